This design comes from an exercise in tuning for small area and a short achievable clock period on the open sky130 flow, not from production work. At most, simulation tests tie the RTL to the original design; equivalence was not proved. Order is by start time. A run may have started before the one above it ended, and the first run may already hold edits. The series may have gaps, and a smaller design here may also do less where the tests do not look. Only the layout flow was run in runs 10, 12, 17, 22, 23, 27 and 31; the RTL was not checked for function there. No activity file was given, so power comes from the tool's default toggle rates.

<file path="design/flow/config.mk">
export PLATFORM = sky130hd
export DESIGN_NAME = cpu
export DESIGN_NICKNAME = cpu
export VERILOG_FILES = /design/flow/design.v
export SDC_FILE = /design/flow/constraint.sdc
export NUM_CORES = 4
export LEC_CHECK = 0
export CAP_MARGIN = 20
export CORE_MARGIN = 2
export CORE_UTILIZATION = 40
export SLEW_MARGIN = 20
</file>
<file path="design/flow/constraint.sdc">
create_clock -name core_clock -period 11.0 [get_ports {CLK}]
set_input_delay 2.2000 -clock core_clock [delete_from_list [all_inputs] [get_ports {CLK}]]
set_output_delay 2.2000 -clock core_clock [all_outputs]
set_load 0.01 [all_outputs]
</file>
<file path="design/flow/design.v">
module twos_compliment(IN,OUT);
    input [7:0] IN;   
    output [7:0] OUT;   
    assign OUT = ~IN + 8'd1;
endmodule
module mux_2x1(IN0,IN1,SELECT,OUT);
    input [7:0] IN0,IN1;   
    input SELECT;   
    output reg [7:0] OUT;   
    always @(*) begin
        if (SELECT == 1'b0)
            OUT = IN0;
        else
            OUT = IN1;
    end
endmodule
module mux_32(IN0,IN1,SELECT,OUT);
    input [31:0] IN0,IN1;   
    input SELECT;   
    output reg [31:0] OUT;   
    always @(*) begin
        if (SELECT == 1'b0)
            OUT = IN0;
        else
            OUT = IN1;
    end
endmodule
module extend(address,byteAddress);
    input [7:0] address;
    output [31:0] byteAddress;
    assign byteAddress = { {32{address[7]}}, address,2'b00 };
endmodule
module branchControl(jump,branch,zero,branch_sel);
    input  branch,zero,jump;
    output branch_sel;
    assign branch_sel = jump ^ (branch & zero);  
endmodule
module pc_adder1(CURRENT_PC,PC_4);
    input [31:0] CURRENT_PC;   
    output [31:0] PC_4;   
    assign PC_4 = CURRENT_PC + 32'd4;
endmodule
module pc_adder2(pc_4,offset,offset_pc);
    input [31:0] offset,pc_4;   
    output [31:0] offset_pc;   
    assign offset_pc = pc_4 + offset;
endmodule
module pc_unit(CLK,RESET,NEXT_PC,PC);
    input CLK,RESET;   
    input  [31:0] NEXT_PC;
    output reg [31:0] PC;   
    always @(posedge CLK) begin
        if (RESET == 1'b1)
            PC <= 32'b0;
        else
            PC <= NEXT_PC;   
    end
endmodule
module control_unit(OPCODE,WRITE_ENABLE,ALUOP,REG2_SIGN_SEL,OP2_SEL,JUMP,BRANCH);
    input [7:0] OPCODE;
    output reg WRITE_ENABLE,REG2_SIGN_SEL,OP2_SEL;     
    output reg [2:0] ALUOP;
    output reg JUMP,BRANCH;
    always @ (*)begin
      JUMP = 0;
      BRANCH=0;
      WRITE_ENABLE = 0;      
      ALUOP = 3'b000;
      REG2_SIGN_SEL = 0;
      OP2_SEL = 0;
      case (OPCODE)
        8'b00000000: {WRITE_ENABLE,ALUOP,REG2_SIGN_SEL,OP2_SEL} = 6'b1_000_0_1;    
        8'b00000001: {WRITE_ENABLE,ALUOP,REG2_SIGN_SEL,OP2_SEL} = 6'b1_000_0_0;
        8'b00000010: {WRITE_ENABLE,ALUOP,REG2_SIGN_SEL,OP2_SEL} = 6'b1_001_0_0;
        8'b00000011: {WRITE_ENABLE,ALUOP,REG2_SIGN_SEL,OP2_SEL} = 6'b1_001_1_0;
        8'b00000100: {WRITE_ENABLE,ALUOP,REG2_SIGN_SEL,OP2_SEL} = 6'b1_010_0_0;
        8'b00000101: {WRITE_ENABLE,ALUOP,REG2_SIGN_SEL,OP2_SEL} = 6'b1_011_0_0;
        8'b00000110: {WRITE_ENABLE,ALUOP,REG2_SIGN_SEL,OP2_SEL,JUMP} = 7'b0_000_0_0_1;
	      8'b00000111: {WRITE_ENABLE,ALUOP,REG2_SIGN_SEL,OP2_SEL,BRANCH} = 7'b0_001_1_0_1;
			  8'b00001000: {WRITE_ENABLE,ALUOP,REG2_SIGN_SEL,OP2_SEL,BRANCH,JUMP} = 8'b0_001_1_0_1_1;
        8'b00001001:	{WRITE_ENABLE,ALUOP,REG2_SIGN_SEL,OP2_SEL} = 6'b1_110_0_0;
        8'b00001010:	{WRITE_ENABLE,ALUOP,REG2_SIGN_SEL,OP2_SEL} = 6'b1_100_0_1;
        8'b00001011:	{WRITE_ENABLE,ALUOP,REG2_SIGN_SEL,OP2_SEL} = 6'b1_101_0_1;
        8'b00001101:	{WRITE_ENABLE,ALUOP,REG2_SIGN_SEL,OP2_SEL} = 6'b1_101_0_1;
        8'b00001100:	{WRITE_ENABLE,ALUOP,REG2_SIGN_SEL,OP2_SEL} = 6'b1_101_0_1;
      endcase
    end
endmodule
module reg_file(IN, OUT1, OUT2, INADDRESS, OUT1ADDRESS, OUT2ADDRESS, WRITE, CLK, RESET );
    input [7:0] IN;   
    input [2:0] INADDRESS, OUT1ADDRESS, OUT2ADDRESS;   
    input WRITE, CLK, RESET;   
    output  [7:0] OUT1, OUT2;   
    reg [7:0] register [7:0];   
    integer i;   
    assign OUT1 = register[OUT1ADDRESS];   
    assign OUT2 = register[OUT2ADDRESS];   
    always @(posedge CLK) begin   
        if (RESET == 1'b1) begin   
            for (i = 0; i < 8; i = i + 1) begin   
                register[i] <= 8'b00000000;   
            end
        end
        else if (WRITE == 1'b1)   
            register[INADDRESS] <= IN;   
    end
endmodule
module FullAdder(A, B, Cin, SUM, Cout);
	input A, B, Cin;
	output SUM, Cout;
	assign SUM = (A ^ B ^ Cin);
	assign Cout = (A & B) + (Cin & (A ^ B));
endmodule
module MULT(OUT,MULTIPLICAND, MULTIPLIER);
	input signed [7:0] MULTIPLICAND, MULTIPLIER;
	output signed[7:0] OUT;
	wire C0 [5:0];
	wire C1 [4:0];
	wire C2 [3:0];
	wire C3 [2:0];
	wire C4 [1:0];
	wire C5;
	wire sum0 [5:0];
	wire sum1 [4:0];
	wire sum2 [3:0];
	wire sum3 [2:0];
	wire sum4 [1:0];
	wire sum5;
	wire [7:0] RESULT;
	assign RESULT[0] = MULTIPLIER[0] & MULTIPLICAND[0];	
	FullAdder FA00(MULTIPLIER[0] & MULTIPLICAND[1], MULTIPLIER[1] & MULTIPLICAND[0], 1'b0, RESULT[1], C0[0]);
	FullAdder FA01(MULTIPLIER[0] & MULTIPLICAND[2], MULTIPLIER[1] & MULTIPLICAND[1], C0[0], sum0[0], C0[1]);
	FullAdder FA02(MULTIPLIER[0] & MULTIPLICAND[3], MULTIPLIER[1] & MULTIPLICAND[2], C0[1], sum0[1], C0[2]);
	FullAdder FA03(MULTIPLIER[0] & MULTIPLICAND[4], MULTIPLIER[1] & MULTIPLICAND[3], C0[2], sum0[2], C0[3]);
	FullAdder FA04(MULTIPLIER[0] & MULTIPLICAND[5], MULTIPLIER[1] & MULTIPLICAND[4], C0[3], sum0[3], C0[4]);
	FullAdder FA05(MULTIPLIER[0] & MULTIPLICAND[6], MULTIPLIER[1] & MULTIPLICAND[5], C0[4], sum0[4], C0[5]);
	FullAdder FA06(MULTIPLIER[0] & MULTIPLICAND[7], MULTIPLIER[1] & MULTIPLICAND[6], C0[5], sum0[5], );
	FullAdder FA10(sum0[0], MULTIPLIER[2] & MULTIPLICAND[0], 1'b0, RESULT[2], C1[0]);
	FullAdder FA11(sum0[1], MULTIPLIER[2] & MULTIPLICAND[1], C1[0], sum1[0], C1[1]);
	FullAdder FA12(sum0[2], MULTIPLIER[2] & MULTIPLICAND[2], C1[1], sum1[1], C1[2]);
	FullAdder FA13(sum0[3], MULTIPLIER[2] & MULTIPLICAND[3], C1[2], sum1[2], C1[3]);
	FullAdder FA14(sum0[4], MULTIPLIER[2] & MULTIPLICAND[4], C1[3], sum1[3], C1[4]);
	FullAdder FA15(sum0[5], MULTIPLIER[2] & MULTIPLICAND[5], C1[4], sum1[4], );
	FullAdder FA20(sum1[0], MULTIPLIER[3] & MULTIPLICAND[0], 1'b0, RESULT[3], C2[0]);
	FullAdder FA21(sum1[1], MULTIPLIER[3] & MULTIPLICAND[1], C2[0], sum2[0], C2[1]);
	FullAdder FA22(sum1[2], MULTIPLIER[3] & MULTIPLICAND[2], C2[1], sum2[1], C2[2]);
	FullAdder FA23(sum1[3], MULTIPLIER[3] & MULTIPLICAND[3], C2[2], sum2[2], C2[3]);
	FullAdder FA24(sum1[4], MULTIPLIER[3] & MULTIPLICAND[4], C2[3], sum2[3], );
	FullAdder FA30(sum2[0], MULTIPLIER[4] & MULTIPLICAND[0], 1'b0, RESULT[4], C3[0]);
	FullAdder FA31(sum2[1], MULTIPLIER[4] & MULTIPLICAND[1], C3[0], sum3[0], C3[1]);
	FullAdder FA32(sum2[2], MULTIPLIER[4] & MULTIPLICAND[2], C3[1], sum3[1], C3[2]);
	FullAdder FA33(sum2[3], MULTIPLIER[4] & MULTIPLICAND[3], C3[2], sum3[2], );
	FullAdder FA40(sum3[0], MULTIPLIER[5] & MULTIPLICAND[0], 1'b0, RESULT[5], C4[0]);
	FullAdder FA41(sum3[1], MULTIPLIER[5] & MULTIPLICAND[1], C4[0], sum4[0], C4[1]);
	FullAdder FA42(sum3[2], MULTIPLIER[5] & MULTIPLICAND[2], C4[1], sum4[1], );
	FullAdder FA50(sum4[0], MULTIPLIER[6] & MULTIPLICAND[0], 1'b0, RESULT[6], C5);
	FullAdder FA51(sum4[1], MULTIPLIER[6] & MULTIPLICAND[1], C5, sum5, );
	FullAdder FA60(sum5, MULTIPLIER[7] & MULTIPLICAND[0], 1'b0, RESULT[7], );
	assign OUT = RESULT;
endmodule
module mux2x1(out, in0,in1,sel);
    input in0, in1,sel;
    output out ;
    wire orIn0 ,orIn1;
    and (orIn0,in0,!sel);
    and (orIn1,in1,sel);
    or (out , orIn0,orIn1);
endmodule
module mux3x1 (out , in2 , in1 , in0 , sel);
    input in0,in1,in2;
    output out ; 
    input [1:0] sel ;
    wire orIn [2:0] ;
    wire andOut[2:0];
    or (out , orIn[0], orIn[1] , orIn[2]);
    and(andOut[0] , !sel[0],!sel[1]);
    and (orIn[0] , in0 , andOut[0]);
    and(andOut[1] , sel[0],!sel[1]);
    and (orIn[1] , in1 , andOut[1]);
    and(andOut[2] , !sel[0],sel[1]);
    and (orIn[2] , in2 , andOut[2]);
endmodule
module LeftShift(out, data1, data2);
    input [7:0] data1, data2;  
    output [7:0] out;  
    wire [7:0] lOut [2:0];  
    mux2x1 layer00(lOut[0][0], data1[0], 1'b0, data2[0]);
    mux2x1 layer01(lOut[0][1], data1[1], data1[0], data2[0]);
    mux2x1 layer02(lOut[0][2], data1[2], data1[1], data2[0]);
    mux2x1 layer03(lOut[0][3], data1[3], data1[2], data2[0]);
    mux2x1 layer04(lOut[0][4], data1[4], data1[3], data2[0]);
    mux2x1 layer05(lOut[0][5], data1[5], data1[4], data2[0]);
    mux2x1 layer06(lOut[0][6], data1[6], data1[5], data2[0]);
    mux2x1 layer07(lOut[0][7], data1[7], data1[6], data2[0]);
    mux2x1 layer10(lOut[1][0], lOut[0][0], 1'b0, data2[1]);
    mux2x1 layer11(lOut[1][1], lOut[0][1], 1'b0, data2[1]);
    mux2x1 layer12(lOut[1][2], lOut[0][2], lOut[0][0], data2[1]);
    mux2x1 layer13(lOut[1][3], lOut[0][3], lOut[0][1], data2[1]);
    mux2x1 layer14(lOut[1][4], lOut[0][4], lOut[0][2], data2[1]);
    mux2x1 layer15(lOut[1][5], lOut[0][5], lOut[0][3], data2[1]);
    mux2x1 layer16(lOut[1][6], lOut[0][6], lOut[0][4], data2[1]);
    mux2x1 layer17(lOut[1][7], lOut[0][7], lOut[0][5], data2[1]);
    mux2x1 layer20(lOut[2][0], lOut[1][0], 1'b0, data2[2]);
    mux2x1 layer21(lOut[2][1], lOut[1][1], 1'b0, data2[2]);
    mux2x1 layer22(lOut[2][2], lOut[1][2], 1'b0, data2[2]);
    mux2x1 layer23(lOut[2][3], lOut[1][3], 1'b0, data2[2]);
    mux2x1 layer24(lOut[2][4], lOut[1][4], lOut[1][0], data2[2]);
    mux2x1 layer25(lOut[2][5], lOut[1][5], lOut[1][1], data2[2]);
    mux2x1 layer26(lOut[2][6], lOut[1][6], lOut[1][2], data2[2]);
    mux2x1 layer27(lOut[2][7], lOut[1][7], lOut[1][3], data2[2]);
    assign out = (data2 == 8'd8) ? 8'd0 : lOut[2];
endmodule
module RightShift(out, data1, data2);
    input [7:0] data1, data2;  
    output reg [7:0] out;  
    wire [7:0] rOut [2:0];  
    wire m07;  
    wire m17, m16;  
    wire m27, m26, m25, m24;  
    mux2x1 layer00(rOut[0][0], data1[0], data1[1], data2[0]);
    mux2x1 layer01(rOut[0][1], data1[1], data1[2], data2[0]);
    mux2x1 layer02(rOut[0][2], data1[2], data1[3], data2[0]);
    mux2x1 layer03(rOut[0][3], data1[3], data1[4], data2[0]);
    mux2x1 layer04(rOut[0][4], data1[4], data1[5], data2[0]);
    mux2x1 layer05(rOut[0][5], data1[5], data1[6], data2[0]);
    mux2x1 layer06(rOut[0][6], data1[6], data1[7], data2[0]);
    mux2x1 layer07(rOut[0][7], data1[7], m07, data2[0]);
    mux3x1 M07(m07, data1[0], data1[7], 1'b0, data2[7:6]);
    mux2x1 layer10(rOut[1][0], rOut[0][0], rOut[0][2], data2[1]);
    mux2x1 layer11(rOut[1][1], rOut[0][1], rOut[0][3], data2[1]);
    mux2x1 layer12(rOut[1][2], rOut[0][2], rOut[0][4], data2[1]);
    mux2x1 layer13(rOut[1][3], rOut[0][3], rOut[0][5], data2[1]);
    mux2x1 layer14(rOut[1][4], rOut[0][4], rOut[0][6], data2[1]);
    mux2x1 layer15(rOut[1][5], rOut[0][5], rOut[0][7], data2[1]);
    mux2x1 layer16(rOut[1][6], rOut[0][6], m16, data2[1]);
    mux3x1 M16(m16, rOut[0][0], rOut[0][7], 1'b0, data2[7:6]);
    mux2x1 layer17(rOut[1][7], rOut[0][7], m17, data2[1]);
    mux3x1 M17(m17, rOut[0][1], rOut[0][7], 1'b0, data2[7:6]);
    mux2x1 layer20(rOut[2][0], rOut[1][0], rOut[1][4], data2[2]);
    mux2x1 layer21(rOut[2][1], rOut[1][1], rOut[1][5], data2[2]);
    mux2x1 layer22(rOut[2][2], rOut[1][2], rOut[1][6], data2[2]);
    mux2x1 layer23(rOut[2][3], rOut[1][3], rOut[1][7], data2[2]);
    mux2x1 layer24(rOut[2][4], rOut[1][4], m24, data2[2]);
    mux3x1 M24(m24, rOut[1][0], rOut[1][7], 1'b0, data2[7:6]);
    mux2x1 layer25(rOut[2][5], rOut[1][5], m25, data2[2]);
    mux3x1 M25(m25, rOut[1][1], rOut[1][7], 1'b0, data2[7:6]);
    mux2x1 layer26(rOut[2][6], rOut[1][6], m26, data2[2]);
    mux3x1 M26(m26, rOut[1][2], rOut[1][7], 1'b0, data2[7:6]);
    mux2x1 layer27(rOut[2][7], rOut[1][7], m27, data2[2]);
    mux3x1 M27(m27, rOut[1][3], rOut[1][7], 1'b0, data2[7:6]);
	always @ (*)
	begin
		out = rOut[2];	 
		if (data2[7:6] == 2'b10) out = rOut[2];	 
		else if (data2[7:6] == 2'b01)    
		begin
			if (data2[3:0] == 4'd8) out = {8{data1[7]}};	 
			else out = rOut[2];		 
		end
		else if (data2[7:6] == 2'b00)    
		begin
			if (data2[3:0] == 4'd8) out = 8'b0;	 
			else out = rOut[2];		 
		end
    end
endmodule
module alu(aluResult, select, data1, data2,zero);
    input [2:0] select;   
    input [7:0] data1, data2;   
    output reg [7:0] aluResult;   
    output  zero;
    wire [7:0] forwardOut, andOut, addOut, orOut,LShiftOut,multOut,rightOut;
    ADD add1(addOut, data1, data2,zero);
    AND and1(andOut, data1, data2);
    OR or1(orOut, data1, data2);
    FORWARD f(forwardOut, data2);
    LeftShift lshiftUnit(LShiftOut,data1, data2 );
	MULT multUnit(multOut,data1, data2);
    RightShift rshiftUnit(rightOut,data1,data2);
    always @ (*) begin
        case (select)
            3'b000 : aluResult = forwardOut;   
            3'b001 : aluResult = addOut;       
            3'b010 : aluResult = andOut;       
            3'b011 : aluResult = orOut;        
            3'b100 : aluResult = LShiftOut;	   
			3'b101 : aluResult = rightOut;	   
            3'b110 : aluResult = multOut;	   
            default : aluResult = 8'b00000000;	   
        endcase
    end
endmodule
module ADD(out, data1, data2,zero);
    input [7:0] data1, data2;   
    output [7:0] out;   
    output zero;
    assign out = data1 + data2;   
    assign zero = (out == 8'b00000000); 
endmodule
module AND(out, data1, data2);
    input [7:0] data1, data2;   
    output [7:0] out;   
    assign out = data1 & data2;   
endmodule
module FORWARD(out, data2);
    input [7:0] data2;   
    output [7:0] out;   
    assign out = data2;   
endmodule
module OR(out, data1, data2);
    input [7:0] data1, data2;   
    output [7:0] out;   
    assign out = data1 | data2;   
endmodule
module cpu(PC,INSTRUCTION,CLK,RESET);
    input [31:0] INSTRUCTION;   
    input CLK,RESET;   
    output [31:0] PC;   
    wire [7:0] opcode , immediate,offset;   
    wire [2:0] readreg1 , readreg2 , writereg , aluop;   
    wire write_enable , reg2_sign_sel , op2_sel;   
    assign opcode   = INSTRUCTION[31:24];
    assign immediate = INSTRUCTION[7:0];
    assign readreg1 = INSTRUCTION[10:8];
    assign readreg2 = INSTRUCTION[2:0];
    assign writereg = INSTRUCTION [18:16]; 
    assign offset = INSTRUCTION [23:16];
    wire jump,branch,zero;
    wire [7:0] regout2,regout1;   
    wire [7:0] aluresult;   
    wire [7:0] regout2_negative;   
    wire [7:0] reg2_mux_out;   
    wire [7:0] oprend2;   
    control_unit cpu_control(opcode,write_enable,aluop,reg2_sign_sel,op2_sel,jump,branch);     
    reg_file cpu_reg(aluresult, regout1, regout2, writereg, readreg1, readreg2, write_enable, CLK, RESET );  
    twos_compliment cpu_compliment(regout2,regout2_negative);    
    mux_2x1 cpu_mux1(regout2,regout2_negative,reg2_sign_sel,reg2_mux_out);   
    mux_2x1 cpu_mux2(reg2_mux_out,immediate,op2_sel,oprend2);    
    alu cpu_alu(aluresult, aluop, regout1, oprend2,zero);    
    wire [31:0] byteAddress;             
    wire [31:0] pc_4,next_pc,b_address;     
    wire branch_sel;                     
    wire [31:0] branch_mux_out;          
    wire [31:0] jumpaddress;             
    extend cpu_extend(offset,byteAddress);   
    pc_adder1 cpu_pcadder1(PC,pc_4);     
    pc_adder2 cpu_pcadder2(pc_4,byteAddress,b_address);     
    branchControl cpu_branch(jump,branch,zero,branch_sel);    
    mux_32 cpu_branch_mux(pc_4,b_address,branch_sel,next_pc);    
    pc_unit cpu_pc(CLK,RESET,next_pc,PC);    
endmodule
</file>
<file path="design/flow/run.sh">
#!/bin/bash
# synth_recipe.tcl (not shown) runs the flow's synth.tcl, then flattens the netlist and writes it again
# the make line also repeats each setting of config.mk as NAME=value (left out here)
make -C /OpenROAD-flow-scripts/flow DESIGN_CONFIG=/design/flow/config.mk WORK_HOME=/design/flow/orfs CLKGATE_MAP_FILE= SYNTH_SCRIPT=/design/flow/synth_recipe.tcl finish
</file>
==> metrics.md, run 1 <==
| Metric | Value |
|---|---|
| Worst vdd ir | `0.0747 mV` |
| LEAKAGE | `about 4.5 nW` |
| Placed cells | `roughly 1400` |
| EDFF count, synth | `64` |
| Post-Route Skew | `0.0105 ns` |
| TritonCTS buffer count | `9` |
| CTS Root Cell | `clkbuf_16` |
| Yosys top cell by area | `edfxtp_1` |
| Power Total | `0.00116 W` |
| Final core occ | `0.489` |
| First-pass GRT wire length | `41100 um` |
| Worst-Skew Late Latency | `between 0.3 and 0.4 ns` |
| Synth warn | `10` |
| FF+latch count, synth | `94` |
| Residual DRC | `0` |
| Pin count of the biggest net entering global routing | `44` |
| Most frequent cells in the layout | `nor2_1, buf_4, edfxtp_1` |
| Num ports | `66` |
| Final GP Congestion | `approximately 0.95` |
| Global Route Usage Sum | `0.213` |
| Final antenna-violating net count | `0` |
| Maximum operating frequency | `about 94 MHz` |
| Hold-fix buffers, CTS | `0` |
| WP data required | `11.08 ns` |
| Pwr Density | `105 nW/um2` |
| Port-buffer cells | `58` |
| Flop2flop setup slack | `about 2.6 ns` |
| Worst EP arrival | `between 10 and 15 ns` |
| Vias in the first global route | `approximately 7600` |
| Post-DR wirelength/cell | `about 18 um` |
| Worst setup EP type | `flop` |
| Clock sink count | `94` |
| Top post-synthesis cells by area | `edfxtp_1, ha_1, mux2i_1, dfxtp_1, nor2_1` |
| Clock slew at the register clock pins of the worst setup and hold paths | `0.07 ns` |
| Width of the chip | `157 um` |
| Hold WC Path Type | `reg -> reg` |
| Cell variety after synth | `87` |
| Antenna Cells | `0` |
| Clock buffer depth | `2` |
| Mapped Cells | `1012` |
| Slew Limit Fails | `0` |
| Die H | `around 160 um` |
| Slew margin rel. | `0.449` |
| Setup violators final | `0` |
| Fillers | `around 2200` |
| Tcrit/Tclk final | `0.963` |
| Via count | `7979` |
| Total Die Area | `approximately 25000 um2` |
| CP peak stage delay | `roughly 0.55 ns` |
| Most frequent CP cell | `fa_1` |
| Initial Util | `0.410` |
| Crit start category | `primary input` |
| Outcome | `complete, no violations` |
| Post-synth design cell area | `9310 um2` |
| Asr flop ratio synth | `0` |
| Via density | `between 5 and 6` |
| Wirelength, routed | `around 26000 um` |
| CTS H-tree lvls | `3` |
| Fin cells | `around 1400` |
| Share of cells above drive strength 1 | `0.153` |
| Slowest cell on the critical path | `fa_1` |
| Crit path time final | `roughly 11 ns` |
| Worst slack, placed | `-0.345 ns` |
| Setup CP Type | `in -> reg` |
| Final net count | `1234` |
| Post-route setup slack | `about 0.41 ns` |
| Hold Fails Final Rpt | `0` |
| CTS tree | `done` |
| Core Region | `between 20000 and 25000 um2` |
| Main synth FF type | `edfxtp_1` |
| Post-Syn Area per Cell | `roughly 9.2 um2` |
| Slew @ Worst Pin | `just over 0.8 ns` |
| FP Rows | `55` |
| Grt ovf | `0` |
| Most common cell after layout, fill and taps aside | `nor2_1` |
| Setup total negative slack | `0 ns` |
| Post-DP HPWL | `20300 um` |
| Maximum Capacitance Violations | `0` |
| Initial antenna violation count | `0` |
| Area grow syn2layout | `19.3%` |
| Crit path max fanout | `8` |
| Synth top area share | `0.207` |
| Starting DRT DRC Count | `549` |
| Pre-antenna DRT Iters | `5` |
| Sequential fraction of the synthesis area | `0.271` |
cells in the mapped netlist (5+ instances only):
| library cell | number |
|---|---|
| nor2_1 | 150 |
| mux2i_1 | 69 |
| edfxtp_1 | 64 |
| ha_1 | 63 |
| nand2_1 | 55 |
| a21oi_1 | 51 |
| inv_1 | 50 |
| xnor2_1 | 44 |
| dfxtp_1 | 30 |
| nand3_1 | 30 |
| o21ai_0 | 23 |
| mux4_2 | 22 |
| nor3_1 | 22 |
| xor2_1 | 21 |
| clkbuf_1 | 19 |
| nand2b_1 | 19 |
| nor2b_1 | 18 |
| a21o_1 | 17 |
| fa_1 | 16 |
| and3_1 | 14 |
| and2_1 | 11 |
| buf_2 | 11 |
| a211oi_1 | 9 |
| a31oi_1 | 9 |
| nand4_1 | 9 |
| o22ai_1 | 9 |
| o21ai_1 | 8 |
| a22oi_1 | 7 |
| mux2_2 | 7 |
| nand3b_1 | 7 |
| nor3b_1 | 7 |
| a222oi_1 | 6 |
| o21a_1 | 6 |
| a2111oi_0 | 5 |
| a211o_1 | 5 |
| or3_1 | 5 |
final timing paths:
kind                          start                endpoint  depth (start not counted)
max                  INSTRUCTION[2]  cpu_reg.register[0][7]                         36
min                   cpu_pc.PC[31]           cpu_pc.PC[31]                          3
max reg2reg  cpu_reg.register[6][0]  cpu_reg.register[0][7]                         33
min reg2reg           cpu_pc.PC[31]           cpu_pc.PC[31]                          3
layer usage:
metal | vias to the layer above | track usage | routed length [um] | share of wire
met3 | 35 | 0.0210 | 1060 | 0.041
met4 | 0 | 0.0690 | 689 | 0.027
met1 | 3805 | 0.287 | 11500 | 0.45
met5 | - | 0 | 0 | 0
li1 | 3937 | - | - | -
met2 | 202 | 0.361 | 12300 | 0.48
flip-flops by register name, indices dropped and copies added (netlist names):
register	count
cpu_reg.register	64
cpu_pc.PC	30
per-stage QoR:
step | hold WS (ns) | cell area (um2)
6_report | 0.640 | 11100
5_1_grt | 0.685 | 11100
4_1_cts | 0.645 | 10900
3_5_place_dp | 0.628 | 10600
3_3_place_gp | 0.617 | 10600
2_1_floorplan | 0.605 | 9310
report_power, final:
group / leakage, nW / internal, W / switching [W] / total, W
Combinational: 3.46 / 0.000186 / 0.000241 / 0.000426
Sequential: 0.904 / 0.000386 / 0.00000808 / 0.000394
Clock: 0.153 / 0.000201 / 0.000138 / 0.000339
Total: 4.52 / 0.000773 / 0.000387 / 0.00116
kinds of logic (layout without fill, tap and decap cells):
kind of cell             after synthesis  in the layout  share of synthesized area
XOR/XNOR                              68             68                     0.0684
AND/OR/NAND/NOR                      367            367                      0.193
other                                  1              2                   0.000403
flip-flops                            94             94                      0.271
AO/OA/AOI/OAI                        208            208                      0.163
buffers and inverters                 94            207                     0.0445
adder cells (fa/ha/maj)               79             79                      0.119
multiplexers                         101            101                      0.141
worst max-delay path, delay by kind of cell:
family,cells,cell delay [ns]
adder cells (fa/ha/maj),12,4.58
buffers and inverters,8,1.21
multiplexers,1,0.20
AO/OA/AOI/OAI,4,0.72
XOR/XNOR,9,1.57
AND/OR/NAND/NOR,2,0.19
cell type report:
class / count / area [um2] / share of cell area
Multi-Input combinational cell: 825 / 6510 / 0.586
Tap cell: 285 / 357 / 0.0321
Clock buffer: 10 / 229 / 0.0206
Sequential cell: 94 / 2520 / 0.227
Timing Repair Buffer: 136 / 1180 / 0.106
Inverter: 55 / 209 / 0.0188
Clock inverter: 6 / 93.8 / 0.00846
repair_timing:
item / CTS / global route
setup endpoints to repair: 4 / 8
resized for setup: 1 / 21
hold endpoints to repair: 0 / 0
buffers inserted: 0 / 4
pin swaps: 0 / 13
==> run 2, diff against run 1 <==
==> design/flow/design.v (replaced) <==
module mul8lo(a, b, p);
    input  [7:0] a, b;
    output [7:0] p;
    assign p = a * b;
endmodule
module shifter(d, imm, is_sll, out);
    input  [7:0] d, imm;
    input        is_sll;
    output [7:0] out;
    wire [2:0] n   = imm[2:0];
    wire [1:0] k   = imm[7:6];
    wire [2:0] amt = is_sll ? (3'd0 - n) : n;
    wire [7:0] r0 = amt[0] ? {d[0],  d[7:1]}  : d;
    wire [7:0] r1 = amt[1] ? {r0[1:0], r0[7:2]} : r0;
    wire [7:0] r2 = amt[2] ? {r1[3:0], r1[7:4]} : r1;
    wire [7:0] ml, mr;
    genvar j;
    generate for (j = 0; j < 8; j = j + 1) begin : m
        assign ml[j] = (n <= j);
        assign mr[j] = (n <= 7 - j);
    end endgenerate
    wire spec_l = (imm == 8'd8);
    wire spec_r = ~k[1] & (imm[3:0] == 4'd8);
    wire [7:0] msk = is_sll ? (spec_l ? 8'd0 : ml)
                            : (k == 2'b10) ? 8'hff : (spec_r ? 8'd0 : mr);
    wire fill = ~is_sll & (k == 2'b01) & d[7];
    assign out = (r2 & msk) | ({8{fill}} & ~msk);
endmodule
module cpu(PC, INSTRUCTION, CLK, RESET);
    input  [31:0] INSTRUCTION;
    input         CLK, RESET;
    output [31:0] PC;
    wire [3:0] o   = INSTRUCTION[27:24];
    wire       vld = (INSTRUCTION[31:28] == 4'd0);
    wire [7:0] off = INSTRUCTION[23:16];
    wire [2:0] rd  = INSTRUCTION[18:16];
    wire [2:0] rt  = INSTRUCTION[10:8];
    wire [2:0] rs  = INSTRUCTION[2:0];
    wire [7:0] imm = INSTRUCTION[7:0];
    reg  [29:0] pc_q;
    reg  [7:0]  R [0:7];
    assign PC = {pc_q, 2'b00};
    wire [7:0] d1 = R[rt];
    wire [7:0] d2 = R[rs];
    wire nr     = ~RESET;
    wire s_imm  = nr & ~o[2] & ~o[1] & ~o[0];           
    wire s_mov  = nr & ~o[3] & ~o[2] & ~o[1] & o[0];    
    wire s_add  = nr & ~o[3] & o[1];                    
    wire s_and  = nr & ~o[3] & o[2] & ~o[0];            
    wire s_or   = nr & ~o[3] & o[2] & o[0];             
    wire s_mul  = nr & o[3] & ~o[2] & ~o[1];            
    wire s_sh   = nr & o[3] & (o[2] | o[1]);            
    wire we     = vld & ((~o[3] & ~(o[2] & o[1])) | (o[3] & (o[2] ? ~o[1] : (o[1] | o[0]))));
    wire       sub = o[0];
    wire [7:0] sum = d1 + (d2 ^ {8{sub}}) + {7'd0, sub};
    wire [7:0] prod;
    mul8lo mu(.a(d1), .b(d2), .p(prod));
    wire [7:0] shv;
    shifter sh(.d(d1), .imm(imm), .is_sll(o[1] & ~o[0]), .out(shv));
    wire [7:0] res = ({8{s_imm}} & imm) | ({8{s_mov}} & d2) | ({8{s_add}} & sum) |
                     ({8{s_and}} & (d1 & d2)) | ({8{s_or}} & (d1 | d2)) |
                     ({8{s_mul}} & prod) | ({8{s_sh}} & shv);
    integer i;
    always @(posedge CLK) begin
        for (i = 0; i < 8; i = i + 1)
            if (RESET | (we & (rd == i))) R[i] <= res;
    end
    wire eq   = (d1 == d2);
    wire take = vld & ((o == 4'd6) | ((o == 4'd7) & eq) | ((o == 4'd8) & ~eq));
    wire [7:0]  L = pc_q[7:0];
    wire [21:0] U = pc_q[29:8];
    wire [8:0] lb = {1'b0, L} + {1'b0, off} + 9'd1;
    wire [8:0] li = {1'b0, L} + 9'd1;
    wire [7:0] nl  = take ? lb[7:0] : li[7:0];
    wire       inc = take ? (lb[8] & ~off[7]) : li[8];
    wire       dec = take & ~lb[8] & off[7];
    wire [21:0] A, Z;
    assign A[0] = 1'b1;
    assign Z[0] = 1'b1;
    genvar g;
    generate for (g = 1; g < 22; g = g + 1) begin : chain
        assign A[g] = A[g-1] & U[g-1];
        assign Z[g] = Z[g-1] & ~U[g-1];
    end endgenerate
    wire [21:0] nu = U ^ (({22{inc}} & A) | ({22{dec}} & Z));
    always @(posedge CLK) begin
        if (RESET) pc_q <= 30'd0;
        else       pc_q <= {nu, nl};
    end
endmodule
==> run 2 against run 1 <==
Net effect:
- cell count is 20% lower
- hold slack worse by 0.15 ns
- utilization shrank 1.4 points
- global-route usage decreased by 0.65 points
- setup slack gained 1.2 ns
- routed wire length down 19%
- critical path type unchanged
- highest routed layer unchanged
==> metrics.md, run 2 <==
| Metric | Value |
|---|---|
| FP Rows | `50` |
| Met3 routed WL | `1260 um` |
| Sequential fraction of the synthesis area | `0.326` |
| Biggest register | `R` |
| Post-Syn Area per Cell | `just under 10 um2` |
| Final antenna-violating net count | `0` |
| Met2 Wirelength | `9730 um` |
| Worst Min Path Start | `pc_q[29]` |
| Total Die Area | `20500 um2` |
| Count leader, synth | `nor2_1` |
| Port-buffer cells | `58` |
| Post-route setup slack | `1.60 ns` |
| Num ports | `66` |
| First-pass GRT wire length | `roughly 33000 um` |
| EDFF count, synth | `64` |
| Share of cells above drive strength 1 | `0.104` |
| CP peak stage delay | `between 0.9 and 1 ns` |
| Cts repair resizes | `0` |
| TritonCTS buffer count | `9` |
| Worst path cell trace | `clkdlybuf4s50_1 > inv_1 > ha_1 > o21bai_4 > a211oi_4 > a22oi_1 > inv_1 > ha_1 > inv_1 > fa_1 > inv_1 > ha_1 > fa_1 > inv_1 > fa_1 > inv_1 > ha_1 > a21oi_1 > xnor2_1 > xnor2_1 > xnor3_1 > xnor2_1 > a221o_1` |
| Wirelength, routed | `20900 um` |
| Pwr Density | `~160 nW/um2` |
| Crit path max fanout | `16` |
| Grt ovf | `0` |
| Final GP Congestion | `approximately 0.91` |
| Worst-case reg-to-reg path depth | `20` |
| Clock buffer depth | `2` |
| Hold-fix buffers, CTS | `0` |
| Setup violators final | `0` |
| Setup CP Type | `in -> reg` |
| Worst setup EP type | `flop` |
| Uppermost routed layer | `met4` |
| Outcome | `complete, no violations` |
| Most common cell after layout, fill and taps aside | `nor2_1` |
| Post-DR wirelength/cell | `around 19 um` |
| Post CTS Setup Buffer Count | `0` |
| Slew margin rel. | `0.288` |
| Cell variety after synth | `a little under 80` |
| Worst slack, placed | `1.27 ns` |
| Die H | `roughly 140 um` |
| Starting DRT DRC Count | `approximately 570` |
| Synth warn | `2` |
| Tcrit/Tclk final | `0.854` |
| Main synth FF type | `edfxtp_1` |
| Most frequent cells after synthesis | `nor2_1, edfxtp_1, inv_1, ha_1, nand2_1` |
| Post-synth design cell area | `slightly below 8000 um2` |
| RSZ-0062 raised after global routing | `false` |
| CTS tree | `done` |
| CP Launch Point | `INSTRUCTION[0]` |
| Setup total negative slack | `0 ns` |
| Most frequent CP cell | `inv_1` |
| Via count | `~6500` |
| Antenna Cells | `0` |
| DRT met1 WL | `9610 um` |
| Slew Limit Fails | `0` |
| Maximum Capacitance Violations | `0` |
| Vias in the first global route | `~6100` |
| WHS Path Cells | `2` |
| Worst vdd ir | `a little over 0.08 mV` |
| Global Route Usage Sum | `0.207` |
| Residual DRC | `0` |
| Pre-antenna DRT Iters | `7` |
| Maximum operating frequency | `~110 MHz` |
| Crit path time final | `~9.4 ns` |
| Most frequent cells in the layout | `nor2_1, edfxtp_1, inv_1` |
| Crit start category | `primary input` |
| Core Region | `around 19000 um2` |
| CTS H-tree lvls | `3` |
| Width of the chip | `143 um` |
| Clock sink count | `between 90 and 100` |
| Initial antenna violation count | `0` |
| Slowest cell on the critical path | `clkdlybuf4s50_1` |
| Hold Fails Final Rpt | `0` |
| Mapped Cells | `about 800` |
| Hold WC Path Type | `reg -> reg` |
| Worst EP arrival | `roughly 9.5 ns` |
| Post-DP HPWL | `around 15000 um` |
| Area grow syn2layout | `15.5%` |
| Top post-synthesis cells by area | `edfxtp_1, ha_1, dfxtp_1, mux4_2, fa_1` |
| Slew @ Worst Pin | `between 1 and 1.5 ns` |
| Asr flop ratio synth | `0` |
| LEAKAGE | `around 3.5 nW` |
| Worst-Skew Late Latency | `roughly 0.36 ns` |
| CTS Root Cell | `clkbuf_16` |
| Reg2reg start | `R[3][3]` |
| Pin count of the biggest net entering global routing | `38` |
| Synth top area share | `0.248` |
| Biggest regs | `R: 64 flops, pc_q: 30 flops` |
| Final core occ | `0.475` |
| Post-Route Skew | `approximately 0.007 ns` |
| Yosys top cell by area | `edfxtp_1` |
| Clock slew at the register clock pins of the worst setup and hold paths | `0.07 ns` |
| WP data required | `roughly 11 ns` |
| FF+latch count, synth | `94` |
| Via density | `5.77` |
| Max reg flops | `between 60 and 70` |
| Final net count | `about 960` |
| Initial Util | `0.411` |
-- run 2: changes by cell type after synthesis, moves of 7 or more --
cell,change
ha_1,-11
inv_1,+13
mux2i_1,-48
nand2b_1,-14
nor2_1,-76
nor3_1,-7
nor4_1,+8
o22ai_1,-7
xnor2_1,-16
-- run 2: worst max-delay path: cells and delay by family --
family | cells | cell delay (ns)
buffers and inverters | 7 | 1.83
adders and majority gates | 7 | 2.71
xor gates and xnor gates | 4 | 0.88
AOI/OAI and AO/OA | 5 | 1.81
-- run 2: worst paths after layout --
| path | end | slack [ns] |
|---|---|---|
| worst max register to register | R[1][7] | 4.99 |
| worst max-delay path | R[1][7] | 1.60 |
| worst min register to register | pc_q[29] | 0.49 |
| worst min-delay path | pc_q[29] | 0.49 |
-- run 2: kinds of logic (layout without fill, tap and decap cells) --
kind of cell	Yosys count	after routing	share of synthesized area
buf+inv	104	163	0.0604
xor+xnor	45	45	0.0545
other cells	1	2	0.000484
compound gates	200	200	0.191
mux	47	47	0.0912
fa+ha+maj	66	66	0.120
flops	94	94	0.326
simple gates	245	245	0.157
-- run 2: power breakdown --
group	internal, W	total, W	switching [W]	leakage, nW
Sequential	0.000452	0.000479	0.0000261	0.896
Clock	0.000159	0.000308	0.000149	0.143
Combinational	0.000306	0.000682	0.000375	2.47
-- run 2: routing by layer --
metal,GRT usage,vias to the layer above
li1,-,3100
met1,0.285,3156
met2,0.341,203
met3,0.0359,19
met4,0.0453,0
met5,0,-
-- run 2: through the flow --
| step | cells | total power (W) | hold slack [ns] | instance area, um2 |
|---|---|---|---|---|
| after global routing | 1122 | 0.00157 | 0.508 | 8940 |
| after detailed placement | 1106 | 0.00117 | 0.481 | 8630 |
| final | 1122 | 0.00147 | 0.494 | 8940 |
| after CTS | 1122 | 0.00148 | 0.496 | 8930 |
| after floorplan | 803 | 0.000982 | 0.500 | 7740 |
| after global placement | 1106 | 0.00116 | 0.476 | 8630 |
-- run 2: area by class of cell --
class | instances | area (um2)
flip-flops and latches | 94 | 2520
multi-input cells | 605 | 4790
clock buffers | 9 | 225
clock inverters | 7 | 68.8
inverters | 64 | 240
repair buffers | 83 | 768
well taps | 260 | 325
fillers | 1780 | 9890
==> run 3, diff against run 2 <==
--- a/design/flow/design.v
+++ b/design/flow/design.v
@@ -1,6 +1,111 @@
+module pcnext(pc, off, take, n);
+    input  [29:0] pc;
+    input  [7:0]  off;
+    input         take;
+    output [29:0] n;
+    wire [7:0]  L = pc[7:0];
+    wire [21:0] U = pc[29:8];
+    wire [8:0] lb = {1'b0, L} + {1'b0, off} + 9'd1;
+    wire [8:0] li = {1'b0, L} + 9'd1;
+    wire [7:0] nl  = take ? lb[7:0] : li[7:0];
+    wire       inc = take ? (lb[8] & ~off[7]) : li[8];
+    wire       dec = take & ~lb[8] & off[7];
+    wire [21:0] A, Z;
+    assign A[0] = 1'b1;
+    assign Z[0] = 1'b1;
+    genvar g;
+    generate for (g = 1; g < 22; g = g + 1) begin : chain
+        assign A[g] = A[g-1] & U[g-1];
+        assign Z[g] = Z[g-1] & ~U[g-1];
+    end endgenerate
+    wire [21:0] nu = U ^ (({22{inc}} & A) | ({22{dec}} & Z));
+    assign n = {nu, nl};
+endmodule
+module rdmux(s, i0, i1, i2, i3, i4, i5, i6, i7, o);
+    input  [2:0] s;
+    input  [7:0] i0, i1, i2, i3, i4, i5, i6, i7;
+    output [7:0] o;
+    wire [7:0] a = s[1] ? (s[0] ? i3 : i2) : (s[0] ? i1 : i0);
+    wire [7:0] b = s[1] ? (s[0] ? i7 : i6) : (s[0] ? i5 : i4);
+    assign o = s[2] ? b : a;
+endmodule
 module mul8lo(a, b, p);
     input  [7:0] a, b;
     output [7:0] p;
-    assign p = a * b;
+    wire pp0_0 = a[0] & b[0];
+    wire pp0_1 = a[1] & b[0];
+    wire pp0_2 = a[2] & b[0];
+    wire pp0_3 = a[3] & b[0];
+    wire pp0_4 = a[4] & b[0];
+    wire pp0_5 = a[5] & b[0];
+    wire pp0_6 = a[6] & b[0];
+    wire pp0_7 = a[7] & b[0];
+    wire pp1_0 = a[0] & b[1];
+    wire pp1_1 = a[1] & b[1];
+    wire pp1_2 = a[2] & b[1];
+    wire pp1_3 = a[3] & b[1];
+    wire pp1_4 = a[4] & b[1];
+    wire pp1_5 = a[5] & b[1];
+    wire pp1_6 = a[6] & b[1];
+    wire pp2_0 = a[0] & b[2];
+    wire pp2_1 = a[1] & b[2];
+    wire pp2_2 = a[2] & b[2];
+    wire pp2_3 = a[3] & b[2];
+    wire pp2_4 = a[4] & b[2];
+    wire pp2_5 = a[5] & b[2];
+    wire pp3_0 = a[0] & b[3];
+    wire pp3_1 = a[1] & b[3];
+    wire pp3_2 = a[2] & b[3];
+    wire pp3_3 = a[3] & b[3];
+    wire pp3_4 = a[4] & b[3];
+    wire pp4_0 = a[0] & b[4];
+    wire pp4_1 = a[1] & b[4];
+    wire pp4_2 = a[2] & b[4];
+    wire pp4_3 = a[3] & b[4];
+    wire pp5_0 = a[0] & b[5];
+    wire pp5_1 = a[1] & b[5];
+    wire pp5_2 = a[2] & b[5];
+    wire pp6_0 = a[0] & b[6];
+    wire pp6_1 = a[1] & b[6];
+    wire pp7_0 = a[0] & b[7];
+    wire s1 = pp0_6 ^ pp1_5;
+    wire c2 = pp0_6 & pp1_5;
+    wire s3 = pp0_7 ^ pp1_6 ^ pp2_5;
+    wire s5 = pp3_4 ^ pp4_3;
+    wire s7 = pp0_4 ^ pp1_3;
+    wire c8 = pp0_4 & pp1_3;
+    wire s9 = pp0_5 ^ pp1_4 ^ pp2_3;
+    wire c10 = (pp0_5 & pp1_4) | (pp2_3 & (pp0_5 ^ pp1_4));
+    wire s11 = pp3_2 ^ pp4_1;
+    wire c12 = pp3_2 & pp4_1;
+    wire s13 = s1 ^ pp2_4 ^ pp3_3;
+    wire c14 = (s1 & pp2_4) | (pp3_3 & (s1 ^ pp2_4));
+    wire s15 = pp4_2 ^ pp5_1 ^ pp6_0;
+    wire c16 = (pp4_2 & pp5_1) | (pp6_0 & (pp4_2 ^ pp5_1));
+    wire s17 = c2 ^ s3 ^ s5;
+    wire s19 = pp5_2 ^ pp6_1 ^ pp7_0;
+    wire s21 = pp0_3 ^ pp1_2;
+    wire c22 = pp0_3 & pp1_2;
+    wire s23 = s7 ^ pp2_2 ^ pp3_1;
+    wire c24 = (s7 & pp2_2) | (pp3_1 & (s7 ^ pp2_2));
+    wire s25 = c8 ^ s9 ^ s11;
+    wire c26 = (c8 & s9) | (s11 & (c8 ^ s9));
+    wire s27 = c10 ^ c12 ^ s13;
+    wire c28 = (c10 & c12) | (s13 & (c10 ^ c12));
+    wire s29 = c14 ^ c16 ^ s17;
+    wire s31 = pp0_2 ^ pp1_1;
+    wire c32 = pp0_2 & pp1_1;
+    wire s33 = s21 ^ pp2_1 ^ pp3_0;
+    wire c34 = (s21 & pp2_1) | (pp3_0 & (s21 ^ pp2_1));
+    wire s35 = c22 ^ s23 ^ pp4_0;
+    wire c36 = (c22 & s23) | (pp4_0 & (c22 ^ s23));
+    wire s37 = c24 ^ s25 ^ pp5_0;
+    wire c38 = (c24 & s25) | (pp5_0 & (c24 ^ s25));
+    wire s39 = c26 ^ s27 ^ s15;
+    wire c40 = (c26 & s27) | (s15 & (c26 ^ s27));
+    wire s41 = c28 ^ s29 ^ s19;
+    wire [7:0] ra = {c40, c38, c36, c34, c32, s31, pp0_1, pp0_0};
+    wire [7:0] rb = {s41, s39, s37, s35, s33, pp2_0, pp1_0, 1'b0};
+    assign p = ra + rb;
 endmodule
 module shifter(d, imm, is_sll, out);
@@ -39,8 +144,9 @@
     wire [7:0] imm = INSTRUCTION[7:0];
     reg  [29:0] pc_q;
-    reg  [7:0]  R [0:7];
+    reg  [7:0]  r0, r1, r2, r3, r4, r5, r6, r7;
     assign PC = {pc_q, 2'b00};
-    wire [7:0] d1 = R[rt];
-    wire [7:0] d2 = R[rs];
+    wire [7:0] d1, d2;
+    rdmux rm1(.s(rt), .i0(r0), .i1(r1), .i2(r2), .i3(r3), .i4(r4), .i5(r5), .i6(r6), .i7(r7), .o(d1));
+    rdmux rm2(.s(rs), .i0(r0), .i1(r1), .i2(r2), .i3(r3), .i4(r4), .i5(r5), .i6(r6), .i7(r7), .o(d2));
     wire nr     = ~RESET;
     wire s_imm  = nr & ~o[2] & ~o[1] & ~o[0];           
@@ -61,30 +167,30 @@
                      ({8{s_and}} & (d1 & d2)) | ({8{s_or}} & (d1 | d2)) |
                      ({8{s_mul}} & prod) | ({8{s_sh}} & shv);
-    integer i;
+    wire [7:0] wen;
+    assign wen[0] = RESET | (we & ~rd[2] & ~rd[1] & ~rd[0]);
+    assign wen[1] = RESET | (we & ~rd[2] & ~rd[1] &  rd[0]);
+    assign wen[2] = RESET | (we & ~rd[2] &  rd[1] & ~rd[0]);
+    assign wen[3] = RESET | (we & ~rd[2] &  rd[1] &  rd[0]);
+    assign wen[4] = RESET | (we &  rd[2] & ~rd[1] & ~rd[0]);
+    assign wen[5] = RESET | (we &  rd[2] & ~rd[1] &  rd[0]);
+    assign wen[6] = RESET | (we &  rd[2] &  rd[1] & ~rd[0]);
+    assign wen[7] = RESET | (we &  rd[2] &  rd[1] &  rd[0]);
     always @(posedge CLK) begin
-        for (i = 0; i < 8; i = i + 1)
-            if (RESET | (we & (rd == i))) R[i] <= res;
+        if (wen[0]) r0 <= res;
+        if (wen[1]) r1 <= res;
+        if (wen[2]) r2 <= res;
+        if (wen[3]) r3 <= res;
+        if (wen[4]) r4 <= res;
+        if (wen[5]) r5 <= res;
+        if (wen[6]) r6 <= res;
+        if (wen[7]) r7 <= res;
     end
     wire eq   = (d1 == d2);
     wire take = vld & ((o == 4'd6) | ((o == 4'd7) & eq) | ((o == 4'd8) & ~eq));
-    wire [7:0]  L = pc_q[7:0];
-    wire [21:0] U = pc_q[29:8];
-    wire [8:0] lb = {1'b0, L} + {1'b0, off} + 9'd1;
-    wire [8:0] li = {1'b0, L} + 9'd1;
-    wire [7:0] nl  = take ? lb[7:0] : li[7:0];
-    wire       inc = take ? (lb[8] & ~off[7]) : li[8];
-    wire       dec = take & ~lb[8] & off[7];
-    wire [21:0] A, Z;
-    assign A[0] = 1'b1;
-    assign Z[0] = 1'b1;
-    genvar g;
-    generate for (g = 1; g < 22; g = g + 1) begin : chain
-        assign A[g] = A[g-1] & U[g-1];
-        assign Z[g] = Z[g-1] & ~U[g-1];
-    end endgenerate
-    wire [21:0] nu = U ^ (({22{inc}} & A) | ({22{dec}} & Z));
+    wire [29:0] pc_n;
+    pcnext pn(.pc(pc_q), .off(off), .take(take), .n(pc_n));
     always @(posedge CLK) begin
         if (RESET) pc_q <= 30'd0;
-        else       pc_q <= {nu, nl};
+        else       pc_q <= pc_n;
     end
 endmodule
==> run 3 against run 2 <==
Net effect:
- area after synthesis is 5.4% lower
- maximum frequency up 17%
- setup slack better by 1.4 ns
- clock skew increased by 0.00052 ns
- critical path type unchanged
- sequential power is 1% lower
- critical path depth is 6 lower
- sequential cell count unchanged
- register-to-register slack better by 0.47 ns
- first-iteration DRC count down 35%
- total power decreased by 5.3%
- cell count is 9.8% lower
==> metrics.md, run 3 <==
| Metric | Value |
|---|---|
| Setup CP Type | `in -> reg` |
| Post-DR wirelength/cell | `18.7 um` |
| Seq pwr share | `0.341` |
| Pin count of the biggest net entering global routing | `37` |
| First-pass GRT wire length | `about 30000 um` |
| Slew Limit Fails | `0` |
| Clock sink count | `between 90 and 100` |
| Total Die Area | `~19000 um2` |
| Switch share | `0.354` |
| Port-buffer cells | `between 50 and 60` |
| Sw power | `around 0.00049 W` |
| Most frequent cells in the layout | `nor2_1, edfxtp_1, inv_1, clkdlybuf4s50_1, nand2_1` |
| Initial antenna violation count | `0` |
| Cell variety after synth | `66` |
| Hold WC Path Type | `reg -> reg` |
| Post-synth design cell area | `about 7300 um2` |
| Worst-Skew Late Latency | `between 0.3 and 0.4 ns` |
| Placed cells | `approximately 1000` |
| Worst slack, placed | `around 2.4 ns` |
| Final antenna-violating net count | `0` |
| Starting DRT DRC Count | `370` |
| Width of the chip | `roughly 140 um` |
| Max reg flops | `30` |
| Initial Util | `0.408` |
| Via density | `about 5.7` |
| Final net count | `between 800 and 900` |
| Grt ovf | `0` |
| Die H | `roughly 140 um` |
| Clock network power share | `0.229` |
| Core Region | `between 15000 and 20000 um2` |
| Final core occ | `0.473` |
| CTS tree | `done` |
| Wirelength, routed | `between 15000 and 20000 um` |
| Area grow syn2layout | `15.9%` |
| Biggest register | `pc_q` |
| Post-Route Skew | `around 0.0074 ns` |
| Clock slew at the register clock pins of the worst setup and hold paths | `approximately 0.070 ns` |
| CTS Root Cell | `clkbuf_16` |
| Hold Fails Final Rpt | `0` |
| LEAKAGE | `3.29 nW` |
| Count leader, synth | `nor2_1` |
| Post CTS Setup Buffer Count | `0` |
| Synth top area share | `0.262` |
| FF+latch count, synth | `94` |
| Setup total negative slack | `0 ns` |
| Most common cell after layout, fill and taps aside | `nor2_1` |
| Tcrit/Tclk final | `0.728` |
| Worst EP arrival | `approximately 8.1 ns` |
| Vias in the first global route | `between 5000 and 6000` |
| Global Route Usage Sum | `0.198` |
| Asr flop ratio synth | `0` |
| Pre-antenna DRT Iters | `6` |
| Worst setup EP type | `flop` |
| FP Rows | `49` |
| Crit path time final | `between 8 and 9 ns` |
| Residual DRC | `0` |
| Num ports | `66` |
| CTS H-tree lvls | `3` |
| Internal | `around 0.00090 W` |
| Share of cells above drive strength 1 | `0.106` |
| Slew @ Worst Pin | `~1.1 ns` |
| Post-route setup slack | `around 3.0 ns` |
| Crit path max fanout | `9` |
| Pwr Density | `between 150 and 200 nW/um2` |
| Final GP Congestion | `between 0.9 and 1` |
| Most frequent cells after synthesis | `nor2_1, edfxtp_1, inv_1, nand2_1, ha_1` |
| Yosys top cell by area | `edfxtp_1` |
| Power Total | `roughly 0.0014 W` |
| Clock buffer depth | `2` |
| Worst vdd ir | `0.142 mV` |
| Comb pwr share | `0.431` |
| Hold-fix buffers, CTS | `0` |
| Antenna Cells | `0` |
| WP data required | `between 10 and 15 ns` |
| Maximum Capacitance Violations | `0` |
| Maximum operating frequency | `between 100 and 150 MHz` |
| EDFF count, synth | `64` |
| Top post-synthesis cells by area | `edfxtp_1, mux4_2, dfxtp_1, ha_1, xnor2_1` |
| Cts repair resizes | `0` |
| Via count | `between 5000 and 6000` |
| Fin cells | `1012` |
| Post-Syn Area per Cell | `roughly 10 um2` |
| Main synth FF type | `edfxtp_1` |
| Mapped Cells | `730` |
| Post-DP HPWL | `about 14000 um` |
| Sequential fraction of the synthesis area | `0.344` |
| Outcome | `complete, no violations` |
| Slew margin rel. | `0.236` |
| Crit start category | `primary input` |
| Synth warn | `1` |
| RSZ-0062 raised after global routing | `false` |
| TritonCTS buffer count | `9` |
| Setup violators final | `0` |
run 3: cells by family after synthesis:
logic type      Yosys count  synth area share
flops                    94             0.344
simple gates            206             0.133
compound gates          151             0.138
mux                      66             0.146
fa+ha+maj                60             0.116
xor+xnor                 58            0.0712
other cells               1          0.000512
buf+inv                  94            0.0506
run 3: worst max-delay path: stages:
cell,delay [ns]
clkdlybuf4s50_1,0.90
mux4_2,0.58
mux2i_1,0.68
inv_1,0.17
ha_1,0.26
inv_1,0.10
fa_1,0.44
fa_1,0.47
fa_1,0.41
xnor2_1,0.22
xnor2_1,0.19
xnor2_1,0.18
xnor2_1,0.16
xnor2_1,0.16
xnor3_1,0.28
xnor2_1,0.14
o211ai_1,0.51
run 3: through the flow:
| step | hold slack, ns | cell area (um2) |
|---|---|---|
| after global routing | 0.547 | 8490 |
| after floorplan | 0.512 | 7330 |
| after global placement | 0.516 | 8180 |
| final | 0.525 | 8490 |
| after detailed placement | 0.518 | 8180 |
| after CTS | 0.527 | 8490 |
run 3: path summary, 6_finish.rpt:
kind	cells past startpoint	slack, ns	endpoint	startpoint
hold reg to reg	2	0.52	pc_q[19]	pc_q[19]
setup / recovery	17	3.00	r6[7]	INSTRUCTION[8]
setup reg to reg	16	5.46	r6[7]	r7[3]
hold / removal	2	0.52	pc_q[19]	pc_q[19]
run 3: power groups by stage:
stage | combinational [W] | clock [W] | sequential [W]
2_1_floorplan | 0.000442 | 0 | 0.000473
3_3_place_gp | 0.000578 | 0 | 0.000476
3_5_place_dp | 0.000596 | 0 | 0.000482
4_1_cts | 0.000600 | 0.000324 | 0.000474
5_1_grt | 0.000671 | 0.000341 | 0.000481
6_report | 0.000599 | 0.000318 | 0.000474
run 3: routing by layer:
metal	routed length [um]	global-route usage
met1	8280	0.254
met2	9420	0.341
met3	679	0.0220
met4	556	0.0813
met5	0	0
run 3: cell type report:
| cell class | count | area (um2) |
|---|---|---|
| fillers | 1643 | 9480 |
| flip-flops and latches | 94 | 2520 |
| multi-input cells | 543 | 4480 |
| well taps | 229 | 287 |
| clock buffers | 9 | 225 |
| inverters | 58 | 218 |
| clock inverters | 7 | 80.1 |
| repair buffers | 72 | 681 |
==> run 4, diff against run 3 <==
--- a/design/flow/config.mk
+++ b/design/flow/config.mk
@@ -9,3 +9,4 @@
 export CORE_MARGIN = 2
 export CORE_UTILIZATION = 40
+export SETUP_SLACK_MARGIN = 4.5
 export SLEW_MARGIN = 20
==> run 4 against run 3 <==
Net effect:
- count of clock-buffer cells in the layout rose by 1
- synthesized cell count did not move
- utilization rose by 3.5 points
- cell count rose by 3.1%
- setup slack improved by 1.5 ns
- sequential cell count did not move
- die area did not move
- area after synthesis did not move
- maximum frequency rose by 23%
- routed wire length rose by 9.9%
- largest power group unchanged
- highest routed layer unchanged
==> metrics.md, run 4 <==
| Metric | Value |
|---|---|
| Pwr Density | `roughly 170 nW/um2` |
| CTS H-tree lvls | `3` |
| Crit path capture | `r6[7]` |
| First-pass GRT wire length | `about 32000 um` |
| Cell variety after synth | `66` |
| Final GP Congestion | `0.902` |
| Hold WC Path Type | `reg -> reg` |
| CTS tree | `done` |
| Asr flop ratio synth | `0` |
| Antenna Cells | `0` |
| Uppermost routed layer | `met4` |
| Global Route Usage Sum | `0.213` |
| Fillers | `about 1600` |
| Placed cells | `a little under 1000` |
| Setup total negative slack | `0 ns` |
| LEAKAGE | `3.52 nW` |
| Via density | `between 5 and 6` |
| Slew @ Worst Pin | `1.18 ns` |
| Pin count of the biggest net entering global routing | `37` |
| CP Launch Point | `INSTRUCTION[1]` |
| Multi-input logic area | `4710 um2` |
| Storage cell area | `around 2500 um2` |
| EDFF count, synth | `64` |
| Worst EP arrival | `about 6.6 ns` |
| Hold-fix buffers, CTS | `0` |
| FP Rows | `49` |
| Initial Util | `0.408` |
| Biggest register | `pc_q` |
| Crit start category | `primary input` |
| Die H | `approximately 140 um` |
| Synth top area share | `0.262` |
| Via count | `6108` |
| WP data required | `11.10 ns` |
| Pre-antenna DRT Iters | `4` |
| CTS Root Cell | `clkbuf_16` |
| Share of cells above drive strength 1 | `0.182` |
| Power Total | `about 0.0015 W` |
| Post-Syn Area per Cell | `roughly 10 um2` |
| Hold Fails Final Rpt | `0` |
| Post-route setup slack | `about 4.5 ns` |
| Crit path max fanout | `8` |
| Main synth FF type | `edfxtp_1` |
| Maximum Capacitance Violations | `0` |
| Flop2flop setup slack | `between 6 and 7 ns` |
| Num ports | `66` |
| Post-synth design cell area | `~7300 um2` |
| Hold_ws | `approximately 0.53 ns` |
| Core Region | `18000 um2` |
| Reg2reg start | `r6[5]` |
| Port-buffer cells | `58` |
| Worst slack, placed | `roughly 2.4 ns` |
| Final antenna-violating net count | `0` |
| Yosys top cell by area | `edfxtp_1` |
| Met3 routed WL | `1220 um` |
| Grt ovf | `0` |
| Final net count | `around 900` |
| Top post-synthesis cells by area | `edfxtp_1, mux4_2, dfxtp_1, ha_1, xnor2_1` |
| Slew Limit Fails | `0` |
| Post-Route Skew | `between 0.009 and 0.01 ns` |
| RSZ-0062 raised after global routing | `true` |
| Tcrit/Tclk final | `0.592` |
| Most frequent cells in the layout | `nor2_1, edfxtp_1, inv_1` |
| Max reg flops | `30` |
| Maximum operating frequency | `about 150 MHz` |
| Worst setup EP type | `flop` |
| Worst vdd ir | `about 0.15 mV` |
| Crit path time final | `around 6.5 ns` |
| Most common cell after layout, fill and taps aside | `nor2_1` |
| Post-DP HPWL | `~15000 um` |
| DRT met1 WL | `a little under 9000 um` |
| Met2 Wirelength | `between 10000 and 15000 um` |
| Clock slew at the register clock pins of the worst setup and hold paths | `about 0.070 ns` |
| Initial antenna violation count | `0` |
| Clock sink count | `between 90 and 100` |
| Setup CP Type | `in -> reg` |
| Width of the chip | `between 100 and 150 um` |
| Mapped Cells | `730` |
| Fin cells | `roughly 1000` |
| FF+latch count, synth | `94` |
| Worst-case reg-to-reg path depth | `17` |
| Starting DRT DRC Count | `493` |
| Area grow syn2layout | `24.6%` |
| Reg-to-reg critical path endpoint | `r6[7]` |
| Residual DRC | `0` |
| Sequential fraction of the synthesis area | `0.344` |
| Setup violators final | `0` |
| Synth warn | `1` |
| Most frequent cells after synthesis | `nor2_1, edfxtp_1, inv_1, nand2_1, ha_1` |
| Total Die Area | `~19000 um2` |
| Clock buffer depth | `2` |
| Worst-Skew Late Latency | `approximately 0.36 ns` |
| Slew margin rel. | `0.208` |
| Vias in the first global route | `around 6000` |
| Outcome | `complete, no violations` |
| TritonCTS buffer count | `9` |
| Post-DR wirelength/cell | `~20 um` |
| Count leader, synth | `nor2_1` |
| Wirelength, routed | `about 21000 um` |
[run 4: kinds of logic (layout without fill, tap and decap cells)]
group	Yosys count	after routing	share of synthesized area
XOR/XNOR	58	58	0.0712
adder cells (fa/ha/maj)	60	60	0.116
flip-flops	94	94	0.344
buffers and inverters	94	177	0.0506
AO/OA/AOI/OAI	151	151	0.138
AND/OR/NAND/NOR	206	206	0.133
other	1	2	0.000512
multiplexers	66	66	0.146
[run 4: layout make-up]
cell class | instances | area share
inverters | 58 | 0.0239
multi-input cells | 543 | 0.516
clock inverters | 6 | 0.00548
clock buffers | 10 | 0.0251
flip-flops and latches | 94 | 0.276
well taps | 229 | 0.0314
repair buffers | 103 | 0.121
[run 4: timing repair]
action / CTS / global route
setup buffers: 24 / 8
gates cloned: 3 / 0
setup endpoints to repair: 86 / 42
pin swaps: 14 / 14
resized for setup: 58 / 16
[run 4: worst min-delay path by stage]
| stage | from | to | slack [ns] | depth (start not counted) |
|---|---|---|---|---|
| after detailed placement | pc_q[19] | pc_q[19] | 0.51 | 2 |
| after floorplan | pc_q[19] | pc_q[19] | 0.51 | 2 |
| after global routing | pc_q[19] | pc_q[19] | 0.58 | 2 |
| after CTS | pc_q[19] | pc_q[19] | 0.54 | 2 |
| final | pc_q[19] | pc_q[19] | 0.53 | 2 |
| after global placement | pc_q[19] | pc_q[19] | 0.51 | 2 |
[run 4: metal layers]
metal	global-route usage	vias up
met5	0	-
met4	0.0840	0
met3	0.0334	33
met2	0.354	208
met1	0.280	3022
li1	-	2845
[run 4: power breakdown]
group	internal (W)	switching [W]	leakage, nW
Clock	0.000157	0.000148	0.136
Combinational	0.000340	0.000398	2.49
Sequential	0.000451	0.0000255	0.897
Total	0.000948	0.000571	3.52
[run 4: stage by stage]
stage               area (um2)  utilization
finish                    9130        0.508
global route              9130        0.508
CTS                       8950        0.498
detailed placement        8250        0.459
global placement          8250        0.459
floorplan                 7510            -
[run 4: worst max-delay path, stage by stage]
cell and delay, ns:
buf_6 0.09, buf_12 0.11, buf_12 0.11, mux4_2 0.52, mux2i_4 0.22, inv_1 0.09, ha_1 0.22, inv_1 0.09
fa_1 0.43, fa_1 0.50, fa_2 0.37, xnor2_2 0.15, xnor2_1 0.22, xnor2_1 0.17, xnor2_1 0.16, xnor2_1 0.17
xnor3_1 0.31, xnor2_2 0.23, o211ai_1 0.10, buf_4 0.18
==> run 5, diff against run 4 <==
--- a/design/flow/design.v
+++ b/design/flow/design.v
@@ -6,9 +6,9 @@
     wire [7:0]  L = pc[7:0];
     wire [21:0] U = pc[29:8];
-    wire [8:0] lb = {1'b0, L} + {1'b0, off} + 9'd1;
-    wire [8:0] li = {1'b0, L} + 9'd1;
-    wire [7:0] nl  = take ? lb[7:0] : li[7:0];
-    wire       inc = take ? (lb[8] & ~off[7]) : li[8];
-    wire       dec = take & ~lb[8] & off[7];
+    wire [8:0] lb = {1'b0, L} + {1'b0, off & {8{take}}} + 9'd1;
+    wire [7:0] nl  = lb[7:0];
+    wire       s   = take & off[7];
+    wire       inc = lb[8] & ~s;
+    wire       dec = ~lb[8] & s;
     wire [21:0] A, Z;
     assign A[0] = 1'b1;
@@ -113,22 +113,20 @@
     input        is_sll;
     output [7:0] out;
-    wire [2:0] n   = imm[2:0];
-    wire [1:0] k   = imm[7:6];
-    wire [2:0] amt = is_sll ? (3'd0 - n) : n;
-    wire [7:0] r0 = amt[0] ? {d[0],  d[7:1]}  : d;
-    wire [7:0] r1 = amt[1] ? {r0[1:0], r0[7:2]} : r0;
-    wire [7:0] r2 = amt[2] ? {r1[3:0], r1[7:4]} : r1;
-    wire [7:0] ml, mr;
+    wire [2:0] n = imm[2:0];
+    wire a0 = n[0];
+    wire a1 = n[1] ^ (is_sll & n[0]);
+    wire a2 = n[2] ^ (is_sll & (n[1] | n[0]));
+    wire [7:0] r0 = a0 ? {d[0],  d[7:1]}  : d;
+    wire [7:0] r1 = a1 ? {r0[1:0], r0[7:2]} : r0;
+    wire [7:0] r2 = a2 ? {r1[3:0], r1[7:4]} : r1;
+    wire kill = is_sll ? (imm == 8'd8) : (~imm[7] & (imm[3:0] == 4'd8));
+    wire all  = ~is_sll & imm[7] & ~imm[6];
+    wire [7:0] keep;
     genvar j;
     generate for (j = 0; j < 8; j = j + 1) begin : m
-        assign ml[j] = (n <= j);
-        assign mr[j] = (n <= 7 - j);
+        assign keep[j] = ~kill & (all | (is_sll ? (n <= j) : (n <= 7 - j)));
     end endgenerate
-    wire spec_l = (imm == 8'd8);
-    wire spec_r = ~k[1] & (imm[3:0] == 4'd8);
-    wire [7:0] msk = is_sll ? (spec_l ? 8'd0 : ml)
-                            : (k == 2'b10) ? 8'hff : (spec_r ? 8'd0 : mr);
-    wire fill = ~is_sll & (k == 2'b01) & d[7];
-    assign out = (r2 & msk) | ({8{fill}} & ~msk);
+    wire fill = ~is_sll & ~imm[7] & imm[6] & d[7];
+    assign out = (r2 & keep) | ({8{fill}} & ~keep);
 endmodule
 module cpu(PC, INSTRUCTION, CLK, RESET);
--- a/design/flow/config.mk
+++ b/design/flow/config.mk
@@ -9,4 +9,4 @@
 export CORE_MARGIN = 2
 export CORE_UTILIZATION = 40
-export SETUP_SLACK_MARGIN = 4.5
+export SETUP_SLACK_MARGIN = 5
 export SLEW_MARGIN = 20
==> run 5 against run 4 <==
Net effect:
- still clean on timing, DRC and antenna
- sequential share of layout area is 1.2 points lower
- cell count decreased by 2.0%
- synthesized cell count decreased by 9.7%
- via count fell by 6.3%
- die area down 1.5%
- first-iteration DRC count decreased by 33%
- non-clock buffer count is 40 higher
- global-route usage down 1.2 points
- utilization rose by 2.7 points
- setup slack got worse by 0.64 ns
- final area rose by 4.6%
- hold slack better by 0.060 ns
==> metrics.md, run 5 <==
| Metric | Value |
|---|---|
| Outcome | `complete, no violations` |
| Share of cells above drive strength 1 | `0.286` |
| Worst EP arrival | `between 7 and 8 ns` |
| CTS H-tree lvls | `3` |
| Post-Route Skew | `~0.0078 ns` |
| Via density | `about 5.6` |
| Synth top area share | `0.267` |
| Multi-input logic area | `4750 um2` |
| Vias in the first global route | `5620` |
| Grt peak-use layer | `met2` |
| LEAKAGE | `roughly 3.8 nW` |
| WP data required | `11.21 ns` |
| Slew @ Worst Pin | `about 1.1 ns` |
| Antenna Cells | `0` |
| EDFF count, synth | `between 60 and 70` |
| Mapped Cells | `between 600 and 700` |
| Setup violators final | `0` |
| Setup total negative slack | `0 ns` |
| Clock buffer depth | `2` |
| Initial Util | `0.404` |
| Clock sink count | `94` |
| Power Total | `0.00163 W` |
| Pwr Density | `roughly 170 nW/um2` |
| FF+latch count, synth | `94` |
| Core Region | `between 15000 and 20000 um2` |
| Met2 usage | `0.354` |
| CP peak stage delay | `roughly 0.53 ns` |
| Final GP Congestion | `0.926` |
| Die H | `approximately 140 um` |
| Post-synth design cell area | `around 7200 um2` |
| Storage cell area | `2520 um2` |
| Hold WC Path Type | `reg -> reg` |
| First-pass GRT wire length | `30300 um` |
| TritonCTS buffer count | `9` |
| Worst setup EP type | `flop` |
| Asr flop ratio synth | `0` |
| Slew margin rel. | `0.290` |
| Starting DRT DRC Count | `331` |
| Placed cells | `a little over 900` |
| Slew Limit Fails | `0` |
| Residual DRC | `0` |
| Fillers | `~1500` |
| Sequential fraction of the synthesis area | `0.350` |
| Most frequent cells in the layout | `nor2_1, buf_4, edfxtp_1` |
| Maximum operating frequency | `approximately 140 MHz` |
| Post-Syn Area per Cell | `approximately 11 um2` |
| Most common cell after layout, fill and taps aside | `nor2_1` |
| Wirelength, routed | `approximately 20000 um` |
| Worst-Skew Late Latency | `approximately 0.34 ns` |
| Max reg flops | `30` |
| Via count | `5725` |
| Crit path time final | `7.16 ns` |
| Final antenna-violating net count | `0` |
| Width of the chip | `roughly 140 um` |
| Initial antenna violation count | `0` |
| Hold-fix buffers, CTS | `0` |
| FP Rows | `49` |
| Num ports | `between 60 and 70` |
| Global Route Usage Sum | `0.201` |
| Crit path max fanout | `8` |
| Biggest register | `pc_q` |
| Pre-antenna DRT Iters | `5` |
| Worst vdd ir | `0.193 mV` |
| Synth warn | `1` |
| Slowest cell on the critical path | `mux4_2` |
| Count leader, synth | `nor2_1` |
| Clock slew at the register clock pins of the worst setup and hold paths | `0.07 ns` |
| Final core occ | `0.535` |
| Grt ovf | `0` |
| Tcrit/Tclk final | `0.651` |
| Met1 GRT Util | `0.247` |
| Maximum Capacitance Violations | `0` |
| Total Die Area | `about 19000 um2` |
| Main synth FF type | `edfxtp_1` |
| Crit start category | `primary input` |
| Top post-synthesis cells by area | `edfxtp_1, mux4_2, dfxtp_1, ha_1, xnor2_1` |
| CTS Root Cell | `clkbuf_16` |
| Pin count of the biggest net entering global routing | `36` |
| CTS tree | `done` |
| Hold Fails Final Rpt | `0` |
| Setup CP Type | `in -> reg` |
| Met3 Use GR | `0.0270` |
| Final net count | `approximately 880` |
| RSZ-0062 raised after global routing | `true` |
| Area grow syn2layout | `32.3%` |
| Port-buffer cells | `58` |
| Fin cells | `roughly 1000` |
| Most frequent cells after synthesis | `nor2_1, edfxtp_1, inv_1, ha_1, xnor2_1` |
| Post-DP HPWL | `roughly 13000 um` |
| Yosys top cell by area | `edfxtp_1` |
| Most frequent CP cell | `buf_4` |
| Cell variety after synth | `69` |
| Post-DR wirelength/cell | `between 15 and 20 um` |
[run 5: cell types whose count changed after synthesis, sizes merged, moves of 9 or more]
cell	delta
o22ai	-9
clkbuf	-14
or3	-9
nand2	-14
nor3	+10
o21ai	-9
a21oi	-9
[run 5: power breakdown]
part,internal [W],switching (W),total [W]
logic,0.000377,0.000421,0.000799
clock network,0.000224,0.000130,0.000355
registers,0.000453,0.0000249,0.000478
[run 5: cell type report]
class	count	area share
clock buffers	10	0.0240
clock inverters	6	0.0122
inverters	56	0.0222
multi-input cells	484	0.498
flip-flops and latches	94	0.264
well taps	229	0.0300
repair buffers	143	0.149
[run 5: metal layers]
layer | wire (um) | up-vias
met5 | 0 | -
met4 | 662 | 0
met3 | 968 | 47
met2 | 10200 | 174
met1 | 7880 | 2840
li1 | - | 2664
[run 5: worst max-delay path, delay by kind of cell]
kind	cells	cell delay, ns
mux	2	0.75
buf+inv	19	2.21
simple gates	7	0.76
compound gates	4	0.64
fa+ha+maj	3	0.79
[run 5: through the flow]
step | setup WS [ns] | instance area [um2] | hold WS (ns)
2_1_floorplan | 3.56 | 7340 | 0.569
3_5_place_dp | 1.60 | 8070 | 0.577
4_1_cts | 3.95 | 9210 | 0.594
3_3_place_gp | 1.62 | 8070 | 0.561
6_report | 3.84 | 9540 | 0.592
5_1_grt | 3.59 | 9540 | 0.627
[run 5: final timing paths]
kind	startpoint	to	slack [ns]	cells after the start
setup / recovery	INSTRUCTION[0]	pc_q[6]	3.84	35
hold / removal	pc_q[0]	pc_q[0]	0.59	3
setup reg to reg	r7[0]	pc_q[6]	5.45	34
hold reg to reg	pc_q[0]	pc_q[0]	0.59	3
[run 5: logic make-up (layout without fill, tap and decap cells)]
| group | count (synthesis) | after routing | synth area share |
|---|---|---|---|
| and+or+nand+nor | 199 | 199 | 0.136 |
| AOI/OAI and AO/OA | 104 | 104 | 0.0970 |
| DFF | 94 | 94 | 0.350 |
| buffers and inverters | 82 | 215 | 0.0583 |
| muxes | 69 | 69 | 0.179 |
| adders and majority gates | 57 | 57 | 0.112 |
| xor gates and xnor gates | 53 | 53 | 0.0673 |
| other | 1 | 2 | 0.000520 |
[run 5: repair_timing]
action                                 CTS  global route
gates resized for setup                 94            33
pin swaps                               30            29
endpoints found under the hold margin    0             0
gates cloned                             3             1
setup endpoints to repair               86            56
setup buffers                           60            13
==> run 6, diff against run 5 <==
--- a/design/flow/design.v
+++ b/design/flow/design.v
@@ -6,9 +6,9 @@
     wire [7:0]  L = pc[7:0];
     wire [21:0] U = pc[29:8];
-    wire [8:0] lb = {1'b0, L} + {1'b0, off & {8{take}}} + 9'd1;
-    wire [7:0] nl  = lb[7:0];
-    wire       s   = take & off[7];
-    wire       inc = lb[8] & ~s;
-    wire       dec = ~lb[8] & s;
+    wire [8:0] lb = {1'b0, L} + {1'b0, off} + 9'd1;
+    wire [8:0] li = {1'b0, L} + 9'd1;
+    wire [7:0] nl  = take ? lb[7:0] : li[7:0];
+    wire       inc = take ? (lb[8] & ~off[7]) : li[8];
+    wire       dec = take & ~lb[8] & off[7];
     wire [21:0] A, Z;
     assign A[0] = 1'b1;
@@ -113,20 +113,22 @@
     input        is_sll;
     output [7:0] out;
-    wire [2:0] n = imm[2:0];
-    wire a0 = n[0];
-    wire a1 = n[1] ^ (is_sll & n[0]);
-    wire a2 = n[2] ^ (is_sll & (n[1] | n[0]));
-    wire [7:0] r0 = a0 ? {d[0],  d[7:1]}  : d;
-    wire [7:0] r1 = a1 ? {r0[1:0], r0[7:2]} : r0;
-    wire [7:0] r2 = a2 ? {r1[3:0], r1[7:4]} : r1;
-    wire kill = is_sll ? (imm == 8'd8) : (~imm[7] & (imm[3:0] == 4'd8));
-    wire all  = ~is_sll & imm[7] & ~imm[6];
-    wire [7:0] keep;
+    wire [2:0] n   = imm[2:0];
+    wire [1:0] k   = imm[7:6];
+    wire [2:0] amt = is_sll ? (3'd0 - n) : n;
+    wire [7:0] r0 = amt[0] ? {d[0],  d[7:1]}  : d;
+    wire [7:0] r1 = amt[1] ? {r0[1:0], r0[7:2]} : r0;
+    wire [7:0] r2 = amt[2] ? {r1[3:0], r1[7:4]} : r1;
+    wire [7:0] ml, mr;
     genvar j;
     generate for (j = 0; j < 8; j = j + 1) begin : m
-        assign keep[j] = ~kill & (all | (is_sll ? (n <= j) : (n <= 7 - j)));
+        assign ml[j] = (n <= j);
+        assign mr[j] = (n <= 7 - j);
     end endgenerate
-    wire fill = ~is_sll & ~imm[7] & imm[6] & d[7];
-    assign out = (r2 & keep) | ({8{fill}} & ~keep);
+    wire spec_l = (imm == 8'd8);
+    wire spec_r = ~k[1] & (imm[3:0] == 4'd8);
+    wire [7:0] msk = is_sll ? (spec_l ? 8'd0 : ml)
+                            : (k == 2'b10) ? 8'hff : (spec_r ? 8'd0 : mr);
+    wire fill = ~is_sll & (k == 2'b01) & d[7];
+    assign out = (r2 & msk) | ({8{fill}} & ~msk);
 endmodule
 module cpu(PC, INSTRUCTION, CLK, RESET);
==> run 6 against run 5 <==
Net effect:
- largest power group unchanged
- sequential cell count unchanged
- utilization down 1.1 points
- largest cell class unchanged
- synthesized cell count up 11%
- die area up 1.5%
- the layout now fails its checks (capacitance limit, slew limit)
- setup slack better by 0.72 ns
- clock power down 9.3%
==> metrics.md, run 6 <==
| Metric | Value |
|---|---|
| Outcome | `complete, but fails checks` |
| SO Viols | `capacitance limit, slew limit` |
| Synth Area in Compound Gates | `0.138` |
| Worst-case reg-to-reg path depth | `18` |
| Setup violators final | `0` |
| Area post-placement | `around 8300 um2` |
| Synth warn | `1` |
| Tcrit/Tclk final | `0.585` |
| Vias in the first global route | `just over 6000` |
| Synth top area share | `0.262` |
| WHS Path Cells | `2` |
| Antenna Cells | `0` |
| Most common cell after layout, fill and taps aside | `nor2_1` |
| FP Rows | `49` |
| Top post-synthesis cells by area | `edfxtp_1, mux4_2, dfxtp_1, ha_1, xnor2_1` |
| Clock sink count | `94` |
| Hold Fails Final Rpt | `0` |
| Worst EP arrival | `6.53 ns` |
| Starting DRT DRC Count | `between 500 and 600` |
| Crit path max fanout | `8` |
| Reg2reg start | `r7[0]` |
| Area grow syn2layout | `28.4%` |
| CP bufs+invs | `7` |
| Mux share of post-synthesis cell area | `0.146` |
| Main synth FF type | `edfxtp_1` |
| Sequential fraction of the synthesis area | `0.344` |
| Setup CP Type | `in -> reg` |
| Adder-Cell Fraction of Synth Area | `0.116` |
| Hold WC Path Type | `reg -> reg` |
| Pre-antenna DRT Iters | `5` |
| Most frequent cells in the layout | `nor2_1, edfxtp_1, inv_1` |
| Crit start category | `primary input` |
| Count leader, synth | `nor2_1` |
| Worst vdd ir | `0.143 mV` |
| Post-synth design cell area | `7330 um2` |
| Num ports | `66` |
| Hold EP | `pc_q[19]` |
| LEAKAGE | `3.65 nW` |
| Post-DR wirelength/cell | `19.8 um` |
| Global Route Usage Sum | `0.214` |
| Grt ovf | `0` |
| Port-buffer cells | `between 50 and 60` |
| Final instance area | `between 9000 and 10000 um2` |
| Slew Limit Fails | `7` |
| Worst setup EP type | `flop` |
| Slew @ Worst Pin | `~1.5 ns` |
| Post-Syn Area per Cell | `between 10 and 15 um2` |
| Cell family with most CP delay | `adder cells` |
| Hold_ws | `roughly 0.51 ns` |
| Yosys top cell by area | `edfxtp_1` |
| Slew margin rel. | `-0.0427` |
| EDFF count, synth | `64` |
| Setup total negative slack | `0 ns` |
| Post-Route Skew | `0.0102 ns` |
| Critical path depth in cells | `19` |
| Wirelength, routed | `roughly 21000 um` |
| Pwr Density | `around 170 nW/um2` |
| Seq pwr share | `0.295` |
| Reg-to-reg critical path endpoint | `r1[7]` |
| Via density | `slightly below 6` |
| Clock network power share | `0.200` |
| Core Region | `~18000 um2` |
| Initial antenna violation count | `0` |
| Die H | `approximately 140 um` |
| Cell variety after synth | `66` |
| Biggest register | `pc_q` |
| Maximum Capacitance Violations | `1` |
| TritonCTS buffer count | `9` |
| Final net count | `around 900` |
| Residual DRC | `0` |
| Worst slack, placed | `between 2 and 2.5 ns` |
| Total Die Area | `between 15000 and 20000 um2` |
| Comb pwr share | `0.505` |
| Width of the chip | `~140 um` |
| Largest family of logic cells by synthesized area | `multiplexers` |
| CP peak stage delay | `0.52 ns` |
| Mapped Cells | `between 700 and 800` |
| Initial Util | `0.408` |
| Maximum operating frequency | `roughly 160 MHz` |
| Synth Area in Simple Gates | `0.133` |
| WP data required | `11.10 ns` |
| CTS H-tree lvls | `3` |
| Sw power | `slightly below 0.0006 W` |
| Asr flop ratio synth | `0` |
| Clock buffer depth | `2` |
| Switch share | `0.369` |
| Flop2flop setup slack | `just over 6 ns` |
| Post-DP HPWL | `roughly 14000 um` |
| Synth Area in XOR/XNOR | `0.0712` |
| Final core occ | `0.524` |
| RSZ-0062 raised after global routing | `true` |
| Internal | `slightly above 0.001 W` |
| Pin count of the biggest net entering global routing | `37` |
| Final GP Congestion | `between 0.9 and 1` |
| Worst path cell trace | `buf_8 > bufbuf_16 > mux4_2 > mux2i_4 > buf_12 > nor2_1 > fa_1 > inv_1 > fa_1 > fa_1 > inv_1 > ha_4 > inv_1 > o21bai_1 > a21oi_2 > xnor3_1 > xnor2_2 > o211ai_1 > buf_4` |
| Crit path time final | `6.44 ns` |
| Max reg flops | `30` |
| CTS tree | `done` |
| Share of cells above drive strength 1 | `0.222` |
| Post-route setup slack | `4.56 ns` |
| Hold-fix buffers, CTS | `0` |
| Worst Min Path Start | `pc_q[19]` |
| Clock slew at the register clock pins of the worst setup and hold paths | `0.07 ns` |
| Via count | `6166` |
| Final antenna-violating net count | `0` |
| CTS Root Cell | `clkbuf_16` |
| Most frequent cells after synthesis | `nor2_1, edfxtp_1, inv_1, nand2_1, ha_1` |
| FF+latch count, synth | `94` |
| Slowest cell on the critical path | `mux4_2` |
| First-pass GRT wire length | `32800 um` |
| Worst-Skew Late Latency | `0.35 ns` |
[run 6: cell types whose count changed in the layout (fill, tap and decap cells not counted), moves of 8 or more]
cell / before / now
buf_4: 70 / 43
nand2_1: 33 / 47
o21ai_0: 13 / 25
buf_6: 11 / 0
nand3_1: 6 / 15
o22ai_1: 3 / 12
a21oi_1: 16 / 24
ha_1: 36 / 44
[run 6: worst register-to-register path, cell delays in order, from the launching register on]
cell      delay [ns]
edfxtp_1        0.40
mux4_2          0.52
mux2i_4         0.18
buf_12          0.13
nor2_2          0.04
ha_1            0.29
inv_2           0.04
fa_1            0.48
fa_1            0.49
fa_2            0.37
xnor2_2         0.14
xnor2_1         0.20
xnor2_1         0.18
xnor2_1         0.18
xnor2_1         0.15
xnor3_1         0.27
xnor2_2         0.21
o211ai_1        0.11
buf_4           0.18
[run 6: worst max path at each step]
stage	slack [ns]	to	start
finish	4.56	r1[7]	INSTRUCTION[9]
global route	4.42	r1[7]	INSTRUCTION[9]
CTS	4.47	r1[7]	INSTRUCTION[1]
detailed placement	2.49	r6[7]	INSTRUCTION[0]
global placement	2.63	r2[7]	INSTRUCTION[0]
floorplan	4.44	r0[7]	INSTRUCTION[9]
[run 6: layer usage]
| layer | global-route usage | vias up | wire length, um |
|---|---|---|---|
| met5 | 0 | - | 0 |
| met4 | 0.0638 | 0 | 510 |
| met3 | 0.0372 | 40 | 1100 |
| met2 | 0.369 | 195 | 10500 |
| met1 | 0.276 | 3076 | 8690 |
| li1 | - | 2855 | - |
[run 6: final cells by class]
cell class                      count  area, um2
Multi-Input combinational cell    544       4930
Clock inverter                      6       75.1
Fill cell                        1591       8560
Inverter                           58        220
Sequential cell                    94       2520
Tap cell                          229        287
Timing Repair Buffer              109       1140
Clock buffer                       10        229
[run 6: power by group through the flow]
| stage | Combinational, W | Sequential [W] | Clock (W) |
|---|---|---|---|
| finish | 0.000810 | 0.000474 | 0.000322 |
| global route | 0.000872 | 0.000480 | 0.000342 |
| CTS | 0.000762 | 0.000474 | 0.000330 |
| detailed placement | 0.000654 | 0.000482 | 0 |
| global placement | 0.000633 | 0.000476 | 0 |
| floorplan | 0.000492 | 0.000473 | 0 |
[run 6: kinds of logic (layout without fill, tap and decap cells)]
| group | count (synthesis) | in the layout |
|---|---|---|
| AOI/OAI and AO/OA | 151 | 152 |
| other | 1 | 2 |
| xor gates and xnor gates | 58 | 58 |
| muxes | 66 | 66 |
| adders and majority gates | 60 | 60 |
| and+or+nand+nor | 206 | 206 |
| buffers and inverters | 94 | 183 |
| DFF | 94 | 94 |
[run 6: what timing repair did]
action                     4_1_cts  5_1_grt
resized for setup               72       36
cloned                           3        1
setup endpoints to repair       94       71
pin swaps                       18       22
buffers inserted                31        8
[run 6: metrics by stage]
stage	std cells	total power (W)
finish	1050	0.00161
global route	1050	0.00169
CTS	1041	0.00157
detailed placement	991	0.00114
global placement	991	0.00111
floorplan	731	0.000965
==> run 7, diff against run 6 <==
==> design/flow/design.v (replaced) <==
module pcout(l, u, t, c, s, take, pc);
    input  [7:0]  l, t;
    input  [21:0] u;
    input         c, s, take;
    output [29:0] pc;
    wire [8:0] ln  = {1'b0, l} + 9'd1;
    wire [7:0] low = take ? t : ln[7:0];
    wire       inc = take ? (c & ~s) : ln[8];
    wire       dec = take & ~c & s;
    wire [21:0] A, Z;
    assign A[0] = 1'b1;
    assign Z[0] = 1'b1;
    genvar g;
    generate for (g = 1; g < 22; g = g + 1) begin : chain
        assign A[g] = A[g-1] & u[g-1];
        assign Z[g] = Z[g-1] & ~u[g-1];
    end endgenerate
    assign pc = {u ^ (({22{inc}} & A) | ({22{dec}} & Z)), low};
endmodule
module control_unit(vld, o, we, br, use_imm);
    input       vld;           
    input [3:0] o;             
    output      we, br, use_imm;
    assign we = vld & ((~o[3] & ~(o[2] & o[1])) | (o[3] & (o[2] ? ~o[1] : (o[1] | o[0]))));
    assign br = vld & ((~o[3] & o[2] & o[1]) | (o[3] & ~o[2] & ~o[1] & ~o[0]));
    assign use_imm = (~o[3] & ~o[2] & ~o[1] & ~o[0]) | (o[3] & (o[2] | o[1]));
endmodule
module wdec(we, rd, rst, wen);
    input       we, rst;
    input [2:0] rd;
    output [7:0] wen;
    genvar i;
    generate for (i = 0; i < 8; i = i + 1) begin : g
        assign wen[i] = rst | (we & (rd == i));
    end endgenerate
endmodule
module rdmux(s, i0, i1, i2, i3, i4, i5, i6, i7, o);
    input  [2:0] s;
    input  [7:0] i0, i1, i2, i3, i4, i5, i6, i7;
    output [7:0] o;
    wire [7:0] a = s[1] ? (s[0] ? i3 : i2) : (s[0] ? i1 : i0);
    wire [7:0] b = s[1] ? (s[0] ? i7 : i6) : (s[0] ? i5 : i4);
    assign o = s[2] ? b : a;
endmodule
module mul8lo(a, b, p);
    input  [7:0] a, b;
    output [7:0] p;
    wire pp0_0 = a[0] & b[0];
    wire pp0_1 = a[1] & b[0];
    wire pp0_2 = a[2] & b[0];
    wire pp0_3 = a[3] & b[0];
    wire pp0_4 = a[4] & b[0];
    wire pp0_5 = a[5] & b[0];
    wire pp0_6 = a[6] & b[0];
    wire pp0_7 = a[7] & b[0];
    wire pp1_0 = a[0] & b[1];
    wire pp1_1 = a[1] & b[1];
    wire pp1_2 = a[2] & b[1];
    wire pp1_3 = a[3] & b[1];
    wire pp1_4 = a[4] & b[1];
    wire pp1_5 = a[5] & b[1];
    wire pp1_6 = a[6] & b[1];
    wire pp2_0 = a[0] & b[2];
    wire pp2_1 = a[1] & b[2];
    wire pp2_2 = a[2] & b[2];
    wire pp2_3 = a[3] & b[2];
    wire pp2_4 = a[4] & b[2];
    wire pp2_5 = a[5] & b[2];
    wire pp3_0 = a[0] & b[3];
    wire pp3_1 = a[1] & b[3];
    wire pp3_2 = a[2] & b[3];
    wire pp3_3 = a[3] & b[3];
    wire pp3_4 = a[4] & b[3];
    wire pp4_0 = a[0] & b[4];
    wire pp4_1 = a[1] & b[4];
    wire pp4_2 = a[2] & b[4];
    wire pp4_3 = a[3] & b[4];
    wire pp5_0 = a[0] & b[5];
    wire pp5_1 = a[1] & b[5];
    wire pp5_2 = a[2] & b[5];
    wire pp6_0 = a[0] & b[6];
    wire pp6_1 = a[1] & b[6];
    wire pp7_0 = a[0] & b[7];
    wire s1 = pp0_6 ^ pp1_5;
    wire c2 = pp0_6 & pp1_5;
    wire s3 = pp0_7 ^ pp1_6 ^ pp2_5;
    wire s5 = pp3_4 ^ pp4_3;
    wire s7 = pp0_4 ^ pp1_3;
    wire c8 = pp0_4 & pp1_3;
    wire s9 = pp0_5 ^ pp1_4 ^ pp2_3;
    wire c10 = (pp0_5 & pp1_4) | (pp2_3 & (pp0_5 ^ pp1_4));
    wire s11 = pp3_2 ^ pp4_1;
    wire c12 = pp3_2 & pp4_1;
    wire s13 = s1 ^ pp2_4 ^ pp3_3;
    wire c14 = (s1 & pp2_4) | (pp3_3 & (s1 ^ pp2_4));
    wire s15 = pp4_2 ^ pp5_1 ^ pp6_0;
    wire c16 = (pp4_2 & pp5_1) | (pp6_0 & (pp4_2 ^ pp5_1));
    wire s17 = c2 ^ s3 ^ s5;
    wire s19 = pp5_2 ^ pp6_1 ^ pp7_0;
    wire s21 = pp0_3 ^ pp1_2;
    wire c22 = pp0_3 & pp1_2;
    wire s23 = s7 ^ pp2_2 ^ pp3_1;
    wire c24 = (s7 & pp2_2) | (pp3_1 & (s7 ^ pp2_2));
    wire s25 = c8 ^ s9 ^ s11;
    wire c26 = (c8 & s9) | (s11 & (c8 ^ s9));
    wire s27 = c10 ^ c12 ^ s13;
    wire c28 = (c10 & c12) | (s13 & (c10 ^ c12));
    wire s29 = c14 ^ c16 ^ s17;
    wire s31 = pp0_2 ^ pp1_1;
    wire c32 = pp0_2 & pp1_1;
    wire s33 = s21 ^ pp2_1 ^ pp3_0;
    wire c34 = (s21 & pp2_1) | (pp3_0 & (s21 ^ pp2_1));
    wire s35 = c22 ^ s23 ^ pp4_0;
    wire c36 = (c22 & s23) | (pp4_0 & (c22 ^ s23));
    wire s37 = c24 ^ s25 ^ pp5_0;
    wire c38 = (c24 & s25) | (pp5_0 & (c24 ^ s25));
    wire s39 = c26 ^ s27 ^ s15;
    wire c40 = (c26 & s27) | (s15 & (c26 ^ s27));
    wire s41 = c28 ^ s29 ^ s19;
    wire [7:0] ra = {c40, c38, c36, c34, c32, s31, pp0_1, pp0_0};
    wire [7:0] rb = {s41, s39, s37, s35, s33, pp2_0, pp1_0, 1'b0};
    assign p = ra + rb;
endmodule
module shifter(d, imm, is_sll, out);
    input  [7:0] d, imm;
    input        is_sll;
    output [7:0] out;
    wire [2:0] n = imm[2:0];
    wire a0 = n[0];
    wire a1 = n[1] ^ (is_sll & n[0]);
    wire a2 = n[2] ^ (is_sll & (n[1] | n[0]));
    wire [7:0] r0 = a0 ? {d[0],  d[7:1]}  : d;
    wire [7:0] r1 = a1 ? {r0[1:0], r0[7:2]} : r0;
    wire [7:0] r2 = a2 ? {r1[3:0], r1[7:4]} : r1;
    wire kill = is_sll ? (imm == 8'd8) : (~imm[7] & (imm[3:0] == 4'd8));
    wire all  = ~is_sll & imm[7] & ~imm[6];
    wire [7:0] keep;
    genvar j;
    generate for (j = 0; j < 8; j = j + 1) begin : m
        assign keep[j] = ~kill & (all | (is_sll ? (n <= j) : (n <= 7 - j)));
    end endgenerate
    wire fill = ~is_sll & ~imm[7] & imm[6] & d[7];
    assign out = (r2 & keep) | ({8{fill}} & ~keep);
endmodule
module alu(o, a, b, br, res, take);
    input  [3:0] o;
    input  [7:0] a, b;
    input        br;
    output [7:0] res;
    output       take;
    wire s_b   = ~o[3] & ~o[2] & ~o[1];             
    wire s_add = ~o[3] & o[1];                      
    wire s_and = ~o[3] & o[2] & ~o[0];              
    wire s_or  = ~o[3] & o[2] & o[0];               
    wire s_mul = o[3] & ~o[2] & ~o[1];              
    wire s_sh  = o[3] & (o[2] | o[1]);              
    wire       sub = o[0];
    wire [7:0] sum = a + (b ^ {8{sub}}) + {7'd0, sub};
    wire [7:0] prod;
    mul8lo u_mul(.a(a), .b(b), .p(prod));
    wire [7:0] shv;
    shifter u_sh(.d(a), .imm(b), .is_sll(o[1] & ~o[0]), .out(shv));
    assign res = ({8{s_b}} & b) | ({8{s_add}} & sum) | ({8{s_and}} & (a & b)) |
                 ({8{s_or}} & (a | b)) | ({8{s_mul}} & prod) | ({8{s_sh}} & shv);
    wire eq = (a == b);
    assign take = br & (o[3] ? ~eq : (o[0] ? eq : 1'b1));
endmodule
module cpu(PC, INSTRUCTION, CLK, RESET);
    input  [31:0] INSTRUCTION;
    input         CLK, RESET;
    output [31:0] PC;
    wire       vld = (INSTRUCTION[31:28] == 4'd0);
    wire [3:0] o   = INSTRUCTION[27:24];
    wire [7:0] off = INSTRUCTION[23:16];
    wire [2:0] rd  = INSTRUCTION[18:16];
    wire [2:0] rt  = INSTRUCTION[10:8];
    wire [2:0] rs  = INSTRUCTION[2:0];
    wire [7:0] imm = INSTRUCTION[7:0];
    reg [7:0] r0, r1, r2, r3, r4, r5, r6, r7;    
    reg [7:0] e_a, e_b;                          
    reg [3:0] e_o;                               
    reg [2:0] e_rd;                              
    reg       e_we, e_br;                        
    reg [7:0] p_l;                               
    reg [21:0] p_u;                              
    reg [7:0] p_t;                               
    reg       p_c, p_s;                          
    wire [7:0] res;
    wire       take;
    alu u_alu(.o(e_o), .a(e_a), .b(e_b), .br(e_br), .res(res), .take(take));
    wire [7:0] wen;
    wdec u_wdec(.we(e_we), .rd(e_rd), .rst(RESET), .wen(wen));
    wire [7:0] wd = res & {8{~RESET}};
    always @(posedge CLK) begin
        if (wen[0]) r0 <= wd;
        if (wen[1]) r1 <= wd;
        if (wen[2]) r2 <= wd;
        if (wen[3]) r3 <= wd;
        if (wen[4]) r4 <= wd;
        if (wen[5]) r5 <= wd;
        if (wen[6]) r6 <= wd;
        if (wen[7]) r7 <= wd;
    end
    wire [29:0] pc;
    pcout u_pc(.l(p_l), .u(p_u), .t(p_t), .c(p_c), .s(p_s), .take(take), .pc(pc));
    assign PC = {pc, 2'b00};
    wire [8:0] tsum = {1'b0, pc[7:0]} + {1'b0, off} + 9'd1;
    always @(posedge CLK) begin
        p_l <= pc[7:0] | {8{RESET}};
        p_u <= pc[29:8] | {22{RESET}};
        p_t <= tsum[7:0];
        p_c <= tsum[8];
        p_s <= off[7];
    end
    wire [7:0] q1, q2;
    rdmux rm1(.s(rt), .i0(r0), .i1(r1), .i2(r2), .i3(r3), .i4(r4), .i5(r5), .i6(r6), .i7(r7), .o(q1));
    rdmux rm2(.s(rs), .i0(r0), .i1(r1), .i2(r2), .i3(r3), .i4(r4), .i5(r5), .i6(r6), .i7(r7), .o(q2));
    wire f1 = e_we & (e_rd == rt);
    wire f2 = e_we & (e_rd == rs);
    wire [7:0] d1 = f1 ? res : q1;
    wire [7:0] d2 = f2 ? res : q2;
    wire we, br, use_imm;
    control_unit u_cu(.vld(vld), .o(o), .we(we), .br(br), .use_imm(use_imm));
    always @(posedge CLK) begin
        e_a  <= d1;
        e_b  <= use_imm ? imm : d2;
        e_o  <= o;
        e_rd <= rd;
        e_we <= we & ~RESET;
        e_br <= br & ~RESET;
    end
endmodule
--- a/design/flow/config.mk
+++ b/design/flow/config.mk
@@ -6,7 +6,8 @@
 export NUM_CORES = 4
 export LEC_CHECK = 0
+export ABC_AREA = 1
 export CAP_MARGIN = 20
 export CORE_MARGIN = 2
 export CORE_UTILIZATION = 40
-export SETUP_SLACK_MARGIN = 5
+export SETUP_SLACK_MARGIN = 4.5
 export SLEW_MARGIN = 20
==> run 7 against run 6 <==
Net effect:
- via count rose by 23%
- cell count rose by 38%
- the run now finishes clean
- area after synthesis rose by 17%
- utilization fell by 4.6 points
- highest routed layer unchanged
==> metrics.md, run 7 <==
| Metric | Value |
|---|---|
| Vias in the first global route | `7147` |
| Residual DRC | `0` |
| Max reg flops | `22` |
| Final net count | `between 1000 and 1500` |
| Hold WC Path Type | `reg -> reg` |
| Internal | `between 0.001 and 0.0015 W` |
| Sequential fraction of the synthesis area | `0.377` |
| Width of the chip | `between 150 and 200 um` |
| Slew margin rel. | `0.289` |
| Worst vdd ir | `about 0.11 mV` |
| Hold_ws | `between 0.4 and 0.5 ns` |
| Top post-synthesis cells by area | `edfxtp_1, dfxtp_1, nand2_1, o21ai_0, inv_1` |
| Post-Syn Area per Cell | `about 7.7 um2` |
| Maximum Capacitance Violations | `0` |
| Port-buffer cells | `between 50 and 60` |
| TritonCTS buffer count | `17` |
| Setup violators final | `0` |
| Crit start category | `flop` |
| Setup CP Type | `reg -> out` |
| Slowest cell on the critical path | `dfxtp_1` |
| Final GP Congestion | `between 0.8 and 0.9` |
| FP Rows | `53` |
| Clock buffer depth | `2` |
| Hold Fails Final Rpt | `0` |
| Placed cells | `1414` |
| Synth warn | `1` |
| WP data required | `8.80 ns` |
| Sw power | `roughly 0.0008 W` |
| Area post-placement | `about 9400 um2` |
| Slew Limit Fails | `0` |
| Global Route Usage Sum | `0.212` |
| Share of cells above drive strength 1 | `0.0767` |
| Synth top area share | `0.225` |
| Comb pwr share | `0.401` |
| Most frequent cells in the layout | `nand2_1, inv_1, o21ai_0` |
| Via count | `about 7600` |
| Worst setup EP type | `primary output` |
| Crit path time final | `just over 6 ns` |
| Initial antenna violation count | `0` |
| Seq pwr share | `0.322` |
| Total Die Area | `22600 um2` |
| Area grow syn2layout | `17.5%` |
| Antenna Cells | `0` |
| Worst EP arrival | `about 3.9 ns` |
| Clock slew at the register clock pins of the worst setup and hold paths | `0.06 ns` |
| Starting DRT DRC Count | `slightly below 500` |
| Post-Route Skew | `0.0125 ns` |
| Outcome | `complete, no violations` |
| Most frequent CP cell | `nand2_1` |
| Setup total negative slack | `0 ns` |
| Post-DP HPWL | `roughly 17000 um` |
| Pin count of the biggest net entering global routing | `between 40 and 50` |
| Final instance area | `roughly 10000 um2` |
| Mapped Cells | `about 1100` |
| Grt ovf | `0` |
| CP peak stage delay | `a little over 0.7 ns` |
| EDFF count, synth | `64` |
| Biggest register | `p_u` |
| Die H | `150 um` |
| Most common cell after layout, fill and taps aside | `nand2_1` |
| Main synth FF type | `dfxtp_1` |
| FF+latch count, synth | `129` |
| CTS H-tree lvls | `4` |
| RSZ-0062 raised after global routing | `false` |
| Yosys top cell by area | `edfxtp_1` |
| Maximum operating frequency | `between 150 and 200 MHz` |
| Tcrit/Tclk final | `0.558` |
| Pre-antenna DRT Iters | `5` |
| Post-DR wirelength/cell | `15.9 um` |
| Clock network power share | `0.277` |
| Initial Util | `0.407` |
| Slew @ Worst Pin | `around 1.1 ns` |
| LEAKAGE | `about 4.5 nW` |
| Count leader, synth | `nand2_1` |
| CTS Root Cell | `clkbuf_16` |
| Via density | `approximately 5.2` |
| Asr flop ratio synth | `0` |
| First-pass GRT wire length | `~37000 um` |
| Core Region | `21000 um2` |
| CTS tree | `done` |
| Most frequent cells after synthesis | `nand2_1, inv_1, o21ai_0, nor2_1, dfxtp_1` |
| Worst path cell trace | `inv_1 > ha_1 > nor2_1 > nand4_1 > nand3_4 > inv_2 > nand2_1 > nand2_4 > inv_4 > nand3_1 > nor2_2 > nand2_1 > clkinv_1 > nand2_1 > nand2_1 > nand2_1 > nand2_1 > clkdlybuf4s50_1` |
| Cell variety after synth | `56` |
| Num ports | `between 60 and 70` |
| Crit path max fanout | `13` |
| Post-synth design cell area | `around 8600 um2` |
| Clock sink count | `~130` |
| Switch share | `0.370` |
| Fin cells | `1448` |
| Pwr Density | `between 200 and 250 nW/um2` |
| Worst-Skew Late Latency | `~0.43 ns` |
| Wirelength, routed | `23000 um` |
| Final antenna-violating net count | `0` |
==> run 7: routing by layer <==
metal | GRT usage | wire length (um)
met1 | 0.281 | 10300
met2 | 0.348 | 11000
met3 | 0.0382 | 1180
met4 | 0.0726 | 497
met5 | 0 | 0
==> run 7: worst max-delay path: cells and delay by family, from the launching register on <==
| family | cells | cell delay (ns) |
|---|---|---|
| adder cells (fa/ha/maj) | 1 | 0.32 |
| AND/OR/NAND/NOR | 12 | 1.40 |
| flip-flops | 1 | 0.72 |
| buffers and inverters | 5 | 1.08 |
==> run 7: cells by family (layout without fill, tap and decap cells) <==
kind of cell	count (synthesis)	count (layout)	synth area share
multiplexers	6	6	0.00702
flip-flops	129	129	0.377
buffers and inverters	201	260	0.0907
adder cells (fa/ha/maj)	55	55	0.0919
AO/OA/AOI/OAI	260	260	0.168
XOR/XNOR	44	44	0.0459
AND/OR/NAND/NOR	417	417	0.219
other	1	2	0.000438
==> run 7: repair_timing <==
item,CTS,global route
setup buffers,0,2
endpoints found under the setup margin,0,9
gates resized for setup,0,3
hold buffers,0,0
==> run 7: area by class of cell <==
class / count / area [um2]
clock inverters: 14 / 200
flip-flops and latches: 129 / 3230
multi-input cells: 784 / 4570
fillers: 2067 / 11000
well taps: 275 / 344
clock buffers: 18 / 429
repair buffers: 70 / 683
inverters: 158 / 596
==> run 7: power groups by stage <==
stage	combinational [W]	clock [W]	sequential [W]
after floorplan	0.000604	0	0.000674
after global placement	0.000860	0	0.000705
after detailed placement	0.000872	0	0.000707
after CTS	0.000879	0.000610	0.000698
after global routing	0.000992	0.000630	0.000712
final	0.000870	0.000602	0.000699
==> run 7: worst paths after layout <==
path	start	to	slack (ns)	depth (start not counted)
worst max register to register	e_b[2]	r7[7]	6.87	15
worst min-delay path	p_t[2]	p_l[2]	0.48	2
worst max-delay path	e_b[2]	PC[17]	4.86	18
worst min register to register	p_t[2]	p_l[2]	0.48	2
==> run 7: through the flow <==
| step | setup WS, ns | utilization | total power [W] |
|---|---|---|---|
| 2_1_floorplan | 6.37 | - | 0.00128 |
| 3_3_place_gp | 4.98 | 0.446 | 0.00157 |
| 3_5_place_dp | 4.98 | 0.446 | 0.00158 |
| 4_1_cts | 4.52 | 0.476 | 0.00219 |
| 5_1_grt | 4.54 | 0.478 | 0.00233 |
| 6_report | 4.86 | 0.478 | 0.00217 |
==> run 8, diff against run 7 <==
==> design/flow/flow/run.sh (new file) <==
#!/bin/bash
# Standard ORFS layout (standard.sh) with: plain buf_1 port buffers,
# a lighter clock tree (no dummy loads), and a tighter setup repair target.
export BUFFER_PORTS_ARGS="-buffer_cell sky130_fd_sc_hd__buf_1"
export CTS_ARGS="-sink_clustering_enable -repair_clock_nets -buf_list sky130_fd_sc_hd__clkbuf_8 -root_buf sky130_fd_sc_hd__clkbuf_8 -sink_clustering_size 20 -dont_use_dummy_load"
bash standard.sh SETUP_SLACK_MARGIN=6.5  finish > standard.log 2>&1
==> design/flow/standard.sh (new file) <==
#!/bin/bash
# synth_recipe.tcl (not shown) runs the flow's synth.tcl, then flattens the netlist and writes it again
# the make line also repeats each setting of config.mk as NAME=value (left out here)
make -C /OpenROAD-flow-scripts/flow DESIGN_CONFIG=/design/flow/config.mk WORK_HOME=/design/flow/orfs CLKGATE_MAP_FILE= SYNTH_SCRIPT=/design/flow/synth_recipe.tcl "${@:-finish}"
--- a/design/flow/config.mk
+++ b/design/flow/config.mk
@@ -6,5 +6,4 @@
 export NUM_CORES = 4
 export LEC_CHECK = 0
-export ABC_AREA = 1
 export CAP_MARGIN = 20
 export CORE_MARGIN = 2
removed: design/flow/run.sh
==> run 8 against run 7 <==
Net effect:
- non-clock buffer count rose by 53
- via count decreased by 13%
- utilization is 2.4 points higher
- sequential power is 5.7% higher
- cell count decreased by 18%
- total power up 4.8%
- area after synthesis down 0.45%
- hold slack improved by 0.14 ns
- clock skew is 0.017 ns higher
- die area is 0.45% lower
==> metrics.md, run 8 <==
| Metric | Value |
|---|---|
| Outcome | `complete, no violations` |
| Grt ovf | `0` |
| Share of cells above drive strength 1 | `0.319` |
| Starting DRT DRC Count | `roughly 470` |
| Wirelength, routed | `around 22000 um` |
| Die H | `between 100 and 150 um` |
| Most frequent cells after synthesis | `dfxtp_1, edfxtp_1, nor2_1, nand2_1, inv_1` |
| Crit path capture | `PC[19]` |
| Crit start category | `flop` |
| Top post-synthesis cells by area | `edfxtp_1, dfxtp_1, mux4_2, ha_1, xnor2_1` |
| Post-Syn Area per Cell | `10.4 um2` |
| Pwr Density | `approximately 220 nW/um2` |
| Vias in the first global route | `between 6000 and 7000` |
| Pre-antenna DRT Iters | `5` |
| Reg-to-reg critical path endpoint | `p_t[7]` |
| Setup CP Type | `reg -> out` |
| Worst EP arrival | `3.19 ns` |
| Flop2flop setup slack | `roughly 6.0 ns` |
| Synth warn | `1` |
| Worst-Skew Late Latency | `between 0.4 and 0.5 ns` |
| Post-DP HPWL | `14400 um` |
| Post-synth design cell area | `roughly 8500 um2` |
| Setup violators final | `0` |
| Seq pwr share | `0.325` |
| Setup total negative slack | `0 ns` |
| Asr flop ratio synth | `0` |
| Hold WC Path Type | `reg -> reg` |
| LEAKAGE | `4.16 nW` |
| Post-route setup slack | `5.61 ns` |
| Final net count | `about 1000` |
| Slew Limit Fails | `0` |
| Biggest register | `p_u` |
| Clock network power share | `0.127` |
| Worst setup EP type | `primary output` |
| Antenna Cells | `0` |
| Post-Route Skew | `just under 0.03 ns` |
| Port-buffer cells | `a little under 60` |
| Clock slew at the register clock pins of the worst setup and hold paths | `approximately 0.06 ns` |
| Total Die Area | `22500 um2` |
| Yosys top cell by area | `edfxtp_1` |
| Slew margin rel. | `0.278` |
| Area grow syn2layout | `23.4%` |
| First-pass GRT wire length | `~34000 um` |
| Crit path time final | `around 5.4 ns` |
| Cell variety after synth | `67` |
| Count leader, synth | `dfxtp_1` |
| Mapped Cells | `about 800` |
| Reg2reg start | `e_b[5]` |
| TritonCTS buffer count | `17` |
| Comb pwr share | `0.548` |
| RSZ-0062 raised after global routing | `true` |
| Most common cell after layout, fill and taps aside | `edfxtp_1` |
| Slew @ Worst Pin | `roughly 1.1 ns` |
| Most frequent cells in the layout | `edfxtp_1, nor2_1, nand2_1` |
| Initial Util | `0.406` |
| Via count | `roughly 6600` |
| CTS tree | `done` |
| CP Launch Point | `e_b[5]` |
| Worst slack, placed | `roughly 5.4 ns` |
| CTS Root Cell | `clkbuf_8` |
| Residual DRC | `0` |
| Crit path max fanout | `5` |
| Synth top area share | `0.226` |
| Switch share | `0.397` |
| Pin count of the biggest net entering global routing | `48` |
| Maximum operating frequency | `around 190 MHz` |
| FP Rows | `53` |
| Maximum Capacitance Violations | `0` |
| Internal | `around 0.0014 W` |
| Core Region | `between 20000 and 25000 um2` |
| Num ports | `66` |
| Worst vdd ir | `between 0.1 and 0.15 mV` |
| Max reg flops | `22` |
| Width of the chip | `between 100 and 150 um` |
| Post-DR wirelength/cell | `roughly 18 um` |
| Via density | `about 5.5` |
| Clock sink count | `~130` |
| Sw power | `0.000903 W` |
| Worst-case reg-to-reg path depth | `34` |
| Tcrit/Tclk final | `0.490` |
| CTS H-tree lvls | `4` |
| Clock buffer depth | `2` |
| Global Route Usage Sum | `0.199` |
| Initial antenna violation count | `0` |
| FF+latch count, synth | `between 100 and 150` |
| EDFF count, synth | `between 60 and 70` |
| Main synth FF type | `dfxtp_1` |
| Final GP Congestion | `0.911` |
| Hold Fails Final Rpt | `0` |
| Sequential fraction of the synthesis area | `0.379` |
| WP data required | `between 8 and 9 ns` |
| Final antenna-violating net count | `0` |
[run 8: cell types whose count changed in the layout (fill, tap and decap cells not counted), moves of 21 or more]
cell and delta:
nand2_1 -141, inv_1 -108, o21ai_0 -97, clkdlybuf4s50_1 -58
nand3_1 -45, buf_4 +41, nor2_1 -40, mux4_2 +38
buf_1 +27, buf_2 +22, a21oi_1 -21
[run 8: critical path, stage by stage, from the launching register on]
cell and delay [ns]:
dfxtp_4 0.39, inv_4 0.05, ha_4 0.24, nor4_4 0.31
a211o_1 0.23, nand2_4 0.09, mux2i_4 0.20, buf_4 0.15
buf_6 0.12, or4b_4 0.50, o31ai_4 0.08, xor2_1 0.22
buf_2 0.16
[run 8: per-stage QoR]
step           std cells  total power [W]   util  cell area, um2  hold slack (ns)
2_1_floorplan        822          0.00149      -            8800            0.496
5_1_grt             1191          0.00243  0.501           10500            0.668
4_1_cts             1180          0.00219  0.487           10200            0.629
3_3_place_gp        1114          0.00171  0.436            9130            0.533
6_report            1191          0.00228  0.501           10500            0.613
3_5_place_dp        1114          0.00172  0.436            9130            0.555
[run 8: power by group through the flow]
stage / Combinational, W / Sequential, W / Clock (W)
floorplan: 0.000789 / 0.000703 / 0
global placement: 0.000961 / 0.000752 / 0
detailed placement: 0.000968 / 0.000754 / 0
CTS: 0.00116 / 0.000731 / 0.000299
global route: 0.00137 / 0.000753 / 0.000315
finish: 0.00125 / 0.000739 / 0.000289
[run 8: final cells by class]
class / count / area, um2
clock buffer: 17 / 234
fill: 1918 / 10400
inverter: 56 / 241
multi-input combinational: 591 / 5480
sequential: 129 / 3280
tap: 275 / 344
timing repair buffer: 123 / 923
[run 8: worst min path at each step]
stage          slack, ns  endpoint  depth (start not counted)  startpoint
2_1_floorplan       0.50    p_l[1]                          2      p_t[1]
3_3_place_gp        0.53    p_l[1]                          2      p_t[1]
3_5_place_dp        0.55    p_l[1]                          2      p_t[1]
4_1_cts             0.63   p_u[15]                          2     p_u[15]
5_1_grt             0.67   p_u[19]                          2     p_u[19]
6_report            0.61   p_u[19]                          2     p_u[19]
[run 8: timing repair]
action                     CTS  global route
cloned                       2             0
hold buffers                 0             0
pin swaps                   25            28
setup buffers               47            11
resized for setup          129            41
setup endpoints to repair   48            49
[run 8: routing by layer]
metal  global-route usage  up-vias  share of wire
li1                     -     3158              -
met1                0.249     3182           0.42
met5                    0        -              0
met3               0.0409       48          0.053
met4               0.0736        0          0.030
met2                0.340      218           0.50
[run 8: cell families after synthesis]
family          Yosys count  share of synthesized area
compound gates          162                      0.126
xor+xnor                 63                     0.0711
fa+ha+maj                55                     0.0923
buf+inv                 102                     0.0475
flops                   129                      0.379
mux                      71                      0.141
other cells               1                   0.000440
simple gates            238                      0.143
==> run 9, diff against run 8 <==
--- a/design/flow/flow/run.sh
+++ b/design/flow/flow/run.sh
@@ -4,3 +4,3 @@
 export BUFFER_PORTS_ARGS="-buffer_cell sky130_fd_sc_hd__buf_1"
 export CTS_ARGS="-sink_clustering_enable -repair_clock_nets -buf_list sky130_fd_sc_hd__clkbuf_8 -root_buf sky130_fd_sc_hd__clkbuf_8 -sink_clustering_size 20 -dont_use_dummy_load"
-bash standard.sh SETUP_SLACK_MARGIN=6.5  finish > standard.log 2>&1
+bash standard.sh SETUP_SLACK_MARGIN=6.5 MATCH_CELL_FOOTPRINT=0 finish > standard.log 2>&1
==> run 9 against run 8 <==
Net effect:
- global-route usage fell by 0.086 points
- maximum frequency fell by 1.4%
- critical path depth did not move
- clock power barely moved
- final area fell by 1.2%
- via count barely moved
- non-clock buffer count fell by 4
- still clean
- setup slack got worse by 0.075 ns
- area after synthesis did not move
==> metrics.md, run 9 <==
| Metric | Value |
|---|---|
| CTS H-tree lvls | `4` |
| Worst setup EP type | `primary output` |
| Final antenna-violating net count | `0` |
| Num ports | `between 60 and 70` |
| Cell variety after synth | `67` |
| Most frequent CP cell | `buf_6` |
| Most frequent cells after synthesis | `dfxtp_1, edfxtp_1, nor2_1, nand2_1, inv_1` |
| Most frequent cells in the layout | `edfxtp_1, nor2_1, nand2_1` |
| Final GP Congestion | `around 0.90` |
| Count leader, synth | `dfxtp_1` |
| Hold Fails Final Rpt | `0` |
| Maximum Capacitance Violations | `0` |
| Fillers | `a little under 2000` |
| Comb pwr share | `0.548` |
| CTS tree | `done` |
| Crit path time final | `5.46 ns` |
| Asr flop ratio synth | `0` |
| Slowest cell on the critical path | `or4_4` |
| Clock network power share | `0.126` |
| Wirelength, routed | `roughly 22000 um` |
| Synth warn | `1` |
| Hold-fix buffers, CTS | `0` |
| Top post-synthesis cells by area | `edfxtp_1, dfxtp_1, mux4_2, ha_1, xnor2_1` |
| Worst-case reg-to-reg path depth | `17` |
| Pin count of the biggest net entering global routing | `48` |
| Tcrit/Tclk final | `0.496` |
| Global Route Usage Sum | `0.198` |
| Via count | `between 6000 and 7000` |
| FP Rows | `53` |
| Post-route setup slack | `~5.5 ns` |
| Critical path depth in cells | `12` |
| Yosys top cell by area | `edfxtp_1` |
| Clock slew at the register clock pins of the worst setup and hold paths | `0.07 ns` |
| Flop2flop setup slack | `about 6.7 ns` |
| Share of cells above drive strength 1 | `0.307` |
| Sequential fraction of the synthesis area | `0.379` |
| Post-synth design cell area | `~8500 um2` |
| Worst EP arrival | `around 3.3 ns` |
| Mapped Cells | `between 800 and 900` |
| Width of the chip | `~150 um` |
| Post-DP HPWL | `14800 um` |
| Reg-to-reg critical path endpoint | `r5[6]` |
| Sw power | `~0.00091 W` |
| Switch share | `0.400` |
| LEAKAGE | `just over 4 nW` |
| CTS Root Cell | `clkbuf_8` |
| WP data required | `8.80 ns` |
| First-pass GRT wire length | `between 30000 and 40000 um` |
| Power Total | `0.00226 W` |
| Port-buffer cells | `between 50 and 60` |
| Residual DRC | `0` |
| Crit path capture | `PC[27]` |
| Max reg flops | `22` |
| Mux share of post-synthesis cell area | `0.141` |
| Starting DRT DRC Count | `434` |
| CP peak stage delay | `around 0.46 ns` |
| Total Die Area | `about 22000 um2` |
| Grt ovf | `0` |
| Maximum operating frequency | `~180 MHz` |
| Setup violators final | `0` |
| Cell family with most CP delay | `simple AND/OR/NAND/NOR gates` |
| Synth Area in Compound Gates | `0.126` |
| Synth Area in XOR/XNOR | `0.0711` |
| Pwr Density | `218 nW/um2` |
| Slew Limit Fails | `0` |
| Biggest register | `p_u` |
| Die H | `roughly 150 um` |
| Via density | `5.56` |
| Setup CP Type | `reg -> out` |
| RSZ-0062 raised after global routing | `true` |
| Most common cell after layout, fill and taps aside | `edfxtp_1` |
| EDFF count, synth | `64` |
| Pre-antenna DRT Iters | `5` |
| Worst vdd ir | `roughly 0.19 mV` |
| Adder-Cell Fraction of Synth Area | `0.0923` |
| Worst slack, placed | `around 5.4 ns` |
| Final core occ | `0.496` |
| Hold WC Path Type | `reg -> reg` |
| Area grow syn2layout | `22.0%` |
| Slew @ Worst Pin | `0.935 ns` |
| Worst-Skew Late Latency | `between 0.4 and 0.5 ns` |
| Clock buffer depth | `2` |
| Post-Route Skew | `between 0.03 and 0.04 ns` |
| Setup total negative slack | `0 ns` |
| Antenna Cells | `0` |
| Vias in the first global route | `6219` |
| Outcome | `complete, no violations` |
| Post-Syn Area per Cell | `roughly 10 um2` |
| Main synth FF type | `dfxtp_1` |
| Synth top area share | `0.226` |
| Initial antenna violation count | `0` |
| Crit path max fanout | `4` |
| Final net count | `around 1000` |
| Worst path cell trace | `clkinvlp_4 > ha_4 > nor4_4 > a211o_1 > nand2_4 > mux2i_4 > buf_6 > or4_4 > buf_6 > o211ai_1 > nand3_2 > buf_6` |
| Initial Util | `0.406` |
| CP Launch Point | `e_a[1]` |
| CP bufs+invs | `4` |
| TritonCTS buffer count | `17` |
| Clock sink count | `roughly 130` |
| Largest family of logic cells by synthesized area | `simple AND/OR/NAND/NOR gates` |
| Post-DR wirelength/cell | `roughly 19 um` |
| Core Region | `21000 um2` |
| FF+latch count, synth | `between 100 and 150` |
| Seq pwr share | `0.326` |
| Reg2reg start | `e_b[0]` |
| Synth Area in Simple Gates | `0.143` |
| Crit start category | `flop` |
| Slew margin rel. | `0.376` |
| Internal | `around 0.0014 W` |
[run 9: cell types whose count changed in the layout (fill, tap and decap cells not counted), moves of 2 or more]
cell,delta
buf_6,-3
buf_16,-2
clkbuf_2,+3
nor2_4,-2
buf_2,-2
o21ai_2,-4
nor2_1,+3
buf_12,-3
o21ai_0,+3
inv_4,-2
[run 9: cell families (layout without fill, tap and decap cells)]
family,count (synthesis),after routing
muxes,71,71
and+or+nand+nor,238,239
DFF,129,129
buffers and inverters,102,192
adders and majority gates,55,55
other,1,2
AOI/OAI and AO/OA,162,162
xor gates and xnor gates,63,63
[run 9: what timing repair did]
item | in CTS | in global routing
gates resized for setup | 89 | 81
setup endpoints to repair | 50 | 47
setup buffers | 20 | 33
endpoints found under the hold margin | 0 | 0
gates cloned | 1 | 1
pin swaps | 17 | 20
[run 9: per-stage QoR]
stage	hold slack (ns)	area [um2]	std cells
floorplan	0.496	8770	822
global placement	0.536	9130	1116
detailed placement	0.554	9130	1116
CTS	0.541	9780	1154
global route	0.575	10400	1188
finish	0.537	10400	1188
[run 9: layer usage]
metal	track usage	part of all wire	wire length (um)	vias up
met5	0	0	0	-
met3	0.0436	0.066	1450	37
met1	0.242	0.40	8930	3201
met4	0.0684	0.025	544	0
li1	-	-	-	3148
met2	0.346	0.51	11200	217
[run 9: final cells by class]
cell class              count  area, um2  share of cell area
well taps                 275        344              0.0331
multi-input cells         592       5470               0.527
repair buffers            119        816              0.0785
inverters                  56        240              0.0231
flip-flops and latches    129       3280               0.316
clock buffers              17        234              0.0225
[run 9: worst min-delay path by stage]
stage | from | to | slack, ns | depth (start not counted)
final | p_t[0] | p_l[0] | 0.54 | 2
after global routing | p_t[1] | p_l[1] | 0.57 | 2
after CTS | p_t[0] | p_l[0] | 0.54 | 2
after detailed placement | p_t[1] | p_l[1] | 0.55 | 2
after global placement | p_t[1] | p_l[1] | 0.54 | 2
after floorplan | p_t[1] | p_l[1] | 0.50 | 2
[run 9: power groups by stage]
| stage | registers (W) | logic [W] | clock network [W] |
|---|---|---|---|
| floorplan | 0.000705 | 0.000781 | 0 |
| detailed placement | 0.000755 | 0.000971 | 0 |
| CTS | 0.000729 | 0.00111 | 0.000294 |
| global route | 0.000752 | 0.00136 | 0.000315 |
| finish | 0.000737 | 0.00124 | 0.000286 |
| global placement | 0.000752 | 0.000967 | 0 |
[run 9: tightest hold or removal path, stage by stage (launching register included)]
cell and delay, ns:
dfxtp_1 0.35, o21ai_4 0.08, nand2b_1 0.07
==> run 10, diff against run 9 <==
--- a/design/flow/design.v
+++ b/design/flow/design.v
@@ -143,8 +143,8 @@
     assign out = (r2 & keep) | ({8{fill}} & ~keep);
 endmodule
-module alu(o, a, b, br, res, take);
+module alu(o, a, b, br, eq, res, take);
     input  [3:0] o;
     input  [7:0] a, b;
-    input        br;
+    input        br, eq;
     output [7:0] res;
     output       take;
@@ -163,5 +163,4 @@
     assign res = ({8{s_b}} & b) | ({8{s_add}} & sum) | ({8{s_and}} & (a & b)) |
                  ({8{s_or}} & (a | b)) | ({8{s_mul}} & prod) | ({8{s_sh}} & shv);
-    wire eq = (a == b);
     assign take = br & (o[3] ? ~eq : (o[0] ? eq : 1'b1));
 endmodule
@@ -182,4 +181,5 @@
     reg [2:0] e_rd;                              
     reg       e_we, e_br;                        
+    reg       e_eq;                              
     reg [7:0] p_l;                               
     reg [21:0] p_u;                              
@@ -188,5 +188,5 @@
     wire [7:0] res;
     wire       take;
-    alu u_alu(.o(e_o), .a(e_a), .b(e_b), .br(e_br), .res(res), .take(take));
+    alu u_alu(.o(e_o), .a(e_a), .b(e_b), .br(e_br), .eq(e_eq), .res(res), .take(take));
     wire [7:0] wen;
     wdec u_wdec(.we(e_we), .rd(e_rd), .rst(RESET), .wen(wen));
@@ -229,4 +229,5 @@
         e_we <= we & ~RESET;
         e_br <= br & ~RESET;
+        e_eq <= (d1 == d2);
     end
 endmodule
==> design/flow/flow/run.sh (replaced) <==
#!/bin/bash
# Standard ORFS layout (standard.sh) with: plain buf_1 port buffers,
# a lighter clock tree (no dummy loads), and a tighter setup repair target.
export BUFFER_PORTS_ARGS="-buffer_cell sky130_fd_sc_hd__buf_1"
export CTS_ARGS="-sink_clustering_enable -repair_clock_nets -buf_list sky130_fd_sc_hd__clkbuf_8 -root_buf sky130_fd_sc_hd__clkbuf_8 -sink_clustering_size 20 -dont_use_dummy_load"
bash standard.sh SETUP_SLACK_MARGIN=6.5  finish > standard.log 2>&1
--- a/design/flow/config.mk
+++ b/design/flow/config.mk
@@ -6,4 +6,5 @@
 export NUM_CORES = 4
 export LEC_CHECK = 0
+export ABC_AREA = 1
 export CAP_MARGIN = 20
 export CORE_MARGIN = 2
==> run 10 against run 9 <==
Net effect:
- critical path type unchanged
- utilization is 2.8 points lower
- setup slack better by 0.60 ns
- total power is 20% lower
- combinational power is 34% lower
- critical path depth is 3 higher
- sequential power is 7.2% lower
- final area is 2.1% lower
- cell count is 32% higher
- critical endpoint is now PC[28]
- clock skew is 0.0055 ns lower
==> metrics.md, run 10 <==
| Metric | Value |
|---|---|
| Setup CP Type | `reg -> out` |
| Max reg flops | `22` |
| Crit path max fanout | `3` |
| Most common cell after layout, fill and taps aside | `nand2_1` |
| Antenna Cells | `0` |
| Worst vdd ir | `0.146 mV` |
| Width of the chip | `153 um` |
| Most frequent cells after synthesis | `nand2_1, inv_1, o21ai_0, a21oi_1, nor2_1` |
| Crit start category | `flop` |
| FP Rows | `54` |
| Hold Fails Final Rpt | `0` |
| Slew Limit Fails | `0` |
| Top post-synthesis cells by area | `edfxtp_1, dfxtp_1, nand2_1, inv_1, o21ai_0` |
| Worst EP arrival | `between 2 and 3 ns` |
| Worst path cell trace | `buf_6 > nand2_4 > nor2_4 > nand4_4 > nor2_4 > nand4_4 > nor2_4 > nand4_4 > nor2_4 > nand4_1 > buf_4 > o22ai_4 > or2_4 > nand2_4 > buf_6` |
| WP data required | `around 8.8 ns` |
| Post-Syn Area per Cell | `around 7.4 um2` |
| Residual DRC | `0` |
| Cell variety after synth | `57` |
| Storage cell area | `~3300 um2` |
| Yosys top cell by area | `edfxtp_1` |
| Clock slew at the register clock pins of the worst setup and hold paths | `about 0.06 ns` |
| Maximum Capacitance Violations | `0` |
| CTS Root Cell | `clkbuf_8` |
| Slew @ Worst Pin | `around 1.1 ns` |
| Synth warn | `1` |
| Die H | `around 150 um` |
| Count leader, synth | `nand2_1` |
| RSZ-0062 raised after global routing | `true` |
| Sequential fraction of the synthesis area | `0.367` |
| Post-DR wirelength/cell | `roughly 15 um` |
| Reg2reg start | `e_a[4]` |
| Pre-antenna DRT Iters | `5` |
| Tcrit/Tclk final | `0.442` |
| Multi-input logic area | `approximately 4900 um2` |
| Reg-to-reg critical path endpoint | `r2[7]` |
| Vias in the first global route | `about 7400` |
| Final antenna-violating net count | `0` |
| Pin count of the biggest net entering global routing | `56` |
| Port-buffer cells | `58` |
| Share of cells above drive strength 1 | `0.154` |
| Core Region | `~22000 um2` |
| LEAKAGE | `approximately 4.7 nW` |
| Worst-case reg-to-reg path depth | `20` |
| Final GP Congestion | `around 0.91` |
| Hold-fix buffers, CTS | `0` |
| Crit path capture | `PC[28]` |
| Main synth FF type | `dfxtp_1` |
| Clock buffer depth | `2` |
| Global Route Usage Sum | `0.204` |
| Critical path depth in cells | `15` |
| CP peak stage delay | `roughly 0.36 ns` |
| First-pass GRT wire length | `38000 um` |
| Wirelength, routed | `about 24000 um` |
| EDFF count, synth | `64` |
| Post-Route Skew | `between 0.03 and 0.04 ns` |
| Via density | `5.20` |
| Maximum operating frequency | `roughly 210 MHz` |
| Via count | `8142` |
| Setup total negative slack | `0 ns` |
| FF+latch count, synth | `130` |
| CP Launch Point | `p_u[1]` |
| TritonCTS buffer count | `17` |
| Flop2flop setup slack | `around 6.8 ns` |
| Biggest register | `p_u` |
| Worst-Skew Late Latency | `around 0.45 ns` |
| Slowest cell on the critical path | `dfxtp_4` |
| Area grow syn2layout | `15.2%` |
| Post-DP HPWL | `about 17000 um` |
| Most frequent CP cell | `nor2_4` |
| Hold_ws | `between 0.4 and 0.5 ns` |
| Clock sink count | `130` |
| Setup violators final | `0` |
| Starting DRT DRC Count | `roughly 580` |
| Total Die Area | `about 23000 um2` |
| Most frequent cells in the layout | `nand2_1, inv_1, a21oi_1` |
| Post-synth design cell area | `8830 um2` |
| Worst setup EP type | `primary output` |
| Final net count | `1362` |
| Mapped Cells | `roughly 1200` |
| Asr flop ratio synth | `0` |
| CTS H-tree lvls | `4` |
| Crit path time final | `just under 5 ns` |
| Initial Util | `0.406` |
| Fillers | `2206` |
| Pwr Density | `approximately 180 nW/um2` |
| CP bufs+invs | `3` |
| Cell family with most CP delay | `simple AND/OR/NAND/NOR gates` |
| Num ports | `66` |
| Grt ovf | `0` |
| Outcome | `complete, no violations` |
| Slew margin rel. | `0.272` |
| Synth top area share | `0.218` |
| Hold WC Path Type | `reg -> reg` |
| CTS tree | `done` |
| Initial antenna violation count | `0` |
[run 10: cell count changes after synthesis, moves of 21 or more]
cell,previous run,this run
nand2_1,58,281
inv_1,55,172
o21ai_0,33,102
a21oi_1,43,101
nand3_1,12,67
mux4_2,38,0
xnor2_1,32,10
mux2i_1,21,0
[run 10: timing repair]
item,4_1_cts,5_1_grt
pin swaps,20,25
gates resized for setup,41,77
buffers inserted,15,25
setup endpoints to repair,30,40
gates cloned,0,1
[run 10: worst min-delay path by stage]
stage	cells after the start	endpoint	startpoint	slack, ns
5_1_grt	2	p_l[4]	p_t[4]	0.49
3_5_place_dp	2	p_l[4]	p_t[4]	0.45
3_3_place_gp	2	p_l[4]	p_t[4]	0.44
4_1_cts	2	p_l[4]	p_t[4]	0.46
2_1_floorplan	2	p_l[4]	p_t[4]	0.44
6_report	2	p_l[4]	p_t[4]	0.46
[run 10: tightest hold or removal path, stage by stage (launching register included)]
cell     delay (ns)
dfxtp_1        0.30
nand2_1        0.06
nand3_1        0.07
[run 10: area by class of cell]
type / instances / area share
clock buffers: 17 / 0.0230
inverters: 180 / 0.0681
multi-input cells: 845 / 0.481
flip-flops and latches: 130 / 0.323
well taps: 280 / 0.0345
repair buffers: 112 / 0.0699
repair inverters: 1 / 0.000739
[run 10: cells by family (layout without fill, tap and decap cells)]
family,after synthesis,in the layout,share of synthesized area
simple gates,493,493,0.252
compound gates,271,271,0.171
buf+inv,224,310,0.100
flops,130,130,0.367
fa+ha+maj,41,41,0.0692
xor+xnor,38,38,0.0398
other cells,1,2,0.000425
[run 10: report_power, final]
part / total, W / internal (W) / switching (W)
clock: 0.000296 / 0.000136 / 0.000161
combinational: 0.000819 / 0.000333 / 0.000487
sequential: 0.000684 / 0.000609 / 0.0000746
[run 10: metrics by stage]
step / util / std cells / total power (W) / setup WS (ns) / instance area, um2
final: 0.467 / 1565 / 0.00180 / 6.14 / 10200
after global routing: 0.467 / 1565 / 0.00195 / 5.91 / 10200
after CTS: 0.447 / 1539 / 0.00172 / 6.14 / 9740
after detailed placement: 0.428 / 1507 / 0.00139 / 5.63 / 9300
after global placement: 0.428 / 1507 / 0.00138 / 5.65 / 9300
after floorplan: - / 1199 / 0.00121 / 6.94 / 8830
[run 10: routing by layer]
| metal | vias up | part of all wire | track usage |
|---|---|---|---|
| li1 | 4129 | - | - |
| met1 | 3747 | 0.46 | 0.272 |
| met2 | 223 | 0.46 | 0.338 |
| met3 | 43 | 0.056 | 0.0373 |
| met4 | 0 | 0.024 | 0.0635 |
| met5 | - | 0 | 0 |
==> run 11, diff against run 10 <==
--- a/design/flow/design.v
+++ b/design/flow/design.v
@@ -39,7 +39,15 @@
     input  [7:0] i0, i1, i2, i3, i4, i5, i6, i7;
     output [7:0] o;
-    wire [7:0] a = s[1] ? (s[0] ? i3 : i2) : (s[0] ? i1 : i0);
-    wire [7:0] b = s[1] ? (s[0] ? i7 : i6) : (s[0] ? i5 : i4);
-    assign o = s[2] ? b : a;
+    wire [7:0] h;
+    assign h[0] = ~s[2] & ~s[1] & ~s[0];
+    assign h[1] = ~s[2] & ~s[1] &  s[0];
+    assign h[2] = ~s[2] &  s[1] & ~s[0];
+    assign h[3] = ~s[2] &  s[1] &  s[0];
+    assign h[4] =  s[2] & ~s[1] & ~s[0];
+    assign h[5] =  s[2] & ~s[1] &  s[0];
+    assign h[6] =  s[2] &  s[1] & ~s[0];
+    assign h[7] =  s[2] &  s[1] &  s[0];
+    assign o = ({8{h[0]}} & i0) | ({8{h[1]}} & i1) | ({8{h[2]}} & i2) | ({8{h[3]}} & i3) |
+               ({8{h[4]}} & i4) | ({8{h[5]}} & i5) | ({8{h[6]}} & i6) | ({8{h[7]}} & i7);
 endmodule
 module mul8lo(a, b, p);
==> run 11 against run 10 <==
Net effect:
- combinational power shrank 3.4%
- sequential share of layout area grew 1.3 points
- largest cell class unchanged
- first-iteration DRC count shrank 5.3%
- still clean on timing, DRC and antenna
==> metrics.md, run 11 <==
| Metric | Value |
|---|---|
| Most frequent cells in the layout | `nand2_1, inv_1, nand3_1` |
| Post-synth design cell area | `8490 um2` |
| Comb pwr share | `0.443` |
| Port-buffer cells | `58` |
| Wirelength, routed | `between 20000 and 25000 um` |
| FF+latch count, synth | `130` |
| Post-Route Skew | `between 0.03 and 0.04 ns` |
| Asr flop ratio synth | `0` |
| Tcrit/Tclk final | `0.433` |
| Maximum Capacitance Violations | `0` |
| Hold EP | `p_l[4]` |
| Slew @ Worst Pin | `~1.1 ns` |
| Worst-Skew Late Latency | `between 0.4 and 0.5 ns` |
| Most frequent cells after synthesis | `nand2_1, inv_1, nor2_1, nand3_1, dfxtp_1` |
| Hold-fix buffers, CTS | `0` |
| Core Region | `21000 um2` |
| Final net count | `approximately 1300` |
| Antenna Cells | `0` |
| Top post-synthesis cells by area | `edfxtp_1, dfxtp_1, nand2_1, inv_1, nand3_1` |
| Initial Util | `0.405` |
| Internal | `between 0.001 and 0.0015 W` |
| Slew margin rel. | `0.273` |
| Clock network power share | `0.167` |
| Setup CP Type | `reg -> out` |
| Maximum operating frequency | `roughly 210 MHz` |
| Reg2reg start | `e_b[1]` |
| Post-DP HPWL | `17400 um` |
| CTS tree | `done` |
| Grt ovf | `0` |
| Setup total negative slack | `0 ns` |
| Worst slack, placed | `5.98 ns` |
| Share of cells above drive strength 1 | `0.142` |
| Pre-antenna DRT Iters | `8` |
| Width of the chip | `about 150 um` |
| Count leader, synth | `nand2_1` |
| WP data required | `8.80 ns` |
| Hold WC Path Type | `reg -> reg` |
| Initial antenna violation count | `0` |
| Final antenna-violating net count | `0` |
| Max reg flops | `22` |
| Worst setup EP type | `primary output` |
| Total Die Area | `around 22000 um2` |
| Clock slew at the register clock pins of the worst setup and hold paths | `roughly 0.060 ns` |
| Crit path time final | `about 4.8 ns` |
| Worst-case reg-to-reg path depth | `21` |
| Slew Limit Fails | `0` |
| RSZ-0062 raised after global routing | `true` |
| Hold Fails Final Rpt | `0` |
| Biggest register | `p_u` |
| Starting DRT DRC Count | `roughly 550` |
| LEAKAGE | `4.52 nW` |
| Vias in the first global route | `~7300` |
| Power Total | `about 0.0018 W` |
| Mapped Cells | `between 1000 and 1500` |
| Worst EP arrival | `approximately 2.6 ns` |
| Clock sink count | `between 100 and 150` |
| Synth warn | `1` |
| Switch share | `0.407` |
| Cell variety after synth | `54` |
| CTS H-tree lvls | `4` |
| Crit path max fanout | `3` |
| WHS Path Cells | `2` |
| Main synth FF type | `dfxtp_1` |
| Seq pwr share | `0.390` |
| Crit start category | `flop` |
| Pwr Density | `between 150 and 200 nW/um2` |
| Worst vdd ir | `between 0.1 and 0.15 mV` |
| Post-DR wirelength/cell | `15.7 um` |
| Area grow syn2layout | `14.5%` |
| Global Route Usage Sum | `0.214` |
| Pin count of the biggest net entering global routing | `29` |
| Sequential fraction of the synthesis area | `0.382` |
| Outcome | `complete, no violations` |
| Yosys top cell by area | `edfxtp_1` |
| Worst Min Path Start | `p_t[4]` |
| Most common cell after layout, fill and taps aside | `nand2_1` |
| CTS Root Cell | `clkbuf_8` |
| FP Rows | `53` |
| Synth top area share | `0.226` |
| Residual DRC | `0` |
| Flop2flop setup slack | `between 6 and 7 ns` |
| Post-Syn Area per Cell | `approximately 7.6 um2` |
| Via count | `between 7000 and 8000` |
| EDFF count, synth | `64` |
| Final GP Congestion | `0.931` |
| Post-route setup slack | `6.23 ns` |
| Die H | `150 um` |
| First-pass GRT wire length | `between 30000 and 40000 um` |
| Num ports | `66` |
| Sw power | `0.000726 W` |
| Clock buffer depth | `2` |
| TritonCTS buffer count | `17` |
| Via density | `approximately 5.2` |
| Setup violators final | `0` |
| Reg-to-reg critical path endpoint | `e_eq` |
==> run 11: kinds of logic after synthesis <==
logic type      Yosys count  synth area share
compound gates          213             0.149
xor+xnor                 38            0.0414
fa+ha+maj                41            0.0719
buf+inv                 226             0.103
flops                   130             0.382
other cells               1          0.000442
simple gates            473             0.252
==> run 11: how the worst max path moves through the flow <==
stage	startpoint	endpoint	slack [ns]	cells after the start
3_5_place_dp	e_o[0]	PC[19]	5.98	14
3_3_place_gp	e_o[0]	PC[19]	6.00	14
6_report	p_u[0]	PC[27]	6.23	13
2_1_floorplan	p_l[0]	PC[19]	6.79	19
5_1_grt	p_u[1]	PC[31]	6.07	15
4_1_cts	p_u[0]	PC[31]	6.25	14
==> run 11: power groups by stage <==
stage | combinational [W] | sequential (W) | clock (W)
final | 0.000791 | 0.000696 | 0.000297
after floorplan | 0.000553 | 0.000665 | 0
after detailed placement | 0.000713 | 0.000697 | 0
after global placement | 0.000705 | 0.000697 | 0
after CTS | 0.000767 | 0.000692 | 0.000304
after global routing | 0.000897 | 0.000706 | 0.000323
==> run 11: cell type report <==
cell class                 instances  area (um2)
multi-input combinational        767        4550
fill                            2119       11200
timing repair buffer              97         553
clock buffer                      17         234
inverter                         202         773
tap                              275         344
sequential                       130        3270
==> run 11: worst max-delay path, cell delays in order (launching register included) <==
cell,delay (ns)
dfxtp_4,0.36
nor2_4,0.11
nand4_1,0.12
nor3_2,0.14
nand4_1,0.14
nor2_2,0.17
nand4_1,0.16
nor2_2,0.15
buf_4,0.13
buf_6,0.09
nand4_1,0.08
o31ai_2,0.08
xor2_1,0.23
buf_2,0.17
==> run 11: repair_timing <==
| item | 4_1_cts | 5_1_grt |
|---|---|---|
| setup buffers | 24 | 6 |
| endpoints found under the setup margin | 22 | 28 |
| gates resized for setup | 66 | 22 |
| pin swaps | 23 | 12 |
==> run 11: metal layers <==
layer,part of all wire,GRT usage
met5,0,0
met4,0.021,0.0736
met3,0.063,0.0424
met2,0.46,0.340
met1,0.46,0.291
==> run 11: metrics by stage <==
| stage | std cells | cell area, um2 | utilization | hold WS (ns) |
|---|---|---|---|---|
| 2_1_floorplan | 1123 | 8500 | - | 0.438 |
| 3_3_place_gp | 1441 | 9010 | 0.430 | 0.460 |
| 3_5_place_dp | 1441 | 9010 | 0.430 | 0.461 |
| 4_1_cts | 1482 | 9610 | 0.458 | 0.482 |
| 5_1_grt | 1488 | 9720 | 0.464 | 0.503 |
| 6_report | 1488 | 9720 | 0.464 | 0.481 |
==> run 12, diff against run 11 <==
--- a/design/flow/design.v
+++ b/design/flow/design.v
@@ -9,10 +9,30 @@
     wire       dec = take & ~c & s;
     wire [21:0] A, Z;
-    assign A[0] = 1'b1;
-    assign Z[0] = 1'b1;
-    genvar g;
-    generate for (g = 1; g < 22; g = g + 1) begin : chain
-        assign A[g] = A[g-1] & u[g-1];
-        assign Z[g] = Z[g-1] & ~u[g-1];
+    wire [5:0] ga, gz;             
+    genvar g, k;
+    generate for (k = 0; k < 6; k = k + 1) begin : grp
+        if (k < 5) begin : full
+            assign ga[k] = &u[4*k+3:4*k];
+            assign gz[k] = ~|u[4*k+3:4*k];
+        end else begin : part
+            assign ga[k] = &u[21:20];
+            assign gz[k] = ~|u[21:20];
+        end
+    end endgenerate
+    generate for (g = 0; g < 22; g = g + 1) begin : chain
+        localparam integer G = g / 4;
+        localparam integer B = g % 4;
+        wire pa = (G == 0) ? 1'b1 : &ga[(G == 0 ? 0 : G - 1):0];
+        wire pz = (G == 0) ? 1'b1 : &gz[(G == 0 ? 0 : G - 1):0];
+        wire la, lz;
+        if (B == 0) begin : b0
+            assign la = 1'b1;
+            assign lz = 1'b1;
+        end else begin : bn
+            assign la = &u[g-1:4*G];
+            assign lz = ~|u[g-1:4*G];
+        end
+        assign A[g] = pa & la;
+        assign Z[g] = pz & lz;
     end endgenerate
     assign pc = {u ^ (({22{inc}} & A) | ({22{dec}} & Z)), low};
==> run 12 against run 11 <==
Net effect:
- first-iteration DRC count increased by 10%
- sequential cell count unchanged
- sequential share of layout area decreased by 1.6 points
- setup slack improved by 0.30 ns
- still clean on timing, DRC and antenna
- utilization increased by 0.59 points
- register-to-register slack got worse by 0.03 ns
- sequential power about the same
- largest cell class unchanged
- clock skew increased by 0.0077 ns
- clock power increased by 2%
==> metrics.md, run 12 <==
| Metric | Value |
|---|---|
| Outcome | `complete, no violations` |
| Setup total negative slack | `0 ns` |
| Most common cell after layout, fill and taps aside | `nand2_1` |
| Yosys top cell by area | `edfxtp_1` |
| Global Route Usage Sum | `0.208` |
| Setup violators final | `0` |
| Slew Limit Fails | `0` |
| First-pass GRT wire length | `38700 um` |
| LEAKAGE | `4.94 nW` |
| Residual DRC | `0` |
| Core Region | `about 22000 um2` |
| Total Die Area | `~23000 um2` |
| FP Rows | `54` |
| Reg2reg start | `e_b[2]` |
| Final antenna-violating net count | `0` |
| WP data required | `roughly 9 ns` |
| Asr flop ratio synth | `0` |
| Biggest register | `p_u` |
| Setup CP Type | `reg -> out` |
| Post-Route Skew | `about 0.039 ns` |
| Slowest cell on the critical path | `dfxtp_1` |
| Worst setup EP type | `primary output` |
| Top post-synthesis cells by area | `edfxtp_1, dfxtp_1, nand2_1, inv_1, nand3_1` |
| Max reg flops | `22` |
| Maximum Capacitance Violations | `0` |
| Final net count | `1388` |
| Hold WC Path Type | `reg -> reg` |
| Crit start category | `flop` |
| Antenna Cells | `0` |
| Post-Syn Area per Cell | `7.22 um2` |
| Clock slew at the register clock pins of the worst setup and hold paths | `around 0.08 ns` |
| Starting DRT DRC Count | `~610` |
| Synth warn | `1` |
| Pre-antenna DRT Iters | `5` |
| Width of the chip | `roughly 150 um` |
| Count leader, synth | `nand2_1` |
| Cell variety after synth | `60` |
| Via density | `~5.2` |
| Num ports | `66` |
| Pin count of the biggest net entering global routing | `25` |
| Initial antenna violation count | `0` |
| Main synth FF type | `dfxtp_1` |
| Post-DP HPWL | `between 15000 and 20000 um` |
| Pwr Density | `between 150 and 200 nW/um2` |
| Worst vdd ir | `roughly 0.14 mV` |
| TritonCTS buffer count | `17` |
| Hold Fails Final Rpt | `0` |
| Post-synth design cell area | `8820 um2` |
| EDFF count, synth | `between 60 and 70` |
| Power Total | `0.00184 W` |
| WHS Path Cells | `2` |
| Worst Min Path Start | `p_t[2]` |
| Hold EP | `p_l[2]` |
| Fillers | `2225` |
| Most frequent cells in the layout | `nand2_1, inv_1, nand3_1` |
| FF+latch count, synth | `130` |
| Flop2flop setup slack | `about 6.8 ns` |
| Synth top area share | `0.218` |
| Grt ovf | `0` |
| CTS Root Cell | `clkbuf_8` |
| CP peak stage delay | `0.35 ns` |
| Worst EP arrival | `roughly 2.3 ns` |
| Area post-placement | `~9300 um2` |
| RSZ-0062 raised after global routing | `true` |
| Final instance area | `~10000 um2` |
| Wirelength, routed | `approximately 25000 um` |
| Via count | `8347` |
| Mapped Cells | `between 1000 and 1500` |
| CTS H-tree lvls | `4` |
| Initial Util | `0.406` |
| Sequential fraction of the synthesis area | `0.368` |
| Clock buffer depth | `2` |
| Vias in the first global route | `between 7000 and 8000` |
| Crit path time final | `roughly 4.5 ns` |
| Clock sink count | `130` |
| Worst-case reg-to-reg path depth | `22` |
| Reg-to-reg critical path endpoint | `e_eq` |
| Area grow syn2layout | `15.8%` |
| Post-DR wirelength/cell | `15.7 um` |
| Crit path max fanout | `3` |
| Die H | `roughly 150 um` |
| Final GP Congestion | `between 0.9 and 1` |
| Worst path cell trace | `nor2_2 > nand3_2 > nor4_4 > nand2_2 > nor4_4 > nand3b_1 > nand2_2 > xor2_2 > buf_2` |
| CTS tree | `done` |
| Share of cells above drive strength 1 | `0.146` |
| Worst-Skew Late Latency | `between 0.4 and 0.5 ns` |
| Tcrit/Tclk final | `0.406` |
| Most frequent cells after synthesis | `nand2_1, inv_1, nand3_1, nor2_1, dfxtp_1` |
| Maximum operating frequency | `about 220 MHz` |
| Hold_ws | `approximately 0.46 ns` |
| Port-buffer cells | `58` |
| Slew margin rel. | `0.258` |
| Slew @ Worst Pin | `1.11 ns` |
[run 12: cell count changes in the layout (fill, tap and decap cells not counted), sizes merged, moves of 10 or more]
cell	delta
inv	+15
nand3	+46
o22ai	+22
a221oi	-17
nand2	+73
xnor2	-10
o21ai	-35
[run 12: worst max-delay path: cells and delay by family (launching register included)]
family,cells,cell delay (ns)
AND/OR/NAND/NOR,7,1.11
flip-flops,1,0.35
XOR/XNOR,1,0.20
buffers and inverters,1,0.17
[run 12: repair_timing]
item | in CTS | in global routing
endpoints found under the setup margin | 30 | 22
gates resized for setup | 51 | 75
buffers inserted | 13 | 15
pin swaps | 15 | 30
hold buffers | 0 | 0
[run 12: how the worst max path moves through the flow]
stage	startpoint	endpoint
after detailed placement	e_o[0]	PC[17]
final	p_u[8]	PC[31]
after CTS	p_u[0]	PC[30]
after floorplan	e_b[2]	e_eq
after global placement	e_o[0]	PC[17]
after global routing	e_o[3]	PC[17]
[run 12: kinds of logic (layout without fill, tap and decap cells)]
| group | after synthesis | after routing | share of synthesized area |
|---|---|---|---|
| xor gates and xnor gates | 28 | 28 | 0.0286 |
| buffers and inverters | 241 | 329 | 0.107 |
| and+or+nand+nor | 599 | 599 | 0.301 |
| DFF | 130 | 130 | 0.368 |
| AOI/OAI and AO/OA | 182 | 182 | 0.125 |
| other | 1 | 2 | 0.000425 |
| adders and majority gates | 41 | 41 | 0.0692 |
[run 12: per-stage QoR]
stage	instances	utilization	worst slack, ns
after global routing	1591	0.470	6.39
after CTS	1576	0.451	6.44
final	1591	0.470	6.53
after floorplan	1223	-	7.16
after detailed placement	1546	0.429	5.96
after global placement	1546	0.429	6.00
[run 12: layer usage]
layer | vias to the layer above | global-route usage | part of all wire
met5 | - | 0 | 0
met4 | 0 | 0.0569 | 0.015
met3 | 27 | 0.0387 | 0.062
met2 | 269 | 0.343 | 0.46
met1 | 3856 | 0.280 | 0.46
li1 | 4195 | - | -
[run 12: where the power goes]
group | internal, W | total [W] | leakage [nW] | switching (W)
registers | 0.000613 | 0.000694 | 1.20 | 0.0000815
logic | 0.000316 | 0.000841 | 3.61 | 0.000525
clock network | 0.000136 | 0.000304 | 0.122 | 0.000168
total | 0.00106 | 0.00184 | 4.94 | 0.000775
[run 12: cell type report]
class                           instances  area [um2]  area share
Sequential cell                       130        3270       0.320
Timing Repair Buffer                   96         541      0.0529
Inverter                              216         828      0.0810
Multi-Input combinational cell        852        5000       0.489
Clock buffer                           17         234      0.0229
Tap cell                              280         350      0.0343
==> run 13, diff against run 12 <==
--- a/design/flow/design.v
+++ b/design/flow/design.v
@@ -110,42 +110,43 @@
     wire pp6_1 = a[1] & b[6];
     wire pp7_0 = a[0] & b[7];
-    wire s1 = pp0_6 ^ pp1_5;
-    wire c2 = pp0_6 & pp1_5;
-    wire s3 = pp0_7 ^ pp1_6 ^ pp2_5;
-    wire s5 = pp3_4 ^ pp4_3;
-    wire s7 = pp0_4 ^ pp1_3;
-    wire c8 = pp0_4 & pp1_3;
+    wire s1 = pp0_2 ^ pp1_1 ^ pp2_0;
+    wire c2 = (pp0_2 & pp1_1) | (pp2_0 & (pp0_2 ^ pp1_1));
+    wire s3 = pp0_3 ^ pp1_2 ^ pp2_1;
+    wire c4 = (pp0_3 & pp1_2) | (pp2_1 & (pp0_3 ^ pp1_2));
+    wire s5 = pp0_4 ^ pp1_3 ^ pp2_2;
+    wire c6 = (pp0_4 & pp1_3) | (pp2_2 & (pp0_4 ^ pp1_3));
+    wire s7 = pp3_1 ^ pp4_0;
+    wire c8 = pp3_1 & pp4_0;
     wire s9 = pp0_5 ^ pp1_4 ^ pp2_3;
     wire c10 = (pp0_5 & pp1_4) | (pp2_3 & (pp0_5 ^ pp1_4));
-    wire s11 = pp3_2 ^ pp4_1;
-    wire c12 = pp3_2 & pp4_1;
-    wire s13 = s1 ^ pp2_4 ^ pp3_3;
-    wire c14 = (s1 & pp2_4) | (pp3_3 & (s1 ^ pp2_4));
-    wire s15 = pp4_2 ^ pp5_1 ^ pp6_0;
-    wire c16 = (pp4_2 & pp5_1) | (pp6_0 & (pp4_2 ^ pp5_1));
-    wire s17 = c2 ^ s3 ^ s5;
-    wire s19 = pp5_2 ^ pp6_1 ^ pp7_0;
-    wire s21 = pp0_3 ^ pp1_2;
-    wire c22 = pp0_3 & pp1_2;
-    wire s23 = s7 ^ pp2_2 ^ pp3_1;
-    wire c24 = (s7 & pp2_2) | (pp3_1 & (s7 ^ pp2_2));
-    wire s25 = c8 ^ s9 ^ s11;
-    wire c26 = (c8 & s9) | (s11 & (c8 ^ s9));
-    wire s27 = c10 ^ c12 ^ s13;
-    wire c28 = (c10 & c12) | (s13 & (c10 ^ c12));
-    wire s29 = c14 ^ c16 ^ s17;
-    wire s31 = pp0_2 ^ pp1_1;
-    wire c32 = pp0_2 & pp1_1;
-    wire s33 = s21 ^ pp2_1 ^ pp3_0;
-    wire c34 = (s21 & pp2_1) | (pp3_0 & (s21 ^ pp2_1));
-    wire s35 = c22 ^ s23 ^ pp4_0;
-    wire c36 = (c22 & s23) | (pp4_0 & (c22 ^ s23));
-    wire s37 = c24 ^ s25 ^ pp5_0;
-    wire c38 = (c24 & s25) | (pp5_0 & (c24 ^ s25));
-    wire s39 = c26 ^ s27 ^ s15;
-    wire c40 = (c26 & s27) | (s15 & (c26 ^ s27));
-    wire s41 = c28 ^ s29 ^ s19;
-    wire [7:0] ra = {c40, c38, c36, c34, c32, s31, pp0_1, pp0_0};
-    wire [7:0] rb = {s41, s39, s37, s35, s33, pp2_0, pp1_0, 1'b0};
+    wire s11 = pp3_2 ^ pp4_1 ^ pp5_0;
+    wire c12 = (pp3_2 & pp4_1) | (pp5_0 & (pp3_2 ^ pp4_1));
+    wire s13 = pp0_6 ^ pp1_5 ^ pp2_4;
+    wire c14 = (pp0_6 & pp1_5) | (pp2_4 & (pp0_6 ^ pp1_5));
+    wire s15 = pp3_3 ^ pp4_2 ^ pp5_1;
+    wire c16 = (pp3_3 & pp4_2) | (pp5_1 & (pp3_3 ^ pp4_2));
+    wire s17 = pp0_7 ^ pp1_6 ^ pp2_5;
+    wire s19 = pp3_4 ^ pp4_3 ^ pp5_2;
+    wire s21 = pp6_1 ^ pp7_0;
+    wire s23 = c2 ^ s3 ^ pp3_0;
+    wire c24 = (c2 & s3) | (pp3_0 & (c2 ^ s3));
+    wire s25 = c4 ^ s5 ^ s7;
+    wire c26 = (c4 & s5) | (s7 & (c4 ^ s5));
+    wire s27 = c6 ^ c8 ^ s9;
+    wire c28 = (c6 & c8) | (s9 & (c6 ^ c8));
+    wire s29 = c10 ^ c12 ^ s13;
+    wire c30 = (c10 & c12) | (s13 & (c10 ^ c12));
+    wire s31 = s15 ^ pp6_0;
+    wire c32 = s15 & pp6_0;
+    wire s33 = c14 ^ c16 ^ s17;
+    wire s35 = s19 ^ s21;
+    wire s37 = c26 ^ s27 ^ s11;
+    wire c38 = (c26 & s27) | (s11 & (c26 ^ s27));
+    wire s39 = c28 ^ s29 ^ s31;
+    wire c40 = (c28 & s29) | (s31 & (c28 ^ s29));
+    wire s41 = c30 ^ c32 ^ s33;
+    wire s43 = c40 ^ s41 ^ s35;
+    wire [7:0] ra = {s43, c38, s37, c24, s23, s1, pp0_1, pp0_0};
+    wire [7:0] rb = {1'b0, s39, 1'b0, s25, 1'b0, 1'b0, pp1_0, 1'b0};
     assign p = ra + rb;
 endmodule
==> design/flow/flow/run.sh (replaced) <==
#!/bin/bash
# Standard ORFS layout (standard.sh) with: plain buf_1 port buffers,
# a lighter clock tree (clkbuf_8, no dummy loads), and a tighter setup repair target.
export BUFFER_PORTS_ARGS="-buffer_cell sky130_fd_sc_hd__buf_1"
export CTS_ARGS="-sink_clustering_enable -repair_clock_nets -buf_list sky130_fd_sc_hd__clkbuf_8 -root_buf sky130_fd_sc_hd__clkbuf_8 -sink_clustering_size 20 -dont_use_dummy_load"
bash standard.sh SETUP_SLACK_MARGIN=7  finish > standard.log 2>&1
==> run 13 against run 12 <==
Net effect:
- first-iteration DRC count fell by 7.4%
- clock skew decreased by 0.0023 ns
- total power rose by 4.3%
- largest power group unchanged
==> metrics.md, run 13 <==
| Metric | Value |
|---|---|
| Outcome | `complete, no violations` |
| Synth Area in Compound Gates | `0.126` |
| Initial Util | `0.408` |
| Initial antenna violation count | `0` |
| Via density | `5.38` |
| Uppermost routed layer | `met4` |
| Worst Min Path Start | `p_t[4]` |
| Met2 Wirelength | `12100 um` |
| Core Region | `approximately 21000 um2` |
| Power Total | `approximately 0.0019 W` |
| Setup total negative slack | `0 ns` |
| TritonCTS buffer count | `17` |
| Cell family with most CP delay | `simple AND/OR/NAND/NOR gates` |
| Hold WC Path Type | `reg -> reg` |
| Worst EP arrival | `between 2 and 2.5 ns` |
| Biggest register | `p_u` |
| WP data required | `8.80 ns` |
| Reg-to-reg critical path endpoint | `r3[7]` |
| Most frequent cells after synthesis | `nand2_1, inv_1, nand3_1, nor2_1, dfxtp_1` |
| Synth Area in Simple Gates | `0.289` |
| Slew margin rel. | `0.256` |
| Yosys top cell by area | `edfxtp_1` |
| WHS Path Cells | `2` |
| Asr flop ratio synth | `0` |
| Pin count of the biggest net entering global routing | `26` |
| Setup CP Type | `reg -> out` |
| DRT met1 WL | `between 10000 and 15000 um` |
| Clock buffer depth | `2` |
| EDFF count, synth | `64` |
| Synth warn | `1` |
| Share of cells above drive strength 1 | `0.209` |
| Via count | `between 8000 and 9000` |
| Num ports | `66` |
| CP Launch Point | `p_u[1]` |
| Clock sink count | `130` |
| Residual DRC | `0` |
| CP bufs+invs | `5` |
| Worst path cell trace | `inv_4 > nor3_4 > nand2_2 > inv_4 > nand2_4 > inv_2 > nand3_2 > inv_2 > nand4_1 > nand3b_1 > nand2_2 > xor2_2 > buf_4` |
| CP peak stage delay | `about 0.35 ns` |
| Synth top area share | `0.223` |
| Slowest cell on the critical path | `dfxtp_2` |
| Width of the chip | `between 150 and 200 um` |
| Final antenna-violating net count | `0` |
| Maximum operating frequency | `224 MHz` |
| Total Die Area | `approximately 23000 um2` |
| Area grow syn2layout | `23.8%` |
| RSZ-0062 raised after global routing | `true` |
| Crit start category | `flop` |
| Antenna Cells | `0` |
| FF+latch count, synth | `130` |
| Worst setup EP type | `primary output` |
| Most common cell after layout, fill and taps aside | `nand2_1` |
| FP Rows | `53` |
| Mapped Cells | `1169` |
| Adder-Cell Fraction of Synth Area | `0.0683` |
| Crit path time final | `approximately 4.5 ns` |
| Post-Syn Area per Cell | `between 7 and 8 um2` |
| Worst vdd ir | `around 0.13 mV` |
| Vias in the first global route | `about 7900` |
| Largest family of logic cells by synthesized area | `simple AND/OR/NAND/NOR gates` |
| Grt ovf | `0` |
| Port-buffer cells | `58` |
| Final GP Congestion | `between 0.9 and 1` |
| Crit path max fanout | `4` |
| Tcrit/Tclk final | `0.407` |
| Wirelength, routed | `approximately 26000 um` |
| Starting DRT DRC Count | `563` |
| Die H | `between 150 and 200 um` |
| Pwr Density | `between 150 and 200 nW/um2` |
| Global Route Usage Sum | `0.228` |
| Post-Route Skew | `roughly 0.037 ns` |
| Slew @ Worst Pin | `1.11 ns` |
| Post-DP HPWL | `~18000 um` |
| Main synth FF type | `dfxtp_1` |
| Clock slew at the register clock pins of the worst setup and hold paths | `roughly 0.07 ns` |
| CTS H-tree lvls | `4` |
| Hold EP | `p_l[4]` |
| First-pass GRT wire length | `between 30000 and 40000 um` |
| Mux share of post-synthesis cell area | `0` |
| Worst-case reg-to-reg path depth | `18` |
| Count leader, synth | `nand2_1` |
| Sequential fraction of the synthesis area | `0.377` |
| CTS tree | `done` |
| Post-DR wirelength/cell | `between 15 and 20 um` |
| Final net count | `around 1400` |
| Pre-antenna DRT Iters | `8` |
| Flop2flop setup slack | `7.29 ns` |
| Synth Area in XOR/XNOR | `0.0366` |
| Most frequent cells in the layout | `nand2_1, inv_1, nand3_1` |
| LEAKAGE | `approximately 5.1 nW` |
| Maximum Capacitance Violations | `0` |
| Slew Limit Fails | `0` |
| Max reg flops | `22` |
| Reg2reg start | `e_b[0]` |
| Setup violators final | `0` |
| Met3 routed WL | `between 1500 and 2000 um` |
| Post-synth design cell area | `8600 um2` |
| CTS Root Cell | `clkbuf_8` |
| Cell variety after synth | `47` |
| Worst-Skew Late Latency | `between 0.4 and 0.5 ns` |
| Top post-synthesis cells by area | `edfxtp_1, dfxtp_1, nand2_1, inv_1, nand3_1` |
| Hold Fails Final Rpt | `0` |
run 13: changes by cell type after synthesis, moves of 5 or more:
cell	previous run	this run
a21oi_1	53	44
o2111ai_1	7	1
nand2_1	300	272
o21ai_0	34	42
nor2_1	95	88
a221oi_1	0	12
xor2_1	24	29
nand3b_1	5	10
ha_1	28	23
inv_1	202	190
run 13: cell type report:
class | count | area, um2
repair buffers | 142 | 1040
fillers | 2054 | 10400
well taps | 275 | 344
inverters | 201 | 778
clock buffers | 17 | 234
multi-input cells | 815 | 4960
flip-flops and latches | 130 | 3290
repair inverters | 1 | 7.51
run 13: how the worst max path moves through the flow:
stage          slack [ns]  depth (start not counted)      to
6_report             6.53                         13  PC[31]
5_1_grt              6.37                          9  PC[31]
4_1_cts              6.51                          9  PC[31]
3_5_place_dp         6.40                         11  PC[29]
3_3_place_gp         6.41                         11  PC[29]
2_1_floorplan        7.14                         12  PC[31]
run 13: power breakdown:
part	internal, W	switching [W]	total (W)
registers	0.000615	0.0000784	0.000693
logic	0.000372	0.000555	0.000927
clock network	0.000135	0.000163	0.000298
total	0.00112	0.000796	0.00192
run 13: timing repair:
item,4_1_cts,5_1_grt
resized for setup,108,105
gates cloned,2,2
setup buffers,34,40
hold buffers,0,0
endpoints found under the setup margin,45,48
pin swaps,29,33
run 13: metrics by stage:
step	cells	area [um2]	setup WS, ns	util	hold slack [ns]
3_5_place_dp	1486	9100	6.40	0.432	0.449
6_report	1581	10700	6.53	0.505	0.462
5_1_grt	1581	10700	6.37	0.505	0.487
2_1_floorplan	1170	8610	7.14	-	0.438
3_3_place_gp	1486	9100	6.41	0.432	0.441
4_1_cts	1539	9930	6.51	0.471	0.464
run 13: worst min-delay path, cell delays in order, from the launching register on:
cell     delay (ns)
dfxtp_1        0.30
nand2_1        0.06
nand3_1        0.07
run 13: cells by family (layout without fill, tap and decap cells):
| logic type | after synthesis | count (layout) |
|---|---|---|
| compound gates | 180 | 180 |
| other cells | 1 | 2 |
| flops | 130 | 130 |
| simple gates | 558 | 559 |
| buf+inv | 226 | 361 |
| fa+ha+maj | 38 | 38 |
| xor+xnor | 36 | 36 |
run 13: metal layers:
metal | global-route usage | vias to the layer above
li1 | - | 4147
met1 | 0.304 | 3998
met2 | 0.361 | 299
met3 | 0.0512 | 57
met4 | 0.0860 | 0
met5 | 0 | -
==> run 14, diff against run 13 <==
==> design/flow/flow/run.sh (replaced) <==
#!/bin/bash
# Standard ORFS layout (standard.sh) with: plain buf_1 port buffers,
# a lighter clock tree (clkbuf_8, no dummy loads), and a tighter setup repair target.
export BUFFER_PORTS_ARGS="-buffer_cell sky130_fd_sc_hd__buf_1"
export CTS_ARGS="-sink_clustering_enable -repair_clock_nets -buf_list sky130_fd_sc_hd__clkbuf_8 -root_buf sky130_fd_sc_hd__clkbuf_8 -sink_clustering_size 30 -dont_use_dummy_load"
bash standard.sh SETUP_SLACK_MARGIN=6.5 CORE_UTILIZATION=65 PLACE_DENSITY=0.75 finish > standard.log 2>&1
==> run 14 against run 13 <==
Net effect:
- critical path depth shrank 3
- clock skew shrank 0.0049 ns
- via count shrank 2.0%
- non-clock buffer count shrank 54
- synthesized cell count is the same
- routed wire length shrank 9.5%
- largest cell class unchanged
==> metrics.md, run 14 <==
| Metric | Value |
|---|---|
| Outcome | `complete, no violations` |
| Cell variety after synth | `between 40 and 50` |
| Post-synth design cell area | `approximately 8600 um2` |
| WHS Path Cells | `2` |
| Asr flop ratio synth | `0` |
| Biggest register | `p_u` |
| Final GP Congestion | `just under 1` |
| Maximum operating frequency | `about 220 MHz` |
| Largest family of logic cells by synthesized area | `simple AND/OR/NAND/NOR gates` |
| DRT met1 WL | `between 9000 and 10000 um` |
| CTS H-tree lvls | `4` |
| Worst setup EP type | `primary output` |
| Power Total | `between 0.0015 and 0.002 W` |
| Maximum Capacitance Violations | `0` |
| Hold WC Path Type | `reg -> reg` |
| Mux share of post-synthesis cell area | `0` |
| Setup CP Type | `reg -> out` |
| Slew margin rel. | `0.210` |
| Post-Syn Area per Cell | `7.36 um2` |
| Initial antenna violation count | `0` |
| Crit path time final | `approximately 4.6 ns` |
| Residual DRC | `0` |
| Most frequent cells in the layout | `nand2_1, inv_1, nand3_1` |
| Fillers | `~1000` |
| EDFF count, synth | `between 60 and 70` |
| Worst vdd ir | `0.143 mV` |
| WP data required | `8.80 ns` |
| Hold-fix buffers, CTS | `0` |
| First-pass GRT wire length | `36800 um` |
| Mapped Cells | `roughly 1200` |
| TritonCTS buffer count | `17` |
| Final instance area | `9720 um2` |
| Width of the chip | `approximately 120 um` |
| Max reg flops | `22` |
| Synth warn | `1` |
| Hold EP | `p_l[4]` |
| CTS tree | `done` |
| Pre-antenna DRT Iters | `8` |
| Setup violators final | `0` |
| Antenna Cells | `0` |
| Reg2reg start | `e_b[1]` |
| Synth Area in XOR/XNOR | `0.0366` |
| Sequential fraction of the synthesis area | `0.377` |
| FP Rows | `42` |
| Global Route Usage Sum | `0.330` |
| Most frequent cells after synthesis | `nand2_1, inv_1, nand3_1, nor2_1, dfxtp_1` |
| Post-Route Skew | `~0.032 ns` |
| Top post-synthesis cells by area | `edfxtp_1, dfxtp_1, nand2_1, inv_1, nand3_1` |
| Num ports | `66` |
| Synth top area share | `0.223` |
| Share of cells above drive strength 1 | `0.125` |
| Starting DRT DRC Count | `~950` |
| Adder-Cell Fraction of Synth Area | `0.0683` |
| Flop2flop setup slack | `6.82 ns` |
| Area grow syn2layout | `13.0%` |
| Pwr Density | `187 nW/um2` |
| Wirelength, routed | `between 20000 and 25000 um` |
| Vias in the first global route | `7763` |
| Port-buffer cells | `58` |
| FF+latch count, synth | `130` |
| Worst-Skew Late Latency | `0.45 ns` |
| Via density | `~5.8` |
| Met2 Wirelength | `11000 um` |
| Grt ovf | `0` |
| Final net count | `about 1300` |
| Synth Area in Simple Gates | `0.289` |
| Post-route setup slack | `between 6 and 7 ns` |
| Worst Min Path Start | `p_t[4]` |
| Setup total negative slack | `0 ns` |
| Reg-to-reg critical path endpoint | `e_eq` |
| Pin count of the biggest net entering global routing | `26` |
| Worst EP arrival | `between 2 and 2.5 ns` |
| Core Region | `approximately 13000 um2` |
| Total Die Area | `14200 um2` |
| Synth Area in Compound Gates | `0.126` |
| Via count | `between 8000 and 9000` |
| Slew @ Worst Pin | `approximately 1.2 ns` |
| Clock slew at the register clock pins of the worst setup and hold paths | `approximately 0.07 ns` |
| Worst slack, placed | `slightly above 6 ns` |
| Count leader, synth | `nand2_1` |
| Area post-placement | `about 9000 um2` |
| Yosys top cell by area | `edfxtp_1` |
| Slew Limit Fails | `0` |
| LEAKAGE | `4.71 nW` |
| RSZ-0062 raised after global routing | `true` |
| Post-DP HPWL | `16600 um` |
| Crit path max fanout | `4` |
| CTS Root Cell | `clkbuf_8` |
| Clock sink count | `130` |
| Met3 routed WL | `roughly 2300 um` |
| Most common cell after layout, fill and taps aside | `nand2_1` |
| Initial Util | `0.658` |
| Hold Fails Final Rpt | `0` |
| Clock buffer depth | `2` |
| Uppermost routed layer | `met4` |
| Crit start category | `flop` |
| Post-DR wirelength/cell | `16.5 um` |
| Tcrit/Tclk final | `0.415` |
| Worst-case reg-to-reg path depth | `21` |
| Die H | `roughly 120 um` |
| Main synth FF type | `dfxtp_1` |
| Final antenna-violating net count | `0` |
==> run 14: repair_timing <==
item                                    in CTS  in global routing
hold endpoints to repair                     0                  0
setup buffers                                6                 18
gates resized for setup                     32                 73
pin swaps                                   10                 23
endpoints found under the setup margin      25                 19
gates cloned                                 1                  1
==> run 14: kinds of logic after synthesis <==
logic type | after synthesis
simple gates | 558
buf+inv | 226
xor+xnor | 36
fa+ha+maj | 38
compound gates | 180
other cells | 1
flops | 130
==> run 14: worst max-delay path: stages, from the launching register on <==
cell and delay [ns]:
dfxtp_2 0.34, inv_4 0.07, nand4_1 0.20, nor4_4 0.29, buf_4 0.19, inv_4 0.04, nor2_4 0.16, nand3_2 0.11
o31ai_2 0.09, xor2_1 0.25, buf_2 0.18
==> run 14: routing by layer <==
| layer | vias up | track usage |
|---|---|---|
| met5 | - | 0 |
| met4 | 0 | 0.124 |
| met3 | 84 | 0.0738 |
| met2 | 431 | 0.542 |
| met1 | 3788 | 0.426 |
| li1 | 4026 | - |
==> run 14: per-stage QoR <==
| stage | hold WS, ns | cells | util |
|---|---|---|---|
| after global placement | 0.442 | 1384 | 0.685 |
| after detailed placement | 0.454 | 1384 | 0.685 |
| after global routing | 0.510 | 1428 | 0.743 |
| after floorplan | 0.438 | 1170 | - |
| after CTS | 0.473 | 1408 | 0.712 |
| final | 0.474 | 1428 | 0.743 |
==> run 14: worst max path at each step <==
stage	startpoint	to	slack, ns	depth (start not counted)
6_report	p_u[0]	PC[23]	6.43	10
3_5_place_dp	e_o[0]	PC[29]	6.10	10
3_3_place_gp	e_o[0]	PC[15]	6.16	10
4_1_cts	p_u[0]	PC[29]	6.47	7
5_1_grt	p_u[1]	PC[23]	6.29	10
2_1_floorplan	p_u[0]	PC[31]	7.14	12
==> run 14: final cells by class <==
cell class | instances | area (um2) | share of cell area
clock buffers | 17 | 234 | 0.0241
inverters | 201 | 782 | 0.0804
multi-input cells | 815 | 4750 | 0.488
well taps | 176 | 220 | 0.0227
repair buffers | 88 | 475 | 0.0489
flip-flops and latches | 130 | 3260 | 0.335
repair inverters | 1 | 6.26 | 0.000644
==> run 14: power by group <==
part           switching, W  leakage, nW  internal (W)
clock network      0.000159        0.122      0.000136
logic              0.000518         3.38      0.000309
registers         0.0000806         1.20      0.000612
==> run 15, diff against run 14 <==
==> design/flow/flow/run.sh (replaced) <==
#!/bin/bash
# Standard ORFS layout (standard.sh) with: plain buf_1 port buffers,
# a lighter clock tree (clkbuf_8, no dummy loads), and a tighter setup repair target.
export BUFFER_PORTS_ARGS="-buffer_cell sky130_fd_sc_hd__buf_1"
export CTS_ARGS="-sink_clustering_enable -repair_clock_nets -buf_list sky130_fd_sc_hd__clkbuf_8 -root_buf sky130_fd_sc_hd__clkbuf_8 -sink_clustering_size 20 -dont_use_dummy_load"
bash standard.sh SETUP_SLACK_MARGIN=6  finish > standard.log 2>&1
==> run 15 against run 14 <==
Net effect:
- total power fell by 5.6%
- still clean
- count of clock-buffer cells in the layout did not move
- maximum frequency fell by 3.4%
- utilization fell by 30 points
- critical endpoint is now PC[11]
- critical path depth rose by 2
- first-iteration DRC count fell by 31%
- final area fell by 3.6%
==> metrics.md, run 15 <==
| Metric | Value |
|---|---|
| Outcome | `complete, no violations` |
| LEAKAGE | `between 4 and 5 nW` |
| Synth Area in Simple Gates | `0.289` |
| Mux share of post-synthesis cell area | `0` |
| Top post-synthesis cells by area | `edfxtp_1, dfxtp_1, nand2_1, inv_1, nand3_1` |
| Count leader, synth | `nand2_1` |
| Starting DRT DRC Count | `653` |
| Adder-Cell Fraction of Synth Area | `0.0683` |
| Slew @ Worst Pin | `roughly 1.1 ns` |
| Post-DR wirelength/cell | `approximately 16 um` |
| Biggest register | `p_u` |
| Met3 routed WL | `1480 um` |
| Residual DRC | `0` |
| Crit path max fanout | `17` |
| Slowest cell on the critical path | `dfxtp_1` |
| Core Region | `21100 um2` |
| Most frequent cells in the layout | `nand2_1, inv_1, nand3_1` |
| WP data required | `8.80 ns` |
| Synth top area share | `0.223` |
| Pwr Density | `around 180 nW/um2` |
| Die H | `151 um` |
| Area post-placement | `~9000 um2` |
| Vias in the first global route | `approximately 7600` |
| Antenna Cells | `0` |
| Via density | `~5.3` |
| Width of the chip | `about 150 um` |
| Fin cells | `around 1500` |
| Main synth FF type | `dfxtp_1` |
| Grt ovf | `0` |
| Area grow syn2layout | `8.87%` |
| Crit path time final | `4.73 ns` |
| Final antenna-violating net count | `0` |
| Worst vdd ir | `about 0.11 mV` |
| Synth Area in Compound Gates | `0.126` |
| Met2 Wirelength | `roughly 11000 um` |
| Wirelength, routed | `23800 um` |
| Global Route Usage Sum | `0.219` |
| RSZ-0062 raised after global routing | `false` |
| TritonCTS buffer count | `17` |
| Most frequent cells after synthesis | `nand2_1, inv_1, nand3_1, nor2_1, dfxtp_1` |
| Synth Area in XOR/XNOR | `0.0366` |
| Post-Route Skew | `0.0416 ns` |
| Slew Limit Fails | `0` |
| Worst-Skew Late Latency | `0.46 ns` |
| Setup CP Type | `reg -> out` |
| Share of cells above drive strength 1 | `0.0618` |
| Via count | `between 8000 and 9000` |
| Initial antenna violation count | `0` |
| Final instance area | `~9400 um2` |
| Slew margin rel. | `0.270` |
| Setup total negative slack | `0 ns` |
| Asr flop ratio synth | `0` |
| Num ports | `between 60 and 70` |
| Pre-antenna DRT Iters | `5` |
| CP peak stage delay | `0.30 ns` |
| EDFF count, synth | `between 60 and 70` |
| CTS Root Cell | `clkbuf_8` |
| Largest family of logic cells by synthesized area | `simple AND/OR/NAND/NOR gates` |
| Worst setup EP type | `primary output` |
| Final GP Congestion | `about 0.90` |
| CTS tree | `done` |
| Worst EP arrival | `2.53 ns` |
| First-pass GRT wire length | `~38000 um` |
| Final net count | `about 1300` |
| FF+latch count, synth | `130` |
| Mapped Cells | `about 1200` |
| Tcrit/Tclk final | `0.430` |
| Sequential fraction of the synthesis area | `0.377` |
| DRT met1 WL | `~11000 um` |
| Post-Syn Area per Cell | `about 7.4 um2` |
| Setup violators final | `0` |
| Clock buffer depth | `2` |
| Worst path cell trace | `buf_4 > nand2_1 > nand2_4 > inv_2 > o21ai_1 > nand2_2 > buf_4 > nor2_1 > a21oi_1 > or2_2 > nand2_1 > buf_1` |
| Initial Util | `0.408` |
| Post-synth design cell area | `around 8600 um2` |
| Placed cells | `roughly 1500` |
| CTS H-tree lvls | `4` |
| Synth warn | `1` |
| Total Die Area | `22700 um2` |
| Hold WC Path Type | `reg -> reg` |
| Most common cell after layout, fill and taps aside | `nand2_1` |
| Post-DP HPWL | `approximately 18000 um` |
| Cell variety after synth | `47` |
| Hold-fix buffers, CTS | `0` |
| Clock sink count | `130` |
| Max reg flops | `22` |
| Fillers | `2195` |
| Yosys top cell by area | `edfxtp_1` |
| Hold_ws | `~0.46 ns` |
| FP Rows | `53` |
| Pin count of the biggest net entering global routing | `26` |
| Hold Fails Final Rpt | `0` |
| Maximum Capacitance Violations | `0` |
| Crit start category | `flop` |
| Port-buffer cells | `58` |
| Uppermost routed layer | `met4` |
| Maximum operating frequency | `211 MHz` |
| Clock slew at the register clock pins of the worst setup and hold paths | `around 0.06 ns` |
[run 15: worst max-delay path: cells and delay by family (launching register included)]
kind | cells | cell delay, ns
flip-flops | 1 | 0.30
buffers and inverters | 4 | 0.69
AND/OR/NAND/NOR | 6 | 0.93
AO/OA/AOI/OAI | 2 | 0.18
[run 15: what timing repair did]
action	4_1_cts	5_1_grt
setup buffers	0	2
gates resized for setup	1	4
pin swaps	0	1
setup endpoints to repair	7	13
[run 15: metal layers]
layer  vias to the layer above  track usage
li1                       3990            -
met1                      3724        0.297
met2                       255        0.343
met3                        52       0.0485
met4                         0       0.0804
met5                         -            0
[run 15: where the power goes]
| group | internal [W] | leakage (nW) | total, W | switching [W] |
|---|---|---|---|---|
| clock network | 0.000135 | 0.122 | 0.000297 | 0.000161 |
| registers | 0.000611 | 1.20 | 0.000683 | 0.0000717 |
| logic | 0.000260 | 3.16 | 0.000732 | 0.000472 |
[run 15: final timing paths]
path | cells after the start | slack (ns) | end | start
worst max-delay path | 12 | 6.27 | PC[11] | e_o[0]
worst min-delay path | 2 | 0.46 | p_l[4] | p_t[4]
worst max register to register | 20 | 6.82 | e_eq | e_b[2]
worst min register to register | 2 | 0.46 | p_l[4] | p_t[4]
[run 15: area by class of cell]
type                       instances  area, um2  share of cell area
timing repair buffer              68        294              0.0314
clock buffer                      17        234              0.0250
tap                              275        344              0.0367
inverter                         201        757              0.0808
sequential                       130       3240               0.346
multi-input combinational        814       4500               0.480
[run 15: cells by family after synthesis]
group           after synthesis
xor+xnor                     36
compound gates              180
simple gates                558
buf+inv                     226
fa+ha+maj                    38
other cells                   1
flops                       130
[run 15: per-stage QoR]
step	setup WS, ns	total power, W	util
after floorplan	7.14	0.00122	-
after global placement	6.41	0.00141	0.432
after detailed placement	6.40	0.00142	0.432
after CTS	6.03	0.00172	0.443
after global routing	6.03	0.00186	0.444
final	6.27	0.00171	0.444
==> run 16, diff against run 15 <==
==> design/flow/flow/run.sh (replaced) <==
#!/bin/bash
# Standard ORFS layout (standard.sh) with: plain buf_1 port buffers,
# a lighter clock tree (no dummy loads), and a tighter setup repair target.
export BUFFER_PORTS_ARGS="-buffer_cell sky130_fd_sc_hd__buf_1"
export CTS_ARGS="-sink_clustering_enable -repair_clock_nets -buf_list sky130_fd_sc_hd__clkbuf_8 -root_buf sky130_fd_sc_hd__clkbuf_8 -sink_clustering_size 20 -dont_use_dummy_load"
bash standard.sh SETUP_SLACK_MARGIN=6.5  finish > standard.log 2>&1
==> run 16 against run 15 <==
Net effect:
- still clean
- die area did not move
- via count grew 2.3%
- clock skew up 0.0011 ns
- global-route usage increased by 0.30 points
- critical path depth is 1 higher
- area after synthesis unchanged
- non-clock buffer count increased by 27
- sequential cell count did not move
- maximum frequency rose by 6.2%
- synthesized cell count stayed put
- hold slack is essentially flat
- register-to-register slack improved by 0.18 ns
- critical path type unchanged
- critical endpoint is now PC[31]
- highest routed layer unchanged
==> metrics.md, run 16 <==
| Metric | Value |
|---|---|
| Outcome | `complete, no violations` |
| Synth warn | `1` |
| Post-Route Skew | `0.0427 ns` |
| Pin count of the biggest net entering global routing | `26` |
| Hold-fix buffers, CTS | `0` |
| CTS H-tree lvls | `4` |
| Clock buffer depth | `2` |
| Clock network power share | `0.163` |
| Max reg flops | `22` |
| Final GP Congestion | `between 0.9 and 1` |
| Cell family with most CP delay | `simple AND/OR/NAND/NOR gates` |
| Switch share | `0.414` |
| Most frequent CP cell | `inv_2` |
| CTS tree | `done` |
| Core Region | `approximately 21000 um2` |
| WHS Path Cells | `2` |
| Met2 usage | `0.348` |
| Setup total negative slack | `0 ns` |
| Crit start category | `flop` |
| Maximum operating frequency | `about 220 MHz` |
| Residual DRC | `0` |
| Most common cell after layout, fill and taps aside | `nand2_1` |
| RSZ-0062 raised after global routing | `true` |
| Vias in the first global route | `7702` |
| FP Rows | `53` |
| Clock sink count | `130` |
| Met1 GRT Util | `0.298` |
| First-pass GRT wire length | `just under 40000 um` |
| EDFF count, synth | `64` |
| CP peak stage delay | `~0.35 ns` |
| Crit path time final | `between 4 and 5 ns` |
| Hold WC Path Type | `reg -> reg` |
| Slowest cell on the critical path | `dfxtp_2` |
| Cell variety after synth | `47` |
| Clock slew at the register clock pins of the worst setup and hold paths | `0.07 ns` |
| Grt peak-use layer | `met2` |
| Port-buffer cells | `between 50 and 60` |
| Worst setup EP type | `primary output` |
| Yosys top cell by area | `edfxtp_1` |
| Setup violators final | `0` |
| Flop2flop setup slack | `about 7.0 ns` |
| Synth top area share | `0.223` |
| Worst slack, placed | `~6.4 ns` |
| Width of the chip | `151 um` |
| Fillers | `roughly 2100` |
| Top post-synthesis cells by area | `edfxtp_1, dfxtp_1, nand2_1, inv_1, nand3_1` |
| Via count | `slightly above 8000` |
| Final net count | `about 1300` |
| Most frequent cells in the layout | `nand2_1, inv_1, nand3_1` |
| Hold EP | `p_l[4]` |
| Biggest register | `p_u` |
| Slew Limit Fails | `0` |
| Global Route Usage Sum | `0.222` |
| Comb pwr share | `0.458` |
| Die H | `about 150 um` |
| LEAKAGE | `4.71 nW` |
| Count leader, synth | `nand2_1` |
| Asr flop ratio synth | `0` |
| Hold Fails Final Rpt | `0` |
| Post-route setup slack | `between 6 and 7 ns` |
| TritonCTS buffer count | `17` |
| Post-DR wirelength/cell | `between 15 and 20 um` |
| Pwr Density | `185 nW/um2` |
| Num ports | `66` |
| Worst-case reg-to-reg path depth | `21` |
| Starting DRT DRC Count | `approximately 590` |
| Total Die Area | `around 23000 um2` |
| CP bufs+invs | `5` |
| Worst path cell trace | `inv_4 > nor3_4 > nand2_2 > inv_2 > nand2_4 > inv_2 > nand3_2 > inv_2 > nand4_1 > nand3b_1 > nand2_2 > xor2_2 > buf_4` |
| Worst vdd ir | `0.106 mV` |
| CTS Root Cell | `clkbuf_8` |
| Main synth FF type | `dfxtp_1` |
| Mapped Cells | `between 1000 and 1500` |
| Slew @ Worst Pin | `1.07 ns` |
| Slew margin rel. | `0.280` |
| Reg-to-reg critical path endpoint | `e_eq` |
| Via density | `around 5.3` |
| Worst Min Path Start | `p_t[4]` |
| Post-synth design cell area | `8600 um2` |
| Share of cells above drive strength 1 | `0.132` |
| Area grow syn2layout | `14.7%` |
| Tcrit/Tclk final | `0.405` |
| Seq pwr share | `0.379` |
| Antenna Cells | `0` |
| Maximum Capacitance Violations | `0` |
| Post-Syn Area per Cell | `about 7.4 um2` |
| Worst-Skew Late Latency | `roughly 0.46 ns` |
| Internal | `0.00107 W` |
| Initial antenna violation count | `0` |
| Worst EP arrival | `about 2.3 ns` |
| Sw power | `0.000755 W` |
| Critical path depth in cells | `13` |
| Most frequent cells after synthesis | `nand2_1, inv_1, nand3_1, nor2_1, dfxtp_1` |
| Pre-antenna DRT Iters | `5` |
| Sequential fraction of the synthesis area | `0.377` |
| WP data required | `8.80 ns` |
| Wirelength, routed | `roughly 25000 um` |
| FF+latch count, synth | `between 100 and 150` |
| Setup CP Type | `reg -> out` |
| Final antenna-violating net count | `0` |
| Met3 Use GR | `0.0506` |
| Grt ovf | `0` |
| Reg2reg start | `e_b[0]` |
| Post-DP HPWL | `roughly 18000 um` |
| Crit path max fanout | `4` |
| Initial Util | `0.408` |
run 16: cell types whose count changed in the layout (fill, tap and decap cells not counted), moves of 4 or more:
cell,delta
buf_1,-12
buf_2,+10
buf_4,+27
dfxtp_1,-10
dfxtp_2,+8
inv_1,-9
inv_4,+5
nand2_1,-6
nand2_4,+5
nor2_1,-4
o21ai_0,-4
run 16: what timing repair did:
item,in CTS,in global routing
buffers inserted,12,17
gates cloned,1,1
resized for setup,46,54
pin swaps,14,19
endpoints found under the setup margin,22,23
run 16: worst register-to-register path, cell delays in order (launching register included):
cell      delay (ns)
dfxtp_1         0.31
buf_4           0.28
nand2_1         0.14
fa_1            0.54
inv_1           0.05
fa_1            0.47
inv_1           0.05
fa_1            0.49
inv_1           0.04
ha_1            0.30
nand3_1         0.09
nand2_1         0.07
nand3b_1        0.18
nand3_1         0.09
nand2_1         0.07
nand2_1         0.14
nand3_1         0.13
nand2_1         0.10
nand2_1         0.10
nand2_1         0.07
nand3_1         0.11
nor2_1          0.11
run 16: layout make-up:
cell class	count	area (um2)	share of cell area
multi-input combinational	815	4710	0.478
timing repair inverter	1	6.26	0.000634
tap	275	344	0.0349
clock buffer	17	234	0.0237
timing repair buffer	95	527	0.0534
inverter	201	782	0.0793
sequential	130	3260	0.330
run 16: worst max-delay path by stage:
| stage | from | to | slack (ns) |
|---|---|---|---|
| after floorplan | p_u[0] | PC[31] | 7.14 |
| after global placement | e_o[0] | PC[29] | 6.41 |
| after detailed placement | e_o[0] | PC[29] | 6.40 |
| after CTS | p_u[2] | PC[31] | 6.45 |
| after global routing | p_u[1] | PC[31] | 6.39 |
| final | p_u[1] | PC[31] | 6.55 |
run 16: kinds of logic (layout without fill, tap and decap cells):
family	Yosys count	in the layout	synth area share
AOI/OAI and AO/OA	180	180	0.126
other	1	2	0.000436
DFF	130	130	0.377
adders and majority gates	38	38	0.0683
buffers and inverters	226	314	0.103
xor gates and xnor gates	36	36	0.0366
and+or+nand+nor	558	559	0.289
run 16: per-stage QoR:
stage                     hold WS, ns   util  cell area [um2]  cells  total power [W]
after CTS                       0.464  0.453             9560   1516          0.00176
after floorplan                 0.438      -             8610   1170          0.00122
after global routing            0.488  0.468             9870   1534          0.00197
after detailed placement        0.449  0.432             9100   1486          0.00142
after global placement          0.441  0.432             9100   1486          0.00141
final                           0.464  0.468             9870   1534          0.00182
run 16: power groups by stage:
| stage | Sequential (W) | Clock (W) | Combinational, W |
|---|---|---|---|
| 5_1_grt | 0.000701 | 0.000321 | 0.000951 |
| 2_1_floorplan | 0.000660 | 0 | 0.000561 |
| 4_1_cts | 0.000683 | 0.000304 | 0.000776 |
| 3_5_place_dp | 0.000691 | 0 | 0.000726 |
| 6_report | 0.000691 | 0.000297 | 0.000836 |
| 3_3_place_gp | 0.000690 | 0 | 0.000720 |
run 16: layer usage:
layer,share of wire,vias up,routed length (um)
met1,0.45,3825,11200
met5,0,-,0
met3,0.065,57,1600
met4,0.027,0,652
met2,0.45,267,11200
li1,-,4056,-
==> run 17, diff against run 16 <==
--- a/design/flow/design.v
+++ b/design/flow/design.v
@@ -151,23 +151,19 @@
     assign p = ra + rb;
 endmodule
-module shifter(d, imm, is_sll, out);
+module shifter(d, imm, out);
     input  [7:0] d, imm;
-    input        is_sll;
     output [7:0] out;
     wire [2:0] n = imm[2:0];
-    wire a0 = n[0];
-    wire a1 = n[1] ^ (is_sll & n[0]);
-    wire a2 = n[2] ^ (is_sll & (n[1] | n[0]));
-    wire [7:0] r0 = a0 ? {d[0],  d[7:1]}  : d;
-    wire [7:0] r1 = a1 ? {r0[1:0], r0[7:2]} : r0;
-    wire [7:0] r2 = a2 ? {r1[3:0], r1[7:4]} : r1;
-    wire kill = is_sll ? (imm == 8'd8) : (~imm[7] & (imm[3:0] == 4'd8));
-    wire all  = ~is_sll & imm[7] & ~imm[6];
+    wire [7:0] r0 = n[0] ? {d[0],  d[7:1]}  : d;
+    wire [7:0] r1 = n[1] ? {r0[1:0], r0[7:2]} : r0;
+    wire [7:0] r2 = n[2] ? {r1[3:0], r1[7:4]} : r1;
+    wire kill = ~imm[7] & (imm[3:0] == 4'd8);
+    wire all  = imm[7] & ~imm[6];
     wire [7:0] keep;
     genvar j;
     generate for (j = 0; j < 8; j = j + 1) begin : m
-        assign keep[j] = ~kill & (all | (is_sll ? (n <= j) : (n <= 7 - j)));
-    end endgenerate
-    wire fill = ~is_sll & ~imm[7] & imm[6] & d[7];
+        assign keep[j] = ~kill & (all | (n <= 7 - j));
+    end endgenerate
+    wire fill = ~imm[7] & imm[6] & d[7];
     assign out = (r2 & keep) | ({8{fill}} & ~keep);
 endmodule
@@ -182,6 +178,6 @@
     wire s_and = ~o[3] & o[2] & ~o[0];              
     wire s_or  = ~o[3] & o[2] & o[0];               
-    wire s_mul = o[3] & ~o[2] & ~o[1];              
-    wire s_sh  = o[3] & (o[2] | o[1]);              
+    wire s_mul = o[3] & ~o[2] & ~(o[1] & o[0]);     
+    wire s_sh  = o[3] & (o[2] | (o[1] & o[0]));     
     wire       sub = o[0];
     wire [7:0] sum = a + (b ^ {8{sub}}) + {7'd0, sub};
@@ -189,5 +185,5 @@
     mul8lo u_mul(.a(a), .b(b), .p(prod));
     wire [7:0] shv;
-    shifter u_sh(.d(a), .imm(b), .is_sll(o[1] & ~o[0]), .out(shv));
+    shifter u_sh(.d(a), .imm(b), .out(shv));
     assign res = ({8{s_b}} & b) | ({8{s_add}} & sum) | ({8{s_and}} & (a & b)) |
                  ({8{s_or}} & (a | b)) | ({8{s_mul}} & prod) | ({8{s_sh}} & shv);
@@ -249,9 +245,11 @@
     wire [7:0] d1 = f1 ? res : q1;
     wire [7:0] d2 = f2 ? res : q2;
+    wire       is_sll = vld & (o == 4'd10);
+    wire [7:0] sll_b  = (imm == 8'd8) ? 8'd0 : (8'd1 << imm[2:0]);
     wire we, br, use_imm;
     control_unit u_cu(.vld(vld), .o(o), .we(we), .br(br), .use_imm(use_imm));
     always @(posedge CLK) begin
         e_a  <= d1;
-        e_b  <= use_imm ? imm : d2;
+        e_b  <= is_sll ? sll_b : use_imm ? imm : d2;
         e_o  <= o;
         e_rd <= rd;
==> run 17 against run 16 <==
Net effect:
- cell count rose by 3.8%
- maximum frequency down 1.2%
- setup slack worse by 0.054 ns
- die area is 2.9% higher
- critical path type unchanged
- largest cell class unchanged
==> metrics.md, run 17 <==
| Metric | Value |
|---|---|
| Outcome | `complete, no violations` |
| CP Launch Point | `p_u[9]` |
| Flop2flop setup slack | `6.86 ns` |
| EDFF count, synth | `64` |
| Crit path time final | `4.51 ns` |
| Most frequent cells in the layout | `nand2_1, inv_1, nand3_1` |
| Asr flop ratio synth | `0` |
| Worst vdd ir | `approximately 0.08 mV` |
| Post-DR wirelength/cell | `~16 um` |
| Most common cell after layout, fill and taps aside | `nand2_1` |
| Cell variety after synth | `60` |
| Power Total | `approximately 0.0019 W` |
| Antenna Cells | `0` |
| Share of cells above drive strength 1 | `0.151` |
| Post-synth design cell area | `8860 um2` |
| Synth warn | `1` |
| Via density | `about 5.2` |
| Slew margin rel. | `0.327` |
| Clock sink count | `130` |
| Worst-Skew Late Latency | `0.46 ns` |
| Count leader, synth | `nand2_1` |
| Worst-case reg-to-reg path depth | `20` |
| Yosys top cell by area | `edfxtp_1` |
| Reg2reg start | `e_a[6]` |
| Final antenna-violating net count | `0` |
| Initial antenna violation count | `0` |
| Top post-synthesis cells by area | `edfxtp_1, dfxtp_1, nand2_1, inv_1, nand3_1` |
| Area grow syn2layout | `14.6%` |
| Worst setup EP type | `primary output` |
| CTS tree | `done` |
| Pin count of the biggest net entering global routing | `29` |
| Residual DRC | `0` |
| Synth top area share | `0.217` |
| Starting DRT DRC Count | `about 740` |
| Final net count | `roughly 1400` |
| Vias in the first global route | `7808` |
| Port-buffer cells | `58` |
| Max reg flops | `22` |
| Maximum operating frequency | `222 MHz` |
| Main synth FF type | `dfxtp_1` |
| Final GP Congestion | `between 0.9 and 1` |
| TritonCTS buffer count | `17` |
| Setup total negative slack | `0 ns` |
| Setup CP Type | `reg -> out` |
| Tcrit/Tclk final | `0.410` |
| Post-DP HPWL | `approximately 19000 um` |
| Core Region | `between 20000 and 25000 um2` |
| Crit path capture | `PC[30]` |
| Crit path max fanout | `4` |
| LEAKAGE | `4.88 nW` |
| Biggest register | `p_u` |
| Clock slew at the register clock pins of the worst setup and hold paths | `~0.090 ns` |
| Global Route Usage Sum | `0.212` |
| Hold-fix buffers, CTS | `0` |
| Pre-antenna DRT Iters | `7` |
| Slew Limit Fails | `0` |
| CTS H-tree lvls | `4` |
| Total Die Area | `between 20000 and 25000 um2` |
| FF+latch count, synth | `between 100 and 150` |
| Post-Route Skew | `about 0.045 ns` |
| Clock buffer depth | `2` |
| Maximum Capacitance Violations | `0` |
| FP Rows | `54` |
| RSZ-0062 raised after global routing | `true` |
| Die H | `around 150 um` |
| WP data required | `8.80 ns` |
| Pwr Density | `186 nW/um2` |
| Grt ovf | `0` |
| Width of the chip | `approximately 150 um` |
| Num ports | `66` |
| Slew @ Worst Pin | `roughly 1 ns` |
| Hold WC Path Type | `reg -> reg` |
| CTS Root Cell | `clkbuf_8` |
| Reg-to-reg critical path endpoint | `r2[7]` |
| Most frequent cells after synthesis | `nand2_1, inv_1, nand3_1, nor2_1, dfxtp_1` |
| First-pass GRT wire length | `39900 um` |
| Post-Syn Area per Cell | `roughly 7.3 um2` |
| Wirelength, routed | `roughly 25000 um` |
| Initial Util | `0.407` |
| Setup violators final | `0` |
| Hold Fails Final Rpt | `0` |
| Worst EP arrival | `between 2 and 2.5 ns` |
| Sequential fraction of the synthesis area | `0.366` |
| Crit start category | `flop` |
| Via count | `approximately 8300` |
| Mapped Cells | `about 1200` |
run 17: power by group:
group          switching [W]  internal, W
Combinational       0.000550     0.000341
Sequential         0.0000842     0.000618
Clock               0.000161     0.000135
run 17: repair_timing:
| item | CTS | global route |
|---|---|---|
| pin swaps | 13 | 20 |
| gates cloned | 2 | 1 |
| resized for setup | 47 | 58 |
| setup buffers | 19 | 13 |
| setup endpoints to repair | 25 | 32 |
run 17: stage by stage:
stage / std cells / setup slack (ns) / area, um2 / utilization / hold slack (ns)
6_report: 1592 / 6.49 / 10200 / 0.467 / 0.459
3_5_place_dp: 1540 / 6.35 / 9320 / 0.428 / 0.443
3_3_place_gp: 1540 / 6.37 / 9320 / 0.428 / 0.437
5_1_grt: 1592 / 6.36 / 10200 / 0.467 / 0.481
4_1_cts: 1578 / 6.45 / 9860 / 0.453 / 0.462
2_1_floorplan: 1223 / 7.07 / 8870 / - / 0.424
run 17: logic make-up after synthesis:
group	Yosys count	share of synthesized area
AND/OR/NAND/NOR	608	0.311
buffers and inverters	247	0.113
flip-flops	130	0.366
AO/OA/AOI/OAI	165	0.111
adder cells (fa/ha/maj)	36	0.0635
XOR/XNOR	35	0.0346
other	1	0.000423
run 17: routing by layer:
| layer | share of wire | vias to the layer above | global-route usage |
|---|---|---|---|
| met5 | 0 | - | 0 |
| met4 | 0.027 | 0 | 0.0767 |
| met3 | 0.048 | 50 | 0.0388 |
| met2 | 0.45 | 256 | 0.346 |
| met1 | 0.47 | 3823 | 0.283 |
| li1 | - | 4176 | - |
run 17: worst max-delay path, cell delays in order (launching register included):
cell     delay, ns
dfxtp_4       0.37
nor2_4        0.13
nand3_4       0.09
nor4_4        0.26
nand2_4       0.10
nor4_4        0.25
nand2_1       0.08
o21ai_1       0.10
xor2_1        0.27
buf_2         0.19
run 17: area by class of cell:
| cell class | count | area (um2) |
|---|---|---|
| clock buffer | 17 | 234 |
| timing repair inverter | 1 | 6.26 |
| fill | 2202 | 11600 |
| timing repair buffer | 99 | 568 |
| multi-input combinational | 848 | 4880 |
| tap | 280 | 350 |
| sequential | 130 | 3270 |
| inverter | 217 | 845 |
run 17: worst min path at each step:
stage          startpoint      to  slack (ns)  depth (start not counted)
6_report           p_t[2]  p_l[2]        0.46                          2
5_1_grt            p_t[2]  p_l[2]        0.48                          2
4_1_cts            p_t[2]  p_l[2]        0.46                          2
3_5_place_dp       p_t[2]  p_l[2]        0.44                          2
3_3_place_gp       p_t[2]  p_l[2]        0.44                          2
2_1_floorplan      p_t[2]  p_l[2]        0.42                          2
==> run 18, diff against run 17 <==
==> design/flow/design.v: back to that of run 13 <==
==> design/flow/flow/run.sh (replaced) <==
#!/bin/bash
# Standard ORFS layout (standard.sh) with: plain buf_1 port buffers,
# a lighter clock tree (clkbuf_8, no dummy loads), and a tighter setup repair target.
export BUFFER_PORTS_ARGS="-buffer_cell sky130_fd_sc_hd__buf_1"
export CTS_ARGS="-sink_clustering_enable -repair_clock_nets -buf_list sky130_fd_sc_hd__clkbuf_8 -root_buf sky130_fd_sc_hd__clkbuf_8 -sink_clustering_size 20 -dont_use_dummy_load"
bash standard.sh SETUP_SLACK_MARGIN=6.5 TNS_END_PERCENT=0 finish > standard.log 2>&1
==> run 18 against run 17 <==
Net effect:
- total power decreased by 5.8%
- non-clock buffer count decreased by 19
- global-route usage increased by 0.91 points
- utilization decreased by 0.94 points
- cell count decreased by 4.6%
- combinational power decreased by 11%
- setup slack improved by 0.054 ns
- hold slack improved by 0.0044 ns
- area after synthesis decreased by 2.9%
- largest power group unchanged
==> metrics.md, run 18 <==
| Metric | Value |
|---|---|
| Worst EP arrival | `between 2 and 2.5 ns` |
| Max reg flops | `22` |
| Worst vdd ir | `between 0.1 and 0.15 mV` |
| Worst setup EP type | `primary output` |
| Num ports | `66` |
| Slew margin rel. | `0.283` |
| CTS Root Cell | `clkbuf_8` |
| Clock sink count | `130` |
| WP data required | `8.80 ns` |
| Sequential fraction of the synthesis area | `0.377` |
| Yosys top cell by area | `edfxtp_1` |
| Global Route Usage Sum | `0.221` |
| Post-Route Skew | `about 0.043 ns` |
| First-pass GRT wire length | `around 40000 um` |
| Clock buffer depth | `2` |
| Slew @ Worst Pin | `approximately 1.1 ns` |
| Initial Util | `0.408` |
| Pwr Density | `around 180 nW/um2` |
| Top post-synthesis cells by area | `edfxtp_1, dfxtp_1, nand2_1, inv_1, nand3_1` |
| Starting DRT DRC Count | `roughly 580` |
| Fillers | `around 2200` |
| Hold Fails Final Rpt | `0` |
| Total Die Area | `~23000 um2` |
| Slew Limit Fails | `0` |
| EDFF count, synth | `64` |
| Via count | `about 8100` |
| Most frequent cells after synthesis | `nand2_1, inv_1, nand3_1, nor2_1, dfxtp_1` |
| Clock slew at the register clock pins of the worst setup and hold paths | `~0.060 ns` |
| Fin cells | `approximately 1500` |
| CTS tree | `done` |
| Via density | `roughly 5.3` |
| Share of cells above drive strength 1 | `0.104` |
| Setup total negative slack | `0 ns` |
| Worst-Skew Late Latency | `0.46 ns` |
| FP Rows | `53` |
| Biggest register | `p_u` |
| Final core occ | `0.457` |
| Synth warn | `1` |
| FF+latch count, synth | `130` |
| Setup CP Type | `reg -> out` |
| Flop2flop setup slack | `6.83 ns` |
| Initial antenna violation count | `0` |
| Hold WC Path Type | `reg -> reg` |
| Asr flop ratio synth | `0` |
| Core Region | `between 20000 and 25000 um2` |
| Most frequent cells in the layout | `nand2_1, inv_1, nand3_1` |
| Vias in the first global route | `7695` |
| Post-Syn Area per Cell | `approximately 7.4 um2` |
| Antenna Cells | `0` |
| Die H | `~150 um` |
| Most common cell after layout, fill and taps aside | `nand2_1` |
| Synth top area share | `0.223` |
| TritonCTS buffer count | `17` |
| Pin count of the biggest net entering global routing | `26` |
| Post-synth design cell area | `~8600 um2` |
| Crit path time final | `~4.5 ns` |
| Mapped Cells | `1169` |
| Wirelength, routed | `around 24000 um` |
| Crit path max fanout | `17` |
| Area grow syn2layout | `12.1%` |
| Grt ovf | `0` |
| Port-buffer cells | `58` |
| CTS H-tree lvls | `4` |
| Residual DRC | `0` |
| Post-DP HPWL | `around 18000 um` |
| Maximum Capacitance Violations | `0` |
| LEAKAGE | `approximately 4.6 nW` |
| Placed cells | `1486` |
| Post-DR wirelength/cell | `between 15 and 20 um` |
| Maximum operating frequency | `225 MHz` |
| Cell variety after synth | `47` |
| Count leader, synth | `nand2_1` |
| Final antenna-violating net count | `0` |
| Main synth FF type | `dfxtp_1` |
| Outcome | `complete, no violations` |
| Width of the chip | `roughly 150 um` |
| Crit start category | `flop` |
| Pre-antenna DRT Iters | `5` |
| Setup violators final | `0` |
| Tcrit/Tclk final | `0.405` |
| Final GP Congestion | `approximately 0.9` |
| Final net count | `1317` |
| RSZ-0062 raised after global routing | `true` |
run 18: cell count changes in the layout (fill, tap and decap cells not counted), moves of 11 or more:
cell     previous run  this run
inv_2              27        14
o21ai_0            50        35
o22ai_1            35        47
or2_2               9        22
dfxtp_1            52        63
buf_4              41        22
nand2_1           288       267
run 18: final cells by class:
| cell class | count | area (um2) | area share |
|---|---|---|---|
| Sequential cell | 130 | 3250 | 0.337 |
| Timing Repair Buffer | 80 | 409 | 0.0424 |
| Tap cell | 275 | 344 | 0.0357 |
| Clock buffer | 17 | 234 | 0.0243 |
| Inverter | 201 | 772 | 0.0800 |
| Multi-Input combinational cell | 815 | 4640 | 0.481 |
run 18: timing repair:
| item | in CTS | in global routing |
|---|---|---|
| pin swaps | 10 | 13 |
| gates cloned | 1 | 0 |
| resized for setup | 30 | 35 |
| buffers inserted | 9 | 5 |
| hold buffers | 0 | 0 |
| setup endpoints to repair | 22 | 23 |
| hold endpoints to repair | 0 | 0 |
run 18: worst paths after layout:
check | depth (start not counted) | end | start
worst max-delay path | 9 | PC[24] | e_o[0]
worst min-delay path | 2 | p_l[4] | p_t[4]
worst max register to register | 20 | e_eq | e_b[2]
worst min register to register | 2 | p_l[4] | p_t[4]
run 18: worst max-delay path: stages, from the launching register on:
cell and delay, ns:
dfxtp_1 0.35, buf_12 0.17, nand2_1 0.10, nand2_4 0.16, inv_6 0.07, o21ai_2 0.10
nand2_4 0.13, o32ai_2 0.30, xor2_1 0.26, buf_2 0.18
run 18: per-stage QoR:
stage                     instance area (um2)  hold WS [ns]  setup WS [ns]  power [W]
after floorplan                          8610         0.438           7.14    0.00122
after global routing                     9650         0.488           6.36    0.00193
after global placement                   9100         0.441           6.41    0.00141
final                                    9650         0.463           6.55    0.00178
after detailed placement                 9100         0.449           6.40    0.00142
after CTS                                9510         0.464           6.44    0.00175
run 18: cells by family (layout without fill, tap and decap cells):
logic type / count (synthesis) / in the layout / share of synthesized area
simple gates: 558 / 559 / 0.289
fa+ha+maj: 38 / 38 / 0.0683
compound gates: 180 / 180 / 0.126
flops: 130 / 130 / 0.377
other cells: 1 / 2 / 0.000436
xor+xnor: 36 / 36 / 0.0366
buf+inv: 226 / 298 / 0.103
run 18: power breakdown:
part           leakage (nW)  switching (W)  internal [W]
Combinational          3.28       0.000498      0.000296
Clock                 0.122       0.000161      0.000135
Sequential             1.20      0.0000757      0.000612
run 18: metal layers:
metal	part of all wire	GRT usage	wire [um]
met5	0	0	0
met4	0.024	0.0832	589
met3	0.066	0.0503	1610
met2	0.45	0.348	10900
met1	0.46	0.298	11000
==> run 19, diff against run 18 <==
--- a/design/flow/flow/run.sh
+++ b/design/flow/flow/run.sh
@@ -4,3 +4,3 @@
 export BUFFER_PORTS_ARGS="-buffer_cell sky130_fd_sc_hd__buf_1"
 export CTS_ARGS="-sink_clustering_enable -repair_clock_nets -buf_list sky130_fd_sc_hd__clkbuf_8 -root_buf sky130_fd_sc_hd__clkbuf_8 -sink_clustering_size 20 -dont_use_dummy_load"
-bash standard.sh SETUP_SLACK_MARGIN=6.5 TNS_END_PERCENT=0 finish > standard.log 2>&1
+bash standard.sh SETUP_SLACK_MARGIN=7 TNS_END_PERCENT=5 finish > standard.log 2>&1
==> run 19 against run 18 <==
Net effect:
- setup slack worse by 0.026 ns
- maximum frequency down 0.58%
- synthesized cell count stayed put
- hold slack better by 0.00056 ns
- via count rose by 0.93%
- count of clock-buffer cells in the layout unchanged
- total power grew 1.5%
- combinational power grew 3.3%
- utilization is 0.65 points higher
- global-route usage increased by 0.064 points
- highest routed layer unchanged
- critical path type unchanged
- register-to-register slack about the same
- critical path depth rose by 1
==> metrics.md, run 19 <==
| Metric | Value |
|---|---|
| RSZ-0062 raised after global routing | `true` |
| CTS H-tree lvls | `4` |
| Worst setup EP type | `primary output` |
| Most frequent cells in the layout | `nand2_1, inv_1, nand3_1` |
| Die H | `151 um` |
| Post-Syn Area per Cell | `7.36 um2` |
| Final net count | `1330` |
| Via count | `just over 8000` |
| Setup CP Type | `reg -> out` |
| Pre-antenna DRT Iters | `5` |
| Crit start category | `flop` |
| Slew margin rel. | `0.286` |
| Outcome | `complete, no violations` |
| Slew Limit Fails | `0` |
| Flop2flop setup slack | `6.83 ns` |
| Area grow syn2layout | `13.7%` |
| Via density | `5.33` |
| Synth top area share | `0.223` |
| Initial antenna violation count | `0` |
| FP Rows | `53` |
| Post-route setup slack | `approximately 6.5 ns` |
| Hold WC Path Type | `reg -> reg` |
| Worst-case reg-to-reg path depth | `20` |
| Cell family with most CP delay | `buffers and inverters` |
| Worst-Skew Late Latency | `about 0.46 ns` |
| Count leader, synth | `nand2_1` |
| Final GP Congestion | `approximately 0.9` |
| Cell variety after synth | `between 40 and 50` |
| FF+latch count, synth | `130` |
| Maximum Capacitance Violations | `0` |
| Biggest register | `p_u` |
| Num ports | `66` |
| Hold EP | `p_l[4]` |
| Power Total | `roughly 0.0018 W` |
| Pwr Density | `185 nW/um2` |
| Fin cells | `1531` |
| Share of cells above drive strength 1 | `0.120` |
| CTS Root Cell | `clkbuf_8` |
| Mapped Cells | `1169` |
| Main synth FF type | `dfxtp_1` |
| TritonCTS buffer count | `17` |
| Clock buffer depth | `2` |
| Worst path cell trace | `buf_12 > nand2_2 > nand2_4 > buf_4 > nor2_4 > buf_4 > nand4_1 > o21ai_1 > xor2_1 > clkbuf_2` |
| Global Route Usage Sum | `0.222` |
| Placed cells | `~1500` |
| Slew @ Worst Pin | `approximately 1.1 ns` |
| Hold Fails Final Rpt | `0` |
| Post-DP HPWL | `17900 um` |
| Vias in the first global route | `approximately 7700` |
| Setup total negative slack | `0 ns` |
| Max reg flops | `22` |
| Initial Util | `0.408` |
| Starting DRT DRC Count | `542` |
| Top post-synthesis cells by area | `edfxtp_1, dfxtp_1, nand2_1, inv_1, nand3_1` |
| Tcrit/Tclk final | `0.407` |
| Yosys top cell by area | `edfxtp_1` |
| Worst vdd ir | `0.111 mV` |
| LEAKAGE | `4.69 nW` |
| CP bufs+invs | `4` |
| Clock slew at the register clock pins of the worst setup and hold paths | `around 0.06 ns` |
| Antenna Cells | `0` |
| Worst Min Path Start | `p_t[4]` |
| Worst EP arrival | `2.28 ns` |
| Most common cell after layout, fill and taps aside | `nand2_1` |
| Most frequent CP cell | `buf_4` |
| Pin count of the biggest net entering global routing | `26` |
| Worst slack, placed | `6.40 ns` |
| Synth warn | `1` |
| Hold-fix buffers, CTS | `0` |
| Post-DR wirelength/cell | `approximately 16 um` |
| Most frequent cells after synthesis | `nand2_1, inv_1, nand3_1, nor2_1, dfxtp_1` |
| First-pass GRT wire length | `between 30000 and 40000 um` |
| Reg2reg start | `e_b[2]` |
| WHS Path Cells | `2` |
| Residual DRC | `0` |
| CP peak stage delay | `~0.32 ns` |
| Port-buffer cells | `58` |
| Maximum operating frequency | `around 220 MHz` |
| Grt ovf | `0` |
| Post-Route Skew | `just over 0.04 ns` |
| Wirelength, routed | `between 20000 and 25000 um` |
| Clock sink count | `between 100 and 150` |
| Width of the chip | `151 um` |
| EDFF count, synth | `64` |
| Reg-to-reg critical path endpoint | `e_eq` |
| CTS tree | `done` |
| Setup violators final | `0` |
| WP data required | `between 8 and 9 ns` |
| Asr flop ratio synth | `0` |
| Sequential fraction of the synthesis area | `0.377` |
| Core Region | `about 21000 um2` |
| Final antenna-violating net count | `0` |
| Crit path time final | `4.48 ns` |
| Crit path max fanout | `17` |
| Post-synth design cell area | `between 8000 and 9000 um2` |
| Total Die Area | `22700 um2` |
| Slowest cell on the critical path | `dfxtp_1` |
[run 19: cell types whose count changed in the layout (fill, tap and decap cells not counted), moves of 3 or more]
cell and change:
dfxtp_2 +4, buf_4 +12, nand2_2 +3, dfxtp_1 -4, nand2_1 -3
[run 19: cell families (layout without fill, tap and decap cells)]
logic type	after synthesis	in the layout	synth area share
AO/OA/AOI/OAI	180	180	0.126
XOR/XNOR	36	36	0.0366
adder cells (fa/ha/maj)	38	38	0.0683
buffers and inverters	226	311	0.103
flip-flops	130	130	0.377
other	1	2	0.000436
AND/OR/NAND/NOR	558	559	0.289
[run 19: worst max path at each step]
stage / from / to / slack, ns / cells past startpoint
after global routing: p_l[1] / PC[14] / 6.40 / 14
after CTS: e_o[0] / PC[15] / 6.47 / 12
after global placement: e_o[0] / PC[29] / 6.41 / 11
final: e_o[0] / PC[17] / 6.52 / 10
after detailed placement: e_o[0] / PC[29] / 6.40 / 11
after floorplan: p_u[0] / PC[31] / 7.14 / 12
[run 19: where the power goes]
part	internal, W	switching, W	total [W]
Sequential	0.000613	0.0000773	0.000690
Combinational	0.000312	0.000508	0.000820
Clock	0.000135	0.000161	0.000296
[run 19: final cells by class]
class | instances | area [um2]
well taps | 275 | 344
repair inverters | 1 | 7.51
clock buffers | 17 | 234
multi-input cells | 815 | 4670
repair buffers | 92 | 499
flip-flops and latches | 130 | 3250
fillers | 2142 | 11300
inverters | 201 | 772
[run 19: routing by layer]
| metal | GRT usage | wire length (um) | vias up |
|---|---|---|---|
| li1 | - | - | 4044 |
| met1 | 0.299 | 10900 | 3796 |
| met2 | 0.349 | 11200 | 274 |
| met3 | 0.0503 | 1860 | 46 |
| met4 | 0.0841 | 576 | 0 |
| met5 | 0 | 0 | - |
[run 19: through the flow]
step / area, um2 / hold WS (ns) / util
floorplan: 8610 / 0.438 / -
global placement: 9100 / 0.441 / 0.432
detailed placement: 9100 / 0.449 / 0.432
CTS: 9590 / 0.464 / 0.455
global route: 9780 / 0.488 / 0.464
finish: 9780 / 0.463 / 0.464
[run 19: timing repair]
item,4_1_cts,5_1_grt
pin swaps,13,14
endpoints found under the setup margin,45,48
hold endpoints to repair,0,0
setup buffers,16,10
resized for setup,41,36
cloned,2,0
[run 19: worst min-delay path: stages (launching register included)]
cell and delay, ns:
dfxtp_1 0.30, nand2_1 0.06, nand3_1 0.07
==> run 20, diff against run 19 <==
--- a/design/flow/flow/run.sh
+++ b/design/flow/flow/run.sh
@@ -4,3 +4,3 @@
 export BUFFER_PORTS_ARGS="-buffer_cell sky130_fd_sc_hd__buf_1"
 export CTS_ARGS="-sink_clustering_enable -repair_clock_nets -buf_list sky130_fd_sc_hd__clkbuf_8 -root_buf sky130_fd_sc_hd__clkbuf_8 -sink_clustering_size 20 -dont_use_dummy_load"
-bash standard.sh SETUP_SLACK_MARGIN=7 TNS_END_PERCENT=5 finish > standard.log 2>&1
+bash standard.sh SETUP_SLACK_MARGIN=6 TNS_END_PERCENT=0 finish > standard.log 2>&1
==> run 20 against run 19 <==
Net effect:
- sequential share of layout area is 1.4 points higher
- sequential power is 1% lower
- critical path depth is 2 higher
- die area stayed put
- global-route usage is 0.34 points lower
- routed wire length is 2.6% lower
- largest cell class unchanged
==> metrics.md, run 20 <==
| Metric | Value |
|---|---|
| Outcome | `complete, no violations` |
| RSZ-0062 raised after global routing | `true` |
| Fillers | `2192` |
| Post-DR wirelength/cell | `15.9 um` |
| Asr flop ratio synth | `0` |
| Global Route Usage Sum | `0.219` |
| Crit start category | `flop` |
| Hold WC Path Type | `reg -> reg` |
| Starting DRT DRC Count | `616` |
| Flop2flop setup slack | `6.85 ns` |
| CP Launch Point | `e_o[0]` |
| Final net count | `1304` |
| Clock sink count | `between 100 and 150` |
| Clock slew at the register clock pins of the worst setup and hold paths | `around 0.060 ns` |
| Most common cell after layout, fill and taps aside | `nand2_1` |
| Clock buffer depth | `2` |
| Pre-antenna DRT Iters | `5` |
| Slew @ Worst Pin | `between 1 and 1.5 ns` |
| Residual DRC | `0` |
| Max reg flops | `22` |
| Slew margin rel. | `0.285` |
| Antenna Cells | `0` |
| Hold-fix buffers, CTS | `0` |
| Main synth FF type | `dfxtp_1` |
| Initial Util | `0.408` |
| Crit path max fanout | `17` |
| Hold Fails Final Rpt | `0` |
| Pin count of the biggest net entering global routing | `26` |
| Yosys top cell by area | `edfxtp_1` |
| Worst Min Path Start | `p_t[4]` |
| Crit path time final | `4.79 ns` |
| Final GP Congestion | `between 0.9 and 1` |
| Wirelength, routed | `23900 um` |
| Mapped Cells | `1169` |
| Total Die Area | `22700 um2` |
| Worst vdd ir | `between 0.1 and 0.15 mV` |
| CTS tree | `done` |
| Vias in the first global route | `7592` |
| Setup total negative slack | `0 ns` |
| Worst slack, placed | `6.40 ns` |
| CTS Root Cell | `clkbuf_8` |
| Width of the chip | `between 150 and 200 um` |
| Worst setup EP type | `primary output` |
| Power Total | `roughly 0.0017 W` |
| WHS Path Cells | `2` |
| FF+latch count, synth | `130` |
| Sequential fraction of the synthesis area | `0.377` |
| Post-Syn Area per Cell | `about 7.4 um2` |
| Port-buffer cells | `between 50 and 60` |
| Area post-placement | `between 9000 and 10000 um2` |
| Via density | `~5.3` |
| Worst-case reg-to-reg path depth | `20` |
| EDFF count, synth | `between 60 and 70` |
| Top post-synthesis cells by area | `edfxtp_1, dfxtp_1, nand2_1, inv_1, nand3_1` |
| Reg2reg start | `e_b[2]` |
| Post-route setup slack | `6.21 ns` |
| Grt ovf | `0` |
| Post-synth design cell area | `between 8000 and 9000 um2` |
| Synth warn | `1` |
| Area grow syn2layout | `8.80%` |
| Reg-to-reg critical path endpoint | `e_eq` |
| Tcrit/Tclk final | `0.435` |
| Pwr Density | `roughly 180 nW/um2` |
| FP Rows | `53` |
| First-pass GRT wire length | `roughly 38000 um` |
| CTS H-tree lvls | `4` |
| Count leader, synth | `nand2_1` |
| Synth top area share | `0.223` |
| Die H | `around 150 um` |
| Most frequent cells in the layout | `nand2_1, inv_1, nand3_1` |
| Worst EP arrival | `2.59 ns` |
| Core Region | `21100 um2` |
| Hold EP | `p_l[4]` |
| Initial antenna violation count | `0` |
| Biggest register | `p_u` |
| Slew Limit Fails | `0` |
| Worst-Skew Late Latency | `~0.46 ns` |
| Cell variety after synth | `47` |
| Num ports | `66` |
| Post-DP HPWL | `between 15000 and 20000 um` |
| Maximum Capacitance Violations | `0` |
| Maximum operating frequency | `about 210 MHz` |
| Via count | `about 8000` |
| Final instance area | `approximately 9400 um2` |
| WP data required | `between 8 and 9 ns` |
| Post-Route Skew | `0.0386 ns` |
| Final antenna-violating net count | `0` |
| Share of cells above drive strength 1 | `0.0610` |
| TritonCTS buffer count | `17` |
| LEAKAGE | `4.48 nW` |
| Most frequent cells after synthesis | `nand2_1, inv_1, nand3_1, nor2_1, dfxtp_1` |
| Final core occ | `0.444` |
| Setup violators final | `0` |
| Setup CP Type | `reg -> out` |
run 20: power by group:
| part | leakage [nW] | internal [W] | switching (W) |
|---|---|---|---|
| sequential | 1.20 | 0.000612 | 0.0000719 |
| combinational | 3.15 | 0.000260 | 0.000472 |
| clock | 0.122 | 0.000135 | 0.000160 |
| total | 4.48 | 0.00101 | 0.000704 |
run 20: metal layers:
layer / global-route usage / wire (um) / up-vias / share of wire
met4: 0.0804 / 532 / 0 / 0.022
li1: - / - / 3989 / -
met2: 0.343 / 10700 / 296 / 0.45
met3: 0.0485 / 1770 / 45 / 0.074
met1: 0.297 / 10900 / 3695 / 0.46
met5: 0 / 0 / - / 0
run 20: layout make-up:
class	instances	area, um2	share of cell area
multi-input combinational	814	4490	0.480
sequential	130	3240	0.346
inverter	201	757	0.0809
tap	275	344	0.0368
timing repair buffer	68	293	0.0313
clock buffer	17	234	0.0250
run 20: how the worst max path moves through the flow:
stage               slack, ns  depth (start not counted)  endpoint
CTS                      6.03                          8    PC[29]
finish                   6.21                         12    PC[11]
detailed placement       6.40                         11    PC[29]
global placement         6.41                         11    PC[29]
global route             5.99                         12    PC[11]
floorplan                7.14                         12    PC[31]
run 20: critical path: stages, from the launching register on:
cell	delay [ns]
dfxtp_1	0.30
buf_4	0.26
nand2_1	0.11
nand2_2	0.21
inv_2	0.14
o21ai_1	0.12
nand2_2	0.15
buf_4	0.18
nor2_1	0.12
a21oi_1	0.07
or2_2	0.30
nand2_1	0.06
buf_1	0.14
run 20: kinds of logic after synthesis:
logic type,Yosys count,synth area share
AND/OR/NAND/NOR,558,0.289
buffers and inverters,226,0.103
AO/OA/AOI/OAI,180,0.126
flip-flops,130,0.377
adder cells (fa/ha/maj),38,0.0683
XOR/XNOR,36,0.0366
other,1,0.000436
run 20: metrics by stage:
step                std cells  hold WS (ns)
floorplan                1170         0.438
global placement         1486         0.441
detailed placement       1486         0.449
CTS                      1503         0.464
global route             1505         0.488
finish                   1505         0.464
run 20: what timing repair did:
action,in CTS,in global routing
setup buffers,0,2
cloned,0,0
pin swaps,0,1
gates resized for setup,1,2
endpoints found under the setup margin,7,13
==> run 21, diff against run 20 <==
--- a/design/flow/flow/run.sh
+++ b/design/flow/flow/run.sh
@@ -4,3 +4,3 @@
 export BUFFER_PORTS_ARGS="-buffer_cell sky130_fd_sc_hd__buf_1"
 export CTS_ARGS="-sink_clustering_enable -repair_clock_nets -buf_list sky130_fd_sc_hd__clkbuf_8 -root_buf sky130_fd_sc_hd__clkbuf_8 -sink_clustering_size 20 -dont_use_dummy_load"
-bash standard.sh SETUP_SLACK_MARGIN=6 TNS_END_PERCENT=0 finish > standard.log 2>&1
+bash standard.sh SETUP_SLACK_MARGIN=6.25 TNS_END_PERCENT=0 finish > standard.log 2>&1
==> run 21 against run 20 <==
Net effect:
- register-to-register slack lost 0.03 ns
- count of clock-buffer cells in the layout is the same
- highest routed layer unchanged
- routed wire length up 0.32%
- clock power about the same
- area after synthesis unchanged
- critical path depth increased by 1
==> metrics.md, run 21 <==
| Metric | Value |
|---|---|
| Outcome | `complete, no violations` |
| Power Total | `between 0.0015 and 0.002 W` |
| Pre-antenna DRT Iters | `5` |
| Worst setup EP type | `primary output` |
| Residual DRC | `0` |
| Num ports | `between 60 and 70` |
| Final net count | `between 1000 and 1500` |
| CTS Root Cell | `clkbuf_8` |
| Seq pwr share | `0.397` |
| Internal | `0.00101 W` |
| WHS Path Cells | `2` |
| Setup total negative slack | `0 ns` |
| Slew margin rel. | `0.294` |
| WP data required | `about 8.8 ns` |
| Crit path capture | `PC[31]` |
| RSZ-0062 raised after global routing | `true` |
| EDFF count, synth | `between 60 and 70` |
| Max reg flops | `22` |
| Starting DRT DRC Count | `~600` |
| CP peak stage delay | `around 0.37 ns` |
| Maximum operating frequency | `between 200 and 250 MHz` |
| Core Region | `21100 um2` |
| Crit start category | `flop` |
| Initial antenna violation count | `0` |
| Clock network power share | `0.172` |
| Yosys top cell by area | `edfxtp_1` |
| FF+latch count, synth | `130` |
| Post-Route Skew | `about 0.043 ns` |
| Total Die Area | `22700 um2` |
| Synth top area share | `0.223` |
| Cell variety after synth | `47` |
| CTS H-tree lvls | `4` |
| Maximum Capacitance Violations | `0` |
| Final antenna-violating net count | `0` |
| Asr flop ratio synth | `0` |
| FP Rows | `53` |
| Setup violators final | `0` |
| Reg-to-reg critical path endpoint | `e_eq` |
| Storage cell area | `~3200 um2` |
| Biggest register | `p_u` |
| Crit path max fanout | `4` |
| Post-synth design cell area | `approximately 8600 um2` |
| Synth Area in Simple Gates | `0.289` |
| Post-DR wirelength/cell | `between 15 and 20 um` |
| Hold-fix buffers, CTS | `0` |
| Worst path cell trace | `inv_1 > nor3_2 > nand2_1 > inv_2 > nand2_2 > inv_1 > nand3_1 > inv_2 > nand4_1 > nand3b_1 > nand2_1 > xor2_2 > buf_2` |
| Adder-Cell Fraction of Synth Area | `0.0683` |
| Reg2reg start | `e_b[2]` |
| Synth warn | `1` |
| CTS tree | `done` |
| Hold Fails Final Rpt | `0` |
| CP bufs+invs | `5` |
| Worst EP arrival | `between 2 and 2.5 ns` |
| Critical path depth in cells | `13` |
| Pin count of the biggest net entering global routing | `26` |
| Worst-Skew Late Latency | `0.46 ns` |
| Synth Area in XOR/XNOR | `0.0366` |
| Area grow syn2layout | `9.77%` |
| Post-Syn Area per Cell | `roughly 7.4 um2` |
| Vias in the first global route | `roughly 7600` |
| Mapped Cells | `between 1000 and 1500` |
| First-pass GRT wire length | `around 38000 um` |
| Worst vdd ir | `between 0.1 and 0.15 mV` |
| Hold WC Path Type | `reg -> reg` |
| Die H | `between 150 and 200 um` |
| Top post-synthesis cells by area | `edfxtp_1, dfxtp_1, nand2_1, inv_1, nand3_1` |
| TritonCTS buffer count | `17` |
| Most frequent cells in the layout | `nand2_1, inv_1, nand3_1` |
| Tcrit/Tclk final | `0.416` |
| Count leader, synth | `nand2_1` |
| Width of the chip | `between 150 and 200 um` |
| Via count | `8057` |
| Wirelength, routed | `about 24000 um` |
| Clock buffer depth | `2` |
| Cell family with most CP delay | `simple AND/OR/NAND/NOR gates` |
| Crit path time final | `around 4.6 ns` |
| Most frequent cells after synthesis | `nand2_1, inv_1, nand3_1, nor2_1, dfxtp_1` |
| Antenna Cells | `0` |
| Slowest cell on the critical path | `dfxtp_1` |
| LEAKAGE | `4.52 nW` |
| Largest family of logic cells by synthesized area | `simple AND/OR/NAND/NOR gates` |
| Comb pwr share | `0.431` |
| Switch share | `0.413` |
| Final GP Congestion | `around 0.9` |
| Synth Area in Compound Gates | `0.126` |
| Via density | `approximately 5.3` |
| Worst-case reg-to-reg path depth | `20` |
| Multi-input logic area | `around 4500 um2` |
| Slew Limit Fails | `0` |
| Clock sink count | `130` |
| Port-buffer cells | `between 50 and 60` |
| Pwr Density | `roughly 180 nW/um2` |
| Most common cell after layout, fill and taps aside | `nand2_1` |
| Hold_ws | `0.463 ns` |
| Main synth FF type | `dfxtp_1` |
| Initial Util | `0.408` |
| Post-DP HPWL | `17900 um` |
| Slew @ Worst Pin | `around 1.1 ns` |
| CP Launch Point | `p_u[1]` |
| Flop2flop setup slack | `6.82 ns` |
| Setup CP Type | `reg -> out` |
| Clock slew at the register clock pins of the worst setup and hold paths | `0.07 ns` |
| Share of cells above drive strength 1 | `0.0737` |
| Sequential fraction of the synthesis area | `0.377` |
| Mux share of post-synthesis cell area | `0` |
| Sw power | `~0.0007 W` |
| Fillers | `2190` |
| Grt ovf | `0` |
| Global Route Usage Sum | `0.219` |
-- run 21: cell counts after synthesis --
Identical to the previous run, type by type.
-- run 21: cell families (layout without fill, tap and decap cells) --
| family | Yosys count | in the layout |
|---|---|---|
| AO/OA/AOI/OAI | 180 | 180 |
| XOR/XNOR | 36 | 36 |
| adder cells (fa/ha/maj) | 38 | 38 |
| buffers and inverters | 226 | 290 |
| flip-flops | 130 | 130 |
| other | 1 | 2 |
| AND/OR/NAND/NOR | 558 | 559 |
-- run 21: worst min path at each step --
stage / startpoint / to / slack, ns
floorplan: p_t[4] / p_l[4] / 0.44
global placement: p_t[4] / p_l[4] / 0.44
detailed placement: p_t[4] / p_l[4] / 0.45
CTS: p_t[4] / p_l[4] / 0.46
global route: p_t[4] / p_l[4] / 0.49
finish: p_t[4] / p_l[4] / 0.46
-- run 21: area by class of cell --
class                   count  share of cell area
clock buffers              17              0.0248
flip-flops and latches    130               0.343
repair buffers             72              0.0348
inverters                 201              0.0804
multi-input cells         815               0.480
well taps                 275              0.0364
-- run 21: worst min-delay path: cells and delay by family (launching register included) --
| family | cells | cell delay [ns] |
|---|---|---|
| flip-flops | 1 | 0.30 |
| AND/OR/NAND/NOR | 2 | 0.13 |
-- run 21: stage by stage --
stage / cells / cell area (um2) / worst slack [ns] / util
3_3_place_gp: 1486 / 9100 / 6.41 / 0.432
4_1_cts: 1503 / 9360 / 6.25 / 0.444
3_5_place_dp: 1486 / 9100 / 6.40 / 0.432
2_1_floorplan: 1170 / 8610 / 7.14 / -
6_report: 1510 / 9450 / 6.42 / 0.448
5_1_grt: 1510 / 9450 / 6.17 / 0.448
-- run 21: timing repair --
| action | CTS | global route |
|---|---|---|
| cloned | 0 | 1 |
| resized for setup | 6 | 15 |
| endpoints found under the setup margin | 17 | 19 |
| pin swaps | 0 | 5 |
| setup buffers | 0 | 6 |
| hold endpoints to repair | 0 | 0 |
-- run 21: per-layer routing --
metal | part of all wire | vias up | track usage
met2 | 0.45 | 307 | 0.343
met3 | 0.071 | 53 | 0.0485
li1 | - | 3999 | -
met1 | 0.46 | 3698 | 0.297
met5 | 0 | - | 0
met4 | 0.025 | 0 | 0.0804
-- run 21: power by group through the flow --
stage | sequential (W) | combinational (W) | clock (W)
floorplan | 0.000660 | 0.000561 | 0
global placement | 0.000690 | 0.000720 | 0
detailed placement | 0.000691 | 0.000726 | 0
CTS | 0.000681 | 0.000732 | 0.000304
global route | 0.000694 | 0.000856 | 0.000321
finish | 0.000684 | 0.000743 | 0.000296
==> run 22, diff against run 21 <==
--- a/design/flow/design.v
+++ b/design/flow/design.v
@@ -1,10 +1,10 @@
-module pcout(l, u, t, c, s, take, pc);
+module pcout(l, n, u, t, c, s, take, pc);
     input  [7:0]  l, t;
     input  [21:0] u;
-    input         c, s, take;
+    input         n, c, s, take;    
     output [29:0] pc;
     wire [8:0] ln  = {1'b0, l} + 9'd1;
     wire [7:0] low = take ? t : ln[7:0];
-    wire       inc = take ? (c & ~s) : ln[8];
+    wire       inc = take ? (c & ~s) : n;
     wire       dec = take & ~c & s;
     wire [21:0] A, Z;
@@ -215,4 +215,5 @@
     reg [7:0] p_t;                               
     reg       p_c, p_s;                          
+    reg       p_n;                               
     wire [7:0] res;
     wire       take;
@@ -232,9 +233,10 @@
     end
     wire [29:0] pc;
-    pcout u_pc(.l(p_l), .u(p_u), .t(p_t), .c(p_c), .s(p_s), .take(take), .pc(pc));
+    pcout u_pc(.l(p_l), .n(p_n), .u(p_u), .t(p_t), .c(p_c), .s(p_s), .take(take), .pc(pc));
     assign PC = {pc, 2'b00};
     wire [8:0] tsum = {1'b0, pc[7:0]} + {1'b0, off} + 9'd1;
     always @(posedge CLK) begin
         p_l <= pc[7:0] | {8{RESET}};
+        p_n <= (&pc[7:0]) | RESET;
         p_u <= pc[29:8] | {22{RESET}};
         p_t <= tsum[7:0];
--- a/design/flow/flow/run.sh
+++ b/design/flow/flow/run.sh
@@ -4,3 +4,3 @@
 export BUFFER_PORTS_ARGS="-buffer_cell sky130_fd_sc_hd__buf_1"
 export CTS_ARGS="-sink_clustering_enable -repair_clock_nets -buf_list sky130_fd_sc_hd__clkbuf_8 -root_buf sky130_fd_sc_hd__clkbuf_8 -sink_clustering_size 20 -dont_use_dummy_load"
-bash standard.sh SETUP_SLACK_MARGIN=6.25 TNS_END_PERCENT=0 finish > standard.log 2>&1
+bash standard.sh SETUP_SLACK_MARGIN=6.5 TNS_END_PERCENT=5 finish > standard.log 2>&1
==> run 22 against run 21 <==
Net effect:
- still clean on timing, DRC and antenna
- register-to-register slack got worse by 0.11 ns
- via count increased by 1.6%
- sequential share of layout area decreased by 1.1 points
- maximum frequency increased by 0.73%
- non-clock buffer count increased by 17
- critical path depth decreased by 1
- critical path type unchanged
- largest cell class unchanged
- highest routed layer unchanged
==> metrics.md, run 22 <==
| Metric | Value |
|---|---|
| Via density | `5.21` |
| Setup violators final | `0` |
| Top post-synthesis cells by area | `edfxtp_1, dfxtp_1, nand2_1, inv_1, nand3_1` |
| Total Die Area | `23100 um2` |
| Starting DRT DRC Count | `roughly 670` |
| Most frequent cells after synthesis | `nand2_1, inv_1, nand3_1, nor2_1, dfxtp_1` |
| Asr flop ratio synth | `0` |
| Die H | `approximately 150 um` |
| Outcome | `complete, no violations` |
| Final net count | `about 1400` |
| Setup total negative slack | `0 ns` |
| Worst Min Path Start | `p_t[5]` |
| First-pass GRT wire length | `39200 um` |
| Maximum Capacitance Violations | `0` |
| RSZ-0062 raised after global routing | `true` |
| Post-synth design cell area | `between 8000 and 9000 um2` |
| Power Total | `around 0.0016 W` |
| Clock slew at the register clock pins of the worst setup and hold paths | `approximately 0.070 ns` |
| Slew margin rel. | `0.304` |
| Biggest register | `p_u` |
| Worst EP arrival | `roughly 2.4 ns` |
| WP data required | `roughly 9 ns` |
| Area grow syn2layout | `12.6%` |
| Width of the chip | `roughly 150 um` |
| Count leader, synth | `nand2_1` |
| Initial antenna violation count | `0` |
| Maximum operating frequency | `around 220 MHz` |
| CP Launch Point | `p_u[0]` |
| EDFF count, synth | `64` |
| TritonCTS buffer count | `17` |
| Share of cells above drive strength 1 | `0.103` |
| Crit start category | `flop` |
| Hold WC Path Type | `reg -> reg` |
| Setup CP Type | `reg -> out` |
| Worst-Skew Late Latency | `~0.45 ns` |
| Max reg flops | `22` |
| Slew Limit Fails | `0` |
| Main synth FF type | `dfxtp_1` |
| Crit path time final | `4.55 ns` |
| Yosys top cell by area | `edfxtp_1` |
| CTS H-tree lvls | `4` |
| CTS tree | `done` |
| Wirelength, routed | `roughly 24000 um` |
| Final antenna-violating net count | `0` |
| Multi-input logic area | `4730 um2` |
| Post-Route Skew | `~0.029 ns` |
| Tcrit/Tclk final | `0.413` |
| Post-DP HPWL | `approximately 18000 um` |
| Core Region | `21700 um2` |
| Flop2flop setup slack | `approximately 6.7 ns` |
| LEAKAGE | `between 4 and 5 nW` |
| Final GP Congestion | `slightly above 0.9` |
| Pwr Density | `163 nW/um2` |
| Pin count of the biggest net entering global routing | `30` |
| Synth top area share | `0.219` |
| CTS Root Cell | `clkbuf_8` |
| Via count | `8182` |
| Sequential fraction of the synthesis area | `0.372` |
| Pre-antenna DRT Iters | `8` |
| Cell variety after synth | `56` |
| Worst vdd ir | `0.0943 mV` |
| Grt ovf | `0` |
| Vias in the first global route | `7730` |
| Clock sink count | `between 100 and 150` |
| Storage cell area | `3280 um2` |
| Port-buffer cells | `58` |
| Hold Fails Final Rpt | `0` |
| Worst setup EP type | `primary output` |
| Clock buffer depth | `2` |
| FF+latch count, synth | `131` |
| Slew @ Worst Pin | `1.04 ns` |
| Reg2reg start | `e_b[2]` |
| Mapped Cells | `1212` |
| FP Rows | `54` |
| Most frequent cells in the layout | `nand2_1, inv_1, nand3_1` |
| Residual DRC | `0` |
| Crit path max fanout | `3` |
| Initial Util | `0.405` |
| Post-Syn Area per Cell | `around 7.2 um2` |
| Antenna Cells | `0` |
| Synth warn | `1` |
| Post-DR wirelength/cell | `roughly 15 um` |
| Global Route Usage Sum | `0.210` |
| Num ports | `66` |
| Most common cell after layout, fill and taps aside | `nand2_1` |
| Fillers | `2219` |
[run 22: cell count changes in the layout (fill, tap and decap cells not counted), moves of 5 or more]
| cell | before | now |
|---|---|---|
| buf_4 | 13 | 31 |
| o21ai_0 | 35 | 58 |
| a221oi_1 | 12 | 4 |
| a21oi_1 | 44 | 37 |
| nand3_2 | 1 | 6 |
| inv_1 | 187 | 204 |
| buf_2 | 1 | 6 |
| o22ai_1 | 48 | 40 |
| dfxtp_1 | 65 | 60 |
[run 22: repair_timing]
action,4_1_cts,5_1_grt
resized for setup,25,31
hold buffers,0,0
pin swaps,5,15
endpoints found under the setup margin,24,29
setup buffers,13,8
cloned,0,0
[run 22: layout make-up]
| type | count | area share |
|---|---|---|
| repair buffers | 89 | 0.0463 |
| multi-input cells | 834 | 0.478 |
| clock buffers | 17 | 0.0237 |
| well taps | 280 | 0.0355 |
| flip-flops and latches | 131 | 0.332 |
| inverters | 219 | 0.0840 |
[run 22: stage by stage]
stage,area (um2),worst slack [ns],instances,utilization,hold WS (ns)
3_3_place_gp,9290,5.77,1532,0.428,0.453
4_1_cts,9700,6.40,1562,0.447,0.470
2_1_floorplan,8780,7.07,1213,-,0.438
3_5_place_dp,9290,5.78,1532,0.428,0.454
6_report,9880,6.45,1570,0.456,0.465
5_1_grt,9880,6.22,1570,0.456,0.524
[run 22: critical path, cell delays in order (launching register included)]
cell     delay, ns
dfxtp_4       0.38
nand2_2       0.06
inv_2         0.06
nand3_2       0.06
inv_2         0.08
nand4_1       0.14
buf_4         0.19
nor4_4        0.18
nor3b_4       0.26
nand2_1       0.10
nand2_2       0.09
xor2_2        0.16
buf_2         0.15
[run 22: where the power goes]
part	internal [W]	total [W]	switching, W
logic	0.000232	0.000641	0.000409
clock network	0.000136	0.000294	0.000158
registers	0.000606	0.000674	0.0000673
[run 22: cell families (layout without fill, tap and decap cells)]
group | after synthesis | in the layout | synth area share
xor+xnor | 35 | 35 | 0.0349
other cells | 1 | 2 | 0.000427
simple gates | 581 | 581 | 0.296
fa+ha+maj | 38 | 38 | 0.0670
mux | 1 | 1 | 0.00114
compound gates | 177 | 177 | 0.119
buf+inv | 248 | 325 | 0.109
flops | 131 | 131 | 0.372
[run 22: routing by layer]
layer / wire (um) / track usage / share of wire
met1: 10800 / 0.281 / 0.45
met2: 11200 / 0.342 / 0.47
met3: 1440 / 0.0376 / 0.060
met4: 473 / 0.0748 / 0.020
met5: 0 / 0 / 0
[run 22: path summary, 6_finish.rpt]
| check | to | cells past startpoint |
|---|---|---|
| max reg2reg | e_eq | 23 |
| min reg2reg | p_l[5] | 2 |
| min | p_l[5] | 2 |
| max | PC[30] | 12 |
==> run 23, diff against run 22 <==
--- a/design/flow/design.v
+++ b/design/flow/design.v
@@ -1,5 +1,6 @@
-module pcout(l, n, u, t, c, s, take, pc);
+module pcout(l, n, u, ga, gz, t, c, s, take, pc);
     input  [7:0]  l, t;
     input  [21:0] u;
+    input  [4:0]  ga, gz;            
     input         n, c, s, take;    
     output [29:0] pc;
@@ -9,15 +10,5 @@
     wire       dec = take & ~c & s;
     wire [21:0] A, Z;
-    wire [5:0] ga, gz;             
-    genvar g, k;
-    generate for (k = 0; k < 6; k = k + 1) begin : grp
-        if (k < 5) begin : full
-            assign ga[k] = &u[4*k+3:4*k];
-            assign gz[k] = ~|u[4*k+3:4*k];
-        end else begin : part
-            assign ga[k] = &u[21:20];
-            assign gz[k] = ~|u[21:20];
-        end
-    end endgenerate
+    genvar g;
     generate for (g = 0; g < 22; g = g + 1) begin : chain
         localparam integer G = g / 4;
@@ -216,4 +207,5 @@
     reg       p_c, p_s;                          
     reg       p_n;                               
+    reg [4:0] p_ga, p_gz;                        
     wire [7:0] res;
     wire       take;
@@ -233,5 +225,5 @@
     end
     wire [29:0] pc;
-    pcout u_pc(.l(p_l), .n(p_n), .u(p_u), .t(p_t), .c(p_c), .s(p_s), .take(take), .pc(pc));
+    pcout u_pc(.l(p_l), .n(p_n), .u(p_u), .ga(p_ga), .gz(p_gz), .t(p_t), .c(p_c), .s(p_s), .take(take), .pc(pc));
     assign PC = {pc, 2'b00};
     wire [8:0] tsum = {1'b0, pc[7:0]} + {1'b0, off} + 9'd1;
@@ -239,4 +231,6 @@
         p_l <= pc[7:0] | {8{RESET}};
         p_n <= (&pc[7:0]) | RESET;
+        p_ga <= {&pc[27:24], &pc[23:20], &pc[19:16], &pc[15:12], &pc[11:8]} | {5{RESET}};
+        p_gz <= {~|pc[27:24], ~|pc[23:20], ~|pc[19:16], ~|pc[15:12], ~|pc[11:8]} & {5{~RESET}};
         p_u <= pc[29:8] | {22{RESET}};
         p_t <= tsum[7:0];
==> run 23 against run 22 <==
Net effect:
- via count up 1.3%
- count of clock-buffer cells in the layout unchanged
- global-route usage down 0.43 points
- still clean
==> metrics.md, run 23 <==
| Metric | Value |
|---|---|
| Outcome | `complete, no violations` |
| Switch share | `0.395` |
| Crit path max fanout | `6` |
| Flop2flop setup slack | `around 6.8 ns` |
| Worst Min Path Start | `p_t[2]` |
| Clock slew at the register clock pins of the worst setup and hold paths | `~0.070 ns` |
| Initial Util | `0.411` |
| Setup CP Type | `reg -> out` |
| Hold-fix buffers, CTS | `0` |
| Max reg flops | `22` |
| Pwr Density | `175 nW/um2` |
| Largest family of logic cells by synthesized area | `simple AND/OR/NAND/NOR gates` |
| Total Die Area | `around 24000 um2` |
| Worst EP arrival | `around 2.3 ns` |
| Worst setup EP type | `primary output` |
| Most frequent cells in the layout | `nand2_1, inv_1, nand3_1` |
| TritonCTS buffer count | `17` |
| Worst-case reg-to-reg path depth | `23` |
| Synth Area in Simple Gates | `0.294` |
| Most frequent CP cell | `nand2_2` |
| CP peak stage delay | `~0.33 ns` |
| Clock network power share | `0.172` |
| Power Total | `around 0.0017 W` |
| Num ports | `66` |
| Asr flop ratio synth | `0` |
| CTS tree | `done` |
| Slew margin rel. | `0.331` |
| FF+latch count, synth | `between 100 and 150` |
| Most common cell after layout, fill and taps aside | `nand2_1` |
| Width of the chip | `roughly 150 um` |
| WHS Path Cells | `2` |
| Die H | `154 um` |
| Area post-placement | `9500 um2` |
| RSZ-0062 raised after global routing | `true` |
| Port-buffer cells | `between 50 and 60` |
| Synth top area share | `0.213` |
| LEAKAGE | `about 4.7 nW` |
| FP Rows | `54` |
| Crit start category | `flop` |
| Comb pwr share | `0.412` |
| Final antenna-violating net count | `0` |
| Post-Syn Area per Cell | `between 7 and 8 um2` |
| Sw power | `between 0.0006 and 0.0007 W` |
| CTS H-tree lvls | `4` |
| Core Region | `22000 um2` |
| Synth Area in XOR/XNOR | `0.0356` |
| Post-DR wirelength/cell | `15.5 um` |
| Worst vdd ir | `0.103 mV` |
| Wirelength, routed | `approximately 24000 um` |
| Hold WC Path Type | `reg -> reg` |
| Worst-Skew Late Latency | `around 0.45 ns` |
| Grt ovf | `0` |
| Area grow syn2layout | `10.4%` |
| Hold EP | `p_l[2]` |
| Hold Fails Final Rpt | `0` |
| Biggest register | `p_u` |
| Pin count of the biggest net entering global routing | `26` |
| Reg2reg start | `e_b[0]` |
| Via count | `8287` |
| Share of cells above drive strength 1 | `0.102` |
| Internal | `roughly 0.0011 W` |
| Slew @ Worst Pin | `about 1.0 ns` |
| Cell variety after synth | `between 50 and 60` |
| Slowest cell on the critical path | `dfxtp_2` |
| Count leader, synth | `nand2_1` |
| Mux share of post-synthesis cell area | `0` |
| Worst path cell trace | `nor2_2 > nand2_1 > nand2_2 > clkinv_4 > o21ai_4 > clkinvlp_4 > buf_4 > nand4_1 > nand3_1 > nand2_2 > clkbuf_2` |
| Cell family with most CP delay | `buffers and inverters` |
| Post-DP HPWL | `approximately 18000 um` |
| Clock sink count | `about 140` |
| Global Route Usage Sum | `0.206` |
| Vias in the first global route | `~7600` |
| Crit path time final | `~4.5 ns` |
| Main synth FF type | `dfxtp_1` |
| Most frequent cells after synthesis | `nand2_1, inv_1, nand3_1, nor2_1, dfxtp_1` |
| Setup total negative slack | `0 ns` |
| Residual DRC | `0` |
| CP bufs+invs | `4` |
| Seq pwr share | `0.415` |
| Critical path depth in cells | `11` |
| Clock buffer depth | `2` |
| Initial antenna violation count | `1` |
| Yosys top cell by area | `edfxtp_1` |
| WP data required | `roughly 8.8 ns` |
| Synth warn | `1` |
| Adder-Cell Fraction of Synth Area | `0.0624` |
| Post-route setup slack | `around 6.5 ns` |
| Via density | `approximately 5.2` |
| Slew Limit Fails | `0` |
| Post-Route Skew | `about 0.025 ns` |
| Maximum operating frequency | `223 MHz` |
| Sequential fraction of the synthesis area | `0.384` |
| Final GP Congestion | `slightly above 0.9` |
| Setup violators final | `0` |
| Final net count | `about 1400` |
| Starting DRT DRC Count | `between 700 and 800` |
| Synth Area in Compound Gates | `0.115` |
| Pre-antenna DRT Iters | `5` |
| Reg-to-reg critical path endpoint | `e_eq` |
| Tcrit/Tclk final | `0.408` |
| CTS Root Cell | `clkbuf_8` |
| EDFF count, synth | `64` |
| Maximum Capacitance Violations | `0` |
| Hold_ws | `roughly 0.48 ns` |
| First-pass GRT wire length | `roughly 39000 um` |
| Final instance area | `between 9000 and 10000 um2` |
| Top post-synthesis cells by area | `edfxtp_1, dfxtp_1, nand2_1, inv_1, nand3_1` |
| Worst slack, placed | `around 6.3 ns` |
| Post-synth design cell area | `about 9000 um2` |
| Mapped Cells | `1225` |
[run 23: how the worst max path moves through the flow]
stage	start	endpoint	slack [ns]
6_report	e_eq	PC[21]	6.51
5_1_grt	e_eq	PC[19]	6.34
4_1_cts	e_o[3]	PC[31]	6.48
3_5_place_dp	e_o[0]	PC[31]	6.29
3_3_place_gp	e_o[0]	PC[31]	6.31
2_1_floorplan	e_o[3]	PC[31]	7.15
[run 23: logic make-up after synthesis]
group	after synthesis
adders and majority gates	36
AOI/OAI and AO/OA	176
and+or+nand+nor	592
DFF	141
xor gates and xnor gates	35
buffers and inverters	244
other	1
[run 23: final cells by class]
class | instances | area, um2
antenna | 2 | 5.00
inverter | 211 | 802
multi-input combinational | 841 | 4630
tap | 280 | 350
sequential | 141 | 3470
timing repair inverter | 1 | 7.51
timing repair buffer | 88 | 459
fill | 2248 | 12000
clock buffer | 17 | 234
[run 23: metrics by stage]
stage	std cells	util
2_1_floorplan	1226	-
6_report	1581	0.454
3_3_place_gp	1543	0.433
4_1_cts	1563	0.445
3_5_place_dp	1543	0.433
5_1_grt	1579	0.454
[run 23: layer usage]
| metal | wire, um | share of wire | vias up | global-route usage |
|---|---|---|---|---|
| met5 | 0 | 0 | - | 0 |
| met4 | 509 | 0.021 | 0 | 0.0663 |
| met3 | 1410 | 0.058 | 42 | 0.0375 |
| met2 | 11400 | 0.47 | 256 | 0.338 |
| met1 | 11100 | 0.46 | 3817 | 0.275 |
| li1 | - | - | 4172 | - |
[run 23: power by group through the flow]
stage / clock network (W) / logic (W) / registers [W]
2_1_floorplan: 0 / 0.000538 / 0.000700
3_3_place_gp: 0 / 0.000677 / 0.000733
3_5_place_dp: 0 / 0.000686 / 0.000735
4_1_cts: 0.000311 / 0.000691 / 0.000723
5_1_grt: 0.000331 / 0.000828 / 0.000735
6_report: 0.000300 / 0.000719 / 0.000725
[run 23: tightest hold or removal path, cell delays in order, from the launching register on]
cell and delay, ns:
dfxtp_1 0.32, nand2_1 0.07, nand3_1 0.06
[run 23: timing repair]
action | CTS | global route
cloned | 0 | 1
resized for setup | 4 | 31
hold endpoints to repair | 0 | 0
endpoints found under the setup margin | 24 | 34
pin swaps | 1 | 11
buffers inserted | 3 | 15
==> run 24, diff against run 23 <==
--- a/design/flow/design.v
+++ b/design/flow/design.v
@@ -1,14 +1,23 @@
-module pcout(l, n, u, ga, gz, t, c, s, take, pc);
+module pcout(l, u, t, c, s, take, pc);
     input  [7:0]  l, t;
     input  [21:0] u;
-    input  [4:0]  ga, gz;            
-    input         n, c, s, take;    
+    input         c, s, take;
     output [29:0] pc;
     wire [8:0] ln  = {1'b0, l} + 9'd1;
     wire [7:0] low = take ? t : ln[7:0];
-    wire       inc = take ? (c & ~s) : n;
+    wire       inc = take ? (c & ~s) : ln[8];
     wire       dec = take & ~c & s;
     wire [21:0] A, Z;
-    genvar g;
+    wire [5:0] ga, gz;             
+    genvar g, k;
+    generate for (k = 0; k < 6; k = k + 1) begin : grp
+        if (k < 5) begin : full
+            assign ga[k] = &u[4*k+3:4*k];
+            assign gz[k] = ~|u[4*k+3:4*k];
+        end else begin : part
+            assign ga[k] = &u[21:20];
+            assign gz[k] = ~|u[21:20];
+        end
+    end endgenerate
     generate for (g = 0; g < 22; g = g + 1) begin : chain
         localparam integer G = g / 4;
@@ -206,6 +215,4 @@
     reg [7:0] p_t;                               
     reg       p_c, p_s;                          
-    reg       p_n;                               
-    reg [4:0] p_ga, p_gz;                        
     wire [7:0] res;
     wire       take;
@@ -225,12 +232,9 @@
     end
     wire [29:0] pc;
-    pcout u_pc(.l(p_l), .n(p_n), .u(p_u), .ga(p_ga), .gz(p_gz), .t(p_t), .c(p_c), .s(p_s), .take(take), .pc(pc));
+    pcout u_pc(.l(p_l), .u(p_u), .t(p_t), .c(p_c), .s(p_s), .take(take), .pc(pc));
     assign PC = {pc, 2'b00};
     wire [8:0] tsum = {1'b0, pc[7:0]} + {1'b0, off} + 9'd1;
     always @(posedge CLK) begin
         p_l <= pc[7:0] | {8{RESET}};
-        p_n <= (&pc[7:0]) | RESET;
-        p_ga <= {&pc[27:24], &pc[23:20], &pc[19:16], &pc[15:12], &pc[11:8]} | {5{RESET}};
-        p_gz <= {~|pc[27:24], ~|pc[23:20], ~|pc[19:16], ~|pc[15:12], ~|pc[11:8]} & {5{~RESET}};
         p_u <= pc[29:8] | {22{RESET}};
         p_t <= tsum[7:0];
==> run 24 against run 23 <==
Net effect:
- sequential share of layout area shrank 1.2 points
- still clean
- first-iteration DRC count fell by 21%
- synthesized cell count down 4.6%
- largest power group is now combinational logic
- critical path type unchanged
- cell count is 4.0% lower
- count of clock-buffer cells in the layout stayed put
- area after synthesis is 4.6% lower
- clock power is essentially flat
- final area fell by 3.2%
- clock skew grew 0.018 ns
==> metrics.md, run 24 <==
| Metric | Value |
|---|---|
| Initial antenna violation count | `0` |
| Maximum operating frequency | `roughly 220 MHz` |
| Slew @ Worst Pin | `1.07 ns` |
| WP data required | `approximately 8.8 ns` |
| Vias in the first global route | `7695` |
| Clock sink count | `130` |
| Post-Route Skew | `approximately 0.043 ns` |
| Worst vdd ir | `~0.11 mV` |
| Port-buffer cells | `58` |
| Grt ovf | `0` |
| Via count | `8085` |
| Die H | `between 150 and 200 um` |
| Crit path max fanout | `17` |
| Outcome | `complete, no violations` |
| Hold-fix buffers, CTS | `0` |
| LEAKAGE | `~4.6 nW` |
| RSZ-0062 raised after global routing | `true` |
| Sequential fraction of the synthesis area | `0.377` |
| EDFF count, synth | `64` |
| Area grow syn2layout | `12.1%` |
| Cell variety after synth | `47` |
| Total Die Area | `between 20000 and 25000 um2` |
| Top post-synthesis cells by area | `edfxtp_1, dfxtp_1, nand2_1, inv_1, nand3_1` |
| FP Rows | `between 50 and 60` |
| CTS Root Cell | `clkbuf_8` |
| CTS tree | `done` |
| Setup total negative slack | `0 ns` |
| Setup violators final | `0` |
| Mapped Cells | `roughly 1200` |
| CTS H-tree lvls | `4` |
| Most frequent cells after synthesis | `nand2_1, inv_1, nand3_1, nor2_1, dfxtp_1` |
| Post-route setup slack | `between 6 and 7 ns` |
| Main synth FF type | `dfxtp_1` |
| Residual DRC | `0` |
| Antenna Cells | `0` |
| Worst EP arrival | `2.25 ns` |
| Most common cell after layout, fill and taps aside | `nand2_1` |
| Worst slack, placed | `~6.4 ns` |
| Post-Syn Area per Cell | `about 7.4 um2` |
| Most frequent cells in the layout | `nand2_1, inv_1, nand3_1` |
| Maximum Capacitance Violations | `0` |
| Storage cell area | `~3200 um2` |
| Via density | `roughly 5.3` |
| Setup CP Type | `reg -> out` |
| Worst-Skew Late Latency | `between 0.4 and 0.5 ns` |
| Yosys top cell by area | `edfxtp_1` |
| Hold WC Path Type | `reg -> reg` |
| Share of cells above drive strength 1 | `0.104` |
| Tcrit/Tclk final | `0.405` |
| Synth warn | `1` |
| Synth top area share | `0.223` |
| Global Route Usage Sum | `0.221` |
| Fillers | `about 2200` |
| Slew Limit Fails | `0` |
| Worst setup EP type | `primary output` |
| Final antenna-violating net count | `0` |
| Pin count of the biggest net entering global routing | `26` |
| Initial Util | `0.408` |
| Final net count | `1317` |
| First-pass GRT wire length | `between 30000 and 40000 um` |
| Core Region | `21100 um2` |
| Asr flop ratio synth | `0` |
| Post-DP HPWL | `about 18000 um` |
| Num ports | `between 60 and 70` |
| TritonCTS buffer count | `17` |
| Hold Fails Final Rpt | `0` |
| Post-DR wirelength/cell | `about 16 um` |
| Max reg flops | `22` |
| Pre-antenna DRT Iters | `5` |
| Post-synth design cell area | `between 8000 and 9000 um2` |
| Multi-input logic area | `4640 um2` |
| Wirelength, routed | `24200 um` |
| Biggest register | `p_u` |
| Pwr Density | `~180 nW/um2` |
| Clock slew at the register clock pins of the worst setup and hold paths | `0.06 ns` |
| Crit path time final | `4.45 ns` |
| Starting DRT DRC Count | `about 580` |
| FF+latch count, synth | `between 100 and 150` |
| Crit start category | `flop` |
| Clock buffer depth | `2` |
| Final GP Congestion | `around 0.9` |
| Slew margin rel. | `0.283` |
| Width of the chip | `around 150 um` |
| Count leader, synth | `nand2_1` |
[run 24: cell count changes in the layout (fill, tap and decap cells not counted), moves of 9 or more]
cell,change
a21oi_1,-9
inv_1,-14
nand3_1,-11
nand4_1,-13
a221oi_1,+10
dfxtp_1,-9
nand2_1,-12
[run 24: cell families (layout without fill, tap and decap cells)]
| family | after synthesis | after routing | share of synthesized area |
|---|---|---|---|
| AO/OA/AOI/OAI | 180 | 180 | 0.126 |
| XOR/XNOR | 36 | 36 | 0.0366 |
| adder cells (fa/ha/maj) | 38 | 38 | 0.0683 |
| buffers and inverters | 226 | 298 | 0.103 |
| flip-flops | 130 | 130 | 0.377 |
| other | 1 | 2 | 0.000436 |
| AND/OR/NAND/NOR | 558 | 559 | 0.289 |
[run 24: final timing paths]
check | endpoint | depth (start not counted) | slack [ns] | startpoint
hold reg to reg | p_l[4] | 2 | 0.46 | p_t[4]
setup / recovery | PC[24] | 9 | 6.55 | e_o[0]
hold / removal | p_l[4] | 2 | 0.46 | p_t[4]
setup reg to reg | e_eq | 20 | 6.83 | e_b[2]
[run 24: report_power, final]
part           leakage [nW]  switching (W)  total, W  internal (W)
registers              1.20      0.0000757  0.000688      0.000612
clock network         0.122       0.000161  0.000297      0.000135
logic                  3.28       0.000498  0.000794      0.000296
[run 24: critical path, cell delays in order (launching register included)]
cell     delay [ns]
dfxtp_1        0.35
buf_12         0.17
nand2_1        0.10
nand2_4        0.16
inv_6          0.07
o21ai_2        0.10
nand2_4        0.13
o32ai_2        0.30
xor2_1         0.26
buf_2          0.18
[run 24: routing by layer]
metal  share of wire  routed length [um]  track usage
met1            0.46               11000        0.298
met2            0.45               10900        0.348
met3           0.066                1610       0.0503
met4           0.024                 589       0.0832
met5               0                   0            0
[run 24: area by class of cell]
| type | instances | share of cell area |
|---|---|---|
| clock buffers | 17 | 0.0243 |
| inverters | 201 | 0.0800 |
| multi-input cells | 815 | 0.481 |
| flip-flops and latches | 130 | 0.337 |
| well taps | 275 | 0.0357 |
| repair buffers | 80 | 0.0424 |
[run 24: what timing repair did]
item / in CTS / in global routing
resized for setup: 30 / 35
endpoints found under the setup margin: 22 / 23
gates cloned: 1 / 0
buffers inserted: 9 / 5
pin swaps: 10 / 13
[run 24: stage by stage]
| stage | hold slack [ns] | cells | instance area (um2) | power (W) | utilization |
|---|---|---|---|---|---|
| floorplan | 0.438 | 1170 | 8610 | 0.00122 | - |
| global placement | 0.441 | 1486 | 9100 | 0.00141 | 0.432 |
| detailed placement | 0.449 | 1486 | 9100 | 0.00142 | 0.432 |
| CTS | 0.464 | 1513 | 9510 | 0.00175 | 0.451 |
| global route | 0.488 | 1518 | 9650 | 0.00193 | 0.457 |
| finish | 0.463 | 1518 | 9650 | 0.00178 | 0.457 |
==> run 25, diff against run 24 <==
==> design/flow/flow/run.sh (replaced) <==
#!/bin/bash
# Standard ORFS layout (standard.sh) with: plain buf_2 port buffers,
# a lighter clock tree (clkbuf_8, no dummy loads), and a tighter setup repair target.
export BUFFER_PORTS_ARGS="-buffer_cell sky130_fd_sc_hd__buf_2"
export CTS_ARGS="-sink_clustering_enable -repair_clock_nets -buf_list sky130_fd_sc_hd__clkbuf_8 -root_buf sky130_fd_sc_hd__clkbuf_8 -sink_clustering_size 20 -dont_use_dummy_load"
bash standard.sh SETUP_SLACK_MARGIN=6.5 TNS_END_PERCENT=5 finish > standard.log 2>&1
==> run 25 against run 24 <==
Net effect:
- critical path type unchanged
- still clean
- setup slack got worse by 0.098 ns
- global-route usage fell by 0.17 points
- sequential share of layout area rose by 0.19 points
- routed wire length rose by 0.58%
==> metrics.md, run 25 <==
| Metric | Value |
|---|---|
| Setup violators final | `0` |
| Most frequent cells in the layout | `nand2_1, inv_1, nand3_1` |
| Sequential fraction of the synthesis area | `0.377` |
| Slew @ Worst Pin | `~1.1 ns` |
| CTS tree | `done` |
| Total Die Area | `between 20000 and 25000 um2` |
| Crit start category | `flop` |
| Via density | `5.29` |
| Internal | `about 0.0011 W` |
| Asr flop ratio synth | `0` |
| Fillers | `2175` |
| Reg2reg start | `e_b[2]` |
| Biggest register | `p_u` |
| Crit path max fanout | `6` |
| Post-Route Skew | `about 0.035 ns` |
| Cell variety after synth | `between 40 and 50` |
| Slew Limit Fails | `0` |
| Initial antenna violation count | `0` |
| Met2 usage | `0.357` |
| Via count | `8026` |
| Max reg flops | `22` |
| Worst-Skew Late Latency | `approximately 0.46 ns` |
| Placed cells | `1483` |
| Final net count | `roughly 1300` |
| Hold WC Path Type | `reg -> reg` |
| Core Region | `between 20000 and 25000 um2` |
| Flop2flop setup slack | `~6.8 ns` |
| CTS H-tree lvls | `4` |
| Most frequent cells after synthesis | `nand2_1, inv_1, nand3_1, nor2_1, dfxtp_1` |
| Worst-case reg-to-reg path depth | `20` |
| Synth warn | `1` |
| Tcrit/Tclk final | `0.414` |
| RSZ-0062 raised after global routing | `true` |
| EDFF count, synth | `64` |
| Fin cells | `about 1500` |
| Maximum operating frequency | `220 MHz` |
| Seq pwr share | `0.387` |
| Met1 GRT Util | `0.301` |
| Post-DR wirelength/cell | `~16 um` |
| Maximum Capacitance Violations | `0` |
| Crit path capture | `PC[31]` |
| Initial Util | `0.408` |
| Num ports | `66` |
| Outcome | `complete, no violations` |
| Post-Syn Area per Cell | `7.36 um2` |
| Share of cells above drive strength 1 | `0.134` |
| Grt peak-use layer | `met2` |
| Width of the chip | `~150 um` |
| Slew margin rel. | `0.244` |
| Vias in the first global route | `7518` |
| Global Route Usage Sum | `0.220` |
| Wirelength, routed | `24300 um` |
| Pin count of the biggest net entering global routing | `26` |
| Pwr Density | `around 190 nW/um2` |
| Most common cell after layout, fill and taps aside | `nand2_1` |
| FF+latch count, synth | `130` |
| Crit path time final | `between 4 and 5 ns` |
| Reg-to-reg critical path endpoint | `e_eq` |
| Worst setup EP type | `primary output` |
| First-pass GRT wire length | `about 39000 um` |
| Final antenna-violating net count | `0` |
| Clock sink count | `between 100 and 150` |
| Mapped Cells | `~1200` |
| WP data required | `8.80 ns` |
| Hold Fails Final Rpt | `0` |
| Worst vdd ir | `between 0.1 and 0.15 mV` |
| Post-DP HPWL | `approximately 18000 um` |
| Setup total negative slack | `0 ns` |
| Met3 Use GR | `0.0406` |
| FP Rows | `53` |
| Post-synth design cell area | `between 8000 and 9000 um2` |
| LEAKAGE | `~4.7 nW` |
| Count leader, synth | `nand2_1` |
| Starting DRT DRC Count | `around 720` |
| Port-buffer cells | `58` |
| Final GP Congestion | `just under 0.9` |
| Comb pwr share | `0.448` |
| Main synth FF type | `dfxtp_1` |
| Grt ovf | `0` |
| Antenna Cells | `0` |
| Clock network power share | `0.165` |
| CP Launch Point | `p_u[0]` |
| CTS Root Cell | `clkbuf_8` |
| Setup CP Type | `reg -> out` |
| Pre-antenna DRT Iters | `6` |
| Clock buffer depth | `2` |
| Switch share | `0.407` |
| Area grow syn2layout | `11.6%` |
| Synth top area share | `0.223` |
| TritonCTS buffer count | `17` |
| Die H | `between 150 and 200 um` |
| Top post-synthesis cells by area | `edfxtp_1, dfxtp_1, nand2_1, inv_1, nand3_1` |
| Sw power | `approximately 0.00072 W` |
| Clock slew at the register clock pins of the worst setup and hold paths | `~0.07 ns` |
| Residual DRC | `0` |
| Yosys top cell by area | `edfxtp_1` |
| Worst EP arrival | `roughly 2.4 ns` |
==> run 25: cell counts after synthesis <==
Identical to the previous run, type by type.
==> run 25: timing repair <==
item	in CTS	in global routing
pin swaps	8	11
gates resized for setup	23	11
gates cloned	1	0
buffers inserted	15	2
hold buffers	0	0
setup endpoints to repair	25	41
==> run 25: logic make-up after synthesis <==
family	count (synthesis)	share of synthesized area
simple gates	558	0.289
buf+inv	226	0.103
compound gates	180	0.126
flops	130	0.377
fa+ha+maj	38	0.0683
xor+xnor	36	0.0366
other cells	1	0.000436
==> run 25: per-stage QoR <==
step	utilization	cell area (um2)	setup slack (ns)	total power, W	hold slack (ns)
floorplan	-	8610	7.14	0.00122	0.438
global placement	0.434	9160	6.08	0.00142	0.443
detailed placement	0.434	9160	6.09	0.00143	0.451
CTS	0.454	9570	6.42	0.00178	0.465
global route	0.456	9610	6.26	0.00193	0.505
finish	0.456	9610	6.45	0.00178	0.460
==> run 25: routing by layer <==
metal  share of wire  up-vias
met4           0.016        0
met1            0.46     3721
met3           0.060       37
met5               0        -
met2            0.46      250
li1                -     4018
==> run 25: layout make-up <==
class / count / area, um2 / share of cell area
clock buffers: 17 / 234 / 0.0244
multi-input cells: 815 / 4560 / 0.474
well taps: 275 / 344 / 0.0358
inverters: 201 / 764 / 0.0796
repair buffers: 80 / 455 / 0.0474
flip-flops and latches: 130 / 3250 / 0.338
==> run 25: how the worst min path moves through the flow <==
stage	from	end	slack, ns	cells after the start
5_1_grt	p_t[5]	p_l[5]	0.50	2
4_1_cts	p_t[4]	p_l[4]	0.47	2
2_1_floorplan	p_t[4]	p_l[4]	0.44	2
6_report	p_t[5]	p_l[5]	0.46	2
3_3_place_gp	p_t[5]	p_l[5]	0.44	2
3_5_place_dp	p_t[4]	p_l[4]	0.45	2
==> run 25: power groups by stage <==
stage,Sequential (W),Combinational (W),Clock [W]
2_1_floorplan,0.000660,0.000561,0
3_3_place_gp,0.000694,0.000728,0
3_5_place_dp,0.000695,0.000737,0
4_1_cts,0.000686,0.000790,0.000304
5_1_grt,0.000699,0.000912,0.000320
6_report,0.000689,0.000797,0.000294
==> run 25: critical path: stages, from the launching register on <==
cell and delay, ns:
dfxtp_2 0.34, inv_4 0.08, nand4_1 0.18, nor4_4 0.27, nand2_2 0.16, nor4_4 0.27, nand3b_1 0.11, nand2_1 0.09
xor2_1 0.22, buf_2 0.19
==> run 26, diff against run 25 <==
==> design/flow/flow/run.sh (replaced) <==
#!/bin/bash
# Standard ORFS layout (standard.sh) with: plain buf_1 port buffers,
# a lighter clock tree (clkbuf_8, no dummy loads), and a tighter setup repair target.
export BUFFER_PORTS_ARGS="-buffer_cell sky130_fd_sc_hd__buf_1"
export CTS_ARGS="-sink_clustering_enable -repair_clock_nets -buf_list sky130_fd_sc_hd__clkbuf_8 -root_buf sky130_fd_sc_hd__clkbuf_8 -sink_clustering_size 30 -sink_clustering_max_diameter 100 -dont_use_dummy_load"
bash standard.sh SETUP_SLACK_MARGIN=6.5 TNS_END_PERCENT=5 finish > standard.log 2>&1
==> run 26 against run 25 <==
Net effect:
- still clean on timing, DRC and antenna
- die area unchanged
- largest cell class unchanged
- utilization rose by 0.18 points
- clock power hardly changed
- area after synthesis is the same
==> metrics.md, run 26 <==
| Metric | Value |
|---|---|
| Width of the chip | `approximately 150 um` |
| Maximum operating frequency | `225 MHz` |
| First-pass GRT wire length | `between 30000 and 40000 um` |
| Grt ovf | `0` |
| Outcome | `complete, no violations` |
| Pwr Density | `between 150 and 200 nW/um2` |
| Clock slew at the register clock pins of the worst setup and hold paths | `roughly 0.060 ns` |
| Post-route setup slack | `around 6.5 ns` |
| Num ports | `66` |
| Final antenna-violating net count | `0` |
| Pre-antenna DRT Iters | `5` |
| Most frequent cells after synthesis | `nand2_1, inv_1, nand3_1, nor2_1, dfxtp_1` |
| Cell variety after synth | `47` |
| TritonCTS buffer count | `17` |
| Post-Route Skew | `between 0.04 and 0.05 ns` |
| Tcrit/Tclk final | `0.405` |
| Worst setup EP type | `primary output` |
| Die H | `approximately 150 um` |
| Initial Util | `0.408` |
| Yosys top cell by area | `edfxtp_1` |
| WHS Path Cells | `2` |
| Vias in the first global route | `7695` |
| Post-synth design cell area | `8600 um2` |
| Setup violators final | `0` |
| Max reg flops | `22` |
| Hold-fix buffers, CTS | `0` |
| LEAKAGE | `roughly 4.6 nW` |
| Asr flop ratio synth | `0` |
| Hold Fails Final Rpt | `0` |
| Worst EP arrival | `between 2 and 2.5 ns` |
| Reg-to-reg critical path endpoint | `e_eq` |
| RSZ-0062 raised after global routing | `true` |
| EDFF count, synth | `64` |
| Via count | `roughly 8000` |
| FP Rows | `53` |
| Most common cell after layout, fill and taps aside | `nand2_1` |
| CTS Root Cell | `clkbuf_8` |
| Share of cells above drive strength 1 | `0.104` |
| Top post-synthesis cells by area | `edfxtp_1, dfxtp_1, nand2_1, inv_1, nand3_1` |
| Core Region | `21100 um2` |
| Worst slack, placed | `~6.4 ns` |
| Biggest register | `p_u` |
| Sequential fraction of the synthesis area | `0.377` |
| Placed cells | `about 1500` |
| Synth top area share | `0.223` |
| Port-buffer cells | `just under 60` |
| Count leader, synth | `nand2_1` |
| Final core occ | `0.457` |
| Worst-Skew Late Latency | `about 0.46 ns` |
| Most frequent cells in the layout | `nand2_1, inv_1, nand3_1` |
| Worst-case reg-to-reg path depth | `20` |
| Hold WC Path Type | `reg -> reg` |
| Global Route Usage Sum | `0.221` |
| Residual DRC | `0` |
| Setup total negative slack | `0 ns` |
| Via density | `roughly 5.3` |
| Starting DRT DRC Count | `582` |
| Initial antenna violation count | `0` |
| Slew @ Worst Pin | `1.07 ns` |
| Maximum Capacitance Violations | `0` |
| Area grow syn2layout | `12.1%` |
| Clock buffer depth | `2` |
| Final GP Congestion | `0.901` |
| Post-Syn Area per Cell | `between 7 and 8 um2` |
| Worst Min Path Start | `p_t[4]` |
| Crit path time final | `roughly 4.5 ns` |
| Hold EP | `p_l[4]` |
| Worst vdd ir | `0.111 mV` |
| Pin count of the biggest net entering global routing | `26` |
| Slew margin rel. | `0.283` |
| Wirelength, routed | `roughly 24000 um` |
| Crit path max fanout | `17` |
| Crit start category | `flop` |
| Setup CP Type | `reg -> out` |
| CTS H-tree lvls | `4` |
| Reg2reg start | `e_b[2]` |
| Total Die Area | `about 23000 um2` |
| Antenna Cells | `0` |
| Post-DP HPWL | `between 15000 and 20000 um` |
| Flop2flop setup slack | `6.83 ns` |
| CP Launch Point | `e_o[0]` |
| Fillers | `between 2000 and 2500` |
| FF+latch count, synth | `between 100 and 150` |
| CTS tree | `done` |
| Final net count | `between 1000 and 1500` |
| Clock sink count | `between 100 and 150` |
| Main synth FF type | `dfxtp_1` |
| Post-DR wirelength/cell | `15.9 um` |
| Mapped Cells | `between 1000 and 1500` |
| Slew Limit Fails | `0` |
| Fin cells | `around 1500` |
| Hold_ws | `approximately 0.46 ns` |
| Synth warn | `1` |
| WP data required | `8.80 ns` |
run 26: cell counts after synthesis:
Identical to the previous run, type by type.
run 26: layout make-up:
type                            instances  area [um2]  area share
Clock buffer                           17         234      0.0243
Inverter                              201         772      0.0800
Multi-Input combinational cell        815        4640       0.481
Sequential cell                       130        3250       0.337
Tap cell                              275         344      0.0357
Timing Repair Buffer                   80         409      0.0424
run 26: what timing repair did:
| action | in CTS | in global routing |
|---|---|---|
| resized for setup | 30 | 35 |
| setup endpoints to repair | 22 | 23 |
| pin swaps | 10 | 13 |
| gates cloned | 1 | 0 |
| buffers inserted | 9 | 5 |
run 26: where the power goes:
group | internal [W] | switching [W] | total, W
Sequential | 0.000612 | 0.0000757 | 0.000688
Clock | 0.000135 | 0.000161 | 0.000297
Combinational | 0.000296 | 0.000498 | 0.000794
Total | 0.00104 | 0.000735 | 0.00178
run 26: how the worst max path moves through the flow:
| stage | end | depth (start not counted) | slack [ns] |
|---|---|---|---|
| after global placement | PC[29] | 11 | 6.41 |
| final | PC[24] | 9 | 6.55 |
| after global routing | PC[30] | 9 | 6.36 |
| after CTS | PC[31] | 9 | 6.44 |
| after detailed placement | PC[29] | 11 | 6.40 |
| after floorplan | PC[31] | 12 | 7.14 |
run 26: metal layers:
layer,GRT usage,wire length [um],vias to the layer above
met5,0,0,-
met4,0.0832,589,0
met3,0.0503,1610,51
met2,0.348,10900,277
met1,0.298,11000,3743
li1,-,-,4014
run 26: worst max-delay path, cell delays in order (launching register included):
cell,delay [ns]
dfxtp_1,0.35
buf_12,0.17
nand2_1,0.10
nand2_4,0.16
inv_6,0.07
o21ai_2,0.10
nand2_4,0.13
o32ai_2,0.30
xor2_1,0.26
buf_2,0.18
run 26: logic make-up after synthesis:
kind of cell | synth area share
AND/OR/NAND/NOR | 0.289
adder cells (fa/ha/maj) | 0.0683
buffers and inverters | 0.103
other | 0.000436
AO/OA/AOI/OAI | 0.126
flip-flops | 0.377
XOR/XNOR | 0.0366
run 26: through the flow:
stage	total power, W	instance area [um2]
after detailed placement	0.00142	9100
final	0.00178	9650
after global routing	0.00193	9650
after global placement	0.00141	9100
after floorplan	0.00122	8610
after CTS	0.00175	9510
==> run 27, diff against run 26 <==
--- a/design/flow/design.v
+++ b/design/flow/design.v
@@ -1,11 +1,9 @@
-module pcout(l, u, t, c, s, take, pc);
+module pcout(l, u, t, take, inc, dec, pc);
     input  [7:0]  l, t;
     input  [21:0] u;
-    input         c, s, take;
+    input         take, inc, dec;
     output [29:0] pc;
-    wire [8:0] ln  = {1'b0, l} + 9'd1;
-    wire [7:0] low = take ? t : ln[7:0];
-    wire       inc = take ? (c & ~s) : ln[8];
-    wire       dec = take & ~c & s;
+    wire [7:0] ln  = l + 8'd1;
+    wire [7:0] low = take ? t : ln;
     wire [21:0] A, Z;
     wire [5:0] ga, gz;             
@@ -172,10 +170,8 @@
     assign out = (r2 & keep) | ({8{fill}} & ~keep);
 endmodule
-module alu(o, a, b, br, eq, res, take);
+module alu(o, a, b, res);
     input  [3:0] o;
     input  [7:0] a, b;
-    input        br, eq;
     output [7:0] res;
-    output       take;
     wire s_b   = ~o[3] & ~o[2] & ~o[1];             
     wire s_add = ~o[3] & o[1];                      
@@ -192,5 +188,4 @@
     assign res = ({8{s_b}} & b) | ({8{s_add}} & sum) | ({8{s_and}} & (a & b)) |
                  ({8{s_or}} & (a | b)) | ({8{s_mul}} & prod) | ({8{s_sh}} & shv);
-    assign take = br & (o[3] ? ~eq : (o[0] ? eq : 1'b1));
 endmodule
 module cpu(PC, INSTRUCTION, CLK, RESET);
@@ -209,13 +204,12 @@
     reg [3:0] e_o;                               
     reg [2:0] e_rd;                              
-    reg       e_we, e_br;                        
+    reg       e_we;                              
     reg       e_eq;                              
     reg [7:0] p_l;                               
     reg [21:0] p_u;                              
     reg [7:0] p_t;                               
-    reg       p_c, p_s;                          
+    reg       p_te, p_tn, p_ie, p_in, p_de, p_dn;
     wire [7:0] res;
-    wire       take;
-    alu u_alu(.o(e_o), .a(e_a), .b(e_b), .br(e_br), .eq(e_eq), .res(res), .take(take));
+    alu u_alu(.o(e_o), .a(e_a), .b(e_b), .res(res));
     wire [7:0] wen;
     wdec u_wdec(.we(e_we), .rd(e_rd), .rst(RESET), .wen(wen));
@@ -232,13 +226,25 @@
     end
     wire [29:0] pc;
-    pcout u_pc(.l(p_l), .u(p_u), .t(p_t), .c(p_c), .s(p_s), .take(take), .pc(pc));
+    wire take = e_eq ? p_te : p_tn;
+    wire inc  = e_eq ? p_ie : p_in;
+    wire dec  = e_eq ? p_de : p_dn;
+    pcout u_pc(.l(p_l), .u(p_u), .t(p_t), .take(take), .inc(inc), .dec(dec), .pc(pc));
     assign PC = {pc, 2'b00};
     wire [8:0] tsum = {1'b0, pc[7:0]} + {1'b0, off} + 9'd1;
+    wire cpos = tsum[8] & ~off[7];                   
+    wire cneg = ~tsum[8] & off[7];                   
+    wire nall = (&pc[7:0]) | RESET;                  
+    wire tk_e = br & ~RESET & ~o[3];
+    wire tk_n = br & ~RESET & (o[3] | ~o[0]);
     always @(posedge CLK) begin
         p_l <= pc[7:0] | {8{RESET}};
         p_u <= pc[29:8] | {22{RESET}};
         p_t <= tsum[7:0];
-        p_c <= tsum[8];
-        p_s <= off[7];
+        p_te <= tk_e;
+        p_tn <= tk_n;
+        p_ie <= tk_e ? cpos : nall;
+        p_in <= tk_n ? cpos : nall;
+        p_de <= tk_e & cneg;
+        p_dn <= tk_n & cneg;
     end
     wire [7:0] q1, q2;
@@ -257,5 +263,4 @@
         e_rd <= rd;
         e_we <= we & ~RESET;
-        e_br <= br & ~RESET;
         e_eq <= (d1 == d2);
     end
==> design/flow/flow/run.sh (replaced) <==
#!/bin/bash
# Standard ORFS layout (standard.sh) with: plain buf_1 port buffers,
# a lighter clock tree (clkbuf_8, no dummy loads), and a tighter setup repair target.
export BUFFER_PORTS_ARGS="-buffer_cell sky130_fd_sc_hd__buf_1"
export CTS_ARGS="-sink_clustering_enable -repair_clock_nets -buf_list sky130_fd_sc_hd__clkbuf_8 -root_buf sky130_fd_sc_hd__clkbuf_8 -sink_clustering_size 20 -dont_use_dummy_load"
bash standard.sh SETUP_SLACK_MARGIN=6.5 TNS_END_PERCENT=5 finish > standard.log 2>&1
==> run 27 against run 26 <==
Net effect:
- utilization shrank 1.2 points
- hold slack gained 0.033 ns
- count of clock-buffer cells in the layout is the same
- total power shrank 5.1%
- critical endpoint is now PC[25]
==> metrics.md, run 27 <==
| Metric | Value |
|---|---|
| Starting DRT DRC Count | `between 700 and 800` |
| WP data required | `roughly 8.8 ns` |
| Slew @ Worst Pin | `around 1.1 ns` |
| Hold Fails Final Rpt | `0` |
| CP bufs+invs | `4` |
| Grt ovf | `0` |
| Via count | `8064` |
| Slew margin rel. | `0.247` |
| Num ports | `66` |
| Met2 usage | `0.315` |
| Area grow syn2layout | `9.82%` |
| Post-Route Skew | `about 0.031 ns` |
| Clock sink count | `around 130` |
| Final net count | `1334` |
| Yosys top cell by area | `edfxtp_1` |
| Crit path time final | `roughly 4.5 ns` |
| Top post-synthesis cells by area | `edfxtp_1, dfxtp_1, nand2_1, inv_1, nand3_1` |
| Crit path max fanout | `4` |
| Met1 GRT Util | `0.292` |
| Clock buffer depth | `2` |
| CP peak stage delay | `between 0.3 and 0.4 ns` |
| Outcome | `complete, no violations` |
| Most frequent CP cell | `inv_1` |
| Worst EP arrival | `between 2 and 2.5 ns` |
| Count leader, synth | `nand2_1` |
| Initial Util | `0.405` |
| Worst-Skew Late Latency | `between 0.4 and 0.5 ns` |
| Met3 Use GR | `0.0520` |
| CTS tree | `done` |
| TritonCTS buffer count | `17` |
| Synth warn | `1` |
| Placed cells | `roughly 1500` |
| Fin cells | `1540` |
| Worst path cell trace | `inv_1 > nand3_2 > nor4_4 > inv_1 > nor2_1 > inv_1 > o41ai_2 > xor2_1 > clkbuf_2` |
| Slowest cell on the critical path | `dfxtp_1` |
| Post-synth design cell area | `8790 um2` |
| LEAKAGE | `between 4 and 5 nW` |
| Via density | `approximately 5.2` |
| Hold-fix buffers, CTS | `0` |
| Final core occ | `0.445` |
| Mapped Cells | `approximately 1200` |
| EDFF count, synth | `64` |
| Slew Limit Fails | `0` |
| Setup total negative slack | `0 ns` |
| CTS Root Cell | `clkbuf_8` |
| Final antenna-violating net count | `0` |
| Residual DRC | `0` |
| Main synth FF type | `dfxtp_1` |
| Port-buffer cells | `58` |
| Worst slack, placed | `roughly 6.6 ns` |
| Post-DP HPWL | `about 18000 um` |
| Setup CP Type | `reg -> out` |
| Pin count of the biggest net entering global routing | `26` |
| Max reg flops | `22` |
| Sequential fraction of the synthesis area | `0.376` |
| Setup violators final | `0` |
| FP Rows | `54` |
| Total Die Area | `about 23000 um2` |
| Most common cell after layout, fill and taps aside | `nand2_1` |
| Vias in the first global route | `7495` |
| RSZ-0062 raised after global routing | `true` |
| Wirelength, routed | `about 24000 um` |
| Power Total | `between 0.0015 and 0.002 W` |
| Antenna Cells | `0` |
| Reg-to-reg critical path endpoint | `e_eq` |
| Reg2reg start | `e_b[0]` |
| Core Region | `approximately 22000 um2` |
| Biggest register | `p_u` |
| Hold EP | `p_l[4]` |
| Die H | `~150 um` |
| Synth top area share | `0.219` |
| Width of the chip | `around 150 um` |
| Crit start category | `flop` |
| Pre-antenna DRT Iters | `6` |
| Cell family with most CP delay | `buffers and inverters` |
| Flop2flop setup slack | `around 7 ns` |
| Worst vdd ir | `0.0773 mV` |
| Worst setup EP type | `primary output` |
| Share of cells above drive strength 1 | `0.0810` |
| Asr flop ratio synth | `0` |
| Post-route setup slack | `6.54 ns` |
| Post-DR wirelength/cell | `around 16 um` |
| FF+latch count, synth | `between 100 and 150` |
| Hold WC Path Type | `reg -> reg` |
| Initial antenna violation count | `0` |
| Tcrit/Tclk final | `0.405` |
| Grt peak-use layer | `met2` |
| Maximum Capacitance Violations | `0` |
| Maximum operating frequency | `around 220 MHz` |
| Final GP Congestion | `0.965` |
| Most frequent cells after synthesis | `nand2_1, inv_1, nand3_1, nor2_1, dfxtp_1` |
| Clock slew at the register clock pins of the worst setup and hold paths | `approximately 0.06 ns` |
| First-pass GRT wire length | `about 39000 um` |
| CTS H-tree lvls | `4` |
| WHS Path Cells | `2` |
| Pwr Density | `175 nW/um2` |
| Worst-case reg-to-reg path depth | `24` |
| Worst Min Path Start | `p_t[4]` |
| Cell variety after synth | `55` |
| Most frequent cells in the layout | `nand2_1, inv_1, nand3_1` |
| Global Route Usage Sum | `0.208` |
| Post-Syn Area per Cell | `~7.3 um2` |
## run 27: report_power, final
part | leakage (nW) | internal (W) | switching [W]
logic | 3.26 | 0.000254 | 0.000460
clock network | 0.122 | 0.000135 | 0.000156
registers | 1.23 | 0.000618 | 0.0000642
total | 4.61 | 0.00101 | 0.000680
## run 27: final cells by class
class	instances	area (um2)
clock buffers	17	234
fillers	2236	12000
inverters	226	853
multi-input cells	815	4600
flip-flops and latches	133	3310
well taps	280	350
repair buffers	69	304
## run 27: cells by family (layout without fill, tap and decap cells)
family                   after synthesis  in the layout  share of synthesized area
adder cells (fa/ha/maj)               38             38                     0.0669
XOR/XNOR                              35             35                     0.0349
AO/OA/AOI/OAI                        191            191                      0.127
buffers and inverters                254            312                      0.114
other                                  1              2                   0.000426
multiplexers                           1              1                    0.00114
flip-flops                           133            133                      0.376
AND/OR/NAND/NOR                      548            548                      0.280
## run 27: repair_timing
| action | 4_1_cts | 5_1_grt |
|---|---|---|
| endpoints found under the hold margin | 0 | 0 |
| pin swaps | 0 | 5 |
| setup buffers | 0 | 1 |
| resized for setup | 7 | 27 |
| setup endpoints to repair | 9 | 22 |
| cloned | 0 | 0 |
## run 27: stage by stage
stage	hold slack (ns)	cell area, um2
after global routing	0.547	9660
after detailed placement	0.479	9300
after floorplan	0.461	8800
final	0.496	9660
after CTS	0.500	9570
after global placement	0.475	9290
## run 27: worst max path at each step
stage / start / to / slack [ns] / cells past startpoint
after floorplan: INSTRUCTION[16] / p_ie / 7.01 / 11
after global placement: INSTRUCTION[1] / e_eq / 6.61 / 15
after detailed placement: INSTRUCTION[0] / e_eq / 6.63 / 14
final: p_u[2] / PC[25] / 6.54 / 9
after global routing: p_u[2] / PC[25] / 6.32 / 9
after CTS: e_eq / PC[21] / 6.41 / 13
## run 27: layer usage
layer,wire length (um),vias up,part of all wire
met4,448,0,0.019
met2,10300,307,0.43
met5,0,-,0
li1,-,4061,-
met1,11400,3666,0.48
met3,1830,30,0.076
## run 27: worst min-delay path: stages, from the launching register on
cell and delay, ns:
dfxtp_1 0.30, o21ai_0 0.10, nand2_1 0.07
==> run 28, diff against run 27 <==
--- a/design/flow/design.v
+++ b/design/flow/design.v
@@ -1,5 +1,6 @@
-module pcout(l, u, t, take, inc, dec, pc);
+module pcout(l, u, ga, gz, t, take, inc, dec, pc);
     input  [7:0]  l, t;
     input  [21:0] u;
+    input  [4:0]  ga, gz;            
     input         take, inc, dec;
     output [29:0] pc;
@@ -7,15 +8,5 @@
     wire [7:0] low = take ? t : ln;
     wire [21:0] A, Z;
-    wire [5:0] ga, gz;             
-    genvar g, k;
-    generate for (k = 0; k < 6; k = k + 1) begin : grp
-        if (k < 5) begin : full
-            assign ga[k] = &u[4*k+3:4*k];
-            assign gz[k] = ~|u[4*k+3:4*k];
-        end else begin : part
-            assign ga[k] = &u[21:20];
-            assign gz[k] = ~|u[21:20];
-        end
-    end endgenerate
+    genvar g;
     generate for (g = 0; g < 22; g = g + 1) begin : chain
         localparam integer G = g / 4;
@@ -209,4 +200,5 @@
     reg [21:0] p_u;                              
     reg [7:0] p_t;                               
+    reg [4:0] p_ga, p_gz;                        
     reg       p_te, p_tn, p_ie, p_in, p_de, p_dn;
     wire [7:0] res;
@@ -229,5 +221,5 @@
     wire inc  = e_eq ? p_ie : p_in;
     wire dec  = e_eq ? p_de : p_dn;
-    pcout u_pc(.l(p_l), .u(p_u), .t(p_t), .take(take), .inc(inc), .dec(dec), .pc(pc));
+    pcout u_pc(.l(p_l), .u(p_u), .ga(p_ga), .gz(p_gz), .t(p_t), .take(take), .inc(inc), .dec(dec), .pc(pc));
     assign PC = {pc, 2'b00};
     wire [8:0] tsum = {1'b0, pc[7:0]} + {1'b0, off} + 9'd1;
@@ -240,4 +232,6 @@
         p_l <= pc[7:0] | {8{RESET}};
         p_u <= pc[29:8] | {22{RESET}};
+        p_ga <= {&pc[27:24], &pc[23:20], &pc[19:16], &pc[15:12], &pc[11:8]} | {5{RESET}};
+        p_gz <= {~|pc[27:24], ~|pc[23:20], ~|pc[19:16], ~|pc[15:12], ~|pc[11:8]} & {5{~RESET}};
         p_t <= tsum[7:0];
         p_te <= tk_e;
--- a/design/flow/flow/run.sh
+++ b/design/flow/flow/run.sh
@@ -4,3 +4,3 @@
 export BUFFER_PORTS_ARGS="-buffer_cell sky130_fd_sc_hd__buf_1"
 export CTS_ARGS="-sink_clustering_enable -repair_clock_nets -buf_list sky130_fd_sc_hd__clkbuf_8 -root_buf sky130_fd_sc_hd__clkbuf_8 -sink_clustering_size 20 -dont_use_dummy_load"
-bash standard.sh SETUP_SLACK_MARGIN=6.5 TNS_END_PERCENT=5 finish > standard.log 2>&1
+bash standard.sh SETUP_SLACK_MARGIN=7 TNS_END_PERCENT=5 finish > standard.log 2>&1
==> run 28 against run 27 <==
Net effect:
- setup slack gained 0.11 ns
- utilization grew 1.8 points
- sequential power grew 7.5%
- sequential cell count grew 10
- via count grew 0.50%
- critical path type is now reg -> reg
- routed wire length grew 1.7%
- still clean
==> metrics.md, run 28 <==
| Metric | Value |
|---|---|
| Sw power | `roughly 0.00073 W` |
| Hold Fails Final Rpt | `0` |
| Crit path max fanout | `5` |
| Wirelength, routed | `between 20000 and 25000 um` |
| Via density | `5.18` |
| Pin count of the biggest net entering global routing | `36` |
| Area grow syn2layout | `14.4%` |
| Uppermost routed layer | `met4` |
| Antenna Cells | `0` |
| Hold-fix buffers, CTS | `0` |
| CTS H-tree lvls | `4` |
| Residual DRC | `0` |
| Crit start category | `flop` |
| Port-buffer cells | `58` |
| Asr flop ratio synth | `0` |
| Synth warn | `1` |
| Hold_ws | `about 0.50 ns` |
| CTS tree | `done` |
| Grt ovf | `0` |
| CP bufs+invs | `25` |
| Starting DRT DRC Count | `593` |
| Mapped Cells | `~1200` |
| Die H | `between 150 and 200 um` |
| Top post-synthesis cells by area | `edfxtp_1, dfxtp_1, nand2_1, inv_1, nand3_1` |
| Pre-antenna DRT Iters | `9` |
| Worst-Skew Late Latency | `around 0.45 ns` |
| Comb pwr share | `0.439` |
| Worst vdd ir | `0.112 mV` |
| Outcome | `complete, no violations` |
| Clock network power share | `0.164` |
| Adder-Cell Fraction of Synth Area | `0.0638` |
| CP peak stage delay | `0.40 ns` |
| Count leader, synth | `nand2_1` |
| Post-Route Skew | `~0.025 ns` |
| Share of cells above drive strength 1 | `0.109` |
| Synth top area share | `0.218` |
| Total Die Area | `23300 um2` |
| Mux share of post-synthesis cell area | `0.00454` |
| WP data required | `around 11 ns` |
| EDFF count, synth | `64` |
| Cell family with most CP delay | `buffers and inverters` |
| Crit path time final | `~4.4 ns` |
| Hold WC Path Type | `reg -> reg` |
| Clock sink count | `approximately 140` |
| Clock buffer depth | `2` |
| Synth Area in XOR/XNOR | `0.0497` |
| Synth Area in Simple Gates | `0.253` |
| Core Region | `between 20000 and 25000 um2` |
| Most common cell after layout, fill and taps aside | `nand2_1` |
| Initial Util | `0.405` |
| Worst EP arrival | `roughly 4.7 ns` |
| Initial antenna violation count | `0` |
| First-pass GRT wire length | `38400 um` |
| Met2 Wirelength | `11400 um` |
| Main synth FF type | `dfxtp_1` |
| FP Rows | `54` |
| LEAKAGE | `approximately 4.9 nW` |
| Post-DP HPWL | `~18000 um` |
| Slew margin rel. | `0.405` |
| CTS Root Cell | `clkbuf_8` |
| RSZ-0062 raised after global routing | `true` |
| Post-DR wirelength/cell | `between 15 and 20 um` |
| Post-synth design cell area | `just under 9000 um2` |
| Most frequent CP cell | `buf_4` |
| Tcrit/Tclk final | `0.395` |
| Final net count | `1357` |
| Yosys top cell by area | `edfxtp_1` |
| Setup total negative slack | `0 ns` |
| Setup CP Type | `reg -> reg` |
| Worst setup EP type | `flop` |
| Biggest register | `p_u` |
| Sequential fraction of the synthesis area | `0.397` |
| Final GP Congestion | `slightly above 0.9` |
| Via count | `8104` |
| Vias in the first global route | `approximately 7400` |
| Global Route Usage Sum | `0.208` |
| Most frequent cells in the layout | `nand2_1, inv_1, nand3_1` |
| Slowest cell on the critical path | `dfxtp_4` |
| Num ports | `66` |
| Pwr Density | `183 nW/um2` |
| Cell variety after synth | `between 40 and 50` |
| Largest family of logic cells by synthesized area | `simple AND/OR/NAND/NOR gates` |
| DRT met1 WL | `approximately 11000 um` |
| TritonCTS buffer count | `17` |
| Synth Area in Compound Gates | `0.124` |
| Switch share | `0.394` |
| Met3 routed WL | `between 1500 and 2000 um` |
| Slew Limit Fails | `0` |
| Internal | `0.00112 W` |
| Max reg flops | `22` |
| Slew @ Worst Pin | `about 0.9 ns` |
| Seq pwr share | `0.397` |
| Maximum operating frequency | `approximately 230 MHz` |
| Post-Syn Area per Cell | `between 7 and 8 um2` |
| Clock slew at the register clock pins of the worst setup and hold paths | `~0.08 ns` |
| Width of the chip | `between 150 and 200 um` |
| Most frequent cells after synthesis | `nand2_1, inv_1, nand3_1, nor2_1, dfxtp_1` |
| Final antenna-violating net count | `0` |
| FF+latch count, synth | `143` |
| Maximum Capacitance Violations | `0` |
| Setup violators final | `0` |
==> run 28: changes by cell type after synthesis, sizes merged, moves of 4 or more <==
cell,change
or2,-5
nand4,-10
o211ai,+4
nor3,-5
dfxtp,+10
nand2,-6
xnor2,+11
o31ai,-4
buf,-8
xor2,+4
nand3,-5
clkbuf,+4
==> run 28: layout make-up <==
| cell class | instances | area (um2) |
|---|---|---|
| repair buffers | 106 | 607 |
| well taps | 280 | 350 |
| fillers | 2214 | 11700 |
| multi-input cells | 795 | 4520 |
| clock buffers | 17 | 234 |
| inverters | 224 | 847 |
| flip-flops and latches | 143 | 3530 |
==> run 28: final timing paths <==
| path | start | to | slack [ns] | depth (start not counted) |
|---|---|---|---|---|
| setup / recovery | e_eq | p_ga[4] | 6.65 | 35 |
| hold reg to reg | p_t[7] | p_l[7] | 0.50 | 2 |
| hold / removal | p_t[7] | p_l[7] | 0.50 | 2 |
| setup reg to reg | e_eq | p_ga[4] | 6.65 | 35 |
==> run 28: metal layers <==
metal	GRT usage	vias to the layer above
met1	0.277	3686
met2	0.343	300
li1	-	4072
met3	0.0361	46
met4	0.0728	0
met5	0	-
==> run 28: timing repair <==
action | CTS | global route
resized for setup | 27 | 40
setup buffers | 26 | 11
setup endpoints to repair | 51 | 53
pin swaps | 7 | 7
==> run 28: per-stage QoR <==
step	instance area [um2]	std cells	util	setup WS (ns)	power (W)
global placement	9360	1511	0.430	6.32	0.00144
detailed placement	9370	1511	0.431	6.33	0.00145
global route	10100	1565	0.464	6.50	0.00199
floorplan	8820	1186	-	7.09	0.00125
CTS	9880	1554	0.454	6.66	0.00181
finish	10100	1565	0.464	6.65	0.00184
==> run 28: tightest hold or removal path, stage by stage (launching register included) <==
cell and delay, ns:
dfxtp_1 0.30, o21ai_0 0.10, nand2_1 0.07
==> run 28: cells by family after synthesis <==
family	after synthesis
DFF	143
and+or+nand+nor	517
xor gates and xnor gates	50
adders and majority gates	36
AOI/OAI and AO/OA	186
buffers and inverters	248
muxes	4
other	1
==> run 28: power groups by stage <==
stage	logic (W)	clock network, W	registers, W
final	0.000808	0.000302	0.000733
after global routing	0.000914	0.000331	0.000743
after floorplan	0.000541	0	0.000710
after detailed placement	0.000702	0	0.000744
after CTS	0.000765	0.000309	0.000734
after global placement	0.000693	0	0.000742
==> run 29, diff against run 28 <==
--- a/design/flow/flow/run.sh
+++ b/design/flow/flow/run.sh
@@ -4,3 +4,3 @@
 export BUFFER_PORTS_ARGS="-buffer_cell sky130_fd_sc_hd__buf_1"
 export CTS_ARGS="-sink_clustering_enable -repair_clock_nets -buf_list sky130_fd_sc_hd__clkbuf_8 -root_buf sky130_fd_sc_hd__clkbuf_8 -sink_clustering_size 20 -dont_use_dummy_load"
-bash standard.sh SETUP_SLACK_MARGIN=7 TNS_END_PERCENT=5 finish > standard.log 2>&1
+bash standard.sh SETUP_SLACK_MARGIN=6.5 TNS_END_PERCENT=5 finish > standard.log 2>&1
==> run 29 against run 28 <==
Net effect:
- still clean
- total power shrank 5.0%
- final area decreased by 4.4%
- utilization fell by 2.0 points
- clock power about the same
- count of clock-buffer cells in the layout unchanged
- non-clock buffer count decreased by 34
- register-to-register slack better by 0.08 ns
==> metrics.md, run 29 <==
| Metric | Value |
|---|---|
| First-pass GRT wire length | `~38000 um` |
| Most common cell after layout, fill and taps aside | `nand2_1` |
| Post-Syn Area per Cell | `7.44 um2` |
| Mapped Cells | `approximately 1200` |
| Area grow syn2layout | `9.39%` |
| Most frequent cells in the layout | `nand2_1, inv_1, nand3_1` |
| Synth warn | `1` |
| CTS H-tree lvls | `4` |
| Biggest register | `p_u` |
| Final net count | `around 1300` |
| Hold-fix buffers, CTS | `0` |
| Count leader, synth | `nand2_1` |
| Maximum operating frequency | `228 MHz` |
| Setup violators final | `0` |
| Pin count of the biggest net entering global routing | `36` |
| Slew Limit Fails | `0` |
| Fin cells | `between 1500 and 2000` |
| Synth top area share | `0.218` |
| Max reg flops | `22` |
| Cell family with most CP delay | `simple AND/OR/NAND/NOR gates` |
| Clock slew at the register clock pins of the worst setup and hold paths | `~0.06 ns` |
| Cell variety after synth | `41` |
| Largest family of logic cells by synthesized area | `simple AND/OR/NAND/NOR gates` |
| Most frequent cells after synthesis | `nand2_1, inv_1, nand3_1, nor2_1, dfxtp_1` |
| TritonCTS buffer count | `17` |
| Synth Area in XOR/XNOR | `0.0497` |
| Wirelength, routed | `23600 um` |
| Clock buffer depth | `2` |
| EDFF count, synth | `64` |
| Yosys top cell by area | `edfxtp_1` |
| FP Rows | `54` |
| Core Region | `about 22000 um2` |
| Area post-placement | `9370 um2` |
| Maximum Capacitance Violations | `0` |
| WP data required | `~8.8 ns` |
| Hold WC Path Type | `reg -> reg` |
| Crit start category | `flop` |
| Initial Util | `0.405` |
| Crit path time final | `between 4 and 5 ns` |
| Crit path max fanout | `5` |
| Width of the chip | `approximately 150 um` |
| Setup total negative slack | `0 ns` |
| Most frequent CP cell | `nand2_1` |
| Share of cells above drive strength 1 | `0.0536` |
| Slowest cell on the critical path | `dfxtp_4` |
| Tcrit/Tclk final | `0.399` |
| Hold Fails Final Rpt | `0` |
| CTS tree | `done` |
| Mux share of post-synthesis cell area | `0.00454` |
| Global Route Usage Sum | `0.203` |
| Port-buffer cells | `58` |
| Placed cells | `1511` |
| Post-Route Skew | `about 0.027 ns` |
| Final GP Congestion | `around 0.93` |
| Residual DRC | `0` |
| Worst setup EP type | `primary output` |
| CP bufs+invs | `4` |
| Synth Area in Compound Gates | `0.124` |
| Synth Area in Simple Gates | `0.253` |
| FF+latch count, synth | `approximately 140` |
| Starting DRT DRC Count | `615` |
| Outcome | `complete, no violations` |
| Asr flop ratio synth | `0` |
| Total Die Area | `23300 um2` |
| Final antenna-violating net count | `0` |
| Adder-Cell Fraction of Synth Area | `0.0638` |
| Via count | `7865` |
| Slew @ Worst Pin | `between 0.9 and 1 ns` |
| LEAKAGE | `approximately 4.6 nW` |
| Worst vdd ir | `a little over 0.1 mV` |
| Slew margin rel. | `0.381` |
| Sequential fraction of the synthesis area | `0.397` |
| Antenna Cells | `0` |
| RSZ-0062 raised after global routing | `true` |
| Final instance area | `between 9000 and 10000 um2` |
| Num ports | `66` |
| Clock sink count | `between 100 and 150` |
| Main synth FF type | `dfxtp_1` |
| CP peak stage delay | `0.39 ns` |
| Vias in the first global route | `~7200` |
| Pre-antenna DRT Iters | `5` |
| CTS Root Cell | `clkbuf_8` |
| Initial antenna violation count | `0` |
| Pwr Density | `between 150 and 200 nW/um2` |
| Fillers | `~2300` |
| Post-DP HPWL | `approximately 18000 um` |
| Worst path cell trace | `nor2_1 > a21oi_2 > nand2_1 > inv_2 > nand2_2 > inv_1 > nand2_1 > nor2_1 > nand2_1 > mux2i_1 > xnor2_1 > inv_1 > buf_1` |
| Post-synth design cell area | `between 8000 and 9000 um2` |
| Post-DR wirelength/cell | `~15 um` |
| Setup CP Type | `reg -> out` |
| Die H | `about 150 um` |
| Via density | `~5` |
| Grt ovf | `0` |
| Worst EP arrival | `about 2.2 ns` |
| Worst-Skew Late Latency | `0.46 ns` |
| Top post-synthesis cells by area | `edfxtp_1, dfxtp_1, nand2_1, inv_1, nand3_1` |
-- run 29: through the flow --
stage / util / setup WS [ns] / hold slack, ns / power [W]
detailed placement: 0.431 / 6.33 / 0.484 / 0.00145
CTS: 0.442 / 6.46 / 0.501 / 0.00175
floorplan: - / 7.09 / 0.453 / 0.00125
global route: 0.443 / 6.40 / 0.556 / 0.00189
finish: 0.443 / 6.61 / 0.496 / 0.00175
global placement: 0.430 / 6.32 / 0.464 / 0.00144
-- run 29: what timing repair did --
| item | CTS | global route |
|---|---|---|
| resized for setup | 3 | 7 |
| endpoints found under the setup margin | 8 | 24 |
| hold endpoints to repair | 0 | 0 |
| buffers inserted | 0 | 3 |
| pin swaps | 0 | 2 |
-- run 29: cell families after synthesis --
kind of cell	count (synthesis)
muxes	4
buffers and inverters	248
AOI/OAI and AO/OA	186
adders and majority gates	36
DFF	143
xor gates and xnor gates	50
other	1
and+or+nand+nor	517
-- run 29: cell type report --
class,count,area (um2),area share
multi-input cells,795,4390,0.455
flip-flops and latches,143,3510,0.364
inverters,224,841,0.0872
well taps,280,350,0.0363
repair buffers,72,324,0.0336
clock buffers,17,234,0.0243
-- run 29: power breakdown --
| part | total (W) | switching, W | internal (W) |
|---|---|---|---|
| logic | 0.000715 | 0.000456 | 0.000259 |
| registers | 0.000734 | 0.0000712 | 0.000662 |
| clock network | 0.000302 | 0.000166 | 0.000136 |
-- run 29: routing by layer --
layer | GRT usage | vias to the layer above | share of wire
met5 | 0 | - | 0
met4 | 0.0728 | 0 | 0.025
met3 | 0.0361 | 34 | 0.064
met2 | 0.330 | 256 | 0.46
met1 | 0.273 | 3580 | 0.45
li1 | - | 3995 | -
-- run 29: final timing paths --
kind                            slack (ns)   start  depth (start not counted)     end
worst max-delay path                  6.61    e_eq                         13  PC[29]
worst min-delay path                  0.50  p_t[7]                          2  p_l[7]
worst min register to register        0.50  p_t[7]                          2  p_l[7]
worst max register to register        6.73  e_b[0]                         21    e_eq
-- run 29: worst register-to-register path, delay by kind of cell (launching register included) --
family / cells / cell delay (ns)
AO/OA/AOI/OAI: 1 / 0.26
adder cells (fa/ha/maj): 4 / 1.85
buffers and inverters: 4 / 0.20
flip-flops: 1 / 0.63
AND/OR/NAND/NOR: 12 / 1.22
==> run 30, diff against run 29 <==
--- a/design/flow/flow/run.sh
+++ b/design/flow/flow/run.sh
@@ -4,3 +4,3 @@
 export BUFFER_PORTS_ARGS="-buffer_cell sky130_fd_sc_hd__buf_1"
 export CTS_ARGS="-sink_clustering_enable -repair_clock_nets -buf_list sky130_fd_sc_hd__clkbuf_8 -root_buf sky130_fd_sc_hd__clkbuf_8 -sink_clustering_size 20 -dont_use_dummy_load"
-bash standard.sh SETUP_SLACK_MARGIN=6.5 TNS_END_PERCENT=5 finish > standard.log 2>&1
+bash standard.sh SETUP_SLACK_MARGIN=6.5 TNS_END_PERCENT=5 CORE_UTILIZATION=70 PLACE_DENSITY=0.75 finish > standard.log 2>&1
==> run 30 against run 29 <==
Net effect:
- still clean on timing, DRC and antenna
- sequential share of layout area is 0.54 points higher
- count of clock-buffer cells in the layout stayed put
- maximum frequency is 1.1% lower
- setup slack worse by 0.050 ns
- sequential cell count stayed put
- register-to-register slack better by 0.12 ns
- routed wire length is 2.4% lower
- critical path type unchanged
- largest power group unchanged
==> metrics.md, run 30 <==
| Metric | Value |
|---|---|
| First-pass GRT wire length | `35800 um` |
| Worst vdd ir | `0.136 mV` |
| Biggest register | `p_u` |
| Width of the chip | `around 120 um` |
| Cell variety after synth | `41` |
| Maximum Capacitance Violations | `0` |
| Mapped Cells | `around 1200` |
| Hold Fails Final Rpt | `0` |
| Hold_ws | `approximately 0.5 ns` |
| Sequential fraction of the synthesis area | `0.397` |
| Initial antenna violation count | `0` |
| Largest family of logic cells by synthesized area | `simple AND/OR/NAND/NOR gates` |
| Asr flop ratio synth | `0` |
| WHS Path Cells | `2` |
| Setup total negative slack | `0 ns` |
| WP data required | `between 8 and 9 ns` |
| Synth Area in Simple Gates | `0.253` |
| TritonCTS buffer count | `17` |
| Vias in the first global route | `~7500` |
| Wirelength, routed | `23000 um` |
| Hold WC Path Type | `reg -> reg` |
| Worst slack, placed | `6.51 ns` |
| Final antenna-violating net count | `0` |
| Via density | `5.84` |
| Clock slew at the register clock pins of the worst setup and hold paths | `0.07 ns` |
| Hold EP | `p_u[21]` |
| CTS H-tree lvls | `4` |
| Pre-antenna DRT Iters | `13` |
| Via count | `approximately 8300` |
| Reg-to-reg critical path endpoint | `r4[7]` |
| Num ports | `66` |
| Starting DRT DRC Count | `900` |
| Flop2flop setup slack | `6.85 ns` |
| Top post-synthesis cells by area | `edfxtp_1, dfxtp_1, nand2_1, inv_1, nand3_1` |
| Worst-Skew Late Latency | `0.45 ns` |
| Most common cell after layout, fill and taps aside | `nand2_1` |
| Slew margin rel. | `0.347` |
| Grt ovf | `0` |
| Slew Limit Fails | `0` |
| Post-Route Skew | `~0.020 ns` |
| Setup violators final | `0` |
| Maximum operating frequency | `around 230 MHz` |
| Area grow syn2layout | `7.80%` |
| Final net count | `roughly 1300` |
| Worst-case reg-to-reg path depth | `18` |
| Port-buffer cells | `just under 60` |
| Max reg flops | `22` |
| Mux share of post-synthesis cell area | `0.00454` |
| Die H | `116 um` |
| Adder-Cell Fraction of Synth Area | `0.0638` |
| LEAKAGE | `about 4.6 nW` |
| Share of cells above drive strength 1 | `0.0553` |
| Pin count of the biggest net entering global routing | `35` |
| Initial Util | `0.707` |
| Post-route setup slack | `6.56 ns` |
| Pwr Density | `185 nW/um2` |
| Crit path max fanout | `5` |
| Residual DRC | `0` |
| Core Region | `12500 um2` |
| Final GP Congestion | `just under 1` |
| Outcome | `complete, no violations` |
| Synth top area share | `0.218` |
| Worst setup EP type | `primary output` |
| Final core occ | `0.763` |
| Post-DR wirelength/cell | `roughly 16 um` |
| Post-Syn Area per Cell | `about 7.4 um2` |
| Synth Area in Compound Gates | `0.124` |
| Worst EP arrival | `around 2.2 ns` |
| EDFF count, synth | `64` |
| Main synth FF type | `dfxtp_1` |
| CTS tree | `done` |
| Count leader, synth | `nand2_1` |
| Reg2reg start | `e_b[2]` |
| Clock buffer depth | `2` |
| Post-synth design cell area | `approximately 8800 um2` |
| Crit start category | `flop` |
| CTS Root Cell | `clkbuf_8` |
| Synth Area in XOR/XNOR | `0.0497` |
| Synth warn | `1` |
| Worst Min Path Start | `p_u[21]` |
| Yosys top cell by area | `edfxtp_1` |
| Most frequent cells after synthesis | `nand2_1, inv_1, nand3_1, nor2_1, dfxtp_1` |
| Setup CP Type | `reg -> out` |
| Clock sink count | `about 140` |
| Post-DP HPWL | `roughly 17000 um` |
| Total Die Area | `13500 um2` |
| Tcrit/Tclk final | `0.403` |
| FP Rows | `41` |
| FF+latch count, synth | `about 140` |
| Global Route Usage Sum | `0.348` |
| Antenna Cells | `0` |
| Crit path time final | `4.44 ns` |
| RSZ-0062 raised after global routing | `true` |
| Slew @ Worst Pin | `just under 1 ns` |
| Most frequent cells in the layout | `nand2_1, inv_1, nand3_1` |
-- run 30: cell counts after synthesis --
Identical to the previous run, type by type.
-- run 30: repair_timing --
item,CTS,global route
pin swaps,0,5
setup buffers,0,2
endpoints found under the setup margin,14,40
endpoints found under the hold margin,0,0
hold buffers,0,0
resized for setup,2,17
-- run 30: layout make-up --
class	instances	area [um2]
Clock buffer	17	234
Fill cell	996	2960
Inverter	224	841
Multi-Input combinational cell	795	4410
Sequential cell	143	3510
Tap cell	172	215
Timing Repair Buffer	68	300
-- run 30: kinds of logic (layout without fill, tap and decap cells) --
| kind of cell | Yosys count | after routing |
|---|---|---|
| muxes | 4 | 4 |
| and+or+nand+nor | 517 | 517 |
| DFF | 143 | 143 |
| xor gates and xnor gates | 50 | 50 |
| buffers and inverters | 248 | 309 |
| other | 1 | 2 |
| AOI/OAI and AO/OA | 186 | 186 |
| adders and majority gates | 36 | 36 |
-- run 30: critical path, cell delays in order, from the launching register on --
cell and delay, ns:
dfxtp_4 0.38, nor2_2 0.05, a21oi_2 0.20, nand2_2 0.10
inv_2 0.08, nand2_1 0.06, or2_2 0.28, mux2i_1 0.17
xnor2_1 0.21, inv_1 0.11, buf_1 0.15
-- run 30: metal layers --
metal | routed length [um] | vias up | global-route usage
li1 | - | 3988 | -
met1 | 9510 | 3829 | 0.453
met2 | 10800 | 421 | 0.565
met3 | 2270 | 50 | 0.0867
met4 | 493 | 0 | 0.130
met5 | 0 | - | 0
-- run 30: stage by stage --
step | power (W) | cells | area, um2
floorplan | 0.00125 | 1186 | 8820
global placement | 0.00141 | 1400 | 9210
CTS | 0.00174 | 1417 | 9450
finish | 0.00175 | 1419 | 9510
detailed placement | 0.00144 | 1400 | 9210
global route | 0.00188 | 1419 | 9510
-- run 30: how the worst max path moves through the flow --
stage | from | slack (ns) | cells past startpoint | to
2_1_floorplan | INSTRUCTION[16] | 7.09 | 12 | p_de
3_3_place_gp | INSTRUCTION[2] | 6.55 | 15 | e_eq
3_5_place_dp | INSTRUCTION[2] | 6.51 | 15 | e_eq
4_1_cts | e_eq | 6.40 | 13 | PC[29]
5_1_grt | e_eq | 6.36 | 10 | PC[21]
6_report | e_eq | 6.56 | 10 | PC[21]
-- run 30: power breakdown --
part | internal, W | leakage [nW] | total [W] | switching, W
sequential | 0.000663 | 1.31 | 0.000735 | 0.0000722
clock | 0.000136 | 0.122 | 0.000303 | 0.000168
combinational | 0.000258 | 3.19 | 0.000716 | 0.000458
total | 0.00106 | 4.62 | 0.00175 | 0.000698
==> run 31, diff against run 30 <==
--- a/design/flow/design.v
+++ b/design/flow/design.v
@@ -35,11 +35,11 @@
     assign use_imm = (~o[3] & ~o[2] & ~o[1] & ~o[0]) | (o[3] & (o[2] | o[1]));
 endmodule
-module wdec(we, rd, rst, wen);
-    input       we, rst;
+module wdec(we, rd, wen);
+    input       we;
     input [2:0] rd;
     output [7:0] wen;
     genvar i;
     generate for (i = 0; i < 8; i = i + 1) begin : g
-        assign wen[i] = rst | (we & (rd == i));
+        assign wen[i] = we & (rd == i);
     end endgenerate
 endmodule
@@ -194,6 +194,5 @@
     reg [7:0] e_a, e_b;                          
     reg [3:0] e_o;                               
-    reg [2:0] e_rd;                              
-    reg       e_we;                              
+    reg [7:0] e_wh;                              
     reg       e_eq;                              
     reg [7:0] p_l;                               
@@ -205,5 +204,5 @@
     alu u_alu(.o(e_o), .a(e_a), .b(e_b), .res(res));
     wire [7:0] wen;
-    wdec u_wdec(.we(e_we), .rd(e_rd), .rst(RESET), .wen(wen));
+    assign wen = e_wh | {8{RESET}};
     wire [7:0] wd = res & {8{~RESET}};
     always @(posedge CLK) begin
@@ -245,16 +244,17 @@
     rdmux rm1(.s(rt), .i0(r0), .i1(r1), .i2(r2), .i3(r3), .i4(r4), .i5(r5), .i6(r6), .i7(r7), .o(q1));
     rdmux rm2(.s(rs), .i0(r0), .i1(r1), .i2(r2), .i3(r3), .i4(r4), .i5(r5), .i6(r6), .i7(r7), .o(q2));
-    wire f1 = e_we & (e_rd == rt);
-    wire f2 = e_we & (e_rd == rs);
+    wire f1 = e_wh[rt];
+    wire f2 = e_wh[rs];
     wire [7:0] d1 = f1 ? res : q1;
     wire [7:0] d2 = f2 ? res : q2;
+    wire [7:0] wh;
     wire we, br, use_imm;
     control_unit u_cu(.vld(vld), .o(o), .we(we), .br(br), .use_imm(use_imm));
+    wdec u_wdec(.we(we & ~RESET), .rd(rd), .wen(wh));
     always @(posedge CLK) begin
         e_a  <= d1;
         e_b  <= use_imm ? imm : d2;
         e_o  <= o;
-        e_rd <= rd;
-        e_we <= we & ~RESET;
+        e_wh <= wh;
         e_eq <= (d1 == d2);
     end
==> design/flow/flow/run.sh (replaced) <==
#!/bin/bash
# Standard ORFS layout (standard.sh) with: plain buf_1 port buffers,
# a lighter clock tree (clkbuf_8, no dummy loads), and a tighter setup repair target.
export BUFFER_PORTS_ARGS="-buffer_cell sky130_fd_sc_hd__buf_1"
export CTS_ARGS="-sink_clustering_enable -repair_clock_nets -buf_list sky130_fd_sc_hd__clkbuf_8 -root_buf sky130_fd_sc_hd__clkbuf_8 -sink_clustering_size 20 -dont_use_dummy_load"
bash standard.sh SETUP_SLACK_MARGIN=6.5 TNS_END_PERCENT=5 CORE_UTILIZATION=55 finish > standard.log 2>&1
==> run 31 against run 30 <==
Net effect:
- still clean
- total power up 15%
- die area up 33%
- maximum frequency up 1.1%
- sequential share of layout area down 0.75 points
- non-clock buffer count down 7
- final area up 4.3%
- critical endpoint is now PC[25]
- highest routed layer unchanged
==> metrics.md, run 31 <==
| Metric | Value |
|---|---|
| Setup CP Type | `reg -> out` |
| Mapped Cells | `between 1000 and 1500` |
| Slew @ Worst Pin | `between 0.7 and 0.8 ns` |
| Crit path capture | `PC[25]` |
| CP Launch Point | `e_eq` |
| First-pass GRT wire length | `approximately 40000 um` |
| RSZ-0062 raised after global routing | `true` |
| Post-DP HPWL | `18700 um` |
| Pwr Density | `204 nW/um2` |
| Post-Route Skew | `about 0.044 ns` |
| Max reg flops | `22` |
| Final core occ | `0.598` |
| Wirelength, routed | `24900 um` |
| Hold WC Path Type | `reg -> reg` |
| Area post-placement | `about 9700 um2` |
| Outcome | `complete, no violations` |
| Worst EP arrival | `roughly 2.2 ns` |
| Residual DRC | `0` |
| Clock sink count | `roughly 150` |
| Crit start category | `flop` |
| CTS Root Cell | `clkbuf_8` |
| Sequential fraction of the synthesis area | `0.384` |
| Post-synth design cell area | `just over 9000 um2` |
| Die H | `approximately 130 um` |
| Total Die Area | `18000 um2` |
| Setup violators final | `0` |
| FP Rows | `47` |
| Setup total negative slack | `0 ns` |
| Core Region | `approximately 17000 um2` |
| Hold Fails Final Rpt | `0` |
| Maximum operating frequency | `between 200 and 250 MHz` |
| Antenna Cells | `0` |
| Post CTS Setup Buffer Count | `0` |
| Worst setup EP type | `primary output` |
| TritonCTS buffer count | `17` |
| Maximum Capacitance Violations | `0` |
| Fillers | `around 1600` |
| Initial Util | `0.563` |
| Tcrit/Tclk final | `0.399` |
| Synth warn | `1` |
| Port-buffer cells | `58` |
| Post-DR wirelength/cell | `roughly 16 um` |
| CTS H-tree lvls | `4` |
| Clock slew at the register clock pins of the worst setup and hold paths | `0.07 ns` |
| Num ports | `66` |
| Asr flop ratio synth | `0` |
| Grt ovf | `0` |
| Post-route setup slack | `between 6 and 7 ns` |
| Via density | `~5.5` |
| Reg-to-reg critical path endpoint | `e_eq` |
| Post-Syn Area per Cell | `around 7.3 um2` |
| Crit path time final | `~4.4 ns` |
| Final instance area | `~9900 um2` |
| Most common cell after layout, fill and taps aside | `nand2_1` |
| Top post-synthesis cells by area | `edfxtp_1, dfxtp_1, nand2_1, inv_1, nand3_1` |
| Final GP Congestion | `0.941` |
| Vias in the first global route | `roughly 7700` |
| Final net count | `around 1400` |
| Count leader, synth | `nand2_1` |
| Slew margin rel. | `0.502` |
| Starting DRT DRC Count | `between 700 and 800` |
| CTS tree | `done` |
| Hold-fix buffers, CTS | `0` |
| Most frequent cells after synthesis | `nand2_1, inv_1, nand3_1, nor2_1, dfxtp_1` |
| Clock buffer depth | `2` |
| Share of cells above drive strength 1 | `0.0590` |
| Initial antenna violation count | `0` |
| Area grow syn2layout | `6.28%` |
| Worst-Skew Late Latency | `0.47 ns` |
| Yosys top cell by area | `edfxtp_1` |
| Flop2flop setup slack | `~6.7 ns` |
| Pre-antenna DRT Iters | `7` |
| Synth top area share | `0.206` |
| Final antenna-violating net count | `0` |
| WP data required | `8.80 ns` |
| LEAKAGE | `4.83 nW` |
| Worst vdd ir | `between 0.15 and 0.2 mV` |
| Worst-case reg-to-reg path depth | `21` |
| Biggest register | `p_u` |
| Main synth FF type | `dfxtp_1` |
| Worst slack, placed | `6.25 ns` |
| EDFF count, synth | `64` |
| Most frequent cells in the layout | `nand2_1, inv_1, nand3_1` |
| Width of the chip | `~130 um` |
| Reg2reg start | `e_b[1]` |
| Slew Limit Fails | `0` |
| FF+latch count, synth | `~150` |
| Pin count of the biggest net entering global routing | `24` |
| Via count | `8493` |
| Crit path max fanout | `5` |
| Global Route Usage Sum | `0.286` |
| Cell variety after synth | `54` |
run 31: cell type report:
cell class,count,area (um2),area share
clock buffers,17,234,0.0236
flip-flops and latches,147,3590,0.362
multi-input cells,879,4760,0.480
well taps,220,275,0.0278
inverters,218,821,0.0828
repair buffers,61,240,0.0242
run 31: timing repair:
action | in CTS | in global routing
resized for setup | 1 | 6
setup endpoints to repair | 11 | 36
pin swaps | 0 | 0
run 31: kinds of logic after synthesis:
| kind of cell | after synthesis | synth area share |
|---|---|---|
| simple gates | 625 | 0.295 |
| buf+inv | 247 | 0.107 |
| flops | 147 | 0.384 |
| fa+ha+maj | 36 | 0.0603 |
| compound gates | 170 | 0.109 |
| xor+xnor | 43 | 0.0404 |
| mux | 3 | 0.00322 |
| other cells | 1 | 0.000402 |
run 31: worst max-delay path, cell delays in order, from the launching register on:
cell,delay (ns)
dfxtp_1,0.43
o21ai_1,0.17
inv_1,0.17
nand2_1,0.08
nor2_1,0.09
inv_1,0.06
nor2_1,0.08
nor2_1,0.05
a21oi_1,0.14
xor2_1,0.24
inv_1,0.09
buf_1,0.13
run 31: per-layer routing:
| layer | vias up | global-route usage | share of wire |
|---|---|---|---|
| li1 | 4220 | - | - |
| met1 | 3870 | 0.410 | 0.46 |
| met2 | 357 | 0.427 | 0.43 |
| met3 | 46 | 0.0711 | 0.089 |
| met4 | 0 | 0.0836 | 0.023 |
| met5 | - | 0 | 0 |
run 31: metrics by stage:
stage | hold slack, ns | power [W] | cells
after global placement | 0.474 | 0.00170 | 1525
after detailed placement | 0.479 | 0.00171 | 1525
final | 0.501 | 0.00202 | 1542
after global routing | 0.559 | 0.00220 | 1542
after floorplan | 0.453 | 0.00148 | 1273
after CTS | 0.501 | 0.00202 | 1542
run 31: worst min path at each step:
stage               startpoint  endpoint  slack (ns)  cells after the start
detailed placement     p_u[21]   p_u[21]        0.48                      2
finish                 p_u[21]   p_u[21]        0.50                      2
floorplan              p_u[21]   p_u[21]        0.45                      2
global route           p_u[11]   p_u[11]        0.56                      2
CTS                    p_u[21]   p_u[21]        0.50                      2
global placement       p_u[21]   p_u[21]        0.47                      2
run 31: where the power goes:
group / internal (W) / switching (W)
Sequential: 0.000694 / 0.0000883
Combinational: 0.000326 / 0.000593
Clock: 0.000136 / 0.000182
==> run 32, diff against run 31 <==
--- a/design/flow/design.v
+++ b/design/flow/design.v
@@ -35,11 +35,11 @@
     assign use_imm = (~o[3] & ~o[2] & ~o[1] & ~o[0]) | (o[3] & (o[2] | o[1]));
 endmodule
-module wdec(we, rd, wen);
-    input       we;
+module wdec(we, rd, rst, wen);
+    input       we, rst;
     input [2:0] rd;
     output [7:0] wen;
     genvar i;
     generate for (i = 0; i < 8; i = i + 1) begin : g
-        assign wen[i] = we & (rd == i);
+        assign wen[i] = rst | (we & (rd == i));
     end endgenerate
 endmodule
@@ -194,5 +194,6 @@
     reg [7:0] e_a, e_b;                          
     reg [3:0] e_o;                               
-    reg [7:0] e_wh;                              
+    reg [2:0] e_rd;                              
+    reg       e_we;                              
     reg       e_eq;                              
     reg [7:0] p_l;                               
@@ -204,5 +205,5 @@
     alu u_alu(.o(e_o), .a(e_a), .b(e_b), .res(res));
     wire [7:0] wen;
-    assign wen = e_wh | {8{RESET}};
+    wdec u_wdec(.we(e_we), .rd(e_rd), .rst(RESET), .wen(wen));
     wire [7:0] wd = res & {8{~RESET}};
     always @(posedge CLK) begin
@@ -244,17 +245,16 @@
     rdmux rm1(.s(rt), .i0(r0), .i1(r1), .i2(r2), .i3(r3), .i4(r4), .i5(r5), .i6(r6), .i7(r7), .o(q1));
     rdmux rm2(.s(rs), .i0(r0), .i1(r1), .i2(r2), .i3(r3), .i4(r4), .i5(r5), .i6(r6), .i7(r7), .o(q2));
-    wire f1 = e_wh[rt];
-    wire f2 = e_wh[rs];
+    wire f1 = e_we & (e_rd == rt);
+    wire f2 = e_we & (e_rd == rs);
     wire [7:0] d1 = f1 ? res : q1;
     wire [7:0] d2 = f2 ? res : q2;
-    wire [7:0] wh;
     wire we, br, use_imm;
     control_unit u_cu(.vld(vld), .o(o), .we(we), .br(br), .use_imm(use_imm));
-    wdec u_wdec(.we(we & ~RESET), .rd(rd), .wen(wh));
     always @(posedge CLK) begin
         e_a  <= d1;
         e_b  <= use_imm ? imm : d2;
         e_o  <= o;
-        e_wh <= wh;
+        e_rd <= rd;
+        e_we <= we & ~RESET;
         e_eq <= (d1 == d2);
     end
==> run 32 against run 31 <==
Net effect:
- still clean
- first-iteration DRC count grew 1.8%
- critical path depth shrank 2
- synthesized cell count shrank 6.8%
- non-clock buffer count grew 6
- sequential power shrank 6.5%
- sequential cell count shrank 4
- critical path type unchanged
- highest routed layer unchanged
==> metrics.md, run 32 <==
| Metric | Value |
|---|---|
| Post-DP HPWL | `between 15000 and 20000 um` |
| CP peak stage delay | `~0.39 ns` |
| Worst Min Path Start | `p_t[7]` |
| Via density | `between 5 and 6` |
| Final core occ | `0.605` |
| Via count | `between 8000 and 9000` |
| Starting DRT DRC Count | `roughly 720` |
| Met3 Use GR | `0.0656` |
| Outcome | `complete, no violations` |
| Storage cell area | `approximately 3500 um2` |
| Reg2reg start | `e_b[2]` |
| Crit path time final | `about 4.3 ns` |
| CTS tree | `done` |
| Mapped Cells | `about 1200` |
| Asr flop ratio synth | `0` |
| Worst-Skew Late Latency | `about 0.46 ns` |
| Post-Syn Area per Cell | `~7.4 um2` |
| Main synth FF type | `dfxtp_1` |
| RSZ-0062 raised after global routing | `true` |
| Num ports | `between 60 and 70` |
| Biggest register | `p_u` |
| Slew margin rel. | `0.394` |
| CP Launch Point | `e_eq` |
| Yosys top cell by area | `edfxtp_1` |
| LEAKAGE | `roughly 4.6 nW` |
| First-pass GRT wire length | `around 36000 um` |
| Maximum operating frequency | `around 230 MHz` |
| CTS H-tree lvls | `4` |
| Post-synth design cell area | `8820 um2` |
| Grt ovf | `0` |
| WP data required | `8.80 ns` |
| Top post-synthesis cells by area | `edfxtp_1, dfxtp_1, nand2_1, inv_1, nand3_1` |
| Hold Fails Final Rpt | `0` |
| CP bufs+invs | `2` |
| Setup total negative slack | `0 ns` |
| Slowest cell on the critical path | `dfxtp_4` |
| CTS Root Cell | `clkbuf_8` |
| Crit start category | `flop` |
| Antenna Cells | `0` |
| Pin count of the biggest net entering global routing | `27` |
| Wirelength, routed | `between 20000 and 25000 um` |
| Clock slew at the register clock pins of the worst setup and hold paths | `~0.060 ns` |
| WHS Path Cells | `2` |
| FP Rows | `46` |
| Worst slack, placed | `about 6.5 ns` |
| Met2 usage | `0.448` |
| Tcrit/Tclk final | `0.395` |
| Total Die Area | `17100 um2` |
| Clock sink count | `roughly 140` |
| Synth top area share | `0.218` |
| Slew Limit Fails | `0` |
| Share of cells above drive strength 1 | `0.0506` |
| Met1 GRT Util | `0.373` |
| Grt peak-use layer | `met2` |
| Post-route setup slack | `between 6 and 7 ns` |
| Worst setup EP type | `primary output` |
| Worst-case reg-to-reg path depth | `17` |
| Final antenna-violating net count | `0` |
| Pre-antenna DRT Iters | `6` |
| Post-Route Skew | `0.0417 ns` |
| TritonCTS buffer count | `17` |
| Setup violators final | `0` |
| Initial antenna violation count | `0` |
| FF+latch count, synth | `around 140` |
| Hold_ws | `0.497 ns` |
| Global Route Usage Sum | `0.277` |
| Core Region | `approximately 16000 um2` |
| Worst path cell trace | `nand2_1 > o21a_4 > nand2_1 > inv_1 > nand2_1 > nor2_1 > or2_2 > xor2_1 > buf_1` |
| Multi-input logic area | `about 4400 um2` |
| Width of the chip | `roughly 130 um` |
| Synth warn | `1` |
| Worst EP arrival | `around 2.2 ns` |
| Crit path max fanout | `6` |
| Critical path depth in cells | `9` |
| EDFF count, synth | `64` |
| Sequential fraction of the synthesis area | `0.397` |
| Pwr Density | `roughly 180 nW/um2` |
| Port-buffer cells | `58` |
| Residual DRC | `0` |
| Final net count | `1318` |
| Most frequent cells in the layout | `nand2_1, inv_1, nand3_1` |
| Die H | `131 um` |
| Clock buffer depth | `2` |
| Setup CP Type | `reg -> out` |
| Cell variety after synth | `a little over 40` |
| Initial Util | `0.559` |
| Vias in the first global route | `around 7200` |
| Slew @ Worst Pin | `0.909 ns` |
| Most frequent CP cell | `nand2_1` |
| Worst vdd ir | `0.137 mV` |
| Cell family with most CP delay | `simple AND/OR/NAND/NOR gates` |
| Max reg flops | `22` |
| Maximum Capacitance Violations | `0` |
| Area grow syn2layout | `8.14%` |
| Count leader, synth | `nand2_1` |
| Most common cell after layout, fill and taps aside | `nand2_1` |
| Final GP Congestion | `roughly 0.99` |
| Post-DR wirelength/cell | `around 16 um` |
| Hold WC Path Type | `reg -> reg` |
| Fillers | `~1500` |
| Most frequent cells after synthesis | `nand2_1, inv_1, nand3_1, nor2_1, dfxtp_1` |
## run 32: changes by cell type after synthesis, sizes merged, moves of 8 or more
cell | before | now
nand2 | 355 | 260
o22ai | 26 | 46
nand3 | 118 | 103
buf | 20 | 9
a22oi | 9 | 1
or2 | 12 | 20
## run 32: path summary, 6_finish.rpt
path                                to  slack [ns]
worst min-delay path            p_l[7]        0.50
worst max-delay path            PC[27]        6.65
worst min register to register  p_l[7]        0.50
worst max register to register   r6[7]        6.72
## run 32: worst min-delay path, delay by kind of cell, from the launching register on
family / cells / cell delay [ns]
and+or+nand+nor: 1 / 0.07
DFF: 1 / 0.30
AOI/OAI and AO/OA: 1 / 0.10
## run 32: report_power, final
group	switching [W]	internal (W)	total [W]
combinational	0.000455	0.000255	0.000710
sequential	0.0000685	0.000663	0.000731
clock	0.000170	0.000136	0.000306
total	0.000693	0.00105	0.00175
## run 32: metrics by stage
| step | cell area, um2 | power, W | instances |
|---|---|---|---|
| 2_1_floorplan | 8820 | 0.00125 | 1186 |
| 3_3_place_gp | 9250 | 0.00143 | 1443 |
| 3_5_place_dp | 9260 | 0.00144 | 1443 |
| 4_1_cts | 9500 | 0.00175 | 1461 |
| 5_1_grt | 9540 | 0.00189 | 1462 |
| 6_report | 9540 | 0.00175 | 1462 |
## run 32: area by class of cell
type	count	share of cell area
sequential	143	0.368
clock buffer	17	0.0245
timing repair buffer	67	0.0300
inverter	224	0.0882
tap	216	0.0283
multi-input combinational	795	0.461
## run 32: what timing repair did
| action | in CTS | in global routing |
|---|---|---|
| pin swaps | 1 | 4 |
| buffers inserted | 1 | 1 |
| setup endpoints to repair | 6 | 23 |
| resized for setup | 2 | 12 |
| hold buffers | 0 | 0 |
## run 32: logic make-up (layout without fill, tap and decap cells)
| group | count (synthesis) | after routing | share of synthesized area |
|---|---|---|---|
| other | 1 | 2 | 0.000425 |
| and+or+nand+nor | 517 | 517 | 0.253 |
| xor gates and xnor gates | 50 | 50 | 0.0497 |
| buffers and inverters | 248 | 308 | 0.108 |
| muxes | 4 | 4 | 0.00454 |
| adders and majority gates | 36 | 36 | 0.0638 |
| AOI/OAI and AO/OA | 186 | 186 | 0.124 |
| DFF | 143 | 143 | 0.397 |
## run 32: layer usage
| layer | routed length [um] | vias up | share of wire |
|---|---|---|---|
| met5 | 0 | - | 0 |
| met4 | 445 | 0 | 0.019 |
| met3 | 2010 | 40 | 0.087 |
| met2 | 10500 | 330 | 0.46 |
| met1 | 10100 | 3646 | 0.44 |
| li1 | - | 3991 | - |
==> run 33, diff against run 32 <==
--- a/design/flow/config.mk
+++ b/design/flow/config.mk
@@ -6,5 +6,4 @@
 export NUM_CORES = 4
 export LEC_CHECK = 0
-export ABC_AREA = 1
 export CAP_MARGIN = 20
 export CORE_MARGIN = 2
==> run 33 against run 32 <==
Net effect:
- still clean
- routed wire length grew 11%
- final area grew 8.1%
- cell count shrank 14%
- sequential power grew 5.2%
- clock skew shrank 0.0038 ns
- critical path depth grew 2
- global-route usage grew 0.30 points
- hold slack gained 0.024 ns
- sequential cell count is the same
- area after synthesis grew 5.2%
- combinational power grew 23%
- setup slack lost 0.16 ns
- critical endpoint is now e_eq
- highest routed layer unchanged
==> metrics.md, run 33 <==
| Metric | Value |
|---|---|
| Outcome | `complete, no violations` |
| Wirelength, routed | `between 20000 and 30000 um` |
| First-pass GRT wire length | `between 30000 and 40000 um` |
| Final antenna-violating net count | `0` |
| Clock slew at the register clock pins of the worst setup and hold paths | `0.08 ns` |
| Clock sink count | `~140` |
| Flop2flop setup slack | `6.54 ns` |
| Slowest cell on the critical path | `or4b_4` |
| TritonCTS buffer count | `17` |
| Worst vdd ir | `around 0.14 mV` |
| Mapped Cells | `994` |
| Pin count of the biggest net entering global routing | `43` |
| LEAKAGE | `between 3 and 4 nW` |
| Antenna Cells | `0` |
| Met3 Use GR | `0.0745` |
| Maximum operating frequency | `222 MHz` |
| Worst-Skew Late Latency | `~0.45 ns` |
| Total Die Area | `around 18000 um2` |
| Pre-antenna DRT Iters | `8` |
| Post-synth design cell area | `around 9300 um2` |
| Slew @ Worst Pin | `between 0.8 and 0.9 ns` |
| Crit path time final | `around 4.5 ns` |
| Grt peak-use layer | `met2` |
| Hold WC Path Type | `reg -> reg` |
| Worst slack, placed | `5.60 ns` |
| Top post-synthesis cells by area | `edfxtp_1, dfxtp_1, xnor2_1, fa_1, mux2i_1` |
| Max reg flops | `22` |
| EDFF count, synth | `64` |
| Via count | `about 8000` |
| Met2 usage | `0.448` |
| Hold EP | `p_l[2]` |
| Asr flop ratio synth | `0` |
| Clock buffer depth | `2` |
| Post-DP HPWL | `17400 um` |
| CP peak stage delay | `~0.5 ns` |
| Most frequent cells in the layout | `nand2_1, nor2_1, dfxtp_1` |
| Starting DRT DRC Count | `approximately 850` |
| Setup CP Type | `in -> reg` |
| Post-DR wirelength/cell | `20.5 um` |
| Slew Limit Fails | `0` |
| WHS Path Cells | `2` |
| Most common cell after layout, fill and taps aside | `nand2_1` |
| Worst path cell trace | `buf_1 > buf_4 > xnor2_1 > nand4_1 > o21ai_0 > nor3_1 > nand2_1 > a21boi_2 > o32ai_1 > or4b_4 > a221oi_2` |
| WP data required | `between 10 and 15 ns` |
| Core Region | `~17000 um2` |
| Die H | `roughly 130 um` |
| Initial antenna violation count | `0` |
| Initial Util | `0.562` |
| Synth top area share | `0.207` |
| CTS H-tree lvls | `4` |
| Hold Fails Final Rpt | `0` |
| Grt ovf | `0` |
| Met1 GRT Util | `0.375` |
| Vias in the first global route | `between 7000 and 8000` |
| Tcrit/Tclk final | `0.410` |
| Share of cells above drive strength 1 | `0.162` |
| Worst EP arrival | `between 4 and 5 ns` |
| Residual DRC | `0` |
| Num ports | `between 60 and 70` |
| Slew margin rel. | `0.457` |
| Main synth FF type | `dfxtp_1` |
| Synth warn | `1` |
| Global Route Usage Sum | `0.281` |
| CTS tree | `done` |
| Post-Syn Area per Cell | `~9.3 um2` |
| Width of the chip | `134 um` |
| Worst-case reg-to-reg path depth | `15` |
| Reg2reg start | `e_b[0]` |
| Count leader, synth | `dfxtp_1` |
| Yosys top cell by area | `edfxtp_1` |
| Port-buffer cells | `between 50 and 60` |
| FP Rows | `47` |
| Via density | `between 6 and 7` |
| Crit start category | `primary input` |
| Biggest register | `p_u` |
| Pwr Density | `189 nW/um2` |
| FF+latch count, synth | `between 100 and 150` |
| Worst Min Path Start | `p_t[2]` |
| Sequential fraction of the synthesis area | `0.378` |
| Cell variety after synth | `84` |
| CTS Root Cell | `clkbuf_8` |
| Area grow syn2layout | `11.1%` |
| Post-route setup slack | `around 6.5 ns` |
| Maximum Capacitance Violations | `0` |
| Crit path max fanout | `28` |
| Post-Route Skew | `between 0.03 and 0.04 ns` |
| Most frequent cells after synthesis | `dfxtp_1, nor2_1, nand2_1, edfxtp_1, a21oi_1` |
| Final GP Congestion | `between 0.9 and 1` |
| RSZ-0062 raised after global routing | `true` |
| Worst setup EP type | `flop` |
| Final net count | `~1100` |
| Reg-to-reg critical path endpoint | `e_eq` |
| Setup total negative slack | `0 ns` |
| Setup violators final | `0` |
[run 33: per-layer routing]
metal / up-vias / share of wire / routed length [um]
met5: - / 0 / 0
met1: 3893 / 0.42 / 10900
met3: 42 / 0.095 / 2430
met4: 0 / 0.016 / 413
li1: 3681 / - / -
met2: 398 / 0.47 / 12000
[run 33: critical path, delay by kind of cell]
family	cells	cell delay, ns
buffers and inverters	2	0.42
xor gates and xnor gates	1	0.16
AOI/OAI and AO/OA	4	0.62
and+or+nand+nor	4	1.43
[run 33: through the flow]
stage / hold WS (ns) / power (W) / cells / utilization / area [um2]
final: 0.520 / 0.00194 / 1252 / 0.624 / 10300
after global routing: 0.543 / 0.00207 / 1252 / 0.624 / 10300
after floorplan: 0.474 / 0.00135 / 995 / - / 9330
after CTS: 0.521 / 0.00190 / 1236 / 0.602 / 9940
after detailed placement: 0.500 / 0.00157 / 1215 / 0.580 / 9580
after global placement: 0.489 / 0.00154 / 1215 / 0.580 / 9580
[run 33: cell families (layout without fill, tap and decap cells)]
kind of cell             count (synthesis)  after routing  share of synthesized area
multiplexers                            58             58                     0.0717
flip-flops                             143            143                      0.378
buffers and inverters                  105            142                     0.0461
XOR/XNOR                                72             72                     0.0680
AND/OR/NAND/NOR                        341            341                      0.190
adder cells (fa/ha/maj)                 41             41                     0.0661
other                                    1              2                   0.000404
AO/OA/AOI/OAI                          233            233                      0.180
[run 33: timing repair]
action,CTS,global route
pin swaps,3,8
setup buffers,4,11
setup endpoints to repair,38,25
gates resized for setup,27,41
gates cloned,0,5
hold buffers,0,0
[run 33: power by group]
part	total (W)	internal [W]	switching [W]
Sequential	0.000769	0.000674	0.0000951
Clock	0.000304	0.000136	0.000168
Combinational	0.000870	0.000380	0.000491
Total	0.00194	0.00119	0.000754
[run 33: cell type report]
class / instances / area (um2)
repair buffers: 87 / 592
clock buffers: 17 / 234
flip-flops and latches: 143 / 3520
inverters: 38 / 144
well taps: 220 / 275
multi-input cells: 747 / 5540
fillers: 1408 / 6220
[run 33: worst max path at each step]
stage	from	end	slack (ns)	cells after the start
2_1_floorplan	e_b[0]	e_eq	6.50	18
3_3_place_gp	INSTRUCTION[10]	e_eq	5.62	8
3_5_place_dp	INSTRUCTION[10]	e_eq	5.60	8
4_1_cts	e_eq	PC[3]	6.39	4
5_1_grt	INSTRUCTION[8]	e_eq	6.38	11
6_report	INSTRUCTION[8]	e_eq	6.49	11
==> run 34, diff against run 33 <==
==> design/flow/flow/run.sh (replaced) <==
#!/bin/bash
# Standard ORFS layout (standard.sh) with: plain buf_1 port buffers,
# a lighter clock tree (clkbuf_8, no dummy loads), and a tighter setup repair target.
export BUFFER_PORTS_ARGS="-buffer_cell sky130_fd_sc_hd__buf_1"
export CTS_ARGS="-sink_clustering_enable -repair_clock_nets -buf_list sky130_fd_sc_hd__clkbuf_8 -root_buf sky130_fd_sc_hd__clkbuf_8 -sink_clustering_size 20 -dont_use_dummy_load"
bash standard.sh SETUP_SLACK_MARGIN=6.75 TNS_END_PERCENT=5 CORE_UTILIZATION=55 finish > standard.log 2>&1
--- a/design/flow/config.mk
+++ b/design/flow/config.mk
@@ -6,4 +6,5 @@
 export NUM_CORES = 4
 export LEC_CHECK = 0
+export ABC_AREA = 1
 export CAP_MARGIN = 20
 export CORE_MARGIN = 2
==> run 34 against run 33 <==
Net effect:
- still clean on timing, DRC and antenna
- total power down 8.5%
- utilization down 0.62 points
- sequential cell count unchanged
- sequential share of layout area up 1.9 points
- maximum frequency up 3.7%
- die area down 4.8%
- area after synthesis down 5.0%
- hold slack worse by 0.025 ns
- setup slack better by 0.16 ns
- via count about the same
- critical path type is now reg -> out
- critical endpoint is now PC[13]
==> metrics.md, run 34 <==
| Metric | Value |
|---|---|
| Tcrit/Tclk final | `0.396` |
| Mapped Cells | `approximately 1200` |
| Placed cells | `~1400` |
| Wirelength, routed | `23400 um` |
| Asr flop ratio synth | `0` |
| Clock slew at the register clock pins of the worst setup and hold paths | `~0.060 ns` |
| FP Rows | `between 40 and 50` |
| Grt ovf | `0` |
| Max reg flops | `22` |
| Crit path max fanout | `5` |
| Outcome | `complete, no violations` |
| Slew margin rel. | `0.399` |
| Most frequent cells in the layout | `nand2_1, inv_1, nand3_1` |
| LEAKAGE | `4.73 nW` |
| Synth warn | `1` |
| Maximum operating frequency | `around 230 MHz` |
| Setup total negative slack | `0 ns` |
| Global Route Usage Sum | `0.280` |
| Post-synth design cell area | `~8800 um2` |
| WP data required | `8.80 ns` |
| Starting DRT DRC Count | `roughly 730` |
| CTS Root Cell | `clkbuf_8` |
| Area grow syn2layout | `10.5%` |
| Worst-Skew Late Latency | `0.47 ns` |
| CP peak stage delay | `0.39 ns` |
| Num ports | `66` |
| Via density | `between 5 and 6` |
| Met3 Use GR | `0.0668` |
| Flop2flop setup slack | `around 7 ns` |
| Most common cell after layout, fill and taps aside | `nand2_1` |
| EDFF count, synth | `64` |
| Slew Limit Fails | `0` |
| Total Die Area | `between 15000 and 20000 um2` |
| Seq pwr share | `0.412` |
| Clock network power share | `0.172` |
| Residual DRC | `0` |
| Reg2reg start | `e_b[0]` |
| Via count | `~8000` |
| Most frequent cells after synthesis | `nand2_1, inv_1, nand3_1, nor2_1, dfxtp_1` |
| Pin count of the biggest net entering global routing | `27` |
| Synth top area share | `0.218` |
| Hold WC Path Type | `reg -> reg` |
| TritonCTS buffer count | `17` |
| Final antenna-violating net count | `0` |
| Final GP Congestion | `0.990` |
| Pwr Density | `around 180 nW/um2` |
| CP bufs+invs | `6` |
| CP Launch Point | `e_eq` |
| Final net count | `roughly 1300` |
| Share of cells above drive strength 1 | `0.0779` |
| Port-buffer cells | `58` |
| Clock sink count | `~140` |
| Post-Syn Area per Cell | `7.44 um2` |
| FF+latch count, synth | `between 100 and 150` |
| Worst setup EP type | `primary output` |
| Pre-antenna DRT Iters | `6` |
| Top post-synthesis cells by area | `edfxtp_1, dfxtp_1, nand2_1, inv_1, nand3_1` |
| Core Region | `15800 um2` |
| Met2 usage | `0.453` |
| Worst vdd ir | `0.147 mV` |
| Clock buffer depth | `2` |
| Main synth FF type | `dfxtp_1` |
| Comb pwr share | `0.415` |
| Setup violators final | `0` |
| Cell family with most CP delay | `buffers and inverters` |
| Post-Route Skew | `between 0.04 and 0.05 ns` |
| Count leader, synth | `nand2_1` |
| Sw power | `about 0.00070 W` |
| Cell variety after synth | `41` |
| Post-DP HPWL | `about 18000 um` |
| Slowest cell on the critical path | `dfxtp_4` |
| Initial antenna violation count | `0` |
| CTS H-tree lvls | `4` |
| Worst path cell trace | `nor2_4 > a21oi_2 > buf_4 > buf_6 > inv_4 > nor2_1 > inv_1 > nor2_1 > nand2_1 > o21ai_2 > xor2_1 > inv_1 > buf_6` |
| Grt peak-use layer | `met2` |
| Antenna Cells | `0` |
| Switch share | `0.396` |
| Setup CP Type | `reg -> out` |
| Post-DR wirelength/cell | `~16 um` |
| Vias in the first global route | `slightly above 7000` |
| Slew @ Worst Pin | `between 0.9 and 1 ns` |
| Crit start category | `flop` |
| CTS tree | `done` |
| Hold Fails Final Rpt | `0` |
| Die H | `between 100 and 150 um` |
| RSZ-0062 raised after global routing | `true` |
| Internal | `0.00107 W` |
| Yosys top cell by area | `edfxtp_1` |
| Initial Util | `0.559` |
| Worst EP arrival | `roughly 2.2 ns` |
| Fin cells | `1474` |
| Biggest register | `p_u` |
| Met1 GRT Util | `0.374` |
| Sequential fraction of the synthesis area | `0.397` |
| Crit path time final | `4.35 ns` |
| Worst Min Path Start | `p_t[7]` |
| Width of the chip | `between 100 and 150 um` |
| Maximum Capacitance Violations | `0` |
| First-pass GRT wire length | `36400 um` |
[run 34: repair_timing]
action	4_1_cts	5_1_grt
buffers inserted	6	8
hold buffers	0	0
gates resized for setup	14	39
setup endpoints to repair	41	37
pin swaps	5	16
[run 34: logic make-up after synthesis]
group                      count (synthesis)  synth area share
buffers and inverters                    248             0.108
adders and majority gates                 36            0.0638
muxes                                      4           0.00454
other                                      1          0.000425
xor gates and xnor gates                  50            0.0497
DFF                                      143             0.397
AOI/OAI and AO/OA                        186             0.124
and+or+nand+nor                          517             0.253
[run 34: cell type report]
type                            instances  area [um2]
Multi-Input combinational cell        795        4490
Inverter                              224         846
Tap cell                              216         270
Sequential cell                       143        3510
Timing Repair Buffer                   79         390
Fill cell                            1518        6030
Clock buffer                           17         234
[run 34: tightest hold or removal path, cell delays in order, from the launching register on]
cell,delay (ns)
dfxtp_1,0.30
o21ai_0,0.10
nand2_1,0.07
[run 34: worst paths after layout]
| path | end | depth (start not counted) |
|---|---|---|
| max reg2reg | r6[7] | 18 |
| min reg2reg | p_l[7] | 2 |
| max | PC[13] | 13 |
| min | p_l[7] | 2 |
[run 34: stage by stage]
| step | hold slack [ns] | util | setup slack (ns) | power (W) | cell area [um2] |
|---|---|---|---|---|---|
| after floorplan | 0.453 | - | 7.09 | 0.00125 | 8820 |
| after global placement | 0.471 | 0.587 | 6.48 | 0.00143 | 9250 |
| after detailed placement | 0.478 | 0.587 | 6.46 | 0.00144 | 9260 |
| after CTS | 0.496 | 0.608 | 6.65 | 0.00176 | 9580 |
| after global routing | 0.527 | 0.618 | 6.54 | 0.00193 | 9740 |
| final | 0.495 | 0.618 | 6.65 | 0.00178 | 9740 |
[run 34: layer usage]
metal	wire (um)	part of all wire	vias to the layer above
met2	10700	0.46	302
li1	-	-	4008
met3	1840	0.079	44
met1	10300	0.44	3668
met5	0	0	-
met4	514	0.022	0
[run 34: power groups by stage]
stage                     registers (W)  logic [W]  clock network (W)
final                          0.000734   0.000739           0.000307
after global routing           0.000744   0.000848           0.000334
after CTS                      0.000731   0.000715           0.000312
after detailed placement       0.000742   0.000700                  0
after global placement         0.000739   0.000692                  0
after floorplan                0.000710   0.000541                  0
==> run 35, diff against run 34 <==
==> design/flow/flow/run.sh (replaced) <==
#!/bin/bash
# Standard ORFS layout (standard.sh) with: plain buf_1 port buffers,
# a lighter clock tree (clkbuf_8, no dummy loads), and a tighter setup repair target.
export BUFFER_PORTS_ARGS="-buffer_cell sky130_fd_sc_hd__buf_1"
export CTS_ARGS="-sink_clustering_enable -repair_clock_nets -buf_list sky130_fd_sc_hd__clkbuf_8 -root_buf sky130_fd_sc_hd__clkbuf_8 -sink_clustering_size 20 -dont_use_dummy_load"
bash standard.sh SETUP_SLACK_MARGIN=6.5 TNS_END_PERCENT=5 CORE_UTILIZATION=50 finish > standard.log 2>&1
==> run 35 against run 34 <==
Net effect:
- synthesized cell count did not move
- area after synthesis did not move
- largest power group is now registers
- combinational power is 3.0% lower
- sequential power hardly changed
- setup slack got worse by 0.074 ns
- die area up 9.7%
- still clean
- count of clock-buffer cells in the layout unchanged
- total power is 1.3% lower
==> metrics.md, run 35 <==
| Metric | Value |
|---|---|
| Outcome | `complete, no violations` |
| Antenna Cells | `0` |
| Final net count | `around 1300` |
| Pre-antenna DRT Iters | `5` |
| Wirelength, routed | `24200 um` |
| Initial Util | `0.510` |
| FF+latch count, synth | `about 140` |
| Worst-Skew Late Latency | `approximately 0.45 ns` |
| CTS tree | `done` |
| Maximum operating frequency | `226 MHz` |
| Via density | `5.43` |
| Hold Fails Final Rpt | `0` |
| Slowest cell on the critical path | `dfxtp_4` |
| Post-Syn Area per Cell | `7.44 um2` |
| Crit path time final | `~4.4 ns` |
| Fin cells | `1474` |
| Slew @ Worst Pin | `1.10 ns` |
| Grt ovf | `0` |
| Vias in the first global route | `between 7000 and 8000` |
| Post-DP HPWL | `around 19000 um` |
| Area grow syn2layout | `8.47%` |
| Post-synth design cell area | `approximately 8800 um2` |
| Most frequent CP cell | `nand2_1` |
| Hold WC Path Type | `reg -> reg` |
| Slew Limit Fails | `0` |
| Clock buffer depth | `2` |
| Setup violators final | `0` |
| Setup total negative slack | `0 ns` |
| Setup CP Type | `reg -> out` |
| CTS Root Cell | `clkbuf_8` |
| Slew margin rel. | `0.266` |
| First-pass GRT wire length | `around 37000 um` |
| Placed cells | `approximately 1500` |
| Worst vdd ir | `roughly 0.10 mV` |
| Most frequent cells in the layout | `nand2_1, inv_1, nand3_1` |
| Sequential fraction of the synthesis area | `0.397` |
| Fillers | `approximately 1700` |
| Most frequent cells after synthesis | `nand2_1, inv_1, nand3_1, nor2_1, dfxtp_1` |
| WP data required | `8.80 ns` |
| FP Rows | `48` |
| Clock slew at the register clock pins of the worst setup and hold paths | `0.06 ns` |
| Max reg flops | `22` |
| Tcrit/Tclk final | `0.402` |
| Synth top area share | `0.218` |
| Port-buffer cells | `just under 60` |
| Maximum Capacitance Violations | `0` |
| Post-Route Skew | `between 0.02 and 0.03 ns` |
| Width of the chip | `between 100 and 150 um` |
| CTS H-tree lvls | `4` |
| Final GP Congestion | `0.997` |
| Starting DRT DRC Count | `between 700 and 800` |
| Main synth FF type | `dfxtp_1` |
| Hold-fix buffers, CTS | `0` |
| Cell variety after synth | `41` |
| EDFF count, synth | `64` |
| Mapped Cells | `approximately 1200` |
| Num ports | `66` |
| Final antenna-violating net count | `0` |
| Total Die Area | `~19000 um2` |
| Biggest register | `p_u` |
| Top post-synthesis cells by area | `edfxtp_1, dfxtp_1, nand2_1, inv_1, nand3_1` |
| Worst setup EP type | `primary output` |
| Yosys top cell by area | `edfxtp_1` |
| Worst EP arrival | `approximately 2.2 ns` |
| Share of cells above drive strength 1 | `0.0528` |
| CP peak stage delay | `approximately 0.38 ns` |
| Core Region | `17300 um2` |
| Pin count of the biggest net entering global routing | `23` |
| Worst path cell trace | `nor2_2 > a21oi_2 > nand2_1 > inv_2 > nand2_4 > inv_2 > nand2_1 > nor2_1 > nand2_1 > mux2i_1 > xnor2_1 > inv_1 > buf_2` |
| RSZ-0062 raised after global routing | `true` |
| Initial antenna violation count | `2` |
| LEAKAGE | `~4.6 nW` |
| Die H | `roughly 140 um` |
| Flop2flop setup slack | `6.91 ns` |
| Pwr Density | `approximately 180 nW/um2` |
| Residual DRC | `0` |
| Count leader, synth | `nand2_1` |
| Via count | `between 7000 and 8000` |
| Crit start category | `flop` |
| Post-DR wirelength/cell | `around 16 um` |
| Crit path max fanout | `5` |
| Most common cell after layout, fill and taps aside | `nand2_1` |
| TritonCTS buffer count | `17` |
| Global Route Usage Sum | `0.265` |
| Synth warn | `1` |
| Clock sink count | `between 100 and 150` |
| Asr flop ratio synth | `0` |
run 35: final cells by class:
type	instances	area, um2	area share
repair buffers	70	309	0.0323
inverters	224	841	0.0879
flip-flops and latches	143	3510	0.367
multi-input cells	795	4390	0.459
well taps	225	282	0.0294
clock buffers	17	234	0.0245
run 35: final timing paths:
kind / to / startpoint / cells after the start
setup / recovery: PC[29] / e_eq / 13
hold reg to reg: p_u[21] / p_u[21] / 2
setup reg to reg: e_eq / e_b[0] / 21
hold / removal: p_u[21] / p_u[21] / 2
run 35: timing repair:
item / in CTS / in global routing
resized for setup: 3 / 12
pin swaps: 0 / 4
endpoints found under the setup margin: 23 / 25
setup buffers: 0 / 1
run 35: worst max-delay path, delay by kind of cell (launching register included):
family	cells	cell delay, ns
flops	1	0.38
buf+inv	4	0.39
simple gates	6	0.49
xor+xnor	1	0.20
mux	1	0.16
compound gates	1	0.18
run 35: metrics by stage:
stage	utilization	setup slack, ns	power (W)	cell area, um2	hold WS, ns
6_report	0.553	6.57	0.00176	9570	0.491
5_1_grt	0.553	6.40	0.00189	9570	0.524
4_1_cts	0.551	6.43	0.00176	9540	0.497
3_5_place_dp	0.537	6.43	0.00145	9300	0.478
3_3_place_gp	0.537	6.40	0.00145	9290	0.468
2_1_floorplan	-	7.09	0.00125	8820	0.453
run 35: where the power goes:
part	internal, W	switching, W	total [W]
sequential	0.000663	0.0000696	0.000732
combinational	0.000254	0.000463	0.000717
clock	0.000136	0.000170	0.000306
run 35: layer usage:
layer  share of wire  routed length (um)  global-route usage  vias up
li1                -                   -                   -     3997
met1            0.47               11200               0.370     3674
met2            0.44               10500               0.404      289
met3           0.081                1970              0.0685       35
met4           0.016                 393              0.0830        2
met5         0.00054                  13                   0        -
run 35: logic make-up after synthesis:
kind of cell,Yosys count,share of synthesized area
xor+xnor,50,0.0497
other cells,1,0.000425
simple gates,517,0.253
mux,4,0.00454
flops,143,0.397
fa+ha+maj,36,0.0638
compound gates,186,0.124
buf+inv,248,0.108

-- afterwards: timing with drivers on the ports --
Ports are ideal in the flow. The routed layouts listed here were re-timed in OpenROAD. Step 1: set_driving_cell puts a clkbuf_16 on CLK and a buf_2 on each other input, an assumption about the parent block. Step 2 moves the port delays by t, midway between the first and last clock arrival at a register: inputs arrive t later, outputs are due t later. That takes back most of the time a late clock gives input paths. Three values: ideal, step 1, step 2; two values: the first two.
| run | t (ns) | setup slack, ns | latest minus earliest clock arrival (ns) |
|---|---|---|---|
| run 1 | 0.379 | 0.406 / 0.421 / 0.042 | 0.011 / 0.010 |
| run 2 | 0.396 | 1.603 / 1.617 / 1.222 | 0.006 / 0.007 |
| run 3 | 0.385 | 2.996 / 3.010 / 2.625 | 0.007 / 0.007 |
| run 4 | 0.395 | 4.487 / 4.478 / 4.083 | 0.010 / 0.009 |
| run 5 | 0.373 | 3.844 / 3.672 / 3.298 | 0.008 / 0.007 |
| run 6 | 0.387 | 4.562 / 4.550 / 4.163 | 0.011 / 0.010 |
| run 7 | 0.469 | 4.863 / 4.819 / 5.288 | 0.014 / 0.013 |
| run 8 | 0.472 | 5.613 / 5.574 / 6.002 | 0.033 / 0.032 |
| run 9 | 0.455 | 5.539 / 5.502 / 5.957 | 0.038 / 0.038 |
| run 10 | 0.471 | 6.136 / 6.100 / 6.276 | 0.040 / 0.039 |
| run 11 | 0.482 | 6.234 / 6.194 / 6.283 | 0.032 / 0.031 |
| run 12 | 0.480 | 6.531 / 6.494 / 6.514 | 0.040 / 0.039 |
| run 13 | 0.483 | 6.527 / 6.485 / 6.671 | 0.045 / 0.044 |
| run 14 | 0.472 | 6.433 / 6.393 / 6.320 | 0.032 / 0.032 |
| run 15 | 0.475 | 6.271 / 6.232 / 6.389 | 0.049 / 0.049 |
| run 16 | 0.477 | 6.547 / 6.509 / 6.383 | 0.052 / 0.053 |
| run 17 | 0.483 | 6.493 / 6.452 / 6.380 | 0.046 / 0.046 |
| run 18 | 0.477 | 6.548 / 6.509 / 6.387 | 0.052 / 0.052 |
| run 19 | 0.474 | 6.522 / 6.483 / 6.394 | 0.051 / 0.051 |
| run 20 | 0.474 | 6.212 / 6.172 / 6.385 | 0.046 / 0.046 |
| run 21 | 0.477 | 6.420 / 6.380 / 6.385 | 0.052 / 0.051 |
| run 22 | 0.468 | 6.453 / 6.415 / 6.296 | 0.033 / 0.033 |
| run 23 | 0.475 | 6.510 / 6.470 / 6.428 | 0.032 / 0.033 |
| run 24 | 0.477 | 6.548 / 6.509 / 6.387 | 0.052 / 0.052 |
| run 25 | 0.477 | 6.450 / 6.410 / 6.591 | 0.041 / 0.042 |
| run 26 | 0.477 | 6.548 / 6.509 / 6.387 | 0.052 / 0.052 |
| run 27 | 0.478 | 6.540 / 6.496 / 6.545 | 0.033 / 0.033 |
| run 28 | 0.473 | 6.650 / 6.620 / 6.588 | 0.026 / 0.026 |
| run 29 | 0.478 | 6.613 / 6.578 / 6.211 | 0.028 / 0.028 |
| run 30 | 0.479 | 6.563 / 6.524 / 6.324 | 0.020 / 0.020 |
| run 31 | 0.494 | 6.612 / 6.573 / 6.159 | 0.051 / 0.051 |
| run 32 | 0.480 | 6.651 / 6.615 / 6.269 | 0.042 / 0.043 |
| run 33 | 0.473 | 6.487 / 6.501 / 6.028 | 0.038 / 0.038 |
| run 34 | 0.483 | 6.648 / 6.611 / 6.315 | 0.043 / 0.043 |
| run 35 | 0.478 | 6.574 / 6.534 / 6.277 | 0.028 / 0.029 |
The setup slack of run 5, which loses most, moves by -0.172 ns with the drivers and by -0.546 ns with both steps.
